What follows belongs to an exercise in optimizing a design on an open flow for small area and a short achievable clock period; a production flow would make more cautious choices.
At most, simulation tests tie the RTL to the original design; equivalence was not proved.
The runs stand in the order in which they began. Some may have run side by side, so a run need not build on the results above it, and the first need not be the original design.
Some runs may be left out. An edit can pass the tests and still lose a function that they never use.
No functional check of the RTL was part of runs 7 to 10, 12, 16, 22, 24, 30, 33, 37 to 42, 47, 49, 50, 53, 54, 57, 59 and 65.
Power is estimated from default activity; no workload was simulated.

<file path="flow/run.sh">
#!/bin/bash
# synth_recipe.tcl (not shown) runs the flow's synth.tcl, then flattens the netlist and writes it again
# the make line also repeats each setting of config.mk as NAME=value (left out here)
make -C /OpenROAD-flow-scripts/flow DESIGN_CONFIG=/design/flow/config.mk WORK_HOME=/design/flow/orfs CLKGATE_MAP_FILE= SYNTH_SCRIPT=/design/flow/synth_recipe.tcl finish
</file>
<file path="flow/config.mk">
export PLATFORM = sky130hd
export DESIGN_NAME = Cordic_Machine
export DESIGN_NICKNAME = Cordic_Machine
export VERILOG_FILES = /design/flow/design.v
export SDC_FILE = /design/flow/constraint.sdc
export NUM_CORES = 4
export LEC_CHECK = 0
export CAP_MARGIN = 20
export CORE_MARGIN = 2
export CORE_UTILIZATION = 40
export SLEW_MARGIN = 20
</file>
<file path="flow/constraint.sdc">
create_clock -name core_clock -period 6.0 [get_ports {clock_pulse}]
set_input_delay 1.2000 -clock core_clock [delete_from_list [all_inputs] [get_ports {clock_pulse}]]
set_output_delay 1.2000 -clock core_clock [all_outputs]
set_load 0.01 [all_outputs]
</file>
<file path="flow/design.v">
`timescale 1ns / 1ps
module Cordic_Machine(clock_pulse, reset, x_input, y_input, z_input, x_output, y_output, z_output, flag);
	input clock_pulse;
	input reset;  
	parameter fractional_bit = 22;
	parameter iteration_number = 22;
	input signed [fractional_bit+2:0] x_input;
	input signed [fractional_bit+2:0] y_input;
	input signed [fractional_bit+2:0] z_input;
	output signed [fractional_bit+2:0] x_output;
	output signed [fractional_bit+2:0] y_output;
	output signed [fractional_bit+2:0] z_output;
	output flag;  
	reg signed [fractional_bit+2:0] x_temp_result;
	reg signed [fractional_bit+2:0] y_temp_result;
	reg signed [fractional_bit+2:0] z_temp_result;
	reg [5:0] counter;  
	wire signed [fractional_bit+2:0] LUT_Atan [0:iteration_number];
	assign LUT_Atan[00] = 25'b000_0010000000000000000000;    
	assign LUT_Atan[01] = 25'b000_0001001011100100000000;   
	assign LUT_Atan[02] = 25'b000_0000100111111011001110;  
	assign LUT_Atan[03] = 25'b000_0000010100010001000100;
	assign LUT_Atan[04] = 25'b000_0000001010001011000011;
	assign LUT_Atan[05] = 25'b000_0000000101000101110101;
	assign LUT_Atan[06] = 25'b000_0000000010100010111101;
	assign LUT_Atan[07] = 25'b000_0000000001010001011111;
	assign LUT_Atan[08] = 25'b000_0000000000101000101111;
	assign LUT_Atan[09] = 25'b000_0000000000010100010111;
	assign LUT_Atan[10] = 25'b000_0000000000001010001011;
	assign LUT_Atan[11] = 25'b000_0000000000000101000101;
	assign LUT_Atan[12] = 25'b000_0000000000000010100010;
	assign LUT_Atan[13] = 25'b000_0000000000000001010001;
	assign LUT_Atan[14] = 25'b000_0000000000000000101000;
	assign LUT_Atan[15] = 25'b000_0000000000000000010100;
	assign LUT_Atan[16] = 25'b000_0000000000000000001010;
	assign LUT_Atan[17] = 25'b000_0000000000000000000101;
	assign LUT_Atan[18] = 25'b000_0000000000000000000010;
	assign LUT_Atan[19] = 25'b000_0000000000000000000001;
	assign LUT_Atan[20] = 25'b000_0000000000000000000000;
	assign LUT_Atan[21] = 25'b000_0000000000000000000000;
	assign LUT_Atan[22] = 25'b000_0000000000000000000000;
	always @(posedge clock_pulse) 
		begin
			if (reset)
				begin
					counter <= 0;
				end
			else if (counter == 0) 
				begin
					x_temp_result <= x_input;
					y_temp_result <= y_input;
					z_temp_result <= z_input;
					counter <= counter +1;
				end
			else 
				begin
					x_temp_result <= z_temp_result[fractional_bit+2] ? x_temp_result + (y_temp_result >>> (counter-1))
																					 : x_temp_result - (y_temp_result >>> (counter-1));
					y_temp_result <= z_temp_result[fractional_bit+2] ? y_temp_result - (x_temp_result >>> (counter-1))
																					 : y_temp_result + (x_temp_result >>> (counter-1));
					z_temp_result <= z_temp_result[fractional_bit+2] ? z_temp_result + LUT_Atan[counter-1]
																					 : z_temp_result - LUT_Atan[counter-1];
					counter <= (counter + 1) % (iteration_number);
				end
		end
	assign flag  = (counter == iteration_number-1) ? 1: 0;
	assign x_output = x_temp_result;
	assign y_output = y_temp_result;
	assign z_output = z_temp_result;
endmodule
</file>
==> run notes, run 1 <==
- Asr flop ratio synth: 0
- Port bufs: 152
- Buf/Inv on CP: 7
- CTS Buffer Depth: 2
- Critical Path Fanout Max: 7
- First-pass GRT wire length: 75.93 mm
- Number of enable flip-flop cells after synthesis: 75
- DRC: 0
- Detailed Route Iter0 Violations: 1,201
- Fin area: 16,700 µm²
- Sum of negative setup slack: 0 ns
- Avg Synthesized Cell Area: 8.249 µm²
- Setup crit end kind: flop
- Share of cells above drive strength 1: 0.2298
- CP required: 6.25 ns
- Sequential share of the synthesized area: 0.1908
- Hold crit path type: reg -> reg
- GRT overflow: 0
- Placement Setup Slack: -0.08500 ns
- Die height: 180.3 µm
- Headroom to the max-slew limit: 0.2852
- Fmax: 172.3 MHz
- GRT Total Usage: 0.3021
- RSZ-0062 raised after global routing: yes
- Max_cap viols: 0
- Router iterations before antenna repair: 5
- Vias per cell: 5.941
- Final hold viol count: 0
- Outcome: finished clean
- TritonCTS Buffers: 9
- Sink Count: 81
- Initial antenna violation count: 0
- #FFs+latches synth: 81
- DR vias: 13,140
- Most used cell, CP: a21oi_2
- Pin count of the biggest net entering global routing: 83
- Crit-path leading delay family: compound AO/OA/AOI/OAI gates
- Yosys cell types: 112
- Post-DP HPWL: 39.21 mm
- Slowest cell on crit path: or3b_4
- Post-DP Area: 15,660 µm²
- Nets: 1,975
- Setup violations, final: 0
- Synthesized area: 12,430 µm²
- Die Span X: 180.3 µm
- Full die area: 32,510 µm²
- Max incr delay on CP: 0.45 ns
- CTS tree: done
- Commonest non-fill, non-tap cells in the layout: buf_4, nand2_1, clkdlybuf4s50_1, a21oi_1, nor2_1
- Initial core utilization: 0.4064
- Final ANT Viol Nets: 0
- Vias in the first global route: 12,670
- WS Path Type: reg -> reg
- Primary FF master, synth: edfxtp_1
- Worst-path clk slew: 0.06 ns
- Core Region: 30,590 µm²
- Commonest non-fill, non-tap cell in the layout: buf_4
- Fin cells: 2,211
- Crit start category: flop
- Clock root buffer: clkbuf_16
- Avg WL per Cell: 23.11 µm
- Synthesis-to-layout area growth: 34.32%
- Row count: 64
- Max Slew Vio Count: 0
- Syn_nets: 1,671
- H-tree depth: 3
- Worst-Margin Slew: 1.072 ns
- Inserted Diodes: 0
- Placer's final routability congestion estimate: 0.9673
- CP Data Arrival Time: 6.05 ns
- Cells after synthesis: 1,507
- Post-Place Cells: 2,161
- Clk Latency, worst-skew pair: 0.39 ns
- Final period util: 0.9675
- Ys Warns: 1
- Min Tclk post-route: 5.805 ns
- Final WS setup: 0.1949 ns
- Skew final: 0.008977 ns
- Detailed Route WL: 51.10 mm
- Ports: 153
routing by layer:
| layer | part of all wire | global-route usage |
|---|---|---|
| met5 | 0 | 0 |
| met4 | 0.024 | 0.09645 |
| met3 | 0.061 | 0.05618 |
| met2 | 0.45 | 0.4702 |
| met1 | 0.47 | 0.4231 |
logic make-up after synthesis:
| family | share of synthesized area |
|---|---|
| mux | 0.1185 |
| buf+inv | 0.05233 |
| fa+ha+maj | 0.09018 |
| xor+xnor | 0.1024 |
| simple gates | 0.1845 |
| flops | 0.1908 |
| compound gates | 0.2614 |
tightest hold or removal path: stages (launching register included):
cell and delay [ns]:
edfxtp_1 0.37, ha_1 0.15, nand2_1 0.05, nand2_1 0.05
cells in the mapped netlist (6+ instances only):
| cell | n | area share |
|---|---|---|
| xor2_1 | 68 | 0.048 |
| or2_2 | 11 | 0.0055 |
| mux2i_1 | 38 | 0.031 |
| ha_1 | 84 | 0.085 |
| xnor2_1 | 71 | 0.050 |
| nand4_1 | 10 | 0.0050 |
| nor2_1 | 132 | 0.040 |
| dfxtp_1 | 6 | 0.0097 |
| o21a_1 | 12 | 0.0072 |
| a21boi_0 | 9 | 0.0054 |
| o211ai_1 | 13 | 0.0078 |
| buf_4 | 14 | 0.0085 |
| nand3_1 | 40 | 0.016 |
| and2_1 | 7 | 0.0035 |
| nor3_1 | 18 | 0.0072 |
| o221ai_1 | 6 | 0.0042 |
| buf_1 | 6 | 0.0018 |
| clkbuf_1 | 40 | 0.012 |
| a21o_1 | 31 | 0.019 |
| mux2_2 | 14 | 0.013 |
| and3_1 | 16 | 0.0081 |
| o22ai_1 | 15 | 0.0075 |
| a22oi_1 | 7 | 0.0042 |
| edfxtp_1 | 75 | 0.18 |
| mux4_2 | 41 | 0.074 |
| nand2b_1 | 10 | 0.0050 |
| a211oi_1 | 13 | 0.0078 |
| inv_1 | 41 | 0.012 |
| o21ai_1 | 13 | 0.0052 |
| o21ai_0 | 94 | 0.038 |
| nand2_1 | 173 | 0.052 |
| a21oi_1 | 155 | 0.062 |
| buf_2 | 22 | 0.0089 |
| a31oi_1 | 31 | 0.016 |
| o21bai_1 | 11 | 0.0066 |
| nor2b_1 | 15 | 0.0075 |
| a221oi_1 | 7 | 0.0049 |
area by class of cell:
class	count	area, µm²
clock buffers	12	236.5
clock inverters	3	90.09
fillers	2901	13890
inverters	43	165.2
multi-input cells	1293	9872
flip-flops and latches	81	2376
well taps	396	495.5
repair buffers	383	3463
registers in the layout, summed over array words and instances (netlist names):
register,cells
x_temp_result,25
y_temp_result,25
z_temp_result,25
counter,6
through the flow:
step / hold WS, ns / utilization
6_report: 0.7254 / 0.5459
3_5_place_dp: 0.7011 / 0.5119
2_1_floorplan: 0.7100 / -
5_1_grt: 0.7709 / 0.5459
3_3_place_gp: 0.6937 / 0.5119
4_1_cts: 0.7293 / 0.5227
worst paths after layout:
check	endpoint	from	cells after the start	slack (ns)
setup / recovery	y_temp_result[24]$_DFFE_PN_	counter[0]$_SDFF_PP0_	29	0.19
hold / removal	z_temp_result[0]$_DFFE_PN_	z_temp_result[0]$_DFFE_PN_	3	0.73
setup reg to reg	y_temp_result[24]$_DFFE_PN_	counter[0]$_SDFF_PP0_	29	0.19
hold reg to reg	z_temp_result[0]$_DFFE_PN_	z_temp_result[0]$_DFFE_PN_	3	0.73
what timing repair did:
item	CTS	global route
pin swaps	0	35
setup endpoints to repair	3	19
gates cloned	0	4
hold buffers	0	0
setup buffers	0	31
gates resized for setup	2	78
Power of run 1 is not shown: the default activity estimate is doubtful for this run.
==> inputs of run 2 (changes only) <==
==> flow/design.v (replaced) <==
`timescale 1ns / 1ps
module Cordic_Machine(clock_pulse, reset, x_input, y_input, z_input, x_output, y_output, z_output, flag);
	input clock_pulse;
	input reset;  
	input signed [24:0] x_input;
	input signed [24:0] y_input;
	input signed [24:0] z_input;
	output signed [24:0] x_output;
	output signed [24:0] y_output;
	output signed [24:0] z_output;
	output flag;
	reg signed [24:0] x, y, z;
	reg [4:0] k;
	wire load = (k == 5'd21);
	reg [24:0] atan;
	always @(*) begin
		case (k)
			5'd0:  atan = 25'b000_0010000000000000000000;
			5'd1:  atan = 25'b000_0001001011100100000000;
			5'd2:  atan = 25'b000_0000100111111011001110;
			5'd3:  atan = 25'b000_0000010100010001000100;
			5'd4:  atan = 25'b000_0000001010001011000011;
			5'd5:  atan = 25'b000_0000000101000101110101;
			5'd6:  atan = 25'b000_0000000010100010111101;
			5'd7:  atan = 25'b000_0000000001010001011111;
			5'd8:  atan = 25'b000_0000000000101000101111;
			5'd9:  atan = 25'b000_0000000000010100010111;
			5'd10: atan = 25'b000_0000000000001010001011;
			5'd11: atan = 25'b000_0000000000000101000101;
			5'd12: atan = 25'b000_0000000000000010100010;
			5'd13: atan = 25'b000_0000000000000001010001;
			5'd14: atan = 25'b000_0000000000000000101000;
			5'd15: atan = 25'b000_0000000000000000010100;
			5'd16: atan = 25'b000_0000000000000000001010;
			5'd17: atan = 25'b000_0000000000000000000101;
			5'd18: atan = 25'b000_0000000000000000000010;
			5'd19: atan = 25'b000_0000000000000000000001;
			default: atan = 25'b0;
		endcase
	end
	wire neg = z[24];
	wire signed [24:0] xs = x >>> k;
	wire signed [24:0] ys = y >>> k;
	always @(posedge clock_pulse) begin
		if (reset)
			k <= 5'd21;
		else
			k <= load ? 5'd0 : k + 5'd1;
		if (load) begin
			x <= x_input;
			y <= y_input;
			z <= z_input;
		end else begin
			x <= neg ? x + ys : x - ys;
			y <= neg ? y - xs : y + xs;
			z <= neg ? z + atan : z - atan;
		end
	end
	assign flag = (k == 5'd20);
	assign x_output = x;
	assign y_output = y;
	assign z_output = z;
endmodule
==> run 2 against run 1 <==
Critical path type unchanged. Still clean on timing, DRC and antenna. Setup slack improved by 0.13 ns. Highest routed layer unchanged. Final cell count fell by 16%. Critical path depth fell by 11. Global-route usage fell by 4.1 points. Die area fell by 13%. Via count fell by 14%. Sequential share of layout area fell by 2.0 points.
==> run notes, run 2 <==
- Outcome: finished clean
- Clock root buffer: clkbuf_16
- Adder-Cell Fraction of Synth Area: 0.1036 (+0.01342)
- RSZ-0062 raised after global routing: no
- Fin area: 13,200 µm² (-21%)
- Commonest non-fill, non-tap cell in the layout: clkdlybuf4s50_1
- Commonest cells in the synthesized netlist: a21oi_1, nor2_1, nand2_1, o21ai_0, ha_1
- Clock-cell share: 0.02162 (+0.002059)
- Worst-path clk slew: 0.07 ns (about the same)
- Min Tclk post-route: 5.672 ns (-0.1327 ns)
- Reg-to-reg slack, setup: 0.33 ns (+0.13 ns)
- CP required: 6.29 ns (+0.04 ns)
- Multiplexer share of the synthesized area: 0.1594 (+0.04090)
- Final ANT Viol Nets: 0 (unchanged)
- Slowest cell on crit path: mux4_1
- Initial antenna violation count: 0 (unchanged)
- Complex-gate fraction of the synthesized area: 0.2615 (about the same)
- Commonest non-fill, non-tap cells in the layout: clkdlybuf4s50_1, a21oi_1, nor2_1, nand2_1, o21ai_0
- Synth area leaders: dfxtp_1, ha_1, mux4_2, a21oi_1, xor2_1
- Critical Path Sink: x[24]$_DFF_P_
- TritonCTS Buffers: 9 (unchanged)
- Core Region: 26,210 µm² (-14%)
- DR vias: 11,270 (-14%)
- Yosys top cell by area: dfxtp_1
- Initial core utilization: 0.4093 (+0.002849)
- Detailed Route Iter0 Violations: 1,250 (+4.1%)
- Share of cells above drive strength 1: 0.1148 (-0.1150)
- Clk Latency, worst-skew pair: 0.36 ns (-0.03 ns)
- Seq area share: 0.1221 (-0.02018)
- Register Area: 1612 µm² (-32%)
- Cells after synthesis: 1,379 (-8.5%)
- Fmax: 176.3 MHz (+2.3%)
- Ports: 153 (unchanged)
- Fraction of area in multi-input gates: 0.6592 (+0.06799)
- Port bufs: 152 (unchanged)
- FILL cells: 2,588 (-11%)
- Yosys cell types: 77 (-31%)
- Primary FF master, synth: dfxtp_1
- Placement Setup Slack: 0.02754 ns (+0.1125 ns)
- Origin of the critical flop-to-flop path: k[0]$_SDFF_PP1_
- Vias in the first global route: 10,660 (-16%)
- Syn_nets: 1,543 (-7.7%)
- CTS tree: done
- Ys Warns: 1 (unchanged)
- Post-synthesis xor/xnor area fraction: 0.09146 (-0.01089)
- RR Endpoint: x[24]$_DFF_P_
- CTS Buffer Depth: 2 (unchanged)
- Sum of negative setup slack: 0 ns (unchanged)
- Top-count cell post-synth: a21oi_1
-- run 2: cell count changes after synthesis, sizes merged, moves of 8 or more --
| cell | previous run | this run |
|---|---|---|
| edfxtp | 75 | 0 |
| dfxtp | 6 | 80 |
| nand2 | 174 | 137 |
| xnor2 | 73 | 44 |
| o21ai | 109 | 87 |
| buf | 50 | 29 |
| nand3 | 40 | 21 |
| a21oi | 157 | 144 |
| clkbuf | 40 | 52 |
| a31oi | 32 | 21 |
| mux2 | 15 | 24 |
| and3 | 19 | 11 |
| o22ai | 15 | 7 |
-- run 2: critical path, delay by kind of cell, from the launching register on --
kind / cells / cell delay (ns)
xor gates and xnor gates: 1 / 0.18
muxes: 4 / 1.81
AOI/OAI and AO/OA: 8 / 1.56
adders and majority gates: 1 / 0.39
and+or+nand+nor: 4 / 1.17
DFF: 1 / 0.48
-- run 2: worst min-delay path by stage --
stage | from | endpoint | slack (ns) | cells past startpoint
global route | z[0]$_DFF_P_ | z[0]$_DFF_P_ | 0.66 | 3
floorplan | y[0]$_DFF_P_ | y[0]$_DFF_P_ | 0.60 | 3
global placement | z[0]$_DFF_P_ | z[0]$_DFF_P_ | 0.59 | 3
detailed placement | z[0]$_DFF_P_ | z[0]$_DFF_P_ | 0.59 | 3
CTS | z[0]$_DFF_P_ | z[0]$_DFF_P_ | 0.61 | 3
finish | z[0]$_DFF_P_ | z[0]$_DFF_P_ | 0.60 | 3
-- run 2: routing by layer --
layer,track usage,share of wire,up-vias
met5,0,0,-
met4,0.1051,0.035,0
met3,0.03262,0.065,80
met2,0.4332,0.46,435
met1,0.3454,0.44,5307
li1,-,-,5449
Power of run 2 is not shown: default switching activity piles up to over one toggle a cycle in this logic, so the estimate is an artifact.
==> inputs of run 3 (changes only) <==
--- a/flow/design.v
+++ b/flow/design.v
@@ -11,7 +11,7 @@
 	output flag;
 	reg signed [24:0] x, y, z;
 	reg [4:0] k;
-	wire load = (k == 5'd21);
+	reg load;  
 	reg [24:0] atan;
 	always @(*) begin
 		case (k)
@@ -39,25 +39,57 @@
 		endcase
 	end
 	wire neg = z[24];
-	wire signed [24:0] xs = x >>> k;
-	wire signed [24:0] ys = y >>> k;
+	wire signed [24:0] xg = load ? 25'sd0 : x;
+	wire signed [24:0] yg = load ? 25'sd0 : y;
+	wire signed [24:0] xs = xg >>> k;
+	wire signed [24:0] ys = yg >>> k;
+	wire [24:0] xa = load ? x_input : x;
+	wire [24:0] ya = load ? y_input : y;
+	wire [24:0] za = load ? z_input : z;
+	wire [24:0] xn, yn, zn;
+	bk_add25 ax (.a(xa), .b(ys ^ {25{~neg}}), .ci(~neg), .s(xn));
+	bk_add25 ay (.a(ya), .b(xs ^ {25{neg}}), .ci(neg), .s(yn));
+	bk_add25 az (.a(za), .b(atan ^ {25{~neg}}), .ci(~neg), .s(zn));
 	always @(posedge clock_pulse) begin
-		if (reset)
+		if (reset) begin
 			k <= 5'd21;
-		else
+			load <= 1'b1;
+		end else begin
 			k <= load ? 5'd0 : k + 5'd1;
-		if (load) begin
-			x <= x_input;
-			y <= y_input;
-			z <= z_input;
-		end else begin
-			x <= neg ? x + ys : x - ys;
-			y <= neg ? y - xs : y + xs;
-			z <= neg ? z + atan : z - atan;
+			load <= (k == 5'd20);
 		end
+		x <= xn;
+		y <= yn;
+		z <= zn;
 	end
 	assign flag = (k == 5'd20);
 	assign x_output = x;
 	assign y_output = y;
 	assign z_output = z;
 endmodule
+module bk_add25(a, b, ci, s);
+	input [24:0] a, b;
+	input ci;
+	output [24:0] s;
+	reg [25:0] g, p, G, P;
+	integer j, d;
+	always @(*) begin
+		g[0] = ci; p[0] = 1'b0;
+		for (j = 0; j < 25; j = j + 1) begin
+			g[j+1] = a[j] & b[j];
+			p[j+1] = a[j] ^ b[j];
+		end
+		G = g; P = p;
+		for (d = 1; d < 26; d = d * 2)
+			for (j = 2*d-1; j < 26; j = j + 2*d) begin
+				G[j] = G[j] | (P[j] & G[j-d]);
+				P[j] = P[j] & P[j-d];
+			end
+		for (d = 8; d >= 1; d = d / 2)
+			for (j = 3*d-1; j < 26; j = j + 2*d) begin
+				G[j] = G[j] | (P[j] & G[j-d]);
+				P[j] = P[j] & P[j-d];
+			end
+	end
+	assign s = p[25:1] ^ G[24:0];
+endmodule
==> run 3 against run 2 <==
Die area down 9.8%. Still clean on timing, DRC and antenna. Sequential share of layout area up 1.7 points. Area after synthesis down 10%. Sequential cell count up 1. Clock-buffer cell count unchanged. Critical path depth down 2. Hold slack worse by 0.011 ns. Via count down 23%.
==> run notes, run 3 <==
- Min Tclk post-route: 5.356 ns (-0.3168 ns)
- Clock root buffer: clkbuf_16
- CTS Buffer Depth: 2 (unchanged)
- WS Path Type: reg -> reg
- Fin area: 11,750 µm² (-11%)
- Commonest non-fill, non-tap cell in the layout: clkdlybuf4s50_1
- Post-DP Area: 11,400 µm²
- Ports: 153 (unchanged)
- Hold Path Depth: 2 (-1)
- Fraction of power spent switching nets: 0.4693
- Worst hold slack: 0.5868 ns
- Primary FF master, synth: dfxtp_1
- Final ANT Viol Nets: 0 (unchanged)
- Syn_nets: 1,298 (-16%)
- Sum of negative setup slack: 0 ns (unchanged)
- Port bufs: 152 (unchanged)
- Synth area leaders: dfxtp_1, ha_1, xnor2_1, fa_1, mux2_2
- CTS Hold Bufs: 0
- Commonest cells in the synthesized netlist: nand2_1, xnor2_1, dfxtp_1, nor2_1, o21ai_0
- Placement Setup Slack: 0.6892 ns (+0.6617 ns)
- Outcome: finished clean
- Commonest non-fill, non-tap cells in the layout: clkdlybuf4s50_1, nand2_1, xnor2_1, nor2_1, o21ai_0
- FILL cells: 2,303 (-11%)
- Detailed Route Iter0 Violations: 742 (-41%)
- Ys Warns: 2 (+1)
- Core Region: 23,610 µm² (-9.9%)
- Initial core utilization: 0.4089 (about the same)
- Vias in the first global route: 8,901 (-16%)
- Fmax: 186.7 MHz (+5.9%)
- Cells after synthesis: 1,111 (-19%)
- Top-count cell post-synth: nand2_1
- Max Slew Vio Count: 0
- CP required: 6.27 ns (-0.02 ns)
- Share of cells above drive strength 1: 0.1293 (+0.01451)
- #FFs+latches synth: 81
- Yosys top cell by area: dfxtp_1
- Register Area: 1635 µm² (+1.5%)
- Comb power frac: 0.714
- Crit start category: flop
- DR vias: 8,725 (-23%)
- TritonCTS Buffers: 9 (unchanged)
- Worst-path clk slew: 0.06 ns (about the same)
- Slowest cell on crit path: dfxtp_2
- RSZ-0062 raised after global routing: no
- Initial antenna violation count: 0 (unchanged)
- Yosys cell types: 84 (+9.1%)
- Critical Path Fanout Max: 30
- Clk Latency, worst-skew pair: 0.36 ns (about the same)
- CTS tree: done
-- run 3: cell types whose count changed in the layout (fill, tap and decap cells not counted), sizes merged, moves of 35 or more --
cell and delta:
nor2 -65, a21oi -89, nand2 -35, xnor2 +45
mux2 +42, xor2 -47
-- run 3: layer usage --
layer,share of wire,vias to the layer above,track usage
met3,0.057,69,0.02527
li1,-,4171,-
met1,0.42,4142,0.2954
met4,0.035,0,0.09793
met5,0,-,0
met2,0.49,343,0.4180
-- run 3: worst paths after layout --
check                                     end  slack [ns]       startpoint
worst min-delay path             z[0]$_DFF_P_        0.59     z[0]$_DFF_P_
worst min register to register   z[0]$_DFF_P_        0.59     z[0]$_DFF_P_
worst max-delay path            z[24]$_DFF_P_        0.64  k[1]$_SDFF_PP0_
worst max register to register  z[24]$_DFF_P_        0.64  k[1]$_SDFF_PP0_
-- run 3: critical path, delay by kind of cell (launching register included) --
kind	cells	cell delay, ns
fa+ha+maj	3	1.14
compound gates	8	2.23
xor+xnor	2	0.37
flops	1	0.75
buf+inv	1	0.60
simple gates	2	0.18
-- run 3: cell families (layout without fill, tap and decap cells) --
family,after synthesis,after routing,share of synthesized area
flip-flops,81,81,0.1680
buffers and inverters,134,253,0.06493
XOR/XNOR,110,110,0.09979
adder cells (fa/ha/maj),110,110,0.1706
AND/OR/NAND/NOR,265,265,0.1243
multiplexers,148,148,0.1912
AO/OA/AOI/OAI,263,263,0.1813
-- run 3: final cells by class --
cell class,count,share of cell area
multi-input combinational,896,0.6304
timing repair buffer,178,0.1472
sequential,81,0.1392
tap,319,0.03398
clock buffer,12,0.02375
inverter,60,0.01960
clock inverter,3,0.005858
==> inputs of run 4 (changes only) <==
--- a/flow/design.v
+++ b/flow/design.v
@@ -39,10 +39,12 @@
 		endcase
 	end
 	wire neg = z[24];
-	wire signed [24:0] xg = load ? 25'sd0 : x;
-	wire signed [24:0] yg = load ? 25'sd0 : y;
-	wire signed [24:0] xs = xg >>> k;
-	wire signed [24:0] ys = yg >>> k;
+	wire signed [25:0] xg = {x[24] & ~load, x};
+	wire signed [25:0] yg = {y[24] & ~load, y};
+	wire signed [25:0] xsh = xg >>> k;
+	wire signed [25:0] ysh = yg >>> k;
+	wire [24:0] xs = xsh[24:0];
+	wire [24:0] ys = ysh[24:0];
 	wire [24:0] xa = load ? x_input : x;
 	wire [24:0] ya = load ? y_input : y;
 	wire [24:0] za = load ? z_input : z;
@@ -52,10 +54,10 @@
 	bk_add25 az (.a(za), .b(atan ^ {25{~neg}}), .ci(~neg), .s(zn));
 	always @(posedge clock_pulse) begin
 		if (reset) begin
-			k <= 5'd21;
+			k <= 5'd31;
 			load <= 1'b1;
 		end else begin
-			k <= load ? 5'd0 : k + 5'd1;
+			k <= (k == 5'd20) ? 5'd31 : k + 5'd1;
 			load <= (k == 5'd20);
 		end
 		x <= xn;
==> flow/flow/run.sh (new file) <==
#!/bin/bash
# Standard layout, with the port buffers made of the smallest buffer cell.
export BUFFER_PORTS_ARGS="-buffer_cell sky130_fd_sc_hd__buf_1"

bash standard.sh > standard.log 2>&1
==> flow/standard.sh (new file) <==
#!/bin/bash
# synth_recipe.tcl (not shown) runs the flow's synth.tcl, then flattens the netlist and writes it again
# the make line also repeats each setting of config.mk as NAME=value (left out here)
make -C /OpenROAD-flow-scripts/flow DESIGN_CONFIG=/design/flow/config.mk WORK_HOME=/design/flow/orfs CLKGATE_MAP_FILE= SYNTH_SCRIPT=/design/flow/synth_recipe.tcl "${@:-finish}"
--- a/flow/config.mk
+++ b/flow/config.mk
@@ -8,4 +8,5 @@
 export CAP_MARGIN = 20
 export CORE_MARGIN = 2
 export CORE_UTILIZATION = 40
+export SETUP_SLACK_MARGIN = 1.0
 export SLEW_MARGIN = 20
removed: flow/run.sh
==> run 4 against run 3 <==
Still clean on timing, DRC and antenna. Sequential share of layout area up 4.3 points. Non-clock buffer count up 1. Final cell count down 1.4%. Utilization down 3.7 points. First-iteration DRC count down 25%. Clock-buffer cell count down 2. Global-route usage down 1.7 points. Register-to-register slack better by 0.55 ns. Hold slack worse by 0.026 ns. Setup slack better by 0.55 ns. Synthesized cell count down 3.7%. Via count down 5.3%.
==> run notes, run 4 <==
- Fmax: 208.1 MHz (+11%)
- Final ANT Viol Nets: 0 (unchanged)
- Hold Path Depth: 1 (-1)
- WS Path Type: reg -> reg
- GR Layer Usage met3: 0.03929 (+0.01402)
- CTS tree: done
- Crit start category: flop
- Sum of negative setup slack: 0 ns (unchanged)
- Origin of the critical flop-to-flop path: k[1]$_SDFF_PP1_
- Reg-to-reg slack, setup: 1.20 ns (+0.55 ns)
- Post-synthesis simple-gate area fraction: 0.09193 (-0.03235)
- Max Slew Vio Count: 0 (unchanged)
- TritonCTS Buffers: 9 (unchanged)
- #FFs+latches synth: 101 (+25%)
- Adder-Cell Fraction of Synth Area: 0.1666 (-0.003909)
- Cells after synthesis: 1,070 (-3.7%)
- Hold Path End: z[0]$_DFF_P_
- Post-synthesis xor/xnor area fraction: 0.1002 (+0.0003720)
- Yosys top cell by area: dfxtp_1
- Multiplexer share of the synthesized area: 0.2224 (+0.03120)
- Critical Path Sink: x[24]$_DFF_P_
- Commonest cells in the synthesized netlist: dfxtp_1, xnor2_1, mux2i_1, inv_1, nand2_1
- Worst Setup SP: k[1]$_SDFF_PP1_
- RSZ-0062 raised after global routing: yes
- Commonest non-fill, non-tap cells in the layout: buf_1, dfxtp_1, xnor2_1, mux2i_1
- Met2 Use GR: 0.3476 (-0.07034)
- Critical Path Fanout Max: 25 (-17%)
- Complex-gate fraction of the synthesized area: 0.1560 (-0.02530)
- Max Used Layer: met4
- Yosys cell types: 64 (-24%)
- Outcome: finished clean
- Met2 WL: 12.90 mm (-13%)
- Post-DP Area: 10,740 µm² (-5.8%)
- Vias in the first global route: 8,061 (-9.4%)
- Synth area leaders: dfxtp_1, ha_1, xnor2_1, mux2i_1, fa_1
- Primary FF master, synth: dfxtp_1
- Synthesis-to-layout area growth: 13.37%
- Met1 WL: 13.90 mm (+11%)
- Detailed Route Iter0 Violations: 554 (-25%)
- GR peak layer: met2
- Clock root buffer: clkbuf_16
- CTS Hold Bufs: 0 (unchanged)
- HP Start: atan[0]$_DFF_P_
- Initial core utilization: 0.4063 (-0.002573)
- Met1 usage: 0.3156 (+0.02027)
- Initial antenna violation count: 0 (unchanged)
- Commonest non-fill, non-tap cell in the layout: buf_1
- DR vias: 8,263 (-5.3%)
- Min Tclk post-route: 4.805 ns (-0.5509 ns)
-- run 4: changes by cell type in the layout (fill, tap and decap cells not counted), moves of 20 or more --
cell	before	now
clkdlybuf4s50_1	152	0
o21ai_0	75	51
inv_1	55	75
nor2_1	76	47
mux2i_1	60	80
nand2_1	102	75
dfxtp_1	74	96
buf_1	0	152
-- run 4: stage by stage --
stage | instances | setup WS (ns) | utilization | hold WS (ns)
6_report | 1528 | 1.195 | 0.4606 | 0.5611
5_1_grt | 1528 | 0.9180 | 0.4606 | 0.5857
3_5_place_dp | 1502 | 0.8737 | 0.4417 | 0.5346
2_1_floorplan | 1070 | 1.133 | - | 0.4783
3_3_place_gp | 1502 | 0.8472 | 0.4417 | 0.5348
4_1_cts | 1518 | 1.004 | 0.4539 | 0.5648
-- run 4: critical path: stages (launching register included) --
cell and delay (ns):
dfxtp_2 0.37, buf_8 0.23, buf_6 0.26, a211oi_1 0.11
a21oi_2 0.24, mux2i_1 0.22, mux4_2 0.54, xnor2_1 0.27
ha_1 0.20, a21oi_1 0.08, nor2_1 0.18, a31oi_4 0.08
o41a_4 0.48, o31a_1 0.33, o21a_1 0.22, fa_1 0.43
xor2_1 0.16, xnor2_1 0.16, xnor2_1 0.13
-- run 4: cell type report --
cell class | count | area [µm²]
clock buffer | 10 | 229.0
clock inverter | 6 | 56.30
fill | 2430 | 13120
inverter | 79 | 306.5
multi-input combinational | 829 | 7323
sequential | 101 | 2036
tap | 324 | 405.4
timing repair buffer | 179 | 845.8
-- run 4: timing repair --
item / CTS / global route
setup buffers: 0 / 10
resized for setup: 3 / 19
pin swaps: 0 / 3
setup endpoints to repair: 2 / 13
Power of run 4 is not shown: the default activity estimate is doubtful for this run.
==> inputs of run 5 (changes only) <==
==> flow/flow/run.sh (replaced) <==
#!/bin/bash
# Standard layout, with the port buffers made of the smallest buffer cell.
export BUFFER_PORTS_ARGS="-buffer_cell sky130_fd_sc_hd__buf_1"
export RECOVER_POWER=100
bash standard.sh > standard.log 2>&1
--- a/flow/config.mk
+++ b/flow/config.mk
@@ -8,5 +8,4 @@
 export CAP_MARGIN = 20
 export CORE_MARGIN = 2
 export CORE_UTILIZATION = 40
-export SETUP_SLACK_MARGIN = 1.0
 export SLEW_MARGIN = 20
==> run 5 against run 4 <==
Utilization fell by 0.90 points. Via count fell by 0.53%. Final area down 1.9%.
==> run notes, run 5 <==
- Outcome: finished clean
- Buf/Inv on CP: 2 (unchanged)
- Headroom to the max-slew limit: 0.2728
- #FFs+latches synth: 101 (unchanged)
- Primary FF master, synth: dfxtp_1
- Commonest non-fill, non-tap cells in the layout: buf_1, dfxtp_1, xnor2_1, mux2i_1, inv_1
- Post-Place Cells: 1,502 (unchanged)
- HP Start: atan[0]$_DFF_P_
- Met2 WL: 12.66 mm (-1.8%)
- Final ANT Viol Nets: 0 (unchanged)
- Full die area: 25,980 µm²
- Clk Latency, worst-skew pair: 0.37 ns
- Vias in the first global route: 8,058 (-0.037%)
- Max incr delay on CP: 0.55 ns (about the same)
- CP Depth: 18 (unchanged)
- Fmax: 194.7 MHz (-6.4%)
- Worst hold slack: 0.5605 ns (-0.0005410 ns)
- Register Area: 2032 µm² (-0.18%)
- Hold Path Depth: 1 (unchanged)
- DRC: 0
- Commonest cells in the synthesized netlist: dfxtp_1, xnor2_1, mux2i_1, inv_1, nand2_1
- DR vias: 8,219 (-0.53%)
- Sum of negative setup slack: 0 ns (unchanged)
- Post-cts sizing count: 0 (-3)
- Die Span X: 161.2 µm
- Yosys top cell by area: dfxtp_1
- Clock root buffer: clkbuf_16
- Setup crit end kind: flop
- Synth area leaders: dfxtp_1, ha_1, xnor2_1, mux2i_1, fa_1
- Max Used Layer: met4
- Post-DP Area: 10,740 µm² (unchanged)
- Crit start category: flop
- Fin cells: 1,518 (-0.65%)
- Initial core utilization: 0.4063 (unchanged)
- Cell Chain, Critical Path: buf_4, buf_4, a211oi_1, a21oi_1, mux2i_1, mux4_2, xnor2_1, ha_1, a21oi_1, nor2_1, a31oi_1, o41a_4, o31a_1, o21a_1, fa_1, xor2_1, xnor2_1, xnor2_1
- Synthesis-to-layout area growth: 11.17%
- Ports: 153
- Max_cap viols: 0
- Setup violations, final: 0
- Multi-input logic area: 7242 µm² (-1.1%)
- Slowest cell on crit path: mux4_2
- Placement Setup Slack: 0.8737 ns (unchanged)
- Critical Path Fanout Max: 25 (unchanged)
- Most used cell, CP: xnor2_1
- Reg-to-reg slack, setup: 0.87 ns (-0.33 ns)
- Hold Path End: z[0]$_DFF_P_
- Cells after synthesis: 1,070 (unchanged)
- CTS Hold Bufs: 0 (unchanged)
- CTS tree: done
- Layout Utilization: 0.4517 (-0.008952)
- Max Slew Vio Count: 0 (unchanged)
- Detailed Route WL: 28.36 mm
- Commonest non-fill, non-tap cell in the layout: buf_1
- Detailed Route Iter0 Violations: 576 (+4.0%)
- Initial antenna violation count: 0 (unchanged)
- Origin of the critical flop-to-flop path: k[1]$_SDFF_PP1_
- Router iterations before antenna repair: 5
- Core Region: 24,320 µm²
- Met1 WL: 13.67 mm (-1.7%)
- Vias per cell: 5.414
- RSZ-0062 raised after global routing: no
- WS Path Type: reg -> reg
- Crit-path leading delay family: compound AO/OA/AOI/OAI gates
- Postcts setup bufs: 0 (unchanged)
- TritonCTS Buffers: 9 (unchanged)
- Min Tclk post-route: 5.135 ns (+0.3302 ns)
- Asr flop ratio synth: 0
- Yosys cell types: 64 (unchanged)
- Final WS setup: 0.8651 ns (-0.3302 ns)
- FILL cells: 2,452 (+0.91%)
- Fin area: 10,980 µm²
[run 5: cells by family (layout without fill, tap and decap cells)]
family | after synthesis | in the layout | synth area share
AO/OA/AOI/OAI | 235 | 235 | 0.1560
XOR/XNOR | 113 | 113 | 0.1002
buffers and inverters | 140 | 264 | 0.05825
flip-flops | 101 | 101 | 0.2046
adder cells (fa/ha/maj) | 110 | 110 | 0.1666
AND/OR/NAND/NOR | 198 | 198 | 0.09193
multiplexers | 173 | 173 | 0.2224
[run 5: worst max path at each step]
stage	from	to	slack, ns
floorplan	k[1]$_SDFF_PP1_	x[24]$_DFF_P_	1.13
global placement	k[1]$_SDFF_PP1_	x[24]$_DFF_P_	0.85
detailed placement	k[1]$_SDFF_PP1_	x[24]$_DFF_P_	0.87
CTS	k[1]$_SDFF_PP1_	x[24]$_DFF_P_	0.87
global route	k[0]$_SDFF_PP1_	y[24]$_DFF_P_	0.43
finish	k[1]$_SDFF_PP1_	x[24]$_DFF_P_	0.87
[run 5: layout make-up]
type                            instances  area share
Sequential cell                       101      0.1850
Clock buffer                           10     0.02085
Tap cell                              324     0.03691
Clock inverter                          6    0.005126
Inverter                               79     0.02700
Multi-Input combinational cell        829      0.6593
Timing Repair Buffer                  169     0.06584
[run 5: layer usage]
| metal | track usage | up-vias |
|---|---|---|
| met5 | 0 | - |
| met4 | 0.05032 | 0 |
| met3 | 0.03929 | 34 |
| met2 | 0.3471 | 236 |
| met1 | 0.3156 | 3929 |
| li1 | - | 4020 |
Power of run 5 is not shown: the default activity estimate is doubtful for this run.
==> inputs of run 6 (changes only) <==
==> flow/flow/run.sh (replaced) <==
#!/bin/bash
# Standard layout, with the port buffers made of the smallest buffer cell.
export BUFFER_PORTS_ARGS="-buffer_cell sky130_fd_sc_hd__buf_1"

bash standard.sh > standard.log 2>&1
--- a/flow/config.mk
+++ b/flow/config.mk
@@ -8,4 +8,5 @@
 export CAP_MARGIN = 20
 export CORE_MARGIN = 2
 export CORE_UTILIZATION = 40
+export SETUP_SLACK_MARGIN = 2.0
 export SLEW_MARGIN = 20
==> run 6 against run 5 <==
Die area is the same. Sequential share of layout area shrank 2.3 points. Clock skew is essentially flat. First-iteration DRC count grew 57%. Register-to-register slack gained 0.70 ns. Final area grew 15%. Utilization grew 6.8 points.
==> run notes, run 6 <==
- Asr flop ratio synth: 0 (unchanged)
- Layout Utilization: 0.5198 (+0.06812)
- Fin area: 12,640 µm² (+15%)
- Origin of the critical flop-to-flop path: k[0]$_SDFF_PP1_
- Yosys cell types: 64 (unchanged)
- Router iterations before antenna repair: 5 (unchanged)
- Detailed Route Iter0 Violations: 904 (+57%)
- Max Slew Vio Count: 0 (unchanged)
- Placement Setup Slack: 0.8088 ns (-0.06492 ns)
- Crit start category: flop
- Headroom to the max-slew limit: 0.4069 (+0.1342)
- Sum of negative setup slack: 0 ns (unchanged)
- Multiplexer share of the synthesized area: 0.2224 (unchanged)
- DRC: 0 (unchanged)
- Crit-path leading delay family: multiplexers
- Commonest non-fill, non-tap cells in the layout: buf_1, dfxtp_1, xnor2_1, nand2_1, inv_1
- CTS Hold Bufs: 0 (unchanged)
- Setup violations, final: 0 (unchanged)
- Commonest non-fill, non-tap cell in the layout: buf_1
- Clk Latency, worst-skew pair: 0.37 ns (about the same)
- WS Path Type: reg -> reg
- Synth area leaders: dfxtp_1, ha_1, xnor2_1, mux2i_1, fa_1
- CTS tree: done
- Critical Path Fanout Max: 14 (-44%)
- Complex-gate fraction of the synthesized area: 0.1560 (unchanged)
- HP Start: atan[0]$_DFF_P_
- Die Span X: 161.2 µm (unchanged)
- RSZ-0062 raised after global routing: yes
- Hold Path End: z[0]$_DFF_P_
- Largest family of logic cells by synthesized area: multiplexers
- Synthesis-to-layout area growth: 27.93%
- Clock root buffer: clkbuf_16
- Initial antenna violation count: 0 (unchanged)
- Post-synthesis simple-gate area fraction: 0.09193 (unchanged)
- Post-Place Cells: 1,498 (-0.27%)
- Full die area: 25,980 µm² (unchanged)
- Vias in the first global route: 8,664 (+7.5%)
- Final WS setup: 1.565 ns (+0.6998 ns)
- Vias per cell: 5.547 (+2.4%)
- Fin cells: 1,607 (+5.9%)
- Hold Path Depth: 1 (unchanged)
- Outcome: finished clean
- Initial core utilization: 0.4063 (unchanged)
- Commonest cells in the synthesized netlist: dfxtp_1, xnor2_1, mux2i_1, inv_1, nand2_1
- Max_cap viols: 0 (unchanged)
- Ports: 153 (unchanged)
- Post-synthesis xor/xnor area fraction: 0.1002 (unchanged)
- Cells after synthesis: 1,070 (unchanged)
- Core Region: 24,320 µm² (unchanged)
-- run 6: metal layers --
layer / global-route usage / wire length, µm / share of wire
met2: 0.3859 / 14660 / 0.47
met3: 0.04545 / 2105 / 0.067
met1: 0.3231 / 13820 / 0.44
met5: 0 / 0 / 0
met4: 0.08239 / 731 / 0.023
-- run 6: worst max path at each step --
stage / startpoint / end / slack (ns) / depth (start not counted)
after detailed placement: k[0]$_SDFF_PP1_ / x[24]$_DFF_P_ / 0.81 / 18
after global placement: k[0]$_SDFF_PP1_ / x[24]$_DFF_P_ / 0.83 / 19
after CTS: k[0]$_SDFF_PP1_ / x[24]$_DFF_P_ / 1.57 / 18
after global routing: k[0]$_SDFF_PP1_ / y[24]$_DFF_P_ / 1.37 / 20
final: k[0]$_SDFF_PP1_ / y[24]$_DFF_P_ / 1.56 / 18
after floorplan: k[0]$_SDFF_PP1_ / y[24]$_DFF_P_ / 1.62 / 22
-- run 6: timing repair --
item,CTS,global route
gates resized for setup,99,67
setup endpoints to repair,49,40
buffers inserted,53,31
pin swaps,25,32
gates cloned,5,3
-- run 6: logic make-up after synthesis --
kind of cell    after synthesis
simple gates                198
compound gates              235
flops                       101
mux                         173
fa+ha+maj                   110
xor+xnor                    113
buf+inv                     140
-- run 6: area by class of cell --
class	instances	area [µm²]	share of cell area
Multi-Input combinational cell	829	7863	0.6220
Inverter	79	312.8	0.02475
Sequential cell	101	2044	0.1617
Timing Repair Buffer	257	1728	0.1367
Antenna cell	1	2.502	0.0001980
Clock inverter	7	60.06	0.004751
Tap cell	324	405.4	0.03207
Clock buffer	9	225.2	0.01782
Power of run 6 is not shown: the default activity estimate is doubtful for this run.
==> inputs of run 7 (changes only) <==
--- a/flow/design.v
+++ b/flow/design.v
@@ -73,25 +73,121 @@
 	input [24:0] a, b;
 	input ci;
 	output [24:0] s;
-	reg [25:0] g, p, G, P;
-	integer j, d;
-	always @(*) begin
-		g[0] = ci; p[0] = 1'b0;
-		for (j = 0; j < 25; j = j + 1) begin
-			g[j+1] = a[j] & b[j];
-			p[j+1] = a[j] ^ b[j];
-		end
-		G = g; P = p;
-		for (d = 1; d < 26; d = d * 2)
-			for (j = 2*d-1; j < 26; j = j + 2*d) begin
-				G[j] = G[j] | (P[j] & G[j-d]);
-				P[j] = P[j] & P[j-d];
-			end
-		for (d = 8; d >= 1; d = d / 2)
-			for (j = 3*d-1; j < 26; j = j + 2*d) begin
-				G[j] = G[j] | (P[j] & G[j-d]);
-				P[j] = P[j] & P[j-d];
-			end
-	end
-	assign s = p[25:1] ^ G[24:0];
+	wire [25:0] g0 = {a & b, ci};
+	wire [25:0] p0 = {a ^ b, 1'b0};
+	wire g_0_1 = g0[1] | (p0[1] & g0[0]);
+	wire p_0_1 = p0[1] & p0[0];
+	wire g_0_3 = g0[3] | (p0[3] & g0[2]);
+	wire p_0_3 = p0[3] & p0[2];
+	wire g_0_5 = g0[5] | (p0[5] & g0[4]);
+	wire p_0_5 = p0[5] & p0[4];
+	wire g_0_7 = g0[7] | (p0[7] & g0[6]);
+	wire p_0_7 = p0[7] & p0[6];
+	wire g_0_9 = g0[9] | (p0[9] & g0[8]);
+	wire p_0_9 = p0[9] & p0[8];
+	wire g_0_11 = g0[11] | (p0[11] & g0[10]);
+	wire p_0_11 = p0[11] & p0[10];
+	wire g_0_13 = g0[13] | (p0[13] & g0[12]);
+	wire p_0_13 = p0[13] & p0[12];
+	wire g_0_15 = g0[15] | (p0[15] & g0[14]);
+	wire p_0_15 = p0[15] & p0[14];
+	wire g_0_17 = g0[17] | (p0[17] & g0[16]);
+	wire p_0_17 = p0[17] & p0[16];
+	wire g_0_19 = g0[19] | (p0[19] & g0[18]);
+	wire p_0_19 = p0[19] & p0[18];
+	wire g_0_21 = g0[21] | (p0[21] & g0[20]);
+	wire p_0_21 = p0[21] & p0[20];
+	wire g_0_23 = g0[23] | (p0[23] & g0[22]);
+	wire p_0_23 = p0[23] & p0[22];
+	wire g_0_25 = g0[25] | (p0[25] & g0[24]);
+	wire p_0_25 = p0[25] & p0[24];
+	wire g_1_2 = g0[2] | (p0[2] & g_0_1);
+	wire p_1_2 = p0[2] & p_0_1;
+	wire g_1_3 = g_0_3 | (p_0_3 & g_0_1);
+	wire p_1_3 = p_0_3 & p_0_1;
+	wire g_1_6 = g0[6] | (p0[6] & g_0_5);
+	wire p_1_6 = p0[6] & p_0_5;
+	wire g_1_7 = g_0_7 | (p_0_7 & g_0_5);
+	wire p_1_7 = p_0_7 & p_0_5;
+	wire g_1_10 = g0[10] | (p0[10] & g_0_9);
+	wire p_1_10 = p0[10] & p_0_9;
+	wire g_1_11 = g_0_11 | (p_0_11 & g_0_9);
+	wire p_1_11 = p_0_11 & p_0_9;
+	wire g_1_14 = g0[14] | (p0[14] & g_0_13);
+	wire p_1_14 = p0[14] & p_0_13;
+	wire g_1_15 = g_0_15 | (p_0_15 & g_0_13);
+	wire p_1_15 = p_0_15 & p_0_13;
+	wire g_1_18 = g0[18] | (p0[18] & g_0_17);
+	wire p_1_18 = p0[18] & p_0_17;
+	wire g_1_19 = g_0_19 | (p_0_19 & g_0_17);
+	wire p_1_19 = p_0_19 & p_0_17;
+	wire g_1_22 = g0[22] | (p0[22] & g_0_21);
+	wire p_1_22 = p0[22] & p_0_21;
+	wire g_1_23 = g_0_23 | (p_0_23 & g_0_21);
+	wire p_1_23 = p_0_23 & p_0_21;
+	wire g_2_4 = g0[4] | (p0[4] & g_1_3);
+	wire p_2_4 = p0[4] & p_1_3;
+	wire g_2_5 = g_0_5 | (p_0_5 & g_1_3);
+	wire p_2_5 = p_0_5 & p_1_3;
+	wire g_2_6 = g_1_6 | (p_1_6 & g_1_3);
+	wire p_2_6 = p_1_6 & p_1_3;
+	wire g_2_7 = g_1_7 | (p_1_7 & g_1_3);
+	wire p_2_7 = p_1_7 & p_1_3;
+	wire g_2_12 = g0[12] | (p0[12] & g_1_11);
+	wire p_2_12 = p0[12] & p_1_11;
+	wire g_2_13 = g_0_13 | (p_0_13 & g_1_11);
+	wire p_2_13 = p_0_13 & p_1_11;
+	wire g_2_14 = g_1_14 | (p_1_14 & g_1_11);
+	wire p_2_14 = p_1_14 & p_1_11;
+	wire g_2_15 = g_1_15 | (p_1_15 & g_1_11);
+	wire p_2_15 = p_1_15 & p_1_11;
+	wire g_2_20 = g0[20] | (p0[20] & g_1_19);
+	wire p_2_20 = p0[20] & p_1_19;
+	wire g_2_21 = g_0_21 | (p_0_21 & g_1_19);
+	wire p_2_21 = p_0_21 & p_1_19;
+	wire g_2_22 = g_1_22 | (p_1_22 & g_1_19);
+	wire p_2_22 = p_1_22 & p_1_19;
+	wire g_2_23 = g_1_23 | (p_1_23 & g_1_19);
+	wire p_2_23 = p_1_23 & p_1_19;
+	wire g_3_8 = g0[8] | (p0[8] & g_2_7);
+	wire p_3_8 = p0[8] & p_2_7;
+	wire g_3_9 = g_0_9 | (p_0_9 & g_2_7);
+	wire p_3_9 = p_0_9 & p_2_7;
+	wire g_3_10 = g_1_10 | (p_1_10 & g_2_7);
+	wire p_3_10 = p_1_10 & p_2_7;
+	wire g_3_11 = g_1_11 | (p_1_11 & g_2_7);
+	wire p_3_11 = p_1_11 & p_2_7;
+	wire g_3_12 = g_2_12 | (p_2_12 & g_2_7);
+	wire p_3_12 = p_2_12 & p_2_7;
+	wire g_3_13 = g_2_13 | (p_2_13 & g_2_7);
+	wire p_3_13 = p_2_13 & p_2_7;
+	wire g_3_14 = g_2_14 | (p_2_14 & g_2_7);
+	wire p_3_14 = p_2_14 & p_2_7;
+	wire g_3_15 = g_2_15 | (p_2_15 & g_2_7);
+	wire p_3_15 = p_2_15 & p_2_7;
+	wire g_3_24 = g0[24] | (p0[24] & g_2_23);
+	wire p_3_24 = p0[24] & p_2_23;
+	wire g_3_25 = g_0_25 | (p_0_25 & g_2_23);
+	wire p_3_25 = p_0_25 & p_2_23;
+	wire g_4_16 = g0[16] | (p0[16] & g_3_15);
+	wire p_4_16 = p0[16] & p_3_15;
+	wire g_4_17 = g_0_17 | (p_0_17 & g_3_15);
+	wire p_4_17 = p_0_17 & p_3_15;
+	wire g_4_18 = g_1_18 | (p_1_18 & g_3_15);
+	wire p_4_18 = p_1_18 & p_3_15;
+	wire g_4_19 = g_1_19 | (p_1_19 & g_3_15);
+	wire p_4_19 = p_1_19 & p_3_15;
+	wire g_4_20 = g_2_20 | (p_2_20 & g_3_15);
+	wire p_4_20 = p_2_20 & p_3_15;
+	wire g_4_21 = g_2_21 | (p_2_21 & g_3_15);
+	wire p_4_21 = p_2_21 & p_3_15;
+	wire g_4_22 = g_2_22 | (p_2_22 & g_3_15);
+	wire p_4_22 = p_2_22 & p_3_15;
+	wire g_4_23 = g_2_23 | (p_2_23 & g_3_15);
+	wire p_4_23 = p_2_23 & p_3_15;
+	wire g_4_24 = g_3_24 | (p_3_24 & g_3_15);
+	wire p_4_24 = p_3_24 & p_3_15;
+	wire g_4_25 = g_3_25 | (p_3_25 & g_3_15);
+	wire p_4_25 = p_3_25 & p_3_15;
+	assign s = p0[25:1] ^ {g_4_24, g_4_23, g_4_22, g_4_21, g_4_20, g_4_19, g_4_18, g_4_17, g_4_16, g_3_15, g_3_14, g_3_13, g_3_12, g_3_11, g_3_10, g_3_9, g_3_8, g_2_7, g_2_6, g_2_5, g_2_4, g_1_3, g_1_2, g_0_1, g0[0]};
 endmodule
--- a/flow/config.mk
+++ b/flow/config.mk
@@ -8,5 +8,5 @@
 export CAP_MARGIN = 20
 export CORE_MARGIN = 2
 export CORE_UTILIZATION = 40
-export SETUP_SLACK_MARGIN = 2.0
+export SETUP_SLACK_MARGIN = 1.0
 export SLEW_MARGIN = 20
==> run 7 against run 6 <==
Still clean on timing, DRC and antenna. First-iteration DRC count up 13%. Utilization shrank 6.7 points. Die area increased by 2.5%. Setup slack got worse by 0.27 ns. Sequential cell count stayed put. Final area shrank 10%. Critical path type unchanged. Critical endpoint is now y[16]$_DFF_P_.
==> run notes, run 7 <==
- Number of enable flip-flop cells after synthesis: 0
- Die Span X: 163.2 µm (+1.2%)
- Core Region: 25,040 µm² (+2.9%)
- Headroom to the max-slew limit: 0.2938 (-0.1132)
- Critical Path Fanout Max: 22 (+8)
- Outcome: finished clean
- Setup violations, final: 0 (unchanged)
- CP Depth: 17 (-1)
- Commonest cells in the synthesized netlist: xnor2_1, dfxtp_1, nand2_1, a21oi_1, nor2_1
- Met2 WL: 13.83 mm (-5.7%)
- Vias in the first global route: 8,721 (+0.66%)
- CP required: 6.25 ns
- Detailed Route Iter0 Violations: 1,023 (+13%)
- Primary FF master, synth: dfxtp_1
- Vias per cell: 5.742 (+3.5%)
- Max incr delay on CP: 0.62 ns
- Most used cell, CP: o21ai_0
- Full die area: 26,620 µm² (+2.5%)
- First-pass GRT wire length: 48.41 mm
- Ports: 153 (unchanged)
- Synth area leaders: dfxtp_1, ha_1, xnor2_1, mux2_2, mux4_2
- Clock root buffer: clkbuf_16
- Yosys top cell by area: dfxtp_1
- Crit start category: flop
- Met1 WL: 14.65 mm (+6.0%)
- Synthesis-to-layout area growth: 11.86%
- Max Slew Vio Count: 0 (unchanged)
- HP Start: atan[0]$_DFF_P_
- Clk Latency, worst-skew pair: 0.37 ns (about the same)
- CTS tree: done
- Crit-path leading delay family: compound AO/OA/AOI/OAI gates
- Worst Setup SP: k[1]$_SDFF_PP1_
- Commonest non-fill, non-tap cells in the layout: buf_1, xnor2_1, nand2_1, dfxtp_1, a21oi_1
- Initial antenna violation count: 0 (unchanged)
- Postcts setup bufs: 0 (-100%)
- Worst-path clk slew: 0.08 ns
- Inserted Diodes: 0 (-1)
- Commonest non-fill, non-tap cell in the layout: buf_1
- Sink Count: 101
- Setup crit end kind: flop
- GR Layer Usage met3: 0.03352 (-0.01193)
- Hold Path Depth: 1 (unchanged)
- Initial core utilization: 0.4047 (-0.001589)
- Syn_nets: 1,347
- Fmax: 212.8 MHz
- Hold Path End: z[0]$_DFF_P_
- Nets: 1,463
- Yosys cell types: 75 (+17%)
- WS Path Type: reg -> reg
- GR peak layer: met2
- Post-cts sizing count: 1 (-99%)
- Max_cap viols: 0 (unchanged)
- Worst-Margin Slew: 1.058 ns
- Sum of negative setup slack: 0 ns (unchanged)
- Wire length on met3: 2.341 mm (+11%)
- DRC: 0 (unchanged)
- RSZ-0062 raised after global routing: no
- CTS Hold Bufs: 0 (unchanged)
- Skew final: 0.01074 ns
- Met1 usage: 0.3414 (+0.01830)
- Met2 Use GR: 0.3638 (-0.02205)
- Router iterations before antenna repair: 6 (+1)
- Critical Path Sink: y[16]$_DFF_P_
- Cells after synthesis: 1,181 (+10%)
- RR Endpoint: y[16]$_DFF_P_
- Final ANT Viol Nets: 0
- Synth top area share: 0.1996
- Path depth of the worst reg2reg path: 17
- Origin of the critical flop-to-flop path: k[1]$_SDFF_PP1_
- Asr flop ratio synth: 0 (unchanged)
- Max Used Layer: met4
-- run 7: cell count changes in the layout (fill, tap and decap cells not counted), sizes merged, moves of 11 or more --
cell / before / now
o21ai: 56 / 68
mux2: 59 / 77
a211oi: 23 / 12
xnor2: 94 / 109
a21o: 33 / 15
buf: 251 / 169
fa: 36 / 12
a21oi: 66 / 95
mux2i: 83 / 47
inv: 84 / 46
nor2: 48 / 79
nand2: 75 / 101
-- run 7: logic make-up (layout without fill, tap and decap cells) --
family,after synthesis,in the layout,synth area share
and+or+nand+nor,295,295,0.1358
adders and majority gates,89,89,0.1188
buffers and inverters,111,232,0.04347
DFF,101,101,0.1996
xor gates and xnor gates,129,129,0.1115
AOI/OAI and AO/OA,302,302,0.1918
muxes,154,154,0.1991
-- run 7: layout make-up --
| cell class | count | area [µm²] |
|---|---|---|
| clock inverters | 7 | 91.34 |
| inverters | 47 | 176.4 |
| repair buffers | 169 | 721.9 |
| fillers | 2519 | 13700 |
| clock buffers | 9 | 225.2 |
| multi-input cells | 969 | 7670 |
| flip-flops and latches | 101 | 2036 |
| well taps | 330 | 412.9 |
-- run 7: per-stage QoR --
step | area [µm²] | cells | utilization | hold slack, ns | worst slack (ns)
after floorplan | 10130 | 1181 | - | 0.4887 | 1.461
after global placement | 10980 | 1615 | 0.4386 | 0.5401 | 0.9217
after detailed placement | 10980 | 1615 | 0.4386 | 0.5128 | 0.9196
after CTS | 11300 | 1631 | 0.4513 | 0.5515 | 1.028
after global routing | 11330 | 1632 | 0.4527 | 0.5891 | 1.015
final | 11330 | 1632 | 0.4527 | 0.5506 | 1.300
Power of run 7 is not shown: the default activity estimate is doubtful for this run.
==> inputs of run 8 (changes only) <==
--- a/flow/design.v
+++ b/flow/design.v
@@ -11,53 +11,57 @@
 	output flag;
 	reg signed [24:0] x, y, z;
 	reg [4:0] k;
+	reg [4:0] kx, kyn;
+	wire [4:0] ky = ~kyn;
 	reg load;  
-	reg [24:0] atan;
-	always @(*) begin
-		case (k)
-			5'd0:  atan = 25'b000_0010000000000000000000;
-			5'd1:  atan = 25'b000_0001001011100100000000;
-			5'd2:  atan = 25'b000_0000100111111011001110;
-			5'd3:  atan = 25'b000_0000010100010001000100;
-			5'd4:  atan = 25'b000_0000001010001011000011;
-			5'd5:  atan = 25'b000_0000000101000101110101;
-			5'd6:  atan = 25'b000_0000000010100010111101;
-			5'd7:  atan = 25'b000_0000000001010001011111;
-			5'd8:  atan = 25'b000_0000000000101000101111;
-			5'd9:  atan = 25'b000_0000000000010100010111;
-			5'd10: atan = 25'b000_0000000000001010001011;
-			5'd11: atan = 25'b000_0000000000000101000101;
-			5'd12: atan = 25'b000_0000000000000010100010;
-			5'd13: atan = 25'b000_0000000000000001010001;
-			5'd14: atan = 25'b000_0000000000000000101000;
-			5'd15: atan = 25'b000_0000000000000000010100;
-			5'd16: atan = 25'b000_0000000000000000001010;
-			5'd17: atan = 25'b000_0000000000000000000101;
-			5'd18: atan = 25'b000_0000000000000000000010;
-			5'd19: atan = 25'b000_0000000000000000000001;
-			default: atan = 25'b0;
-		endcase
-	end
+	wire [24:0] atan =
+		(k == 5'd0) ? 25'b000_0010000000000000000000 :
+		(k == 5'd1) ? 25'b000_0001001011100100000000 :
+		(k == 5'd2) ? 25'b000_0000100111111011001110 :
+		(k == 5'd3) ? 25'b000_0000010100010001000100 :
+		(k == 5'd4) ? 25'b000_0000001010001011000011 :
+		(k == 5'd5) ? 25'b000_0000000101000101110101 :
+		(k == 5'd6) ? 25'b000_0000000010100010111101 :
+		(k == 5'd7) ? 25'b000_0000000001010001011111 :
+		(k == 5'd8) ? 25'b000_0000000000101000101111 :
+		(k == 5'd9) ? 25'b000_0000000000010100010111 :
+		(k == 5'd10) ? 25'b000_0000000000001010001011 :
+		(k == 5'd11) ? 25'b000_0000000000000101000101 :
+		(k == 5'd12) ? 25'b000_0000000000000010100010 :
+		(k == 5'd13) ? 25'b000_0000000000000001010001 :
+		(k == 5'd14) ? 25'b000_0000000000000000101000 :
+		(k == 5'd15) ? 25'b000_0000000000000000010100 :
+		(k == 5'd16) ? 25'b000_0000000000000000001010 :
+		(k == 5'd17) ? 25'b000_0000000000000000000101 :
+		(k == 5'd18) ? 25'b000_0000000000000000000010 :
+		(k == 5'd19) ? 25'b000_0000000000000000000001 :
+		25'b0;
 	wire neg = z[24];
-	wire signed [25:0] xg = {x[24] & ~load, x};
-	wire signed [25:0] yg = {y[24] & ~load, y};
-	wire signed [25:0] xsh = xg >>> k;
-	wire signed [25:0] ysh = yg >>> k;
-	wire [24:0] xs = xsh[24:0];
-	wire [24:0] ys = ysh[24:0];
+	wire [24:0] mx = {25{neg}};    
+	wire [24:0] my = {25{~neg}};   
+	wire [24:0] xi = x ^ mx;
+	wire [24:0] yi = y ^ my;
+	wire fx = mx[0] ^ (x[24] & ~load);
+	wire fy = my[0] ^ (y[24] & ~load);
+	wire signed [25:0] xsh = $signed({fx, xi}) >>> kx;
+	wire signed [25:0] ysh = $signed({fy, yi}) >>> ky;
 	wire [24:0] xa = load ? x_input : x;
 	wire [24:0] ya = load ? y_input : y;
 	wire [24:0] za = load ? z_input : z;
 	wire [24:0] xn, yn, zn;
-	bk_add25 ax (.a(xa), .b(ys ^ {25{~neg}}), .ci(~neg), .s(xn));
-	bk_add25 ay (.a(ya), .b(xs ^ {25{neg}}), .ci(neg), .s(yn));
+	bk_add25 ax (.a(xa), .b(ysh[24:0]), .ci(~neg), .s(xn));
+	bk_add25 ay (.a(ya), .b(xsh[24:0]), .ci(neg), .s(yn));
 	bk_add25 az (.a(za), .b(atan ^ {25{~neg}}), .ci(~neg), .s(zn));
 	always @(posedge clock_pulse) begin
 		if (reset) begin
 			k <= 5'd31;
+			kx <= 5'd31;
+			kyn <= 5'd0;
 			load <= 1'b1;
 		end else begin
 			k <= (k == 5'd20) ? 5'd31 : k + 5'd1;
+			kx <= (kx == 5'd20) ? 5'd31 : kx + 5'd1;
+			kyn <= (kyn == 5'd11) ? 5'd0 : kyn - 5'd1;
 			load <= (k == 5'd20);
 		end
 		x <= xn;
==> run 8 against run 7 <==
Clock-buffer cell count up 1. Setup slack improved by 0.074 ns. Critical path depth is the same. Clock skew rose by 0.0078 ns. Sequential share of layout area shrank 1.3 points. Sequential cell count shrank 10. Die area fell by 2.7%. Register-to-register slack better by 0.07 ns. Area after synthesis shrank 2.8%. Utilization is 0.058 points higher. Final area shrank 3.0%.
==> run notes, run 8 <==
- Outcome: finished clean
- RR Endpoint: y[24]$_DFF_P_
- Headroom to the max-slew limit: 0.3441 (+0.05027)
- Synthesis-to-layout area growth: 11.61%
- Max incr delay on CP: 0.62 ns (about the same)
- Worst-path clk slew: 0.07 ns (about the same)
- CTS tree: done
- Postcts setup bufs: 0 (unchanged)
- DRC: 0 (unchanged)
- Clk Latency, worst-skew pair: 0.37 ns (about the same)
- Vias per cell: 5.619 (-2.1%)
- Hold Path End: k[0]$_SDFF_PP1_
- First-pass GRT wire length: 45.91 mm (-5.2%)
- Router iterations before antenna repair: 8 (+2)
- Cells after synthesis: 1,167 (-1.2%)
- Initial core utilization: 0.4061 (+0.001391)
- Origin of the critical flop-to-flop path: z[24]$_DFF_P_
- CP required: 6.29 ns (+0.04 ns)
- Full die area: 25,890 µm² (-2.7%)
- Worst Setup SP: z[24]$_DFF_P_
- Commonest cells in the synthesized netlist: xnor2_1, nand2_1, a21oi_1, dfxtp_1, ha_1
- Crit-path leading delay family: compound AO/OA/AOI/OAI gates
- Most used cell, CP: a21oi_1
- RSZ-0062 raised after global routing: no
- Commonest non-fill, non-tap cell in the layout: buf_1
- Fmax: 216.2 MHz (+1.6%)
- Fin area: 10,990 µm² (-3.0%)
- Crit start category: flop
- Critical Path Fanout Max: 34 (+55%)
- Hold Path Depth: 1 (unchanged)
- Core Region: 24,250 µm² (-3.1%)
- WS Path Type: reg -> reg
- Commonest non-fill, non-tap cells in the layout: buf_1, xnor2_1, nand2_1, a21oi_1, dfxtp_1
- Final ANT Viol Nets: 0 (unchanged)
- Worst-Margin Slew: 0.9826 ns (-0.07559 ns)
- Vias in the first global route: 8,583 (-1.6%)
- CP Depth: 17 (unchanged)
- Asr flop ratio synth: 0 (unchanged)
- Nets: 1,445 (-1.2%)
- Skew final: 0.01852 ns (+0.007772 ns)
- Sum of negative setup slack: 0 ns (unchanged)
- Number of enable flip-flop cells after synthesis: 0 (unchanged)
- Post-cts sizing count: 0 (-1)
- Die Span X: 160.9 µm (-1.4%)
- Inserted Diodes: 0 (unchanged)
- CTS Hold Bufs: 0 (unchanged)
- Detailed Route Iter0 Violations: 706 (-31%)
- Layout Utilization: 0.4533 (+0.0005770)
- Synth top area share: 0.1850 (-0.01455)
==> run 8: changes by cell type after synthesis, sizes merged, moves of 5 or more <==
cell    delta
o22ai      -6
mux2       -8
a211oi    +15
a22oi      -5
xor2       +8
a21boi     -7
xnor2      +9
a21o      +18
nand4      -7
dfxtp     -10
a31oi      +7
o21ai      -5
==> run 8: kinds of logic (layout without fill, tap and decap cells) <==
logic type	Yosys count	count (layout)	share of synthesized area
AO/OA/AOI/OAI	294	294	0.1877
XOR/XNOR	146	146	0.1299
adder cells (fa/ha/maj)	91	91	0.1255
buffers and inverters	120	235	0.04752
flip-flops	91	91	0.1850
multiplexers	146	146	0.1940
AND/OR/NAND/NOR	279	279	0.1304
==> run 8: layout make-up <==
class | count | area [µm²]
Fill cell | 2516 | 13260
Multi-Input combinational cell | 956 | 7557
Sequential cell | 91 | 1834
Timing Repair Buffer | 169 | 701.9
Tap cell | 324 | 405.4
Clock buffer | 10 | 239.0
Inverter | 50 | 187.7
Clock inverter | 6 | 65.06
==> run 8: through the flow <==
stage	cells	setup slack, ns
floorplan	1167	1.679
global placement	1590	1.268
detailed placement	1590	1.190
CTS	1606	1.154
global route	1606	1.006
finish	1606	1.374
==> run 8: layer usage <==
layer / up-vias / GRT usage / routed length (µm)
met5: - / 0 / 0
met4: 0 / 0.06372 / 646
met3: 40 / 0.03512 / 1538
met1: 4277 / 0.2884 / 12690
li1: 4416 / - / -
met2: 291 / 0.3837 / 14140
Power of run 8 is not shown: the default activity estimate is doubtful for this run.
==> inputs of run 9 (changes only) <==
--- a/flow/design.v
+++ b/flow/design.v
@@ -11,8 +11,6 @@
 	output flag;
 	reg signed [24:0] x, y, z;
 	reg [4:0] k;
-	reg [4:0] kx, kyn;
-	wire [4:0] ky = ~kyn;
 	reg load;  
 	wire [24:0] atan =
 		(k == 5'd0) ? 25'b000_0010000000000000000000 :
@@ -37,31 +35,25 @@
 		(k == 5'd19) ? 25'b000_0000000000000000000001 :
 		25'b0;
 	wire neg = z[24];
-	wire [24:0] mx = {25{neg}};    
-	wire [24:0] my = {25{~neg}};   
-	wire [24:0] xi = x ^ mx;
-	wire [24:0] yi = y ^ my;
-	wire fx = mx[0] ^ (x[24] & ~load);
-	wire fy = my[0] ^ (y[24] & ~load);
-	wire signed [25:0] xsh = $signed({fx, xi}) >>> kx;
-	wire signed [25:0] ysh = $signed({fy, yi}) >>> ky;
+	wire signed [25:0] xg = {x[24] & ~load, x};
+	wire signed [25:0] yg = {y[24] & ~load, y};
+	wire signed [25:0] xsh = xg >>> k;
+	wire signed [25:0] ysh = yg >>> k;
+	wire [24:0] xs = xsh[24:0];
+	wire [24:0] ys = ysh[24:0];
 	wire [24:0] xa = load ? x_input : x;
 	wire [24:0] ya = load ? y_input : y;
 	wire [24:0] za = load ? z_input : z;
 	wire [24:0] xn, yn, zn;
-	bk_add25 ax (.a(xa), .b(ysh[24:0]), .ci(~neg), .s(xn));
-	bk_add25 ay (.a(ya), .b(xsh[24:0]), .ci(neg), .s(yn));
+	bk_add25 ax (.a(xa), .b(ys ^ {25{~neg}}), .ci(~neg), .s(xn));
+	bk_add25 ay (.a(ya), .b(xs ^ {25{neg}}), .ci(neg), .s(yn));
 	bk_add25 az (.a(za), .b(atan ^ {25{~neg}}), .ci(~neg), .s(zn));
 	always @(posedge clock_pulse) begin
 		if (reset) begin
 			k <= 5'd31;
-			kx <= 5'd31;
-			kyn <= 5'd0;
 			load <= 1'b1;
 		end else begin
 			k <= (k == 5'd20) ? 5'd31 : k + 5'd1;
-			kx <= (kx == 5'd20) ? 5'd31 : kx + 5'd1;
-			kyn <= (kyn == 5'd11) ? 5'd0 : kyn - 5'd1;
 			load <= (k == 5'd20);
 		end
 		x <= xn;
==> run 9 against run 8 <==
Critical path type unchanged. Register-to-register slack worse by 0.17 ns. Clock skew down 0.012 ns. Still clean. First-iteration DRC count up 5.5%. Largest cell class unchanged. Highest routed layer unchanged.
==> run notes, run 9 <==
- Die Span X: 158.3 µm (-1.6%)
- CP required: 6.31 ns (+0.02 ns)
- Core Region: 23,400 µm² (-3.5%)
- Die height: 158.3 µm
- Wire length on met3: 2.172 mm (+41%)
- Commonest cells in the synthesized netlist: nand2_1, xnor2_1, a21oi_1, o21ai_0, nor2_1
- Skew final: 0.006694 ns (-0.01182 ns)
- Min Tclk post-route: 4.793 ns
- Initial core utilization: 0.4068 (+0.0006692)
- Post-synthesis xor/xnor area fraction: 0.1159 (-0.01393)
- Worst-path clk slew: 0.07 ns (about the same)
- Yosys cell types: 71
- Full die area: 25,050 µm² (-3.2%)
- Adder-Cell Fraction of Synth Area: 0.1204 (-0.005140)
- CTS tree: done
- Vias per cell: 5.560 (-1.1%)
- Headroom to the max-slew limit: 0.5145 (+0.1704)
- DRC: 0 (unchanged)
- Final ANT Viol Nets: 0 (unchanged)
- Postcts setup bufs: 0 (unchanged)
- Commonest non-fill, non-tap cells in the layout: buf_1, nand2_1, xnor2_1, a21oi_1, nor2_1
- GR Layer Usage met3: 0.04219 (+0.007064)
- Port bufs: 152
- Critical Path Fanout Max: 49 (+44%)
- Synthesis-to-layout area growth: 13.18%
- Row count: 56
- Number of enable flip-flop cells after synthesis: 0 (unchanged)
- Met2 WL: 12.33 mm (-13%)
- Inserted Diodes: 0 (unchanged)
- Max incr delay on CP: 0.39 ns (-0.23 ns)
- Setup crit end kind: flop
- Synth top area share: 0.1703 (-0.01466)
- Ports: 153
- Register Area: 1635 µm² (-11%)
- Asr flop ratio synth: 0 (unchanged)
- Outcome: finished clean
- Sum of negative setup slack: 0 ns (unchanged)
- Detailed Route Iter0 Violations: 745 (+5.5%)
- Cells after synthesis: 1,195 (+2.4%)
- Router iterations before antenna repair: 6 (-2)
- Ys Warns: 1
- Nets: 1,473 (+1.9%)
- RSZ-0062 raised after global routing: yes
- Met1 WL: 13.34 mm (+5.1%)
- Vias in the first global route: 8,388 (-2.3%)
- Most used cell, CP: o21ai_0
- WS Path Type: reg -> reg
- Crit-path leading delay family: compound AO/OA/AOI/OAI gates
- Met2 Use GR: 0.3549 (-0.02886)
- Pin count of the biggest net entering global routing: 59
- First-pass GRT wire length: 44.70 mm (-2.6%)
- FILL cells: 2,417 (-3.9%)
- Crit start category: flop
- Post-synthesis simple-gate area fraction: 0.1509 (+0.02053)
- Syn_nets: 1,357
- Placer's final routability congestion estimate: 0.9618
- Largest family of logic cells by synthesized area: compound AO/OA/AOI/OAI gates
- Multi-input logic area: 7451 µm² (-1.4%)
- Worst-Margin Slew: 0.7282 ns (-0.2543 ns)
- Clk Latency, worst-skew pair: 0.36 ns (about the same)
- Met1 usage: 0.3212 (+0.03283)
- Max Used Layer: met4
- DR vias: 9,090
- Complex-gate fraction of the synthesized area: 0.1990 (+0.01133)
- CTS Hold Bufs: 0 (unchanged)
- Post-cts sizing count: 12 (+12)
- Max Slew Vio Count: 0
- Multiplexer share of the synthesized area: 0.1903 (-0.003702)
- Fmax: 208.6 MHz (-3.5%)
- Commonest non-fill, non-tap cell in the layout: buf_1
- GR peak layer: met2
run 9: cell count changes in the layout (fill, tap and decap cells not counted), sizes merged, moves of 8 or more:
cell    delta
xor2       -9
mux4      -18
a211oi    -13
o22ai      +8
xnor2     -11
a21o      -12
mux2i     +22
buf       +11
o21ai     +28
a31oi     -11
dfxtp     -10
run 9: area by class of cell:
cell class | count | area share
Multi-Input combinational cell | 986 | 0.6916
Sequential cell | 81 | 0.1518
Timing Repair Buffer | 180 | 0.07502
Tap cell | 319 | 0.03705
Clock buffer | 9 | 0.02090
Inverter | 53 | 0.01881
Clock inverter | 7 | 0.004877
run 9: path summary, 6_finish.rpt:
path	from	endpoint	slack, ns	cells after the start
worst max register to register	k[0]$_SDFF_PP1_	x[15]$_DFF_P_	1.21	22
worst min-delay path	k[0]$_SDFF_PP1_	k[0]$_SDFF_PP1_	0.66	2
worst min register to register	k[0]$_SDFF_PP1_	k[0]$_SDFF_PP1_	0.66	2
worst max-delay path	k[0]$_SDFF_PP1_	x[15]$_DFF_P_	1.21	22
run 9: per-stage QoR:
stage	cell area [µm²]	hold slack [ns]	utilization	cells	worst slack, ns
after floorplan	9522	0.6299	-	1195	1.029
after global routing	10770	0.6874	0.4604	1635	0.9257
after CTS	10670	0.6732	0.4561	1629	0.9996
after detailed placement	10360	0.6567	0.4425	1613	0.7920
after global placement	10360	0.6716	0.4425	1613	0.9572
final	10770	0.6563	0.4604	1635	1.207
run 9: tightest hold or removal path, cell delays in order (launching register included):
cell     delay [ns]
dfxtp_1        0.36
buf_12         0.19
nand2_1        0.07
Power of run 9 is not shown: the default activity estimate is doubtful for this run.
==> inputs of run 10 (changes only) <==
--- a/flow/design.v
+++ b/flow/design.v
@@ -11,6 +11,8 @@
 	output flag;
 	reg signed [24:0] x, y, z;
 	reg [4:0] k;
+	reg [4:0] kx, kyn;
+	wire [4:0] ky = ~kyn;
 	reg load;  
 	wire [24:0] atan =
 		(k == 5'd0) ? 25'b000_0010000000000000000000 :
@@ -35,25 +37,31 @@
 		(k == 5'd19) ? 25'b000_0000000000000000000001 :
 		25'b0;
 	wire neg = z[24];
-	wire signed [25:0] xg = {x[24] & ~load, x};
-	wire signed [25:0] yg = {y[24] & ~load, y};
-	wire signed [25:0] xsh = xg >>> k;
-	wire signed [25:0] ysh = yg >>> k;
-	wire [24:0] xs = xsh[24:0];
-	wire [24:0] ys = ysh[24:0];
+	wire [24:0] mx = {25{neg}};    
+	wire [24:0] my = {25{~neg}};   
+	wire [24:0] xi = x ^ mx;
+	wire [24:0] yi = y ^ my;
+	wire fx = mx[0] ^ (x[24] & ~load);
+	wire fy = my[0] ^ (y[24] & ~load);
+	wire signed [25:0] xsh = $signed({fx, xi}) >>> kx;
+	wire signed [25:0] ysh = $signed({fy, yi}) >>> ky;
 	wire [24:0] xa = load ? x_input : x;
 	wire [24:0] ya = load ? y_input : y;
 	wire [24:0] za = load ? z_input : z;
 	wire [24:0] xn, yn, zn;
-	bk_add25 ax (.a(xa), .b(ys ^ {25{~neg}}), .ci(~neg), .s(xn));
-	bk_add25 ay (.a(ya), .b(xs ^ {25{neg}}), .ci(neg), .s(yn));
+	bk_add25 ax (.a(xa), .b(ysh[24:0]), .ci(~neg), .s(xn));
+	bk_add25 ay (.a(ya), .b(xsh[24:0]), .ci(neg), .s(yn));
 	bk_add25 az (.a(za), .b(atan ^ {25{~neg}}), .ci(~neg), .s(zn));
 	always @(posedge clock_pulse) begin
 		if (reset) begin
 			k <= 5'd31;
+			kx <= 5'd31;
+			kyn <= 5'd0;
 			load <= 1'b1;
 		end else begin
 			k <= (k == 5'd20) ? 5'd31 : k + 5'd1;
+			kx <= (kx == 5'd20) ? 5'd31 : kx + 5'd1;
+			kyn <= (kyn == 5'd11) ? 5'd0 : kyn - 5'd1;
 			load <= (k == 5'd20);
 		end
 		x <= xn;
--- a/flow/config.mk
+++ b/flow/config.mk
@@ -8,5 +8,5 @@
 export CAP_MARGIN = 20
 export CORE_MARGIN = 2
 export CORE_UTILIZATION = 40
-export SETUP_SLACK_MARGIN = 1.0
+export SETUP_SLACK_MARGIN = 1.5
 export SLEW_MARGIN = 20
==> run 10 against run 9 <==
First-iteration DRC count decreased by 6.6%. Critical path depth fell by 9. Via count shrank 0.46%. Final cell count down 1.5%. Clock skew increased by 0.012 ns. Non-clock buffer count down 7. Critical path type unchanged. Hold slack worse by 0.22 ns. Critical endpoint is now x[16]$_DFF_P_. Clock-buffer cell count is 1 higher. Fmax rose by 13%.
==> run notes, run 10 <==
- Outcome: finished clean
- Die Span X: 160.9 µm (+1.7%)
- Commonest non-fill, non-tap cell in the layout: buf_1
- Tap Count: 324 (+1.6%)
- Multi-input comb cells: 956 (-3.0%)
- DR vias: 9,048 (-0.46%)
- RSZ-0062 raised after global routing: no
- Worst-path clk slew: 0.08 ns (about the same)
- Final ANT Viol Nets: 0 (unchanged)
- Fmax: 234.8 MHz (+13%)
- Fin cells: 1,610 (-1.5%)
- Min Tclk post-route: 4.260 ns (-0.5337 ns)
- FILL cells: 2,502 (+3.5%)
- Register Area: 1837 µm² (+12%)
- CTS tree: done
- Seq cells: 91 (+12%)
- Placer's final routability congestion estimate: 0.9455 (-1.7%)
- Post-Place Cells: 1,590 (-1.4%)
- Vias in the first global route: 8,601 (+2.5%)
- Setup crit end kind: flop
- Multi-input logic area: 7636 µm² (+2.5%)
- Commonest non-fill, non-tap cells in the layout: buf_1, xnor2_1, nand2_1, a21oi_1, dfxtp_1
- GR peak layer: met2
- Yosys cell types: 70 (-1.4%)
- Non-clock buffer share: 0.06874 (-0.006279)
- Max Slew Vio Count: 0 (unchanged)
- Full die area: 25,890 µm² (+3.4%)
- Signal inverters: 50 (-5.7%)
- Nets: 1,449 (-1.6%)
- Crit start category: flop
- Worst-Margin Slew: 1.006 ns (+0.2776 ns)
- GR Layer Usage met3: 0.03357 (-0.008614)
- Skew final: 0.01832 ns (+0.01163 ns)
- Ys Warns: 1 (unchanged)
- Headroom to the max-slew limit: 0.3285 (-0.1860)
- Ports: 153 (unchanged)
- Inserted Diodes: 0 (unchanged)
- Critical Path Fanout Max: 19 (-61%)
- Clock-cell share: 0.02729 (+0.001513)
- Final WS setup: 1.740 ns (+0.5337 ns)
- Postcts setup bufs: 0 (unchanged)
- Top cell category: multi-input gates
- Commonest cells in the synthesized netlist: xnor2_1, nand2_1, a21oi_1, dfxtp_1, ha_1
- WS Path Type: reg -> reg
- Core Region: 24,250 µm² (+3.6%)
- Port bufs: 152 (unchanged)
- Number of enable flip-flop cells after synthesis: 0 (unchanged)
- Asr flop ratio synth: 0 (unchanged)
- Seq area share: 0.1649 (+0.01311)
==> run 10: cell count changes after synthesis, moves of 9 or more <==
cell      change
a31oi_1      +10
dfxtp_1      +10
o21ai_0      -24
xor2_1        +9
a21o_1       +12
mux2i_1      -22
a211oi_1     +12
xnor2_1      +11
mux4_2       +18
==> run 10: final timing paths <==
check / startpoint / endpoint / slack [ns] / cells after the start
setup / recovery: kyn[0]$_SDFF_PP0_ / x[16]$_DFF_P_ / 1.74 / 13
hold / removal: k[0]$_SDFF_PP1_ / k[0]$_SDFF_PP1_ / 0.44 / 1
setup reg to reg: kyn[0]$_SDFF_PP0_ / x[16]$_DFF_P_ / 1.74 / 13
hold reg to reg: k[0]$_SDFF_PP1_ / k[0]$_SDFF_PP1_ / 0.44 / 1
==> run 10: kinds of logic after synthesis <==
logic type / count (synthesis) / share of synthesized area
AOI/OAI and AO/OA: 294 / 0.1877
and+or+nand+nor: 279 / 0.1304
xor gates and xnor gates: 146 / 0.1299
muxes: 146 / 0.1940
buffers and inverters: 120 / 0.04752
adders and majority gates: 91 / 0.1255
DFF: 91 / 0.1850
==> run 10: worst max-delay path: stages (launching register included) <==
cell and delay, ns:
dfxtp_4 0.56, mux4_2 0.56, xnor2_1 0.24, mux4_2 0.49, nand2_1 0.08, o21ai_0 0.19
ha_1 0.37, a21o_1 0.16, a21oi_1 0.20, nor3b_1 0.29, a21oi_1 0.17, a31o_2 0.28
fa_1 0.43, xor2_1 0.15
==> run 10: layer usage <==
metal,vias up,share of wire
li1,4417,-
met1,4292,0.43
met2,299,0.49
met3,40,0.054
met4,0,0.022
met5,-,0
Power of run 10 is not shown: the default activity estimate is doubtful for this run.
==> inputs of run 11 (changes only) <==
--- a/flow/design.v
+++ b/flow/design.v
@@ -43,8 +43,10 @@
 	wire [24:0] yi = y ^ my;
 	wire fx = mx[0] ^ (x[24] & ~load);
 	wire fy = my[0] ^ (y[24] & ~load);
-	wire signed [25:0] xsh = $signed({fx, xi}) >>> kx;
-	wire signed [25:0] ysh = $signed({fy, yi}) >>> ky;
+	wire signed [25:0] xe = {fx, xi};
+	wire signed [25:0] ye = {fy, yi};
+	wire signed [25:0] xsh = xe >>> kx;
+	wire signed [25:0] ysh = ye >>> ky;
 	wire [24:0] xa = load ? x_input : x;
 	wire [24:0] ya = load ? y_input : y;
 	wire [24:0] za = load ? z_input : z;
--- a/flow/config.mk
+++ b/flow/config.mk
@@ -8,5 +8,5 @@
 export CAP_MARGIN = 20
 export CORE_MARGIN = 2
 export CORE_UTILIZATION = 40
-export SETUP_SLACK_MARGIN = 1.5
+export SETUP_SLACK_MARGIN = 1.0
 export SLEW_MARGIN = 20
==> run 11 against run 10 <==
Clock-buffer cell count unchanged. Via count shrank 0.27%. Global-route usage is essentially flat. Register-to-register slack lost 0.37 ns. Sequential cell count unchanged. Fmax is 7.9% lower. Synthesized cell count is the same. Critical path type unchanged. Largest cell class unchanged.
==> run notes, run 11 <==
- Outcome: finished clean
- CTS tree: done
- Full die area: 25,890 µm² (unchanged)
- Skew final: 0.01852 ns (+0.0001951 ns)
- Path depth of the worst reg2reg path: 17 (+4)
- DR vias: 9,024 (-0.27%)
- Asr flop ratio synth: 0 (unchanged)
- Headroom to the max-slew limit: 0.3441 (+0.01557)
- Setup crit end kind: flop
- CP Depth: 17 (+4)
- Post-Place Cells: 1,590 (unchanged)
- HP Start: k[0]$_SDFF_PP1_
- Fmax: 216.2 MHz (-7.9%)
- Ys Warns: 1 (unchanged)
- Complex-gate fraction of the synthesized area: 0.1877 (unchanged)
- Crit-path leading delay family: compound AO/OA/AOI/OAI gates
- Post-synthesis xor/xnor area fraction: 0.1299 (unchanged)
- Worst-path clk slew: 0.07 ns (about the same)
- Die Span X: 160.9 µm (unchanged)
- Commonest cells in the synthesized netlist: xnor2_1, nand2_1, a21oi_1, dfxtp_1, ha_1
- Final WS setup: 1.374 ns (-0.3661 ns)
- Max incr delay on CP: 0.62 ns (+0.06 ns)
- Core Region: 24,250 µm² (unchanged)
- Port bufs: 152 (unchanged)
- Fin cells: 1,606 (-0.25%)
- Commonest non-fill, non-tap cells in the layout: buf_1, xnor2_1, nand2_1, a21oi_1, dfxtp_1
- Largest family of logic cells by synthesized area: multiplexers
- Worst-Margin Slew: 0.9826 ns (-0.02332 ns)
- WS Path Type: reg -> reg
- Max Slew Vio Count: 0 (unchanged)
- GR Layer Usage met3: 0.03512 (+0.001550)
- Vias per cell: 5.619
- Number of enable flip-flop cells after synthesis: 0 (unchanged)
- Vias in the first global route: 8,583 (-0.21%)
- Critical Path Fanout Max: 34 (+15)
- Buf/Inv on CP: 1 (+1)
- RSZ-0062 raised after global routing: no
- Cell Chain, Critical Path: buf_4, xnor2_1, nand2_1, a21oi_1, a21oi_1, nor2_1, a211oi_1, a21oi_1, ha_1, o21ai_0, o21a_1, o311ai_1, nand3_1, a21oi_1, nor3_1, o41ai_1, xnor2_1
- Critical Path Sink: y[24]$_DFF_P_
- Worst Setup SP: z[24]$_DFF_P_
- GR peak layer: met2
- Post-synthesis simple-gate area fraction: 0.1304 (unchanged)
- Yosys cell types: 70 (unchanged)
- Adder-Cell Fraction of Synth Area: 0.1255 (unchanged)
- RR Endpoint: y[24]$_DFF_P_
- Origin of the critical flop-to-flop path: z[24]$_DFF_P_
- FILL cells: 2,516 (+0.56%)
- Multiplexer share of the synthesized area: 0.1940 (unchanged)
- Inserted Diodes: 0 (unchanged)
==> run 11: changes by cell type in the layout (fill, tap and decap cells not counted), moves of 2 or more <==
cell	before	now
xnor2_1	115	118
ha_2	2	0
buf_4	13	16
buf_8	2	0
buf_6	6	1
dfxtp_2	3	1
dfxtp_1	85	87
o311ai_2	2	0
xnor2_2	3	0
o311ai_1	0	2
ha_1	76	78
==> run 11: repair_timing <==
| action | CTS | global route |
|---|---|---|
| setup endpoints to repair | 0 | 6 |
| gates resized for setup | 0 | 4 |
| buffers inserted | 0 | 0 |
==> run 11: worst min path at each step <==
stage                 endpoint  slack, ns  depth (start not counted)
6_report       k[0]$_SDFF_PP1_       0.44                          1
5_1_grt        k[0]$_SDFF_PP1_       0.48                          1
4_1_cts        k[0]$_SDFF_PP1_       0.44                          1
3_5_place_dp   k[0]$_SDFF_PP1_       0.43                          1
3_3_place_gp   k[0]$_SDFF_PP1_       0.42                          1
2_1_floorplan  k[0]$_SDFF_PP1_       0.40                          1
==> run 11: cell type report <==
| type | count | area [µm²] | share of cell area |
|---|---|---|---|
| clock buffers | 10 | 239.0 | 0.02174 |
| multi-input cells | 956 | 7557 | 0.6876 |
| inverters | 50 | 187.7 | 0.01708 |
| clock inverters | 6 | 65.06 | 0.005920 |
| well taps | 324 | 405.4 | 0.03689 |
| repair buffers | 169 | 701.9 | 0.06387 |
| flip-flops and latches | 91 | 1834 | 0.1669 |
==> run 11: metal layers <==
metal / share of wire / vias up
li1: - / 4416
met1: 0.44 / 4277
met2: 0.49 / 291
met3: 0.053 / 40
met4: 0.022 / 0
met5: 0 / -
Power of run 11 is not shown: the default activity estimate is doubtful for this run.
==> inputs of run 12 (changes only) <==
--- a/flow/design.v
+++ b/flow/design.v
@@ -37,12 +37,11 @@
 		(k == 5'd19) ? 25'b000_0000000000000000000001 :
 		25'b0;
 	wire neg = z[24];
-	wire [24:0] mx = {25{neg}};    
-	wire [24:0] my = {25{~neg}};   
-	wire [24:0] xi = x ^ mx;
-	wire [24:0] yi = y ^ my;
-	wire fx = mx[0] ^ (x[24] & ~load);
-	wire fy = my[0] ^ (y[24] & ~load);
+	reg cx, cy;                    
+	wire [24:0] xi = x ^ {25{cx}};
+	wire [24:0] yi = y ^ {25{cy}};
+	wire fx = cx ^ (x[24] & ~load);
+	wire fy = cy ^ (y[24] & ~load);
 	wire signed [25:0] xe = {fx, xi};
 	wire signed [25:0] ye = {fy, yi};
 	wire signed [25:0] xsh = xe >>> kx;
@@ -51,8 +50,8 @@
 	wire [24:0] ya = load ? y_input : y;
 	wire [24:0] za = load ? z_input : z;
 	wire [24:0] xn, yn, zn;
-	bk_add25 ax (.a(xa), .b(ysh[24:0]), .ci(~neg), .s(xn));
-	bk_add25 ay (.a(ya), .b(xsh[24:0]), .ci(neg), .s(yn));
+	bk_add25 ax (.a(xa), .b(ysh[24:0]), .ci(cy), .s(xn));
+	bk_add25 ay (.a(ya), .b(xsh[24:0]), .ci(cx), .s(yn));
 	bk_add25 az (.a(za), .b(atan ^ {25{~neg}}), .ci(~neg), .s(zn));
 	always @(posedge clock_pulse) begin
 		if (reset) begin
@@ -60,7 +59,11 @@
 			kx <= 5'd31;
 			kyn <= 5'd0;
 			load <= 1'b1;
+			cx <= 1'b0;
+			cy <= 1'b0;
 		end else begin
+			cx <= zn[24] & (k != 5'd20);
+			cy <= ~zn[24] & (k != 5'd20);
 			k <= (k == 5'd20) ? 5'd31 : k + 5'd1;
 			kx <= (kx == 5'd20) ? 5'd31 : kx + 5'd1;
 			kyn <= (kyn == 5'd11) ? 5'd0 : kyn - 5'd1;
--- a/flow/config.mk
+++ b/flow/config.mk
@@ -8,5 +8,5 @@
 export CAP_MARGIN = 20
 export CORE_MARGIN = 2
 export CORE_UTILIZATION = 40
-export SETUP_SLACK_MARGIN = 1.0
+export SETUP_SLACK_MARGIN = 1.5
 export SLEW_MARGIN = 20
==> run 12 against run 11 <==
Sequential cell count up 2. Sequential share of layout area about the same. Still clean. Clock skew down 0.0069 ns.
==> run notes, run 12 <==
- Register Area: 1883 µm² (+2.7%)
- Clock buffer count: 10 (unchanged)
- Worst-Margin Slew: 1.020 ns (+0.03738 ns)
- Fmax: 236.1 MHz (+9.2%)
- Multiplexer share of the synthesized area: 0.1952 (+0.001128)
- Port bufs: 152 (unchanged)
- Met1 WL: 13.27 mm (+4.6%)
- Fraction of area in multi-input gates: 0.6851 (-0.002553)
- Yosys cell types: 67 (-4.3%)
- CTS tree: done
- Largest family of logic cells by synthesized area: compound AO/OA/AOI/OAI gates
- CP Depth: 19 (+2)
- Crit-path leading delay family: compound AO/OA/AOI/OAI gates
- Commonest cells in the synthesized netlist: nor2_1, a21oi_1, nand2_1, dfxtp_1, xnor2_1
- Post-cts sizing count: 5 (+5)
- Multi-input comb cells: 971 (+1.6%)
- Origin of the critical flop-to-flop path: kyn[1]$_SDFF_PP0_
- Critical Path Fanout Max: 28 (-18%)
- Clock-cell share: 0.02438 (-0.003284)
- Post-synthesis xor/xnor area fraction: 0.1154 (-0.01447)
- WS Path Type: reg -> reg
- Non-clock buffer share: 0.07425 (+0.01038)
- Complex-gate fraction of the synthesized area: 0.1974 (+0.009764)
- RR Endpoint: x[23]$_DFF_P_
- Postcts setup bufs: 0 (unchanged)
- Adder-Cell Fraction of Synth Area: 0.1253 (-0.0002547)
- Ys Warns: 1 (unchanged)
- Asr flop ratio synth: 0 (unchanged)
- GR Layer Usage met3: 0.03005 (-0.005078)
- Seq cells: 93 (+2.2%)
- Non-clock buffers: 182 (+7.7%)
- Post-synthesis simple-gate area fraction: 0.1356 (+0.005188)
- Worst-path clk slew: 0.07 ns (about the same)
- GR peak layer: met2
- Die Span X: 161.1 µm (about the same)
- Buf/Inv on CP: 3 (+2)
- Outcome: finished clean
- FILL cells: 2,476 (-1.6%)
- Skew final: 0.01158 ns (-0.006933 ns)
- Commonest non-fill, non-tap cells in the layout: buf_1, nor2_1, a21oi_1, nand2_1, xnor2_1
- Cell Chain, Critical Path: buf_6, clkinvlp_4, buf_4, a21oi_1, xnor2_2, mux2_2, o21ai_0, nand2_1, o31ai_1, ha_1, a211oi_2, o21a_1, o32ai_4, o2111a_1, o2111ai_1, nand2_1, o21a_1, nor3_1, nor2_1
- Top cell category: multi-input gates
- Multi-input logic area: 7735 µm² (+2.4%)
- RSZ-0062 raised after global routing: no
- Inserted Diodes: 1 (+1)
- HP Start: k[0]$_SDFF_PP1_
- Path depth of the worst reg2reg path: 19 (+2)
- Core Region: 24,250 µm² (unchanged)
- Number of enable flip-flop cells after synthesis: 0 (unchanged)
==> run 12: cell types whose count changed after synthesis, moves of 6 or more <==
cell,previous run,this run
mux2i_1,48,54
inv_1,46,34
xnor2_1,118,91
o21a_1,6,23
nand2_1,105,96
nand3_1,18,12
nor2_1,76,114
xor2_1,28,39
==> run 12: stage by stage <==
step                cells  setup WS, ns  cell area, µm²  utilization  hold WS (ns)
global route         1624         1.502           11290       0.4655        0.5048
detailed placement   1590         1.104           10670       0.4399        0.4305
floorplan            1170         1.708            9867            -        0.4035
CTS                  1606         1.498           10960       0.4520        0.4473
finish               1625         1.765           11290       0.4656        0.4740
global placement     1590         1.212           10670       0.4399        0.4224
==> run 12: how the worst max path moves through the flow <==
stage,startpoint,end,slack [ns]
4_1_cts,load$_SDFF_PP1_,x[18]$_DFF_P_,1.50
5_1_grt,kx[1]$_SDFF_PP1_,y[18]$_DFF_P_,1.50
3_5_place_dp,kyn[0]$_SDFF_PP0_,x[18]$_DFF_P_,1.10
2_1_floorplan,kyn[0]$_SDFF_PP0_,x[18]$_DFF_P_,1.71
6_report,kyn[1]$_SDFF_PP0_,x[23]$_DFF_P_,1.76
3_3_place_gp,kyn[0]$_SDFF_PP0_,x[18]$_DFF_P_,1.21
==> run 12: kinds of logic (layout without fill, tap and decap cells) <==
logic type      count (synthesis)  after routing
simple gates                  298            298
compound gates                302            302
buf+inv                       106            236
flops                          93             93
xor+xnor                      130            130
mux                           150            150
other cells                     0              1
fa+ha+maj                      91             91
Power of run 12 is not shown: the default activity estimate is doubtful for this run.
==> inputs of run 13 (changes only) <==
--- a/flow/design.v
+++ b/flow/design.v
@@ -37,11 +37,12 @@
 		(k == 5'd19) ? 25'b000_0000000000000000000001 :
 		25'b0;
 	wire neg = z[24];
-	reg cx, cy;                    
-	wire [24:0] xi = x ^ {25{cx}};
-	wire [24:0] yi = y ^ {25{cy}};
-	wire fx = cx ^ (x[24] & ~load);
-	wire fy = cy ^ (y[24] & ~load);
+	wire [24:0] mx = {25{neg}};    
+	wire [24:0] my = {25{~neg}};   
+	wire [24:0] xi = x ^ mx;
+	wire [24:0] yi = y ^ my;
+	wire fx = mx[0] ^ (x[24] & ~load);
+	wire fy = my[0] ^ (y[24] & ~load);
 	wire signed [25:0] xe = {fx, xi};
 	wire signed [25:0] ye = {fy, yi};
 	wire signed [25:0] xsh = xe >>> kx;
@@ -50,8 +51,8 @@
 	wire [24:0] ya = load ? y_input : y;
 	wire [24:0] za = load ? z_input : z;
 	wire [24:0] xn, yn, zn;
-	bk_add25 ax (.a(xa), .b(ysh[24:0]), .ci(cy), .s(xn));
-	bk_add25 ay (.a(ya), .b(xsh[24:0]), .ci(cx), .s(yn));
+	bk_add25 ax (.a(xa), .b(ysh[24:0]), .ci(~neg), .s(xn));
+	bk_add25 ay (.a(ya), .b(xsh[24:0]), .ci(neg), .s(yn));
 	bk_add25 az (.a(za), .b(atan ^ {25{~neg}}), .ci(~neg), .s(zn));
 	always @(posedge clock_pulse) begin
 		if (reset) begin
@@ -59,11 +60,7 @@
 			kx <= 5'd31;
 			kyn <= 5'd0;
 			load <= 1'b1;
-			cx <= 1'b0;
-			cy <= 1'b0;
 		end else begin
-			cx <= zn[24] & (k != 5'd20);
-			cy <= ~zn[24] & (k != 5'd20);
 			k <= (k == 5'd20) ? 5'd31 : k + 5'd1;
 			kx <= (kx == 5'd20) ? 5'd31 : kx + 5'd1;
 			kyn <= (kyn == 5'd11) ? 5'd0 : kyn - 5'd1;
--- a/flow/config.mk
+++ b/flow/config.mk
@@ -8,5 +8,5 @@
 export CAP_MARGIN = 20
 export CORE_MARGIN = 2
 export CORE_UTILIZATION = 40
-export SETUP_SLACK_MARGIN = 1.5
+export SETUP_SLACK_MARGIN = 2.0
 export SLEW_MARGIN = 20
==> run 13 against run 12 <==
Sequential cell count decreased by 2. Via count increased by 3.8%. Non-clock buffer count increased by 43. Clock skew decreased by 0.0013 ns. Final area increased by 8.0%. Synthesized cell count decreased by 0.26%. Final cell count increased by 2.3%. Critical path type unchanged. Critical endpoint is now z[17]$_DFF_P_.
==> run notes, run 13 <==
- Fmax: 253.5 MHz (+7.4%)
- Path depth of the worst reg2reg path: 17 (-2)
- H-tree depth: 3
- Die height: 160.9 µm
- Worst-path clk slew: 0.08 ns (about the same)
- Crit-path leading delay family: simple AND/OR/NAND/NOR gates
- Inserted Diodes: 0 (-1)
- Ys Warns: 1 (unchanged)
- Post-synthesis simple-gate area fraction: 0.1304 (-0.005188)
- FILL cells: 2,373 (-4.2%)
- WS Path Type: reg -> reg
- Yosys cell types: 70 (+4.5%)
- Worst-Margin Slew: 0.7089 ns (-0.3111 ns)
- Multiplexer share of the synthesized area: 0.1940 (-0.001128)
- Outcome: finished clean
- Clock root buffer: clkbuf_16
- Cell Chain, Critical Path: ha_4, and3_4, ha_4, or4b_4, o22ai_2, a221oi_2, o211ai_1, nand2_1, xnor2_2, ha_2, a21o_1, nand2b_4, a211o_4, and3b_4, or3_4, a21oi_2, xnor2_1
- Placement Setup Slack: 1.254 ns (+0.1493 ns)
- Synth area leaders: dfxtp_1, xnor2_1, ha_1, mux2_2, mux4_2
- Buf/Inv on CP: 0 (-3)
- Share of cells above drive strength 1: 0.2317
- Fin area: 12,190 µm² (+8.0%)
- Post-synthesis xor/xnor area fraction: 0.1299 (+0.01447)
- Vias per cell: 5.706
- Port bufs: 152 (unchanged)
- Largest family of logic cells by synthesized area: multiplexers
- Commonest non-fill, non-tap cells in the layout: buf_1, nand2_1, xnor2_1, a21oi_1, dfxtp_1
- Core Region: 24,250 µm² (unchanged)
- Detailed Route WL: 31.06 mm
- Final WS setup: 2.056 ns (+0.2911 ns)
- Reg-to-reg slack, setup: 2.06 ns
- Asr flop ratio synth: 0 (unchanged)
- Number of enable flip-flop cells after synthesis: 0 (unchanged)
- CTS Buffer Depth: 2
- Complex-gate fraction of the synthesized area: 0.1877 (-0.009764)
- Post-DP Area: 10,660 µm² (about the same)
- Critical Path Fanout Max: 5 (-82%)
- GRT Total Usage: 0.2308
- First-pass GRT wire length: 48.03 mm
- DR vias: 9,483
- Cells after synthesis: 1,167
- Skew final: 0.01030 ns (-0.001279 ns)
- Yosys top cell by area: dfxtp_1
- RSZ-0062 raised after global routing: yes
- Adder-Cell Fraction of Synth Area: 0.1255 (+0.0002547)
- CP Depth: 17 (-2)
- CTS tree: done
- Die Span X: 160.9 µm (about the same)
- Commonest cells in the synthesized netlist: xnor2_1, nand2_1, a21oi_1, dfxtp_1, ha_1
[run 13: cell types whose count changed after synthesis, sizes merged, moves of 6 or more]
cell   change
nor2      -38
xnor2     +27
o21a      -17
inv       +13
xor2      -11
nand2      +9
nor3       -7
mux2i      -6
[run 13: metal layers]
metal  wire [µm]  track usage  share of wire
met3        1896      0.03512          0.061
met2       15330       0.4054           0.49
met4        1037      0.07062          0.033
met5           0            0              0
met1       12800       0.2917           0.41
[run 13: final cells by class]
cell class,count,area [µm²],share of cell area
inverters,50,210.2,0.01724
repair buffers,225,1264,0.1037
well taps,324,405.4,0.03325
clock buffers,9,225.2,0.01847
flip-flops and latches,91,1863,0.1528
clock inverters,7,57.56,0.004721
multi-input cells,956,8165,0.6698
[run 13: path summary, 6_finish.rpt]
check	from	endpoint
worst max register to register	k[0]$_SDFF_PP1_	z[17]$_DFF_P_
worst min-delay path	k[0]$_SDFF_PP1_	k[0]$_SDFF_PP1_
worst min register to register	k[0]$_SDFF_PP1_	k[0]$_SDFF_PP1_
worst max-delay path	k[0]$_SDFF_PP1_	z[17]$_DFF_P_
[run 13: stage by stage]
step	instances	util	hold WS, ns
2_1_floorplan	1167	-	0.4035
3_3_place_gp	1587	0.4398	0.4217
3_5_place_dp	1587	0.4398	0.4288
4_1_cts	1615	0.4667	0.4524
5_1_grt	1662	0.5027	0.4689
6_report	1662	0.5027	0.4494
[run 13: timing repair]
item | 4_1_cts | 5_1_grt
buffers inserted | 12 | 45
hold endpoints to repair | 0 | 0
setup endpoints to repair | 51 | 44
pin swaps | 5 | 36
gates cloned | 0 | 2
resized for setup | 59 | 102
Power of run 13 is not shown: the default activity estimate is doubtful for this run.
==> inputs of run 14 (changes only) <==
--- a/flow/config.mk
+++ b/flow/config.mk
@@ -8,5 +8,5 @@
 export CAP_MARGIN = 20
 export CORE_MARGIN = 2
 export CORE_UTILIZATION = 40
-export SETUP_SLACK_MARGIN = 2.0
+export SETUP_SLACK_MARGIN = 1.5
 export SLEW_MARGIN = 20
==> run 14 against run 13 <==
Utilization down 4.3 points. Wire length down 5.3%. Critical path depth down 4. Still clean on timing, DRC and antenna. Clock-buffer cell count up 1. Sequential share of layout area up 1.2 points. Synthesized cell count unchanged. Fmax down 7.4%. Via count down 4.6%. Area after synthesis unchanged. Global-route usage down 0.81 points. Critical endpoint is now x[16]$_DFF_P_.
==> run notes, run 14 <==
- Detailed Route WL: 29.41 mm (-5.3%)
- Critical Path Sink: x[16]$_DFF_P_
- Ys Warns: 1 (unchanged)
- Commonest non-fill, non-tap cells in the layout: buf_1, xnor2_1, nand2_1, a21oi_1, dfxtp_1
- RR Endpoint: x[16]$_DFF_P_
- Fin area: 11,140 µm² (-8.6%)
- CTS Hold Bufs: 0
- Outcome: finished clean
- Worst Setup SP: kyn[0]$_SDFF_PP0_
- H-tree depth: 3 (unchanged)
- Layout Utilization: 0.4594 (-0.04334)
- RSZ-0062 raised after global routing: no
- Path depth of the worst reg2reg path: 13 (-4)
- Hold Path End: k[0]$_SDFF_PP1_
- Register Area: 1837 µm² (-1.4%)
- CP required: 6.26 ns
- Yosys top cell by area: dfxtp_1
- WS Path Type: reg -> reg
- Fin cells: 1,610 (-3.1%)
- Yosys cell types: 70 (unchanged)
- Final WS setup: 1.740 ns (-0.3154 ns)
- Syn_nets: 1,335
- Worst-path clk slew: 0.08 ns (about the same)
- Worst hold slack: 0.4404 ns (-0.008989 ns)
- Port bufs: 152 (unchanged)
- Post-DP Area: 10,680 µm² (+0.14%)
- HP Start: k[0]$_SDFF_PP1_
- Share of cells above drive strength 1: 0.1322 (-0.09950)
- Reg-to-reg slack, setup: 1.74 ns (-0.32 ns)
- CTS Buffer Depth: 2 (unchanged)
- Asr flop ratio synth: 0 (unchanged)
- Clock root buffer: clkbuf_16
- Synth area leaders: dfxtp_1, xnor2_1, ha_1, mux2_2, mux4_2
- DR vias: 9,048 (-4.6%)
- Inserted Diodes: 0 (unchanged)
- Die height: 160.9 µm (unchanged)
- Placement Setup Slack: 1.190 ns (-0.06419 ns)
- Skew final: 0.01832 ns (+0.008018 ns)
- Multi-input logic area: 7636 µm² (-6.5%)
- FILL cells: 2,502 (+5.4%)
- Post-Place Cells: 1,590 (+0.19%)
- Critical Path Fanout Max: 19 (+14)
- Number of enable flip-flop cells after synthesis: 0 (unchanged)
- First-pass GRT wire length: 45.93 mm (-4.4%)
- Origin of the critical flop-to-flop path: kyn[0]$_SDFF_PP0_
- Post-DP HPWL: 22.90 mm
- Core Region: 24,250 µm² (unchanged)
- GRT Total Usage: 0.2228 (-0.008063)
- CTS tree: done
run 14: cell types whose count changed in the layout (fill, tap and decap cells not counted), sizes merged:
cell	before	now
clkbuf	12	10
inv	49	51
clkinv	3	4
clkinvlp	5	1
buf	222	173
run 14: cell families after synthesis:
logic type | after synthesis | share of synthesized area
flip-flops | 91 | 0.1850
adder cells (fa/ha/maj) | 91 | 0.1255
XOR/XNOR | 146 | 0.1299
buffers and inverters | 120 | 0.04752
AND/OR/NAND/NOR | 279 | 0.1304
multiplexers | 146 | 0.1940
AO/OA/AOI/OAI | 294 | 0.1877
run 14: final cells by class:
type                       instances  area share
multi-input combinational        956      0.6855
sequential                        91      0.1649
timing repair buffer             173     0.06874
tap                              324     0.03639
clock buffer                      10     0.02145
inverter                          50     0.01719
clock inverter                     6    0.005841
run 14: worst max-delay path, cell delays in order, from the launching register on:
cell and delay [ns]:
dfxtp_4 0.56, mux4_2 0.56, xnor2_1 0.24, mux4_2 0.49, nand2_1 0.08, o21ai_0 0.19, ha_1 0.37, a21o_1 0.16
a21oi_1 0.20, nor3b_1 0.29, a21oi_1 0.17, a31o_2 0.28, fa_1 0.43, xor2_1 0.15
run 14: metal layers:
layer / global-route usage / vias to the layer above / routed length (µm) / part of all wire
met3: 0.03357 / 40 / 1582 / 0.054
met2: 0.3843 / 299 / 14450 / 0.49
met1: 0.2892 / 4292 / 12740 / 0.43
met5: 0 / - / 0 / 0
met4: 0.06331 / 0 / 634 / 0.022
li1: - / 4417 / - / -
Power of run 14 is not shown: the default activity estimate is doubtful for this run.
==> inputs of run 15 (changes only) <==
--- a/flow/config.mk
+++ b/flow/config.mk
@@ -8,5 +8,6 @@
 export CAP_MARGIN = 20
 export CORE_MARGIN = 2
 export CORE_UTILIZATION = 40
-export SETUP_SLACK_MARGIN = 1.5
+export CTS_BUF_LIST = sky130_fd_sc_hd__clkbuf_4 sky130_fd_sc_hd__clkbuf_8
+export SETUP_SLACK_MARGIN = 1.75
 export SLEW_MARGIN = 20
==> run 15 against run 14 <==
Still clean on timing, DRC and antenna. Final cell count increased by 0.87%. Fmax increased by 3.5%. Global-route usage increased by 0.43 points. Non-clock buffer count increased by 15. Area after synthesis unchanged. Wire length increased by 2.3%. Die area unchanged. Sequential cell count unchanged. Final area increased by 1.9%. Via count increased by 0.53%. Critical path type unchanged. Largest cell class unchanged.
==> run notes, run 15 <==
- CP required: 6.32 ns (+0.06 ns)
- Seq area share: 0.1626 (-0.002243)
- Core Region: 24,250 µm² (unchanged)
- Yosys top cell by area: dfxtp_1
- Tap Count: 324 (unchanged)
- CTS tree: done
- Outcome: finished clean
- Max incr delay on CP: 0.53 ns (-0.03 ns)
- Yosys cell types: 70 (unchanged)
- Share of cells above drive strength 1: 0.1623 (+0.03011)
- Asr flop ratio synth: 0 (unchanged)
- Port bufs: 152 (unchanged)
- Most used cell, CP: ha_1
- Inserted Diodes: 0 (unchanged)
- Fraction of area in multi-input gates: 0.6852 (about the same)
- Worst-path clk slew: 0.10 ns (+0.02 ns)
- Number of enable flip-flop cells after synthesis: 0 (unchanged)
- Multi-input logic area: 7780 µm² (+1.9%)
- Multi-input comb cells: 956 (unchanged)
- Buf/Inv on CP: 0 (unchanged)
- H-tree depth: 3 (unchanged)
- GR peak layer: met2
- RSZ-0062 raised after global routing: yes
- Synth area leaders: dfxtp_1, xnor2_1, ha_1, mux2_2, mux4_2
- Clock root buffer: clkbuf_8
- Clock buffer count: 9 (-1)
- FILL cells: 2,445 (-2.3%)
- Wire length on met3: 1.516 mm (-4.2%)
- Met2 WL: 14.68 mm (+1.6%)
- First-pass GRT wire length: 46.70 mm (+1.7%)
- GRT Total Usage: 0.2271 (+0.004316)
- Layout Utilization: 0.4683 (+0.008875)
- Slowest cell on crit path: or4b_4
- Die height: 160.9 µm (unchanged)
- Met1 WL: 13.04 mm (+2.3%)
- WS Path Type: reg -> reg
- DR vias: 9,096 (+0.53%)
- Met1 usage: 0.2882 (-0.0009409)
- GR Layer Usage met3: 0.03383 (+0.0002583)
- Non-clock buffers: 188 (+8.7%)
- Cell Chain, Critical Path: ha_4, and3_1, ha_1, or4b_4, o22ai_1, a221oi_1, o211ai_1, nand2_1, xnor2_2, ha_1, a21o_1, nand2b_1, a211o_4, and3b_4, or3_4, a21oi_2, xnor2_1
- Detailed Route WL: 30.09 mm (+2.3%)
- Skew final: 0.01878 ns (+0.0004582 ns)
- CTS Hold Bufs: 0 (unchanged)
- Syn_nets: 1,335 (unchanged)
- Signal inverters: 50 (unchanged)
- CTS Buffer Depth: 2 (unchanged)
- Ys Warns: 1 (unchanged)
- Commonest non-fill, non-tap cells in the layout: buf_1, xnor2_1, nand2_1, a21oi_1, dfxtp_1
## run 15: cell types whose count changed in the layout (fill, tap and decap cells not counted), sizes merged
cell / delta
bufinv: +2
clkbuf: +1
buf: +13
clkinv: +1
inv: -6
clkinvlp: +3
## run 15: logic make-up after synthesis
family,Yosys count,share of synthesized area
flops,91,0.1850
simple gates,279,0.1304
compound gates,294,0.1877
buf+inv,120,0.04752
mux,146,0.1940
xor+xnor,146,0.1299
fa+ha+maj,91,0.1255
## run 15: metrics by stage
stage                     setup slack, ns  cell area (µm²)  cells  hold slack [ns]
final                               1.884            11350   1624           0.4624
after floorplan                     1.727             9851   1167           0.4035
after global placement              1.237            10660   1587           0.4125
after global routing                1.675            11350   1624           0.4792
after detailed placement            1.143            10660   1587           0.4281
after CTS                           1.752            11050   1612           0.4516
## run 15: what timing repair did
item	in CTS	in global routing
resized for setup	28	40
pin swaps	0	8
hold endpoints to repair	0	0
setup endpoints to repair	45	34
setup buffers	10	11
gates cloned	0	1
## run 15: path summary, 6_finish.rpt
path / startpoint / to / cells after the start
setup / recovery: k[0]$_SDFF_PP1_ / z[17]$_DFF_P_ / 17
setup reg to reg: k[0]$_SDFF_PP1_ / z[17]$_DFF_P_ / 17
hold reg to reg: k[0]$_SDFF_PP1_ / k[0]$_SDFF_PP1_ / 1
hold / removal: k[0]$_SDFF_PP1_ / k[0]$_SDFF_PP1_ / 1
Power of run 15 is not shown: the default activity estimate is doubtful for this run.
==> inputs of run 16 (changes only) <==
--- a/flow/design.v
+++ b/flow/design.v
@@ -11,8 +11,7 @@
 	output flag;
 	reg signed [24:0] x, y, z;
 	reg [4:0] k;
-	reg [4:0] kx, kyn;
-	wire [4:0] ky = ~kyn;
+	reg [4:0] kx0, kx1, ky0, ky1;
 	reg load;  
 	wire [24:0] atan =
 		(k == 5'd0) ? 25'b000_0010000000000000000000 :
@@ -43,10 +42,9 @@
 	wire [24:0] yi = y ^ my;
 	wire fx = mx[0] ^ (x[24] & ~load);
 	wire fy = my[0] ^ (y[24] & ~load);
-	wire signed [25:0] xe = {fx, xi};
-	wire signed [25:0] ye = {fy, yi};
-	wire signed [25:0] xsh = xe >>> kx;
-	wire signed [25:0] ysh = ye >>> ky;
+	wire [25:0] xsh, ysh;
+	rshift26 shx (.v({fx, xi}), .k0(kx0), .k1(kx1), .o(xsh));
+	rshift26 shy (.v({fy, yi}), .k0(ky0), .k1(ky1), .o(ysh));
 	wire [24:0] xa = load ? x_input : x;
 	wire [24:0] ya = load ? y_input : y;
 	wire [24:0] za = load ? z_input : z;
@@ -57,13 +55,17 @@
 	always @(posedge clock_pulse) begin
 		if (reset) begin
 			k <= 5'd31;
-			kx <= 5'd31;
-			kyn <= 5'd0;
+			kx0 <= 5'd31;
+			kx1 <= 5'd31;
+			ky0 <= 5'd31;
+			ky1 <= 5'd31;
 			load <= 1'b1;
 		end else begin
 			k <= (k == 5'd20) ? 5'd31 : k + 5'd1;
-			kx <= (kx == 5'd20) ? 5'd31 : kx + 5'd1;
-			kyn <= (kyn == 5'd11) ? 5'd0 : kyn - 5'd1;
+			kx0 <= (kx0 == 5'd20) ? 5'd31 : kx0 + 5'd1;
+			kx1 <= (kx1 == 5'd20) ? 5'd31 : kx1 + 5'd1;
+			ky0 <= (ky0 == 5'd20) ? 5'd31 : ky0 + 5'd1;
+			ky1 <= (ky1 == 5'd20) ? 5'd31 : ky1 + 5'd1;
 			load <= (k == 5'd20);
 		end
 		x <= xn;
@@ -197,3 +199,20 @@
 	wire p_4_25 = p_3_25 & p_3_15;
 	assign s = p0[25:1] ^ {g_4_24, g_4_23, g_4_22, g_4_21, g_4_20, g_4_19, g_4_18, g_4_17, g_4_16, g_3_15, g_3_14, g_3_13, g_3_12, g_3_11, g_3_10, g_3_9, g_3_8, g_2_7, g_2_6, g_2_5, g_2_4, g_1_3, g_1_2, g_0_1, g0[0]};
 endmodule
+module rshift26(v, k0, k1, o);
+	input [25:0] v;
+	input [4:0] k0, k1;
+	output [25:0] o;
+	wire [25:0] s [0:5];
+	assign s[0] = v;
+	genvar t, j;
+	generate
+		for (t = 0; t < 5; t = t + 1) begin : stage
+			for (j = 0; j < 26; j = j + 1) begin : b
+				wire sel = (j < 13) ? k0[t] : k1[t];
+				assign s[t+1][j] = sel ? s[t][(j + (1 << t) > 25) ? 25 : j + (1 << t)] : s[t][j];
+			end
+		end
+	endgenerate
+	assign o = s[5];
+endmodule
--- a/flow/config.mk
+++ b/flow/config.mk
@@ -8,6 +8,5 @@
 export CAP_MARGIN = 20
 export CORE_MARGIN = 2
 export CORE_UTILIZATION = 40
-export CTS_BUF_LIST = sky130_fd_sc_hd__clkbuf_4 sky130_fd_sc_hd__clkbuf_8
-export SETUP_SLACK_MARGIN = 1.75
+export SETUP_SLACK_MARGIN = 1.5
 export SLEW_MARGIN = 20
==> run 16 against run 15 <==
Sequential cell count rose by 10. Die area rose by 3.8%. Utilization fell by 0.54 points. Critical path type unchanged. Global-route usage fell by 1.1 points. Critical path depth rose by 1. Clock skew fell by 0.0041 ns. Clock-buffer cell count did not move. First-iteration DRC count fell by 8.2%. Area after synthesis rose by 3.9%. Via count rose by 2.5%.
==> run notes, run 16 <==
- HP Start: k[0]$_SDFF_PP1_
- Post-Place Cells: 1,649 (+3.9%)
- Core Region: 25,110 µm² (+3.5%)
- Ports: 153
- Ys Warns: 2 (+1)
- Asr flop ratio synth: 0 (unchanged)
- Outcome: finished clean
- Met2 WL: 14.64 mm (-0.29%)
- Worst Setup SP: kx1[0]$_SDFF_PP1_
- H-tree depth: 3 (unchanged)
- Die height: 163.9 µm (+1.9%)
- Max incr delay on CP: 0.50 ns (-0.03 ns)
- Yosys top cell by area: dfxtp_1
- Largest family of logic cells by synthesized area: compound AO/OA/AOI/OAI gates
- Multiplexer share of the synthesized area: 0.1764 (-0.01759)
- Worst hold slack: 0.4646 ns (+0.002190 ns)
- Fin cells: 1,677 (+3.3%)
- First-pass GRT wire length: 45.72 mm (-2.1%)
- CTS Hold Bufs: 0 (unchanged)
- RSZ-0062 raised after global routing: yes
- GRT Total Usage: 0.2164 (-0.01065)
- Synthesized area: 10,230 µm²
- Detailed Route WL: 29.32 mm (-2.6%)
- Skew final: 0.01464 ns (-0.004143 ns)
- CTS Buffer Depth: 2 (unchanged)
- Final WS setup: 1.787 ns (-0.09723 ns)
- Share of cells above drive strength 1: 0.1433 (-0.01903)
- Multi-input logic area: 7861 µm² (+1.0%)
- Inserted Diodes: 0 (unchanged)
- Complex-gate fraction of the synthesized area: 0.1890 (+0.001362)
- Port bufs: 152 (unchanged)
- Wire length on met3: 1.414 mm (-6.7%)
- Post-synthesis xor/xnor area fraction: 0.1268 (-0.003101)
- Post-synthesis simple-gate area fraction: 0.1343 (+0.003976)
- Post-cts sizing count: 20 (-29%)
- Adder-Cell Fraction of Synth Area: 0.1258 (+0.0002400)
- Commonest non-fill, non-tap cells in the layout: buf_1, nand2_1, xnor2_1, a21oi_1
- FILL cells: 2,577 (+5.4%)
- DR vias: 9,320 (+2.5%)
- Placement Setup Slack: 1.021 ns (-0.1221 ns)
- Syn_nets: 1,399 (+4.8%)
- CP required: 6.29 ns (-0.03 ns)
- WS Path Type: reg -> reg
- Postcts setup bufs: 2 (-8)
- Number of enable flip-flop cells after synthesis: 0 (unchanged)
- Yosys cell types: 61 (-13%)
- Buf/Inv on CP: 2 (+2)
- Nets: 1,514
- Synth area leaders: dfxtp_1, ha_1, xnor2_1, mux2_2, mux4_2
run 16: cell count changes in the layout (fill, tap and decap cells not counted), sizes merged, moves of 10 or more:
cell / previous run / this run
nand2: 105 / 117
a31oi: 19 / 6
nand2b: 11 / 21
o21ai: 63 / 82
dfxtp: 91 / 101
nor2: 76 / 89
inv: 45 / 61
buf: 186 / 175
mux2i: 48 / 34
o21a: 6 / 19
a21o: 33 / 22
run 16: kinds of logic (layout without fill, tap and decap cells):
logic type	count (synthesis)	in the layout
flops	101	101
xor+xnor	148	148
mux	133	133
fa+ha+maj	95	95
buf+inv	131	251
simple gates	308	308
compound gates	311	311
run 16: worst paths after layout:
kind              slack (ns)               to  cells after the start
hold reg to reg         0.46  k[0]$_SDFF_PP1_                      1
setup / recovery        1.79    y[24]$_DFF_P_                     18
setup reg to reg        1.79    y[24]$_DFF_P_                     18
hold / removal          0.46  k[0]$_SDFF_PP1_                      1
run 16: metal layers:
layer / vias up / GRT usage
met5: - / 0
met4: 0 / 0.06419
met3: 39 / 0.02576
met2: 284 / 0.3812
met1: 4404 / 0.2772
li1: 4593 / -
run 16: final cells by class:
cell class              instances  area share
clock buffers                   9     0.01938
repair buffers                176     0.06632
flip-flops and latches        101      0.1776
well taps                     330     0.03553
clock inverters                 7    0.005599
inverters                      59     0.01906
multi-input cells             995      0.6765
run 16: stage by stage:
| step | util | cell area, µm² |
|---|---|---|
| 6_report | 0.4628 | 11620 |
| 5_1_grt | 0.4628 | 11620 |
| 4_1_cts | 0.4533 | 11380 |
| 3_5_place_dp | 0.4388 | 11020 |
| 3_3_place_gp | 0.4388 | 11020 |
| 2_1_floorplan | - | 10240 |
Power of run 16 is not shown: the default activity estimate is doubtful for this run.
==> inputs of run 17 (changes only) <==
--- a/flow/design.v
+++ b/flow/design.v
@@ -11,7 +11,8 @@
 	output flag;
 	reg signed [24:0] x, y, z;
 	reg [4:0] k;
-	reg [4:0] kx0, kx1, ky0, ky1;
+	reg [4:0] kx, kyn;
+	wire [4:0] ky = ~kyn;
 	reg load;  
 	wire [24:0] atan =
 		(k == 5'd0) ? 25'b000_0010000000000000000000 :
@@ -42,9 +43,10 @@
 	wire [24:0] yi = y ^ my;
 	wire fx = mx[0] ^ (x[24] & ~load);
 	wire fy = my[0] ^ (y[24] & ~load);
-	wire [25:0] xsh, ysh;
-	rshift26 shx (.v({fx, xi}), .k0(kx0), .k1(kx1), .o(xsh));
-	rshift26 shy (.v({fy, yi}), .k0(ky0), .k1(ky1), .o(ysh));
+	wire signed [25:0] xe = {fx, xi};
+	wire signed [25:0] ye = {fy, yi};
+	wire signed [25:0] xsh = xe >>> kx;
+	wire signed [25:0] ysh = ye >>> ky;
 	wire [24:0] xa = load ? x_input : x;
 	wire [24:0] ya = load ? y_input : y;
 	wire [24:0] za = load ? z_input : z;
@@ -55,17 +57,13 @@
 	always @(posedge clock_pulse) begin
 		if (reset) begin
 			k <= 5'd31;
-			kx0 <= 5'd31;
-			kx1 <= 5'd31;
-			ky0 <= 5'd31;
-			ky1 <= 5'd31;
+			kx <= 5'd31;
+			kyn <= 5'd0;
 			load <= 1'b1;
 		end else begin
 			k <= (k == 5'd20) ? 5'd31 : k + 5'd1;
-			kx0 <= (kx0 == 5'd20) ? 5'd31 : kx0 + 5'd1;
-			kx1 <= (kx1 == 5'd20) ? 5'd31 : kx1 + 5'd1;
-			ky0 <= (ky0 == 5'd20) ? 5'd31 : ky0 + 5'd1;
-			ky1 <= (ky1 == 5'd20) ? 5'd31 : ky1 + 5'd1;
+			kx <= (kx == 5'd20) ? 5'd31 : kx + 5'd1;
+			kyn <= (kyn == 5'd11) ? 5'd0 : kyn - 5'd1;
 			load <= (k == 5'd20);
 		end
 		x <= xn;
@@ -199,20 +197,3 @@
 	wire p_4_25 = p_3_25 & p_3_15;
 	assign s = p0[25:1] ^ {g_4_24, g_4_23, g_4_22, g_4_21, g_4_20, g_4_19, g_4_18, g_4_17, g_4_16, g_3_15, g_3_14, g_3_13, g_3_12, g_3_11, g_3_10, g_3_9, g_3_8, g_2_7, g_2_6, g_2_5, g_2_4, g_1_3, g_1_2, g_0_1, g0[0]};
 endmodule
-module rshift26(v, k0, k1, o);
-	input [25:0] v;
-	input [4:0] k0, k1;
-	output [25:0] o;
-	wire [25:0] s [0:5];
-	assign s[0] = v;
-	genvar t, j;
-	generate
-		for (t = 0; t < 5; t = t + 1) begin : stage
-			for (j = 0; j < 26; j = j + 1) begin : b
-				wire sel = (j < 13) ? k0[t] : k1[t];
-				assign s[t+1][j] = sel ? s[t][(j + (1 << t) > 25) ? 25 : j + (1 << t)] : s[t][j];
-			end
-		end
-	endgenerate
-	assign o = s[5];
-endmodule
--- a/flow/config.mk
+++ b/flow/config.mk
@@ -7,6 +7,7 @@
 export LEC_CHECK = 0
 export CAP_MARGIN = 20
 export CORE_MARGIN = 2
-export CORE_UTILIZATION = 40
-export SETUP_SLACK_MARGIN = 1.5
+export CORE_UTILIZATION = 60
+export CTS_BUF_LIST = sky130_fd_sc_hd__clkbuf_4 sky130_fd_sc_hd__clkbuf_8
+export SETUP_SLACK_MARGIN = 1.75
 export SLEW_MARGIN = 20
==> run 17 against run 16 <==
Final area shrank 3.7%. First-iteration DRC count grew 36%. Synthesized cell count shrank 4.9%. Sequential share of layout area shrank 1.2 points. Critical path depth shrank 1. Final cell count shrank 9.2%. Area after synthesis shrank 3.7%. Critical endpoint is now z[17]$_DFF_P_. Global-route usage grew 9.7 points. Still clean. Die area shrank 35%. Non-clock buffer count grew 18.
==> run notes, run 17 <==
- CTS Buffer Depth: 2 (unchanged)
- Yosys cell types: 70 (+15%)
- Port bufs: 152 (unchanged)
- Sum of negative setup slack: 0 ns
- Worst-path clk slew: 0.10 ns
- Synth area leaders: dfxtp_1, xnor2_1, ha_1, mux2_2, mux4_2
- Die height: 132.1 µm (-19%)
- Hold Path Depth: 1 (unchanged)
- Complex-gate fraction of the synthesized area: 0.1877 (-0.001362)
- Synthesis-to-layout area growth: 13.66%
- Adder-Cell Fraction of Synth Area: 0.1255 (-0.0002400)
- Detailed Route Iter0 Violations: 720
- H-tree depth: 3 (unchanged)
- Initial antenna violation count: 0
- Worst Setup SP: k[0]$_SDFF_PP1_
- Number of enable flip-flop cells after synthesis: 0 (unchanged)
- Ports: 153 (unchanged)
- Syn_nets: 1,335 (-4.6%)
- Post-synthesis xor/xnor area fraction: 0.1299 (+0.003101)
- Met2 WL: 13.49 mm (-7.8%)
- WS Path Type: reg -> reg
- Critical Path Sink: z[17]$_DFF_P_
- Largest family of logic cells by synthesized area: multiplexers
- RR Endpoint: z[17]$_DFF_P_
- Nets: 1,470 (-2.9%)
- Reg-to-reg slack, setup: 1.89 ns (+0.10 ns)
- Yosys top cell by area: dfxtp_1
- Commonest non-fill, non-tap cells in the layout: buf_1, xnor2_1, nand2_1, a21oi_1, dfxtp_1
- Inserted Diodes: 0 (unchanged)
- Outcome: finished clean
- Synthesized area: 9847 µm² (-3.7%)
- Top-count cell post-synth: xnor2_1
- Asr flop ratio synth: 0 (unchanged)
- DR vias: 9,256 (-0.69%)
- Multiplexer share of the synthesized area: 0.1940 (+0.01759)
- Ys Warns: 1 (-1)
- Wire length on met3: 1.961 mm (+39%)
- Hold Path End: k[0]$_SDFF_PP1_
- Post-synthesis simple-gate area fraction: 0.1304 (-0.003976)
- Skew final: 0.009574 ns (-0.005063 ns)
- HP Start: k[0]$_SDFF_PP1_
- Path depth of the worst reg2reg path: 17 (-1)
- FILL cells: 1,399 (-46%)
- Share of cells above drive strength 1: 0.1683 (+0.02504)
- CP required: 6.33 ns (+0.04 ns)
- RSZ-0062 raised after global routing: yes
- Die Span X: 132.1 µm
- Detailed Route WL: 28.20 mm (-3.8%)
- GRT Total Usage: 0.3137 (+0.09726)
[run 17: stage by stage]
stage                     setup slack [ns]  utilization  cells  instance area, µm²  hold slack, ns
after global placement               1.346       0.6595   1478               10510          0.4242
after global routing                 1.688       0.7020   1523               11190          0.4718
after detailed placement             1.211       0.6595   1478               10510          0.4374
final                                1.885       0.7020   1523               11190          0.4516
after floorplan                      1.727            -   1167                9851          0.4035
after CTS                            1.713       0.6778   1501               10810          0.4621
[run 17: cell type report]
cell class,instances,area (µm²),share of cell area
multi-input combinational,956,7749,0.6923
sequential,91,1849,0.1652
timing repair buffer,194,937.1,0.08373
tap,216,270.3,0.02415
inverter,50,202.7,0.01811
clock buffer,10,137.6,0.01230
clock inverter,6,46.29,0.004136
[run 17: critical path: stages (launching register included)]
cell and delay [ns]:
dfxtp_2 0.37, ha_4 0.22, and3_1 0.18, ha_2 0.20
or4b_4 0.51, o22ai_1 0.18, a221oi_1 0.10, o211ai_1 0.25
nand2_1 0.14, xnor2_2 0.17, ha_1 0.21, a21o_1 0.18
nand2b_1 0.15, a211o_1 0.33, and3b_4 0.24, or3_4 0.35
a21oi_2 0.16, xnor2_1 0.13
[run 17: metal layers]
metal  track usage  vias to the layer above
met5             0                        -
met4        0.1304                        0
met3       0.05998                       75
met2        0.5330                      385
met1        0.3901                     4336
li1              -                     4460
[run 17: what timing repair did]
action | CTS | global route
hold buffers | 0 | 0
setup endpoints to repair | 42 | 37
cloned | 0 | 0
gates resized for setup | 15 | 49
buffers inserted | 7 | 22
pin swaps | 1 | 3
Power of run 17 is not shown: the default activity estimate is doubtful for this run.
==> inputs of run 18 (changes only) <==
==> flow/flow/run.sh (replaced) <==
#!/bin/bash
# Standard layout, with the port buffers made of the smallest buffer cell.
export BUFFER_PORTS_ARGS="-buffer_cell sky130_fd_sc_hd__buf_1"
export CTS_ARGS="-sink_clustering_enable -repair_clock_nets -buf_list {sky130_fd_sc_hd__clkbuf_4 sky130_fd_sc_hd__clkbuf_8} -dont_use_dummy_load"
bash standard.sh > standard.log 2>&1
--- a/flow/config.mk
+++ b/flow/config.mk
@@ -7,7 +7,6 @@
 export LEC_CHECK = 0
 export CAP_MARGIN = 20
 export CORE_MARGIN = 2
-export CORE_UTILIZATION = 60
-export CTS_BUF_LIST = sky130_fd_sc_hd__clkbuf_4 sky130_fd_sc_hd__clkbuf_8
+export CORE_UTILIZATION = 40
 export SETUP_SLACK_MARGIN = 1.75
 export SLEW_MARGIN = 20
==> run 18 against run 17 <==
Still clean on timing, DRC and antenna. Wire length rose by 6.4%. Via count fell by 1.6%. Register-to-register slack worse by 0.02 ns. Global-route usage is 8.6 points lower. Clock skew increased by 0.029 ns. Critical endpoint unchanged.
==> run notes, run 18 <==
- Ys Warns: 1 (unchanged)
- RR Endpoint: z[17]$_DFF_P_
- H-tree depth: 3 (unchanged)
- Inserted Diodes: 0 (unchanged)
- CTS Buffer Depth: 2 (unchanged)
- Fin area: 11,270 µm² (+0.70%)
- Met1 usage: 0.2884 (-0.1017)
- Worst-path clk slew: 0.10 ns (about the same)
- Worst hold slack: 0.4611 ns (+0.009584 ns)
- Nets: 1,465 (-0.34%)
- Met2 WL: 14.70 mm (+8.9%)
- Top-count cell post-synth: xnor2_1
- Skew final: 0.03897 ns (+0.02940 ns)
- Headroom to the max-slew limit: 0.3402
- Share of cells above drive strength 1: 0.1583 (-0.01002)
- Commonest non-fill, non-tap cells in the layout: buf_1, xnor2_1, nand2_1, a21oi_1, dfxtp_1
- Fin cells: 1,619 (+6.3%)
- Max incr delay on CP: 0.53 ns (+0.02 ns)
- Asr flop ratio synth: 0 (unchanged)
- Initial antenna violation count: 1 (+1)
- Path depth of the worst reg2reg path: 17 (unchanged)
- Post-Place Cells: 1,587 (+7.4%)
- Port bufs: 152 (unchanged)
- Yosys top cell by area: dfxtp_1
- GRT Total Usage: 0.2275 (-0.08624)
- Worst Setup SP: k[1]$_SDFF_PP1_
- FILL cells: 2,450 (+75%)
- Synthesis-to-layout area growth: 14.46%
- Core Region: 24,250 µm²
- Wire length on met3: 1.560 mm (-20%)
- Detailed Route Iter0 Violations: 508 (-29%)
- Placement Setup Slack: 1.143 ns (-0.06795 ns)
- Yosys cell types: 70 (unchanged)
- CP Depth: 17 (unchanged)
- Buf/Inv on CP: 0 (unchanged)
- Ports: 153 (unchanged)
- GR Layer Usage met3: 0.03487 (-0.02511)
- Slowest cell on crit path: or4b_4
- Outcome: finished clean
- Synth area leaders: dfxtp_1, xnor2_1, ha_1, mux2_2, mux4_2
- Reg-to-reg slack, setup: 1.87 ns (-0.02 ns)
- Sum of negative setup slack: 0 ns (unchanged)
- Syn_nets: 1,335 (unchanged)
- DR vias: 9,109 (-1.6%)
- Synthesized area: 9847 µm² (unchanged)
- Number of enable flip-flop cells after synthesis: 0 (unchanged)
- Post-DP Area: 10,660 µm² (+1.4%)
- GR peak layer: met2
- Most used cell, CP: ha_1
run 18: timing repair:
item	CTS	global route
endpoints found under the hold margin	0	0
resized for setup	28	39
setup buffers	10	12
cloned	1	0
setup endpoints to repair	45	34
pin swaps	0	7
hold buffers	0	0
run 18: kinds of logic (layout without fill, tap and decap cells):
family | Yosys count | count (layout) | synth area share
fa+ha+maj | 91 | 91 | 0.1255
buf+inv | 120 | 248 | 0.04752
flops | 91 | 91 | 0.1850
simple gates | 279 | 279 | 0.1304
compound gates | 294 | 294 | 0.1877
xor+xnor | 146 | 146 | 0.1299
mux | 146 | 146 | 0.1940
run 18: worst min-delay path by stage:
| stage | start | end | slack (ns) | cells after the start |
|---|---|---|---|---|
| floorplan | k[0]$_SDFF_PP1_ | k[0]$_SDFF_PP1_ | 0.40 | 1 |
| global placement | kx[0]$_SDFF_PP1_ | kx[0]$_SDFF_PP1_ | 0.41 | 1 |
| detailed placement | k[0]$_SDFF_PP1_ | k[0]$_SDFF_PP1_ | 0.43 | 1 |
| CTS | k[0]$_SDFF_PP1_ | k[0]$_SDFF_PP1_ | 0.45 | 1 |
| global route | k[0]$_SDFF_PP1_ | k[0]$_SDFF_PP1_ | 0.48 | 1 |
| finish | k[0]$_SDFF_PP1_ | k[0]$_SDFF_PP1_ | 0.46 | 1 |
run 18: final cells by class:
class	instances	area, µm²	share of cell area
flip-flops and latches	91	1844	0.1636
inverters	50	200.2	0.01776
well taps	324	405.4	0.03597
multi-input cells	956	7777	0.6901
repair buffers	189	919.6	0.08159
clock buffers	9	123.9	0.01099
Power of run 18 is not shown: the default activity estimate is doubtful for this run.
==> inputs of run 19 (changes only) <==
--- a/flow/design.v
+++ b/flow/design.v
@@ -14,28 +14,33 @@
 	reg [4:0] kx, kyn;
 	wire [4:0] ky = ~kyn;
 	reg load;  
-	wire [24:0] atan =
-		(k == 5'd0) ? 25'b000_0010000000000000000000 :
-		(k == 5'd1) ? 25'b000_0001001011100100000000 :
-		(k == 5'd2) ? 25'b000_0000100111111011001110 :
-		(k == 5'd3) ? 25'b000_0000010100010001000100 :
-		(k == 5'd4) ? 25'b000_0000001010001011000011 :
-		(k == 5'd5) ? 25'b000_0000000101000101110101 :
-		(k == 5'd6) ? 25'b000_0000000010100010111101 :
-		(k == 5'd7) ? 25'b000_0000000001010001011111 :
-		(k == 5'd8) ? 25'b000_0000000000101000101111 :
-		(k == 5'd9) ? 25'b000_0000000000010100010111 :
-		(k == 5'd10) ? 25'b000_0000000000001010001011 :
-		(k == 5'd11) ? 25'b000_0000000000000101000101 :
-		(k == 5'd12) ? 25'b000_0000000000000010100010 :
-		(k == 5'd13) ? 25'b000_0000000000000001010001 :
-		(k == 5'd14) ? 25'b000_0000000000000000101000 :
-		(k == 5'd15) ? 25'b000_0000000000000000010100 :
-		(k == 5'd16) ? 25'b000_0000000000000000001010 :
-		(k == 5'd17) ? 25'b000_0000000000000000000101 :
-		(k == 5'd18) ? 25'b000_0000000000000000000010 :
-		(k == 5'd19) ? 25'b000_0000000000000000000001 :
-		25'b0;
+	wire [31:0] kdec = 32'd1 << k;
+	wire [24:0] atan;
+	assign atan[0] = |(kdec & 32'h000a2ff0);
+	assign atan[1] = |(kdec & 32'h00051794);
+	assign atan[2] = |(kdec & 32'h00028bec);
+	assign atan[3] = |(kdec & 32'h000145c4);
+	assign atan[4] = |(kdec & 32'h0000a2e0);
+	assign atan[5] = |(kdec & 32'h00005160);
+	assign atan[6] = |(kdec & 32'h000028bc);
+	assign atan[7] = |(kdec & 32'h00001454);
+	assign atan[8] = |(kdec & 32'h00000a22);
+	assign atan[9] = |(kdec & 32'h00000514);
+	assign atan[10] = |(kdec & 32'h0000028c);
+	assign atan[11] = |(kdec & 32'h00000146);
+	assign atan[12] = |(kdec & 32'h000000a6);
+	assign atan[13] = |(kdec & 32'h00000056);
+	assign atan[14] = |(kdec & 32'h0000002c);
+	assign atan[15] = |(kdec & 32'h00000012);
+	assign atan[16] = |(kdec & 32'h00000008);
+	assign atan[17] = |(kdec & 32'h00000004);
+	assign atan[18] = |(kdec & 32'h00000002);
+	assign atan[19] = |(kdec & 32'h00000001);
+	assign atan[20] = 1'b0;
+	assign atan[21] = 1'b0;
+	assign atan[22] = 1'b0;
+	assign atan[23] = 1'b0;
+	assign atan[24] = 1'b0;
 	wire neg = z[24];
 	wire [24:0] mx = {25{neg}};    
 	wire [24:0] my = {25{~neg}};   
==> flow/flow/run.sh (replaced) <==
#!/bin/bash
# Standard layout, with the port buffers made of the smallest buffer cell.
export BUFFER_PORTS_ARGS="-buffer_cell sky130_fd_sc_hd__buf_1"

bash standard.sh > standard.log 2>&1
--- a/flow/config.mk
+++ b/flow/config.mk
@@ -7,6 +7,7 @@
 export LEC_CHECK = 0
 export CAP_MARGIN = 20
 export CORE_MARGIN = 2
-export CORE_UTILIZATION = 40
+export CORE_UTILIZATION = 60
+export CTS_BUF_LIST = sky130_fd_sc_hd__clkbuf_4 sky130_fd_sc_hd__clkbuf_8
 export SETUP_SLACK_MARGIN = 1.75
 export SLEW_MARGIN = 20
==> run 19 against run 18 <==
Critical endpoint is now y[24]$_DFF_P_. Largest cell class unchanged. Sequential share of layout area increased by 0.68 points. Global-route usage grew 6.9 points. Sequential cell count unchanged. Fmax rose by 1.1%.
==> run notes, run 19 <==
- Outcome: finished clean
- Fmax: 244.6 MHz
- Ys Warns: 1 (unchanged)
- Headroom to the max-slew limit: 0.4036 (+0.06343)
- CP Depth: 20 (+3)
- Wire length on met3: 1.431 mm (-8.3%)
- H-tree depth: 3 (unchanged)
- First-pass GRT wire length: 39.53 mm
- Die height: 130.2 µm
- Number of enable flip-flop cells after synthesis: 0 (unchanged)
- Avg WL per Cell: 17.18 µm
- Yosys top cell by area: dfxtp_1
- Worst hold slack: 0.4506 ns (-0.01057 ns)
- Clk Latency, worst-skew pair: 0.39 ns
- Final period util: 0.6814
- Fin cells: 1,486 (-8.2%)
- Max incr delay on CP: 0.41 ns (-0.12 ns)
- Asr flop ratio synth: 0 (unchanged)
- Yosys cell types: 69 (-1.4%)
- GRT Total Usage: 0.2962 (+0.06870)
- Crit-path leading delay family: compound AO/OA/AOI/OAI gates
- Synthesized area: 9550 µm² (-3.0%)
- CTS Hold Bufs: 0 (unchanged)
- Port bufs: 152 (unchanged)
- Nets: 1,432 (-2.3%)
- Worst-path clk slew: 0.09 ns (about the same)
- Core Region: 15,710 µm² (-35%)
- DR vias: 8,724 (-4.2%)
- Fin area: 10,820 µm² (-4.0%)
- Router iterations before antenna repair: 5
- Max Slew Vio Count: 0
- Reg-to-reg slack, setup: 1.91 ns (+0.04 ns)
- Commonest non-fill, non-tap cells in the layout: buf_1, xnor2_1, nand2_1, a21oi_1, nor2_1
- Hold crit path type: reg -> reg
- Sum of negative setup slack: 0 ns (unchanged)
- #FFs+latches synth: 91
- Sequential share of the synthesized area: 0.1908
- Avg Synthesized Cell Area: 8.429 µm²
- Slowest cell on crit path: dfxtp_4
- CTS Buffer Depth: 2 (unchanged)
- Inserted Diodes: 0 (unchanged)
- Setup violations, final: 0
- Max Used Layer: met4
- Crit start category: flop
- Syn_nets: 1,300 (-2.6%)
- Synth area leaders: dfxtp_1, xnor2_1, ha_1, mux2_2, mux4_2
- WS Path Type: reg -> reg
- Skew final: 0.01891 ns (-0.02006 ns)
- Synthesis-to-layout area growth: 13.25%
- Placement Setup Slack: 1.272 ns (+0.1290 ns)
- Top-count cell post-synth: xnor2_1
- FILL cells: 1,359 (-45%)
- Ports: 153 (unchanged)
- Max_cap viols: 0
- Initial antenna violation count: 0 (-1)
- DRC: 0
- Detailed Route Iter0 Violations: 560 (+10%)
- Commonest cells in the synthesized netlist: xnor2_1, nand2_1, a21oi_1, dfxtp_1, nor2_1
- Buf/Inv on CP: 4 (+4)
- Biggest regs: x x25, y x25, z x25
- Share of cells above drive strength 1: 0.1528 (-0.005545)
- Path depth of the worst reg2reg path: 20 (+3)
- Commonest non-fill, non-tap cell in the layout: buf_1
- Synth top area share: 0.1908
- Multi-input logic area: 7427 µm² (-4.5%)
- Hold Path Depth: 1 (unchanged)
- Post-Place Cells: 1,444 (-9.0%)
- Post-DP Area: 10,170 µm² (-4.5%)
- Register Area: 1843 µm² (about the same)
- Cells after synthesis: 1,133
- Met2 WL: 12.34 mm (-16%)
## run 19: final timing paths
| check | startpoint | endpoint |
|---|---|---|
| hold reg to reg | k[0]$_SDFF_PP1_ | k[0]$_SDFF_PP1_ |
| hold / removal | k[0]$_SDFF_PP1_ | k[0]$_SDFF_PP1_ |
| setup / recovery | kx[0]$_SDFF_PP1_ | y[24]$_DFF_P_ |
| setup reg to reg | kx[0]$_SDFF_PP1_ | y[24]$_DFF_P_ |
## run 19: cells by family (layout without fill, tap and decap cells)
kind of cell               Yosys count  after routing  synth area share
muxes                              138            138            0.1851
xor gates and xnor gates           138            138            0.1266
and+or+nand+nor                    274            274            0.1267
adders and majority gates           90             90            0.1266
buffers and inverters              105            242           0.04599
AOI/OAI and AO/OA                  297            297            0.1984
DFF                                 91             91            0.1908
## run 19: what timing repair did
action,4_1_cts,5_1_grt
buffers inserted,7,19
hold endpoints to repair,0,0
pin swaps,1,6
setup endpoints to repair,24,30
cloned,0,0
resized for setup,14,34
## run 19: area by class of cell
class                           count  area share
Clock inverter                      4    0.004743
Clock buffer                       12     0.01411
Sequential cell                    91      0.1704
Inverter                           40     0.01446
Tap cell                          216     0.02499
Multi-Input combinational cell    937      0.6867
Timing Repair Buffer              186     0.08457
## run 19: metal layers
| layer | vias up | GRT usage |
|---|---|---|
| met3 | 50 | 0.04428 |
| met2 | 282 | 0.5075 |
| met1 | 4064 | 0.3816 |
| met5 | - | 0 |
| met4 | 0 | 0.1025 |
| li1 | 4328 | - |
Power of run 19 is not shown: the default activity estimate is doubtful for this run.
==> inputs of run 20 (changes only) <==
==> flow/flow/run.sh (replaced) <==
#!/bin/bash
# Standard layout, with the port buffers made of the smallest buffer cell.
export BUFFER_PORTS_ARGS="-buffer_cell sky130_fd_sc_hd__buf_1"
export CTS_ARGS="-sink_clustering_enable -repair_clock_nets -buf_list {sky130_fd_sc_hd__clkbuf_4 sky130_fd_sc_hd__clkbuf_8} -dont_use_dummy_load"
bash standard.sh > standard.log 2>&1
--- a/flow/config.mk
+++ b/flow/config.mk
@@ -8,6 +8,5 @@
 export CAP_MARGIN = 20
 export CORE_MARGIN = 2
 export CORE_UTILIZATION = 60
-export CTS_BUF_LIST = sky130_fd_sc_hd__clkbuf_4 sky130_fd_sc_hd__clkbuf_8
-export SETUP_SLACK_MARGIN = 1.75
+export SETUP_SLACK_MARGIN = 2.0
 export SLEW_MARGIN = 20
==> run 20 against run 19 <==
Still clean on timing, DRC and antenna. Final area grew 4.4%. Fmax decreased by 0.28%. Via count grew 3.4%. Die area is the same. Clock skew up 0.014 ns. First-iteration DRC count increased by 62%. Synthesized cell count unchanged. Critical path depth fell by 2. Wire length is 8.7% higher. Setup slack worse by 0.012 ns. Utilization is 3.0 points higher. Critical path type unchanged.
==> run notes, run 20 <==
- Outcome: finished clean
- #FFs+latches synth: 91 (unchanged)
- Cells after synthesis: 1,133 (unchanged)
- Avg WL per Cell: 18.49 µm (+7.7%)
- CTS Buffer Depth: 2 (unchanged)
- Nets: 1,454 (+1.5%)
- Buf/Inv on CP: 2 (-2)
- Headroom to the max-slew limit: 0.5219 (+0.1183)
- Port bufs: 152 (unchanged)
- Synthesized area: 9550 µm² (unchanged)
- FILL cells: 1,276 (-6.1%)
- Crit-path leading delay family: compound AO/OA/AOI/OAI gates
- First-pass GRT wire length: 40.72 mm (+3.0%)
- Die height: 130.2 µm (unchanged)
- WS Path Type: reg -> reg
- Max_cap viols: 0 (unchanged)
- Number of enable flip-flop cells after synthesis: 0 (unchanged)
- GRT Total Usage: 0.3075 (+0.01135)
- Fin cells: 1,501 (+1.0%)
- Share of cells above drive strength 1: 0.1992 (+0.04647)
- Yosys cell types: 69 (unchanged)
- Commonest non-fill, non-tap cell in the layout: buf_1
- Asr flop ratio synth: 0 (unchanged)
- Max Slew Vio Count: 0 (unchanged)
- Ports: 153 (unchanged)
- Commonest non-fill, non-tap cells in the layout: buf_1, nand2_1, xnor2_1, nor2_1
- Commonest cells in the synthesized netlist: xnor2_1, nand2_1, a21oi_1, dfxtp_1, nor2_1
- DR vias: 9,023 (+3.4%)
- Skew final: 0.03340 ns (+0.01449 ns)
- Sequential share of the synthesized area: 0.1908 (unchanged)
- HP Start: k[0]$_SDFF_PP1_
- CP Depth: 18 (-10%)
- Initial antenna violation count: 0 (unchanged)
- Slowest cell on crit path: a211oi_1
- Reg-to-reg slack, setup: 1.90 ns (about the same)
- Clk Latency, worst-skew pair: 0.39 ns (about the same)
- Path depth of the worst reg2reg path: 18 (-10%)
- Biggest regs: x x25, y x25, z x25
- CTS Hold Bufs: 0 (unchanged)
- Fin area: 11,290 µm² (+4.4%)
- Detailed Route Iter0 Violations: 907 (+62%)
- Final period util: 0.6833 (+0.001950)
- Post-Place Cells: 1,444 (unchanged)
- Sum of negative setup slack: 0 ns (unchanged)
- Synth top area share: 0.1908 (unchanged)
- Hold crit path type: reg -> reg
- Placement Setup Slack: 1.287 ns (+0.01531 ns)
- Ys Warns: 1 (unchanged)
- Syn_nets: 1,300 (unchanged)
==> run 20: cell count changes in the layout (fill, tap and decap cells not counted), moves of 5 or more <==
| cell | change |
|---|---|
| o21ai_0 | -8 |
| buf_4 | +17 |
| a21oi_1 | -10 |
| xnor2_2 | +9 |
| a21oi_2 | +9 |
| mux2i_1 | -8 |
| xnor2_1 | -10 |
| mux2i_2 | +5 |
| ha_1 | -6 |
==> run 20: area by class of cell <==
cell class | instances | area [µm²] | share of cell area
sequential | 91 | 1848 | 0.1637
timing repair buffer | 208 | 1179 | 0.1044
inverter | 40 | 162.7 | 0.01440
tap | 216 | 270.3 | 0.02393
multi-input combinational | 937 | 7709 | 0.6827
clock buffer | 9 | 123.9 | 0.01097
==> run 20: what timing repair did <==
action	4_1_cts	5_1_grt
setup buffers	19	25
cloned	0	4
setup endpoints to repair	39	32
gates resized for setup	29	82
endpoints found under the hold margin	0	0
pin swaps	4	27
==> run 20: cell families (layout without fill, tap and decap cells) <==
group           Yosys count  count (layout)  synth area share
mux                     138             138            0.1851
flops                    91              91            0.1908
xor+xnor                138             138            0.1266
buf+inv                 105             257           0.04599
fa+ha+maj                90              90            0.1266
compound gates          297             297            0.1984
simple gates            274             274            0.1267
==> run 20: metal layers <==
| metal | share of wire | track usage | routed length [µm] |
|---|---|---|---|
| met4 | 0.030 | 0.09108 | 837 |
| met2 | 0.48 | 0.5233 | 13450 |
| met5 | 0 | 0 | 0 |
| met1 | 0.42 | 0.3998 | 11640 |
| met3 | 0.066 | 0.05535 | 1828 |
Power of run 20 is not shown: the default activity estimate is doubtful for this run.
==> inputs of run 21 (changes only) <==
--- a/flow/config.mk
+++ b/flow/config.mk
@@ -8,5 +8,5 @@
 export CAP_MARGIN = 20
 export CORE_MARGIN = 2
 export CORE_UTILIZATION = 60
-export SETUP_SLACK_MARGIN = 2.0
+export SETUP_SLACK_MARGIN = 1.75
 export SLEW_MARGIN = 20
==> run 21 against run 20 <==
Synthesized cell count is the same. First-iteration DRC count shrank 31%. Non-clock buffer count shrank 19. Clock skew shrank 0.0089 ns. Largest cell class unchanged. Global-route usage shrank 1.1 points. Critical path depth is the same. Hold slack lost 0.0059 ns.
==> run notes, run 21 <==
- Syn_nets: 1,300 (unchanged)
- Post-DP Area: 10,170 µm²
- Sequential share of the synthesized area: 0.1908 (unchanged)
- GR peak layer: met2
- Commonest cells in the synthesized netlist: xnor2_1, nand2_1, a21oi_1, dfxtp_1, nor2_1
- Initial antenna violation count: 0 (unchanged)
- Clk Latency, worst-skew pair: 0.38 ns (about the same)
- Die Span X: 130.2 µm
- CTS Hold Bufs: 0 (unchanged)
- Worst-path clk slew: 0.09 ns
- Cells after synthesis: 1,133 (unchanged)
- Top-count cell post-synth: xnor2_1
- Core Region: 15,710 µm²
- Max Used Layer: met4
- RSZ-0062 raised after global routing: yes
- Postcts setup bufs: 10 (-9)
- Inserted Diodes: 0
- Post-DP HPWL: 19.41 mm
- Asr flop ratio synth: 0 (unchanged)
- Number of enable flip-flop cells after synthesis: 0 (unchanged)
- Commonest non-fill, non-tap cells in the layout: buf_1, xnor2_1, nand2_1, a21oi_1, nor2_1
- Setup violations, final: 0
- Fin cells: 1,482 (-1.3%)
- Commonest non-fill, non-tap cell in the layout: buf_1
- Outcome: finished clean
- Post-cts sizing count: 14 (-52%)
- Synthesized area: 9550 µm² (unchanged)
- Placer's final routability congestion estimate: 0.9714
- Primary FF master, synth: dfxtp_1
- Critical Path Fanout Max: 6
- Headroom to the max-slew limit: 0.3835 (-0.1384)
- Met2 WL: 12.35 mm (-8.2%)
- DR vias: 8,708 (-3.5%)
- Met2 Use GR: 0.5106 (-0.01263)
- GRT Total Usage: 0.2965 (-0.01103)
- WS Path Type: reg -> reg
- Vias in the first global route: 7,812
- Met1 usage: 0.3808 (-0.01908)
- TritonCTS Buffers: 9
- Port bufs: 152 (unchanged)
- GR Layer Usage met3: 0.04305 (-0.01230)
- Ys Warns: 1 (unchanged)
- Nets: 1,435 (-1.3%)
- Final period util: 0.6809 (-0.002420)
- Detailed Route Iter0 Violations: 626 (-31%)
- Synthesis-to-layout area growth: 12.66%
- Sum of negative setup slack: 0 ns (unchanged)
- Synth top area share: 0.1908 (unchanged)
- Yosys cell types: 69 (unchanged)
- CTS Buffer Depth: 2 (unchanged)
- Max Slew Vio Count: 0 (unchanged)
- Hold crit path type: reg -> reg
- Fin area: 10,760 µm² (-4.7%)
- Met1 WL: 10.99 mm (-5.6%)
- Final ANT Viol Nets: 0
- Ports: 153 (unchanged)
- Slowest cell on crit path: mux4_2
- #FFs+latches synth: 91 (unchanged)
- Skew final: 0.02450 ns (-0.008906 ns)
- Router iterations before antenna repair: 5
- Share of cells above drive strength 1: 0.1485 (-0.05072)
- Max_cap viols: 0 (unchanged)
- Avg WL per Cell: 17.31 µm (-6.4%)
- Die height: 130.2 µm (unchanged)
- Setup crit end kind: flop
- Biggest regs: x x25, y x25, z x25
- First-pass GRT wire length: 39.52 mm (-2.9%)
- Vias per cell: 5.876
- Post-Place Cells: 1,444 (unchanged)
- Sink Count: 91
- Wire length on met3: 1.606 mm (-12%)
## run 21: logic make-up after synthesis
group,synth area share
XOR/XNOR,0.1266
buffers and inverters,0.04599
AND/OR/NAND/NOR,0.1267
AO/OA/AOI/OAI,0.1984
adder cells (fa/ha/maj),0.1266
flip-flops,0.1908
multiplexers,0.1851
## run 21: area by class of cell
cell class                 count  area [µm²]
tap                          216       270.3
timing repair buffer         189       943.4
sequential                    91        1843
multi-input combinational    937        7422
clock buffer                   9       123.9
fill                        1369        4954
inverter                      40       156.4
## run 21: final timing paths
check | start | end | slack [ns] | cells after the start
worst max-delay path | kyn[0]$_SDFF_PP0_ | x[23]$_DFF_P_ | 1.91 | 18
worst min-delay path | k[0]$_SDFF_PP1_ | k[0]$_SDFF_PP1_ | 0.45 | 1
worst max register to register | kyn[0]$_SDFF_PP0_ | x[23]$_DFF_P_ | 1.91 | 18
worst min register to register | k[0]$_SDFF_PP1_ | k[0]$_SDFF_PP1_ | 0.45 | 1
## run 21: critical path: cells and delay by family, from the launching register on
kind / cells / cell delay, ns
simple gates: 4 / 0.63
flops: 1 / 0.42
buf+inv: 2 / 0.27
xor+xnor: 1 / 0.15
fa+ha+maj: 1 / 0.35
compound gates: 9 / 1.65
mux: 1 / 0.50
## run 21: per-stage QoR
stage                     worst slack (ns)  hold WS, ns  utilization
after floorplan                      1.865       0.4035            -
after global placement               1.369       0.4251       0.6474
after detailed placement             1.272       0.4314       0.6474
after CTS                            1.771       0.4506       0.6652
after global routing                 1.694       0.4759       0.6847
final                                1.915       0.4457       0.6847
Power of run 21 is not shown: the default activity estimate is doubtful for this run.
==> inputs of run 22 (changes only) <==
--- a/flow/design.v
+++ b/flow/design.v
@@ -10,10 +10,11 @@
 	output signed [24:0] z_output;
 	output flag;
 	reg signed [24:0] x, y, z;
-	reg [4:0] k;
-	reg [4:0] kx, kyn;
+	reg [4:0] k, kyn;
+	wire [4:0] kx = k;
 	wire [4:0] ky = ~kyn;
 	reg load;  
+	reg nload;  
 	wire [31:0] kdec = 32'd1 << k;
 	wire [24:0] atan;
 	assign atan[0] = |(kdec & 32'h000a2ff0);
@@ -52,9 +53,9 @@
 	wire signed [25:0] ye = {fy, yi};
 	wire signed [25:0] xsh = xe >>> kx;
 	wire signed [25:0] ysh = ye >>> ky;
-	wire [24:0] xa = load ? x_input : x;
-	wire [24:0] ya = load ? y_input : y;
-	wire [24:0] za = load ? z_input : z;
+	wire [24:0] xa = (x_input & {25{load}}) | (x & {25{nload}});
+	wire [24:0] ya = (y_input & {25{load}}) | (y & {25{nload}});
+	wire [24:0] za = (z_input & {25{load}}) | (z & {25{nload}});
 	wire [24:0] xn, yn, zn;
 	bk_add25 ax (.a(xa), .b(ysh[24:0]), .ci(~neg), .s(xn));
 	bk_add25 ay (.a(ya), .b(xsh[24:0]), .ci(neg), .s(yn));
@@ -62,14 +63,14 @@
 	always @(posedge clock_pulse) begin
 		if (reset) begin
 			k <= 5'd31;
-			kx <= 5'd31;
 			kyn <= 5'd0;
 			load <= 1'b1;
+			nload <= 1'b0;
 		end else begin
 			k <= (k == 5'd20) ? 5'd31 : k + 5'd1;
-			kx <= (kx == 5'd20) ? 5'd31 : kx + 5'd1;
 			kyn <= (kyn == 5'd11) ? 5'd0 : kyn - 5'd1;
 			load <= (k == 5'd20);
+			nload <= (k != 5'd20);
 		end
 		x <= xn;
 		y <= yn;
==> run 22 against run 21 <==
Still clean. Clock-buffer cell count is the same. Fmax shrank 0.35%. Synthesized cell count is essentially flat. Die area shrank 3.1%.
==> run notes, run 22 <==
- Sum of negative setup slack: 0 ns (unchanged)
- Core Region: 15,150 µm² (-3.6%)
- First-pass GRT wire length: 40.86 mm (+3.4%)
- Synthesized area: 9243 µm² (-3.2%)
- GR Layer Usage met3: 0.04591 (+0.002859)
- Met2 Use GR: 0.5175 (+0.006833)
- Skew final: 0.03806 ns (+0.01357 ns)
- Post-DP HPWL: 19.67 mm (+1.3%)
- Setup crit end kind: flop
- Inserted Diodes: 0 (unchanged)
- Synth top area share: 0.1884 (-0.002312)
- Met1 usage: 0.4361 (+0.05537)
- Commonest non-fill, non-tap cells in the layout: buf_1, nand2_1, xnor2_1, nor2_1, dfxtp_1
- Port bufs: 152 (unchanged)
- GR peak layer: met2
- Max_cap viols: 0 (unchanged)
- TritonCTS Buffers: 9 (unchanged)
- Post-Place Cells: 1,415 (-2.0%)
- Wire length on met3: 1.825 mm (+14%)
- Fin area: 10,700 µm² (-0.58%)
- Initial antenna violation count: 0 (unchanged)
- HP Start: z[0]$_DFF_P_
- Buf/Inv on CP: 1 (-1)
- WS Path Type: reg -> reg
- Post-DP Area: 9877 µm² (-2.9%)
- Final period util: 0.6833 (+0.002400)
- Met1 WL: 11.79 mm (+7.3%)
- DR vias: 9,120 (+4.7%)
- Max Slew Vio Count: 0 (unchanged)
- Top-count cell post-synth: nand2_1
- Die Span X: 128.1 µm (-1.6%)
- CTS Buffer Depth: 2 (unchanged)
- Ys Warns: 1 (unchanged)
- Final WS setup: 1.900 ns (-0.01440 ns)
- Yosys cell types: 68 (-1.4%)
- Avg WL per Cell: 18.44 µm (+6.5%)
- Initial core utilization: 0.6102
- Sequential share of the synthesized area: 0.1884 (-0.002312)
- Slowest cell on crit path: mux4_2
- Asr flop ratio synth: 0 (unchanged)
- Fin cells: 1,461 (-1.4%)
- Setup violations, final: 0 (unchanged)
- Origin of the critical flop-to-flop path: kyn[0]$_SDFF_PP0_
- GRT Total Usage: 0.3161 (+0.01963)
- Synthesis-to-layout area growth: 15.73%
- Primary FF master, synth: dfxtp_1
- CTS Hold Bufs: 0 (unchanged)
- Number of enable flip-flop cells after synthesis: 0 (unchanged)
- Commonest non-fill, non-tap cell in the layout: buf_1
- Max Used Layer: met4
- Syn_nets: 1,297 (-0.23%)
- Met2 WL: 12.76 mm (+3.3%)
- Final ANT Viol Nets: 0 (unchanged)
- Headroom to the max-slew limit: 0.5608 (+0.1773)
- Sink Count: 87 (-4.4%)
- Ports: 153 (unchanged)
- Outcome: finished clean
- Share of cells above drive strength 1: 0.1280 (-0.02046)
- Worst hold slack: 0.6226 ns (+0.1769 ns)
- Layout Utilization: 0.7062 (+0.02149)
- Worst-path clk slew: 0.09 ns (about the same)
- Nets: 1,440 (+0.35%)
- Detailed Route Iter0 Violations: 827 (+32%)
- Clk Latency, worst-skew pair: 0.39 ns (about the same)
- Die height: 128.1 µm (-1.6%)
- Cells after synthesis: 1,132 (-0.088%)
- Placement Setup Slack: 1.178 ns (-0.09410 ns)
- Router iterations before antenna repair: 6 (+1)
- Biggest regs: x x25, y x25, z x25
- #FFs+latches synth: 87 (-4.4%)
- Hold crit path type: reg -> reg
==> run 22: cell count changes in the layout (fill, tap and decap cells not counted), sizes merged, moves of 8 or more <==
| cell | before | now |
|---|---|---|
| a22o | 2 | 70 |
| nor3 | 17 | 8 |
| mux2i | 45 | 31 |
| a21oi | 98 | 76 |
| buf | 188 | 205 |
| o21ai | 67 | 52 |
| inv | 37 | 45 |
| nand2 | 101 | 124 |
| mux2 | 69 | 5 |
==> run 22: area by class of cell <==
class,instances,area (µm²)
fillers,1355,4449
multi-input cells,922,7312
clock buffers,9,123.9
inverters,49,195.2
repair buffers,206,1070
flip-flops and latches,87,1760
well taps,188,235.2
==> run 22: kinds of logic (layout without fill, tap and decap cells) <==
group,after synthesis,in the layout,synth area share
mux,62,62,0.1030
fa+ha+maj,88,88,0.1281
simple gates,290,290,0.1350
compound gates,344,344,0.2618
flops,87,87,0.1884
xor+xnor,138,138,0.1308
buf+inv,123,264,0.05293
==> run 22: worst paths after layout <==
kind | end | slack [ns] | depth (start not counted)
worst max register to register | x[24]$_DFF_P_ | 1.90 | 16
worst min register to register | z[0]$_DFF_P_ | 0.62 | 2
worst min-delay path | z[0]$_DFF_P_ | 0.62 | 2
worst max-delay path | x[24]$_DFF_P_ | 1.90 | 16
==> run 22: repair_timing <==
action,4_1_cts,5_1_grt
cloned,0,1
setup buffers,14,22
resized for setup,22,60
pin swaps,1,12
setup endpoints to repair,41,38
Power of run 22 is not shown: the default activity estimate is doubtful for this run.
==> inputs of run 23 (changes only) <==
--- a/flow/design.v
+++ b/flow/design.v
@@ -14,7 +14,6 @@
 	wire [4:0] kx = k;
 	wire [4:0] ky = ~kyn;
 	reg load;  
-	reg nload;  
 	wire [31:0] kdec = 32'd1 << k;
 	wire [24:0] atan;
 	assign atan[0] = |(kdec & 32'h000a2ff0);
@@ -53,9 +52,9 @@
 	wire signed [25:0] ye = {fy, yi};
 	wire signed [25:0] xsh = xe >>> kx;
 	wire signed [25:0] ysh = ye >>> ky;
-	wire [24:0] xa = (x_input & {25{load}}) | (x & {25{nload}});
-	wire [24:0] ya = (y_input & {25{load}}) | (y & {25{nload}});
-	wire [24:0] za = (z_input & {25{load}}) | (z & {25{nload}});
+	wire [24:0] xa = load ? x_input : x;
+	wire [24:0] ya = load ? y_input : y;
+	wire [24:0] za = load ? z_input : z;
 	wire [24:0] xn, yn, zn;
 	bk_add25 ax (.a(xa), .b(ysh[24:0]), .ci(~neg), .s(xn));
 	bk_add25 ay (.a(ya), .b(xsh[24:0]), .ci(neg), .s(yn));
@@ -65,12 +64,10 @@
 			k <= 5'd31;
 			kyn <= 5'd0;
 			load <= 1'b1;
-			nload <= 1'b0;
 		end else begin
 			k <= (k == 5'd20) ? 5'd31 : k + 5'd1;
 			kyn <= (kyn == 5'd11) ? 5'd0 : kyn - 5'd1;
 			load <= (k == 5'd20);
-			nload <= (k != 5'd20);
 		end
 		x <= xn;
 		y <= yn;
--- a/flow/config.mk
+++ b/flow/config.mk
@@ -8,5 +8,5 @@
 export CAP_MARGIN = 20
 export CORE_MARGIN = 2
 export CORE_UTILIZATION = 60
-export SETUP_SLACK_MARGIN = 1.75
+export SETUP_SLACK_MARGIN = 1.5
 export SLEW_MARGIN = 20
==> run 23 against run 22 <==
Final area down 4.6%. Highest routed layer unchanged. Sequential share of layout area rose by 0.59 points. Register-to-register slack got worse by 0.11 ns. Sequential cell count shrank 1. Global-route usage decreased by 2.5 points. Die area increased by 0.55%. Clock-buffer cell count unchanged.
==> run notes, run 23 <==
- Core Region: 15,150 µm² (unchanged)
- WS Path Type: reg -> reg
- Clock-cell share: 0.01214 (+0.0005610)
- Synthesized area: 9295 µm² (+0.57%)
- Ports: 153 (unchanged)
- Clock buffer count: 9 (unchanged)
- Max Used Layer: met4
- Sum of negative setup slack: 0 ns (unchanged)
- Max_cap viols: 0 (unchanged)
- Hold crit path type: reg -> reg
- GRT Total Usage: 0.2911 (-0.02506)
- Sequential share of the synthesized area: 0.1852 (-0.003219)
- Layout Utilization: 0.6736 (-0.03263)
- Nets: 1,367 (-5.1%)
- #FFs+latches synth: 86 (-1.1%)
- DR vias: 8,260 (-9.4%)
- Final period util: 0.7021 (+0.01879)
- Worst-path clk slew: 0.07 ns (-0.02 ns)
- Number of enable flip-flop cells after synthesis: 0 (unchanged)
- Outcome: finished clean
- Seq area share: 0.1705 (+0.005887)
- Die height: 128.5 µm (+0.27%)
- Skew final: 0.03116 ns (-0.006903 ns)
- Biggest regs: x x25, y x25, z x25
- Wire length on met3: 1.385 mm (-24%)
- Cells after synthesis: 1,085 (-4.2%)
- Sink Count: 86 (-1.1%)
- TritonCTS Buffers: 9 (unchanged)
- Final ANT Viol Nets: 0 (unchanged)
- Setup crit end kind: flop
- Router iterations before antenna repair: 5 (-1)
- Syn_nets: 1,250 (-3.6%)
- Share of cells above drive strength 1: 0.1375 (+0.009456)
- Signal inverters: 35 (-29%)
- Worst hold slack: 0.5737 ns (-0.04885 ns)
- Multi-input comb cells: 898 (-2.6%)
- Fin area: 10,200 µm² (-4.6%)
- Synthesis-to-layout area growth: 9.759%
- CTS Hold Bufs: 0 (unchanged)
- Non-clock buffer share: 0.07420 (-0.02582)
- Headroom to the max-slew limit: 0.3115 (-0.2493)
- Post-Place Cells: 1,372 (-3.0%)
- First-pass GRT wire length: 37.58 mm (-8.0%)
- Register Area: 1739 µm² (-1.2%)
- Asr flop ratio synth: 0 (unchanged)
- Ys Warns: 1 (unchanged)
- Yosys cell types: 67 (-1.5%)
- Fin cells: 1,388 (-5.0%)
- Avg WL per Cell: 17.41 µm (-5.6%)
[run 23: changes by cell type after synthesis, sizes merged, moves of 5 or more]
| cell | before | now |
|---|---|---|
| a22o | 70 | 0 |
| mux2 | 5 | 74 |
| nand2 | 124 | 105 |
| nor2 | 95 | 79 |
| inv | 47 | 33 |
| mux2i | 31 | 45 |
| o21ai | 52 | 66 |
| nor3 | 8 | 18 |
| clkbuf | 50 | 41 |
| a22oi | 10 | 2 |
| a21oi | 76 | 82 |
| nand3 | 13 | 7 |
| o31ai | 6 | 1 |
[run 23: kinds of logic (layout without fill, tap and decap cells)]
group           count (synthesis)  after routing  synth area share
mux                           147            147            0.2073
flops                          86             86            0.1852
buf+inv                       101            216           0.04455
fa+ha+maj                      88             88            0.1273
xor+xnor                      136            136            0.1281
simple gates                  254            254            0.1206
compound gates                273            273            0.1868
[run 23: metal layers]
metal | vias to the layer above | track usage
li1 | 4119 | -
met1 | 3857 | 0.3624
met2 | 248 | 0.5197
met3 | 36 | 0.04241
met4 | 0 | 0.09114
met5 | - | 0
[run 23: critical path, cell delays in order (launching register included)]
cell and delay, ns:
dfxtp_4 0.55, mux4_2 0.57, xnor2_1 0.24, mux2i_1 0.14
mux2i_1 0.30, a21oi_1 0.15, fa_1 0.47, a21o_1 0.20
nand4_1 0.14, a311oi_2 0.18, o21ai_2 0.26, o211ai_1 0.14
a31o_1 0.25, a21o_1 0.21, a21oi_1 0.19, xnor2_1 0.14
[run 23: what timing repair did]
action	in CTS	in global routing
gates resized for setup	6	19
endpoints found under the setup margin	16	19
pin swaps	0	1
setup buffers	0	7
cloned	0	0
Power of run 23 is not shown: the default activity estimate is doubtful for this run.
==> inputs of run 24 (changes only) <==
--- a/flow/design.v
+++ b/flow/design.v
@@ -10,10 +10,11 @@
 	output signed [24:0] z_output;
 	output flag;
 	reg signed [24:0] x, y, z;
-	reg [4:0] k, kyn;
+	reg [4:0] k;
 	wire [4:0] kx = k;
-	wire [4:0] ky = ~kyn;
+	wire [4:0] ky = k;
 	reg load;  
+	reg nload;  
 	wire [31:0] kdec = 32'd1 << k;
 	wire [24:0] atan;
 	assign atan[0] = |(kdec & 32'h000a2ff0);
@@ -52,9 +53,9 @@
 	wire signed [25:0] ye = {fy, yi};
 	wire signed [25:0] xsh = xe >>> kx;
 	wire signed [25:0] ysh = ye >>> ky;
-	wire [24:0] xa = load ? x_input : x;
-	wire [24:0] ya = load ? y_input : y;
-	wire [24:0] za = load ? z_input : z;
+	wire [24:0] xa = (x_input & {25{load}}) | (x & {25{nload}});
+	wire [24:0] ya = (y_input & {25{load}}) | (y & {25{nload}});
+	wire [24:0] za = (z_input & {25{load}}) | (z & {25{nload}});
 	wire [24:0] xn, yn, zn;
 	bk_add25 ax (.a(xa), .b(ysh[24:0]), .ci(~neg), .s(xn));
 	bk_add25 ay (.a(ya), .b(xsh[24:0]), .ci(neg), .s(yn));
@@ -62,12 +63,12 @@
 	always @(posedge clock_pulse) begin
 		if (reset) begin
 			k <= 5'd31;
-			kyn <= 5'd0;
 			load <= 1'b1;
+			nload <= 1'b0;
 		end else begin
 			k <= (k == 5'd20) ? 5'd31 : k + 5'd1;
-			kyn <= (kyn == 5'd11) ? 5'd0 : kyn - 5'd1;
 			load <= (k == 5'd20);
+			nload <= (k != 5'd20);
 		end
 		x <= xn;
 		y <= yn;
--- a/flow/config.mk
+++ b/flow/config.mk
@@ -8,5 +8,5 @@
 export CAP_MARGIN = 20
 export CORE_MARGIN = 2
 export CORE_UTILIZATION = 60
-export SETUP_SLACK_MARGIN = 1.5
+export SETUP_SLACK_MARGIN = 1.75
 export SLEW_MARGIN = 20
==> run 24 against run 23 <==
Critical path depth increased by 4. Sequential cell count decreased by 4. Final cell count increased by 0.29%. Critical path type unchanged. Hold slack improved by 0.054 ns. Synthesized cell count decreased by 0.92%. Critical endpoint is now x[24]$_DFF_P_. Area after synthesis decreased by 3.2%. Sequential share of layout area decreased by 1.2 points.
==> run notes, run 24 <==
- Final ANT Viol Nets: 0 (unchanged)
- Sequential share of the synthesized area: 0.1825 (-0.002770)
- Complex-gate fraction of the synthesized area: 0.2659 (+0.07905)
- Slowest cell on crit path: dfxtp_4
- Post-synthesis simple-gate area fraction: 0.1229 (+0.002323)
- Router iterations before antenna repair: 5 (unchanged)
- Post-Place Cells: 1,354 (-1.3%)
- Sum of negative setup slack: 0 ns (unchanged)
- Avg WL per Cell: 19.61 µm (+13%)
- Most used cell, CP: a21oi_1
- Headroom to the max-slew limit: 0.5056 (+0.1941)
- Hold crit path type: reg -> reg
- Share of cells above drive strength 1: 0.1375 (about the same)
- Biggest regs: x x25, y x25, z x25
- TritonCTS Buffers: 9 (unchanged)
- Cells after synthesis: 1,075 (-0.92%)
- Postcts setup bufs: 14 (+14)
- CTS Hold Bufs: 0 (unchanged)
- GRT Total Usage: 0.3282 (+0.03711)
- Worst-path clk slew: 0.09 ns (+0.02 ns)
- Setup crit end kind: flop
- Die height: 126.5 µm (-1.6%)
- Synthesized area: 8997 µm² (-3.2%)
- Final period util: 0.7136 (+0.01155)
- Yosys cell types: 63 (-6.0%)
- DR vias: 8,910 (+7.9%)
- Adder-Cell Fraction of Synth Area: 0.1288 (+0.001433)
- Nets: 1,372 (+0.37%)
- GR peak layer: met2
- Skew final: 0.03420 ns (+0.003045 ns)
- Cell Chain, Critical Path: buf_4, clkbuf_16, nor2b_1, a211oi_1, a21oi_1, xnor2_1, a21oi_1, mux2_2, o21ai_1, ha_1, a21o_1, a21o_1, a21oi_1, o21ai_0, a21oi_1, nand3_2, a31o_4, a21oi_2, xnor2_1
- Outcome: finished clean
- First-pass GRT wire length: 41.80 mm (+11%)
- Synthesis-to-layout area growth: 16.60%
- Number of enable flip-flop cells after synthesis: 0 (unchanged)
- Post-synthesis xor/xnor area fraction: 0.1343 (+0.006188)
- #FFs+latches synth: 82 (-4.7%)
- Ys Warns: 1 (unchanged)
- Core Region: 14,590 µm² (-3.7%)
- Max incr delay on CP: 0.47 ns (-0.10 ns)
- Met2 Use GR: 0.5061 (-0.01358)
- Largest family of logic cells by synthesized area: compound AO/OA/AOI/OAI gates
- GR Layer Usage met3: 0.05019 (+0.007778)
- Syn_nets: 1,238 (-0.96%)
- Asr flop ratio synth: 0 (unchanged)
- Multiplexer share of the synthesized area: 0.1197 (-0.08756)
- Register Area: 1658 µm² (-4.7%)
- Met1 usage: 0.4712 (+0.1087)
- Post-cts sizing count: 39 (+33)
## run 24: critical path: cells and delay by family (launching register included)
family                   cells  cell delay (ns)
multiplexers                 1             0.31
buffers and inverters        2             0.29
AO/OA/AOI/OAI               11             2.23
adder cells (fa/ha/maj)      1             0.36
XOR/XNOR                     2             0.37
flip-flops                   1             0.47
AND/OR/NAND/NOR              2             0.18
## run 24: final timing paths
| check | from | end | slack (ns) | depth (start not counted) |
|---|---|---|---|---|
| hold reg to reg | z[0]$_DFF_P_ | z[0]$_DFF_P_ | 0.63 | 2 |
| hold / removal | z[0]$_DFF_P_ | z[0]$_DFF_P_ | 0.63 | 2 |
| setup / recovery | k[0]$_SDFF_PP1_ | x[24]$_DFF_P_ | 1.72 | 19 |
| setup reg to reg | k[0]$_SDFF_PP1_ | x[24]$_DFF_P_ | 1.72 | 19 |
## run 24: through the flow
step                hold slack, ns  cell area [µm²]  utilization
floorplan                   0.5545             9011            -
global placement            0.5837             9654       0.6618
detailed placement          0.6041             9654       0.6618
CTS                         0.6294            10090       0.6913
global route                0.6566            10490       0.7190
finish                      0.6278            10490       0.7191
## run 24: area by class of cell
cell class,instances,share of cell area
Tap cell,184,0.02194
Multi-Input combinational cell,888,0.6966
Timing Repair inverter,1,0.0007156
Sequential cell,82,0.1580
Clock buffer,9,0.01181
Timing Repair Buffer,196,0.09887
Inverter,31,0.01181
Antenna cell,1,0.0002385
## run 24: layer usage
layer  vias up  routed length [µm]
met5         -                   0
met3        79                2438
li1       4184                   -
met4         0                 933
met2       452               11880
met1      4195               12040
Power of run 24 is not shown: the default activity estimate is doubtful for this run.
==> inputs of run 25 (changes only) <==
--- a/flow/design.v
+++ b/flow/design.v
@@ -10,11 +10,10 @@
 	output signed [24:0] z_output;
 	output flag;
 	reg signed [24:0] x, y, z;
-	reg [4:0] k;
+	reg [4:0] k, kyn;
 	wire [4:0] kx = k;
-	wire [4:0] ky = k;
+	wire [4:0] ky = ~kyn;
 	reg load;  
-	reg nload;  
 	wire [31:0] kdec = 32'd1 << k;
 	wire [24:0] atan;
 	assign atan[0] = |(kdec & 32'h000a2ff0);
@@ -53,9 +52,9 @@
 	wire signed [25:0] ye = {fy, yi};
 	wire signed [25:0] xsh = xe >>> kx;
 	wire signed [25:0] ysh = ye >>> ky;
-	wire [24:0] xa = (x_input & {25{load}}) | (x & {25{nload}});
-	wire [24:0] ya = (y_input & {25{load}}) | (y & {25{nload}});
-	wire [24:0] za = (z_input & {25{load}}) | (z & {25{nload}});
+	wire [24:0] xa = load ? x_input : x;
+	wire [24:0] ya = load ? y_input : y;
+	wire [24:0] za = load ? z_input : z;
 	wire [24:0] xn, yn, zn;
 	bk_add25 ax (.a(xa), .b(ysh[24:0]), .ci(~neg), .s(xn));
 	bk_add25 ay (.a(ya), .b(xsh[24:0]), .ci(neg), .s(yn));
@@ -63,12 +62,12 @@
 	always @(posedge clock_pulse) begin
 		if (reset) begin
 			k <= 5'd31;
+			kyn <= 5'd0;
 			load <= 1'b1;
-			nload <= 1'b0;
 		end else begin
 			k <= (k == 5'd20) ? 5'd31 : k + 5'd1;
+			kyn <= (kyn == 5'd11) ? 5'd0 : kyn - 5'd1;
 			load <= (k == 5'd20);
-			nload <= (k != 5'd20);
 		end
 		x <= xn;
 		y <= yn;
--- a/flow/config.mk
+++ b/flow/config.mk
@@ -7,6 +7,6 @@
 export LEC_CHECK = 0
 export CAP_MARGIN = 20
 export CORE_MARGIN = 2
-export CORE_UTILIZATION = 60
+export CORE_UTILIZATION = 70
 export SETUP_SLACK_MARGIN = 1.75
 export SLEW_MARGIN = 20
==> run 25 against run 24 <==
Still clean. Hold slack worse by 0.046 ns. Clock skew down 0.0074 ns. Final area down 0.11%. Final cell count about the same. Die area down 11%. Register-to-register slack about the same. Global-route usage up 1.4 points. Critical endpoint is now y[24]$_DFF_P_.
==> run notes, run 25 <==
- Yosys cell types: 67 (+6.3%)
- Headroom to the max-slew limit: 0.3881 (-0.1175)
- Cell Chain, Critical Path: buf_8, mux2i_1, xnor2_1, nor2_1, a211oi_1, a211oi_1, a211oi_1, a21oi_1, fa_1, a21o_1, nand4_1, a311oi_4, o21ai_2, o211ai_1, a31o_1, a21o_1, a21oi_1, xnor2_1
- CP Depth: 18 (-1)
- GRT Total Usage: 0.3424 (+0.01419)
- GR peak layer: met2
- Reg-to-reg slack, setup: 1.72 ns (about the same)
- Met1 usage: 0.4171 (-0.05404)
- Postcts setup bufs: 5 (-9)
- Number of enable flip-flop cells after synthesis: 0 (unchanged)
- Syn_nets: 1,250 (+0.97%)
- Origin of the critical flop-to-flop path: k[0]$_SDFF_PP1_
- Router iterations before antenna repair: 6 (+1)
- Post-DP Area: 9901 µm² (+2.6%)
- Fin area: 10,480 µm² (-0.11%)
- Worst Setup SP: k[0]$_SDFF_PP1_
- Ys Warns: 1 (unchanged)
- Slowest cell on crit path: fa_1
- TritonCTS Buffers: 9 (unchanged)
- Post-Place Cells: 1,359 (+0.37%)
- Core Region: 13,090 µm² (-10%)
- Hold Path End: kyn[3]$_SDFF_PP0_
- Share of cells above drive strength 1: 0.1684 (+0.03092)
- Outcome: finished clean
- Critical Path Sink: y[24]$_DFF_P_
- Biggest regs: x x25, y x25, z x25
- Buf/Inv on CP: 1 (-1)
- Nets: 1,384 (+0.87%)
- Worst hold slack: 0.5818 ns (-0.04601 ns)
- First-pass GRT wire length: 38.68 mm (-7.5%)
- Inserted Diodes: 0 (-1)
- #FFs+latches synth: 86 (+4.9%)
- Sum of negative setup slack: 0 ns (unchanged)
- Synthesized area: 9295 µm² (+3.3%)
- Worst-path clk slew: 0.09 ns (about the same)
- Hold crit path type: reg -> reg
- Setup crit end kind: flop
- DR vias: 8,728 (-2.0%)
- Sequential share of the synthesized area: 0.1852 (+0.002770)
- RR Endpoint: y[24]$_DFF_P_
- Asr flop ratio synth: 0 (unchanged)
- HP Start: kyn[3]$_SDFF_PP0_
- Cells after synthesis: 1,085 (+0.93%)
- Skew final: 0.02676 ns (-0.007445 ns)
- GR Layer Usage met3: 0.04358 (-0.006607)
- Layout Utilization: 0.8009 (+0.08179)
- Max incr delay on CP: 0.46 ns (about the same)
- Crit-path leading delay family: compound AO/OA/AOI/OAI gates
- Final period util: 0.7127 (-0.0009650)
==> run 25: layer usage <==
metal,routed length [µm],vias up
met4,784,0
li1,-,4157
met2,12890,382
met5,0,-
met3,1768,71
met1,10000,4118
==> run 25: final cells by class <==
| class | count | area, µm² | area share |
|---|---|---|---|
| multi-input combinational | 898 | 7338 | 0.7002 |
| sequential | 86 | 1740 | 0.1661 |
| timing repair inverter | 1 | 5.005 | 0.0004776 |
| clock buffer | 9 | 123.9 | 0.01182 |
| tap | 176 | 220.2 | 0.02101 |
| inverter | 35 | 137.6 | 0.01313 |
| timing repair buffer | 188 | 914.6 | 0.08727 |
==> run 25: logic make-up (layout without fill, tap and decap cells) <==
logic type / after synthesis / count (layout) / share of synthesized area
buffers and inverters: 101 / 233 / 0.04455
adders and majority gates: 88 / 88 / 0.1273
AOI/OAI and AO/OA: 273 / 273 / 0.1868
xor gates and xnor gates: 136 / 136 / 0.1281
DFF: 86 / 86 / 0.1852
and+or+nand+nor: 254 / 254 / 0.1206
muxes: 147 / 147 / 0.2073
==> run 25: worst reg2reg max path: stages, from the launching register on <==
cell and delay [ns]:
dfxtp_4 0.42, buf_8 0.20, mux2i_1 0.28, xnor2_1 0.17, nor2_1 0.09, a211oi_1 0.31, a211oi_1 0.13, a211oi_1 0.23
a21oi_1 0.08, fa_1 0.46, a21o_1 0.21, nand4_1 0.22, a311oi_4 0.18, o21ai_2 0.25, o211ai_1 0.17, a31o_1 0.26
a21o_1 0.21, a21oi_1 0.19, xnor2_1 0.14
Power of run 25 is not shown: the default activity estimate is doubtful for this run.
==> inputs of run 26 (changes only) <==
--- a/flow/config.mk
+++ b/flow/config.mk
@@ -7,6 +7,6 @@
 export LEC_CHECK = 0
 export CAP_MARGIN = 20
 export CORE_MARGIN = 2
-export CORE_UTILIZATION = 70
+export CORE_UTILIZATION = 60
 export SETUP_SLACK_MARGIN = 1.75
 export SLEW_MARGIN = 20
==> run 26 against run 25 <==
Global-route usage is 4.5 points lower. Via count is 4.0% lower. Non-clock buffer count is 3 lower. Clock skew is 0.0054 ns higher. Synthesized cell count stayed put. Final cell count is 0.57% higher. Wire length is 2.7% lower. Critical path depth is 2 lower. Critical endpoint unchanged. Largest cell class unchanged.
==> run notes, run 26 <==
- Core Region: 15,150 µm² (+16%)
- Vias in the first global route: 7,595
- Headroom to the max-slew limit: 0.3539 (-0.03417)
- Synthesized area: 9295 µm² (unchanged)
- Clock root buffer: clkbuf_8
- FILL cells: 1,293
- Worst hold slack: 0.5754 ns (-0.006348 ns)
- Hold crit path type: reg -> reg
- Nets: 1,380 (-0.29%)
- Yosys cell types: 67 (unchanged)
- GRT overflow: 0
- Buf/Inv on CP: 1 (unchanged)
- Skew final: 0.03211 ns (+0.005354 ns)
- Cells after synthesis: 1,085 (unchanged)
- Met1 usage: 0.3771 (-0.03998)
- Die Span X: 128.5 µm
- Initial antenna violation count: 0
- Share of cells above drive strength 1: 0.1698 (+0.001380)
- Commonest cells in the synthesized netlist: xnor2_1, nand2_1, dfxtp_1, a21oi_1, nor2_1
- Fin cells: 1,401
- Slowest cell on crit path: mux4_2
- Yosys top cell by area: dfxtp_1
- RSZ-0062 raised after global routing: yes
- GRT Total Usage: 0.2969 (-0.04549)
- Detailed Route WL: 24.76 mm
- Final period util: 0.6772 (-0.03548)
- Vias per cell: 5.981
- Critical Path Fanout Max: 8
- TritonCTS Buffers: 9 (unchanged)
- Setup crit end kind: flop
- Worst-path clk slew: 0.08 ns (about the same)
- Crit-path leading delay family: compound AO/OA/AOI/OAI gates
- Layout Utilization: 0.6956 (-0.1053)
- DR vias: 8,379 (-4.0%)
- CP Data Arrival Time: 4.36 ns
- Max Slew Vio Count: 0
- Cell Chain, Critical Path: buf_4, mux4_2, xnor2_2, mux2i_2, a211oi_2, a21oi_2, ha_1, a21o_1, a21oi_1, a311oi_2, o21ai_2, o211ai_1, a31o_1, a21o_1, a21oi_1, xnor2_1
- Sequential share of the synthesized area: 0.1852 (unchanged)
- Fin area: 10,540 µm² (+0.52%)
- Sum of negative setup slack: 0 ns (unchanged)
- Post-DP Area: 9916 µm² (+0.15%)
- Commonest non-fill, non-tap cell in the layout: buf_1
- Post-DP HPWL: 18.89 mm
- Router iterations before antenna repair: 4 (-2)
- Placement Setup Slack: 1.153 ns
- GR Layer Usage met3: 0.03659 (-0.006992)
- Outcome: finished clean
- Fmax: 246.1 MHz
- #FFs+latches synth: 86 (unchanged)
- Inserted Diodes: 0 (unchanged)
- Post-Place Cells: 1,371 (+0.88%)
- Crit start category: flop
- Asr flop ratio synth: 0 (unchanged)
- Min Tclk post-route: 4.063 ns
- WS Path Type: reg -> reg
- First-pass GRT wire length: 38.47 mm (-0.55%)
- CTS Hold Bufs: 0
- Avg Synthesized Cell Area: 8.567 µm²
- Syn_nets: 1,250 (unchanged)
- Biggest regs: x x25, y x25, z x25
- Full die area: 16,500 µm²
- Max incr delay on CP: 0.55 ns (+0.09 ns)
- Final WS setup: 1.937 ns
- CTS tree: done
- Number of enable flip-flop cells after synthesis: 0 (unchanged)
- CTS Buffer Depth: 2
- Met2 Use GR: 0.5141
- Ys Warns: 1 (unchanged)
- Synth area leaders: dfxtp_1, ha_1, xnor2_1, mux2_2, mux4_2
- Setup violations, final: 0
- GR peak layer: met2
run 26: repair_timing:
action	CTS	global route
gates cloned	0	1
gates resized for setup	16	55
endpoints found under the setup margin	34	22
setup buffers	8	12
pin swaps	1	7
run 26: cell families (layout without fill, tap and decap cells):
kind of cell,after synthesis,count (layout),share of synthesized area
compound gates,273,273,0.1868
simple gates,254,254,0.1206
mux,147,147,0.2073
xor+xnor,136,136,0.1281
buf+inv,101,229,0.04455
fa+ha+maj,88,88,0.1273
flops,86,86,0.1852
run 26: layout make-up:
type                    count  area, µm²  share of cell area
repair buffers            185      885.9             0.08409
clock buffers               9      123.9             0.01176
well taps                 188      235.2             0.02233
inverters                  35      141.4             0.01342
multi-input cells         898       7405              0.7029
flip-flops and latches     86       1744              0.1656
run 26: final timing paths:
| path | depth (start not counted) | endpoint | slack (ns) | start |
|---|---|---|---|---|
| hold / removal | 2 | kyn[3]$_SDFF_PP0_ | 0.58 | kyn[3]$_SDFF_PP0_ |
| setup reg to reg | 16 | y[24]$_DFF_P_ | 1.94 | k[0]$_SDFF_PP1_ |
| hold reg to reg | 2 | kyn[3]$_SDFF_PP0_ | 0.58 | kyn[3]$_SDFF_PP0_ |
| setup / recovery | 16 | y[24]$_DFF_P_ | 1.94 | k[0]$_SDFF_PP1_ |
run 26: per-layer routing:
metal / up-vias / part of all wire / wire, µm
li1: 4149 / - / -
met1: 3922 / 0.43 / 10600
met2: 255 / 0.49 / 12070
met3: 53 / 0.051 / 1257
met4: 0 / 0.033 / 828
met5: - / 0 / 0
Power of run 26 is not shown: the default activity estimate is doubtful for this run.
==> inputs of run 27 (changes only) <==
==> flow/flow/run.sh (replaced) <==
#!/bin/bash
# Standard layout, with the port buffers made of the smallest buffer cell.
export BUFFER_PORTS_ARGS="-buffer_cell sky130_fd_sc_hd__buf_1"
export CTS_ARGS="-sink_clustering_enable -repair_clock_nets -buf_list {sky130_fd_sc_hd__clkbuf_4 sky130_fd_sc_hd__clkbuf_8} -dont_use_dummy_load"
export ADDER_MAP_FILE=
bash standard.sh > standard.log 2>&1
==> run 27 against run 26 <==
Still clean. Register-to-register slack worse by 0.14 ns. Critical path depth down 2. Global-route usage up 6.9 points. Synthesized cell count up 23%. Final cell count up 23%. Die area up 18%. Critical endpoint is now x[15]$_DFF_P_.
==> run notes, run 27 <==
- Origin of the critical flop-to-flop path: y[10]$_DFF_P_
- Slowest cell on crit path: dfxtp_1
- RR Endpoint: x[15]$_DFF_P_
- Hold Path End: z[0]$_DFF_P_
- Fmax: 237.8 MHz (-3.4%)
- Crit-path leading delay family: compound AO/OA/AOI/OAI gates
- Commonest cells in the synthesized netlist: mux2i_1, xnor2_1, nand2_1, dfxtp_1, nor2_1
- GRT overflow: 0 (unchanged)
- Final WS setup: 1.795 ns (-0.1424 ns)
- Vias per cell: 6.694 (+12%)
- Post-cts sizing count: 55 (+39)
- Synth area leaders: dfxtp_1, mux2i_1, xnor2_1, mux4_2, mux2_2
- First-pass GRT wire length: 56.72 mm (+47%)
- CTS tree: done
- Syn_nets: 1,409 (+13%)
- Min Tclk post-route: 4.205 ns (+0.1424 ns)
- Synthesized area: 11,060 µm² (+19%)
- Hold crit path type: reg -> reg
- Worst hold slack: 0.6021 ns (+0.02670 ns)
- Skew final: 0.04024 ns (+0.008128 ns)
- Setup violations, final: 0 (unchanged)
- TritonCTS Buffers: 9 (unchanged)
- Buf/Inv on CP: 1 (unchanged)
- Asr flop ratio synth: 0 (unchanged)
- Postcts setup bufs: 28 (+20)
- Sequential share of the synthesized area: 0.1557 (-0.02955)
- Placement Setup Slack: 0.8878 ns (-0.2649 ns)
- RSZ-0062 raised after global routing: yes
- Avg Synthesized Cell Area: 8.303 µm² (-3.1%)
- Crit start category: flop
- Sum of negative setup slack: 0 ns (unchanged)
- CTS Hold Bufs: 0 (unchanged)
- Outcome: finished clean
- Router iterations before antenna repair: 6 (+2)
- GRT Total Usage: 0.3654 (+0.06855)
- Critical Path Fanout Max: 6 (-2)
- Cell Chain, Critical Path: mux2i_1, mux4_2, xnor2_1, a211o_1, a32oi_1, o311ai_2, o211ai_1, a21oi_2, buf_6, nor3b_4, o31ai_2, maj3_2, maj3_1, xnor2_1
- Worst-path clk slew: 0.11 ns (+0.03 ns)
- DR vias: 11,510 (+37%)
- #FFs+latches synth: 86 (unchanged)
- HP Start: z[0]$_DFF_P_
- CP Depth: 14 (-2)
- Share of cells above drive strength 1: 0.2007 (+0.03084)
- Headroom to the max-slew limit: 0.4287 (+0.07478)
- Yosys top cell by area: dfxtp_1
- Setup crit end kind: flop
- Final period util: 0.7009 (+0.02373)
- Post-DP HPWL: 27.07 mm (+43%)
- Die Span X: 139.8 µm (+8.8%)
[run 27: kinds of logic after synthesis]
group	share of synthesized area
and+or+nand+nor	0.1674
AOI/OAI and AO/OA	0.1809
muxes	0.2612
xor gates and xnor gates	0.1509
buffers and inverters	0.04944
DFF	0.1557
adders and majority gates	0.03439
[run 27: worst max path at each step]
stage,start,to,slack (ns)
global route,kyn[1]$_SDFF_PP0_,x[15]$_DFF_P_,1.69
global placement,kyn[0]$_SDFF_PP0_,x[23]$_DFF_P_,0.93
floorplan,z_input[8],z[24]$_DFF_P_,1.75
CTS,kyn[2]$_SDFF_PP0_,x[23]$_DFF_P_,1.73
detailed placement,kyn[0]$_SDFF_PP0_,x[23]$_DFF_P_,0.89
finish,y[10]$_DFF_P_,x[15]$_DFF_P_,1.79
[run 27: stage by stage]
| step | instances | instance area, µm² |
|---|---|---|
| 6_report | 1719 | 13030 |
| 5_1_grt | 1719 | 13030 |
| 4_1_cts | 1694 | 12380 |
| 3_5_place_dp | 1656 | 11790 |
| 3_3_place_gp | 1656 | 11790 |
| 2_1_floorplan | 1332 | 11080 |
[run 27: per-layer routing]
metal | global-route usage | part of all wire | vias up
met4 | 0.1811 | 0.055 | 0
met3 | 0.06504 | 0.088 | 160
met1 | 0.4500 | 0.38 | 5437
li1 | - | - | 5239
met2 | 0.6151 | 0.47 | 671
met5 | 0 | 0 | -
[run 27: cell type report]
cell class                 count  area (µm²)
multi-input combinational   1122        9270
fill                        1424        5000
sequential                    86        1765
timing repair buffer         239        1440
tap                          229       286.5
inverter                      34       138.9
clock buffer                   9       123.9
Power of run 27 is not shown: the default activity estimate is doubtful for this run.
==> inputs of run 28 (changes only) <==
==> flow/flow/run.sh (replaced) <==
#!/bin/bash
# Standard layout, with the port buffers made of the smallest buffer cell.
export BUFFER_PORTS_ARGS="-buffer_cell sky130_fd_sc_hd__buf_1"
export CTS_ARGS="-sink_clustering_enable -repair_clock_nets -buf_list {sky130_fd_sc_hd__clkbuf_4 sky130_fd_sc_hd__clkbuf_8} -dont_use_dummy_load"
bash standard.sh > standard.log 2>&1
--- a/flow/config.mk
+++ b/flow/config.mk
@@ -8,5 +8,6 @@
 export CAP_MARGIN = 20
 export CORE_MARGIN = 2
 export CORE_UTILIZATION = 60
+export PLACE_DENSITY = 0.8
 export SETUP_SLACK_MARGIN = 1.75
 export SLEW_MARGIN = 20
==> run 28 against run 27 <==
Final cell count decreased by 19%. Setup slack improved by 0.083 ns. Fmax increased by 2.0%. Still clean. Wire length decreased by 34%. First-iteration DRC count decreased by 28%. Die area decreased by 16%. Clock-buffer cell count unchanged. Utilization decreased by 3.2 points. Largest cell class unchanged. Via count decreased by 25%. Highest routed layer unchanged. Critical path depth increased by 4.
==> run notes, run 28 <==
- Largest family of logic cells by synthesized area: multiplexers
- Final WS setup: 1.878 ns (+0.08312 ns)
- Yosys top cell by area: dfxtp_1
- Avg Synthesized Cell Area: 8.567 µm² (+3.2%)
- Router iterations before antenna repair: 5 (-1)
- Post-cts sizing count: 15 (-73%)
- Skew final: 0.02136 ns (-0.01889 ns)
- Adder-Cell Fraction of Synth Area: 0.1273 (+0.09295)
- Synth area leaders: dfxtp_1, ha_1, xnor2_1, mux2_2, mux4_2
- TritonCTS Buffers: 9 (unchanged)
- GRT overflow: 0 (unchanged)
- DR vias: 8,609 (-25%)
- Placement Setup Slack: 1.333 ns (+0.4453 ns)
- Synthesized area: 9295 µm² (-16%)
- Post-synthesis xor/xnor area fraction: 0.1281 (-0.02278)
- Vias per cell: 6.167 (-7.9%)
- Buf/Inv on CP: 1 (unchanged)
- Complex-gate fraction of the synthesized area: 0.1868 (+0.005933)
- Die Span X: 128.5 µm (-8.1%)
- Sequential share of the synthesized area: 0.1852 (+0.02955)
- Headroom to the max-slew limit: 0.4384 (+0.009684)
- First-pass GRT wire length: 39.15 mm (-31%)
- Crit start category: flop
- Fin cells: 1,396 (-19%)
- Fin area: 10,460 µm² (-20%)
- Fmax: 242.6 MHz (+2.0%)
- RSZ-0062 raised after global routing: yes
- Syn_nets: 1,250 (-11%)
- Post-DP HPWL: 19.22 mm (-29%)
- Critical Path Fanout Max: 16 (+10)
- Worst-path clk slew: 0.09 ns (-0.02 ns)
- Min Tclk post-route: 4.122 ns (-0.08312 ns)
- CTS tree: done
- Post-DP Area: 9923 µm² (-16%)
- Outcome: finished clean
- Final period util: 0.6871 (-0.01385)
- Layout Utilization: 0.6904
- Synth top area share: 0.1852
- Asr flop ratio synth: 0 (unchanged)
- Share of cells above drive strength 1: 0.1647 (-0.03594)
- Commonest cells in the synthesized netlist: xnor2_1, nand2_1, dfxtp_1, a21oi_1, nor2_1
- DRC: 0
- Multiplexer share of the synthesized area: 0.2073 (-0.05393)
- #FFs+latches synth: 86 (unchanged)
- Slowest cell on crit path: dfxtp_4
- Cell Chain, Critical Path: buf_6, mux2i_1, xnor2_1, nor2_1, a211oi_1, a211oi_1, a211oi_1, a21oi_1, ha_1, a21o_1, nand4_1, a311oi_4, o21ai_2, o211ai_1, a31o_1, a21o_1, a21oi_2, xnor2_1
- Post-synthesis simple-gate area fraction: 0.1206 (-0.04683)
- Setup violations, final: 0 (unchanged)
- Setup crit end kind: flop
-- run 28: cell count changes in the layout (fill, tap and decap cells not counted), sizes merged, moves of 31 or more --
cell / change
mux2i: -124
ha: +77
buf: -56
xnor2: -39
maj3: -38
a21oi: +31
-- run 28: per-layer routing --
| layer | routed length (µm) | part of all wire | up-vias | global-route usage |
|---|---|---|---|---|
| met1 | 11010 | 0.44 | 4082 | 0.3984 |
| met5 | 0 | 0 | - | 0 |
| met2 | 11800 | 0.47 | 338 | 0.4966 |
| li1 | - | - | 4130 | - |
| met4 | 756 | 0.030 | 0 | 0.09114 |
| met3 | 1677 | 0.066 | 59 | 0.05156 |
-- run 28: area by class of cell --
class | count | area (µm²)
clock buffer | 9 | 123.9
fill | 1229 | 4690
inverter | 35 | 136.4
multi-input combinational | 898 | 7372
sequential | 86 | 1743
tap | 188 | 235.2
timing repair buffer | 180 | 845.8
-- run 28: path summary, 6_finish.rpt --
path	from	end	slack, ns	depth (start not counted)
max reg2reg	k[0]$_SDFF_PP1_	y[24]$_DFF_P_	1.88	18
min	kyn[0]$_SDFF_PP0_	kyn[0]$_SDFF_PP0_	0.54	1
max	k[0]$_SDFF_PP1_	y[24]$_DFF_P_	1.88	18
min reg2reg	kyn[0]$_SDFF_PP0_	kyn[0]$_SDFF_PP0_	0.54	1
-- run 28: cell families (layout without fill, tap and decap cells) --
logic type | Yosys count | count (layout)
buf+inv | 101 | 224
compound gates | 273 | 273
fa+ha+maj | 88 | 88
mux | 147 | 147
flops | 86 | 86
simple gates | 254 | 254
xor+xnor | 136 | 136
Power of run 28 is not shown: the default activity estimate is doubtful for this run.
==> inputs of run 29 (changes only) <==
--- a/flow/config.mk
+++ b/flow/config.mk
@@ -7,7 +7,7 @@
 export LEC_CHECK = 0
 export CAP_MARGIN = 20
 export CORE_MARGIN = 2
-export CORE_UTILIZATION = 60
-export PLACE_DENSITY = 0.8
+export CORE_UTILIZATION = 40
+export PLACE_DENSITY = 0.9
 export SETUP_SLACK_MARGIN = 1.75
 export SLEW_MARGIN = 20
==> run 29 against run 28 <==
Still clean. Sequential share of layout area fell by 0.35 points. Clock-buffer cell count did not move. Critical path depth rose by 1. Clock skew fell by 0.00080 ns. Sequential cell count did not move. Register-to-register slack got worse by 0.05 ns. Synthesized cell count did not move. First-iteration DRC count rose by 10%. Critical endpoint unchanged. Highest routed layer unchanged.
==> run notes, run 29 <==
- Slowest cell on crit path: a311oi_4
- Setup violations, final: 0 (unchanged)
- Skew final: 0.02056 ns (-0.0007965 ns)
- Post-Place Cells: 1,469
- Fin area: 10,670 µm² (+2.1%)
- Min Tclk post-route: 4.174 ns (+0.05170 ns)
- Vias per cell: 5.930 (-3.8%)
- Post-DP Area: 10,040 µm² (+1.2%)
- Hold crit path type: reg -> reg
- Final WS setup: 1.826 ns (-0.05170 ns)
- Post-DP HPWL: 21.57 mm (+12%)
- Critical Path Fanout Max: 16 (unchanged)
- Synthesized area: 9295 µm² (unchanged)
- First-pass GRT wire length: 42.80 mm (+9.3%)
- Yosys top cell by area: dfxtp_1
- Die Span X: 156.4 µm (+22%)
- Commonest cells in the synthesized netlist: xnor2_1, nand2_1, dfxtp_1, a21oi_1, nor2_1
- Core Region: 22,710 µm²
- Cells after synthesis: 1,085
- GRT overflow: 0 (unchanged)
- Max_cap viols: 0
- Avg Synthesized Cell Area: 8.567 µm² (unchanged)
- Nets: 1,388
- Sequential share of the synthesized area: 0.1852 (unchanged)
- Synth top area share: 0.1852 (unchanged)
- Placement Setup Slack: 1.113 ns (-0.2203 ns)
- Synth area leaders: dfxtp_1, ha_1, xnor2_1, mux2_2, mux4_2
- Buf/Inv on CP: 2 (+1)
- Final period util: 0.6957 (+0.008617)
- #FFs+latches synth: 86 (unchanged)
- Router iterations before antenna repair: 6 (+1)
- Headroom to the max-slew limit: 0.4587 (+0.02036)
- CTS tree: done
- FILL cells: 2,112 (+72%)
- DRC: 0 (unchanged)
- DR vias: 8,931 (+3.7%)
- Vias in the first global route: 8,079
- Pin count of the biggest net entering global routing: 36
- Outcome: finished clean
- Worst-path clk slew: 0.10 ns (about the same)
- Layout Utilization: 0.4699 (-0.2205)
- Fmax: 239.6 MHz (-1.2%)
- Asr flop ratio synth: 0 (unchanged)
- Share of cells above drive strength 1: 0.1753 (+0.01053)
- Fin cells: 1,506 (+7.9%)
- RSZ-0062 raised after global routing: yes
- Setup crit end kind: flop
- Crit start category: flop
- Syn_nets: 1,250 (unchanged)
[run 29: path summary, 6_finish.rpt]
| path | from | end | slack (ns) | depth (start not counted) |
|---|---|---|---|---|
| worst min-delay path | k[0]$_SDFF_PP1_ | k[0]$_SDFF_PP1_ | 0.62 | 2 |
| worst max register to register | k[0]$_SDFF_PP1_ | y[24]$_DFF_P_ | 1.83 | 19 |
| worst min register to register | k[0]$_SDFF_PP1_ | k[0]$_SDFF_PP1_ | 0.62 | 2 |
| worst max-delay path | k[0]$_SDFF_PP1_ | y[24]$_DFF_P_ | 1.83 | 19 |
[run 29: cell families after synthesis]
logic type	synth area share
xor gates and xnor gates	0.1281
buffers and inverters	0.04455
AOI/OAI and AO/OA	0.1868
DFF	0.1852
muxes	0.2073
and+or+nand+nor	0.1206
adders and majority gates	0.1273
[run 29: cell type report]
cell class              count  area (µm²)  area share
repair inverters            1       5.005   0.0004690
multi-input cells         898        7376      0.6912
inverters                  35       137.6     0.01290
well taps                 285       356.6     0.03342
clock buffers               9       123.9     0.01161
flip-flops and latches     86        1742      0.1632
repair buffers            192       930.9     0.08723
[run 29: per-layer routing]
metal	vias up	routed length, µm	global-route usage
met5	-	0	0
met2	498	13510	0.3801
li1	4156	-	-
met4	0	1147	0.08563
met3	97	2375	0.03212
met1	4180	11350	0.2849
[run 29: what timing repair did]
action | in CTS | in global routing
pin swaps | 0 | 7
buffers inserted | 6 | 21
resized for setup | 15 | 42
setup endpoints to repair | 39 | 26
gates cloned | 0 | 1
Power of run 29 is not shown: the default activity estimate is doubtful for this run.
==> inputs of run 30 (changes only) <==
--- a/flow/design.v
+++ b/flow/design.v
@@ -14,6 +14,7 @@
 	wire [4:0] kx = k;
 	wire [4:0] ky = ~kyn;
 	reg load;  
+	reg nload;  
 	wire [31:0] kdec = 32'd1 << k;
 	wire [24:0] atan;
 	assign atan[0] = |(kdec & 32'h000a2ff0);
@@ -52,9 +53,9 @@
 	wire signed [25:0] ye = {fy, yi};
 	wire signed [25:0] xsh = xe >>> kx;
 	wire signed [25:0] ysh = ye >>> ky;
-	wire [24:0] xa = load ? x_input : x;
-	wire [24:0] ya = load ? y_input : y;
-	wire [24:0] za = load ? z_input : z;
+	wire [24:0] xa = (x_input & {25{load}}) | (x & {25{nload}});
+	wire [24:0] ya = (y_input & {25{load}}) | (y & {25{nload}});
+	wire [24:0] za = (z_input & {25{load}}) | (z & {25{nload}});
 	wire [24:0] xn, yn, zn;
 	bk_add25 ax (.a(xa), .b(ysh[24:0]), .ci(~neg), .s(xn));
 	bk_add25 ay (.a(ya), .b(xsh[24:0]), .ci(neg), .s(yn));
@@ -64,10 +65,12 @@
 			k <= 5'd31;
 			kyn <= 5'd0;
 			load <= 1'b1;
+			nload <= 1'b0;
 		end else begin
 			k <= (k == 5'd20) ? 5'd31 : k + 5'd1;
 			kyn <= (kyn == 5'd11) ? 5'd0 : kyn - 5'd1;
 			load <= (k == 5'd20);
+			nload <= (k != 5'd20);
 		end
 		x <= xn;
 		y <= yn;
--- a/flow/config.mk
+++ b/flow/config.mk
@@ -7,7 +7,6 @@
 export LEC_CHECK = 0
 export CAP_MARGIN = 20
 export CORE_MARGIN = 2
-export CORE_UTILIZATION = 40
-export PLACE_DENSITY = 0.9
-export SETUP_SLACK_MARGIN = 1.75
+export CORE_UTILIZATION = 60
+export SETUP_SLACK_MARGIN = 1.6
 export SLEW_MARGIN = 20
==> run 30 against run 29 <==
Critical path depth decreased by 4. Setup slack got worse by 0.084 ns. Clock-buffer cell count unchanged. Fmax decreased by 2.0%. Non-clock buffer count decreased by 5. Utilization increased by 21 points. First-iteration DRC count decreased by 11%. Global-route usage increased by 9.0 points. Register-to-register slack got worse by 0.08 ns. Sequential cell count increased by 1. Synthesized cell count increased by 4.3%. Final area decreased by 3.2%.
==> run notes, run 30 <==
- Non-clock buffer share: 0.08743 (+0.0001987)
- Post-DP HPWL: 19.67 mm (-8.8%)
- DRC: 0 (unchanged)
- Setup crit end kind: flop
- Register Area: 1760 µm² (+1.1%)
- Placement Setup Slack: 1.178 ns (+0.06487 ns)
- Fin cells: 1,442 (-4.2%)
- Synth top area share: 0.1884 (+0.003219)
- #FFs+latches synth: 87 (+1.2%)
- Nets: 1,421 (+2.4%)
- Outcome: finished clean
- DR vias: 8,952 (+0.24%)
- Tap Count: 188 (-34%)
- Layout Utilization: 0.6822 (+0.2123)
- RSZ-0062 raised after global routing: yes
- Min Tclk post-route: 4.258 ns (+0.08416 ns)
- Headroom to the max-slew limit: 0.5527 (+0.09398)
- Avg Synthesized Cell Area: 8.165 µm² (-4.7%)
- GR peak layer: met2
- Vias in the first global route: 7,884 (-2.4%)
- Met1 usage: 0.4326 (+0.1477)
- Fmax: 234.8 MHz (-2.0%)
- Setup violations, final: 0 (unchanged)
- Core Region: 15,150 µm² (-33%)
- Commonest cells in the synthesized netlist: nand2_1, xnor2_1, nor2_1, dfxtp_1, ha_1
- Multi-input logic area: 7116 µm² (-3.5%)
- Non-clock buffers: 187 (-2.6%)
- GRT overflow: 0 (unchanged)
- Fin area: 10,330 µm² (-3.2%)
- Sequential share of the synthesized area: 0.1884 (+0.003219)
- Die Span X: 128.1 µm (-18%)
- Router iterations before antenna repair: 6 (unchanged)
- Synth area leaders: dfxtp_1, ha_1, xnor2_1, a22o_1, mux4_2
- FILL cells: 1,421 (-33%)
- Worst-path clk slew: 0.08 ns (-0.02 ns)
- Share of cells above drive strength 1: 0.09171 (-0.08356)
- Clock buffer count: 9 (unchanged)
- Skew final: 0.03779 ns (+0.01723 ns)
- Seq cells: 87 (+1.2%)
- Max_cap viols: 0 (unchanged)
- Fraction of area in multi-input gates: 0.6887 (-0.002504)
- Cells after synthesis: 1,132 (+4.3%)
- Syn_nets: 1,297 (+3.8%)
- Final period util: 0.7097 (+0.01403)
- Vias per cell: 6.208 (+4.7%)
- Signal inverters: 49 (+36%)
- GR Layer Usage met3: 0.05050 (+0.01838)
- Critical Path Fanout Max: 11 (-5)
- Met2 Use GR: 0.5112 (+0.1311)
run 30: cells by family (layout without fill, tap and decap cells):
| family | Yosys count | in the layout | synth area share |
|---|---|---|---|
| compound gates | 344 | 344 | 0.2618 |
| simple gates | 290 | 290 | 0.1350 |
| xor+xnor | 138 | 138 | 0.1308 |
| buf+inv | 123 | 245 | 0.05293 |
| fa+ha+maj | 88 | 88 | 0.1281 |
| flops | 87 | 87 | 0.1884 |
| mux | 62 | 62 | 0.1030 |
run 30: critical path, delay by kind of cell (launching register included):
kind,cells,cell delay [ns]
compound gates,8,1.67
mux,3,1.20
flops,1,0.44
fa+ha+maj,1,0.36
xor+xnor,2,0.34
buf+inv,1,0.17
run 30: repair_timing:
item,4_1_cts,5_1_grt
endpoints found under the setup margin,34,38
gates resized for setup,12,28
pin swaps,0,4
gates cloned,0,1
buffers inserted,5,12
run 30: path summary, 6_finish.rpt:
| check | from | end | slack [ns] | cells after the start |
|---|---|---|---|---|
| setup / recovery | k[0]$_SDFF_PP1_ | y[24]$_DFF_P_ | 1.74 | 15 |
| hold / removal | z[0]$_DFF_P_ | z[0]$_DFF_P_ | 0.63 | 2 |
| setup reg to reg | k[0]$_SDFF_PP1_ | y[24]$_DFF_P_ | 1.74 | 15 |
| hold reg to reg | z[0]$_DFF_P_ | z[0]$_DFF_P_ | 0.63 | 2 |
run 30: metal layers:
metal | part of all wire | vias up
met1 | 0.44 | 4213
li1 | - | 4335
met3 | 0.068 | 55
met5 | 0 | -
met4 | 0.025 | 0
met2 | 0.46 | 349
Power of run 30 is not shown: the default activity estimate is doubtful for this run.
==> inputs of run 31 (changes only) <==
--- a/flow/design.v
+++ b/flow/design.v
@@ -14,7 +14,6 @@
 	wire [4:0] kx = k;
 	wire [4:0] ky = ~kyn;
 	reg load;  
-	reg nload;  
 	wire [31:0] kdec = 32'd1 << k;
 	wire [24:0] atan;
 	assign atan[0] = |(kdec & 32'h000a2ff0);
@@ -43,34 +42,35 @@
 	assign atan[23] = 1'b0;
 	assign atan[24] = 1'b0;
 	wire neg = z[24];
-	wire [24:0] mx = {25{neg}};    
-	wire [24:0] my = {25{~neg}};   
-	wire [24:0] xi = x ^ mx;
-	wire [24:0] yi = y ^ my;
-	wire fx = mx[0] ^ (x[24] & ~load);
-	wire fy = my[0] ^ (y[24] & ~load);
+	reg cx, cy;                    
+	wire [24:0] xi = x ^ {25{cx}};
+	wire [24:0] yi = y ^ {25{cy}};
+	wire fx = cx ^ (x[24] & ~load);
+	wire fy = cy ^ (y[24] & ~load);
 	wire signed [25:0] xe = {fx, xi};
 	wire signed [25:0] ye = {fy, yi};
 	wire signed [25:0] xsh = xe >>> kx;
 	wire signed [25:0] ysh = ye >>> ky;
-	wire [24:0] xa = (x_input & {25{load}}) | (x & {25{nload}});
-	wire [24:0] ya = (y_input & {25{load}}) | (y & {25{nload}});
-	wire [24:0] za = (z_input & {25{load}}) | (z & {25{nload}});
+	wire [24:0] xa = load ? x_input : x;
+	wire [24:0] ya = load ? y_input : y;
+	wire [24:0] za = load ? z_input : z;
 	wire [24:0] xn, yn, zn;
-	bk_add25 ax (.a(xa), .b(ysh[24:0]), .ci(~neg), .s(xn));
-	bk_add25 ay (.a(ya), .b(xsh[24:0]), .ci(neg), .s(yn));
+	bk_add25 ax (.a(xa), .b(ysh[24:0]), .ci(cy), .s(xn));
+	bk_add25 ay (.a(ya), .b(xsh[24:0]), .ci(cx), .s(yn));
 	bk_add25 az (.a(za), .b(atan ^ {25{~neg}}), .ci(~neg), .s(zn));
 	always @(posedge clock_pulse) begin
 		if (reset) begin
 			k <= 5'd31;
 			kyn <= 5'd0;
 			load <= 1'b1;
-			nload <= 1'b0;
+			cx <= 1'b0;
+			cy <= 1'b0;
 		end else begin
+			cx <= zn[24] & (k != 5'd20);
+			cy <= ~zn[24] & (k != 5'd20);
 			k <= (k == 5'd20) ? 5'd31 : k + 5'd1;
 			kyn <= (kyn == 5'd11) ? 5'd0 : kyn - 5'd1;
 			load <= (k == 5'd20);
-			nload <= (k != 5'd20);
 		end
 		x <= xn;
 		y <= yn;
--- a/flow/config.mk
+++ b/flow/config.mk
@@ -8,5 +8,5 @@
 export CAP_MARGIN = 20
 export CORE_MARGIN = 2
 export CORE_UTILIZATION = 60
-export SETUP_SLACK_MARGIN = 1.6
+export SETUP_SLACK_MARGIN = 1.75
 export SLEW_MARGIN = 20
==> run 31 against run 30 <==
Still clean. Wire length down 3.8%. Setup slack better by 0.26 ns. Die area grew 3.4%. Largest cell class unchanged.
==> run notes, run 31 <==
- Min Tclk post-route: 4.001 ns (-0.2571 ns)
- Synth area leaders: dfxtp_1, ha_1, xnor2_1, mux2_2, mux2i_1
- GRT overflow: 0 (unchanged)
- Adder-Cell Fraction of Synth Area: 0.1279 (-0.0001862)
- HP Start: kyn[4]$_SDFF_PP0_
- Buf/Inv on CP: 2 (+1)
- RR Endpoint: x[7]$_DFF_P_
- RSZ-0062 raised after global routing: no
- #FFs+latches synth: 88 (+1.1%)
- Hold Path End: kyn[4]$_SDFF_PP0_
- Fin area: 10,570 µm² (+2.3%)
- DRC: 0 (unchanged)
- Worst Setup SP: kyn[0]$_SDFF_PP0_
- Synth top area share: 0.1841 (-0.004339)
- Hold Path Depth: 2 (unchanged)
- Fmax: 249.9 MHz (+6.4%)
- Die Span X: 130.3 µm (+1.7%)
- GR Layer Usage met3: 0.03772 (-0.01278)
- Final period util: 0.6668 (-0.04285)
- Commonest cells in the synthesized netlist: nand2_1, xnor2_1, a21oi_1, dfxtp_1, nor2_1
- Placement Setup Slack: 1.525 ns (+0.3474 ns)
- Critical Path Fanout Max: 17 (+6)
- Share of cells above drive strength 1: 0.1245 (+0.03279)
- Fin cells: 1,469 (+1.9%)
- Outcome: finished clean
- Setup violations, final: 0 (unchanged)
- Syn_nets: 1,304 (+0.54%)
- Vias per cell: 5.824 (-6.2%)
- Multiplexer share of the synthesized area: 0.1986 (+0.09560)
- Headroom to the max-slew limit: 0.3877 (-0.1650)
- Met2 Use GR: 0.4940 (-0.01717)
- Worst-path clk slew: 0.09 ns (about the same)
- Post-DP HPWL: 19.76 mm (+0.47%)
- Post-synthesis simple-gate area fraction: 0.1304 (-0.004606)
- Avg Synthesized Cell Area: 8.416 µm² (+3.1%)
- Cells after synthesis: 1,137 (+0.44%)
- Skew final: 0.01968 ns (-0.01811 ns)
- Sequential share of the synthesized area: 0.1841 (-0.004339)
- DR vias: 8,555 (-4.4%)
- CP Depth: 17 (+2)
- Layout Utilization: 0.6726 (-0.009558)
- Critical Path Sink: x[7]$_DFF_P_
- CTS Hold Bufs: 0
- Router iterations before antenna repair: 5 (-1)
- Path depth of the worst reg2reg path: 17 (+2)
- GR peak layer: met2
- Post-synthesis xor/xnor area fraction: 0.1364 (+0.005605)
- Max_cap viols: 0 (unchanged)
- Core Region: 15,710 µm² (+3.7%)
## run 31: cell count changes after synthesis, sizes merged, moves of 7 or more
cell | previous run | this run
mux2 | 5 | 71
mux2i | 31 | 65
inv | 47 | 40
a21o | 34 | 27
clkbuf | 50 | 40
a21oi | 76 | 99
a22oi | 10 | 1
nor2 | 95 | 80
a22o | 70 | 0
xor2 | 29 | 42
o21a | 13 | 4
nand2 | 124 | 114
## run 31: cell families (layout without fill, tap and decap cells)
| group | count (synthesis) | in the layout |
|---|---|---|
| AO/OA/AOI/OAI | 264 | 264 |
| XOR/XNOR | 149 | 149 |
| adder cells (fa/ha/maj) | 90 | 90 |
| buffers and inverters | 112 | 228 |
| flip-flops | 88 | 88 |
| multiplexers | 156 | 156 |
| AND/OR/NAND/NOR | 278 | 278 |
## run 31: repair_timing
| item | in CTS | in global routing |
|---|---|---|
| gates resized for setup | 8 | 18 |
| endpoints found under the setup margin | 26 | 31 |
| endpoints found under the hold margin | 0 | 0 |
| setup buffers | 0 | 12 |
| gates cloned | 0 | 1 |
| pin swaps | 0 | 2 |
## run 31: final cells by class
class,count,area [µm²]
Timing Repair Buffer,176,792.0
Inverter,43,165.2
Multi-Input combinational cell,937,7441
Clock buffer,9,123.9
Fill cell,1433,5144
Tap cell,216,270.3
Sequential cell,88,1777
## run 31: layer usage
| metal | part of all wire | vias up |
|---|---|---|
| met5 | 0 | - |
| met4 | 0.018 | 0 |
| met3 | 0.044 | 30 |
| met2 | 0.47 | 224 |
| met1 | 0.46 | 4017 |
| li1 | - | 4284 |
Power of run 31 is not shown: the default activity estimate is doubtful for this run.
==> inputs of run 32 (changes only) <==
--- a/flow/config.mk
+++ b/flow/config.mk
@@ -8,5 +8,5 @@
 export CAP_MARGIN = 20
 export CORE_MARGIN = 2
 export CORE_UTILIZATION = 60
-export SETUP_SLACK_MARGIN = 1.75
+export SETUP_SLACK_MARGIN = 1.6
 export SLEW_MARGIN = 20
==> run 32 against run 31 <==
Setup slack got worse by 0.075 ns. Fmax fell by 1.8%. Largest cell class unchanged. Via count fell by 1.2%.
==> run notes, run 32 <==
- Outcome: finished clean
- Max_cap viols: 0 (unchanged)
- Final period util: 0.6793 (+0.01248)
- Avg WL per Cell: 17.21 µm
- Asr flop ratio synth: 0
- FILL cells: 1,448 (+1.0%)
- Fin area: 10,460 µm² (-1.0%)
- Synth area leaders: dfxtp_1, ha_1, xnor2_1, mux2_2, mux2i_1
- DR vias: 8,454 (-1.2%)
- Nets: 1,413
- Met2 Use GR: 0.4937 (about the same)
- Worst Setup SP: kyn[0]$_SDFF_PP0_
- Row count: 46
- Yosys cell types: 63
- Buf/Inv on CP: 2 (unchanged)
- Hold crit path type: reg -> reg
- Hold Path End: kyn[4]$_SDFF_PP0_
- Path depth of the worst reg2reg path: 18 (+1)
- Fmax: 245.3 MHz (-1.8%)
- Critical Path Sink: x[7]$_DFF_P_
- Yosys top cell by area: dfxtp_1
- Primary FF master, synth: dfxtp_1
- Synth top area share: 0.1841 (unchanged)
- H-tree depth: 3
- CTS tree: done
- Avg Synthesized Cell Area: 8.416 µm² (unchanged)
- Fin cells: 1,460 (-0.61%)
- Share of cells above drive strength 1: 0.1133 (-0.01116)
- CP Data Arrival Time: 4.42 ns
- Port bufs: 152
- GR Layer Usage met3: 0.03772 (unchanged)
- Skew final: 0.02004 ns (+0.0003627 ns)
- DRC: 0 (unchanged)
- Layout Utilization: 0.6657 (-0.006928)
- Pin count of the biggest net entering global routing: 52
- Vias per cell: 5.790 (-0.57%)
- Router iterations before antenna repair: 5 (unchanged)
- Cells after synthesis: 1,137 (unchanged)
- CTS Hold Bufs: 0 (unchanged)
- Number of enable flip-flop cells after synthesis: 0
- Syn_nets: 1,304 (unchanged)
- Clk Latency, worst-skew pair: 0.39 ns
- CP Depth: 18 (+1)
- GR peak layer: met2
- GRT overflow: 0 (unchanged)
- Origin of the critical flop-to-flop path: kyn[0]$_SDFF_PP0_
- Sequential share of the synthesized area: 0.1841 (unchanged)
- Met1 usage: 0.4101
- Die Span X: 130.3 µm (unchanged)
- Commonest cells in the synthesized netlist: nand2_1, xnor2_1, a21oi_1, dfxtp_1, nor2_1
- Crit start category: flop
- #FFs+latches synth: 88 (unchanged)
- Detailed Route Iter0 Violations: 479
- Setup violations, final: 0 (unchanged)
- Worst-path clk slew: 0.09 ns (about the same)
- HP Start: kyn[4]$_SDFF_PP0_
- Core Region: 15,710 µm² (unchanged)
- Post-DP HPWL: 19.76 mm (unchanged)
- Placement Setup Slack: 1.525 ns (unchanged)
- Commonest non-fill, non-tap cell in the layout: buf_1
- Critical Path Fanout Max: 33 (+16)
- Headroom to the max-slew limit: 0.3449 (-0.04276)
- TritonCTS Buffers: 9
- RR Endpoint: x[7]$_DFF_P_
- Cell Chain, Critical Path: buf_12, mux2i_1, xnor2_1, and2_1, a211oi_1, a21oi_1, o21ai_0, mux2i_1, ha_1, a211oi_1, o21bai_1, a21oi_1, nor2b_1, nor2_1, nor2b_1, nor2_1, fa_1, inv_1
- GRT Total Usage: 0.2971
- Post-Place Cells: 1,447
- Hold Path Depth: 2 (unchanged)
- Placer's final routability congestion estimate: 0.9371
- RSZ-0062 raised after global routing: no
- Min Tclk post-route: 4.076 ns (+0.07489 ns)
run 32: cell counts after synthesis:
No cell type changed its count.
run 32: kinds of logic (layout without fill, tap and decap cells):
group           Yosys count  in the layout  synth area share
flops                    88             88            0.1841
xor+xnor                149            149            0.1364
fa+ha+maj                90             90            0.1279
buf+inv                 112            219           0.04537
mux                     156            156            0.1986
compound gates          264            264            0.1773
simple gates            278            278            0.1304
run 32: worst reg2reg max path, stage by stage, from the launching register on:
cell	delay, ns
dfxtp_1	0.36
buf_12	0.23
mux2i_1	0.31
xnor2_1	0.23
and2_1	0.18
a211oi_1	0.05
a21oi_1	0.21
o21ai_0	0.13
mux2i_1	0.35
ha_1	0.32
a211oi_1	0.34
o21bai_1	0.13
a21oi_1	0.24
nor2b_1	0.08
nor2_1	0.15
nor2b_1	0.07
nor2_1	0.16
fa_1	0.43
inv_1	0.06
run 32: layer usage:
metal	up-vias	wire, µm
li1	4273	-
met1	3946	11750
met2	205	11910
met3	30	1024
met4	0	443
met5	-	0
run 32: layout make-up:
cell class	count	area [µm²]	area share
Clock buffer	9	123.9	0.01184
Inverter	43	167.7	0.01603
Multi-Input combinational cell	937	7421	0.7095
Sequential cell	88	1774	0.1696
Tap cell	216	270.3	0.02584
Timing Repair Buffer	167	703.2	0.06723
run 32: timing repair:
item,CTS,global route
endpoints found under the setup margin,9,31
setup buffers,0,4
gates resized for setup,2,16
pin swaps,0,2
gates cloned,0,0
Power of run 32 is not shown: the default activity estimate is doubtful for this run.
==> inputs of run 33 (changes only) <==
--- a/flow/design.v
+++ b/flow/design.v
@@ -14,6 +14,7 @@
 	wire [4:0] kx = k;
 	wire [4:0] ky = ~kyn;
 	reg load;  
+	reg nload;  
 	wire [31:0] kdec = 32'd1 << k;
 	wire [24:0] atan;
 	assign atan[0] = |(kdec & 32'h000a2ff0);
@@ -42,35 +43,34 @@
 	assign atan[23] = 1'b0;
 	assign atan[24] = 1'b0;
 	wire neg = z[24];
-	reg cx, cy;                    
-	wire [24:0] xi = x ^ {25{cx}};
-	wire [24:0] yi = y ^ {25{cy}};
-	wire fx = cx ^ (x[24] & ~load);
-	wire fy = cy ^ (y[24] & ~load);
+	wire [24:0] mx = {25{neg}};    
+	wire [24:0] my = {25{~neg}};   
+	wire [24:0] xi = x ^ mx;
+	wire [24:0] yi = y ^ my;
+	wire fx = mx[0] ^ (x[24] & ~load);
+	wire fy = my[0] ^ (y[24] & ~load);
 	wire signed [25:0] xe = {fx, xi};
 	wire signed [25:0] ye = {fy, yi};
 	wire signed [25:0] xsh = xe >>> kx;
 	wire signed [25:0] ysh = ye >>> ky;
-	wire [24:0] xa = load ? x_input : x;
-	wire [24:0] ya = load ? y_input : y;
-	wire [24:0] za = load ? z_input : z;
+	wire [24:0] xa = (x_input & {25{load}}) | (x & {25{nload}});
+	wire [24:0] ya = (y_input & {25{load}}) | (y & {25{nload}});
+	wire [24:0] za = (z_input & {25{load}}) | (z & {25{nload}});
 	wire [24:0] xn, yn, zn;
-	bk_add25 ax (.a(xa), .b(ysh[24:0]), .ci(cy), .s(xn));
-	bk_add25 ay (.a(ya), .b(xsh[24:0]), .ci(cx), .s(yn));
+	bk_add25 ax (.a(xa), .b(ysh[24:0]), .ci(~neg), .s(xn));
+	bk_add25 ay (.a(ya), .b(xsh[24:0]), .ci(neg), .s(yn));
 	bk_add25 az (.a(za), .b(atan ^ {25{~neg}}), .ci(~neg), .s(zn));
 	always @(posedge clock_pulse) begin
 		if (reset) begin
 			k <= 5'd31;
 			kyn <= 5'd0;
 			load <= 1'b1;
-			cx <= 1'b0;
-			cy <= 1'b0;
+			nload <= 1'b0;
 		end else begin
-			cx <= zn[24] & (k != 5'd20);
-			cy <= ~zn[24] & (k != 5'd20);
 			k <= (k == 5'd20) ? 5'd31 : k + 5'd1;
 			kyn <= (kyn == 5'd11) ? 5'd0 : kyn - 5'd1;
 			load <= (k == 5'd20);
+			nload <= (k != 5'd20);
 		end
 		x <= xn;
 		y <= yn;
--- a/flow/config.mk
+++ b/flow/config.mk
@@ -8,5 +8,5 @@
 export CAP_MARGIN = 20
 export CORE_MARGIN = 2
 export CORE_UTILIZATION = 60
-export SETUP_SLACK_MARGIN = 1.6
+export SETUP_SLACK_MARGIN = 1.9
 export SLEW_MARGIN = 20
==> run 33 against run 32 <==
Now fails the layout checks on antenna rules. Critical path depth is 1 higher. Setup slack gained 0.015 ns. Area after synthesis is 3.4% lower. Highest routed layer unchanged.
==> run notes, run 33 <==
- Wire length on met3: 1.630 mm (+59%)
- Final ANT Viol Nets: 1
- Cells after synthesis: 1,132 (-0.44%)
- Worst Setup SP: k[0]$_SDFF_PP1_
- Crit start category: flop
- Postcts setup bufs: 20 (+20)
- Die Span X: 128.1 µm (-1.7%)
- Avg WL per Cell: 18.90 µm (+9.8%)
- Core Region: 15,150 µm² (-3.6%)
- Commonest cells in the synthesized netlist: nand2_1, xnor2_1, nor2_1, dfxtp_1, ha_1
- GRT Total Usage: 0.3231 (+0.02594)
- Port bufs: 152 (unchanged)
- Complex-gate fraction of the synthesized area: 0.2618 (+0.08451)
- H-tree depth: 3 (unchanged)
- Clk Latency, worst-skew pair: 0.39 ns (about the same)
- Skew final: 0.02258 ns (+0.002537 ns)
- Min Tclk post-route: 4.061 ns (-0.01518 ns)
- Met1 WL: 11.93 mm (+1.6%)
- Primary FF master, synth: dfxtp_1
- Adder-Cell Fraction of Synth Area: 0.1281 (+0.0001862)
- Outcome: failed layout checks
- DRC: 0 (unchanged)
- Final period util: 0.6768 (-0.002530)
- Row count: 45 (-2.2%)
- Register Area: 1762 µm² (-0.71%)
- Fail Reasons: antenna rules
- Largest family of logic cells by synthesized area: compound AO/OA/AOI/OAI gates
- GRT overflow: 0 (unchanged)
- Asr flop ratio synth: 0 (unchanged)
- Max_cap viols: 0 (unchanged)
- Synth top area share: 0.1884 (+0.004339)
- Setup violations, final: 0 (unchanged)
- Post-synthesis xor/xnor area fraction: 0.1308 (-0.005605)
- Share of cells above drive strength 1: 0.1739 (+0.06060)
- Hold crit path type: reg -> reg
- CTS tree: done
- RSZ-0062 raised after global routing: yes
- Placer's final routability congestion estimate: 0.9995 (+6.7%)
- Post-cts sizing count: 59 (+57)
- Multi-input logic area: 7599 µm² (+2.4%)
- TritonCTS Buffers: 9 (unchanged)
- Max Used Layer: met4
- Vias per cell: 6.235 (+7.7%)
- Post-DP HPWL: 19.65 mm (-0.57%)
- Sequential share of the synthesized area: 0.1884 (+0.004339)
- Pin count of the biggest net entering global routing: 59 (+13%)
- Origin of the critical flop-to-flop path: k[0]$_SDFF_PP1_
- Fmax: 246.3 MHz (+0.37%)
- Yosys cell types: 68 (+7.9%)
[run 33: changes by cell type after synthesis, moves of 7 or more]
cell,previous run,this run
o21a_1,4,13
nand2_1,114,124
clkbuf_1,40,49
a21oi_1,98,73
mux2_2,71,5
a22o_1,0,70
xor2_1,42,29
nor2_1,80,94
buf_1,20,10
a22oi_1,1,10
a21o_1,27,34
mux2i_1,65,31
[run 33: worst min-delay path: stages, from the launching register on]
cell and delay, ns:
dfxtp_1 0.33, a22oi_1 0.10, xor2_1 0.14
[run 33: layer usage]
layer,vias up,GRT usage
met5,-,0
met3,48,0.04800
met2,368,0.5480
li1,4391,-
met4,0,0.08727
met1,4390,0.4310
[run 33: per-stage QoR]
step	instances	setup WS, ns	hold slack [ns]	util
after floorplan	1132	1.900	0.5781	-
after global placement	1414	1.275	0.5849	0.6516
after detailed placement	1414	1.167	0.5903	0.6516
after CTS	1444	1.849	0.6122	0.6890
after global routing	1470	1.705	0.6571	0.7334
final	1475	1.939	0.6045	0.7342
[run 33: area by class of cell]
type / instances / share of cell area
repair inverters: 1 / 0.0004500
inverters: 49 / 0.01811
clock buffers: 9 / 0.01114
well taps: 188 / 0.02115
flip-flops and latches: 87 / 0.1584
diodes: 5 / 0.001125
multi-input cells: 922 / 0.6833
repair buffers: 214 / 0.1063
[run 33: path summary, 6_finish.rpt]
path	end	slack (ns)	depth (start not counted)
setup reg to reg	y[8]$_DFF_P_	1.94	19
hold / removal	z[0]$_DFF_P_	0.60	2
hold reg to reg	z[0]$_DFF_P_	0.60	2
setup / recovery	y[8]$_DFF_P_	1.94	19
Power of run 33 is not shown: the default activity estimate is doubtful for this run.
==> inputs of run 34 (changes only) <==
--- a/flow/design.v
+++ b/flow/design.v
@@ -14,7 +14,6 @@
 	wire [4:0] kx = k;
 	wire [4:0] ky = ~kyn;
 	reg load;  
-	reg nload;  
 	wire [31:0] kdec = 32'd1 << k;
 	wire [24:0] atan;
 	assign atan[0] = |(kdec & 32'h000a2ff0);
@@ -43,34 +42,35 @@
 	assign atan[23] = 1'b0;
 	assign atan[24] = 1'b0;
 	wire neg = z[24];
-	wire [24:0] mx = {25{neg}};    
-	wire [24:0] my = {25{~neg}};   
-	wire [24:0] xi = x ^ mx;
-	wire [24:0] yi = y ^ my;
-	wire fx = mx[0] ^ (x[24] & ~load);
-	wire fy = my[0] ^ (y[24] & ~load);
+	reg cx, cy;                    
+	wire [24:0] xi = x ^ {25{cx}};
+	wire [24:0] yi = y ^ {25{cy}};
+	wire fx = cx ^ (x[24] & ~load);
+	wire fy = cy ^ (y[24] & ~load);
 	wire signed [25:0] xe = {fx, xi};
 	wire signed [25:0] ye = {fy, yi};
 	wire signed [25:0] xsh = xe >>> kx;
 	wire signed [25:0] ysh = ye >>> ky;
-	wire [24:0] xa = (x_input & {25{load}}) | (x & {25{nload}});
-	wire [24:0] ya = (y_input & {25{load}}) | (y & {25{nload}});
-	wire [24:0] za = (z_input & {25{load}}) | (z & {25{nload}});
+	wire [24:0] xa = load ? x_input : x;
+	wire [24:0] ya = load ? y_input : y;
+	wire [24:0] za = load ? z_input : z;
 	wire [24:0] xn, yn, zn;
-	bk_add25 ax (.a(xa), .b(ysh[24:0]), .ci(~neg), .s(xn));
-	bk_add25 ay (.a(ya), .b(xsh[24:0]), .ci(neg), .s(yn));
+	bk_add25 ax (.a(xa), .b(ysh[24:0]), .ci(cy), .s(xn));
+	bk_add25 ay (.a(ya), .b(xsh[24:0]), .ci(cx), .s(yn));
 	bk_add25 az (.a(za), .b(atan ^ {25{~neg}}), .ci(~neg), .s(zn));
 	always @(posedge clock_pulse) begin
 		if (reset) begin
 			k <= 5'd31;
 			kyn <= 5'd0;
 			load <= 1'b1;
-			nload <= 1'b0;
+			cx <= 1'b0;
+			cy <= 1'b0;
 		end else begin
+			cx <= zn[24] & (k != 5'd20);
+			cy <= ~zn[24] & (k != 5'd20);
 			k <= (k == 5'd20) ? 5'd31 : k + 5'd1;
 			kyn <= (kyn == 5'd11) ? 5'd0 : kyn - 5'd1;
 			load <= (k == 5'd20);
-			nload <= (k != 5'd20);
 		end
 		x <= xn;
 		y <= yn;
--- a/flow/config.mk
+++ b/flow/config.mk
@@ -8,5 +8,5 @@
 export CAP_MARGIN = 20
 export CORE_MARGIN = 2
 export CORE_UTILIZATION = 60
-export SETUP_SLACK_MARGIN = 1.9
+export SETUP_SLACK_MARGIN = 2.1
 export SLEW_MARGIN = 20
==> run 34 against run 33 <==
Now clean on timing, DRC and antenna. Hold slack better by 0.0058 ns. Clock skew rose by 0.0085 ns. Register-to-register slack better by 0.21 ns. Setup slack gained 0.21 ns. Clock-buffer cell count did not move. Final cell count is 1.2% higher. Utilization shrank 1.2 points. Wire length fell by 2.7%. Synthesized cell count is 0.44% higher. Global-route usage shrank 2.1 points.
==> run notes, run 34 <==
- Clock root buffer: clkbuf_8
- Commonest cells in the synthesized netlist: nand2_1, xnor2_1, a21oi_1, dfxtp_1, nor2_1
- Die Span X: 130.3 µm (+1.7%)
- RSZ-0062 raised after global routing: yes
- Hold crit path type: reg -> reg
- Asr flop ratio synth: 0 (unchanged)
- Fin cells: 1,492 (+1.2%)
- Cells after synthesis: 1,137 (+0.44%)
- Crit start category: flop
- Setup violations, final: 0 (unchanged)
- Post-Place Cells: 1,445 (+2.2%)
- Core Region: 15,710 µm² (+3.7%)
- Inserted Diodes: 0 (-5)
- Vias per cell: 5.891 (-5.5%)
- TritonCTS Buffers: 9 (unchanged)
- Avg WL per Cell: 18.19 µm (-3.8%)
- Synthesized area: 9569 µm²
- Syn_nets: 1,304
- Final period util: 0.6424 (-0.03439)
- CTS tree: done
- Nets: 1,445
- Min Tclk post-route: 3.854 ns (-0.2063 ns)
- GRT Total Usage: 0.3023 (-0.02073)
- Complex-gate fraction of the synthesized area: 0.1773 (-0.08451)
- Largest family of logic cells by synthesized area: multiplexers
- Final ANT Viol Nets: 0 (-1)
- H-tree depth: 3 (unchanged)
- Adder-Cell Fraction of Synth Area: 0.1279 (-0.0001862)
- Share of cells above drive strength 1: 0.2030 (+0.02903)
- Layout Utilization: 0.7218 (-0.01247)
- Skew final: 0.03113 ns (+0.008547 ns)
- Outcome: finished clean
- Post-synthesis simple-gate area fraction: 0.1304
- Sequential share of the synthesized area: 0.1841 (-0.004339)
- Sum of negative setup slack: 0 ns
- Max_cap viols: 0 (unchanged)
- Port bufs: 152 (unchanged)
- Clk Latency, worst-skew pair: 0.38 ns (about the same)
- Crit-path leading delay family: compound AO/OA/AOI/OAI gates
- Pin count of the biggest net entering global routing: 51 (-14%)
- GRT overflow: 0 (unchanged)
- Row count: 46 (+2.2%)
- Primary FF master, synth: dfxtp_1
- DRC: 0 (unchanged)
- Buf/Inv on CP: 1
- Yosys cell types: 63 (-7.4%)
- Post-DP HPWL: 19.79 mm (+0.70%)
- Placer's final routability congestion estimate: 0.9701 (-2.9%)
- Synth top area share: 0.1841 (-0.004339)
[run 34: what timing repair did]
item,4_1_cts,5_1_grt
endpoints found under the setup margin,53,43
pin swaps,3,36
gates cloned,1,3
resized for setup,36,103
setup buffers,12,22
[run 34: per-stage QoR]
| step | setup slack [ns] | hold WS [ns] |
|---|---|---|
| 2_1_floorplan | 2.078 | 0.5186 |
| 3_3_place_gp | 1.570 | 0.4443 |
| 3_5_place_dp | 1.510 | 0.4480 |
| 4_1_cts | 2.048 | 0.4801 |
| 5_1_grt | 2.033 | 0.6250 |
| 6_report | 2.146 | 0.6103 |
[run 34: path summary, 6_finish.rpt]
kind	start	end	slack, ns	depth (start not counted)
hold / removal	kyn[0]$_SDFF_PP0_	kyn[0]$_SDFF_PP0_	0.61	2
setup / recovery	kyn[0]$_SDFF_PP0_	x[24]$_DFF_P_	2.15	16
setup reg to reg	kyn[0]$_SDFF_PP0_	x[24]$_DFF_P_	2.15	16
hold reg to reg	kyn[0]$_SDFF_PP0_	kyn[0]$_SDFF_PP0_	0.61	2
[run 34: area by class of cell]
type                    count  area (µm²)  share of cell area
repair buffers            199        1069             0.09422
clock buffers               9       123.9             0.01092
multi-input cells         937        7908              0.6973
flip-flops and latches     88        1789              0.1578
inverters                  43       181.4             0.01600
well taps                 216       270.3             0.02383
[run 34: per-layer routing]
metal  up-vias  track usage  wire, µm
li1       4329            -         -
met1      4096       0.4136     12140
met2       317       0.4958     12880
met3        47      0.03772      1479
met4         0       0.1012       639
met5         -            0         0
Power of run 34 is not shown: the default activity estimate is doubtful for this run.
==> inputs of run 35 (changes only) <==
==> flow/flow/run.sh (replaced) <==
#!/bin/bash
# Standard layout, with the port buffers made of the smallest buffer cell.
export BUFFER_PORTS_ARGS="-buffer_cell sky130_fd_sc_hd__buf_1"
export CTS_ARGS="-sink_clustering_enable -repair_clock_nets -buf_list {sky130_fd_sc_hd__clkbuf_4 sky130_fd_sc_hd__clkbuf_8} -dont_use_dummy_load"
export RECOVER_POWER=100
bash standard.sh > standard.log 2>&1
--- a/flow/config.mk
+++ b/flow/config.mk
@@ -8,5 +8,5 @@
 export CAP_MARGIN = 20
 export CORE_MARGIN = 2
 export CORE_UTILIZATION = 60
-export SETUP_SLACK_MARGIN = 2.1
+export SETUP_SLACK_MARGIN = 1.9
 export SLEW_MARGIN = 20
==> run 35 against run 34 <==
Fmax shrank 16%. Clock skew decreased by 0.013 ns. Highest routed layer unchanged. Wire length shrank 4.6%. Die area did not move. Clock-buffer cell count stayed put. Non-clock buffer count decreased by 18. Via count fell by 2.1%. Synthesized cell count is the same. Utilization decreased by 4.2 points. Register-to-register slack got worse by 0.76 ns. Final area down 5.8%.
==> run notes, run 35 <==
- Commonest cells in the synthesized netlist: nand2_1, xnor2_1, a21oi_1, dfxtp_1, nor2_1
- Final ANT Viol Nets: 0 (unchanged)
- Post-cts sizing count: 11 (-69%)
- Max_cap viols: 0 (unchanged)
- Hold Path Depth: 2 (unchanged)
- GRT Total Usage: 0.2984 (-0.003914)
- RSZ-0062 raised after global routing: yes
- Synthesized area: 9569 µm² (unchanged)
- Postcts setup bufs: 1 (-11)
- Clock root buffer: clkbuf_8
- Primary FF master, synth: dfxtp_1
- Origin of the critical flop-to-flop path: kyn[0]$_SDFF_PP0_
- Wire length on met3: 1.259 mm (-15%)
- Largest family of logic cells by synthesized area: multiplexers
- GR Layer Usage met3: 0.03772 (unchanged)
- Nets: 1,427 (-1.2%)
- Final period util: 0.7682 (+0.1258)
- Inserted Diodes: 0 (unchanged)
- Hold Path End: kyn[4]$_SDFF_PP0_
- Met1 usage: 0.4124 (-0.001213)
- Reg-to-reg slack, setup: 1.39 ns (-0.76 ns)
- Min Tclk post-route: 4.609 ns (+0.7550 ns)
- Hold crit path type: reg -> reg
- Yosys cell types: 63 (unchanged)
- TritonCTS Buffers: 9 (unchanged)
- Crit-path leading delay family: compound AO/OA/AOI/OAI gates
- Core Region: 15,710 µm² (unchanged)
- Clk Latency, worst-skew pair: 0.39 ns (about the same)
- Layout Utilization: 0.6796 (-0.04213)
- Vias per cell: 5.838 (-0.90%)
- Placer's final routability congestion estimate: 0.9371 (-3.4%)
- DRC: 0 (unchanged)
- Met1 WL: 11.87 mm (-2.2%)
- Met2 Use GR: 0.4955 (about the same)
- GR peak layer: met2
- CP Depth: 16 (unchanged)
- Cells after synthesis: 1,137 (unchanged)
- Crit start category: flop
- Pin count of the biggest net entering global routing: 52 (+2.0%)
- GRT overflow: 0 (unchanged)
- Buf/Inv on CP: 1 (unchanged)
- Sequential share of the synthesized area: 0.1841 (unchanged)
- Post-synthesis simple-gate area fraction: 0.1304 (unchanged)
- Setup violations, final: 0 (unchanged)
- Syn_nets: 1,304 (unchanged)
- Outcome: finished clean
- Complex-gate fraction of the synthesized area: 0.1773 (unchanged)
- Max Used Layer: met4
- Share of cells above drive strength 1: 0.1312 (-0.07182)
[run 35: cell count changes in the layout (fill, tap and decap cells not counted), moves of 6 or more]
cell,before,now
o21ai_0,35,48
mux2i_1,52,61
o21ai_1,11,1
xnor2_2,12,5
xnor2_1,95,101
buf_4,34,20
a21oi_2,14,5
a21oi_1,83,94
ha_1,65,72
[run 35: metrics by stage]
step | cells | hold WS (ns) | setup WS (ns)
CTS | 1457 | 0.5548 | 1.877
global placement | 1447 | 0.5252 | 1.570
detailed placement | 1447 | 0.5318 | 1.525
finish | 1474 | 0.5453 | 1.391
floorplan | 1137 | 0.5186 | 1.918
global route | 1474 | 0.5991 | 0.9959
[run 35: final cells by class]
class / count / area, µm²
clock buffers: 9 / 123.9
repair buffers: 181 / 832.0
flip-flops and latches: 88 / 1773
well taps: 216 / 270.3
multi-input cells: 937 / 7512
inverters: 43 / 167.7
fillers: 1428 / 5034
[run 35: how the worst max path moves through the flow]
stage                            from            end  slack (ns)
finish              kyn[0]$_SDFF_PP0_  x[24]$_DFF_P_        1.39
global route        kyn[0]$_SDFF_PP0_  x[24]$_DFF_P_         1.0
CTS                   k[0]$_SDFF_PP1_  y[24]$_DFF_P_        1.88
detailed placement    k[2]$_SDFF_PP1_   z[8]$_DFF_P_        1.53
global placement      k[2]$_SDFF_PP1_   z[7]$_DFF_P_        1.57
floorplan             k[0]$_SDFF_PP1_   y[7]$_DFF_P_        1.92
[run 35: worst min-delay path, stage by stage (launching register included)]
cell and delay, ns:
dfxtp_1 0.37, xor2_1 0.08, nor2_1 0.07
Power of run 35 is not shown: the default activity estimate is doubtful for this run.
==> inputs of run 36 (changes only) <==
==> flow/flow/run.sh (replaced) <==
#!/bin/bash
# Standard layout, with the port buffers made of the smallest buffer cell.
export BUFFER_PORTS_ARGS="-buffer_cell sky130_fd_sc_hd__buf_1"
export CTS_ARGS="-sink_clustering_enable -repair_clock_nets -buf_list {sky130_fd_sc_hd__clkbuf_4 sky130_fd_sc_hd__clkbuf_8} -dont_use_dummy_load"
bash standard.sh > standard.log 2>&1
--- a/flow/config.mk
+++ b/flow/config.mk
@@ -8,5 +8,5 @@
 export CAP_MARGIN = 20
 export CORE_MARGIN = 2
 export CORE_UTILIZATION = 60
-export SETUP_SLACK_MARGIN = 1.9
+export SETUP_SLACK_MARGIN = 2.3
 export SLEW_MARGIN = 20
==> run 36 against run 35 <==
Via count up 8.1%. Wire length up 16%. Clock skew down 0.0060 ns. Largest cell class unchanged. Die area unchanged. Synthesized cell count unchanged. Register-to-register slack better by 0.69 ns. Final cell count up 4.2%. Hold slack better by 0.020 ns. Still clean. First-iteration DRC count up 23%. Sequential cell count unchanged. Utilization up 10 points. Global-route usage up 1.7 points.
==> run notes, run 36 <==
- Inserted Diodes: 0 (unchanged)
- Met1 usage: 0.4081 (-0.004273)
- GR Layer Usage met3: 0.04428 (+0.006560)
- Fin cells: 1,536 (+4.2%)
- Outcome: finished clean
- Synthesized area: 9569 µm² (unchanged)
- Reg-to-reg slack, setup: 2.08 ns (+0.69 ns)
- Primary FF master, synth: dfxtp_1
- Row count: 46
- Biggest regs: x x25, y x25, z x25
- Worst hold slack: 0.5650 ns (+0.01970 ns)
- RR Endpoint: x[21]$_DFF_P_
- Sequential share of the synthesized area: 0.1841 (unchanged)
- FILL cells: 1,117 (-22%)
- RSZ-0062 raised after global routing: yes
- Worst Setup SP: kyn[0]$_SDFF_PP0_
- Top-count cell post-synth: nand2_1
- Die Span X: 130.3 µm
- GR peak layer: met2
- Final ANT Viol Nets: 0 (unchanged)
- Critical Path Sink: x[21]$_DFF_P_
- Worst-Margin Slew: 0.7149 ns
- Ys Warns: 1
- Setup crit end kind: flop
- CTS Buffer Depth: 2
- Origin of the critical flop-to-flop path: kyn[0]$_SDFF_PP0_
- CP Data Arrival Time: 4.20 ns
- Nets: 1,489 (+4.3%)
- Clk Latency, worst-skew pair: 0.38 ns (about the same)
- Initial core utilization: 0.6090
- Placer's final routability congestion estimate: 0.9601 (+2.5%)
- Yosys cell types: 63 (unchanged)
- Path depth of the worst reg2reg path: 19
- WS Path Type: reg -> reg
- Syn_nets: 1,304 (unchanged)
- Commonest cells in the synthesized netlist: nand2_1, xnor2_1, a21oi_1, dfxtp_1, nor2_1
- Final WS setup: 2.081 ns (+0.6908 ns)
- HP Start: kyn[4]$_SDFF_PP0_
- Synth top area share: 0.1841
- Final hold viol count: 0
- Post-Place Cells: 1,448 (+0.069%)
- Met2 Use GR: 0.5279 (+0.03234)
- Core Region: 15,710 µm² (unchanged)
- Crit start category: flop
- H-tree depth: 3
- Initial antenna violation count: 0
- Hold crit path type: reg -> reg
- Clock root buffer: clkbuf_8
- Synthesis-to-layout area growth: 28.66%
- DRC: 0 (unchanged)
- Final period util: 0.6531 (-0.1151)
- Hold Path Depth: 2 (unchanged)
- Pin count of the biggest net entering global routing: 48 (-7.7%)
- Cells after synthesis: 1,137 (unchanged)
- Setup violations, final: 0 (unchanged)
- Full die area: 16,970 µm²
- Critical Path Fanout Max: 8
- Placement Setup Slack: 1.371 ns (-0.1541 ns)
- Sum of negative setup slack: 0 ns
- Min Tclk post-route: 3.919 ns (-0.6908 ns)
- TritonCTS Buffers: 9 (unchanged)
- Layout Utilization: 0.7836 (+0.1039)
- GRT Total Usage: 0.3158 (+0.01737)
- Max_cap viols: 0 (unchanged)
- Fmax: 255.2 MHz
- Sink Count: 88
- Share of cells above drive strength 1: 0.2947 (+0.1635)
- GRT overflow: 0 (unchanged)
- Hold Path End: kyn[4]$_SDFF_PP0_
- CTS tree: done
- Vias per cell: 6.053 (+3.7%)
## run 36: repair_timing
item / CTS / global route
pin swaps: 31 / 68
resized for setup: 100 / 166
setup endpoints to repair: 68 / 41
gates cloned: 1 / 3
buffers inserted: 26 / 49
## run 36: final cells by class
type	instances	area [µm²]	share of cell area
Inverter	43	181.4	0.01474
Clock buffer	9	123.9	0.01006
Sequential cell	88	1788	0.1452
Multi-Input combinational cell	937	8482	0.6889
Tap cell	216	270.3	0.02195
Timing Repair Buffer	243	1466	0.1191
## run 36: per-layer routing
layer	vias up	part of all wire
met3	83	0.056
met2	379	0.49
met5	-	0
met1	4424	0.41
met4	0	0.040
li1	4412	-
## run 36: worst max-delay path: stages, from the launching register on
cell	delay, ns
dfxtp_4	0.43
clkbuf_16	0.19
mux2i_1	0.23
xnor2_1	0.26
nand2_1	0.09
o21ai_1	0.12
nand2_1	0.07
o21ai_1	0.14
a21oi_2	0.11
mux2i_2	0.27
ha_1	0.35
a211oi_4	0.33
buf_4	0.17
o21ai_2	0.09
nand3_2	0.13
a21oi_4	0.08
o21ai_0	0.28
nand2b_1	0.17
a211oi_2	0.24
nor2_1	0.06
## run 36: logic make-up after synthesis
| group | share of synthesized area |
|---|---|
| AO/OA/AOI/OAI | 0.1773 |
| XOR/XNOR | 0.1364 |
| adder cells (fa/ha/maj) | 0.1279 |
| buffers and inverters | 0.04537 |
| flip-flops | 0.1841 |
| multiplexers | 0.1986 |
| AND/OR/NAND/NOR | 0.1304 |
Power of run 36 is not shown: the default activity estimate is doubtful for this run.
==> inputs of run 37 (changes only) <==
--- a/flow/design.v
+++ b/flow/design.v
@@ -41,8 +41,7 @@
 	assign atan[22] = 1'b0;
 	assign atan[23] = 1'b0;
 	assign atan[24] = 1'b0;
-	wire neg = z[24];
-	reg cx, cy;                    
+	reg cx, cy;    
 	wire [24:0] xi = x ^ {25{cx}};
 	wire [24:0] yi = y ^ {25{cy}};
 	wire fx = cx ^ (x[24] & ~load);
@@ -57,7 +56,7 @@
 	wire [24:0] xn, yn, zn;
 	bk_add25 ax (.a(xa), .b(ysh[24:0]), .ci(cy), .s(xn));
 	bk_add25 ay (.a(ya), .b(xsh[24:0]), .ci(cx), .s(yn));
-	bk_add25 az (.a(za), .b(atan ^ {25{~neg}}), .ci(~neg), .s(zn));
+	bk_add25 az (.a(za), .b(atan ^ {25{cy}}), .ci(cy), .s(zn));
 	always @(posedge clock_pulse) begin
 		if (reset) begin
 			k <= 5'd31;
--- a/flow/config.mk
+++ b/flow/config.mk
@@ -8,5 +8,5 @@
 export CAP_MARGIN = 20
 export CORE_MARGIN = 2
 export CORE_UTILIZATION = 60
-export SETUP_SLACK_MARGIN = 2.3
+export SETUP_SLACK_MARGIN = 1.75
 export SLEW_MARGIN = 20
==> run 37 against run 36 <==
Area after synthesis is 1.3% lower. Synthesized cell count is 3.2% lower. Non-clock buffer count shrank 45. First-iteration DRC count shrank 19%. Critical path type unchanged. Die area is 1.3% lower. Wire length fell by 13%. Highest routed layer unchanged.
==> run notes, run 37 <==
- Final period util: 0.7199 (+0.06678)
- Outcome: finished clean
- RSZ-0062 raised after global routing: yes
- Die Span X: 129.5 µm (-0.64%)
- Setup crit end kind: flop
- Full die area: 16,760 µm² (-1.3%)
- Primary FF master, synth: dfxtp_1
- Met2 WL: 12.31 mm (-16%)
- Sum of negative setup slack: 0 ns (unchanged)
- Biggest regs: x x25, y x25, z x25
- Layout Utilization: 0.7212 (-0.06232)
- Ys Warns: 1 (unchanged)
- Sink Count: 88 (unchanged)
- Max Used Layer: met4
- Pin count of the biggest net entering global routing: 54 (+13%)
- CTS tree: done
- Crit start category: flop
- Worst-Margin Slew: 0.9814 ns (+0.2665 ns)
- Max incr delay on CP: 0.52 ns (+0.09 ns)
- Cells after synthesis: 1,101 (-3.2%)
- Wire length on met3: 1.797 mm (+7.7%)
- Initial antenna violation count: 0 (unchanged)
- Synthesized area: 9443 µm² (-1.3%)
- Slowest cell on crit path: mux4_2
- Min Tclk post-route: 4.319 ns (+0.4007 ns)
- Critical Path Fanout Max: 4 (-4)
- Final hold viol count: 0 (unchanged)
- Synth top area share: 0.1866 (+0.002464)
- Fmax: 231.5 MHz (-9.3%)
- Share of cells above drive strength 1: 0.1977 (-0.09695)
- Vias per cell: 5.990 (-1.0%)
- Worst hold slack: 0.6304 ns (+0.06549 ns)
- CTS Buffer Depth: 2 (unchanged)
- Commonest cells in the synthesized netlist: nand2_1, nor2_1, xnor2_1, dfxtp_1, a21oi_1
- Top-count cell post-synth: nand2_1
- Syn_nets: 1,268 (-2.8%)
- Met1 WL: 11.57 mm (-6.8%)
- Row count: 45 (-2.2%)
- Inserted Diodes: 0 (unchanged)
- Initial core utilization: 0.6166 (+0.007571)
- Postcts setup bufs: 15 (-42%)
- Yosys cell types: 62 (-1.6%)
- Multi-input logic area: 7645 µm² (-9.9%)
- Sequential share of the synthesized area: 0.1866 (+0.002464)
- H-tree depth: 3 (unchanged)
- Final ANT Viol Nets: 0 (unchanged)
- Clk Latency, worst-skew pair: 0.39 ns (about the same)
- GR Layer Usage met3: 0.05945 (+0.01517)
- Synthesis-to-layout area growth: 16.97%
==> run 37: cell types whose count changed after synthesis, moves of 9 or more <==
cell	delta
nor2_1	+9
xnor2_1	-18
mux2_2	+11
nand2_1	-21
mux2i_1	-20
a21oi_1	-11
nor2b_1	+10
==> run 37: area by class of cell <==
cell class | instances | share of cell area
flip-flops and latches | 88 | 0.1615
well taps | 211 | 0.02390
repair inverters | 1 | 0.0004531
inverters | 40 | 0.01450
multi-input cells | 908 | 0.6921
repair buffers | 198 | 0.09628
clock buffers | 9 | 0.01121
==> run 37: final timing paths <==
kind	startpoint	to	slack, ns	cells after the start
worst max-delay path	k[0]$_SDFF_PP1_	y[24]$_DFF_P_	1.68	17
worst min-delay path	kyn[3]$_SDFF_PP0_	kyn[3]$_SDFF_PP0_	0.63	2
worst max register to register	k[0]$_SDFF_PP1_	y[24]$_DFF_P_	1.68	17
worst min register to register	kyn[3]$_SDFF_PP0_	kyn[3]$_SDFF_PP0_	0.63	2
==> run 37: metrics by stage <==
step	instances	worst slack, ns
global route	1455	1.533
floorplan	1101	1.721
finish	1455	1.681
global placement	1413	1.254
CTS	1439	1.732
detailed placement	1413	1.199
==> run 37: cells by family after synthesis <==
family	count (synthesis)	share of synthesized area
AND/OR/NAND/NOR	264	0.1261
flip-flops	88	0.1866
AO/OA/AOI/OAI	260	0.1738
buffers and inverters	105	0.04267
XOR/XNOR	139	0.1289
multiplexers	155	0.2123
adder cells (fa/ha/maj)	90	0.1296
==> run 37: worst min-delay path, stage by stage, from the launching register on <==
cell and delay [ns]:
dfxtp_1 0.38, xnor2_1 0.18, nor2_1 0.04
Power of run 37 is not shown: the default activity estimate is doubtful for this run.
==> inputs of run 38 (changes only) <==
--- a/flow/config.mk
+++ b/flow/config.mk
@@ -8,5 +8,5 @@
 export CAP_MARGIN = 20
 export CORE_MARGIN = 2
 export CORE_UTILIZATION = 60
-export SETUP_SLACK_MARGIN = 1.75
+export SETUP_SLACK_MARGIN = 1.9
 export SLEW_MARGIN = 20
==> run 38 against run 37 <==
Utilization rose by 0.86 points. Fmax up 3.3%. Non-clock buffer count grew 20. Sequential share of layout area shrank 0.17 points. Still clean on timing, DRC and antenna. Die area unchanged. Critical path type unchanged. Setup slack improved by 0.14 ns. Critical path depth down 1. Final cell count is 1.3% higher. Register-to-register slack improved by 0.14 ns. Via count is essentially flat. Synthesized cell count unchanged.
==> run notes, run 38 <==
- Outcome: finished clean
- RSZ-0062 raised after global routing: yes
- Commonest cells in the synthesized netlist: nand2_1, nor2_1, xnor2_1, dfxtp_1, a21oi_1
- Final period util: 0.6970 (-0.02290)
- Sequential share of the synthesized area: 0.1866 (unchanged)
- Setup crit end kind: flop
- Max_cap viols: 0
- Share of cells above drive strength 1: 0.2122 (+0.01444)
- Detailed Route WL: 27.06 mm
- Layout Utilization: 0.7298 (+0.008578)
- CTS Buffer Depth: 2 (unchanged)
- Yosys cell types: 62 (unchanged)
- Post-DP HPWL: 19.54 mm
- GR Layer Usage met3: 0.05409 (-0.005367)
- Slowest cell on crit path: mux4_2
- Max incr delay on CP: 0.52 ns (about the same)
- Die Span X: 129.5 µm (unchanged)
- Clk Latency, worst-skew pair: 0.40 ns (about the same)
- Final hold viol count: 0 (unchanged)
- Post-Place Cells: 1,412 (-0.071%)
- Final ANT Viol Nets: 0 (unchanged)
- Synth top area share: 0.1866 (unchanged)
- Placement Setup Slack: 1.123 ns (-0.07620 ns)
- Setup violations, final: 0
- H-tree depth: 3 (unchanged)
- RR Endpoint: y[24]$_DFF_P_
- Biggest regs: x x25, y x25, z x25
- Path depth of the worst reg2reg path: 16 (-1)
- Crit start category: flop
- Fmax: 239.1 MHz (+3.3%)
- Core Region: 15,310 µm²
- Top-count cell post-synth: nand2_1
- Postcts setup bufs: 29 (+14)
- Ys Warns: 1 (unchanged)
- Number of enable flip-flop cells after synthesis: 0
- Met2 Use GR: 0.5263
- Synthesized area: 9443 µm² (unchanged)
- Full die area: 16,760 µm² (unchanged)
- Hold Path End: z[0]$_DFF_P_
- Sum of negative setup slack: 0 ns (unchanged)
- Avg Synthesized Cell Area: 8.577 µm²
- Crit-path leading delay family: compound AO/OA/AOI/OAI gates
- Vias per cell: 5.917 (-1.2%)
- Cells after synthesis: 1,101 (unchanged)
- Fin cells: 1,474 (+1.3%)
- Vias in the first global route: 7,944
- Final WS setup: 1.818 ns (+0.1374 ns)
- Sink Count: 88 (unchanged)
- Nets: 1,432
- Origin of the critical flop-to-flop path: k[0]$_SDFF_PP1_
- Post-cts sizing count: 46
- Hold Path Depth: 2 (unchanged)
- Initial core utilization: 0.6166 (unchanged)
- Synthesis-to-layout area growth: 18.37%
- Hold crit path type: reg -> reg
- Row count: 45 (unchanged)
- Max Slew Vio Count: 0
- Worst-Margin Slew: 0.7032 ns (-0.2782 ns)
- Primary FF master, synth: dfxtp_1
- CTS tree: done
- Syn_nets: 1,268 (unchanged)
- Initial antenna violation count: 0 (unchanged)
- Min Tclk post-route: 4.182 ns (-0.1374 ns)
- HP Start: z[0]$_DFF_P_
- Post-DP Area: 10,150 µm²
- CP Data Arrival Time: 4.51 ns
- Reg-to-reg slack, setup: 1.82 ns (+0.14 ns)
- Worst hold slack: 0.6288 ns (-0.001641 ns)
- Pin count of the biggest net entering global routing: 55 (+1.9%)
- Inserted Diodes: 0 (unchanged)
- Critical Path Fanout Max: 7 (+3)
## run 38: cell counts after synthesis
No cell type changed its count.
## run 38: layout make-up
class	instances	area (µm²)
flip-flops and latches	88	1787
multi-input cells	908	7682
well taps	211	264.0
fillers	1229	4138
inverters	40	153.9
clock buffers	9	123.9
repair buffers	218	1166
## run 38: logic make-up (layout without fill, tap and decap cells)
| kind of cell | count (synthesis) | after routing | share of synthesized area |
|---|---|---|---|
| compound gates | 260 | 260 | 0.1738 |
| mux | 155 | 155 | 0.2123 |
| fa+ha+maj | 90 | 90 | 0.1296 |
| simple gates | 264 | 264 | 0.1261 |
| flops | 88 | 88 | 0.1866 |
| buf+inv | 105 | 267 | 0.04267 |
| xor+xnor | 139 | 139 | 0.1289 |
## run 38: per-layer routing
| metal | part of all wire | routed length (µm) |
|---|---|---|
| met1 | 0.44 | 11940 |
| met2 | 0.47 | 12790 |
| met3 | 0.061 | 1661 |
| met4 | 0.025 | 668 |
| met5 | 0 | 0 |
## run 38: worst max path at each step
stage                      start            end  cells past startpoint
6_report         k[0]$_SDFF_PP1_  y[24]$_DFF_P_                     16
5_1_grt          k[0]$_SDFF_PP1_  y[24]$_DFF_P_                     18
4_1_cts        kyn[0]$_SDFF_PP0_  x[23]$_DFF_P_                     15
3_5_place_dp   kyn[0]$_SDFF_PP0_  x[23]$_DFF_P_                     14
3_3_place_gp   kyn[0]$_SDFF_PP0_  x[23]$_DFF_P_                     14
2_1_floorplan    k[0]$_SDFF_PP1_  y[24]$_DFF_P_                     17
Power of run 38 is not shown: the default activity estimate is doubtful for this run.
==> inputs of run 39 (changes only) <==
--- a/flow/config.mk
+++ b/flow/config.mk
@@ -8,5 +8,5 @@
 export CAP_MARGIN = 20
 export CORE_MARGIN = 2
 export CORE_UTILIZATION = 60
-export SETUP_SLACK_MARGIN = 1.9
+export SETUP_SLACK_MARGIN = 1.6
 export SLEW_MARGIN = 20
==> run 39 against run 38 <==
Via count shrank 2.4%. Sequential cell count is the same. Fmax shrank 1.1%. Utilization shrank 2.9 points. Synthesized cell count is the same. Final area shrank 3.9%. First-iteration DRC count shrank 6.6%. Final cell count shrank 2.1%. Setup slack lost 0.046 ns.
==> run notes, run 39 <==
- Final hold viol count: 0 (unchanged)
- Row count: 45 (unchanged)
- Hold crit path type: reg -> reg
- Vias per cell: 5.897 (-0.32%)
- CTS Buffer Depth: 2 (unchanged)
- H-tree depth: 3 (unchanged)
- Initial core utilization: 0.6166 (unchanged)
- CP Data Arrival Time: 4.55 ns (+0.04 ns)
- Crit start category: flop
- Sum of negative setup slack: 0 ns (unchanged)
- Origin of the critical flop-to-flop path: k[0]$_SDFF_PP1_
- Nets: 1,401 (-2.2%)
- Biggest regs: x x25, y x25, z x25
- Worst Setup SP: k[0]$_SDFF_PP1_
- Max Used Layer: met5
- Final ANT Viol Nets: 0 (unchanged)
- HP Start: kyn[3]$_SDFF_PP0_
- Synthesized area: 9443 µm² (unchanged)
- Critical Path Fanout Max: 7 (unchanged)
- Setup crit end kind: flop
- Core Region: 15,310 µm² (unchanged)
- Worst-Margin Slew: 0.7119 ns (+0.008727 ns)
- FILL cells: 1,310 (+6.6%)
- Final period util: 0.7047 (+0.007738)
- Multi-input logic area: 7491 µm² (-2.5%)
- Top-count cell post-synth: nand2_1
- Syn_nets: 1,268 (unchanged)
- Post-DP HPWL: 19.68 mm (+0.73%)
- Max_cap viols: 0 (unchanged)
- Sequential share of the synthesized area: 0.1866 (unchanged)
- Share of cells above drive strength 1: 0.1713 (-0.04093)
- GR Layer Usage met3: 0.04913 (-0.004955)
- Register Area: 1778 µm² (-0.49%)
- Die Span X: 129.5 µm (unchanged)
- Commonest cells in the synthesized netlist: nand2_1, nor2_1, xnor2_1, dfxtp_1, a21oi_1
- Pin count of the biggest net entering global routing: 53 (-3.6%)
- CTS tree: done
- Clk Latency, worst-skew pair: 0.39 ns (about the same)
- Met2 Use GR: 0.4910 (-0.03529)
- Full die area: 16,760 µm² (unchanged)
- Detailed Route WL: 25.99 mm (-4.0%)
- RSZ-0062 raised after global routing: yes
- Sink Count: 88 (unchanged)
- Outcome: finished clean
- Wire length on met3: 1.642 mm (-1.1%)
- Max Slew Vio Count: 0 (unchanged)
- Synth top area share: 0.1866 (unchanged)
- Min Tclk post-route: 4.228 ns (+0.04643 ns)
- Vias in the first global route: 7,614 (-4.2%)
run 39: final timing paths:
kind / to / slack, ns / depth (start not counted)
hold reg to reg: kyn[3]$_SDFF_PP0_ / 0.55 / 2
setup / recovery: y[24]$_DFF_P_ / 1.77 / 16
setup reg to reg: y[24]$_DFF_P_ / 1.77 / 16
hold / removal: kyn[3]$_SDFF_PP0_ / 0.55 / 2
run 39: metrics by stage:
stage	setup slack [ns]	hold WS [ns]	util	cell area, µm²	instances
detailed placement	1.067	0.5364	0.6633	10160	1416
floorplan	1.601	0.5573	-	9444	1101
finish	1.772	0.5537	0.7011	10740	1443
global route	1.534	0.5769	0.7011	10740	1443
CTS	1.621	0.5591	0.6838	10470	1433
global placement	1.058	0.5274	0.6633	10160	1416
run 39: layout make-up:
type / instances / share of cell area
Inverter: 40 / 0.01433
Timing Repair Buffer: 187 / 0.08624
Multi-Input combinational cell: 908 / 0.6977
Clock buffer: 9 / 0.01154
Sequential cell: 88 / 0.1656
Tap cell: 211 / 0.02459
run 39: cell families (layout without fill, tap and decap cells):
kind of cell | Yosys count | count (layout) | synth area share
compound gates | 260 | 260 | 0.1738
simple gates | 264 | 264 | 0.1261
fa+ha+maj | 90 | 90 | 0.1296
flops | 88 | 88 | 0.1866
xor+xnor | 139 | 139 | 0.1289
buf+inv | 105 | 236 | 0.04267
mux | 155 | 155 | 0.2123
run 39: timing repair:
| action | 4_1_cts | 5_1_grt |
|---|---|---|
| buffers inserted | 7 | 10 |
| gates cloned | 1 | 0 |
| setup endpoints to repair | 25 | 15 |
| pin swaps | 1 | 11 |
| gates resized for setup | 24 | 44 |
Power of run 39 is not shown: the default activity estimate is doubtful for this run.
==> inputs of run 40 (changes only) <==
--- a/flow/config.mk
+++ b/flow/config.mk
@@ -8,5 +8,5 @@
 export CAP_MARGIN = 20
 export CORE_MARGIN = 2
 export CORE_UTILIZATION = 60
-export SETUP_SLACK_MARGIN = 1.6
+export SETUP_SLACK_MARGIN = 1.7
 export SLEW_MARGIN = 20
==> run 40 against run 39 <==
Clock-buffer cell count unchanged. Sequential share of layout area is 0.32 points lower. Sequential cell count is the same. Still clean on timing, DRC and antenna. Register-to-register slack better by 0.04 ns. Utilization is 1.6 points higher. Clock skew rose by 0.00063 ns. Hold slack better by 0.077 ns. Global-route usage down 0.51 points. Final area rose by 2.3%. Area after synthesis stayed put. Fmax increased by 1.1%.
==> run notes, run 40 <==
- Biggest regs: x x25, y x25, z x25
- Setup crit end kind: flop
- Multi-input logic area: 7630 µm² (+1.9%)
- Adder-Cell Fraction of Synth Area: 0.1296 (unchanged)
- Post-synthesis xor/xnor area fraction: 0.1289 (unchanged)
- Post-DP HPWL: 18.99 mm (-3.5%)
- Met2 Use GR: 0.4827 (-0.008359)
- Hold crit path type: reg -> reg
- Full die area: 16,760 µm² (unchanged)
- Final ANT Viol Nets: 0 (unchanged)
- Clk Latency, worst-skew pair: 0.39 ns (about the same)
- Syn_nets: 1,268 (unchanged)
- Avg WL per Cell: 17.79 µm
- Critical Path Fanout Max: 4 (-3)
- Worst-Margin Slew: 0.6709 ns (-0.04097 ns)
- Core Region: 15,310 µm² (unchanged)
- CP Data Arrival Time: 4.51 ns (-0.04 ns)
- Detailed Route WL: 25.82 mm (-0.64%)
- Final WS setup: 1.816 ns (+0.04424 ns)
- Top-count cell post-synth: nand2_1
- Post-DP Area: 10,140 µm² (-0.15%)
- Placement Setup Slack: 1.199 ns (+0.1323 ns)
- FILL cells: 1,267 (-3.3%)
- Vias in the first global route: 7,548 (-0.87%)
- Layout Utilization: 0.7174 (+0.01634)
- Final hold viol count: 0 (unchanged)
- Sum of negative setup slack: 0 ns (unchanged)
- Die Span X: 129.5 µm (unchanged)
- Max Slew Vio Count: 0 (unchanged)
- Commonest cells in the synthesized netlist: nand2_1, nor2_1, xnor2_1, dfxtp_1, a21oi_1
- Synth top area share: 0.1866 (unchanged)
- Outcome: finished clean
- Row count: 45 (unchanged)
- GR Layer Usage met3: 0.05945 (+0.01032)
- Post-synthesis simple-gate area fraction: 0.1261 (unchanged)
- Largest family of logic cells by synthesized area: multiplexers
- CTS tree: done
- Vias per cell: 5.953 (+0.95%)
- Multiplexer share of the synthesized area: 0.2123 (unchanged)
- Post-Place Cells: 1,413 (-0.21%)
- Fin area: 10,990 µm² (+2.3%)
- Nets: 1,410 (+0.64%)
- Path depth of the worst reg2reg path: 17 (+1)
- Share of cells above drive strength 1: 0.1934 (+0.02213)
- Crit start category: flop
- Sequential share of the synthesized area: 0.1866 (unchanged)
- Sink Count: 88 (unchanged)
- Initial core utilization: 0.6166 (unchanged)
- CTS Buffer Depth: 2 (unchanged)
-- run 40: cell types whose count changed in the layout (fill, tap and decap cells not counted), sizes merged --
| cell | change |
|---|---|
| buf | +7 |
| clkinvlp | +2 |
| clkbuf | +1 |
| inv | -1 |
-- run 40: timing repair --
item,CTS,global route
pin swaps,3,21
hold buffers,0,0
gates cloned,2,1
setup buffers,13,14
setup endpoints to repair,32,28
resized for setup,28,70
-- run 40: metal layers --
layer	share of wire	wire [µm]
met5	0	0
met4	0.018	455
met3	0.066	1708
met2	0.47	12140
met1	0.45	11520
-- run 40: path summary, 6_finish.rpt --
path | endpoint | slack, ns
max | y[24]$_DFF_P_ | 1.82
min | z[0]$_DFF_P_ | 0.63
max reg2reg | y[24]$_DFF_P_ | 1.82
min reg2reg | z[0]$_DFF_P_ | 0.63
-- run 40: worst register-to-register path: stages, from the launching register on --
cell      delay (ns)
dfxtp_4         0.41
buf_12          0.12
mux4_2          0.52
xnor2_2         0.17
mux2i_1         0.11
mux2_2          0.29
nand2_1         0.07
o21ai_1         0.08
fa_2            0.38
a21o_1          0.17
a21o_1          0.17
a2111o_1        0.43
a21oi_2         0.20
o31ai_2         0.10
o41a_1          0.41
a21o_1          0.21
a21oi_2         0.15
xnor2_1         0.12
-- run 40: area by class of cell --
| type | instances | share of cell area |
|---|---|---|
| repair inverters | 1 | 0.0004555 |
| multi-input cells | 908 | 0.6945 |
| inverters | 40 | 0.01458 |
| clock buffers | 9 | 0.01127 |
| flip-flops and latches | 88 | 0.1624 |
| well taps | 211 | 0.02403 |
| repair buffers | 195 | 0.09281 |
Power of run 40 is not shown: the default activity estimate is doubtful for this run.
==> inputs of run 41 (changes only) <==
--- a/flow/config.mk
+++ b/flow/config.mk
@@ -8,5 +8,5 @@
 export CAP_MARGIN = 20
 export CORE_MARGIN = 2
 export CORE_UTILIZATION = 60
-export SETUP_SLACK_MARGIN = 1.7
+export SETUP_SLACK_MARGIN = 1.8
 export SLEW_MARGIN = 20
==> run 41 against run 40 <==
Still clean. Clock skew decreased by 0.0055 ns. Final area increased by 0.26%. Hold slack improved by 0.0085 ns. Wire length decreased by 1.0%. Non-clock buffer count increased by 8. Area after synthesis unchanged. Register-to-register slack about the same. Utilization increased by 0.19 points. Fmax about the same. Final cell count increased by 0.48%. Via count decreased by 0.52%. Setup slack improved by 0.00059 ns. Largest cell class unchanged.
==> run notes, run 41 <==
- Met2 WL: 12.16 mm (+0.16%)
- Top-count cell post-synth: nand2_1
- CP Data Arrival Time: 4.51 ns (about the same)
- Layout Utilization: 0.7193 (+0.001879)
- Sequential share of the synthesized area: 0.1866 (unchanged)
- Syn_nets: 1,268 (unchanged)
- Nets: 1,417 (+0.50%)
- Slowest cell on crit path: mux4_2
- Full die area: 16,760 µm² (unchanged)
- Max Used Layer: met4
- Final hold viol count: 0 (unchanged)
- Setup crit end kind: flop
- Vias per cell: 5.894 (-1.0%)
- Die Span X: 129.5 µm (unchanged)
- Clk Latency, worst-skew pair: 0.40 ns (about the same)
- Crit start category: flop
- Met1 WL: 11.45 mm (-0.58%)
- Hold crit path type: reg -> reg
- Post-DP Area: 10,140 µm² (about the same)
- Share of cells above drive strength 1: 0.2019 (+0.008531)
- Placement Setup Slack: 0.9963 ns (-0.2027 ns)
- Row count: 45 (unchanged)
- RR Endpoint: y[24]$_DFF_P_
- Detailed Route WL: 25.56 mm (-1.0%)
- Final WS setup: 1.816 ns (+0.0005900 ns)
- Outcome: finished clean
- Clock root buffer: clkbuf_8
- Router iterations before antenna repair: 5
- CP required: 6.32 ns
- Commonest cells in the synthesized netlist: nand2_1, nor2_1, xnor2_1, dfxtp_1, a21oi_1
- Core Region: 15,310 µm² (unchanged)
- Sum of negative setup slack: 0 ns (unchanged)
- Path depth of the worst reg2reg path: 16 (-1)
- Hold Path End: kyn[0]$_SDFF_PP0_
- Critical Path Fanout Max: 6 (+2)
- Fin area: 11,020 µm² (+0.26%)
- Worst-Margin Slew: 1.044 ns (+0.3728 ns)
- Initial core utilization: 0.6166 (unchanged)
- FILL cells: 1,303 (+2.8%)
- Sink Count: 88 (unchanged)
- Max Slew Vio Count: 0 (unchanged)
- Yosys top cell by area: dfxtp_1
- Synth top area share: 0.1866 (unchanged)
- Avg WL per Cell: 17.52 µm (-1.5%)
- Vias in the first global route: 7,514 (-0.45%)
- Final ANT Viol Nets: 0 (unchanged)
- CTS Buffer Depth: 2 (unchanged)
- Post-Place Cells: 1,412 (-0.071%)
- Biggest regs: x x25, y x25, z x25
[run 41: cell counts after synthesis]
Identical to the previous run, type by type.
[run 41: cell families (layout without fill, tap and decap cells)]
kind of cell               count (synthesis)  after routing  share of synthesized area
muxes                                    155            155                     0.2123
DFF                                       88             88                     0.1866
adders and majority gates                 90             90                     0.1296
AOI/OAI and AO/OA                        260            260                     0.1738
xor gates and xnor gates                 139            139                     0.1289
and+or+nand+nor                          264            264                     0.1261
buffers and inverters                    105            252                    0.04267
[run 41: per-layer routing]
metal  track usage  up-vias
met5             0        -
met3       0.06028       32
li1              -     4250
met1        0.4023     4047
met4       0.07464        0
met2        0.4749      270
[run 41: how the worst max path moves through the flow]
stage                     cells after the start             from  slack [ns]            end
after floorplan                              17  k[0]$_SDFF_PP1_        1.80  y[24]$_DFF_P_
after detailed placement                     17  k[1]$_SDFF_PP1_         1.0  z[24]$_DFF_P_
final                                        16  k[0]$_SDFF_PP1_        1.82  y[24]$_DFF_P_
after global routing                         18  k[0]$_SDFF_PP1_        1.63  y[24]$_DFF_P_
after global placement                       17  k[1]$_SDFF_PP1_        1.07  z[24]$_DFF_P_
after CTS                                    16  k[0]$_SDFF_PP1_        1.79  z[24]$_DFF_P_
[run 41: final cells by class]
type,instances,area share
well taps,211,0.02397
clock buffers,9,0.01124
flip-flops and latches,88,0.1622
multi-input cells,908,0.6963
repair buffers,203,0.09268
inverters,40,0.01363
[run 41: what timing repair did]
item / CTS / global route
setup endpoints to repair: 52 / 27
setup buffers: 13 / 25
pin swaps: 8 / 30
resized for setup: 48 / 53
gates cloned: 0 / 0
hold buffers: 0 / 0
Power of run 41 is not shown: the default activity estimate is doubtful for this run.
==> inputs of run 42 (changes only) <==
--- a/flow/config.mk
+++ b/flow/config.mk
@@ -8,5 +8,5 @@
 export CAP_MARGIN = 20
 export CORE_MARGIN = 2
 export CORE_UTILIZATION = 60
-export SETUP_SLACK_MARGIN = 1.8
+export SETUP_SLACK_MARGIN = 2.0
 export SLEW_MARGIN = 20
==> run 42 against run 41 <==
Non-clock buffer count grew 19. Area after synthesis is the same. Sequential cell count is the same. Final area grew 4.8%. Utilization grew 3.5 points. Fmax grew 0.69%. Setup slack gained 0.029 ns. Clock skew grew 0.0056 ns. Critical path type unchanged.
==> run notes, run 42 <==
- Complex-gate fraction of the synthesized area: 0.1738 (unchanged)
- CP required: 6.32 ns (about the same)
- Router iterations before antenna repair: 5 (unchanged)
- Path depth of the worst reg2reg path: 19 (+3)
- Sink Count: 88 (unchanged)
- GRT Total Usage: 0.3076
- Crit start category: flop
- FILL cells: 1,181 (-9.4%)
- Sequential share of the synthesized area: 0.1866 (unchanged)
- Hold crit path type: reg -> reg
- Ys Warns: 1
- Pin count of the biggest net entering global routing: 51
- Row count: 45 (unchanged)
- Top-count cell post-synth: nand2_1
- Largest family of logic cells by synthesized area: multiplexers
- Die Span X: 129.5 µm (unchanged)
- Nets: 1,437 (+1.4%)
- Post-DP Area: 10,130 µm² (about the same)
- Syn_nets: 1,268 (unchanged)
- Synthesized area: 9443 µm²
- Commonest cells in the synthesized netlist: nand2_1, nor2_1, xnor2_1, dfxtp_1, a21oi_1
- Yosys top cell by area: dfxtp_1
- Clock root buffer: clkbuf_8
- Layout Utilization: 0.7542 (+0.03489)
- Synth top area share: 0.1866 (unchanged)
- Full die area: 16,760 µm² (unchanged)
- Final hold viol count: 0 (unchanged)
- Multiplexer share of the synthesized area: 0.2123 (unchanged)
- Sum of negative setup slack: 0 ns (unchanged)
- Adder-Cell Fraction of Synth Area: 0.1296 (unchanged)
- Hold Path End: kyn[2]$_SDFF_PP0_
- Share of cells above drive strength 1: 0.2500 (+0.04808)
- Outcome: finished clean
- Critical Path Sink: y[24]$_DFF_P_
- Avg WL per Cell: 18.69 µm (+6.7%)
- RR Endpoint: y[24]$_DFF_P_
- Critical Path Fanout Max: 16 (+10)
- Worst Setup SP: k[0]$_SDFF_PP1_
- Post-synthesis simple-gate area fraction: 0.1261 (unchanged)
- Biggest regs: x x25, y x25, z x25
- Placer's final routability congestion estimate: 0.9911
- Initial core utilization: 0.6166 (unchanged)
- CP Depth: 19 (+3)
- Core Region: 15,310 µm² (unchanged)
- CTS Buffer Depth: 2 (unchanged)
- Max Slew Vio Count: 0 (unchanged)
- TritonCTS Buffers: 9
- Clk Latency, worst-skew pair: 0.40 ns (about the same)
- Setup crit end kind: flop
-- run 42: layer usage --
layer / track usage / vias to the layer above / wire, µm
li1: - / 4271 / -
met2: 0.5003 / 380 / 13260
met3: 0.03964 / 47 / 1933
met5: 0 / - / 0
met1: 0.4330 / 4192 / 11760
met4: 0.08349 / 0 / 685
-- run 42: cell type report --
| class | count | area [µm²] | share of cell area |
|---|---|---|---|
| clock buffers | 9 | 123.9 | 0.01072 |
| inverters | 40 | 160.2 | 0.01387 |
| multi-input cells | 908 | 8010 | 0.6935 |
| flip-flops and latches | 88 | 1789 | 0.1549 |
| well taps | 211 | 264.0 | 0.02286 |
| repair buffers | 222 | 1197 | 0.1037 |
| repair inverters | 1 | 5.005 | 0.0004333 |
-- run 42: what timing repair did --
item / CTS / global route
setup buffers: 29 / 32
endpoints found under the hold margin: 0 / 0
cloned: 0 / 1
setup endpoints to repair: 53 / 45
pin swaps: 18 / 47
hold buffers: 0 / 0
gates resized for setup: 37 / 127
-- run 42: through the flow --
step,setup slack [ns],std cells,hold slack (ns)
6_report,1.845,1479,0.5796
5_1_grt,1.632,1479,0.6296
4_1_cts,1.757,1446,0.5894
3_5_place_dp,1.033,1408,0.5664
3_3_place_gp,1.181,1408,0.5641
2_1_floorplan,2.000,1101,0.6035
-- run 42: worst min-delay path, cell delays in order (launching register included) --
cell,delay (ns)
dfxtp_1,0.34
xnor2_1,0.13
nor2_1,0.07
Power of run 42 is not shown: the default activity estimate is doubtful for this run.
==> inputs of run 43 (changes only) <==
--- a/flow/design.v
+++ b/flow/design.v
@@ -42,6 +42,7 @@
 	assign atan[23] = 1'b0;
 	assign atan[24] = 1'b0;
 	reg cx, cy;    
+	reg czn;       
 	wire [24:0] xi = x ^ {25{cx}};
 	wire [24:0] yi = y ^ {25{cy}};
 	wire fx = cx ^ (x[24] & ~load);
@@ -56,7 +57,7 @@
 	wire [24:0] xn, yn, zn;
 	bk_add25 ax (.a(xa), .b(ysh[24:0]), .ci(cy), .s(xn));
 	bk_add25 ay (.a(ya), .b(xsh[24:0]), .ci(cx), .s(yn));
-	bk_add25 az (.a(za), .b(atan ^ {25{cy}}), .ci(cy), .s(zn));
+	bk_add25 az (.a(za), .b(atan ^ {25{~czn}}), .ci(~czn), .s(zn));
 	always @(posedge clock_pulse) begin
 		if (reset) begin
 			k <= 5'd31;
@@ -64,9 +65,11 @@
 			load <= 1'b1;
 			cx <= 1'b0;
 			cy <= 1'b0;
+			czn <= 1'b1;
 		end else begin
 			cx <= zn[24] & (k != 5'd20);
 			cy <= ~zn[24] & (k != 5'd20);
+			czn <= zn[24] | (k == 5'd20);
 			k <= (k == 5'd20) ? 5'd31 : k + 5'd1;
 			kyn <= (kyn == 5'd11) ? 5'd0 : kyn - 5'd1;
 			load <= (k == 5'd20);
--- a/flow/config.mk
+++ b/flow/config.mk
@@ -8,5 +8,5 @@
 export CAP_MARGIN = 20
 export CORE_MARGIN = 2
 export CORE_UTILIZATION = 60
-export SETUP_SLACK_MARGIN = 2.0
+export SETUP_SLACK_MARGIN = 1.75
 export SLEW_MARGIN = 20
==> run 43 against run 42 <==
First-iteration DRC count decreased by 24%. Critical path depth decreased by 5. Setup slack improved by 0.073 ns. Hold slack got worse by 0.024 ns. Synthesized cell count increased by 2.1%. Clock-buffer cell count unchanged. Non-clock buffer count decreased by 43. Critical path type unchanged.
==> run notes, run 43 <==
- Router iterations before antenna repair: 6 (+1)
- GR peak layer: met2
- Biggest regs: x x25, y x25, z x25
- Full die area: 16,990 µm² (+1.4%)
- Yosys top cell by area: dfxtp_1
- CP required: 6.26 ns (-0.06 ns)
- Final hold viol count: 0 (unchanged)
- DRC: 0
- FILL cells: 1,428 (+21%)
- Sequential share of the synthesized area: 0.1861 (-0.0004934)
- Post-synthesis simple-gate area fraction: 0.1312 (+0.005048)
- Complex-gate fraction of the synthesized area: 0.1624 (-0.01142)
- Largest family of logic cells by synthesized area: multiplexers
- Sum of negative setup slack: 0 ns (unchanged)
- Row count: 46 (+2.2%)
- Primary FF master, synth: dfxtp_1
- Met1 WL: 12.13 mm (+3.1%)
- Nets: 1,412 (-1.7%)
- Hold crit path type: reg -> reg
- Sink Count: 89 (+1.1%)
- Critical Path Fanout Max: 17 (+1)
- Outcome: finished clean
- Max Used Layer: met4
- Register Area: 1805 µm² (+0.91%)
- Commonest cells in the synthesized netlist: nand2_1, xnor2_1, a21oi_1, dfxtp_1, nor2_1
- Placer's final routability congestion estimate: 0.9325 (-5.9%)
- Clock root buffer: clkbuf_8
- Clk Latency, worst-skew pair: 0.41 ns (about the same)
- Path depth of the worst reg2reg path: 14 (-5)
- CTS Buffer Depth: 2 (unchanged)
- Adder-Cell Fraction of Synth Area: 0.1278 (-0.001795)
- Met1 usage: 0.4296 (-0.003488)
- Avg WL per Cell: 17.13 µm (-8.4%)
- Met2 WL: 11.26 mm (-15%)
- Core Region: 15,710 µm² (+2.6%)
- Top-count cell post-synth: nand2_1
- CTS Hold Bufs: 0 (unchanged)
- Synthesized area: 9575 µm² (+1.4%)
- Multiplexer share of the synthesized area: 0.2106 (-0.001633)
- Multi-input logic area: 7387 µm² (-7.8%)
- Syn_nets: 1,291 (+1.8%)
- GR Layer Usage met3: 0.02829 (-0.01135)
- Worst hold slack: 0.5556 ns (-0.02404 ns)
- Wire length on met3: 1.306 mm (-32%)
- GRT Total Usage: 0.2892 (-0.01838)
- Share of cells above drive strength 1: 0.1239 (-0.1261)
- Pin count of the biggest net entering global routing: 47 (-7.8%)
- Die Span X: 130.3 µm (+0.68%)
- Fin cells: 1,459 (-1.4%)
run 43: layout make-up:
cell class | instances | share of cell area
Clock buffer | 9 | 0.01173
Tap cell | 216 | 0.02559
Timing Repair Buffer | 179 | 0.07713
Sequential cell | 89 | 0.1710
Multi-Input combinational cell | 924 | 0.6995
Inverter | 42 | 0.01505
run 43: worst max-delay path: stages (launching register included):
cell     delay (ns)
dfxtp_4        0.50
buf_8          0.22
mux4_2         0.54
xnor2_1        0.20
mux2i_1        0.16
mux4_2         0.50
ha_1           0.34
o21ai_0        0.11
o21ai_0        0.32
nand3_1        0.14
a21oi_1        0.23
o21a_1         0.23
a41o_1         0.22
a21oi_1        0.09
xnor2_1        0.12
run 43: worst paths after layout:
check	slack [ns]	end	from
setup / recovery	1.92	y[24]$_DFF_P_	k[0]$_SDFF_PP1_
hold / removal	0.56	kyn[4]$_SDFF_PP0_	kyn[4]$_SDFF_PP0_
setup reg to reg	1.92	y[24]$_DFF_P_	k[0]$_SDFF_PP1_
hold reg to reg	0.56	kyn[4]$_SDFF_PP0_	kyn[4]$_SDFF_PP0_
run 43: cells by family after synthesis:
family	count (synthesis)
fa+ha+maj	90
flops	89
compound gates	253
buf+inv	111
simple gates	268
xor+xnor	148
mux	165
run 43: timing repair:
item,CTS,global route
resized for setup,5,17
endpoints found under the setup margin,37,35
setup buffers,0,14
pin swaps,0,1
run 43: stage by stage:
stage	utilization	area (µm²)	setup WS (ns)
after CTS	0.6597	10370	1.728
after detailed placement	0.6513	10230	1.294
final	0.6721	10560	1.918
after global routing	0.6721	10560	1.705
after global placement	0.6513	10230	1.381
after floorplan	-	9575	2.169
Power of run 43 is not shown: the default activity estimate is doubtful for this run.
==> inputs of run 44 (changes only) <==
--- a/flow/config.mk
+++ b/flow/config.mk
@@ -8,5 +8,5 @@
 export CAP_MARGIN = 20
 export CORE_MARGIN = 2
 export CORE_UTILIZATION = 60
-export SETUP_SLACK_MARGIN = 1.75
+export SETUP_SLACK_MARGIN = 1.6
 export SLEW_MARGIN = 20
==> run 44 against run 43 <==
Still clean. Non-clock buffer count shrank 12. Setup slack lost 0.061 ns. Global-route usage is essentially flat. Via count shrank 1.1%. Fmax shrank 1.5%. Final area shrank 1.3%. Area after synthesis is the same. Utilization shrank 0.88 points. Critical path depth is the same. Clock-buffer cell count is the same. Clock skew grew 0.0013 ns. Critical endpoint unchanged.
==> run notes, run 44 <==
- Synthesized area: 9575 µm² (unchanged)
- Syn_nets: 1,291 (unchanged)
- Sequential share of the synthesized area: 0.1861 (unchanged)
- Reg-to-reg slack, setup: 1.86 ns (-0.06 ns)
- HP Start: kyn[4]$_SDFF_PP0_
- Outcome: finished clean
- Core Region: 15,710 µm² (unchanged)
- Fin cells: 1,447 (-0.82%)
- Worst hold slack: 0.5560 ns (+0.0004160 ns)
- Cell Chain, Critical Path: buf_8, mux4_2, xnor2_1, mux2i_1, mux4_2, ha_1, o21ai_0, o21ai_0, nand3_1, a21oi_1, o21a_1, a41o_1, a21oi_1, xnor2_1
- Yosys top cell by area: dfxtp_1
- Critical Path Fanout Max: 18 (+1)
- Post-DP Area: 10,230 µm² (unchanged)
- Sum of negative setup slack: 0 ns (unchanged)
- Hold Path End: kyn[4]$_SDFF_PP0_
- Critical Path Sink: y[24]$_DFF_P_
- CTS Buffer Depth: 2 (unchanged)
- CTS Hold Bufs: 0 (unchanged)
- Sink Count: 89 (unchanged)
- Worst Setup SP: k[0]$_SDFF_PP1_
- Nets: 1,400 (-0.85%)
- Final hold viol count: 0 (unchanged)
- Top-count cell post-synth: nand2_1
- Placement Setup Slack: 1.294 ns (unchanged)
- Row count: 46 (unchanged)
- Primary FF master, synth: dfxtp_1
- Crit start category: flop
- Clock root buffer: clkbuf_8
- Die Span X: 130.3 µm (unchanged)
- Clk Latency, worst-skew pair: 0.40 ns (about the same)
- Max incr delay on CP: 0.56 ns (+0.02 ns)
- RR Endpoint: y[24]$_DFF_P_
- Share of cells above drive strength 1: 0.1097 (-0.01423)
- GRT Total Usage: 0.2893 (about the same)
- Placer's final routability congestion estimate: 0.9325 (unchanged)
- DRC: 0 (unchanged)
- DR vias: 8,303
- Origin of the critical flop-to-flop path: k[0]$_SDFF_PP1_
- FILL cells: 1,448 (+1.4%)
- Hold crit path type: reg -> reg
- Fin area: 10,420 µm² (-1.3%)
- Path depth of the worst reg2reg path: 14 (unchanged)
- Commonest non-fill, non-tap cell in the layout: buf_1
- Commonest cells in the synthesized netlist: nand2_1, xnor2_1, a21oi_1, dfxtp_1, nor2_1
- Layout Utilization: 0.6632 (-0.008839)
- Final WS setup: 1.857 ns (-0.06081 ns)
- Pin count of the biggest net entering global routing: 47 (unchanged)
- Router iterations before antenna repair: 7 (+1)
- Slowest cell on crit path: dfxtp_4
[run 44: cell count changes in the layout (fill, tap and decap cells not counted), sizes merged]
cell,delta
buf,-12
clkinv,-1
clkinvlp,+1
[run 44: kinds of logic (layout without fill, tap and decap cells)]
logic type	count (synthesis)	after routing	synth area share
AO/OA/AOI/OAI	253	253	0.1624
AND/OR/NAND/NOR	268	268	0.1312
multiplexers	165	165	0.2106
buffers and inverters	111	218	0.04652
XOR/XNOR	148	148	0.1354
adder cells (fa/ha/maj)	90	90	0.1278
flip-flops	89	89	0.1861
[run 44: timing repair]
action,CTS,global route
gates resized for setup,2,11
gates cloned,0,0
hold endpoints to repair,0,0
buffers inserted,0,2
endpoints found under the setup margin,17,26
[run 44: cell type report]
cell class	count	area, µm²	area share
Timing Repair Buffer	167	700.7	0.06724
Inverter	42	161.4	0.01549
Clock buffer	9	123.9	0.01189
Tap cell	216	270.3	0.02593
Multi-Input combinational cell	924	7360	0.7062
Sequential cell	89	1805	0.1733
[run 44: worst max-delay path: cells and delay by family (launching register included)]
| kind | cells | cell delay [ns] |
|---|---|---|
| DFF | 1 | 0.56 |
| and+or+nand+nor | 1 | 0.14 |
| adders and majority gates | 1 | 0.34 |
| buffers and inverters | 1 | 0.23 |
| AOI/OAI and AO/OA | 6 | 1.20 |
| xor gates and xnor gates | 2 | 0.32 |
| muxes | 3 | 1.20 |
[run 44: layer usage]
layer,GRT usage,vias up,routed length [µm]
li1,-,4202,-
met5,0,-,0
met1,0.4298,3816,12100
met4,0.06946,0,295
met3,0.02829,19,1269
met2,0.4536,266,11050
Power of run 44 is not shown: the default activity estimate is doubtful for this run.
==> inputs of run 45 (changes only) <==
--- a/flow/config.mk
+++ b/flow/config.mk
@@ -8,5 +8,5 @@
 export CAP_MARGIN = 20
 export CORE_MARGIN = 2
 export CORE_UTILIZATION = 60
-export SETUP_SLACK_MARGIN = 1.6
+export SETUP_SLACK_MARGIN = 1.9
 export SLEW_MARGIN = 20
==> run 45 against run 44 <==
Area after synthesis stayed put. Critical path depth is 1 higher. Fmax is 4.5% higher. Utilization rose by 3.3 points. Final cell count rose by 2.0%. Hold slack hardly changed. Via count up 4.0%. Sequential cell count did not move. Clock skew fell by 0.0016 ns. Synthesized cell count did not move. Setup slack better by 0.18 ns. Wire length is 4.8% higher. Critical path type unchanged. Largest cell class unchanged. Highest routed layer unchanged.
==> run notes, run 45 <==
- Postcts setup bufs: 2 (+2)
- Clock root buffer: clkbuf_8
- Layout Utilization: 0.6959 (+0.03265)
- Nets: 1,429 (+2.1%)
- Commonest cells in the synthesized netlist: nand2_1, xnor2_1, a21oi_1, dfxtp_1, nor2_1
- Final hold viol count: 0 (unchanged)
- Die Span X: 130.3 µm (unchanged)
- Largest family of logic cells by synthesized area: multiplexers
- Post-DP Area: 10,230 µm² (unchanged)
- Commonest non-fill, non-tap cell in the layout: buf_1
- GRT Total Usage: 0.2911 (+0.001817)
- Row count: 46 (unchanged)
- Multiplexer share of the synthesized area: 0.2106 (unchanged)
- Path depth of the worst reg2reg path: 15 (+1)
- Router iterations before antenna repair: 5 (-2)
- Hold Path End: kyn[4]$_SDFF_PP0_
- Max Used Layer: met4
- Sink Count: 89 (unchanged)
- Primary FF master, synth: dfxtp_1
- Clk Latency, worst-skew pair: 0.41 ns (about the same)
- CTS Hold Bufs: 0 (unchanged)
- Placer's final routability congestion estimate: 0.9325 (unchanged)
- Synthesized area: 9575 µm² (unchanged)
- Sequential share of the synthesized area: 0.1861 (unchanged)
- Complex-gate fraction of the synthesized area: 0.1624 (unchanged)
- Top-count cell post-synth: nand2_1
- Hold crit path type: reg -> reg
- Wire length on met3: 1.490 mm (+17%)
- Final WS setup: 2.036 ns (+0.1788 ns)
- Worst hold slack: 0.5563 ns (+0.0002630 ns)
- HP Start: kyn[4]$_SDFF_PP0_
- Post-synthesis xor/xnor area fraction: 0.1354 (unchanged)
- Met2 Use GR: 0.4564 (+0.002772)
- Crit start category: flop
- Sum of negative setup slack: 0 ns (unchanged)
- Reg-to-reg slack, setup: 2.04 ns (+0.18 ns)
- Met1 usage: 0.4329 (+0.003052)
- RR Endpoint: x[24]$_DFF_P_
- Post-synthesis simple-gate area fraction: 0.1312 (unchanged)
- Outcome: finished clean
- Syn_nets: 1,291 (unchanged)
- DRC: 0 (unchanged)
- DR vias: 8,639 (+4.0%)
- GR Layer Usage met3: 0.02829 (unchanged)
- Post-cts sizing count: 8 (+6)
- Share of cells above drive strength 1: 0.1619 (+0.05224)
- Met1 WL: 12.34 mm (+2.0%)
- CTS Buffer Depth: 2 (unchanged)
- Fin cells: 1,476 (+2.0%)
==> run 45: cell type report <==
type	count	area, µm²
Clock buffer	9	123.9
Fill cell	1361	4778
Inverter	42	163.9
Multi-Input combinational cell	924	7599
Sequential cell	89	1805
Tap cell	216	270.3
Timing Repair Buffer	196	972.2
==> run 45: cell families after synthesis <==
| family | count (synthesis) |
|---|---|
| XOR/XNOR | 148 |
| flip-flops | 89 |
| multiplexers | 165 |
| AND/OR/NAND/NOR | 268 |
| buffers and inverters | 111 |
| AO/OA/AOI/OAI | 253 |
| adder cells (fa/ha/maj) | 90 |
==> run 45: worst max-delay path, cell delays in order, from the launching register on <==
cell and delay [ns]:
dfxtp_4 0.41, buf_4 0.20, buf_4 0.14, mux2i_4 0.24, xnor2_2 0.11, mux4_2 0.49, mux4_2 0.56, ha_1 0.25
nor4_1 0.29, o21ai_1 0.14, nand3_1 0.13, a21oi_2 0.09, o21a_1 0.24, a41o_1 0.28, a21oi_1 0.18, xnor2_1 0.13
==> run 45: worst max path at each step <==
| stage | start | endpoint | cells after the start |
|---|---|---|---|
| 6_report | kyn[0]$_SDFF_PP0_ | x[24]$_DFF_P_ | 15 |
| 5_1_grt | k[0]$_SDFF_PP1_ | y[8]$_DFF_P_ | 19 |
| 4_1_cts | kyn[1]$_SDFF_PP0_ | x[24]$_DFF_P_ | 16 |
| 3_5_place_dp | kyn[0]$_SDFF_PP0_ | x[24]$_DFF_P_ | 15 |
| 3_3_place_gp | kyn[0]$_SDFF_PP0_ | x[7]$_DFF_P_ | 18 |
| 2_1_floorplan | k[0]$_SDFF_PP1_ | z[18]$_DFF_P_ | 18 |
Power of run 45 is not shown: the default activity estimate is doubtful for this run.
==> inputs of run 46 (changes only) <==
--- a/flow/config.mk
+++ b/flow/config.mk
@@ -8,5 +8,5 @@
 export CAP_MARGIN = 20
 export CORE_MARGIN = 2
 export CORE_UTILIZATION = 60
-export SETUP_SLACK_MARGIN = 1.9
+export SETUP_SLACK_MARGIN = 2.0
 export SLEW_MARGIN = 20
==> run 46 against run 45 <==
First-iteration DRC count rose by 14%. Synthesized cell count stayed put. Final cell count up 0.41%. Fmax increased by 0.27%. Area after synthesis stayed put. Global-route usage grew 0.14 points. Non-clock buffer count increased by 6.
==> run notes, run 46 <==
- Commonest non-fill, non-tap cells in the layout: buf_1, nand2_1, xnor2_1, a21oi_1, dfxtp_1
- Path depth of the worst reg2reg path: 17 (+2)
- FILL cells: 1,364 (+0.22%)
- Top-count cell post-synth: nand2_1
- Asr flop ratio synth: 0
- Ports: 153
- Primary FF master, synth: dfxtp_1
- TritonCTS Buffers: 9
- Sequential share of the synthesized area: 0.1861 (unchanged)
- Commonest cells in the synthesized netlist: nand2_1, xnor2_1, a21oi_1, dfxtp_1, nor2_1
- Synthesis-to-layout area growth: 15.90%
- Detailed Route WL: 26.07 mm
- Worst-Margin Slew: 0.6589 ns
- Syn_nets: 1,291 (unchanged)
- Synthesized area: 9575 µm² (unchanged)
- Reg-to-reg slack, setup: 2.05 ns (about the same)
- Max incr delay on CP: 0.55 ns (about the same)
- Inserted Diodes: 0
- GRT overflow: 0
- HP Start: kyn[4]$_SDFF_PP0_
- Initial core utilization: 0.6094
- Port bufs: 152
- H-tree depth: 3
- Crit start category: flop
- Row count: 46 (unchanged)
- Final period util: 0.6589
- Final hold viol count: 0 (unchanged)
- RSZ-0062 raised after global routing: yes
- Slowest cell on crit path: mux4_2
- Clock root buffer: clkbuf_8
- Biggest regs: x x25, y x25, z x25
- CP Depth: 17 (+2)
- Sum of negative setup slack: 0 ns (unchanged)
- Headroom to the max-slew limit: 0.5602
- Vias in the first global route: 7,391
- Setup violations, final: 0
- Share of cells above drive strength 1: 0.1777 (+0.01582)
- Clk Latency, worst-skew pair: 0.40 ns (about the same)
- Most used cell, CP: a21oi_1
- Outcome: finished clean
- DRC: 0 (unchanged)
- RR Endpoint: x[24]$_DFF_P_
- Crit-path leading delay family: compound AO/OA/AOI/OAI gates
- Die height: 130.3 µm
- CTS Buffer Depth: 2 (unchanged)
- Placer's final routability congestion estimate: 0.9325 (unchanged)
- Hold crit path type: reg -> reg
- Sink Count: 89 (unchanged)
- CP required: 6.30 ns
- Nets: 1,435 (+0.42%)
- Fin cells: 1,482 (+0.41%)
- Die Span X: 130.3 µm (unchanged)
- Buf/Inv on CP: 2 (unchanged)
- Commonest non-fill, non-tap cell in the layout: buf_1
- Critical Path Sink: x[24]$_DFF_P_
- Cell Chain, Critical Path: buf_12, mux2i_2, xor2_1, buf_4, nor2_1, a211oi_1, a21oi_1, mux4_2, ha_4, nor4_1, nor3_2, nand3_1, a21oi_2, o21a_1, a41o_1, a21oi_1, xnor2_1
- Vias per cell: 5.810
- Origin of the critical flop-to-flop path: kyn[0]$_SDFF_PP0_
- Worst Setup SP: kyn[0]$_SDFF_PP0_
- Min Tclk post-route: 3.953 ns
- Router iterations before antenna repair: 5 (unchanged)
- Synth area leaders: dfxtp_1, ha_1, xnor2_1, mux2_2, mux2i_1
- #FFs+latches synth: 89
- Post-Place Cells: 1,436
- Max_cap viols: 0
- Skew final: 0.03937 ns
- Fmax: 252.9 MHz
- Avg WL per Cell: 17.59 µm
- GRT Total Usage: 0.2925 (+0.001410)
- DR vias: 8,610 (-0.34%)
- Hold Path End: kyn[4]$_SDFF_PP0_
## run 46: cell counts after synthesis
No cell type changed its count.
## run 46: logic make-up after synthesis
logic type               count (synthesis)  share of synthesized area
multiplexers                           165                     0.2106
AO/OA/AOI/OAI                          253                     0.1624
buffers and inverters                  111                    0.04652
adder cells (fa/ha/maj)                 90                     0.1278
flip-flops                              89                     0.1861
AND/OR/NAND/NOR                        268                     0.1312
XOR/XNOR                               148                     0.1354
## run 46: metal layers
metal,wire length (µm),up-vias,track usage
met1,12120,3998,0.4309
met4,358,0,0.07509
li1,-,4276,-
met3,1673,24,0.02952
met2,11910,312,0.4601
met5,0,-,0
## run 46: layout make-up
cell class | instances | area, µm² | share of cell area
well taps | 216 | 270.3 | 0.02435
repair buffers | 202 | 1052 | 0.09481
multi-input cells | 924 | 7685 | 0.6924
inverters | 42 | 158.9 | 0.01432
flip-flops and latches | 89 | 1808 | 0.1629
clock buffers | 9 | 123.9 | 0.01116
## run 46: stage by stage
step	hold slack (ns)	area, µm²	util	worst slack (ns)
global placement	0.5294	10230	0.6513	1.381
finish	0.5581	11100	0.7063	2.047
global route	0.6026	11100	0.7063	1.922
detailed placement	0.5336	10230	0.6513	1.294
floorplan	0.5186	9575	-	2.169
CTS	0.5606	10460	0.6660	1.984
## run 46: what timing repair did
item | in CTS | in global routing
resized for setup | 15 | 74
pin swaps | 0 | 9
setup endpoints to repair | 57 | 39
buffers inserted | 7 | 30
hold buffers | 0 | 0
Power of run 46 is not shown: the default activity estimate is doubtful for this run.
==> inputs of run 47 (changes only) <==
--- a/flow/design.v
+++ b/flow/design.v
@@ -41,8 +41,9 @@
 	assign atan[22] = 1'b0;
 	assign atan[23] = 1'b0;
 	assign atan[24] = 1'b0;
-	reg cx, cy;    
-	reg czn;       
+	wire neg = z[24];
+	wire mz = ~neg | load;
+	reg cx, cy;                    
 	wire [24:0] xi = x ^ {25{cx}};
 	wire [24:0] yi = y ^ {25{cy}};
 	wire fx = cx ^ (x[24] & ~load);
@@ -57,7 +58,7 @@
 	wire [24:0] xn, yn, zn;
 	bk_add25 ax (.a(xa), .b(ysh[24:0]), .ci(cy), .s(xn));
 	bk_add25 ay (.a(ya), .b(xsh[24:0]), .ci(cx), .s(yn));
-	bk_add25 az (.a(za), .b(atan ^ {25{~czn}}), .ci(~czn), .s(zn));
+	bk_add25 az (.a(za), .b(atan ^ {25{mz}}), .ci(mz), .s(zn));
 	always @(posedge clock_pulse) begin
 		if (reset) begin
 			k <= 5'd31;
@@ -65,11 +66,9 @@
 			load <= 1'b1;
 			cx <= 1'b0;
 			cy <= 1'b0;
-			czn <= 1'b1;
 		end else begin
 			cx <= zn[24] & (k != 5'd20);
 			cy <= ~zn[24] & (k != 5'd20);
-			czn <= zn[24] | (k == 5'd20);
 			k <= (k == 5'd20) ? 5'd31 : k + 5'd1;
 			kyn <= (kyn == 5'd11) ? 5'd0 : kyn - 5'd1;
 			load <= (k == 5'd20);
--- a/flow/config.mk
+++ b/flow/config.mk
@@ -8,5 +8,5 @@
 export CAP_MARGIN = 20
 export CORE_MARGIN = 2
 export CORE_UTILIZATION = 60
-export SETUP_SLACK_MARGIN = 2.0
+export SETUP_SLACK_MARGIN = 1.9
 export SLEW_MARGIN = 20
==> run 47 against run 46 <==
Clock-buffer cell count unchanged. Via count up 1.1%. Clock skew down 0.0034 ns. Utilization down 0.78 points. Register-to-register slack worse by 0.08 ns. First-iteration DRC count down 1.9%. Area after synthesis down 0.61%.
==> run notes, run 47 <==
- Final period util: 0.6730 (+0.01407)
- Die height: 129.9 µm (-0.30%)
- Clock root buffer: clkbuf_8
- HP Start: kyn[0]$_SDFF_PP0_
- Multi-input logic area: 7600 µm² (-1.1%)
- CP Depth: 17 (unchanged)
- Sequential share of the synthesized area: 0.1851 (-0.0009538)
- Max_cap viols: 0 (unchanged)
- Synthesis-to-layout area growth: 15.33%
- Crit start category: flop
- Crit-path leading delay family: compound AO/OA/AOI/OAI gates
- Fmax: 247.7 MHz (-2.1%)
- Syn_nets: 1,307 (+1.2%)
- DR vias: 8,708 (+1.1%)
- GRT Total Usage: 0.3028 (+0.01031)
- #FFs+latches synth: 88 (-1.1%)
- Max incr delay on CP: 0.55 ns (about the same)
- Signal inverters: 46 (+9.5%)
- Vias in the first global route: 7,889 (+6.7%)
- Die Span X: 129.9 µm (-0.30%)
- Skew final: 0.03594 ns (-0.003421 ns)
- Commonest non-fill, non-tap cells in the layout: buf_1, nand2_1, nor2_1, xnor2_1, a21oi_1
- Sink Count: 88 (-1.1%)
- Hold Path End: kyn[0]$_SDFF_PP0_
- Min Tclk post-route: 4.038 ns (+0.08445 ns)
- Synthesized area: 9517 µm² (-0.61%)
- Primary FF master, synth: dfxtp_1
- Fraction of area in multi-input gates: 0.6924 (about the same)
- Outcome: finished clean
- Tap Count: 216 (unchanged)
- Asr flop ratio synth: 0 (unchanged)
- Row count: 46 (unchanged)
- Path depth of the worst reg2reg path: 17 (unchanged)
- Non-clock buffer share: 0.09257 (-0.002247)
- Router iterations before antenna repair: 6 (+1)
- Placer's final routability congestion estimate: 0.9176 (-1.6%)
- H-tree depth: 3 (unchanged)
- Seq cells: 88 (-1.1%)
- Reg-to-reg slack, setup: 1.96 ns (-0.08 ns)
- Initial core utilization: 0.6057 (-0.003743)
- Seq area share: 0.1630 (about the same)
- Origin of the critical flop-to-flop path: kyn[0]$_SDFF_PP0_
- Synth area leaders: dfxtp_1, ha_1, xnor2_1, mux2_2, mux2i_1
- Top-count cell post-synth: nand2_1
- RSZ-0062 raised after global routing: yes
- Buf/Inv on CP: 3 (+1)
- GRT overflow: 0 (unchanged)
- Non-clock buffers: 197 (-2.5%)
- Headroom to the max-slew limit: 0.4184 (-0.1418)
==> run 47: changes by cell type after synthesis, moves of 4 or more <==
| cell | delta |
|---|---|
| nor2_1 | +19 |
| mux2i_1 | -13 |
| o21ai_0 | -7 |
| buf_1 | +6 |
| nor4_1 | -5 |
| a21boi_0 | +4 |
| and3_1 | +4 |
| buf_2 | -4 |
| nor3_1 | +4 |
==> run 47: metal layers <==
layer	track usage	routed length (µm)	vias up
li1	-	-	4314
met1	0.4106	11960	4114
met2	0.5165	12920	241
met3	0.03731	1155	39
met4	0.07084	470	0
met5	0	0	-
==> run 47: through the flow <==
step           instances    util  cell area (µm²)  setup WS, ns  hold slack [ns]
2_1_floorplan       1140       -             9524         1.851           0.5186
3_3_place_gp        1456  0.6495            10200         1.444           0.4554
3_5_place_dp        1456  0.6495            10200         1.386           0.4686
4_1_cts             1470  0.6679            10500         1.844           0.4850
5_1_grt             1493  0.6985            10980         1.824           0.5339
6_report            1493  0.6985            10980         1.962           0.5096
==> run 47: logic make-up (layout without fill, tap and decap cells) <==
group           after synthesis  after routing  share of synthesized area
compound gates              270            270                     0.1820
xor+xnor                    148            148                     0.1362
fa+ha+maj                    90             90                     0.1286
buf+inv                     115            252                    0.04825
flops                        88             88                     0.1851
mux                         150            150                     0.1923
simple gates                279            279                     0.1275
==> run 47: repair_timing <==
| item | CTS | global route |
|---|---|---|
| endpoints found under the setup margin | 49 | 38 |
| gates resized for setup | 28 | 61 |
| buffers inserted | 4 | 22 |
| cloned | 1 | 1 |
| pin swaps | 0 | 13 |
| endpoints found under the hold margin | 0 | 0 |
Power of run 47 is not shown: the default activity estimate is doubtful for this run.
==> inputs of run 48 (changes only) <==
--- a/flow/design.v
+++ b/flow/design.v
@@ -42,7 +42,6 @@
 	assign atan[23] = 1'b0;
 	assign atan[24] = 1'b0;
 	wire neg = z[24];
-	wire mz = ~neg | load;
 	reg cx, cy;                    
 	wire [24:0] xi = x ^ {25{cx}};
 	wire [24:0] yi = y ^ {25{cy}};
@@ -58,7 +57,7 @@
 	wire [24:0] xn, yn, zn;
 	bk_add25 ax (.a(xa), .b(ysh[24:0]), .ci(cy), .s(xn));
 	bk_add25 ay (.a(ya), .b(xsh[24:0]), .ci(cx), .s(yn));
-	bk_add25 az (.a(za), .b(atan ^ {25{mz}}), .ci(mz), .s(zn));
+	bk_add25 az (.a(za), .b(atan ^ {25{~neg}}), .ci(~neg), .s(zn));
 	always @(posedge clock_pulse) begin
 		if (reset) begin
 			k <= 5'd31;
==> run 48 against run 47 <==
Register-to-register slack improved by 0.17 ns. Synthesized cell count fell by 0.26%. Area after synthesis grew 0.55%.
==> run notes, run 48 <==
- Outcome: finished clean
- Placer's final routability congestion estimate: 0.9371 (+2.1%)
- Sequential share of the synthesized area: 0.1841 (-0.001017)
- Max incr delay on CP: 0.54 ns (about the same)
- Worst-path clk slew: 0.09 ns
- Core Region: 15,710 µm²
- Seq cells: 88 (unchanged)
- Origin of the critical flop-to-flop path: kyn[0]$_SDFF_PP0_
- Fraction of area in multi-input gates: 0.7040 (+0.01158)
- Crit start category: flop
- Clock root buffer: clkbuf_8
- DR vias: 8,583 (-1.4%)
- Buf/Inv on CP: 2 (-1)
- Syn_nets: 1,304 (-0.23%)
- First-pass GRT wire length: 39.50 mm
- Slowest cell on crit path: mux4_2
- Wire length on met3: 1.135 mm (-1.7%)
- Vias in the first global route: 7,672 (-2.8%)
- Crit-path leading delay family: multiplexers
- Tap Count: 216 (unchanged)
- Signal inverters: 43 (-6.5%)
- Multi-input logic area: 7619 µm² (+0.25%)
- Headroom to the max-slew limit: 0.5366 (+0.1182)
- Final WS setup: 2.128 ns (+0.1656 ns)
- Met1 usage: 0.4124 (+0.001823)
- RSZ-0062 raised after global routing: yes
- Max_cap viols: 0 (unchanged)
- Sink Count: 88 (unchanged)
- Synthesized area: 9569 µm² (+0.55%)
- Clock-cell share: 0.01145
- Met2 Use GR: 0.4955 (-0.02094)
- Non-clock buffers: 181 (-8.1%)
- HP Start: kyn[4]$_SDFF_PP0_
- GRT overflow: 0 (unchanged)
- Layout Utilization: 0.6887 (-0.009795)
- Placement Setup Slack: 1.525 ns (+0.1394 ns)
- GRT Total Usage: 0.2984 (-0.004392)
- Skew final: 0.01962 ns (-0.01632 ns)
- Initial core utilization: 0.6090 (+0.003345)
- Commonest cells in the synthesized netlist: nand2_1, xnor2_1, a21oi_1, dfxtp_1, nor2_1
- Post-Place Cells: 1,447 (-0.62%)
- Yosys top cell by area: dfxtp_1
- Clock buffer count: 9
- Final period util: 0.6454 (-0.02760)
- Max Slew Vio Count: 0
- Max Used Layer: met4
- Port bufs: 152
- Min Tclk post-route: 3.872 ns (-0.1656 ns)
- Asr flop ratio synth: 0 (unchanged)
- Synth area leaders: dfxtp_1, ha_1, xnor2_1, mux2_2, mux2i_1
- Die height: 130.3 µm (+0.27%)
- Most used cell, CP: mux4_2
- Fmax: 258.2 MHz (+4.3%)
- Cells after synthesis: 1,137
- Non-clock buffer share: 0.07943 (-0.01314)
- Row count: 46 (unchanged)
- Nets: 1,427
- H-tree depth: 3 (unchanged)
- Primary FF master, synth: dfxtp_1
- Die Span X: 130.3 µm (+0.27%)
- Fin cells: 1,474 (-1.3%)
- Commonest non-fill, non-tap cells in the layout: buf_1, nand2_1, xnor2_1, a21oi_1, dfxtp_1
- GR peak layer: met2
- Met1 WL: 12.03 mm (+0.62%)
- Top-count cell post-synth: nand2_1
- GR Layer Usage met3: 0.03772 (+0.0004100)
- #FFs+latches synth: 88 (unchanged)
- Synthesis-to-layout area growth: 13.09%
- Met2 WL: 12.29 mm (-4.9%)
- Seq area share: 0.1646 (+0.001624)
- Router iterations before antenna repair: 5 (-1)
[run 48: cell types whose count changed after synthesis, moves of 4 or more]
cell,change
nor2_1,-18
a31oi_1,-7
mux2i_1,+7
xnor2_1,+6
a211oi_1,+5
buf_2,-5
nand2_1,+5
nand2b_1,+5
xor2_1,-5
a21boi_0,-4
buf_1,+4
nor4_1,+4
o21ai_0,+4
[run 48: kinds of logic (layout without fill, tap and decap cells)]
kind of cell,Yosys count,in the layout,synth area share
AO/OA/AOI/OAI,264,264,0.1773
AND/OR/NAND/NOR,278,278,0.1304
multiplexers,156,156,0.1986
XOR/XNOR,149,149,0.1364
adder cells (fa/ha/maj),90,90,0.1279
buffers and inverters,112,233,0.04537
flip-flops,88,88,0.1841
[run 48: path summary, 6_finish.rpt]
kind | to | slack (ns) | cells after the start
worst max-delay path | x[24]$_DFF_P_ | 2.13 | 15
worst min-delay path | kyn[4]$_SDFF_PP0_ | 0.55 | 2
worst max register to register | x[24]$_DFF_P_ | 2.13 | 15
worst min register to register | kyn[4]$_SDFF_PP0_ | 0.55 | 2
[run 48: through the flow]
step / area (µm²) / hold slack [ns]
6_report: 10820 / 0.5451
3_3_place_gp: 10230 / 0.5252
2_1_floorplan: 9569 / 0.5186
3_5_place_dp: 10230 / 0.5318
4_1_cts: 10410 / 0.5548
5_1_grt: 10820 / 0.5991
[run 48: what timing repair did]
item | 4_1_cts | 5_1_grt
hold endpoints to repair | 0 | 0
endpoints found under the setup margin | 39 | 36
pin swaps | 2 | 4
cloned | 0 | 2
gates resized for setup | 11 | 54
setup buffers | 1 | 15
Power of run 48 is not shown: the default activity estimate is doubtful for this run.
==> inputs of run 49 (changes only) <==
--- a/flow/design.v
+++ b/flow/design.v
@@ -42,6 +42,7 @@
 	assign atan[23] = 1'b0;
 	assign atan[24] = 1'b0;
 	wire neg = z[24];
+	wire mz = ~neg | load;
 	reg cx, cy;                    
 	wire [24:0] xi = x ^ {25{cx}};
 	wire [24:0] yi = y ^ {25{cy}};
@@ -57,7 +58,7 @@
 	wire [24:0] xn, yn, zn;
 	bk_add25 ax (.a(xa), .b(ysh[24:0]), .ci(cy), .s(xn));
 	bk_add25 ay (.a(ya), .b(xsh[24:0]), .ci(cx), .s(yn));
-	bk_add25 az (.a(za), .b(atan ^ {25{~neg}}), .ci(~neg), .s(zn));
+	bk_add25 az (.a(za), .b(atan ^ {25{mz}}), .ci(mz), .s(zn));
 	always @(posedge clock_pulse) begin
 		if (reset) begin
 			k <= 5'd31;
--- a/flow/config.mk
+++ b/flow/config.mk
@@ -8,5 +8,5 @@
 export CAP_MARGIN = 20
 export CORE_MARGIN = 2
 export CORE_UTILIZATION = 60
-export SETUP_SLACK_MARGIN = 1.9
+export SETUP_SLACK_MARGIN = 1.75
 export SLEW_MARGIN = 20
==> run 49 against run 48 <==
Area after synthesis fell by 0.55%. Fmax down 4.9%. Final cell count grew 0.34%. Via count rose by 1.3%. Critical endpoint is now x[22]$_DFF_P_. Largest cell class unchanged.
==> run notes, run 49 <==
- Outcome: finished clean
- Nets: 1,432 (+0.35%)
- Synthesis-to-layout area growth: 11.64%
- First-pass GRT wire length: 40.54 mm (+2.6%)
- Cells after synthesis: 1,140 (+0.26%)
- Multiplexer share of the synthesized area: 0.1923 (-0.006266)
- Synth area leaders: dfxtp_1, ha_1, xnor2_1, mux2_2, mux2i_1
- Post-DP Area: 10,190 µm² (-0.37%)
- Post-synthesis simple-gate area fraction: 0.1275 (-0.002830)
- Non-clock buffers: 182 (+0.55%)
- #FFs+latches synth: 88 (unchanged)
- Met1 WL: 11.83 mm (-1.6%)
- Clock-cell share: 0.01166 (+0.0002130)
- Die height: 129.9 µm (-0.26%)
- Wire length on met3: 1.338 mm (+18%)
- Max_cap viols: 0 (unchanged)
- Max Slew Vio Count: 0 (unchanged)
- Tap Count: 216 (unchanged)
- GR peak layer: met2
- Post-synthesis xor/xnor area fraction: 0.1362 (-0.0001673)
- Clock buffer count: 9 (unchanged)
- HP Start: kyn[0]$_SDFF_PP0_
- Sequential share of the synthesized area: 0.1851 (+0.001017)
- Die Span X: 129.9 µm (-0.26%)
- Signal inverters: 47 (+9.3%)
- Max Used Layer: met4
- Final period util: 0.6788 (+0.03342)
- Non-clock buffer share: 0.08150 (+0.002067)
- Placer's final routability congestion estimate: 0.9353 (-0.19%)
- Fmax: 245.5 MHz (-4.9%)
- Met1 usage: 0.4218 (+0.009426)
- GR Layer Usage met3: 0.03772 (unchanged)
- Yosys top cell by area: dfxtp_1
- Commonest cells in the synthesized netlist: nand2_1, xnor2_1, a21oi_1, nor2_1, dfxtp_1
- Crit start category: flop
- Top-count cell post-synth: nand2_1
- Asr flop ratio synth: 0 (unchanged)
- Skew final: 0.02777 ns (+0.008147 ns)
- Core Region: 15,710 µm² (unchanged)
- Headroom to the max-slew limit: 0.3329 (-0.2037)
- Adder-Cell Fraction of Synth Area: 0.1286 (+0.0007061)
- Origin of the critical flop-to-flop path: kyn[0]$_SDFF_PP0_
- GRT Total Usage: 0.3062 (+0.007777)
- Router iterations before antenna repair: 5 (unchanged)
- Seq area share: 0.1677 (+0.003064)
- Worst-path clk slew: 0.09 ns (about the same)
- Syn_nets: 1,307 (+0.23%)
- Met2 Use GR: 0.4983 (+0.002772)
- GRT overflow: 0 (unchanged)
-- run 49: critical path, cell delays in order, from the launching register on --
cell,delay [ns]
dfxtp_4,0.39
buf_12,0.17
mux2i_2,0.25
xor2_1,0.23
nor2_1,0.06
or3_1,0.36
o21ai_2,0.10
inv_1,0.06
mux4_2,0.51
ha_4,0.28
a211o_1,0.28
a311o_1,0.38
nand4_1,0.18
a31oi_4,0.13
a211o_1,0.31
a21oi_1,0.18
xnor2_1,0.13
-- run 49: kinds of logic after synthesis --
| logic type | count (synthesis) |
|---|---|
| multiplexers | 150 |
| AND/OR/NAND/NOR | 279 |
| adder cells (fa/ha/maj) | 90 |
| AO/OA/AOI/OAI | 270 |
| flip-flops | 88 |
| buffers and inverters | 115 |
| XOR/XNOR | 148 |
-- run 49: through the flow --
step,hold slack (ns),setup WS (ns),std cells,utilization
after floorplan,0.5186,1.769,1140,-
after global placement,0.4228,1.302,1454,0.6485
after detailed placement,0.4304,1.262,1454,0.6485
after CTS,0.4898,1.753,1470,0.6651
after global routing,0.4830,1.753,1479,0.6761
final,0.4647,1.927,1479,0.6761
-- run 49: worst paths after layout --
check | endpoint | slack [ns] | depth (start not counted)
worst min-delay path | kyn[0]$_SDFF_PP0_ | 0.46 | 1
worst max register to register | x[22]$_DFF_P_ | 1.93 | 16
worst max-delay path | x[22]$_DFF_P_ | 1.93 | 16
worst min register to register | kyn[0]$_SDFF_PP0_ | 0.46 | 1
-- run 49: timing repair --
action,4_1_cts,5_1_grt
gates cloned,1,1
pin swaps,0,3
resized for setup,14,28
hold endpoints to repair,0,0
setup buffers,6,8
setup endpoints to repair,34,30
Power of run 49 is not shown: the default activity estimate is doubtful for this run.
==> inputs of run 50 (changes only) <==
--- a/flow/config.mk
+++ b/flow/config.mk
@@ -8,5 +8,5 @@
 export CAP_MARGIN = 20
 export CORE_MARGIN = 2
 export CORE_UTILIZATION = 60
-export SETUP_SLACK_MARGIN = 1.75
+export SETUP_SLACK_MARGIN = 1.65
 export SLEW_MARGIN = 20
==> run 50 against run 49 <==
Via count fell by 1.1%. Final cell count rose by 0.14%. Sequential share of layout area rose by 0.089 points. Non-clock buffer count rose by 2. Fmax fell by 0.79%. Register-to-register slack got worse by 0.03 ns. Global-route usage fell by 0.43 points. Sequential cell count did not move. Wire length fell by 1.2%. First-iteration DRC count rose by 20%. Hold slack improved by 0.15 ns. Area after synthesis did not move.
==> run notes, run 50 <==
- Met2 Use GR: 0.4965 (-0.001848)
- Worst-path clk slew: 0.09 ns (about the same)
- Commonest cells in the synthesized netlist: nand2_1, xnor2_1, a21oi_1, nor2_1, dfxtp_1
- Sequential share of the synthesized area: 0.1851 (unchanged)
- Initial antenna violation count: 0
- Crit start category: flop
- Cell Chain, Critical Path: buf_12, mux2i_1, xor2_1, nor2_1, or3_1, o21ai_2, inv_1, mux4_2, ha_2, a211o_1, a311o_1, nand4_1, a31oi_2, a211o_1, a21oi_1, xnor2_1
- Setup violations, final: 0
- First-pass GRT wire length: 39.79 mm (-1.9%)
- Met1 usage: 0.4123 (-0.009557)
- Max incr delay on CP: 0.48 ns (-0.03 ns)
- #FFs+latches synth: 88 (unchanged)
- Path depth of the worst reg2reg path: 16 (unchanged)
- Router iterations before antenna repair: 5 (unchanged)
- HP Start: k[2]$_SDFF_PP1_
- Die Span X: 129.9 µm (unchanged)
- Outcome: finished clean
- Placement Setup Slack: 1.312 ns (+0.05035 ns)
- Post-DP Area: 10,210 µm² (+0.22%)
- Post-Place Cells: 1,457 (+0.21%)
- Postcts setup bufs: 1 (-5)
- Final period util: 0.6842 (+0.005397)
- GRT overflow: 0 (unchanged)
- Final WS setup: 1.895 ns (-0.03238 ns)
- Asr flop ratio synth: 0 (unchanged)
- Worst hold slack: 0.6184 ns (+0.1536 ns)
- Fmax: 243.6 MHz (-0.79%)
- Most used cell, CP: a211o_1
- GR peak layer: met2
- Nets: 1,434 (+0.14%)
- Placer's final routability congestion estimate: 0.9293 (-0.64%)
- Fin cells: 1,481 (+0.14%)
- Synthesis-to-layout area growth: 11.20%
- Core Region: 15,710 µm² (unchanged)
- Cells after synthesis: 1,140 (unchanged)
- Met1 WL: 11.78 mm (-0.44%)
- Yosys top cell by area: dfxtp_1
- Reg-to-reg slack, setup: 1.89 ns (-0.03 ns)
- Origin of the critical flop-to-flop path: kyn[0]$_SDFF_PP0_
- Syn_nets: 1,307 (unchanged)
- Synth area leaders: dfxtp_1, ha_1, xnor2_1, mux2_2, mux2i_1
- GR Layer Usage met3: 0.04551 (+0.007790)
- GRT Total Usage: 0.3019 (-0.004321)
- Hold Path Depth: 3 (+2)
- Layout Utilization: 0.6735 (-0.002628)
- Headroom to the max-slew limit: 0.2980 (-0.03482)
- Top-count cell post-synth: nand2_1
- RR Endpoint: x[22]$_DFF_P_
- Post-cts sizing count: 8 (-6)
-- run 50: worst max-delay path, delay by kind of cell, from the launching register on --
kind / cells / cell delay [ns]
DFF: 1 / 0.39
muxes: 2 / 0.70
xor gates and xnor gates: 2 / 0.39
buffers and inverters: 2 / 0.22
and+or+nand+nor: 3 / 0.57
adders and majority gates: 1 / 0.34
AOI/OAI and AO/OA: 6 / 1.43
-- run 50: worst max-delay path by stage --
stage | from | endpoint | slack (ns) | depth (start not counted)
after floorplan | k[0]$_SDFF_PP1_ | y[15]$_DFF_P_ | 1.66 | 19
after global placement | k[0]$_SDFF_PP1_ | y[15]$_DFF_P_ | 1.38 | 15
after detailed placement | k[0]$_SDFF_PP1_ | y[15]$_DFF_P_ | 1.31 | 15
after CTS | kyn[0]$_SDFF_PP0_ | x[24]$_DFF_P_ | 1.66 | 16
after global routing | k[0]$_SDFF_PP1_ | y[15]$_DFF_P_ | 1.60 | 15
final | kyn[0]$_SDFF_PP0_ | x[22]$_DFF_P_ | 1.89 | 16
-- run 50: cells by family after synthesis --
kind of cell / share of synthesized area
adders and majority gates: 0.1286
and+or+nand+nor: 0.1275
muxes: 0.1923
xor gates and xnor gates: 0.1362
DFF: 0.1851
buffers and inverters: 0.04825
AOI/OAI and AO/OA: 0.1820
-- run 50: cell type report --
| type | count | area, µm² |
|---|---|---|
| inverter | 46 | 180.2 |
| tap | 216 | 270.3 |
| sequential | 88 | 1784 |
| clock buffer | 9 | 123.9 |
| fill | 1442 | 5130 |
| timing repair inverter | 1 | 5.005 |
| timing repair buffer | 184 | 872.1 |
| multi-input combinational | 937 | 7347 |
Power of run 50 is not shown: the default activity estimate is doubtful for this run.
==> inputs of run 51 (changes only) <==
--- a/flow/design.v
+++ b/flow/design.v
@@ -41,9 +41,8 @@
 	assign atan[22] = 1'b0;
 	assign atan[23] = 1'b0;
 	assign atan[24] = 1'b0;
-	wire neg = z[24];
-	wire mz = ~neg | load;
-	reg cx, cy;                    
+	reg cx, cy;    
+	reg czn;       
 	wire [24:0] xi = x ^ {25{cx}};
 	wire [24:0] yi = y ^ {25{cy}};
 	wire fx = cx ^ (x[24] & ~load);
@@ -58,7 +57,7 @@
 	wire [24:0] xn, yn, zn;
 	bk_add25 ax (.a(xa), .b(ysh[24:0]), .ci(cy), .s(xn));
 	bk_add25 ay (.a(ya), .b(xsh[24:0]), .ci(cx), .s(yn));
-	bk_add25 az (.a(za), .b(atan ^ {25{mz}}), .ci(mz), .s(zn));
+	bk_add25 az (.a(za), .b(atan ^ {25{~czn}}), .ci(~czn), .s(zn));
 	always @(posedge clock_pulse) begin
 		if (reset) begin
 			k <= 5'd31;
@@ -66,9 +65,11 @@
 			load <= 1'b1;
 			cx <= 1'b0;
 			cy <= 1'b0;
+			czn <= 1'b1;
 		end else begin
 			cx <= zn[24] & (k != 5'd20);
 			cy <= ~zn[24] & (k != 5'd20);
+			czn <= zn[24] | (k == 5'd20);
 			k <= (k == 5'd20) ? 5'd31 : k + 5'd1;
 			kyn <= (kyn == 5'd11) ? 5'd0 : kyn - 5'd1;
 			load <= (k == 5'd20);
==> run 51 against run 50 <==
Still clean. Fmax shrank 1.0%. Register-to-register slack lost 0.04 ns. Utilization shrank 0.72 points. Sequential share of layout area grew 0.38 points. Final cell count shrank 1.9%. Setup slack lost 0.042 ns. Area after synthesis grew 0.62%. Via count shrank 3.4%. Synthesized cell count shrank 1.4%. Critical path depth shrank 1.
==> run notes, run 51 <==
- Outcome: finished clean
- Path depth of the worst reg2reg path: 15 (-1)
- Top-count cell post-synth: nand2_1
- Cells after synthesis: 1,124 (-1.4%)
- Initial antenna violation count: 0 (unchanged)
- Worst Setup SP: kyn[0]$_SDFF_PP0_
- Syn_nets: 1,291 (-1.2%)
- Die Span X: 130.3 µm (+0.30%)
- Fin cells: 1,453 (-1.9%)
- Critical Path Sink: x[24]$_DFF_P_
- Origin of the critical flop-to-flop path: kyn[0]$_SDFF_PP0_
- GRT overflow: 0 (unchanged)
- Multiplexer share of the synthesized area: 0.2106 (+0.01829)
- Worst hold slack: 0.5572 ns (-0.06114 ns)
- Min Tclk post-route: 4.147 ns
- Row count: 46
- Cell Chain, Critical Path: buf_4, mux2i_1, xor2_1, inv_1, mux4_2, mux4_2, ha_1, o21ai_0, o21ai_0, nand3_1, a21oi_1, o21a_1, a41o_1, a21oi_1, xnor2_1
- CP Depth: 15 (-1)
- Sequential share of the synthesized area: 0.1861 (+0.0009538)
- Synthesis-to-layout area growth: 9.342%
- Core Region: 15,710 µm² (unchanged)
- Adder-Cell Fraction of Synth Area: 0.1278 (-0.0007897)
- Asr flop ratio synth: 0 (unchanged)
- Crit start category: flop
- GRT Total Usage: 0.2893 (-0.01260)
- Commonest cells in the synthesized netlist: nand2_1, xnor2_1, a21oi_1, dfxtp_1, nor2_1
- Met2 Use GR: 0.4536 (-0.04281)
- Largest family of logic cells by synthesized area: multiplexers
- #FFs+latches synth: 89 (+1.1%)
- First-pass GRT wire length: 38.14 mm (-4.1%)
- Synth area leaders: dfxtp_1, ha_1, xnor2_1, mux2_2, mux2i_1
- Final ANT Viol Nets: 0
- FILL cells: 1,441 (-0.069%)
- Post-synthesis xor/xnor area fraction: 0.1354 (-0.0008365)
- Post-DP HPWL: 19.38 mm
- Yosys top cell by area: dfxtp_1
- Buf/Inv on CP: 2 (unchanged)
- Reg-to-reg slack, setup: 1.85 ns (-0.04 ns)
- Nets: 1,406 (-2.0%)
- Headroom to the max-slew limit: 0.4718 (+0.1737)
- Post-Place Cells: 1,436 (-1.4%)
- GR peak layer: met2
- HP Start: kyn[4]$_SDFF_PP0_
- Placer's final routability congestion estimate: 0.9325 (+0.34%)
- Setup violations, final: 0 (unchanged)
- Crit-path leading delay family: multiplexers
- GR Layer Usage met3: 0.02829 (-0.01722)
- Fmax: 241.1 MHz (-1.0%)
- Hold Path Depth: 2 (-1)
run 51: cell type report:
type | instances | area, µm² | area share
well taps | 216 | 270.3 | 0.02581
multi-input cells | 924 | 7363 | 0.7033
flip-flops and latches | 89 | 1805 | 0.1724
clock buffers | 9 | 123.9 | 0.01183
repair buffers | 173 | 745.7 | 0.07122
inverters | 42 | 161.4 | 0.01542
run 51: metrics by stage:
| step | instance area (µm²) | worst slack, ns | utilization |
|---|---|---|---|
| after floorplan | 9575 | 2.169 | - |
| final | 10470 | 1.853 | 0.6663 |
| after detailed placement | 10230 | 1.294 | 0.6513 |
| after global placement | 10230 | 1.381 | 0.6513 |
| after global routing | 10470 | 1.617 | 0.6663 |
| after CTS | 10360 | 1.603 | 0.6594 |
run 51: what timing repair did:
item | in CTS | in global routing
buffers inserted | 0 | 8
resized for setup | 2 | 12
setup endpoints to repair | 26 | 32
pin swaps | 0 | 0
cloned | 0 | 0
run 51: cell families (layout without fill, tap and decap cells):
kind of cell,count (synthesis),count (layout)
flops,89,89
mux,165,165
fa+ha+maj,90,90
simple gates,268,268
compound gates,253,253
buf+inv,111,224
xor+xnor,148,148
run 51: worst reg2reg max path: stages (launching register included):
cell	delay, ns
dfxtp_4	0.48
buf_4	0.24
mux2i_1	0.25
xor2_1	0.23
inv_1	0.07
mux4_2	0.48
mux4_2	0.56
ha_1	0.32
o21ai_0	0.11
o21ai_0	0.22
nand3_1	0.14
a21oi_1	0.26
o21a_1	0.23
a41o_1	0.23
a21oi_1	0.09
xnor2_1	0.12
Power of run 51 is not shown: the default activity estimate is doubtful for this run.
==> inputs of run 52 (changes only) <==
--- a/flow/config.mk
+++ b/flow/config.mk
@@ -8,5 +8,5 @@
 export CAP_MARGIN = 20
 export CORE_MARGIN = 2
 export CORE_UTILIZATION = 60
-export SETUP_SLACK_MARGIN = 1.65
+export SETUP_SLACK_MARGIN = 1.8
 export SLEW_MARGIN = 20
==> run 52 against run 51 <==
Still clean. Fmax increased by 2.5%. Non-clock buffer count is 6 higher. Via count increased by 1.2%. Wire length rose by 2.1%. Hold slack about the same. Register-to-register slack improved by 0.10 ns. Critical path type unchanged.
==> run notes, run 52 <==
- Outcome: finished clean
- Core Region: 15,710 µm² (unchanged)
- Final WS setup: 1.954 ns (+0.1013 ns)
- Post-DP Area: 10,230 µm² (unchanged)
- Multi-input comb cells: 924 (unchanged)
- Headroom to the max-slew limit: 0.4530 (-0.01876)
- Buf/Inv on CP: 2 (unchanged)
- HP Start: kyn[4]$_SDFF_PP0_
- Register Area: 1805 µm² (unchanged)
- Synth area leaders: dfxtp_1, ha_1, xnor2_1, mux2_2, mux2i_1
- Final ANT Viol Nets: 0 (unchanged)
- Setup violations, final: 0 (unchanged)
- FILL cells: 1,415 (-1.8%)
- Post-synthesis xor/xnor area fraction: 0.1354 (unchanged)
- Initial antenna violation count: 0 (unchanged)
- Commonest cells in the synthesized netlist: nand2_1, xnor2_1, a21oi_1, dfxtp_1, nor2_1
- Multiplexer share of the synthesized area: 0.2106 (unchanged)
- Seq area share: 0.1704 (-0.002057)
- Min Tclk post-route: 4.046 ns (-0.1013 ns)
- Placement Setup Slack: 1.294 ns (unchanged)
- Hold Path Depth: 2 (unchanged)
- GRT Total Usage: 0.2900 (+0.0006923)
- Die Span X: 130.3 µm (unchanged)
- Non-clock buffer share: 0.07994 (+0.008715)
- Synthesis-to-layout area growth: 10.66%
- Worst hold slack: 0.5568 ns (-0.0004350 ns)
- Signal inverters: 42 (unchanged)
- Clock buffer count: 9 (unchanged)
- Row count: 46 (unchanged)
- Cells after synthesis: 1,124 (unchanged)
- Path depth of the worst reg2reg path: 15 (unchanged)
- Fraction of area in multi-input gates: 0.6975 (-0.005791)
- Nets: 1,412 (+0.43%)
- Non-clock buffers: 179 (+3.5%)
- Multi-input logic area: 7391 µm² (+0.37%)
- Seq cells: 89 (unchanged)
- Adder-Cell Fraction of Synth Area: 0.1278 (unchanged)
- Origin of the critical flop-to-flop path: kyn[0]$_SDFF_PP0_
- Top cell category: multi-input gates
- Crit start category: flop
- #FFs+latches synth: 89 (unchanged)
- Cell Chain, Critical Path: buf_4, mux2i_1, xor2_1, inv_1, mux4_2, mux4_2, ha_1, o21ai_0, o21ai_0, nand3_1, a21oi_2, o21a_1, a41o_1, a21oi_1, xnor2_1
- Largest family of logic cells by synthesized area: multiplexers
- Post-DP HPWL: 19.38 mm (unchanged)
- Asr flop ratio synth: 0 (unchanged)
- Crit-path leading delay family: multiplexers
- Layout Utilization: 0.6744 (+0.008043)
- First-pass GRT wire length: 38.22 mm (+0.22%)
- CP Depth: 15 (unchanged)
run 52: kinds of logic (layout without fill, tap and decap cells):
logic type	after synthesis	in the layout
AND/OR/NAND/NOR	268	268
flip-flops	89	89
buffers and inverters	111	230
AO/OA/AOI/OAI	253	253
adder cells (fa/ha/maj)	90	90
multiplexers	165	165
XOR/XNOR	148	148
run 52: layer usage:
| metal | vias up | global-route usage | routed length (µm) |
|---|---|---|---|
| met3 | 22 | 0.02829 | 1323 |
| met2 | 266 | 0.4549 | 11360 |
| met1 | 3888 | 0.4308 | 12250 |
| li1 | 4233 | - | - |
| met4 | 0 | 0.06946 | 371 |
| met5 | - | 0 | 0 |
run 52: worst max-delay path by stage:
| stage | startpoint | slack, ns | to |
|---|---|---|---|
| after floorplan | k[0]$_SDFF_PP1_ | 2.17 | z[18]$_DFF_P_ |
| after global placement | kyn[0]$_SDFF_PP0_ | 1.38 | x[7]$_DFF_P_ |
| after detailed placement | kyn[0]$_SDFF_PP0_ | 1.29 | x[24]$_DFF_P_ |
| after CTS | kyn[0]$_SDFF_PP0_ | 1.78 | x[24]$_DFF_P_ |
| after global routing | k[0]$_SDFF_PP1_ | 1.74 | y[7]$_DFF_P_ |
| final | kyn[0]$_SDFF_PP0_ | 1.95 | x[24]$_DFF_P_ |
run 52: what timing repair did:
action / in CTS / in global routing
cloned: 0 / 0
gates resized for setup: 6 / 19
setup buffers: 1 / 13
endpoints found under the setup margin: 39 / 35
pin swaps: 0 / 3
Power of run 52 is not shown: the default activity estimate is doubtful for this run.
==> inputs of run 53 (changes only) <==
--- a/flow/design.v
+++ b/flow/design.v
@@ -41,8 +41,9 @@
 	assign atan[22] = 1'b0;
 	assign atan[23] = 1'b0;
 	assign atan[24] = 1'b0;
-	reg cx, cy;    
-	reg czn;       
+	wire neg = z[24];
+	wire mz = ~neg | load;
+	reg cx, cy;                    
 	wire [24:0] xi = x ^ {25{cx}};
 	wire [24:0] yi = y ^ {25{cy}};
 	wire fx = cx ^ (x[24] & ~load);
@@ -57,7 +58,7 @@
 	wire [24:0] xn, yn, zn;
 	bk_add25 ax (.a(xa), .b(ysh[24:0]), .ci(cy), .s(xn));
 	bk_add25 ay (.a(ya), .b(xsh[24:0]), .ci(cx), .s(yn));
-	bk_add25 az (.a(za), .b(atan ^ {25{~czn}}), .ci(~czn), .s(zn));
+	bk_add25 az (.a(za), .b(atan ^ {25{mz}}), .ci(mz), .s(zn));
 	always @(posedge clock_pulse) begin
 		if (reset) begin
 			k <= 5'd31;
@@ -65,11 +66,9 @@
 			load <= 1'b1;
 			cx <= 1'b0;
 			cy <= 1'b0;
-			czn <= 1'b1;
 		end else begin
 			cx <= zn[24] & (k != 5'd20);
 			cy <= ~zn[24] & (k != 5'd20);
-			czn <= zn[24] | (k == 5'd20);
 			k <= (k == 5'd20) ? 5'd31 : k + 5'd1;
 			kyn <= (kyn == 5'd11) ? 5'd0 : kyn - 5'd1;
 			load <= (k == 5'd20);
==> run 53 against run 52 <==
Via count grew 2.4%. Setup slack lost 0.066 ns. Critical path depth grew 2. Die area shrank 0.60%. Synthesized cell count grew 1.4%. Sequential cell count shrank 1. Global-route usage grew 1.3 points. Register-to-register slack lost 0.07 ns. Fmax shrank 1.6%. Hold slack lost 0.044 ns. Clock-buffer cell count is the same. Utilization grew 1.2 points. Largest cell class unchanged.
==> run notes, run 53 <==
- Outcome: finished clean
- Vias in the first global route: 7,891
- Max_cap viols: 0
- Multiplexer share of the synthesized area: 0.1923 (-0.01829)
- Worst-Margin Slew: 0.7503 ns
- WS Path Type: reg -> reg
- Post-synthesis xor/xnor area fraction: 0.1362 (+0.0008365)
- Met2 Use GR: 0.5162 (+0.06129)
- Core Region: 15,710 µm² (unchanged)
- Post-DP Area: 10,200 µm² (-0.28%)
- Post-synthesis simple-gate area fraction: 0.1275
- Share of cells above drive strength 1: 0.1494
- Asr flop ratio synth: 0 (unchanged)
- FILL cells: 1,404 (-0.78%)
- Complex-gate fraction of the synthesized area: 0.1820
- Final ANT Viol Nets: 0 (unchanged)
- Origin of the critical flop-to-flop path: kyn[0]$_SDFF_PP0_
- RSZ-0062 raised after global routing: yes
- Worst-path clk slew: 0.09 ns
- Met1 WL: 11.71 mm (-4.3%)
- Adder-Cell Fraction of Synth Area: 0.1286 (+0.0007897)
- Router iterations before antenna repair: 5
- Full die area: 16,880 µm²
- Avg Synthesized Cell Area: 8.348 µm²
- Sequential share of the synthesized area: 0.1851
- Placer's final routability congestion estimate: 0.9176
- Fmax: 243.2 MHz
- Detailed Route Iter0 Violations: 643
- Min Tclk post-route: 4.112 ns (+0.06589 ns)
- Biggest regs: x x25, y x25, z x25
- Port bufs: 152
- Final WS setup: 1.888 ns (-0.06589 ns)
- GRT Total Usage: 0.3026 (+0.01265)
- Headroom to the max-slew limit: 0.4992 (+0.04622)
- Fin cells: 1,481
- Synthesized area: 9517 µm²
- Sink Count: 88
- Row count: 46 (unchanged)
- Commonest cells in the synthesized netlist: nand2_1, xnor2_1, a21oi_1, nor2_1, dfxtp_1
- Avg WL per Cell: 17.72 µm
- Crit start category: flop
- First-pass GRT wire length: 40.16 mm (+5.1%)
- Wire length on met3: 1.316 mm (-0.53%)
- #FFs+latches synth: 88 (-1.1%)
- Final hold viol count: 0
- Commonest non-fill, non-tap cells in the layout: buf_1, nand2_1, xnor2_1, nor2_1, a21oi_1
- Top-count cell post-synth: nand2_1
- Setup violations, final: 0 (unchanged)
- Yosys top cell by area: dfxtp_1
- Cells after synthesis: 1,140 (+1.4%)
- Nets: 1,434 (+1.6%)
- Met2 WL: 12.80 mm (+13%)
- Synth area leaders: dfxtp_1, ha_1, xnor2_1, mux2_2, mux2i_1
- Placement Setup Slack: 1.386 ns (+0.09159 ns)
- GR peak layer: met2
- Layout Utilization: 0.6867 (+0.01226)
- Max Used Layer: met4
- GR Layer Usage met3: 0.03731 (+0.009020)
- Initial antenna violation count: 0 (unchanged)
- CP required: 6.32 ns
- HP Start: kyn[0]$_SDFF_PP0_
- Die Span X: 129.9 µm (-0.30%)
- Worst Setup SP: kyn[0]$_SDFF_PP0_
- Met1 usage: 0.4102 (-0.02060)
- Post-DP HPWL: 20.17 mm (+4.1%)
- DR vias: 8,610
- Worst hold slack: 0.5125 ns (-0.04435 ns)
- Number of enable flip-flop cells after synthesis: 0
- Largest family of logic cells by synthesized area: multiplexers
- H-tree depth: 3
- Synthesis-to-layout area growth: 13.37%
run 53: worst max-delay path, stage by stage, from the launching register on:
cell and delay (ns):
dfxtp_4 0.42, buf_12 0.15, buf_12 0.14, mux2i_2 0.23
xor2_1 0.31, buf_4 0.18, nor2_1 0.03, a211oi_1 0.17
a21oi_1 0.10, mux4_2 0.53, ha_1 0.24, a211o_1 0.25
a311o_1 0.37, nand4_1 0.17, a31oi_4 0.14, a211o_1 0.36
a21oi_2 0.16, xnor2_1 0.12
run 53: cell type report:
cell class,instances,area (µm²),area share
multi-input cells,937,7508,0.6959
flip-flops and latches,88,1789,0.1658
repair buffers,185,920.9,0.08535
well taps,216,270.3,0.02505
inverters,46,176.4,0.01635
clock buffers,9,123.9,0.01148
run 53: final timing paths:
path / to / slack, ns / cells past startpoint
setup / recovery: x[22]$_DFF_P_ / 1.89 / 17
hold reg to reg: kyn[0]$_SDFF_PP0_ / 0.51 / 1
hold / removal: kyn[0]$_SDFF_PP0_ / 0.51 / 1
setup reg to reg: x[22]$_DFF_P_ / 1.89 / 17
run 53: cell families after synthesis:
family          count (synthesis)
simple gates                  279
compound gates                270
mux                           150
xor+xnor                      148
buf+inv                       115
fa+ha+maj                      90
flops                          88
run 53: timing repair:
item,in CTS,in global routing
gates cloned,1,1
setup buffers,4,10
endpoints found under the setup margin,40,35
pin swaps,0,4
resized for setup,22,49
hold buffers,0,0
Power of run 53 is not shown: the default activity estimate is doubtful for this run.
==> inputs of run 54 (changes only) <==
--- a/flow/config.mk
+++ b/flow/config.mk
@@ -8,5 +8,5 @@
 export CAP_MARGIN = 20
 export CORE_MARGIN = 2
 export CORE_UTILIZATION = 60
-export SETUP_SLACK_MARGIN = 1.8
+export SETUP_SLACK_MARGIN = 2.0
 export SLEW_MARGIN = 20
==> run 54 against run 53 <==
Area after synthesis did not move. Clock-buffer cell count is the same. Wire length grew 4.0%. Setup slack improved by 0.18 ns. Final cell count is 1.2% higher. First-iteration DRC count is 9.8% lower. Global-route usage increased by 1.1 points. Clock skew barely moved. Hold slack better by 0.094 ns. Non-clock buffer count up 17. Critical path depth is the same.
==> run notes, run 54 <==
- Outcome: finished clean
- Asr flop ratio synth: 0 (unchanged)
- Post-synthesis simple-gate area fraction: 0.1275 (unchanged)
- H-tree depth: 3 (unchanged)
- Initial antenna violation count: 0 (unchanged)
- Setup violations, final: 0 (unchanged)
- Multiplexer share of the synthesized area: 0.1923 (unchanged)
- Row count: 46 (unchanged)
- Port bufs: 152 (unchanged)
- Core Region: 15,710 µm² (unchanged)
- Post-synthesis xor/xnor area fraction: 0.1362 (unchanged)
- Biggest regs: x x25, y x25, z x25
- Path depth of the worst reg2reg path: 17 (unchanged)
- Placer's final routability congestion estimate: 0.9199 (+0.25%)
- Fin cells: 1,499 (+1.2%)
- Vias in the first global route: 7,787 (-1.3%)
- Final ANT Viol Nets: 0 (unchanged)
- Cells after synthesis: 1,140 (unchanged)
- Max_cap viols: 0 (unchanged)
- Origin of the critical flop-to-flop path: kyn[0]$_SDFF_PP0_
- Placement Setup Slack: 1.374 ns (-0.01166 ns)
- Worst Setup SP: kyn[0]$_SDFF_PP0_
- Final WS setup: 2.071 ns (+0.1824 ns)
- Headroom to the max-slew limit: 0.3434 (-0.1558)
- WS Path Type: reg -> reg
- GRT Total Usage: 0.3134 (+0.01074)
- Nets: 1,452 (+1.3%)
- RSZ-0062 raised after global routing: yes
- Layout Utilization: 0.7053 (+0.01863)
- #FFs+latches synth: 88 (unchanged)
- Met1 WL: 12.09 mm (+3.2%)
- Worst-path clk slew: 0.10 ns (about the same)
- Number of enable flip-flop cells after synthesis: 0 (unchanged)
- Crit start category: flop
- Multi-input logic area: 7631 µm² (+1.6%)
- Adder-Cell Fraction of Synth Area: 0.1286 (unchanged)
- Share of cells above drive strength 1: 0.1769 (+0.02752)
- RR Endpoint: x[22]$_DFF_P_
- Commonest non-fill, non-tap cells in the layout: buf_1, nand2_1, nor2_1, a21oi_1, xnor2_1
- Largest family of logic cells by synthesized area: multiplexers
- Complex-gate fraction of the synthesized area: 0.1820 (unchanged)
- Full die area: 16,880 µm² (unchanged)
- FILL cells: 1,363 (-2.9%)
- Yosys top cell by area: dfxtp_1
- Fmax: 254.5 MHz (+4.6%)
- Synthesis-to-layout area growth: 16.45%
- Final hold viol count: 0 (unchanged)
- Register Area: 1787 µm² (-0.14%)
- Top-count cell post-synth: nand2_1
==> run 54: cell counts after synthesis <==
No cell type changed its count.
==> run 54: how the worst min path moves through the flow <==
stage                        startpoint            to  cells after the start
after floorplan           cy$_SDFF_PP0_  x[0]$_DFF_P_                      1
final                      z[0]$_DFF_P_  z[0]$_DFF_P_                      2
after global routing       z[0]$_DFF_P_  z[0]$_DFF_P_                      2
after detailed placement   z[0]$_DFF_P_  z[0]$_DFF_P_                      2
after global placement     z[0]$_DFF_P_  z[0]$_DFF_P_                      2
after CTS                  z[0]$_DFF_P_  z[0]$_DFF_P_                      2
==> run 54: cell type report <==
class / count / area share
Tap cell: 216 / 0.02439
Timing Repair Buffer: 202 / 0.09811
Timing Repair inverter: 1 / 0.0004516
Inverter: 46 / 0.01603
Clock buffer: 9 / 0.01118
Sequential cell: 88 / 0.1612
Multi-Input combinational cell: 937 / 0.6886
==> run 54: critical path: stages, from the launching register on <==
cell and delay [ns]:
dfxtp_4 0.42, bufbuf_16 0.32, mux2i_1 0.26, xor2_1 0.30, o211ai_1 0.16, o211ai_1 0.14, o21ai_0 0.12, nor2_1 0.14
a21oi_2 0.06, ha_1 0.32, a21o_1 0.19, a21o_1 0.22, a311o_1 0.33, nand4_1 0.18, a31oi_4 0.13, a211o_1 0.33
a21oi_2 0.15, xnor2_1 0.12
==> run 54: repair_timing <==
action	in CTS	in global routing
cloned	2	1
buffers inserted	11	21
pin swaps	4	21
setup endpoints to repair	55	38
gates resized for setup	36	56
==> run 54: routing by layer <==
layer,track usage,vias up
met5,0,-
met4,0.08982,0
met3,0.03895,67
met2,0.5331,340
met1,0.4193,4081
li1,-,4329
Power of run 54 is not shown: the default activity estimate is doubtful for this run.
==> inputs of run 55 (changes only) <==
--- a/flow/design.v
+++ b/flow/design.v
@@ -41,9 +41,8 @@
 	assign atan[22] = 1'b0;
 	assign atan[23] = 1'b0;
 	assign atan[24] = 1'b0;
-	wire neg = z[24];
-	wire mz = ~neg | load;
-	reg cx, cy;                    
+	reg cx, cy;    
+	reg czn;       
 	wire [24:0] xi = x ^ {25{cx}};
 	wire [24:0] yi = y ^ {25{cy}};
 	wire fx = cx ^ (x[24] & ~load);
@@ -58,7 +57,7 @@
 	wire [24:0] xn, yn, zn;
 	bk_add25 ax (.a(xa), .b(ysh[24:0]), .ci(cy), .s(xn));
 	bk_add25 ay (.a(ya), .b(xsh[24:0]), .ci(cx), .s(yn));
-	bk_add25 az (.a(za), .b(atan ^ {25{mz}}), .ci(mz), .s(zn));
+	bk_add25 az (.a(za), .b(atan ^ {25{~czn}}), .ci(~czn), .s(zn));
 	always @(posedge clock_pulse) begin
 		if (reset) begin
 			k <= 5'd31;
@@ -66,9 +65,11 @@
 			load <= 1'b1;
 			cx <= 1'b0;
 			cy <= 1'b0;
+			czn <= 1'b1;
 		end else begin
 			cx <= zn[24] & (k != 5'd20);
 			cy <= ~zn[24] & (k != 5'd20);
+			czn <= zn[24] | (k == 5'd20);
 			k <= (k == 5'd20) ? 5'd31 : k + 5'd1;
 			kyn <= (kyn == 5'd11) ? 5'd0 : kyn - 5'd1;
 			load <= (k == 5'd20);
--- a/flow/config.mk
+++ b/flow/config.mk
@@ -8,5 +8,5 @@
 export CAP_MARGIN = 20
 export CORE_MARGIN = 2
 export CORE_UTILIZATION = 60
-export SETUP_SLACK_MARGIN = 2.0
+export SETUP_SLACK_MARGIN = 1.85
 export SLEW_MARGIN = 20
==> run 55 against run 54 <==
Final cell count fell by 2.7%. Still clean. Setup slack lost 0.084 ns. Synthesized cell count fell by 1.4%. Critical path type unchanged. Clock-buffer cell count unchanged. Wire length shrank 6.8%. Register-to-register slack worse by 0.08 ns.
==> run notes, run 55 <==
- Port bufs: 152 (unchanged)
- Die height: 130.3 µm
- Final WS setup: 1.987 ns (-0.08367 ns)
- Nets: 1,412 (-2.8%)
- Core Region: 15,710 µm² (unchanged)
- Postcts setup bufs: 1 (-10)
- Avg WL per Cell: 17.45 µm
- #FFs+latches synth: 89 (+1.1%)
- Final ANT Viol Nets: 0 (unchanged)
- Post-cts sizing count: 7 (-81%)
- Synth area leaders: dfxtp_1, ha_1, xnor2_1, mux2_2, mux2i_1
- Row count: 46 (unchanged)
- Commonest cells in the synthesized netlist: nand2_1, xnor2_1, a21oi_1, dfxtp_1, nor2_1
- Vias per cell: 5.782
- Worst-path clk slew: 0.11 ns (about the same)
- Outcome: finished clean
- Full die area: 16,990 µm² (+0.60%)
- Fin area: 10,680 µm²
- Worst hold slack: 0.5578 ns
- CTS Hold Bufs: 0
- Share of cells above drive strength 1: 0.1335 (-0.04338)
- WS Path Type: reg -> reg
- Layout Utilization: 0.6795 (-0.02580)
- Initial antenna violation count: 0 (unchanged)
- HP Start: kyn[4]$_SDFF_PP0_
- Number of enable flip-flop cells after synthesis: 0 (unchanged)
- Min Tclk post-route: 4.013 ns
- FILL cells: 1,413 (+3.7%)
- Vias in the first global route: 7,308 (-6.2%)
- Hold crit path type: reg -> reg
- Ports: 153
- Sink Count: 89
- DRC: 0
- Most used cell, CP: a21oi_1
- Placement Setup Slack: 1.294 ns (-0.07993 ns)
- Fin cells: 1,459 (-2.7%)
- Final hold viol count: 0 (unchanged)
- Max_cap viols: 0 (unchanged)
- Biggest regs: x x25, y x25, z x25
- H-tree depth: 3 (unchanged)
- Top-count cell post-synth: nand2_1
- Path depth of the worst reg2reg path: 14 (-3)
- Max incr delay on CP: 0.50 ns (+0.08 ns)
- Inserted Diodes: 0
- GRT Total Usage: 0.2901 (-0.02330)
- Hold Path Depth: 2 (unchanged)
- Sequential share of the synthesized area: 0.1861
- Detailed Route Iter0 Violations: 606
- CP required: 6.30 ns
- Worst Setup SP: k[0]$_SDFF_PP1_
- Headroom to the max-slew limit: 0.4481 (+0.1047)
- Commonest non-fill, non-tap cells in the layout: buf_1, nand2_1, xnor2_1, a21oi_1, dfxtp_1
- Placer's final routability congestion estimate: 0.9325 (+1.4%)
- Syn_nets: 1,291
- Yosys top cell by area: dfxtp_1
- Setup violations, final: 0 (unchanged)
- Asr flop ratio synth: 0 (unchanged)
- Worst-Margin Slew: 0.8249 ns
- Pin count of the biggest net entering global routing: 47
- RSZ-0062 raised after global routing: yes
- Cell Chain, Critical Path: buf_4, mux4_2, xnor2_1, mux2i_1, mux4_2, ha_1, a21oi_1, o21ai_0, a31oi_1, a21oi_1, o21a_1, a41o_1, a21oi_1, xnor2_1
- Crit start category: flop
- Max Slew Vio Count: 0
- Synthesis-to-layout area growth: 11.50%
- Fmax: 249.2 MHz (-2.1%)
- Slowest cell on crit path: mux4_2
- Clk Latency, worst-skew pair: 0.40 ns
- Cells after synthesis: 1,124 (-1.4%)
- Final period util: 0.6688
- CTS Buffer Depth: 2
- Origin of the critical flop-to-flop path: k[0]$_SDFF_PP1_
[run 55: changes by cell type after synthesis, sizes merged, moves of 4 or more]
cell | previous run | this run
mux2i | 58 | 71
nor3 | 13 | 9
and3 | 7 | 3
nor4 | 0 | 7
a21boi | 5 | 1
nor2 | 98 | 79
a21oi | 101 | 97
o21ai | 47 | 53
[run 55: area by class of cell]
type,instances,area (µm²),area share
Clock buffer,9,123.9,0.01160
Multi-Input combinational cell,924,7466,0.6993
Tap cell,216,270.3,0.02531
Inverter,42,158.9,0.01488
Timing Repair Buffer,179,852.1,0.07981
Sequential cell,89,1805,0.1691
[run 55: worst paths after layout]
check / end / slack (ns)
setup / recovery: y[24]$_DFF_P_ / 1.99
hold / removal: kyn[4]$_SDFF_PP0_ / 0.56
setup reg to reg: y[24]$_DFF_P_ / 1.99
hold reg to reg: kyn[4]$_SDFF_PP0_ / 0.56
[run 55: cells by family after synthesis]
family	Yosys count	synth area share
flip-flops	89	0.1861
buffers and inverters	111	0.04652
AND/OR/NAND/NOR	268	0.1312
AO/OA/AOI/OAI	253	0.1624
adder cells (fa/ha/maj)	90	0.1278
multiplexers	165	0.2106
XOR/XNOR	148	0.1354
[run 55: routing by layer]
metal  track usage  wire length [µm]
met5             0                 0
met3       0.02829              1351
met4       0.06946               303
met2        0.4552             11530
met1        0.4308             12270
[run 55: critical path: cells and delay by family (launching register included)]
kind,cells,cell delay [ns]
compound gates,7,1.41
mux,3,1.14
flops,1,0.48
fa+ha+maj,1,0.36
xor+xnor,2,0.35
buf+inv,1,0.16
Power of run 55 is not shown: the default activity estimate is doubtful for this run.
==> inputs of run 56 (changes only) <==
==> flow/flow/run.sh (replaced) <==
#!/bin/bash
# The standard layout (standard.sh: the standard synthesis, then the ORFS
# flow to the routed layout), with two changes passed to ORFS:
#  - the port buffers are the smallest buffer cell, buf_1, instead of the
#    cell buffer_ports picks by default (clkdlybuf4s50_1);
#  - clock tree synthesis builds the tree from clkbuf_4/clkbuf_8 and adds no
#    dummy loads.
# ORFS writes each step's full log under orfs/logs/; make's own output goes
# to standard.log here.
export BUFFER_PORTS_ARGS="-buffer_cell sky130_fd_sc_hd__buf_1"
export CTS_ARGS="-sink_clustering_enable -repair_clock_nets -buf_list {sky130_fd_sc_hd__clkbuf_4 sky130_fd_sc_hd__clkbuf_8} -dont_use_dummy_load"
bash standard.sh > standard.log 2>&1
--- a/flow/config.mk
+++ b/flow/config.mk
@@ -8,5 +8,5 @@
 export CAP_MARGIN = 20
 export CORE_MARGIN = 2
 export CORE_UTILIZATION = 60
-export SETUP_SLACK_MARGIN = 1.85
+export SETUP_SLACK_MARGIN = 1.8
 export SLEW_MARGIN = 20
==> run 56 against run 55 <==
Critical endpoint is now x[24]$_DFF_P_. Via count fell by 0.32%. Global-route usage barely moved. Critical path depth rose by 1. Critical path type unchanged. Sequential cell count did not move. Utilization fell by 0.51 points. Highest routed layer unchanged. Fmax fell by 0.81%. Sequential share of layout area rose by 0.13 points. Register-to-register slack got worse by 0.03 ns.
==> run notes, run 56 <==
- Outcome: finished clean
- Hold Path End: kyn[4]$_SDFF_PP0_
- Detailed Route Iter0 Violations: 604 (-0.33%)
- HP Start: kyn[4]$_SDFF_PP0_
- Clk Latency, worst-skew pair: 0.41 ns (about the same)
- Synthesis-to-layout area growth: 10.66%
- RR Endpoint: x[24]$_DFF_P_
- #FFs+latches synth: 89 (unchanged)
- Asr flop ratio synth: 0 (unchanged)
- Register Area: 1805 µm² (unchanged)
- Tap Count: 216 (unchanged)
- CTS Buffer Depth: 2 (unchanged)
- Max Slew Vio Count: 0 (unchanged)
- Sequential share of the synthesized area: 0.1861 (unchanged)
- Placer's final routability congestion estimate: 0.9325 (unchanged)
- GRT Total Usage: 0.2900 (about the same)
- Full die area: 16,990 µm² (unchanged)
- Worst-Margin Slew: 0.8175 ns (-0.007401 ns)
- Met1 usage: 0.4308 (unchanged)
- Slowest cell on crit path: mux4_2
- Final period util: 0.6743 (+0.005472)
- FILL cells: 1,415 (+0.14%)
- Port bufs: 152 (unchanged)
- Multi-input logic area: 7391 µm² (-1.0%)
- Reg-to-reg slack, setup: 1.95 ns (-0.03 ns)
- Hold crit path type: reg -> reg
- Yosys top cell by area: dfxtp_1
- Synth area leaders: dfxtp_1, ha_1, xnor2_1, mux2_2, mux2i_1
- Crit-path leading delay family: multiplexers
- Biggest regs: x x25, y x25, z x25
- Cells after synthesis: 1,124 (unchanged)
- Syn_nets: 1,291 (unchanged)
- Hold Path Depth: 2 (unchanged)
- Path depth of the worst reg2reg path: 15 (+1)
- Met2 Use GR: 0.4549 (about the same)
- Number of enable flip-flop cells after synthesis: 0 (unchanged)
- Die height: 130.3 µm (unchanged)
- Non-clock buffers: 179 (unchanged)
- Inserted Diodes: 0 (unchanged)
- CTS Hold Bufs: 0 (unchanged)
- Fraction of area in multi-input gates: 0.6975 (-0.001798)
- GR Layer Usage met3: 0.02829 (unchanged)
- Worst-path clk slew: 0.09 ns (-0.02 ns)
- Commonest non-fill, non-tap cells in the layout: buf_1, nand2_1, xnor2_1, a21oi_1, dfxtp_1
- Seq cells: 89 (unchanged)
- Ports: 153 (unchanged)
- Row count: 46 (unchanged)
- Postcts setup bufs: 1 (unchanged)
- Setup violations, final: 0 (unchanged)
[run 56: cell count changes in the layout (fill, tap and decap cells not counted), moves of 2 or more]
cell     change
a21oi_1      +2
a21oi_2      -2
mux2i_1      +4
mux2i_2      -2
mux2i_4      -2
xnor2_1      +2
xnor2_2      -2
[run 56: worst max path at each step]
stage	endpoint	startpoint	depth (start not counted)
floorplan	z[18]$_DFF_P_	k[0]$_SDFF_PP1_	18
global placement	x[7]$_DFF_P_	kyn[0]$_SDFF_PP0_	18
detailed placement	x[24]$_DFF_P_	kyn[0]$_SDFF_PP0_	15
CTS	x[24]$_DFF_P_	kyn[0]$_SDFF_PP0_	15
global route	y[7]$_DFF_P_	k[0]$_SDFF_PP1_	17
finish	x[24]$_DFF_P_	kyn[0]$_SDFF_PP0_	15
[run 56: per-stage QoR]
| stage | instances | instance area (µm²) | utilization | hold WS, ns |
|---|---|---|---|---|
| floorplan | 1124 | 9575 | - | 0.5186 |
| global placement | 1436 | 10230 | 0.6513 | 0.5294 |
| detailed placement | 1436 | 10230 | 0.6513 | 0.5336 |
| CTS | 1446 | 10380 | 0.6606 | 0.5606 |
| global route | 1459 | 10600 | 0.6744 | 0.6027 |
| finish | 1459 | 10600 | 0.6744 | 0.5568 |
[run 56: tightest hold or removal path, stage by stage (launching register included)]
cell and delay [ns]:
dfxtp_1 0.37, xor2_1 0.08, nor2_1 0.07
[run 56: cell families after synthesis]
logic type	synth area share
and+or+nand+nor	0.1312
AOI/OAI and AO/OA	0.1624
muxes	0.2106
xor gates and xnor gates	0.1354
buffers and inverters	0.04652
adders and majority gates	0.1278
DFF	0.1861
Power of run 56 is not shown: the default activity estimate is doubtful for this run.
==> inputs of run 57 (changes only) <==
--- a/flow/design.v
+++ b/flow/design.v
@@ -14,6 +14,7 @@
 	wire [4:0] kx = k;
 	wire [4:0] ky = ~kyn;
 	reg load;  
+	reg nload;  
 	wire [31:0] kdec = 32'd1 << k;
 	wire [24:0] atan;
 	assign atan[0] = |(kdec & 32'h000a2ff0);
@@ -41,8 +42,9 @@
 	assign atan[22] = 1'b0;
 	assign atan[23] = 1'b0;
 	assign atan[24] = 1'b0;
-	reg cx, cy;    
-	reg czn;       
+	wire neg = z[24];
+	wire mz = ~neg | load;
+	reg cx, cy;                    
 	wire [24:0] xi = x ^ {25{cx}};
 	wire [24:0] yi = y ^ {25{cy}};
 	wire fx = cx ^ (x[24] & ~load);
@@ -51,28 +53,28 @@
 	wire signed [25:0] ye = {fy, yi};
 	wire signed [25:0] xsh = xe >>> kx;
 	wire signed [25:0] ysh = ye >>> ky;
-	wire [24:0] xa = load ? x_input : x;
-	wire [24:0] ya = load ? y_input : y;
-	wire [24:0] za = load ? z_input : z;
+	wire [24:0] xa = (x_input & {25{load}}) | (x & {25{nload}});
+	wire [24:0] ya = (y_input & {25{load}}) | (y & {25{nload}});
+	wire [24:0] za = (z_input & {25{load}}) | (z & {25{nload}});
 	wire [24:0] xn, yn, zn;
 	bk_add25 ax (.a(xa), .b(ysh[24:0]), .ci(cy), .s(xn));
 	bk_add25 ay (.a(ya), .b(xsh[24:0]), .ci(cx), .s(yn));
-	bk_add25 az (.a(za), .b(atan ^ {25{~czn}}), .ci(~czn), .s(zn));
+	bk_add25 az (.a(za), .b(atan ^ {25{mz}}), .ci(mz), .s(zn));
 	always @(posedge clock_pulse) begin
 		if (reset) begin
 			k <= 5'd31;
 			kyn <= 5'd0;
 			load <= 1'b1;
+			nload <= 1'b0;
 			cx <= 1'b0;
 			cy <= 1'b0;
-			czn <= 1'b1;
 		end else begin
 			cx <= zn[24] & (k != 5'd20);
 			cy <= ~zn[24] & (k != 5'd20);
-			czn <= zn[24] | (k == 5'd20);
 			k <= (k == 5'd20) ? 5'd31 : k + 5'd1;
 			kyn <= (kyn == 5'd11) ? 5'd0 : kyn - 5'd1;
 			load <= (k == 5'd20);
+			nload <= (k != 5'd20);
 		end
 		x <= xn;
 		y <= yn;
==> flow/flow/run.sh (replaced) <==
#!/bin/bash
# Standard layout, with the port buffers made of the smallest buffer cell.
export BUFFER_PORTS_ARGS="-buffer_cell sky130_fd_sc_hd__buf_1"
export CTS_ARGS="-sink_clustering_enable -repair_clock_nets -buf_list {sky130_fd_sc_hd__clkbuf_4 sky130_fd_sc_hd__clkbuf_8} -dont_use_dummy_load"
bash standard.sh > standard.log 2>&1
==> run 57 against run 56 <==
Still clean on timing, DRC and antenna. Global-route usage rose by 2.4 points. First-iteration DRC count rose by 29%. Critical path depth fell by 1. Setup slack improved by 0.025 ns. Sequential cell count unchanged. Wire length up 8.6%. Fmax grew 0.62%.
==> run notes, run 57 <==
- CTS Hold Bufs: 0 (unchanged)
- Cells after synthesis: 1,169 (+4.0%)
- Multiplexer share of the synthesized area: 0.1140 (-0.09666)
- Number of enable flip-flop cells after synthesis: 0 (unchanged)
- Outcome: finished clean
- Final ANT Viol Nets: 0
- Synth area leaders: dfxtp_1, xnor2_1, ha_1, mux4_2, a22o_1
- Core Region: 15,770 µm²
- Complex-gate fraction of the synthesized area: 0.2471 (+0.08471)
- Detailed Route Iter0 Violations: 778 (+29%)
- Final period util: 0.6702 (-0.004158)
- Setup violations, final: 0 (unchanged)
- Port bufs: 152 (unchanged)
- FILL cells: 1,391 (-1.7%)
- Commonest non-fill, non-tap cells in the layout: buf_1, xnor2_1, nand2_1, nor2_1, a21oi_1
- Reg-to-reg slack, setup: 1.98 ns (+0.02 ns)
- Biggest regs: x x25, y x25, z x25
- Adder-Cell Fraction of Synth Area: 0.1275 (-0.0002500)
- Yosys top cell by area: dfxtp_1
- Fin area: 10,840 µm² (+2.3%)
- Max Slew Vio Count: 0 (unchanged)
- Post-synthesis xor/xnor area fraction: 0.1223 (-0.01305)
- Post-Place Cells: 1,474 (+2.6%)
- Critical Path Sink: x[16]$_DFF_P_
- Ports: 153 (unchanged)
- Worst-path clk slew: 0.09 ns (about the same)
- Postcts setup bufs: 2 (+1)
- Row count: 46 (unchanged)
- Placer's final routability congestion estimate: 0.9352 (+0.29%)
- Synthesis-to-layout area growth: 13.00%
- Worst hold slack: 0.6053 ns (+0.04852 ns)
- First-pass GRT wire length: 41.77 mm
- Hold crit path type: reg -> reg
- CTS Buffer Depth: 2 (unchanged)
- Path depth of the worst reg2reg path: 14 (-1)
- Worst Setup SP: kyn[0]$_SDFF_PP0_
- #FFs+latches synth: 89 (unchanged)
- Layout Utilization: 0.6875 (+0.01309)
- Post-synthesis simple-gate area fraction: 0.1474 (+0.01618)
- Full die area: 17,020 µm² (+0.18%)
- Die height: 130.5 µm (about the same)
- Top-count cell post-synth: xnor2_1
- Sequential share of the synthesized area: 0.1857 (-0.0003640)
- Fin cells: 1,512 (+3.6%)
- GRT Total Usage: 0.3137 (+0.02374)
- CP Depth: 14 (-1)
- Asr flop ratio synth: 0 (unchanged)
- Post-DP Area: 10,230 µm² (about the same)
- Worst-Margin Slew: 0.9665 ns (+0.1490 ns)
-- run 57: cell count changes after synthesis, sizes merged, moves of 16 or more --
cell,change
a22o,+69
mux2,-66
inv,+16
xor2,-25
mux2i,-36
nor2,+26
-- run 57: area by class of cell --
| type | count | area (µm²) | share of cell area |
|---|---|---|---|
| multi-input cells | 945 | 7426 | 0.6849 |
| repair buffers | 196 | 991.0 | 0.09140 |
| well taps | 216 | 270.3 | 0.02493 |
| inverters | 57 | 221.5 | 0.02043 |
| flip-flops and latches | 89 | 1809 | 0.1669 |
| clock buffers | 9 | 123.9 | 0.01143 |
-- run 57: worst min path at each step --
stage | from | end | slack [ns] | cells after the start
2_1_floorplan | kyn[4]$_SDFF_PP0_ | kyn[1]$_SDFF_PP0_ | 0.55 | 2
3_3_place_gp | k[0]$_SDFF_PP1_ | k[0]$_SDFF_PP1_ | 0.61 | 1
3_5_place_dp | k[0]$_SDFF_PP1_ | k[0]$_SDFF_PP1_ | 0.63 | 1
4_1_cts | k[1]$_SDFF_PP1_ | k[3]$_SDFF_PP1_ | 0.65 | 3
5_1_grt | k[2]$_SDFF_PP1_ | k[4]$_SDFF_PP1_ | 0.63 | 3
6_report | k[2]$_SDFF_PP1_ | k[4]$_SDFF_PP1_ | 0.61 | 3
-- run 57: metal layers --
metal,up-vias,GRT usage,share of wire
met1,4228,0.4524,0.45
met3,45,0.03787,0.070
met4,0,0.1045,0.029
met5,-,0,0
met2,417,0.4909,0.45
li1,4462,-,-
Power of run 57 is not shown: the default activity estimate is doubtful for this run.
==> inputs of run 58 (changes only) <==
--- a/flow/design.v
+++ b/flow/design.v
@@ -14,7 +14,6 @@
 	wire [4:0] kx = k;
 	wire [4:0] ky = ~kyn;
 	reg load;  
-	reg nload;  
 	wire [31:0] kdec = 32'd1 << k;
 	wire [24:0] atan;
 	assign atan[0] = |(kdec & 32'h000a2ff0);
@@ -42,9 +41,8 @@
 	assign atan[22] = 1'b0;
 	assign atan[23] = 1'b0;
 	assign atan[24] = 1'b0;
-	wire neg = z[24];
-	wire mz = ~neg | load;
-	reg cx, cy;                    
+	reg cx, cy;    
+	reg czn;       
 	wire [24:0] xi = x ^ {25{cx}};
 	wire [24:0] yi = y ^ {25{cy}};
 	wire fx = cx ^ (x[24] & ~load);
@@ -53,28 +51,28 @@
 	wire signed [25:0] ye = {fy, yi};
 	wire signed [25:0] xsh = xe >>> kx;
 	wire signed [25:0] ysh = ye >>> ky;
-	wire [24:0] xa = (x_input & {25{load}}) | (x & {25{nload}});
-	wire [24:0] ya = (y_input & {25{load}}) | (y & {25{nload}});
-	wire [24:0] za = (z_input & {25{load}}) | (z & {25{nload}});
+	wire [24:0] xa = load ? x_input : x;
+	wire [24:0] ya = load ? y_input : y;
+	wire [24:0] za = load ? z_input : z;
 	wire [24:0] xn, yn, zn;
 	bk_add25 ax (.a(xa), .b(ysh[24:0]), .ci(cy), .s(xn));
 	bk_add25 ay (.a(ya), .b(xsh[24:0]), .ci(cx), .s(yn));
-	bk_add25 az (.a(za), .b(atan ^ {25{mz}}), .ci(mz), .s(zn));
+	bk_add25 az (.a(za), .b(atan ^ {25{~czn}}), .ci(~czn), .s(zn));
 	always @(posedge clock_pulse) begin
 		if (reset) begin
 			k <= 5'd31;
 			kyn <= 5'd0;
 			load <= 1'b1;
-			nload <= 1'b0;
 			cx <= 1'b0;
 			cy <= 1'b0;
+			czn <= 1'b1;
 		end else begin
 			cx <= zn[24] & (k != 5'd20);
 			cy <= ~zn[24] & (k != 5'd20);
+			czn <= zn[24] | (k == 5'd20);
 			k <= (k == 5'd20) ? 5'd31 : k + 5'd1;
 			kyn <= (kyn == 5'd11) ? 5'd0 : kyn - 5'd1;
 			load <= (k == 5'd20);
-			nload <= (k != 5'd20);
 		end
 		x <= xn;
 		y <= yn;
--- a/flow/config.mk
+++ b/flow/config.mk
@@ -8,5 +8,6 @@
 export CAP_MARGIN = 20
 export CORE_MARGIN = 2
 export CORE_UTILIZATION = 60
+export GPL_ROUTABILITY_DRIVEN = 0
 export SETUP_SLACK_MARGIN = 1.8
 export SLEW_MARGIN = 20
==> run 58 against run 57 <==
Still clean on timing, DRC and antenna. Wire length down 7.9%. Final cell count down 3.5%. Final area down 2.3%. Synthesized cell count down 3.8%. Setup slack worse by 0.025 ns. Non-clock buffer count down 17. Area after synthesis down 0.20%. Via count down 8.1%. Sequential cell count unchanged. Register-to-register slack worse by 0.02 ns. Die area down 0.18%. Largest cell class unchanged.
==> run notes, run 58 <==
- Multiplexer share of the synthesized area: 0.2106 (+0.09666)
- Setup violations, final: 0 (unchanged)
- Yosys top cell by area: dfxtp_1
- Postcts setup bufs: 1 (-1)
- CTS Hold Bufs: 0 (unchanged)
- Signal inverters: 42 (-26%)
- Synthesis-to-layout area growth: 10.66%
- Full die area: 16,990 µm² (-0.18%)
- Sequential share of the synthesized area: 0.1861 (+0.0003640)
- Ports: 153 (unchanged)
- Max Slew Vio Count: 0 (unchanged)
- Multi-input comb cells: 924 (-2.2%)
- Die height: 130.3 µm (about the same)
- Tap Count: 216 (unchanged)
- Worst-path clk slew: 0.09 ns (about the same)
- CTS Buffer Depth: 2 (unchanged)
- Asr flop ratio synth: 0 (unchanged)
- Clock-cell share: 0.01169 (+0.0002644)
- Seq cells: 89 (unchanged)
- Final ANT Viol Nets: 0 (unchanged)
- Adder-Cell Fraction of Synth Area: 0.1278 (+0.0002500)
- Fin cells: 1,459 (-3.5%)
- Hold crit path type: reg -> reg
- Complex-gate fraction of the synthesized area: 0.1624 (-0.08471)
- Row count: 46 (unchanged)
- Register Area: 1805 µm² (-0.21%)
- Top-count cell post-synth: nand2_1
- Cells after synthesis: 1,124 (-3.8%)
- Post-synthesis xor/xnor area fraction: 0.1354 (+0.01305)
- Reg-to-reg slack, setup: 1.95 ns (-0.02 ns)
- First-pass GRT wire length: 38.22 mm (-8.5%)
- Biggest regs: x x25, y x25, z x25
- Fraction of area in multi-input gates: 0.6975 (+0.01254)
- Clock buffer count: 9 (unchanged)
- Top cell category: multi-input gates
- Detailed Route Iter0 Violations: 604 (-22%)
- FILL cells: 1,415 (+1.7%)
- Multi-input logic area: 7391 µm² (-0.47%)
- Final period util: 0.6743 (+0.004158)
- Path depth of the worst reg2reg path: 15 (+1)
- Worst hold slack: 0.5568 ns (-0.04852 ns)
- Non-clock buffer share: 0.07994 (-0.01146)
- Worst Setup SP: kyn[0]$_SDFF_PP0_
- Core Region: 15,710 µm² (-0.36%)
- Worst-Margin Slew: 0.8175 ns (-0.1490 ns)
- Seq area share: 0.1704 (+0.003507)
- Post-synthesis simple-gate area fraction: 0.1312 (-0.01618)
- Outcome: finished clean
- Commonest non-fill, non-tap cells in the layout: buf_1, nand2_1, xnor2_1, a21oi_1, dfxtp_1
==> run 58: changes by cell type in the layout (fill, tap and decap cells not counted), moves of 8 or more <==
cell	before	now
a22o_1	69	0
mux2_2	6	71
mux2i_1	33	68
xor2_1	23	47
nor2_1	102	79
buf_4	33	20
inv_1	52	40
a21oi_1	85	95
nor3_1	19	9
a31oi_1	7	16
mux4_2	30	22
o21a_1	12	4
or2_2	8	0
==> run 58: worst max-delay path, cell delays in order (launching register included) <==
cell and delay (ns):
dfxtp_4 0.44, buf_4 0.22, mux2i_1 0.25, xor2_1 0.22
inv_1 0.07, mux4_2 0.48, mux4_2 0.56, ha_1 0.31
o21ai_0 0.11, o21ai_0 0.22, nand3_1 0.15, a21oi_2 0.20
o21a_1 0.21, a41o_1 0.23, a21oi_1 0.09, xnor2_1 0.12
==> run 58: worst min path at each step <==
stage                            from                 to  slack (ns)  cells past startpoint
floorplan               cy$_SDFF_PP0_       x[0]$_DFF_P_        0.52                      1
global placement    kyn[4]$_SDFF_PP0_  kyn[4]$_SDFF_PP0_        0.53                      2
detailed placement  kyn[4]$_SDFF_PP0_  kyn[4]$_SDFF_PP0_        0.53                      2
CTS                 kyn[4]$_SDFF_PP0_  kyn[4]$_SDFF_PP0_        0.56                      2
global route        kyn[4]$_SDFF_PP0_  kyn[4]$_SDFF_PP0_        0.60                      2
finish              kyn[4]$_SDFF_PP0_  kyn[4]$_SDFF_PP0_        0.56                      2
==> run 58: per-layer routing <==
layer,GRT usage,up-vias,part of all wire
li1,-,4233,-
met1,0.4308,3888,0.48
met2,0.4549,266,0.45
met3,0.02829,22,0.052
met4,0.06946,0,0.015
met5,0,-,0
Power of run 58 is not shown: the default activity estimate is doubtful for this run.
==> inputs of run 59 (changes only) <==
--- a/flow/design.v
+++ b/flow/design.v
@@ -14,6 +14,7 @@
 	wire [4:0] kx = k;
 	wire [4:0] ky = ~kyn;
 	reg load;  
+	reg nload;  
 	wire [31:0] kdec = 32'd1 << k;
 	wire [24:0] atan;
 	assign atan[0] = |(kdec & 32'h000a2ff0);
@@ -41,8 +42,9 @@
 	assign atan[22] = 1'b0;
 	assign atan[23] = 1'b0;
 	assign atan[24] = 1'b0;
-	reg cx, cy;    
-	reg czn;       
+	wire neg = z[24];
+	wire mz = ~neg | load;
+	reg cx, cy;                    
 	wire [24:0] xi = x ^ {25{cx}};
 	wire [24:0] yi = y ^ {25{cy}};
 	wire fx = cx ^ (x[24] & ~load);
@@ -51,28 +53,28 @@
 	wire signed [25:0] ye = {fy, yi};
 	wire signed [25:0] xsh = xe >>> kx;
 	wire signed [25:0] ysh = ye >>> ky;
-	wire [24:0] xa = load ? x_input : x;
-	wire [24:0] ya = load ? y_input : y;
-	wire [24:0] za = load ? z_input : z;
+	wire [24:0] xa = (x_input & {25{load}}) | (x & {25{nload}});
+	wire [24:0] ya = (y_input & {25{load}}) | (y & {25{nload}});
+	wire [24:0] za = (z_input & {25{load}}) | (z & {25{nload}});
 	wire [24:0] xn, yn, zn;
 	bk_add25 ax (.a(xa), .b(ysh[24:0]), .ci(cy), .s(xn));
 	bk_add25 ay (.a(ya), .b(xsh[24:0]), .ci(cx), .s(yn));
-	bk_add25 az (.a(za), .b(atan ^ {25{~czn}}), .ci(~czn), .s(zn));
+	bk_add25 az (.a(za), .b(atan ^ {25{mz}}), .ci(mz), .s(zn));
 	always @(posedge clock_pulse) begin
 		if (reset) begin
 			k <= 5'd31;
 			kyn <= 5'd0;
 			load <= 1'b1;
+			nload <= 1'b0;
 			cx <= 1'b0;
 			cy <= 1'b0;
-			czn <= 1'b1;
 		end else begin
 			cx <= zn[24] & (k != 5'd20);
 			cy <= ~zn[24] & (k != 5'd20);
-			czn <= zn[24] | (k == 5'd20);
 			k <= (k == 5'd20) ? 5'd31 : k + 5'd1;
 			kyn <= (kyn == 5'd11) ? 5'd0 : kyn - 5'd1;
 			load <= (k == 5'd20);
+			nload <= (k != 5'd20);
 		end
 		x <= xn;
 		y <= yn;
--- a/flow/config.mk
+++ b/flow/config.mk
@@ -8,6 +8,5 @@
 export CAP_MARGIN = 20
 export CORE_MARGIN = 2
 export CORE_UTILIZATION = 60
-export GPL_ROUTABILITY_DRIVEN = 0
-export SETUP_SLACK_MARGIN = 1.8
+export SETUP_SLACK_MARGIN = 1.9
 export SLEW_MARGIN = 20
==> run 59 against run 58 <==
Global-route usage is 2.5 points higher. Still clean. Synthesized cell count is 4.0% higher. Critical path type unchanged. Fmax is 2.3% higher. Clock skew is 0.020 ns lower. Critical path depth is 2 higher. Hold slack better by 0.11 ns. Sequential cell count stayed put. Clock-buffer cell count stayed put. Die area is 0.18% higher.
==> run notes, run 59 <==
- FILL cells: 1,370 (-3.2%)
- Row count: 46 (unchanged)
- CTS Hold Bufs: 0 (unchanged)
- Max Used Layer: met4
- Met2 WL: 12.76 mm (+12%)
- First-pass GRT wire length: 41.92 mm (+9.7%)
- Detailed Route Iter0 Violations: 749 (+24%)
- Met2 Use GR: 0.5162 (+0.06129)
- Synthesis-to-layout area growth: 14.50%
- Multi-input comb cells: 945 (+2.3%)
- Clock-cell share: 0.01128 (-0.0004140)
- Tap Count: 216 (unchanged)
- CTS tree: done
- Worst-path clk slew: 0.09 ns (about the same)
- Complex-gate fraction of the synthesized area: 0.2471 (+0.08471)
- Hold Path End: k[0]$_SDFF_PP1_
- Multiplexer share of the synthesized area: 0.1140 (-0.09666)
- Post-synthesis simple-gate area fraction: 0.1474 (+0.01618)
- Met1 WL: 12.21 mm (-0.30%)
- Adder-Cell Fraction of Synth Area: 0.1275 (-0.0002500)
- Met1 usage: 0.4342 (+0.003326)
- Max Slew Vio Count: 0 (unchanged)
- CTS Buffer Depth: 2 (unchanged)
- Hold crit path type: reg -> reg
- Fin cells: 1,519 (+4.1%)
- Yosys top cell by area: dfxtp_1
- Seq cells: 89 (unchanged)
- Path depth of the worst reg2reg path: 17 (+2)
- Non-clock buffer share: 0.09624 (+0.01630)
- Core Region: 15,770 µm² (+0.37%)
- Cells after synthesis: 1,169 (+4.0%)
- Seq area share: 0.1653 (-0.005124)
- Hold Path Depth: 2 (unchanged)
- Final ANT Viol Nets: 0 (unchanged)
- GR peak layer: met2
- Register Area: 1815 µm² (+0.55%)
- Full die area: 17,020 µm² (+0.18%)
- Worst-Margin Slew: 1.015 ns (+0.1973 ns)
- Signal inverters: 57 (+36%)
- Reg-to-reg slack, setup: 2.05 ns (+0.09 ns)
- Final period util: 0.6589 (-0.01539)
- Biggest regs: x x25, y x25, z x25
- Outcome: finished clean
- Commonest non-fill, non-tap cells in the layout: buf_1, nor2_1, nand2_1, xnor2_1, a21oi_1
- HP Start: k[0]$_SDFF_PP1_
- Fraction of area in multi-input gates: 0.6821 (-0.01536)
- Die height: 130.5 µm (about the same)
- Worst Setup SP: cy$_SDFF_PP0_
- Clock buffer count: 9 (unchanged)
## run 59: cell types whose count changed in the layout (fill, tap and decap cells not counted), sizes merged, moves of 10 or more
cell,previous run,this run
or2,0,10
a22o,0,69
nor2,79,105
mux2,72,6
a31oi,17,7
nor3,9,19
mux2i,71,35
buf,178,202
xnor2,100,111
inv,41,54
xor2,48,23
## run 59: worst max-delay path: stages (launching register included)
cell        delay (ns)
dfxtp_2           0.42
buf_12            0.18
clkinvlp_4        0.16
buf_4             0.17
buf_4             0.16
xnor2_1           0.17
a21oi_2           0.20
mux2i_1           0.11
mux2_2            0.30
fa_2              0.38
nor2b_1           0.12
o21a_1            0.14
o21ai_1           0.10
a21oi_2           0.21
a21oi_2           0.10
o31a_1            0.33
fa_1              0.45
xnor2_1           0.14
## run 59: cells by family (layout without fill, tap and decap cells)
group,count (synthesis),count (layout)
adder cells (fa/ha/maj),90,90
AO/OA/AOI/OAI,342,342
AND/OR/NAND/NOR,308,308
multiplexers,71,71
buffers and inverters,135,269
XOR/XNOR,134,134
flip-flops,89,89
## run 59: through the flow
step	area (µm²)	hold WS (ns)
4_1_cts	10580	0.6848
3_5_place_dp	10250	0.5996
2_1_floorplan	9603	0.5487
3_3_place_gp	10250	0.5876
5_1_grt	10990	0.7058
6_report	10990	0.6684
## run 59: what timing repair did
item / CTS / global route
buffers inserted: 12 / 20
setup endpoints to repair: 50 / 34
gates cloned: 0 / 1
gates resized for setup: 29 / 54
pin swaps: 1 / 9
Power of run 59 is not shown: the default activity estimate is doubtful for this run.
==> inputs of run 60 (changes only) <==
--- a/flow/design.v
+++ b/flow/design.v
@@ -14,7 +14,6 @@
 	wire [4:0] kx = k;
 	wire [4:0] ky = ~kyn;
 	reg load;  
-	reg nload;  
 	wire [31:0] kdec = 32'd1 << k;
 	wire [24:0] atan;
 	assign atan[0] = |(kdec & 32'h000a2ff0);
@@ -42,9 +41,8 @@
 	assign atan[22] = 1'b0;
 	assign atan[23] = 1'b0;
 	assign atan[24] = 1'b0;
-	wire neg = z[24];
-	wire mz = ~neg | load;
-	reg cx, cy;                    
+	reg cx, cy;    
+	reg czn;       
 	wire [24:0] xi = x ^ {25{cx}};
 	wire [24:0] yi = y ^ {25{cy}};
 	wire fx = cx ^ (x[24] & ~load);
@@ -53,28 +51,28 @@
 	wire signed [25:0] ye = {fy, yi};
 	wire signed [25:0] xsh = xe >>> kx;
 	wire signed [25:0] ysh = ye >>> ky;
-	wire [24:0] xa = (x_input & {25{load}}) | (x & {25{nload}});
-	wire [24:0] ya = (y_input & {25{load}}) | (y & {25{nload}});
-	wire [24:0] za = (z_input & {25{load}}) | (z & {25{nload}});
+	wire [24:0] xa = load ? x_input : x;
+	wire [24:0] ya = load ? y_input : y;
+	wire [24:0] za = load ? z_input : z;
 	wire [24:0] xn, yn, zn;
 	bk_add25 ax (.a(xa), .b(ysh[24:0]), .ci(cy), .s(xn));
 	bk_add25 ay (.a(ya), .b(xsh[24:0]), .ci(cx), .s(yn));
-	bk_add25 az (.a(za), .b(atan ^ {25{mz}}), .ci(mz), .s(zn));
+	bk_add25 az (.a(za), .b(atan ^ {25{~czn}}), .ci(~czn), .s(zn));
 	always @(posedge clock_pulse) begin
 		if (reset) begin
 			k <= 5'd31;
 			kyn <= 5'd0;
 			load <= 1'b1;
-			nload <= 1'b0;
 			cx <= 1'b0;
 			cy <= 1'b0;
+			czn <= 1'b1;
 		end else begin
 			cx <= zn[24] & (k != 5'd20);
 			cy <= ~zn[24] & (k != 5'd20);
+			czn <= zn[24] | (k == 5'd20);
 			k <= (k == 5'd20) ? 5'd31 : k + 5'd1;
 			kyn <= (kyn == 5'd11) ? 5'd0 : kyn - 5'd1;
 			load <= (k == 5'd20);
-			nload <= (k != 5'd20);
 		end
 		x <= xn;
 		y <= yn;
==> flow/config.mk (replaced) <==
export PLATFORM = sky130hd
export DESIGN_NAME = Cordic_Machine
export DESIGN_NICKNAME = Cordic_Machine
export VERILOG_FILES = /design/flow/design.v
export SDC_FILE = /design/flow/constraint.sdc
export NUM_CORES = 4
export LEC_CHECK = 0
export CAP_MARGIN = 5
export CORE_MARGIN = 2
export CORE_UTILIZATION = 60
export SETUP_SLACK_MARGIN = 1.8
export SLEW_MARGIN = 5
==> run 60 against run 59 <==
Clock skew grew 0.020 ns. Utilization shrank 2.2 points. Fmax shrank 2.3%. Final cell count shrank 3.9%. Register-to-register slack lost 0.09 ns. Critical path depth shrank 2. Die area shrank 0.18%. Area after synthesis shrank 0.20%. Clock-buffer cell count is the same. Non-clock buffer count shrank 24. Setup slack lost 0.092 ns. Hold slack lost 0.11 ns. Critical endpoint is now x[24]$_DFF_P_.
==> run notes, run 60 <==
- Worst-path clk slew: 0.09 ns (about the same)
- Max incr delay on CP: 0.56 ns (+0.11 ns)
- Met2 Use GR: 0.4549 (-0.06129)
- Synthesized area: 9575 µm²
- Biggest regs: x x25, y x25, z x25
- Max Slew Vio Count: 0 (unchanged)
- CTS Buffer Depth: 2 (unchanged)
- Setup crit end kind: flop
- Sequential share of the synthesized area: 0.1861
- Synthesis-to-layout area growth: 10.66%
- Yosys cell types: 62
- Crit-path leading delay family: multiplexers
- Commonest non-fill, non-tap cells in the layout: buf_1, nand2_1, xnor2_1, a21oi_1, dfxtp_1
- First-pass GRT wire length: 38.22 mm (-8.8%)
- Critical Path Fanout Max: 10
- GR peak layer: met2
- Commonest non-fill, non-tap cell in the layout: buf_1
- Yosys top cell by area: dfxtp_1
- Reg-to-reg slack, setup: 1.95 ns (-0.09 ns)
- Outcome: finished clean
- Hold Path Depth: 2 (unchanged)
- Detailed Route Iter0 Violations: 604 (-19%)
- #FFs+latches synth: 89
- Final ANT Viol Nets: 0 (unchanged)
- Cell Chain, Critical Path: buf_4, mux2i_1, xor2_1, inv_1, mux4_2, mux4_2, ha_1, o21ai_0, o21ai_0, nand3_1, a21oi_2, o21a_1, a41o_1, a21oi_1, xnor2_1
- Die height: 130.3 µm (about the same)
- Met1 usage: 0.4308 (-0.003326)
- Core Region: 15,710 µm² (-0.36%)
- Ys Warns: 1
- Final period util: 0.6743 (+0.01539)
- GRT Total Usage: 0.2900
- Full die area: 16,990 µm² (-0.18%)
- Hold Path End: kyn[4]$_SDFF_PP0_
- RR Endpoint: x[24]$_DFF_P_
- Buf/Inv on CP: 2 (-2)
- Fmax: 247.2 MHz
- HP Start: kyn[4]$_SDFF_PP0_
- Hold crit path type: reg -> reg
- Row count: 46 (unchanged)
- Cells after synthesis: 1,124 (-3.8%)
- CTS tree: done
- CP Depth: 15 (-2)
- Number of enable flip-flop cells after synthesis: 0
- Slowest cell on crit path: mux4_2
- Clk Latency, worst-skew pair: 0.41 ns
- Path depth of the worst reg2reg path: 15 (-2)
- Sum of negative setup slack: 0 ns
- Worst Setup SP: kyn[0]$_SDFF_PP0_
- Worst-Margin Slew: 0.8175 ns (-0.1973 ns)
## run 60: worst min-delay path, delay by kind of cell, from the launching register on
kind	cells	cell delay, ns
xor gates and xnor gates	1	0.08
DFF	1	0.37
and+or+nand+nor	1	0.07
## run 60: cell families after synthesis
group / after synthesis / share of synthesized area
multiplexers: 165 / 0.2106
flip-flops: 89 / 0.1861
AO/OA/AOI/OAI: 253 / 0.1624
XOR/XNOR: 148 / 0.1354
buffers and inverters: 111 / 0.04652
AND/OR/NAND/NOR: 268 / 0.1312
adder cells (fa/ha/maj): 90 / 0.1278
## run 60: cell type report
cell class / instances / area, µm²
Sequential cell: 89 / 1805
Timing Repair Buffer: 179 / 847.1
Inverter: 42 / 158.9
Clock buffer: 9 / 123.9
Multi-Input combinational cell: 924 / 7391
Tap cell: 216 / 270.3
Fill cell: 1415 / 5116
## run 60: metrics by stage
stage	utilization	hold WS, ns	instances	cell area [µm²]	worst slack (ns)
2_1_floorplan	-	0.5186	1124	9575	2.169
3_3_place_gp	0.6513	0.5294	1436	10230	1.381
3_5_place_dp	0.6513	0.5336	1436	10230	1.294
6_report	0.6744	0.5568	1459	10600	1.954
4_1_cts	0.6606	0.5606	1446	10380	1.779
5_1_grt	0.6744	0.6027	1459	10600	1.738
## run 60: layer usage
metal	vias to the layer above	wire (µm)
met5	-	0
met4	0	371
met3	22	1323
met2	266	11360
met1	3888	12250
li1	4233	-
## run 60: repair_timing
action / CTS / global route
endpoints found under the hold margin: 0 / 0
hold buffers: 0 / 0
gates resized for setup: 6 / 19
setup buffers: 1 / 13
pin swaps: 0 / 3
setup endpoints to repair: 39 / 35
cloned: 0 / 0
Power of run 60 is not shown: the default activity estimate is doubtful for this run.
==> inputs of run 61 (changes only) <==
==> flow/flow/run.sh (replaced) <==
#!/bin/bash
# Standard layout, with the port buffers made of the smallest buffer cell.
export BUFFER_PORTS_ARGS="-buffer_cell sky130_fd_sc_hd__buf_1"
export CTS_ARGS="-sink_clustering_enable -sink_clustering_size 30 -sink_clustering_max_diameter 150 -repair_clock_nets -buf_list {sky130_fd_sc_hd__clkbuf_8 sky130_fd_sc_hd__clkbuf_16} -dont_use_dummy_load"
bash standard.sh > standard.log 2>&1
--- a/flow/config.mk
+++ b/flow/config.mk
@@ -5,8 +5,8 @@
 export SDC_FILE = /design/flow/constraint.sdc
 export NUM_CORES = 4
 export LEC_CHECK = 0
-export CAP_MARGIN = 5
+export CAP_MARGIN = 20
 export CORE_MARGIN = 2
 export CORE_UTILIZATION = 60
 export SETUP_SLACK_MARGIN = 1.8
-export SLEW_MARGIN = 5
+export SLEW_MARGIN = 20
==> run 61 against run 60 <==
Sequential cell count is the same. Sequential share of layout area fell by 0.17 points. First-iteration DRC count rose by 5.1%. Utilization increased by 0.66 points. Register-to-register slack is essentially flat. Non-clock buffer count shrank 1. Area after synthesis did not move. Clock skew shrank 0.015 ns. Final area increased by 0.98%. Via count barely moved. Clock-buffer cell count is the same. Fmax down 0.22%. Critical endpoint unchanged. Highest routed layer unchanged.
==> run notes, run 61 <==
- Met2 Use GR: 0.4580 (+0.003080)
- Cells after synthesis: 1,124 (unchanged)
- Hold crit path type: reg -> reg
- Sequential share of the synthesized area: 0.1861 (unchanged)
- Yosys cell types: 62 (unchanged)
- Wire length on met3: 1.229 mm (-7.1%)
- RSZ-0062 raised after global routing: yes
- Ys Warns: 1 (unchanged)
- FILL cells: 1,405 (-0.71%)
- CTS Buffer Depth: 2 (unchanged)
- Max Used Layer: met4
- Max incr delay on CP: 0.57 ns (about the same)
- Row count: 46 (unchanged)
- CTS Hold Bufs: 0 (unchanged)
- Commonest non-fill, non-tap cell in the layout: buf_1
- Final period util: 0.6758 (+0.001465)
- Met2 WL: 11.48 mm (+1.1%)
- Setup crit end kind: flop
- Met1 WL: 12.29 mm (+0.37%)
- Core Region: 15,710 µm² (unchanged)
- Met1 usage: 0.4321 (+0.001237)
- Cell Chain, Critical Path: buf_4, mux2i_1, xor2_1, inv_1, mux4_2, mux4_2, ha_1, o21ai_0, o21ai_0, nand3_1, a21oi_1, o21a_1, a41o_1, a21oi_1, xnor2_1
- Critical Path Fanout Max: 9 (-1)
- Worst-Margin Slew: 0.7971 ns (-0.02034 ns)
- GR peak layer: met2
- Max Slew Vio Count: 0 (unchanged)
- Die height: 130.3 µm (unchanged)
- Fin cells: 1,458 (-0.069%)
- Number of enable flip-flop cells after synthesis: 0 (unchanged)
- Synthesis-to-layout area growth: 11.75%
- Commonest non-fill, non-tap cells in the layout: buf_1, nand2_1, xnor2_1, a21oi_1, dfxtp_1
- Sum of negative setup slack: 0 ns (unchanged)
- First-pass GRT wire length: 38.36 mm (+0.38%)
- Full die area: 16,990 µm² (unchanged)
- Post-Place Cells: 1,436 (unchanged)
- Clk Latency, worst-skew pair: 0.36 ns (-0.05 ns)
- GRT Total Usage: 0.2910 (+0.001002)
- Biggest regs: x x25, y x25, z x25
- Outcome: finished clean
- Buf/Inv on CP: 2 (unchanged)
- Fmax: 246.6 MHz (-0.22%)
- Avg Synthesized Cell Area: 8.519 µm²
- Final ANT Viol Nets: 0 (unchanged)
- Yosys top cell by area: dfxtp_1
- Worst-path clk slew: 0.06 ns (-0.03 ns)
- Vias per cell: 5.762
- Crit-path leading delay family: multiplexers
- CTS tree: done
- Detailed Route Iter0 Violations: 635 (+5.1%)
run 61: cell families (layout without fill, tap and decap cells):
kind of cell	after synthesis	in the layout	share of synthesized area
mux	165	165	0.2106
simple gates	268	268	0.1312
flops	89	89	0.1861
buf+inv	111	229	0.04652
xor+xnor	148	148	0.1354
fa+ha+maj	90	90	0.1278
compound gates	253	253	0.1624
run 61: area by class of cell:
class	count	area, µm²	area share
tap	216	270.3	0.02526
multi-input combinational	924	7388	0.6905
clock buffer	9	225.2	0.02105
inverter	42	158.9	0.01485
sequential	89	1805	0.1687
timing repair buffer	178	852.1	0.07963
run 61: through the flow:
step / instance area, µm² / setup WS, ns / hold WS [ns] / utilization
final: 10700 / 1.945 / 0.5507 / 0.6810
after global routing: 10700 / 1.721 / 0.5965 / 0.6810
after CTS: 10490 / 1.791 / 0.5550 / 0.6673
after detailed placement: 10230 / 1.294 / 0.5336 / 0.6513
after global placement: 10230 / 1.381 / 0.5294 / 0.6513
after floorplan: 9575 / 2.169 / 0.5186 / -
run 61: path summary, 6_finish.rpt:
kind              slack, ns  depth (start not counted)              start                end
setup / recovery       1.95                         15  kyn[0]$_SDFF_PP0_      x[24]$_DFF_P_
hold / removal         0.55                          2  kyn[4]$_SDFF_PP0_  kyn[4]$_SDFF_PP0_
setup reg to reg       1.95                         15  kyn[0]$_SDFF_PP0_      x[24]$_DFF_P_
hold reg to reg        0.55                          2  kyn[4]$_SDFF_PP0_  kyn[4]$_SDFF_PP0_
run 61: timing repair:
action	4_1_cts	5_1_grt
gates resized for setup	6	15
endpoints found under the setup margin	39	37
setup buffers	1	12
endpoints found under the hold margin	0	0
Power of run 61 is not shown: the default activity estimate is doubtful for this run.
==> inputs of run 62 (changes only) <==
==> flow/flow/run.sh (replaced) <==
#!/bin/bash
# Standard layout, with the port buffers made of the smallest buffer cell.
export BUFFER_PORTS_ARGS="-buffer_cell sky130_fd_sc_hd__buf_1"
export CTS_ARGS="-sink_clustering_enable -repair_clock_nets -buf_list {sky130_fd_sc_hd__clkbuf_4 sky130_fd_sc_hd__clkbuf_8} -dont_use_dummy_load"
bash standard.sh > standard.log 2>&1
--- a/flow/config.mk
+++ b/flow/config.mk
@@ -7,6 +7,6 @@
 export LEC_CHECK = 0
 export CAP_MARGIN = 20
 export CORE_MARGIN = 2
-export CORE_UTILIZATION = 60
+export CORE_UTILIZATION = 65
 export SETUP_SLACK_MARGIN = 1.8
 export SLEW_MARGIN = 20
==> run 62 against run 61 <==
Clock-buffer cell count unchanged. Critical path depth did not move. Via count up 1.0%. Sequential cell count stayed put. Synthesized cell count did not move. Final cell count fell by 2.0%. Fmax is 1.1% higher. Critical endpoint is now czn$_SDFF_PP1_. First-iteration DRC count decreased by 0.31%. Global-route usage grew 2.2 points. Critical path type unchanged.
==> run notes, run 62 <==
- Yosys top cell by area: dfxtp_1
- Met1 WL: 11.81 mm (-3.9%)
- Seq cells: 89 (unchanged)
- Yosys cell types: 62 (unchanged)
- Max Used Layer: met4
- Vias per cell: 5.939 (+3.1%)
- Full die area: 15,720 µm² (-7.5%)
- Number of enable flip-flop cells after synthesis: 0 (unchanged)
- Multi-input logic area: 7440 µm² (+0.69%)
- Ys Warns: 1 (unchanged)
- Final period util: 0.6686 (-0.007150)
- Crit-path leading delay family: compound AO/OA/AOI/OAI gates
- Biggest regs: x x25, y x25, z x25
- Register Area: 1802 µm² (-0.21%)
- Fmax: 249.3 MHz (+1.1%)
- CTS Buffer Depth: 2 (unchanged)
- Final ANT Viol Nets: 0 (unchanged)
- Detailed Route Iter0 Violations: 633 (-0.31%)
- Outcome: finished clean
- Sum of negative setup slack: 0 ns (unchanged)
- Clock buffer count: 9 (unchanged)
- HP Start: kyn[0]$_SDFF_PP0_
- Non-clock buffer share: 0.07796 (-0.001672)
- Hold crit path type: reg -> reg
- Signal inverters: 43 (+2.4%)
- Worst Setup SP: k[1]$_SDFF_PP1_
- Critical Path Fanout Max: 31 (+22)
- Met1 usage: 0.4456 (+0.01352)
- Buf/Inv on CP: 2 (unchanged)
- Clk Latency, worst-skew pair: 0.40 ns (+0.04 ns)
- Max incr delay on CP: 0.42 ns (-0.15 ns)
- Clock-cell share: 0.01169 (-0.009354)
- Setup crit end kind: flop
- Avg Synthesized Cell Area: 8.519 µm² (unchanged)
- Multi-input comb cells: 924 (unchanged)
- FILL cells: 1,197 (-15%)
- Core Region: 14,480 µm² (-7.9%)
- Non-clock buffers: 180 (+1.1%)
- CTS tree: done
- Met2 Use GR: 0.4850 (+0.02701)
- Die height: 125.4 µm (-3.8%)
- Seq area share: 0.1701 (+0.001360)
- CTS Hold Bufs: 0 (unchanged)
- Row count: 44 (-4.3%)
- Worst-Margin Slew: 0.8441 ns (+0.04694 ns)
- Commonest non-fill, non-tap cells in the layout: buf_1, nand2_1, xnor2_1, a21oi_1, dfxtp_1
- Origin of the critical flop-to-flop path: k[1]$_SDFF_PP1_
- Cells after synthesis: 1,124 (unchanged)
- Fraction of area in multi-input gates: 0.7023 (+0.01186)
==> run 62: cell count changes in the layout (fill, tap and decap cells not counted), sizes merged <==
cell,delta
buf,+2
clkinvlp,+3
inv,-2
==> run 62: worst paths after layout <==
kind                        to  slack [ns]  cells past startpoint
max             czn$_SDFF_PP1_        1.99                     15
min          kyn[0]$_SDFF_PP0_        0.50                      1
max reg2reg     czn$_SDFF_PP1_        1.99                     15
min reg2reg  kyn[0]$_SDFF_PP0_        0.50                      1
==> run 62: cell families after synthesis <==
| group | after synthesis | share of synthesized area |
|---|---|---|
| flops | 89 | 0.1861 |
| simple gates | 268 | 0.1312 |
| buf+inv | 111 | 0.04652 |
| fa+ha+maj | 90 | 0.1278 |
| mux | 165 | 0.2106 |
| compound gates | 253 | 0.1624 |
| xor+xnor | 148 | 0.1354 |
==> run 62: stage by stage <==
| stage | util | setup WS (ns) | instances | hold WS [ns] | instance area [µm²] |
|---|---|---|---|---|---|
| floorplan | - | 2.169 | 1124 | 0.5186 | 9575 |
| global placement | 0.7030 | 1.653 | 1402 | 0.4010 | 10180 |
| detailed placement | 0.7030 | 1.517 | 1402 | 0.4049 | 10180 |
| CTS | 0.7141 | 1.802 | 1414 | 0.4397 | 10340 |
| global route | 0.7316 | 1.772 | 1429 | 0.5167 | 10590 |
| finish | 0.7316 | 1.988 | 1429 | 0.5047 | 10590 |
==> run 62: timing repair <==
action,4_1_cts,5_1_grt
pin swaps,0,3
gates resized for setup,7,32
buffers inserted,2,14
gates cloned,1,1
endpoints found under the setup margin,30,36
Power of run 62 is not shown: the default activity estimate is doubtful for this run.
==> inputs of run 63 (changes only) <==
--- a/flow/config.mk
+++ b/flow/config.mk
@@ -7,6 +7,6 @@
 export LEC_CHECK = 0
 export CAP_MARGIN = 20
 export CORE_MARGIN = 2
-export CORE_UTILIZATION = 65
+export CORE_UTILIZATION = 55
 export SETUP_SLACK_MARGIN = 1.8
 export SLEW_MARGIN = 20
==> run 63 against run 62 <==
Sequential share of layout area fell by 0.16 points. Critical path type unchanged. Sequential cell count stayed put. Non-clock buffer count shrank 2.
==> run notes, run 63 <==
- Post-DP Area: 10,220 µm² (+0.43%)
- Critical Path Sink: x[24]$_DFF_P_
- Worst hold slack: 0.6179 ns (+0.1132 ns)
- Origin of the critical flop-to-flop path: kyn[0]$_SDFF_PP0_
- Layout Utilization: 0.6218 (-0.1098)
- Die height: 135.9 µm (+8.4%)
- Post-synthesis simple-gate area fraction: 0.1312 (unchanged)
- Hold Path End: z[0]$_DFF_P_
- CP Depth: 14 (-1)
- Complex-gate fraction of the synthesized area: 0.1624 (unchanged)
- Fin area: 10,680 µm² (+0.83%)
- Max incr delay on CP: 0.55 ns (+0.13 ns)
- Hold crit path type: reg -> reg
- Post-Place Cells: 1,442 (+2.9%)
- Crit-path leading delay family: compound AO/OA/AOI/OAI gates
- Hold Path Depth: 2 (+1)
- Number of enable flip-flop cells after synthesis: 0 (unchanged)
- Worst-Margin Slew: 1.066 ns (+0.2215 ns)
- Outcome: finished clean
- Core Region: 17,180 µm² (+19%)
- Critical Path Fanout Max: 17 (-45%)
- Path depth of the worst reg2reg path: 14 (-1)
- Full die area: 18,480 µm² (+18%)
- Buf/Inv on CP: 1 (-1)
- CTS tree: done
- Biggest regs: x x25, y x25, z x25
- Sum of negative setup slack: 0 ns (unchanged)
- Clk Latency, worst-skew pair: 0.39 ns (about the same)
- CTS Buffer Depth: 2 (unchanged)
- Final period util: 0.6657 (-0.002910)
- Final ANT Viol Nets: 0 (unchanged)
- Ys Warns: 1 (unchanged)
- Reg-to-reg slack, setup: 2.01 ns (+0.02 ns)
- Detailed Route Iter0 Violations: 587 (-7.3%)
- Placement Setup Slack: 1.467 ns (-0.05030 ns)
- Yosys cell types: 62 (unchanged)
- CTS Hold Bufs: 0 (unchanged)
- Min Tclk post-route: 3.994 ns
- Vias per cell: 5.794 (-2.4%)
- Yosys top cell by area: dfxtp_1
- RR Endpoint: x[24]$_DFF_P_
- Adder-Cell Fraction of Synth Area: 0.1278 (unchanged)
- CP Data Arrival Time: 4.30 ns
- Multiplexer share of the synthesized area: 0.2106 (unchanged)
- Setup crit end kind: flop
- Largest family of logic cells by synthesized area: multiplexers
- Final WS setup: 2.006 ns (+0.01746 ns)
- Fmax: 250.4 MHz (+0.44%)
- DRC: 0
[run 63: cell count changes in the layout (fill, tap and decap cells not counted), moves of 2 or more]
cell	before	now
buf_4	22	16
mux2i_1	71	68
mux2i_2	0	3
a21oi_1	92	94
a21oi_2	5	3
buf_12	1	3
buf_8	0	2
xnor2_1	98	100
xnor2_2	2	0
[run 63: tightest hold or removal path, stage by stage, from the launching register on]
cell	delay, ns
dfxtp_1	0.32
mux2i_1	0.12
xor2_1	0.14
[run 63: cell type report]
type | instances | area [µm²]
multi-input cells | 924 | 7436
repair inverters | 1 | 5.005
well taps | 225 | 281.5
flip-flops and latches | 89 | 1799
repair buffers | 178 | 867.1
clock buffers | 9 | 123.9
inverters | 42 | 167.7
fillers | 1632 | 6496
[run 63: repair_timing]
| action | in CTS | in global routing |
|---|---|---|
| gates resized for setup | 7 | 33 |
| setup buffers | 3 | 12 |
| cloned | 0 | 2 |
| setup endpoints to repair | 26 | 38 |
| pin swaps | 0 | 1 |
[run 63: cells by family after synthesis]
family                     Yosys count
AOI/OAI and AO/OA                  253
buffers and inverters              111
muxes                              165
DFF                                 89
and+or+nand+nor                    268
xor gates and xnor gates           148
adders and majority gates           90
[run 63: layer usage]
metal / routed length [µm] / vias up / track usage
met2: 11320 / 287 / 0.4108
li1: - / 4241 / -
met5: 0 / - / 0
met3: 1399 / 29 / 0.02610
met1: 13010 / 3949 / 0.4235
met4: 518 / 0 / 0.08160
Power of run 63 is not shown: the default activity estimate is doubtful for this run.
==> inputs of run 64 (changes only) <==
==> flow/flow/run.sh (replaced) <==
#!/bin/bash
# The standard layout (standard.sh: the standard synthesis, then the ORFS
# flow to the routed layout), with two changes passed to ORFS:
#  - the port buffers are the smallest buffer cell, buf_1, instead of the
#    cell buffer_ports picks by default (clkdlybuf4s50_1);
#  - clock tree synthesis builds the tree from clkbuf_4/clkbuf_8 and adds no
#    dummy loads.
# ORFS writes each step's full log under orfs/logs/; make's own output goes
# to standard.log here.
export BUFFER_PORTS_ARGS="-buffer_cell sky130_fd_sc_hd__buf_1"
export CTS_ARGS="-sink_clustering_enable -repair_clock_nets -buf_list {sky130_fd_sc_hd__clkbuf_4 sky130_fd_sc_hd__clkbuf_8} -dont_use_dummy_load"
bash standard.sh > standard.log 2>&1
==> run 64 against run 63 <==
Die area did not move. Final area did not move. Critical path depth unchanged. Still clean on timing, DRC and antenna. Hold slack stayed put. Clock skew is the same. Via count stayed put. Register-to-register slack is essentially flat. Clock-buffer cell count unchanged. Sequential share of layout area did not move. Wire length stayed put.
==> run notes, run 64 <==
- Initial antenna violation count: 0
- Setup crit end kind: flop
- Placer's final routability congestion estimate: 0.9214
- Clock root buffer: clkbuf_8
- Hold crit path type: reg -> reg
- Ports: 153
- GR Layer Usage met3: 0.02610 (unchanged)
- Synthesized area: 9575 µm²
- Full die area: 18,480 µm² (unchanged)
- Met2 WL: 11.32 mm (unchanged)
- CP Data Arrival Time: 4.30 ns (about the same)
- Setup violations, final: 0
- Max Used Layer: met4
- FILL cells: 1,632 (unchanged)
- Die Span X: 135.9 µm
- Worst hold slack: 0.6179 ns (unchanged)
- #FFs+latches synth: 89
- Number of enable flip-flop cells after synthesis: 0 (unchanged)
- Fin area: 10,680 µm² (unchanged)
- Detailed Route Iter0 Violations: 587 (unchanged)
- CTS Buffer Depth: 2 (unchanged)
- Fmax: 250.4 MHz (unchanged)
- Worst-Margin Slew: 1.066 ns (unchanged)
- Max_cap viols: 0
- WS Path Type: reg -> reg
- Wire length on met3: 1.399 mm (unchanged)
- Sequential share of the synthesized area: 0.1861
- Die height: 135.9 µm (unchanged)
- Top-count cell post-synth: nand2_1
- GR peak layer: met1
- Origin of the critical flop-to-flop path: kyn[0]$_SDFF_PP0_
- Pin count of the biggest net entering global routing: 47
- Clk Latency, worst-skew pair: 0.39 ns (about the same)
- CTS tree: done
- Port bufs: 152
- Layout Utilization: 0.6218 (unchanged)
- Yosys top cell by area: dfxtp_1
- Post-DP Area: 10,220 µm² (unchanged)
- Vias per cell: 5.794 (unchanged)
- DRC: 0 (unchanged)
- Outcome: finished clean
- Sum of negative setup slack: 0 ns (unchanged)
- Share of cells above drive strength 1: 0.1335
- Cell Chain, Critical Path: buf_12, mux4_2, xnor2_1, mux2i_1, mux4_2, ha_1, a21oi_2, o21ai_0, a31oi_1, a21oi_2, o21a_1, a41o_1, a21oi_1, xnor2_1
- DR vias: 8,506
- Synth top area share: 0.1861
- Min Tclk post-route: 3.994 ns (unchanged)
- Yosys cell types: 62 (unchanged)
- GRT Total Usage: 0.2771
- Final hold viol count: 0
- GRT overflow: 0
- Post-Place Cells: 1,442 (unchanged)
- Row count: 48
- Final period util: 0.6657 (unchanged)
- Skew final: 0.03068 ns
- HP Start: z[0]$_DFF_P_
- Final ANT Viol Nets: 0 (unchanged)
- Core Region: 17,180 µm² (unchanged)
- Met1 WL: 13.01 mm (unchanged)
- Slowest cell on crit path: mux4_2
- Syn_nets: 1,291
- Placement Setup Slack: 1.467 ns (unchanged)
- Biggest regs: x x25, y x25, z x25
- Critical Path Fanout Max: 17 (unchanged)
- Sink Count: 89
- Max incr delay on CP: 0.55 ns (about the same)
- Ys Warns: 1 (unchanged)
- Synth area leaders: dfxtp_1, ha_1, xnor2_1, mux2_2, mux2i_1
- Met2 Use GR: 0.4108 (unchanged)
- Met1 usage: 0.4235 (unchanged)
- Final WS setup: 2.006 ns (unchanged)
[run 64: kinds of logic (layout without fill, tap and decap cells)]
family / count (synthesis) / in the layout / share of synthesized area
DFF: 89 / 89 / 0.1861
muxes: 165 / 165 / 0.2106
xor gates and xnor gates: 148 / 148 / 0.1354
AOI/OAI and AO/OA: 253 / 253 / 0.1624
and+or+nand+nor: 268 / 268 / 0.1312
adders and majority gates: 90 / 90 / 0.1278
buffers and inverters: 111 / 230 / 0.04652
[run 64: layout make-up]
cell class,count,area (µm²),area share
sequential,89,1799,0.1685
multi-input combinational,924,7436,0.6962
timing repair buffer,178,867.1,0.08119
inverter,42,167.7,0.01570
tap,225,281.5,0.02636
timing repair inverter,1,5.005,0.0004686
clock buffer,9,123.9,0.01160
[run 64: timing repair]
item / 4_1_cts / 5_1_grt
pin swaps: 0 / 1
setup endpoints to repair: 26 / 38
gates cloned: 0 / 2
hold buffers: 0 / 0
gates resized for setup: 7 / 33
setup buffers: 3 / 12
[run 64: worst max-delay path, delay by kind of cell (launching register included)]
kind | cells | cell delay, ns
AOI/OAI and AO/OA | 7 | 1.40
muxes | 3 | 1.23
DFF | 1 | 0.39
adders and majority gates | 1 | 0.38
xor gates and xnor gates | 2 | 0.33
buffers and inverters | 1 | 0.19
[run 64: path summary, 6_finish.rpt]
path	endpoint	slack, ns	depth (start not counted)
max	x[24]$_DFF_P_	2.01	14
min	z[0]$_DFF_P_	0.62	2
max reg2reg	x[24]$_DFF_P_	2.01	14
min reg2reg	z[0]$_DFF_P_	0.62	2
Power of run 64 is not shown: the default activity estimate is doubtful for this run.
==> inputs of run 65 (changes only) <==
--- a/flow/design.v
+++ b/flow/design.v
@@ -10,8 +10,7 @@
 	output signed [24:0] z_output;
 	output flag;
 	reg signed [24:0] x, y, z;
-	reg [4:0] k, kyn;
-	wire [4:0] kx = k;
+	reg [4:0] k, kx, kyn;
 	wire [4:0] ky = ~kyn;
 	reg load;  
 	wire [31:0] kdec = 32'd1 << k;
@@ -61,6 +60,7 @@
 	always @(posedge clock_pulse) begin
 		if (reset) begin
 			k <= 5'd31;
+			kx <= 5'd31;
 			kyn <= 5'd0;
 			load <= 1'b1;
 			cx <= 1'b0;
@@ -71,6 +71,7 @@
 			cy <= ~zn[24] & (k != 5'd20);
 			czn <= zn[24] | (k == 5'd20);
 			k <= (k == 5'd20) ? 5'd31 : k + 5'd1;
+			kx <= (kx == 5'd20) ? 5'd31 : kx + 5'd1;
 			kyn <= (kyn == 5'd11) ? 5'd0 : kyn - 5'd1;
 			load <= (k == 5'd20);
 		end
==> flow/flow/run.sh (replaced) <==
#!/bin/bash
# Standard layout, with the port buffers made of the smallest buffer cell.
export BUFFER_PORTS_ARGS="-buffer_cell sky130_fd_sc_hd__buf_1"
export CTS_ARGS="-sink_clustering_enable -repair_clock_nets -buf_list {sky130_fd_sc_hd__clkbuf_4 sky130_fd_sc_hd__clkbuf_8} -dont_use_dummy_load"
bash standard.sh > standard.log 2>&1
==> run 65 against run 64 <==
Setup slack worse by 0.12 ns. Clock-buffer cell count unchanged. Sequential cell count up 5. Via count up 7.3%. Critical path depth up 5. Synthesized cell count up 7.1%. Largest cell class unchanged.
==> run notes, run 65 <==
- Outcome: finished clean
- Wire length on met3: 1.491 mm (+6.6%)
- FILL cells: 1,631 (-0.061%)
- Die height: 138.6 µm (+1.9%)
- Row count: 49 (+2.1%)
- Met1 usage: 0.3858 (-0.03771)
- #FFs+latches synth: 94 (+5.6%)
- Final hold viol count: 0 (unchanged)
- Multi-input logic area: 7951 µm² (+6.9%)
- Setup violations, final: 0 (unchanged)
- Post-DP Area: 10,630 µm² (+3.9%)
- Synthesized area: 9960 µm² (+4.0%)
- GR peak layer: met2
- H-tree depth: 3
- Register Area: 1908 µm² (+6.0%)
- Syn_nets: 1,373 (+6.4%)
- Final ANT Viol Nets: 0 (unchanged)
- Top cell category: multi-input gates
- Yosys top cell by area: dfxtp_1
- Synth top area share: 0.1889 (+0.002874)
- Top-count cell post-synth: nand2_1
- CP Data Arrival Time: 4.44 ns (+0.14 ns)
- Vias per cell: 5.821 (+0.47%)
- Initial antenna violation count: 0 (unchanged)
- Clock-cell share: 0.01076 (-0.0008360)
- Met1 WL: 12.67 mm (-2.6%)
- Final period util: 0.6853 (+0.01958)
- Clock root buffer: clkbuf_8
- Final WS setup: 1.888 ns (-0.1175 ns)
- Die Span X: 138.6 µm (+1.9%)
- Biggest regs: x x25, y x25, z x25
- Max_cap viols: 0 (unchanged)
- Multi-input comb cells: 990 (+7.1%)
- Layout Utilization: 0.6451 (+0.02334)
- WS Path Type: reg -> reg
- Yosys cell types: 76 (+23%)
- CTS Buffer Depth: 2 (unchanged)
- Max Used Layer: met4
- Met2 Use GR: 0.4987 (+0.08792)
- Clock buffer count: 9 (unchanged)
- Met2 WL: 14.02 mm (+24%)
- Worst hold slack: 0.4549 ns (-0.1629 ns)
- Sequential share of the synthesized area: 0.1889 (+0.002874)
- Tap Count: 229 (+1.8%)
- Min Tclk post-route: 4.112 ns (+0.1175 ns)
- Full die area: 19,200 µm² (+3.9%)
- Fraction of area in multi-input gates: 0.6908 (-0.005395)
- Number of enable flip-flop cells after synthesis: 0 (unchanged)
- Fmax: 243.2 MHz (-2.9%)
- Non-clock buffers: 200 (+12%)
- Non-clock buffer share: 0.09208 (+0.01089)
- Detailed Route Iter0 Violations: 669 (+14%)
- CTS Hold Bufs: 0 (unchanged)
- Synth area leaders: dfxtp_1, ha_1, xnor2_1, mux2_2, mux2i_1
- Core Region: 17,840 µm² (+3.9%)
- Clk Latency, worst-skew pair: 0.40 ns (about the same)
- GRT Total Usage: 0.2877 (+0.01061)
- Setup crit end kind: flop
- Share of cells above drive strength 1: 0.1703 (+0.03673)
- GRT overflow: 0 (unchanged)
- Ys Warns: 1 (unchanged)
- DR vias: 9,128 (+7.3%)
- Sink Count: 94 (+5.6%)
- Pin count of the biggest net entering global routing: 51 (+8.5%)
- Critical Path Fanout Max: 11 (-6)
- Hold crit path type: reg -> reg
- Seq cells: 94 (+5.6%)
- Placement Setup Slack: 1.446 ns (-0.02092 ns)
- Post-Place Cells: 1,525 (+5.8%)
- Skew final: 0.04047 ns (+0.009787 ns)
- Placer's final routability congestion estimate: 0.9145 (-0.75%)
## run 65: final timing paths
| check | start | endpoint | slack (ns) | cells past startpoint |
|---|---|---|---|---|
| worst min register to register | k[0]$_SDFF_PP1_ | k[0]$_SDFF_PP1_ | 0.45 | 1 |
| worst max-delay path | kx[0]$_SDFF_PP1_ | y[24]$_DFF_P_ | 1.89 | 19 |
| worst max register to register | kx[0]$_SDFF_PP1_ | y[24]$_DFF_P_ | 1.89 | 19 |
| worst min-delay path | k[0]$_SDFF_PP1_ | k[0]$_SDFF_PP1_ | 0.45 | 1 |
## run 65: cell families (layout without fill, tap and decap cells)
logic type      Yosys count  after routing  share of synthesized area
flops                    94             94                     0.1889
compound gates          306            306                     0.1946
simple gates            294            294                     0.1319
fa+ha+maj                92             92                     0.1254
xor+xnor                145            145                     0.1283
buf+inv                 120            255                    0.04799
mux                     153            153                     0.1829
## run 65: worst max-delay path, cell delays in order (launching register included)
cell and delay (ns):
dfxtp_4 0.36, buf_4 0.15, buf_6 0.11, clkbuf_16 0.15
mux2i_1 0.24, xnor2_1 0.19, nand2_1 0.09, a21oi_1 0.27
a21oi_1 0.07, nor2_1 0.11, a21oi_1 0.05, o21ai_1 0.21
ha_1 0.29, a21o_1 0.23, a31o_2 0.24, a221o_1 0.40
a211oi_2 0.36, o31ai_4 0.11, o41ai_2 0.27, xnor2_1 0.15
## run 65: timing repair
action | 4_1_cts | 5_1_grt
gates resized for setup | 22 | 77
setup buffers | 13 | 18
pin swaps | 4 | 27
setup endpoints to repair | 21 | 22
gates cloned | 0 | 3
Power of run 65 is not shown: the default activity estimate is doubtful for this run.
==> inputs of run 66 (changes only) <==
--- a/flow/design.v
+++ b/flow/design.v
@@ -10,7 +10,8 @@
 	output signed [24:0] z_output;
 	output flag;
 	reg signed [24:0] x, y, z;
-	reg [4:0] k, kx, kyn;
+	reg [4:0] k, kyn;
+	wire [4:0] kx = k;
 	wire [4:0] ky = ~kyn;
 	reg load;  
 	wire [31:0] kdec = 32'd1 << k;
@@ -60,7 +61,6 @@
 	always @(posedge clock_pulse) begin
 		if (reset) begin
 			k <= 5'd31;
-			kx <= 5'd31;
 			kyn <= 5'd0;
 			load <= 1'b1;
 			cx <= 1'b0;
@@ -71,7 +71,6 @@
 			cy <= ~zn[24] & (k != 5'd20);
 			czn <= zn[24] | (k == 5'd20);
 			k <= (k == 5'd20) ? 5'd31 : k + 5'd1;
-			kx <= (kx == 5'd20) ? 5'd31 : kx + 5'd1;
 			kyn <= (kyn == 5'd11) ? 5'd0 : kyn - 5'd1;
 			load <= (k == 5'd20);
 		end
--- a/flow/config.mk
+++ b/flow/config.mk
@@ -8,5 +8,5 @@
 export CAP_MARGIN = 20
 export CORE_MARGIN = 2
 export CORE_UTILIZATION = 55
-export SETUP_SLACK_MARGIN = 1.8
+export SETUP_SLACK_MARGIN = 1.9
 export SLEW_MARGIN = 20
==> run 66 against run 65 <==
Die area down 3.7%. Sequential cell count down 5. Area after synthesis down 3.9%. Setup slack better by 0.21 ns. Synthesized cell count down 6.6%. Final area down 6.0%. Non-clock buffer count down 19.
==> run notes, run 66 <==
- Die height: 135.9 µm (-1.9%)
- Outcome: finished clean
- Pin count of the biggest net entering global routing: 42 (-18%)
- Detailed Route Iter0 Violations: 520 (-22%)
- Final WS setup: 2.095 ns (+0.2064 ns)
- Clk Latency, worst-skew pair: 0.39 ns (about the same)
- Biggest regs: x x25, y x25, z x25
- Number of enable flip-flop cells after synthesis: 0 (unchanged)
- Complex-gate fraction of the synthesized area: 0.1624 (-0.03218)
- Critical Path Sink: x[24]$_DFF_P_
- Sequential share of the synthesized area: 0.1861 (-0.002874)
- H-tree depth: 3 (unchanged)
- GRT overflow: 0 (unchanged)
- HP Start: z[0]$_DFF_P_
- Placement Setup Slack: 1.467 ns (+0.02092 ns)
- Postcts setup bufs: 5 (-8)
- DR vias: 8,527 (-6.6%)
- Adder-Cell Fraction of Synth Area: 0.1278 (+0.002416)
- Share of cells above drive strength 1: 0.1517 (-0.01859)
- Syn_nets: 1,291 (-6.0%)
- Yosys cell types: 62 (-18%)
- Final ANT Viol Nets: 0 (unchanged)
- Core Region: 17,180 µm² (-3.7%)
- #FFs+latches synth: 89 (-5.3%)
- Hold Path End: z[0]$_DFF_P_
- Max_cap viols: 0 (unchanged)
- Row count: 48 (-2.0%)
- RR Endpoint: x[24]$_DFF_P_
- CTS Hold Bufs: 0 (unchanged)
- Post-cts sizing count: 13 (-41%)
- Synth area leaders: dfxtp_1, ha_1, xnor2_1, mux2_2, mux2i_1
- Post-synthesis simple-gate area fraction: 0.1312 (-0.0007192)
- Fmax: 256.1 MHz (+5.3%)
- Path depth of the worst reg2reg path: 16 (-3)
- Post-DP Area: 10,220 µm² (-3.8%)
- Post-synthesis xor/xnor area fraction: 0.1354 (+0.007105)
- Critical Path Fanout Max: 17 (+6)
- CTS Buffer Depth: 2 (unchanged)
- Sink Count: 89 (-5.3%)
- Largest family of logic cells by synthesized area: multiplexers
- Placer's final routability congestion estimate: 0.9214 (+0.75%)
- Origin of the critical flop-to-flop path: kyn[0]$_SDFF_PP0_
- Die Span X: 135.9 µm (-1.9%)
- WS Path Type: reg -> reg
- FILL cells: 1,609 (-1.3%)
- Clock root buffer: clkbuf_8
- Final hold viol count: 0 (unchanged)
- Multiplexer share of the synthesized area: 0.2106 (+0.02772)
- Yosys top cell by area: dfxtp_1
[run 66: changes by cell type in the layout (fill, tap and decap cells not counted), moves of 8 or more]
cell and delta:
a31oi_1 +10, buf_4 -17, mux2i_1 +14, nor2_1 -22, nor3_1 -11, o21a_1 -15, o21ai_0 -11, xor2_1 +8
[run 66: cell type report]
type                    instances  area [µm²]  area share
repair buffers                181       869.6     0.08040
inverters                      42       167.7     0.01550
well taps                     225       281.5     0.02603
repair inverters                1       5.005   0.0004627
clock buffers                   9       123.9     0.01145
multi-input cells             924        7569      0.6998
flip-flops and latches         89        1799      0.1664
[run 66: worst max-delay path: stages, from the launching register on]
cell      delay, ns
dfxtp_2        0.38
buf_12         0.19
mux2i_1        0.25
xor2_1         0.27
nor2_1         0.07
a211oi_1       0.22
a21oi_1        0.10
mux4_2         0.53
ha_1           0.37
nor4_1         0.31
nor3_2         0.08
nand3_1        0.14
a21oi_2        0.09
o21a_1         0.24
a41o_1         0.30
a21oi_2        0.16
xnor2_1        0.12
[run 66: cells by family (layout without fill, tap and decap cells)]
family | after synthesis | after routing
AND/OR/NAND/NOR | 268 | 268
AO/OA/AOI/OAI | 253 | 253
multiplexers | 165 | 165
XOR/XNOR | 148 | 148
buffers and inverters | 111 | 233
adder cells (fa/ha/maj) | 90 | 90
flip-flops | 89 | 89
[run 66: per-layer routing]
layer  vias to the layer above  part of all wire  track usage
met5                         -                 0            0
met4                         0             0.017      0.06713
met2                       280              0.43       0.4212
met1                      3974              0.49       0.4273
met3                        29             0.056      0.03095
li1                       4244                 -            -
Power of run 66 is not shown: the default activity estimate is doubtful for this run.
==> inputs of run 67 (changes only) <==
--- a/flow/config.mk
+++ b/flow/config.mk
@@ -8,5 +8,5 @@
 export CAP_MARGIN = 20
 export CORE_MARGIN = 2
 export CORE_UTILIZATION = 55
-export SETUP_SLACK_MARGIN = 1.9
+export SETUP_SLACK_MARGIN = 1.7
 export SLEW_MARGIN = 20
==> run 67 against run 66 <==
Clock skew fell by 0.00074 ns. Via count fell by 0.93%. Setup slack worse by 0.13 ns. Critical path depth increased by 1. Synthesized cell count stayed put. Utilization decreased by 1.4 points. First-iteration DRC count rose by 15%. Fmax down 3.3%. Non-clock buffer count is 6 lower. Hold slack gained 0.0033 ns. Final cell count is 0.41% lower. Area after synthesis unchanged. Highest routed layer unchanged.
==> run notes, run 67 <==
- Die height: 135.9 µm (unchanged)
- Initial core utilization: 0.5575
- Synth area leaders: dfxtp_1, ha_1, xnor2_1, mux2_2, mux2i_1
- Router iterations before antenna repair: 5
- Biggest regs: x x25, y x25, z x25
- Clk Latency, worst-skew pair: 0.39 ns (about the same)
- Ys Warns: 1
- Headroom to the max-slew limit: 0.3029
- Core Region: 17,180 µm² (unchanged)
- #FFs+latches synth: 89 (unchanged)
- RSZ-0062 raised after global routing: no
- Port bufs: 152
- Primary FF master, synth: dfxtp_1
- Final hold viol count: 0 (unchanged)
- Row count: 48 (unchanged)
- CP Data Arrival Time: 4.29 ns
- Yosys cell types: 62 (unchanged)
- Final ANT Viol Nets: 0 (unchanged)
- Post-synthesis xor/xnor area fraction: 0.1354 (unchanged)
- Initial antenna violation count: 0
- Synth top area share: 0.1861
- Placement Setup Slack: 1.467 ns (unchanged)
- Complex-gate fraction of the synthesized area: 0.1624 (unchanged)
- Max Slew Vio Count: 0
- Fmax: 247.7 MHz (-3.3%)
- Skew final: 0.02898 ns
- Ports: 153
- Full die area: 18,480 µm²
- DR vias: 8,448 (-0.93%)
- Clock root buffer: clkbuf_8
- Worst hold slack: 0.6182 ns
- Synthesized area: 9575 µm²
- Post-DP HPWL: 20.10 mm
- WS Path Type: reg -> reg
- Outcome: finished clean
- Sum of negative setup slack: 0 ns
- Avg WL per Cell: 17.68 µm
- Post-synthesis simple-gate area fraction: 0.1312 (unchanged)
- Worst-Margin Slew: 1.044 ns
- TritonCTS Buffers: 9
- Share of cells above drive strength 1: 0.1210 (-0.03072)
- Multiplexer share of the synthesized area: 0.2106 (unchanged)
- Yosys top cell by area: dfxtp_1
- Sequential share of the synthesized area: 0.1861 (unchanged)
- Final WS setup: 1.962 ns (-0.1321 ns)
- Syn_nets: 1,291 (unchanged)
- GRT overflow: 0 (unchanged)
- DRC: 0
- Adder-Cell Fraction of Synth Area: 0.1278 (unchanged)
- Sink Count: 89 (unchanged)
- Worst-path clk slew: 0.08 ns
- Die Span X: 135.9 µm (unchanged)
- Placer's final routability congestion estimate: 0.9214 (unchanged)
- Setup crit end kind: flop
- H-tree depth: 3 (unchanged)
- Synthesis-to-layout area growth: 10.39%
- Number of enable flip-flop cells after synthesis: 0 (unchanged)
- Cells after synthesis: 1,124
- First-pass GRT wire length: 39.51 mm
- Largest family of logic cells by synthesized area: multiplexers
- Detailed Route Iter0 Violations: 600 (+15%)
- Critical Path Fanout Max: 38 (+21)
- Pin count of the biggest net entering global routing: 47 (+12%)
- Max_cap viols: 0 (unchanged)
- Post-Place Cells: 1,442
- Post-DP Area: 10,220 µm² (unchanged)
- Commonest non-fill, non-tap cell in the layout: buf_1
- CTS Buffer Depth: 2 (unchanged)
- Vias per cell: 5.767
- Vias in the first global route: 7,460
- Final period util: 0.6729
[run 67: layout make-up]
cell class,count,area [µm²]
Multi-Input combinational cell,924,7381
Fill cell,1645,6606
Sequential cell,89,1799
Timing Repair Buffer,175,813.3
Tap cell,225,281.5
Inverter,42,166.4
Clock buffer,9,123.9
Timing Repair inverter,1,5.005
[run 67: critical path, cell delays in order, from the launching register on]
cell	delay, ns
dfxtp_1	0.33
buf_6	0.27
clkinvlp_4	0.25
a211oi_1	0.21
a21oi_1	0.07
xor2_1	0.21
mux2i_1	0.12
mux2_2	0.29
a21oi_1	0.34
ha_1	0.30
o211ai_1	0.12
nor3_1	0.27
nand3_1	0.15
a21oi_1	0.27
o21a_1	0.25
a41o_1	0.24
a21oi_1	0.09
xnor2_1	0.12
[run 67: final timing paths]
check / to / slack, ns / cells after the start / start
setup / recovery: x[24]$_DFF_P_ / 1.96 / 17 / kyn[1]$_SDFF_PP0_
hold / removal: z[0]$_DFF_P_ / 0.62 / 2 / z[0]$_DFF_P_
setup reg to reg: x[24]$_DFF_P_ / 1.96 / 17 / kyn[1]$_SDFF_PP0_
hold reg to reg: z[0]$_DFF_P_ / 0.62 / 2 / z[0]$_DFF_P_
[run 67: timing repair]
item | CTS | global route
gates cloned | 0 | 2
endpoints found under the hold margin | 0 | 0
pin swaps | 0 | 1
endpoints found under the setup margin | 16 | 33
hold buffers | 0 | 0
gates resized for setup | 3 | 21
setup buffers | 0 | 12
[run 67: metal layers]
layer  track usage  vias to the layer above  wire length (µm)
li1              -                     4236                 -
met1        0.4215                     3929             12900
met2        0.4094                      257             11160
met3       0.02647                       26              1375
met4       0.07755                        0               469
met5             0                        -                 0
Power of run 67 is not shown: the default activity estimate is doubtful for this run.
==> inputs of run 68 (changes only) <==
--- a/flow/config.mk
+++ b/flow/config.mk
@@ -7,6 +7,6 @@
 export LEC_CHECK = 0
 export CAP_MARGIN = 20
 export CORE_MARGIN = 2
-export CORE_UTILIZATION = 55
-export SETUP_SLACK_MARGIN = 1.7
+export CORE_UTILIZATION = 45
+export SETUP_SLACK_MARGIN = 1.8
 export SLEW_MARGIN = 20
==> run 68 against run 67 <==
Setup slack got worse by 0.0013 ns. Via count rose by 0.64%. Register-to-register slack barely moved. Critical path type unchanged. Synthesized cell count did not move. Clock-buffer cell count did not move.
==> run notes, run 68 <==
- Commonest non-fill, non-tap cell in the layout: buf_1
- Sum of negative setup slack: 0 ns (unchanged)
- Setup crit end kind: flop
- DRC: 0 (unchanged)
- GRT overflow: 0 (unchanged)
- Vias in the first global route: 7,816 (+4.8%)
- Yosys top cell by area: dfxtp_1
- Synth area leaders: dfxtp_1, ha_1, xnor2_1, mux2_2, mux2i_1
- Final ANT Viol Nets: 0 (unchanged)
- Final hold viol count: 0 (unchanged)
- CTS Hold Bufs: 0 (unchanged)
- Detailed Route Iter0 Violations: 548 (-8.7%)
- Buf/Inv on CP: 2 (unchanged)
- Max_cap viols: 0 (unchanged)
- Full die area: 22,460 µm² (+22%)
- Fmax: 247.6 MHz (about the same)
- Hold Path End: z[0]$_DFF_P_
- Synthesis-to-layout area growth: 12.88%
- Avg WL per Cell: 17.36 µm (-1.8%)
- Worst-path clk slew: 0.09 ns (about the same)
- Reg-to-reg slack, setup: 1.96 ns (about the same)
- FILL cells: 2,103 (+28%)
- Placer's final routability congestion estimate: 0.9279 (+0.71%)
- Sink Count: 89 (unchanged)
- WS Path Type: reg -> reg
- Post-DP Area: 10,310 µm² (+0.91%)
- Initial antenna violation count: 0 (unchanged)
- Initial core utilization: 0.4570 (-0.1005)
- Port bufs: 152 (unchanged)
- Vias per cell: 5.546 (-3.8%)
- Final period util: 0.6731 (about the same)
- RSZ-0062 raised after global routing: yes
- Die height: 149.9 µm (+10%)
- Origin of the critical flop-to-flop path: kyn[0]$_SDFF_PP0_
- Worst-Margin Slew: 0.8310 ns (-0.2132 ns)
- Crit-path leading delay family: multiplexers
- Critical Path Fanout Max: 9 (-76%)
- Router iterations before antenna repair: 5 (unchanged)
- Pin count of the biggest net entering global routing: 47 (unchanged)
- Synth top area share: 0.1861 (unchanged)
- TritonCTS Buffers: 9 (unchanged)
- Synthesized area: 9575 µm² (unchanged)
- Row count: 53 (+10%)
- Slowest cell on crit path: mux4_2
- DR vias: 8,502 (+0.64%)
- Most used cell, CP: mux4_2
- Number of enable flip-flop cells after synthesis: 0 (unchanged)
- Max Slew Vio Count: 0 (unchanged)
- RR Endpoint: x[24]$_DFF_P_
- Clk Latency, worst-skew pair: 0.40 ns (about the same)
- Path depth of the worst reg2reg path: 15 (-2)
- Ports: 153 (unchanged)
- Worst Setup SP: kyn[0]$_SDFF_PP0_
- Cell Chain, Critical Path: buf_6, mux2i_1, xor2_1, inv_1, mux4_2, mux4_2, ha_1, nor4_1, o21ai_0, nand3_1, a21oi_2, o21a_1, a41o_1, a21oi_1, xnor2_1
- Share of cells above drive strength 1: 0.1415 (+0.02053)
- #FFs+latches synth: 89 (unchanged)
- Yosys cell types: 62 (unchanged)
- Post-DP HPWL: 20.29 mm (+0.96%)
- Die Span X: 149.9 µm (+10%)
- Headroom to the max-slew limit: 0.4439 (+0.1410)
- H-tree depth: 3 (unchanged)
- HP Start: z[0]$_DFF_P_
- Biggest regs: x x25, y x25, z x25
- CP Depth: 15 (-2)
- Clock root buffer: clkbuf_8
- Syn_nets: 1,291 (unchanged)
- Outcome: finished clean
- Post-Place Cells: 1,496 (+3.7%)
- CP required: 6.30 ns
- Core Region: 20,960 µm² (+22%)
- Critical Path Sink: x[24]$_DFF_P_
-- run 68: final cells by class --
cell class              count  area (µm²)  area share
repair buffers            194       945.9     0.08751
multi-input cells         924        7427      0.6871
clock buffers               9       123.9     0.01146
flip-flops and latches     89        1800      0.1666
inverters                  42       167.7     0.01551
well taps                 275       344.1     0.03183
-- run 68: kinds of logic (layout without fill, tap and decap cells) --
kind of cell,Yosys count,after routing,share of synthesized area
buffers and inverters,111,245,0.04652
and+or+nand+nor,268,268,0.1312
xor gates and xnor gates,148,148,0.1354
DFF,89,89,0.1861
AOI/OAI and AO/OA,253,253,0.1624
adders and majority gates,90,90,0.1278
muxes,165,165,0.2106
-- run 68: stage by stage --
step,hold WS (ns),setup WS [ns]
2_1_floorplan,0.5186,2.169
3_3_place_gp,0.5960,1.504
3_5_place_dp,0.6097,1.436
4_1_cts,0.6295,1.768
5_1_grt,0.6825,1.730
6_report,0.6095,1.961
-- run 68: what timing repair did --
action	4_1_cts	5_1_grt
endpoints found under the setup margin	34	44
gates resized for setup	5	31
pin swaps	0	2
setup buffers	1	27
-- run 68: routing by layer --
metal  global-route usage  part of all wire  vias to the layer above
met5                    0                 0                        -
met4              0.06132             0.019                        0
met3              0.03201             0.049                       38
met2               0.3863              0.47                      245
met1               0.3166              0.46                     3962
li1                     -                 -                     4257
Power of run 68 is not shown: the default activity estimate is doubtful for this run.
==> inputs of run 69 (changes only) <==
--- a/flow/config.mk
+++ b/flow/config.mk
@@ -7,6 +7,6 @@
 export LEC_CHECK = 0
 export CAP_MARGIN = 20
 export CORE_MARGIN = 2
-export CORE_UTILIZATION = 45
+export CORE_UTILIZATION = 50
 export SETUP_SLACK_MARGIN = 1.8
 export SLEW_MARGIN = 20
==> run 69 against run 68 <==
Still clean on timing, DRC and antenna. Clock skew is 0.0016 ns lower. Area after synthesis unchanged. First-iteration DRC count up 0.55%. Setup slack gained 0.062 ns. Non-clock buffer count is 6 lower. Final cell count fell by 3.1%. Final area shrank 0.83%. Utilization up 5.5 points. Critical path depth fell by 1. Critical endpoint is now y[24]$_DFF_P_. Largest cell class unchanged.
==> run notes, run 69 <==
- RR Endpoint: y[24]$_DFF_P_
- Post-synthesis xor/xnor area fraction: 0.1354 (unchanged)
- Sink Count: 89 (unchanged)
- Clk Latency, worst-skew pair: 0.39 ns (about the same)
- WS Path Type: reg -> reg
- Origin of the critical flop-to-flop path: k[0]$_SDFF_PP1_
- Path depth of the worst reg2reg path: 14 (-1)
- Synthesized area: 9575 µm² (unchanged)
- Biggest regs: x x25, y x25, z x25
- Worst hold slack: 0.5916 ns (-0.01790 ns)
- Router iterations before antenna repair: 5 (unchanged)
- Die Span X: 142.4 µm (-5.0%)
- Pin count of the biggest net entering global routing: 48 (+2.1%)
- Largest family of logic cells by synthesized area: multiplexers
- #FFs+latches synth: 89 (unchanged)
- Commonest non-fill, non-tap cell in the layout: buf_1
- Avg WL per Cell: 17.70 µm (+2.0%)
- Multiplexer share of the synthesized area: 0.2106 (unchanged)
- Yosys cell types: 62 (unchanged)
- Number of enable flip-flop cells after synthesis: 0 (unchanged)
- DR vias: 8,446 (-0.66%)
- Detailed Route Iter0 Violations: 551 (+0.55%)
- Post-synthesis simple-gate area fraction: 0.1312 (unchanged)
- FILL cells: 1,820 (-13%)
- Cell Chain, Critical Path: buf_8, mux4_2, xnor2_2, mux2i_1, mux4_2, ha_1, a21oi_1, o21ai_0, a31oi_1, a21oi_1, o21a_1, a41o_1, a21oi_1, xnor2_1
- Post-DP Area: 10,260 µm² (-0.50%)
- Core Region: 18,770 µm² (-10%)
- Complex-gate fraction of the synthesized area: 0.1624 (unchanged)
- Reg-to-reg slack, setup: 2.02 ns (+0.06 ns)
- Synth top area share: 0.1861 (unchanged)
- Placement Setup Slack: 1.392 ns (-0.04342 ns)
- Outcome: finished clean
- Final WS setup: 2.023 ns (+0.06179 ns)
- Clock root buffer: clkbuf_8
- CP required: 6.30 ns (about the same)
- Critical Path Fanout Max: 11 (+2)
- Sum of negative setup slack: 0 ns (unchanged)
- Worst-path clk slew: 0.09 ns (about the same)
- Placer's final routability congestion estimate: 0.8785 (-5.3%)
- Register Area: 1808 µm² (+0.42%)
- Most used cell, CP: a21oi_1
- Yosys top cell by area: dfxtp_1
- Ports: 153 (unchanged)
- Post-DP HPWL: 20.25 mm (-0.20%)
- Vias in the first global route: 7,458 (-4.6%)
- Crit-path leading delay family: compound AO/OA/AOI/OAI gates
- Slowest cell on crit path: mux4_2
- Syn_nets: 1,291 (unchanged)
- Die height: 142.4 µm (-5.0%)
[run 69: how the worst max path moves through the flow]
stage	end	slack [ns]	cells past startpoint
after global routing	x[7]$_DFF_P_	1.76	17
after floorplan	z[18]$_DFF_P_	2.17	18
after CTS	x[7]$_DFF_P_	1.75	17
after global placement	y[7]$_DFF_P_	1.41	16
final	y[24]$_DFF_P_	2.02	14
after detailed placement	x[7]$_DFF_P_	1.39	17
[run 69: area by class of cell]
| class | instances | area share |
|---|---|---|
| Tap cell | 234 | 0.02731 |
| Clock buffer | 9 | 0.01156 |
| Sequential cell | 89 | 0.1687 |
| Timing Repair Buffer | 188 | 0.08276 |
| Multi-Input combinational cell | 924 | 0.6945 |
| Inverter | 42 | 0.01517 |
[run 69: timing repair]
item                                    CTS  global route
resized for setup                        10            28
setup buffers                             1            21
pin swaps                                 0             3
hold buffers                              0             0
endpoints found under the setup margin   35            33
[run 69: cells by family (layout without fill, tap and decap cells)]
| family | after synthesis | in the layout |
|---|---|---|
| simple gates | 268 | 268 |
| compound gates | 253 | 253 |
| mux | 165 | 165 |
| xor+xnor | 148 | 148 |
| buf+inv | 111 | 239 |
| fa+ha+maj | 90 | 90 |
| flops | 89 | 89 |
[run 69: tightest hold or removal path: stages (launching register included)]
cell	delay, ns
dfxtp_1	0.39
xor2_1	0.09
nor2_1	0.08
[run 69: metal layers]
layer  GRT usage  routed length, µm  vias up
met1      0.3565              12410     3920
met3     0.02658               1041       40
met2      0.4071              12160      222
met5           0                  0        -
li1            -                  -     4264
met4     0.07504                688        0
Power of run 69 is not shown: the default activity estimate is doubtful for this run.
==> inputs of run 70 (changes only) <==
==> flow/flow/run.sh (replaced) <==
#!/bin/bash
# The standard layout (standard.sh: the standard synthesis, then the ORFS
# flow to the routed layout), with two changes passed to ORFS:
#  - the port buffers are the smallest buffer cell, buf_1, instead of the
#    cell buffer_ports picks by default (clkdlybuf4s50_1);
#  - clock tree synthesis builds the tree from clkbuf_4/clkbuf_8 and adds no
#    dummy loads.
# ORFS writes each step's full log under orfs/logs/; make's own output goes
# to standard.log here.
export BUFFER_PORTS_ARGS="-buffer_cell sky130_fd_sc_hd__buf_1"
export CTS_ARGS="-sink_clustering_enable -repair_clock_nets -buf_list {sky130_fd_sc_hd__clkbuf_4 sky130_fd_sc_hd__clkbuf_8} -dont_use_dummy_load"
bash standard.sh > standard.log 2>&1
--- a/flow/config.mk
+++ b/flow/config.mk
@@ -7,6 +7,6 @@
 export LEC_CHECK = 0
 export CAP_MARGIN = 20
 export CORE_MARGIN = 2
-export CORE_UTILIZATION = 50
-export SETUP_SLACK_MARGIN = 1.8
+export CORE_UTILIZATION = 55
+export SETUP_SLACK_MARGIN = 1.9
 export SLEW_MARGIN = 20
==> run 70 against run 69 <==
Still clean. Synthesized cell count stayed put. Sequential share of layout area shrank 0.23 points. Clock skew down 0.0039 ns. Register-to-register slack better by 0.07 ns. Die area shrank 8.8%. Setup slack better by 0.072 ns. First-iteration DRC count fell by 5.6%. Non-clock buffer count is 7 lower. Final cell count is 1.0% lower. Utilization grew 5.9 points. Clock-buffer cell count did not move. Area after synthesis stayed put. Critical path type unchanged. Highest routed layer unchanged.
==> run notes, run 70 <==
- Outcome: finished clean
- Max Used Layer: met4
- #FFs+latches synth: 89 (unchanged)
- Router iterations before antenna repair: 5 (unchanged)
- Post-DP HPWL: 20.10 mm (-0.75%)
- Met2 WL: 11.45 mm (-5.9%)
- Wire length on met3: 1.469 mm (+41%)
- GR peak layer: met1
- Synth top area share: 0.1861 (unchanged)
- Placement Setup Slack: 1.467 ns (+0.07447 ns)
- Syn_nets: 1,291 (unchanged)
- Final WS setup: 2.095 ns (+0.07165 ns)
- Slowest cell on crit path: mux4_2
- GR Layer Usage met3: 0.03095 (+0.004366)
- Clock root buffer: clkbuf_8
- Critical Path Fanout Max: 17 (+6)
- Die height: 135.9 µm (-4.5%)
- Yosys cell types: 62 (unchanged)
- Crit-path leading delay family: compound AO/OA/AOI/OAI gates
- CTS Hold Bufs: 0 (unchanged)
- Worst-path clk slew: 0.07 ns (-0.02 ns)
- Met1 WL: 12.97 mm (+4.5%)
- Primary FF master, synth: dfxtp_1
- Die Span X: 135.9 µm (-4.5%)
- Detailed Route Iter0 Violations: 520 (-5.6%)
- Yosys top cell by area: dfxtp_1
- Cell Chain, Critical Path: buf_12, mux2i_1, xor2_1, nor2_1, a211oi_1, a21oi_1, mux4_2, ha_1, nor4_1, nor3_2, nand3_1, a21oi_2, o21a_1, a41o_1, a21oi_2, xnor2_1
- Synthesized area: 9575 µm² (unchanged)
- Sink Count: 89 (unchanged)
- Vias in the first global route: 7,513 (+0.74%)
- DR vias: 8,527 (+0.96%)
- Clk Latency, worst-skew pair: 0.39 ns (about the same)
- Biggest regs: x x25, y x25, z x25
- Met2 Use GR: 0.4212 (+0.01409)
- Synthesis-to-layout area growth: 12.95%
- Avg WL per Cell: 17.91 µm (+1.2%)
- Worst hold slack: 0.6148 ns (+0.02328 ns)
- Pin count of the biggest net entering global routing: 42 (-13%)
- Post-Place Cells: 1,442
- Met1 usage: 0.4273 (+0.07081)
- Post-DP Area: 10,220 µm² (-0.40%)
- Commonest non-fill, non-tap cell in the layout: buf_1
- Placer's final routability congestion estimate: 0.9214 (+4.9%)
- Ports: 153 (unchanged)
- Sum of negative setup slack: 0 ns (unchanged)
- FILL cells: 1,609 (-12%)
- Number of enable flip-flop cells after synthesis: 0 (unchanged)
- Most used cell, CP: a21oi_2
- Core Region: 17,180 µm² (-8.5%)
run 70: cell counts after synthesis:
Identical to the previous run, type by type.
run 70: final timing paths:
kind	start	endpoint	slack, ns	cells after the start
setup / recovery	kyn[0]$_SDFF_PP0_	x[24]$_DFF_P_	2.09	16
hold / removal	z[0]$_DFF_P_	z[0]$_DFF_P_	0.61	2
setup reg to reg	kyn[0]$_SDFF_PP0_	x[24]$_DFF_P_	2.09	16
hold reg to reg	z[0]$_DFF_P_	z[0]$_DFF_P_	0.61	2
run 70: kinds of logic after synthesis:
kind of cell             synth area share
adder cells (fa/ha/maj)            0.1278
XOR/XNOR                           0.1354
buffers and inverters             0.04652
AO/OA/AOI/OAI                      0.1624
flip-flops                         0.1861
AND/OR/NAND/NOR                    0.1312
multiplexers                       0.2106
run 70: worst min-delay path, cell delays in order, from the launching register on:
cell and delay (ns):
dfxtp_1 0.32, mux2i_1 0.12, xor2_1 0.14
run 70: timing repair:
action | in CTS | in global routing
gates resized for setup | 13 | 54
endpoints found under the setup margin | 37 | 38
pin swaps | 0 | 8
cloned | 1 | 1
buffers inserted | 5 | 13
run 70: final cells by class:
cell class / instances / area, µm² / share of cell area
Timing Repair Buffer: 181 / 869.6 / 0.08040
Multi-Input combinational cell: 924 / 7569 / 0.6998
Clock buffer: 9 / 123.9 / 0.01145
Inverter: 42 / 167.7 / 0.01550
Sequential cell: 89 / 1799 / 0.1664
Timing Repair inverter: 1 / 5.005 / 0.0004627
Tap cell: 225 / 281.5 / 0.02603
Power of run 70 is not shown: the default activity estimate is doubtful for this run.
==> inputs of run 71 (changes only) <==
==> flow/flow/run.sh (replaced) <==
#!/bin/bash
# Standard layout, with the port buffers made of the smallest buffer cell.
export BUFFER_PORTS_ARGS="-buffer_cell sky130_fd_sc_hd__buf_1"
export CTS_ARGS="-sink_clustering_enable -repair_clock_nets -buf_list {sky130_fd_sc_hd__clkbuf_4 sky130_fd_sc_hd__clkbuf_8} -dont_use_dummy_load"
bash standard.sh > standard.log 2>&1
--- a/flow/config.mk
+++ b/flow/config.mk
@@ -7,6 +7,6 @@
 export LEC_CHECK = 0
 export CAP_MARGIN = 20
 export CORE_MARGIN = 2
-export CORE_UTILIZATION = 55
+export CORE_UTILIZATION = 50
 export SETUP_SLACK_MARGIN = 1.9
 export SLEW_MARGIN = 20
==> run 71 against run 70 <==
Still clean on timing, DRC and antenna. Setup slack lost 0.050 ns. Clock skew grew 0.0083 ns. Wire length grew 0.35%. Global-route usage shrank 2.7 points. Non-clock buffer count grew 8. Utilization shrank 5.3 points. Area after synthesis is the same. First-iteration DRC count grew 3.5%. Sequential cell count is the same. Critical path depth shrank 2. Fmax shrank 1.3%. Synthesized cell count is the same. Critical path type unchanged. Critical endpoint is now y[24]$_DFF_P_.
==> run notes, run 71 <==
- Met1 WL: 12.20 mm (-5.9%)
- Vias in the first global route: 7,489 (-0.32%)
- Hold Path Depth: 2 (unchanged)
- Core Region: 18,770 µm² (+9.3%)
- Post-cts sizing count: 15 (+2)
- DR vias: 8,503 (-0.28%)
- RR Endpoint: y[24]$_DFF_P_
- Met2 Use GR: 0.4086 (-0.01256)
- Reg-to-reg slack, setup: 2.04 ns (-0.05 ns)
- Outcome: finished clean
- Synth top area share: 0.1861 (unchanged)
- Final period util: 0.6593
- Number of enable flip-flop cells after synthesis: 0 (unchanged)
- Critical Path Fanout Max: 11 (-6)
- Router iterations before antenna repair: 5 (unchanged)
- Avg WL per Cell: 17.78 µm (-0.73%)
- Hold Path End: kyn[4]$_SDFF_PP0_
- Commonest non-fill, non-tap cell in the layout: buf_1
- Clk Latency, worst-skew pair: 0.39 ns (about the same)
- Final WS setup: 2.044 ns (-0.05042 ns)
- Worst-path clk slew: 0.09 ns (+0.02 ns)
- HP Start: kyn[4]$_SDFF_PP0_
- Post-DP Area: 10,260 µm² (+0.40%)
- Port bufs: 152
- Worst hold slack: 0.5915 ns (-0.02336 ns)
- Die height: 142.4 µm (+4.7%)
- Yosys cell types: 62 (unchanged)
- TritonCTS Buffers: 9
- Origin of the critical flop-to-flop path: k[0]$_SDFF_PP1_
- Primary FF master, synth: dfxtp_1
- Pin count of the biggest net entering global routing: 48 (+14%)
- Ports: 153 (unchanged)
- Die Span X: 142.4 µm (+4.7%)
- GR peak layer: met2
- Wire length on met3: 1.229 mm (-16%)
- Met2 WL: 12.35 mm (+7.9%)
- #FFs+latches synth: 89 (unchanged)
- Post-DP HPWL: 20.25 mm (+0.75%)
- Setup violations, final: 0
- Postcts setup bufs: 6 (+1)
- GR Layer Usage met3: 0.02961 (-0.001337)
- Placer's final routability congestion estimate: 0.8785 (-4.7%)
- CTS Hold Bufs: 0 (unchanged)
- Post-Place Cells: 1,455 (+0.90%)
- Biggest regs: x x25, y x25, z x25
- Cells after synthesis: 1,124
- Path depth of the worst reg2reg path: 14 (-2)
- Detailed Route Iter0 Violations: 538 (+3.5%)
- Yosys top cell by area: dfxtp_1
run 71: cell counts after synthesis:
No cell type changed its count.
run 71: critical path: stages (launching register included):
cell and delay (ns):
dfxtp_4 0.44, buf_8 0.18, mux4_2 0.56, xnor2_2 0.18, mux2i_1 0.14, mux4_2 0.50, ha_1 0.37, a21oi_2 0.17
o21ai_0 0.15, a31oi_1 0.24, a21oi_1 0.14, o21a_1 0.24, a41o_1 0.27, a21oi_1 0.18, xnor2_1 0.15
run 71: logic make-up after synthesis:
kind of cell | after synthesis | share of synthesized area
buffers and inverters | 111 | 0.04652
XOR/XNOR | 148 | 0.1354
adder cells (fa/ha/maj) | 90 | 0.1278
multiplexers | 165 | 0.2106
flip-flops | 89 | 0.1861
AO/OA/AOI/OAI | 253 | 0.1624
AND/OR/NAND/NOR | 268 | 0.1312
run 71: how the worst max path moves through the flow:
stage	startpoint	endpoint	slack (ns)	depth (start not counted)
after detailed placement	kyn[0]$_SDFF_PP0_	x[7]$_DFF_P_	1.39	17
after CTS	k[2]$_SDFF_PP1_	czn$_SDFF_PP1_	1.90	15
final	k[0]$_SDFF_PP1_	y[24]$_DFF_P_	2.04	14
after global placement	k[0]$_SDFF_PP1_	y[7]$_DFF_P_	1.41	16
after global routing	k[0]$_SDFF_PP1_	y[24]$_DFF_P_	1.83	14
after floorplan	k[0]$_SDFF_PP1_	z[18]$_DFF_P_	2.17	18
run 71: final cells by class:
cell class	instances	area, µm²
inverters	42	167.7
fillers	1807	7945
well taps	234	292.8
multi-input cells	924	7536
flip-flops and latches	89	1808
repair buffers	189	894.6
clock buffers	9	123.9
Power of run 71 is not shown: the default activity estimate is doubtful for this run.
==> inputs of run 72 (changes only) <==
--- a/flow/config.mk
+++ b/flow/config.mk
@@ -7,6 +7,6 @@
 export LEC_CHECK = 0
 export CAP_MARGIN = 20
 export CORE_MARGIN = 2
-export CORE_UTILIZATION = 50
-export SETUP_SLACK_MARGIN = 1.9
+export CORE_UTILIZATION = 55
+export SETUP_SLACK_MARGIN = 2.0
 export SLEW_MARGIN = 20
==> run 72 against run 71 <==
Clock skew fell by 0.0092 ns. Critical path depth did not move. Wire length rose by 1.0%. Hold slack improved by 0.023 ns. Sequential cell count did not move. Via count rose by 1.1%. Area after synthesis did not move. Synthesized cell count did not move. Fmax rose by 2.9%. First-iteration DRC count rose by 0.37%. Still clean on timing, DRC and antenna. Register-to-register slack improved by 0.11 ns.
==> run notes, run 72 <==
- Outcome: finished clean
- Post-Place Cells: 1,442 (-0.89%)
- Yosys cell types: 62 (unchanged)
- Die height: 135.9 µm (-4.5%)
- GRT overflow: 0
- Syn_nets: 1,291
- TritonCTS Buffers: 9 (unchanged)
- Worst-path clk slew: 0.08 ns (about the same)
- Max incr delay on CP: 0.58 ns (+0.02 ns)
- Detailed Route Iter0 Violations: 540 (+0.37%)
- Core Region: 17,180 µm² (-8.5%)
- #FFs+latches synth: 89 (unchanged)
- Final period util: 0.6407 (-0.01857)
- Primary FF master, synth: dfxtp_1
- Ports: 153 (unchanged)
- Synth top area share: 0.1861 (unchanged)
- Yosys top cell by area: dfxtp_1
- Post-DP HPWL: 20.10 mm (-0.75%)
- Met2 WL: 11.74 mm (-4.9%)
- Number of enable flip-flop cells after synthesis: 0 (unchanged)
- DR vias: 8,596 (+1.1%)
- Most used cell, CP: a21oi_2
- Buf/Inv on CP: 1 (unchanged)
- Vias in the first global route: 7,552 (+0.84%)
- Met1 WL: 12.93 mm (+6.0%)
- CTS Hold Bufs: 0 (unchanged)
- Cells after synthesis: 1,124 (unchanged)
- Inserted Diodes: 0
- Die Span X: 135.9 µm (-4.5%)
- Postcts setup bufs: 8 (+2)
- Setup violations, final: 0 (unchanged)
- Commonest non-fill, non-tap cell in the layout: buf_1
- Post-cts sizing count: 19 (+4)
- Clk Latency, worst-skew pair: 0.39 ns (about the same)
- Slowest cell on crit path: mux4_2
- Avg WL per Cell: 18.09 µm (+1.8%)
- Max_cap viols: 0
- Cell Chain, Critical Path: buf_12, mux4_2, xnor2_1, mux2i_1, mux4_2, ha_4, a21oi_2, o21ai_0, a31oi_1, a21oi_2, o21a_1, a41o_1, a21oi_2, xnor2_1
- Biggest regs: x x25, y x25, z x25
- Synthesized area: 9575 µm²
- Wire length on met3: 1.624 mm (+32%)
- Critical Path Fanout Max: 9 (-2)
- Crit-path leading delay family: compound AO/OA/AOI/OAI gates
- GRT Total Usage: 0.2813
- Port bufs: 152 (unchanged)
- RSZ-0062 raised after global routing: yes
- Router iterations before antenna repair: 6 (+1)
- Pin count of the biggest net entering global routing: 42 (-13%)
- Placer's final routability congestion estimate: 0.9214 (+4.9%)
run 72: metal layers:
layer | global-route usage | vias up
met5 | 0 | -
met4 | 0.06887 | 0
met3 | 0.02983 | 29
met2 | 0.4242 | 283
met1 | 0.4275 | 4024
li1 | - | 4260
run 72: cell type report:
type	count	area, µm²
clock buffers	9	123.9
fillers	1580	6146
inverters	42	171.4
multi-input cells	924	7692
flip-flops and latches	89	1804
well taps	225	281.5
repair buffers	186	952.2
repair inverters	1	5.005
run 72: kinds of logic after synthesis:
| family | Yosys count | synth area share |
|---|---|---|
| and+or+nand+nor | 268 | 0.1312 |
| AOI/OAI and AO/OA | 253 | 0.1624 |
| muxes | 165 | 0.2106 |
| xor gates and xnor gates | 148 | 0.1354 |
| buffers and inverters | 111 | 0.04652 |
| adders and majority gates | 90 | 0.1278 |
| DFF | 89 | 0.1861 |
run 72: final timing paths:
path         slack (ns)               from            end  cells past startpoint
max                2.16  kyn[0]$_SDFF_PP0_  x[24]$_DFF_P_                     14
max reg2reg        2.16  kyn[0]$_SDFF_PP0_  x[24]$_DFF_P_                     14
min                0.61       z[0]$_DFF_P_   z[0]$_DFF_P_                      2
min reg2reg        0.61       z[0]$_DFF_P_   z[0]$_DFF_P_                      2
run 72: stage by stage:
step	hold slack, ns	utilization	instance area [µm²]	setup WS [ns]
after floorplan	0.5186	-	9575	2.169
after global placement	0.6071	0.5951	10220	1.574
after detailed placement	0.6119	0.5951	10220	1.467
after CTS	0.6272	0.6130	10530	2.016
after global routing	0.6657	0.6422	11030	1.950
final	0.6149	0.6422	11030	2.156
Power of run 72 is not shown: the default activity estimate is doubtful for this run.

afterwards: timing with drivers on the ports:
No port has a modelled driver above. Below, the same layouts with a new extraction and two added sets of constraints.
Step 1 sets driving cells, clkbuf_16 on the clock port and buf_2 on the other inputs (assumed; they add their load-dependent delay and slew).
Step 2 moves the port delays by t, midway between the first and last clock arrival at a register: inputs arrive t later, outputs are due t later. That takes back most of the time a late clock gives input paths.
Three values: ideal ports, drivers, drivers and shift; two values: the first two.
| run | t, ns | slack for setup (ns) | worst setup path after step 2 | cell pins on the clock port's net |
|---|---|---|---|---|
| run 1 | 0.437 | 0.195 / 0.195 / 0.195 | register to register | 1 |
| run 2 | 0.401 | 0.328 / 0.328 / 0.328 | register to register | 1 |
| run 3 | 0.402 | 0.644 / 0.644 / 0.644 | register to register | 1 |
| run 4 | 0.412 | 1.195 / 1.195 / 1.195 | register to register | 1 |
| run 5 | 0.411 | 0.865 / 0.865 / 0.865 | register to register | 1 |
| run 6 | 0.412 | 1.565 / 1.565 / 1.565 | register to register | 1 |
| run 7 | 0.410 | 1.300 / 1.300 / 1.300 | register to register | 1 |
| run 8 | 0.410 | 1.374 / 1.374 / 1.374 | register to register | 1 |
| run 9 | 0.401 | 1.207 / 1.207 / 1.207 | register to register | 1 |
| run 10 | 0.408 | 1.740 / 1.740 / 1.740 | register to register | 1 |
| run 11 | 0.410 | 1.374 / 1.374 / 1.374 | register to register | 1 |
| run 12 | 0.414 | 1.765 / 1.765 / 1.765 | register to register | 1 |
| run 13 | 0.399 | 2.056 / 2.056 / 2.056 | register to register | 1 |
| run 14 | 0.408 | 1.740 / 1.740 / 1.740 | register to register | 1 |
| run 15 | 0.429 | 1.884 / 1.884 / 1.884 | register to register | 1 |
| run 16 | 0.416 | 1.787 / 1.787 / 1.787 | register to register | 1 |
| run 17 | 0.429 | 1.885 / 1.885 / 1.885 | register to register | 1 |
| run 18 | 0.412 | 1.868 / 1.868 / 1.868 | register to register | 1 |
| run 19 | 0.420 | 1.912 / 1.912 / 1.912 | register to register | 1 |
| run 20 | 0.420 | 1.900 / 1.900 / 1.900 | register to register | 1 |
| run 21 | 0.407 | 1.915 / 1.915 / 1.915 | register to register | 1 |
| run 22 | 0.410 | 1.900 / 1.900 / 1.900 | register to register | 1 |
| run 23 | 0.421 | 1.788 / 1.788 / 1.788 | register to register | 1 |
| run 24 | 0.410 | 1.718 / 1.718 / 1.718 | register to register | 1 |
| run 25 | 0.421 | 1.724 / 1.724 / 1.724 | register to register | 1 |
| run 26 | 0.417 | 1.937 / 1.937 / 1.937 | register to register | 1 |
| run 27 | 0.426 | 1.795 / 1.795 / 1.508 | input to register | 1 |
| run 28 | 0.412 | 1.878 / 1.878 / 1.878 | register to register | 1 |
| run 29 | 0.428 | 1.826 / 1.826 / 1.826 | register to register | 1 |
| run 30 | 0.415 | 1.742 / 1.742 / 1.742 | register to register | 1 |
| run 31 | 0.417 | 1.999 / 1.999 / 1.999 | register to register | 1 |
| run 32 | 0.416 | 1.924 / 1.924 / 1.924 | register to register | 1 |
| run 33 | 0.416 | 1.939 / 1.939 / 1.939 | register to register | 1 |
| run 34 | 0.411 | 2.146 / 2.146 / 2.146 | register to register | 1 |
| run 35 | 0.419 | 1.391 / 1.391 / 1.391 | register to register | 1 |
| run 36 | 0.414 | 2.081 / 2.081 / 2.081 | register to register | 1 |
| run 37 | 0.419 | 1.681 / 1.681 / 1.681 | register to register | 1 |
| run 38 | 0.426 | 1.818 / 1.818 / 1.818 | register to register | 1 |
| run 39 | 0.414 | 1.772 / 1.772 / 1.772 | register to register | 1 |
| run 40 | 0.419 | 1.816 / 1.816 / 1.816 | register to register | 1 |
| run 41 | 0.427 | 1.816 / 1.816 / 1.816 | register to register | 1 |
| run 42 | 0.424 | 1.845 / 1.845 / 1.845 | register to register | 1 |
| run 43 | 0.429 | 1.918 / 1.918 / 1.918 | register to register | 1 |
| run 44 | 0.423 | 1.857 / 1.857 / 1.857 | register to register | 1 |
| run 45 | 0.426 | 2.036 / 2.036 / 2.036 | register to register | 1 |
| run 46 | 0.425 | 2.047 / 2.047 / 2.047 | register to register | 1 |
| run 47 | 0.417 | 1.962 / 1.962 / 1.962 | register to register | 1 |
| run 48 | 0.418 | 2.128 / 2.128 / 2.128 | register to register | 1 |
| run 49 | 0.408 | 1.927 / 1.927 / 1.927 | register to register | 1 |
| run 50 | 0.403 | 1.895 / 1.895 / 1.895 | register to register | 1 |
| run 51 | 0.426 | 1.853 / 1.853 / 1.853 | register to register | 1 |
| run 52 | 0.426 | 1.954 / 1.954 / 1.954 | register to register | 1 |
| run 53 | 0.417 | 1.888 / 1.888 / 1.888 | register to register | 1 |
| run 54 | 0.417 | 2.071 / 2.071 / 2.071 | register to register | 1 |
| run 55 | 0.423 | 1.987 / 1.987 / 1.987 | register to register | 1 |
| run 56 | 0.426 | 1.954 / 1.954 / 1.954 | register to register | 1 |
| run 57 | 0.415 | 1.979 / 1.979 / 1.979 | register to register | 1 |
| run 58 | 0.426 | 1.954 / 1.954 / 1.954 | register to register | 1 |
| run 59 | 0.411 | 2.046 / 2.046 / 2.046 | register to register | 1 |
| run 60 | 0.426 | 1.954 / 1.954 / 1.954 | register to register | 1 |
| run 61 | 0.394 | 1.945 / 1.945 / 1.945 | register to register | 1 |
| run 62 | 0.419 | 1.988 / 1.988 / 1.988 | register to register | 1 |
| run 63 | 0.415 | 2.006 / 2.006 / 2.006 | register to register | 1 |
| run 64 | 0.415 | 2.006 / 2.006 / 2.006 | register to register | 1 |
| run 65 | 0.423 | 1.888 / 1.888 / 1.888 | register to register | 1 |
| run 66 | 0.416 | 2.095 / 2.095 / 2.095 | register to register | 1 |
| run 67 | 0.414 | 1.962 / 1.962 / 1.962 | register to register | 1 |
| run 68 | 0.423 | 1.961 / 1.961 / 1.961 | register to register | 1 |
| run 69 | 0.416 | 2.023 / 2.023 / 2.023 | register to register | 1 |
| run 70 | 0.416 | 2.095 / 2.095 / 2.095 | register to register | 1 |
| run 71 | 0.415 | 2.044 / 2.044 / 2.044 | register to register | 1 |
| run 72 | 0.414 | 2.156 / 2.156 / 2.156 | register to register | 1 |
The setup slack of run 27, which loses most, moves by 0.000 ns with the drivers and by -0.287 ns with both steps.
